What follows belongs to an exercise in optimizing a design on an open flow for small area and a short achievable clock period; a production flow would make more cautious choices. RTL that was checked went through simulation tests only; none was proved equivalent to the original. Runs are listed by start time; runs that overlapped did not see each other's results, and the first one shown may already differ from the original design. The series may have gaps, and a smaller design here may also do less where the tests do not look. For runs 2 to 9, 12 to 17, 19 and 21 to 23, only the layout was checked, not whether the RTL still works.

==> design.v <==
module DSP(
  input  [17:0] io_Input1,
  input  [17:0] io_Input2,
  output [35:0] io_Out
);
  assign io_Out = io_Input1 * io_Input2;  
endmodule
module SineGenerator(
  input         clock,
  input         reset,
  output [19:0] io_WaveOut,
  input  [17:0] io_Amp,
  input  [19:0] io_Index,
  output        io_OutputValid
);
  wire [17:0] DSP_io_Input1;  
  wire [17:0] DSP_io_Input2;  
  wire [35:0] DSP_io_Out;  
  reg  OpCounter;  
  reg [17:0] WaveReg;  
  reg [19:0] WaveReg2;  
  wire [17:0] _IndexAr_T_3 = 18'h3ffff - io_Index[17:0];  
  wire [17:0] IndexAr = io_Index[18] ? io_Index[17:0] : _IndexAr_T_3;  
  wire [35:0] DSPOut = DSP_io_Out;  
  wire [19:0] _io_WaveOut_T_1 = {1'b0,$signed(DSPOut[35:17])};  
  wire [19:0] _io_WaveOut_T_4 = 20'sh0 - $signed(_io_WaveOut_T_1);  
  wire [19:0] _GEN_2 = io_Index[19] ? $signed(_io_WaveOut_T_4) : $signed(_io_WaveOut_T_1);  
  wire [17:0] _WaveReg_T_2 = 18'h3ffff - DSPOut[35:18];  
  DSP DSP (  
    .io_Input1(DSP_io_Input1),
    .io_Input2(DSP_io_Input2),
    .io_Out(DSP_io_Out)
  );
  assign io_WaveOut = OpCounter ? $signed(_GEN_2) : $signed(WaveReg2);  
  assign io_OutputValid = OpCounter;  
  assign DSP_io_Input1 = OpCounter ? WaveReg : IndexAr;  
  assign DSP_io_Input2 = OpCounter ? io_Amp : IndexAr;  
  always @(posedge clock) begin
    if (reset) begin  
      OpCounter <= 1'h0;  
    end else if (OpCounter) begin  
      OpCounter <= 1'h0;  
    end else begin
      OpCounter <= OpCounter + 1'h1;  
    end
    if (reset) begin  
      WaveReg <= 18'h0;  
    end else if (!(OpCounter)) begin  
      WaveReg <= _WaveReg_T_2;  
    end
    if (reset) begin  
      WaveReg2 <= 20'sh0;  
    end else if (OpCounter) begin  
      if (io_Index[19]) begin  
        WaveReg2 <= _io_WaveOut_T_4;  
      end else begin
        WaveReg2 <= _io_WaveOut_T_1;  
      end
    end
  end
endmodule
module IntructionMemory(
  input  [2:0] io_Step,
  output [5:0] io_ReadReg,
  output [2:0] io_WriteReg,
  output       io_IsOutput
);
  wire [7:0] _GEN_6 = {{5'd0}, io_Step};  
  wire [7:0] Address = 8'h8 + _GEN_6;  
  wire [9:0] _GEN_1 = 3'h1 == Address[2:0] ? 10'h160 : 10'h180;  
  wire [9:0] _GEN_2 = 3'h2 == Address[2:0] ? 10'h110 : _GEN_1;  
  wire [9:0] _GEN_3 = 3'h3 == Address[2:0] ? 10'h2c8 : _GEN_2;  
  wire [9:0] _GEN_4 = 3'h4 == Address[2:0] ? 10'h82 : _GEN_3;  
  wire [9:0] Data = 3'h5 == Address[2:0] ? 10'h242 : _GEN_4;  
  assign io_ReadReg = Data[5:0];  
  assign io_WriteReg = Data[8:6];  
  assign io_IsOutput = Data[9];  
endmodule
module Voice(
  input         clock,
  input         reset,
  output [22:0] io_WaveOut,
  input  [19:0] io_Freq_0,
  input  [19:0] io_Freq_1,
  input  [19:0] io_Freq_2,
  input  [19:0] io_Freq_3,
  input  [19:0] io_Freq_4,
  input  [19:0] io_Freq_5,
  input  [17:0] io_Amp_0,
  input  [17:0] io_Amp_1,
  input  [17:0] io_Amp_2,
  input  [17:0] io_Amp_3,
  input  [17:0] io_Amp_4,
  input  [17:0] io_Amp_5
);
  wire  SineGenerator_clock;  
  wire  SineGenerator_reset;  
  wire [19:0] SineGenerator_io_WaveOut;  
  wire [17:0] SineGenerator_io_Amp;  
  wire [19:0] SineGenerator_io_Index;  
  wire  SineGenerator_io_OutputValid;  
  wire [2:0] Mem_io_Step;  
  wire [5:0] Mem_io_ReadReg;  
  wire [2:0] Mem_io_WriteReg;  
  wire  Mem_io_IsOutput;  
  reg [19:0] WaveReg_0;  
  reg [19:0] WaveReg_1;  
  reg [19:0] WaveReg_2;  
  reg [19:0] WaveReg_3;  
  reg [19:0] WaveReg_4;  
  reg [19:0] WaveReg_5;  
  reg [2:0] OpCounter;  
  reg [1:0] ScaleReg;  
  reg [19:0] FreqReg_0;  
  reg [19:0] FreqReg_1;  
  reg [19:0] FreqReg_2;  
  reg [19:0] FreqReg_3;  
  reg [19:0] FreqReg_4;  
  reg [19:0] FreqReg_5;  
  reg [19:0] IndexReg_0;  
  reg [19:0] IndexReg_1;  
  reg [19:0] IndexReg_2;  
  reg [19:0] IndexReg_3;  
  reg [19:0] IndexReg_4;  
  reg [19:0] IndexReg_5;  
  reg [22:0] OutputTempReg;  
  reg [22:0] OutputReg;  
  wire [19:0] _FreqReg_0_T_1 = FreqReg_0 + 20'h1;  
  wire [19:0] _IndexReg_0_T_1 = IndexReg_0 + 20'h1;  
  wire [19:0] _FreqReg_1_T_1 = FreqReg_1 + 20'h1;  
  wire [19:0] _IndexReg_1_T_1 = IndexReg_1 + 20'h1;  
  wire [19:0] _FreqReg_2_T_1 = FreqReg_2 + 20'h1;  
  wire [19:0] _IndexReg_2_T_1 = IndexReg_2 + 20'h1;  
  wire [19:0] _FreqReg_3_T_1 = FreqReg_3 + 20'h1;  
  wire [19:0] _IndexReg_3_T_1 = IndexReg_3 + 20'h1;  
  wire [19:0] _FreqReg_4_T_1 = FreqReg_4 + 20'h1;  
  wire [19:0] _IndexReg_4_T_1 = IndexReg_4 + 20'h1;  
  wire [19:0] _FreqReg_5_T_1 = FreqReg_5 + 20'h1;  
  wire [19:0] _IndexReg_5_T_1 = IndexReg_5 + 20'h1;  
  wire [1:0] _ScaleReg_T_1 = ScaleReg + 2'h1;  
  wire  _T_6 = ScaleReg == 2'h1;  
  wire [2:0] _OpCounter_T_1 = OpCounter + 3'h1;  
  wire [19:0] _IndexTemp_T_2 = Mem_io_ReadReg[0] ? $signed(WaveReg_0) : $signed(20'sh0);  
  wire [19:0] _IndexTemp_T_5 = Mem_io_ReadReg[1] ? $signed(WaveReg_1) : $signed(20'sh0);  
  wire [19:0] _IndexTemp_T_8 = $signed(_IndexTemp_T_2) + $signed(_IndexTemp_T_5);  
  wire [19:0] _IndexTemp_T_11 = Mem_io_ReadReg[2] ? $signed(WaveReg_2) : $signed(20'sh0);  
  wire [19:0] _IndexTemp_T_14 = $signed(_IndexTemp_T_8) + $signed(_IndexTemp_T_11);  
  wire [19:0] _IndexTemp_T_17 = Mem_io_ReadReg[3] ? $signed(WaveReg_3) : $signed(20'sh0);  
  wire [19:0] _IndexTemp_T_20 = $signed(_IndexTemp_T_14) + $signed(_IndexTemp_T_17);  
  wire [19:0] _IndexTemp_T_23 = Mem_io_ReadReg[4] ? $signed(WaveReg_4) : $signed(20'sh0);  
  wire [19:0] _IndexTemp_T_26 = $signed(_IndexTemp_T_20) + $signed(_IndexTemp_T_23);  
  wire [19:0] _IndexTemp_T_29 = Mem_io_ReadReg[5] ? $signed(WaveReg_5) : $signed(20'sh0);  
  wire [19:0] _IndexTemp_T_32 = $signed(_IndexTemp_T_26) + $signed(_IndexTemp_T_29);  
  wire [22:0] _SineGenerator_io_Index_T = {{3{_IndexTemp_T_32[19]}},_IndexTemp_T_32};  
  wire [19:0] _GEN_16 = 3'h1 == OpCounter ? IndexReg_1 : IndexReg_0;  
  wire [19:0] _GEN_17 = 3'h2 == OpCounter ? IndexReg_2 : _GEN_16;  
  wire [19:0] _GEN_18 = 3'h3 == OpCounter ? IndexReg_3 : _GEN_17;  
  wire [19:0] _GEN_19 = 3'h4 == OpCounter ? IndexReg_4 : _GEN_18;  
  wire [19:0] _GEN_20 = 3'h5 == OpCounter ? IndexReg_5 : _GEN_19;  
  wire [22:0] _GEN_45 = {{3'd0}, _GEN_20};  
  wire [22:0] _SineGenerator_io_Index_T_2 = _SineGenerator_io_Index_T + _GEN_45;  
  wire [17:0] _GEN_21 = 3'h1 == OpCounter ? io_Amp_1 : io_Amp_0;  
  wire [17:0] _GEN_22 = 3'h2 == OpCounter ? io_Amp_2 : _GEN_21;  
  wire [17:0] _GEN_23 = 3'h3 == OpCounter ? io_Amp_3 : _GEN_22;  
  wire [17:0] _GEN_24 = 3'h4 == OpCounter ? io_Amp_4 : _GEN_23;  
  wire [17:0] _GEN_25 = 3'h5 == OpCounter ? io_Amp_5 : _GEN_24;  
  wire [2:0] _T_9 = Mem_io_WriteReg - 3'h1;  
  wire [19:0] _WaveReg_T_9 = SineGenerator_io_WaveOut;  
  wire [22:0] _GEN_46 = {{3{SineGenerator_io_WaveOut[19]}},SineGenerator_io_WaveOut};  
  wire [22:0] _OutputTempReg_T_2 = $signed(OutputTempReg) + $signed(_GEN_46);  
  SineGenerator SineGenerator (  
    .clock(SineGenerator_clock),
    .reset(SineGenerator_reset),
    .io_WaveOut(SineGenerator_io_WaveOut),
    .io_Amp(SineGenerator_io_Amp),
    .io_Index(SineGenerator_io_Index),
    .io_OutputValid(SineGenerator_io_OutputValid)
  );
  IntructionMemory Mem (  
    .io_Step(Mem_io_Step),
    .io_ReadReg(Mem_io_ReadReg),
    .io_WriteReg(Mem_io_WriteReg),
    .io_IsOutput(Mem_io_IsOutput)
  );
  assign io_WaveOut = OutputReg;  
  assign SineGenerator_clock = clock;
  assign SineGenerator_reset = reset;
  assign SineGenerator_io_Amp = _GEN_25;  
  assign SineGenerator_io_Index = _SineGenerator_io_Index_T_2[19:0];  
  assign Mem_io_Step = OpCounter;  
  always @(posedge clock) begin
    if (reset) begin
      WaveReg_0 <= 20'h0;
    end else if (SineGenerator_io_OutputValid) begin  
      if (3'h0 == _T_9) begin  
        WaveReg_0 <= _WaveReg_T_9;  
      end
    end
    if (reset) begin
      WaveReg_1 <= 20'h0;
    end else if (SineGenerator_io_OutputValid) begin  
      if (3'h1 == _T_9) begin  
        WaveReg_1 <= _WaveReg_T_9;  
      end
    end
    if (reset) begin
      WaveReg_2 <= 20'h0;
    end else if (SineGenerator_io_OutputValid) begin  
      if (3'h2 == _T_9) begin  
        WaveReg_2 <= _WaveReg_T_9;  
      end
    end
    if (reset) begin
      WaveReg_3 <= 20'h0;
    end else if (SineGenerator_io_OutputValid) begin  
      if (3'h3 == _T_9) begin  
        WaveReg_3 <= _WaveReg_T_9;  
      end
    end
    if (reset) begin
      WaveReg_4 <= 20'h0;
    end else if (SineGenerator_io_OutputValid) begin  
      if (3'h4 == _T_9) begin  
        WaveReg_4 <= _WaveReg_T_9;  
      end
    end
    if (reset) begin
      WaveReg_5 <= 20'h0;
    end else if (SineGenerator_io_OutputValid) begin  
      if (3'h5 == _T_9) begin  
        WaveReg_5 <= _WaveReg_T_9;  
      end
    end
    if (reset) begin  
      OpCounter <= 3'h0;  
    end else if (ScaleReg == 2'h1) begin  
      if (OpCounter != 3'h5) begin  
        OpCounter <= _OpCounter_T_1;  
      end else begin
        OpCounter <= 3'h0;  
      end
    end
    if (reset) begin  
      ScaleReg <= 2'h0;  
    end else if (ScaleReg == 2'h1) begin  
      ScaleReg <= 2'h0;  
    end else begin
      ScaleReg <= _ScaleReg_T_1;  
    end
    if (reset) begin
      FreqReg_0 <= 20'h0;
    end else if (FreqReg_0 == io_Freq_0) begin  
      FreqReg_0 <= 20'h0;  
    end else begin
      FreqReg_0 <= _FreqReg_0_T_1;  
    end
    if (reset) begin
      FreqReg_1 <= 20'h0;
    end else if (FreqReg_1 == io_Freq_1) begin  
      FreqReg_1 <= 20'h0;  
    end else begin
      FreqReg_1 <= _FreqReg_1_T_1;  
    end
    if (reset) begin
      FreqReg_2 <= 20'h0;
    end else if (FreqReg_2 == io_Freq_2) begin  
      FreqReg_2 <= 20'h0;  
    end else begin
      FreqReg_2 <= _FreqReg_2_T_1;  
    end
    if (reset) begin
      FreqReg_3 <= 20'h0;
    end else if (FreqReg_3 == io_Freq_3) begin  
      FreqReg_3 <= 20'h0;  
    end else begin
      FreqReg_3 <= _FreqReg_3_T_1;  
    end
    if (reset) begin
      FreqReg_4 <= 20'h0;
    end else if (FreqReg_4 == io_Freq_4) begin  
      FreqReg_4 <= 20'h0;  
    end else begin
      FreqReg_4 <= _FreqReg_4_T_1;  
    end
    if (reset) begin
      FreqReg_5 <= 20'h0;
    end else if (FreqReg_5 == io_Freq_5) begin  
      FreqReg_5 <= 20'h0;  
    end else begin
      FreqReg_5 <= _FreqReg_5_T_1;  
    end
    if (reset) begin
      IndexReg_0 <= 20'h0;
    end else if (FreqReg_0 == io_Freq_0) begin  
      IndexReg_0 <= _IndexReg_0_T_1;  
    end
    if (reset) begin
      IndexReg_1 <= 20'h0;
    end else if (FreqReg_1 == io_Freq_1) begin  
      IndexReg_1 <= _IndexReg_1_T_1;  
    end
    if (reset) begin
      IndexReg_2 <= 20'h0;
    end else if (FreqReg_2 == io_Freq_2) begin  
      IndexReg_2 <= _IndexReg_2_T_1;  
    end
    if (reset) begin
      IndexReg_3 <= 20'h0;
    end else if (FreqReg_3 == io_Freq_3) begin  
      IndexReg_3 <= _IndexReg_3_T_1;  
    end
    if (reset) begin
      IndexReg_4 <= 20'h0;
    end else if (FreqReg_4 == io_Freq_4) begin  
      IndexReg_4 <= _IndexReg_4_T_1;  
    end
    if (reset) begin
      IndexReg_5 <= 20'h0;
    end else if (FreqReg_5 == io_Freq_5) begin  
      IndexReg_5 <= _IndexReg_5_T_1;  
    end
    if (reset) begin  
      OutputTempReg <= 23'sh0;  
    end else if (SineGenerator_io_OutputValid) begin  
      if (Mem_io_IsOutput) begin  
        if (OpCounter == 3'h5 & _T_6) begin  
          OutputTempReg <= 23'sh0;  
        end else begin
          OutputTempReg <= _OutputTempReg_T_2;  
        end
      end
    end
    if (reset) begin  
      OutputReg <= 23'sh0;  
    end else if (SineGenerator_io_OutputValid) begin  
      if (Mem_io_IsOutput) begin  
        if (OpCounter == 3'h5 & _T_6) begin  
          OutputReg <= _OutputTempReg_T_2;  
        end
      end
    end
  end
endmodule
module Synth(
  input         clock,
  input         reset,
  input  [19:0] io_Freq_0,
  input  [19:0] io_Freq_1,
  input  [19:0] io_Freq_2,
  input  [19:0] io_Freq_3,
  input  [19:0] io_Freq_4,
  input  [19:0] io_Freq_5,
  input  [17:0] io_Amp_0,
  input  [17:0] io_Amp_1,
  input  [17:0] io_Amp_2,
  input  [17:0] io_Amp_3,
  input  [17:0] io_Amp_4,
  input  [17:0] io_Amp_5,
  output [22:0] io_Out
);
  wire [22:0] Voice0_io_WaveOut;  
  Voice Voice0 (  
    .clock(clock),
    .reset(reset),
    .io_WaveOut(Voice0_io_WaveOut),
    .io_Freq_0(io_Freq_0),
    .io_Freq_1(io_Freq_1),
    .io_Freq_2(io_Freq_2),
    .io_Freq_3(io_Freq_3),
    .io_Freq_4(io_Freq_4),
    .io_Freq_5(io_Freq_5),
    .io_Amp_0(io_Amp_0),
    .io_Amp_1(io_Amp_1),
    .io_Amp_2(io_Amp_2),
    .io_Amp_3(io_Amp_3),
    .io_Amp_4(io_Amp_4),
    .io_Amp_5(io_Amp_5)
  );
  assign io_Out = Voice0_io_WaveOut;  
endmodule
==> run.sh <==
#!/bin/bash
# synth_recipe.tcl (not shown) runs the flow's synth.tcl, then flattens the netlist and writes it again
# the make line also repeats each setting of config.mk as NAME=value (left out here)
make -C /OpenROAD-flow-scripts/flow DESIGN_CONFIG=/design/flow/config.mk WORK_HOME=/design/flow/orfs CLKGATE_MAP_FILE= SYNTH_SCRIPT=/design/flow/synth_recipe.tcl finish
==> config.mk <==
export PLATFORM = sky130hd
export DESIGN_NAME = Synth
export DESIGN_NICKNAME = Synth
export VERILOG_FILES = /design/flow/design.v
export SDC_FILE = /design/flow/constraint.sdc
export NUM_CORES = 4
export LEC_CHECK = 0
export CAP_MARGIN = 20
export CORE_MARGIN = 2
export CORE_UTILIZATION = 40
export SLEW_MARGIN = 20
==> constraint.sdc <==
create_clock -name core_clock -period 15.0 [get_ports {clock}]
set_input_delay 3.0000 -clock core_clock [delete_from_list [all_inputs] [get_ports {clock}]]
set_output_delay 3.0000 -clock core_clock [all_outputs]
set_load 0.01 [all_outputs]
==> results of run 1 <==
[worst max-delay path, delay by kind of cell (launching register included)]
| family | cells | cell delay [ns] |
|---|---|---|
| AO/OA/AOI/OAI | 13 | 2.83 |
| XOR/XNOR | 1 | 0.29 |
| adder cells (fa/ha/maj) | 12 | 5.64 |
| buffers and inverters | 14 | 2.01 |
| flip-flops | 1 | 0.40 |
| multiplexers | 2 | 0.48 |
| AND/OR/NAND/NOR | 14 | 2.68 |
[path summary, 6_finish.rpt]
| path | start | to | depth (start not counted) |
|---|---|---|---|
| max | Voice0.OpCounter[0] | Voice0.OutputReg[22] | 56 |
| min | Voice0.ScaleReg[0] | Voice0.ScaleReg[0] | 1 |
| max reg2reg | Voice0.OpCounter[0] | Voice0.OutputReg[22] | 56 |
| min reg2reg | Voice0.ScaleReg[0] | Voice0.ScaleReg[0] | 1 |
[state kept, by name, indices dropped and copies added, names as in the netlist]
register                        cells
Voice0.IndexReg_5                  20
Voice0.FreqReg_1                   20
Voice0.OutputReg                   23
Voice0.ScaleReg                     2
Voice0.WaveReg_3                   20
Voice0.IndexReg_3                  20
Voice0.FreqReg_0                   20
Voice0.IndexReg_4                  20
Voice0.IndexReg_1                  20
Voice0.OutputTempReg               23
Voice0.FreqReg_2                   20
Voice0.SineGenerator.OpCounter      1
Voice0.WaveReg_5                   20
Voice0.WaveReg_4                   20
Voice0.FreqReg_3                   20
Voice0.IndexReg_0                  20
Voice0.FreqReg_5                   20
Voice0.WaveReg_1                   20
Voice0.FreqReg_4                   20
Voice0.SineGenerator.WaveReg2      20
Voice0.OpCounter                    3
Voice0.IndexReg_2                  20
Voice0.SineGenerator.WaveReg       18
[routing by layer]
metal | share of wire [%] | up-vias
met1 | 42 | 16000
met5 | 0.023 | -
met2 | 44 | 1435
met4 | 5.6 | 4
met3 | 8.4 | 328
li1 | - | 15800
[Yosys cell counts, drive strengths merged, types with 5 or more instances]
master / instances / area share [%]
a31oi: 33 / 0.57
a21boi: 5 / 0.10
xnor2: 177 / 4.2
nand3: 129 / 1.8
or2: 19 / 0.33
dfxtp: 410 / 22
o31ai: 11 / 0.26
nor2b: 19 / 0.33
a21o: 52 / 1.1
o211a: 7 / 0.19
or3: 62 / 1.1
and4: 19 / 0.46
and2: 70 / 1.2
a21oi: 321 / 4.4
buf: 43 / 0.54
nand4: 58 / 1.0
and3: 59 / 1.0
o211ai: 18 / 0.37
a2bb2oi: 15 / 0.36
nor4: 31 / 0.55
o21ai: 194 / 2.7
fa: 311 / 17
nor3: 77 / 1.1
ha: 165 / 5.7
xor2: 179 / 4.3
a211o: 10 / 0.25
mux2i: 141 / 3.9
o21bai: 11 / 0.23
nand2b: 26 / 0.45
o22ai: 49 / 0.84
a211oi: 106 / 2.2
clkbuf: 193 / 2.0
inv: 462 / 4.7
nand2: 360 / 3.7
o21a: 25 / 0.51
nor2: 526 / 5.4
nor3b: 8 / 0.18
o22a: 23 / 0.55
a22oi: 19 / 0.39
[final cells by class]
cell class / instances / share of cell area (%)
well taps: 1176 / 3.35
flip-flops and latches: 410 / 18.7
inverters: 462 / 3.95
multi-input cells: 3391 / 59.3
repair buffers: 540 / 11.1
clock buffers: 62 / 2.92
clock inverters: 21 / 0.621
[per-stage QoR]
stage          utilization [%]  hold slack (ns)  setup WS, ns  instance area (sq um)
2_1_floorplan                -            0.404        0.0130                  36600
3_3_place_gp              46.3            0.417         0.235                  41800
3_5_place_dp              46.3            0.430         0.102                  41800
4_1_cts                   48.1            0.437        0.0463                  43400
5_1_grt                   48.6            0.454       -0.0808                  43900
6_report                  48.6            0.433         0.495                  43900
[kinds of logic after synthesis]
logic type	count (synthesis)
multiplexers	145
flip-flops	410
AO/OA/AOI/OAI	937
AND/OR/NAND/NOR	1477
XOR/XNOR	356
adder cells (fa/ha/maj)	476
buffers and inverters	699
[what timing repair did]
item                                    4_1_cts  5_1_grt
setup buffers                                 0       22
pin swaps                                     0       27
endpoints found under the hold margin         0        0
gates resized for setup                       1       85
endpoints found under the setup margin        2       20
gates cloned                                  0        2
==> impl_metrics.toml, run 1 <==
[yosys]
synth_ff_type = "dfxtp_1"
synth_top_family_by_area = "adder cells"
syn_area_sq_mm = 0.0365
muxShareOfSynthArea_pct = 3.99
synth_seq_cells = 410
synth-compound-area-share_pct = 16.0
syn_nets = 5206
synthSimpleGateAreaFrac_pct = 18.9
yosysUniqueCellTypes = 95
async_flop_share_pct = 0
ys_seq_area_share_pct = 22.5
synthAdderAreaFrac_pct = 22.7
synth_cells = 4500
yosysWarnings = 2
synth-xor-area-share_pct = 8.54
avgSynthCellArea_sq_um = 8.11
synth_edf_count = 0

[clock_tree]
tritoncts = "built"
cts_buffers = 46
clock_latency_ns = 0.62
cts_root_buf = "clkbuf_16"
clk_pin_slew_worst_paths_ns = 0.06
hold_buffers = 0
htree_levels = 2
clock_sinks = 410
cts.path.max_buffers = 3

[sta]
setup_viol = 0
fin_tns_setup_ns = 0
fmax_ghz = 0.0689
final.min_clock_period_ns = 14.51
tightest_slew_ns = 0.962
relSlewSlack_pct = 35.2
drv_slew = 0
hold_violations = 0
fin_crit_sh_pct = 96.7
fin_skew_ns = 0.0377

[global_routing]
met2_usage_pct = 43.8
grt.overflow.total = 0
grt_pass1_wl_um = 200000
grtUsageMet1_pct = 36.3
grt_pass1_vias = 32800
grtUsageTotal_pct = 27.6
antenna_found_initial = 2
grt-busiest-layer = "met2"
met3_usage_pct = 5.39
grt_max_degree = 164

[worst_hold_path]
hold_class = "reg2reg"

[layout]
multi_input_area_sq_mm = 0.0260
nNetsFinal = 5557
diodes = 0
nFillCells = 8968
area_growth_pct = 20.3
final_cells = 6062
regArea_sq_mm = 0.00822
layout_commonest_cell = "nor2_1"
final_cell_mix = "520 x nor2_1, 460 x inv_1, 406 x dfxtp_1"
drive_gt1_share_pct = 10.3

[die]
rows = 110
io_pins = 253
die_w_um = 306
initial_core_util_pct = 40.4
die_h_um = 306
die_area_sq_mm = 0.0937
core_area_sq_mm = 0.0903

[setup_path]
cp-end-kind = "flip-flop"
required_ns = 15.51
start_kind = "flip-flop"
cpPeakStageDelay_ns = 0.66
path_max_fanout = 17
slowest_stage = "fa_1"
regToRegSetupSlack_ns = 0.49
crit_type = "reg2reg"
critPathArrivalTime_ns = 15.02
cp_common_cell = "fa_1"

[route]
drt_wl_total_um = 132000
ant_nets = 0
first_pass_iters = 5
drt_iter0_markers = 3161
via_per_inst = 5.55
num_vias = 33600
wl_per_cell_um = 21.8
remaining_drc_errors = 0

[run]
drv_cap = 0

[placed_design]
place_congestion = 1.03
portBuffers = 252
placed_cells = 5955
dp_hpwl_um = 104000

[run_status]
status = "complete, no violations"
Power of run 1 is left out: the tool's default activity adds up to more than one toggle a clock period on the data nets, which glitch-free logic cannot reach.
==> run 2: changes to the inputs <==
==> design.v (replaced) <==
module Synth(
  input         clock,
  input         reset,
  input  [19:0] io_Freq_0,
  input  [19:0] io_Freq_1,
  input  [19:0] io_Freq_2,
  input  [19:0] io_Freq_3,
  input  [19:0] io_Freq_4,
  input  [19:0] io_Freq_5,
  input  [17:0] io_Amp_0,
  input  [17:0] io_Amp_1,
  input  [17:0] io_Amp_2,
  input  [17:0] io_Amp_3,
  input  [17:0] io_Amp_4,
  input  [17:0] io_Amp_5,
  output [22:0] io_Out
);
  reg        ph;             
  reg  [2:0] step;           
  reg [19:0] div [0:5];
  reg [19:0] idx [0:5];
  reg [19:0] P;
  reg [19:0] W1;
  reg [17:0] WaveReg;
  reg [22:0] OutputReg;
  wire [19:0] freq [0:5];
  wire [17:0] amp  [0:5];
  assign freq[0] = io_Freq_0; assign freq[1] = io_Freq_1; assign freq[2] = io_Freq_2;
  assign freq[3] = io_Freq_3; assign freq[4] = io_Freq_4; assign freq[5] = io_Freq_5;
  assign amp[0] = io_Amp_0; assign amp[1] = io_Amp_1; assign amp[2] = io_Amp_2;
  assign amp[3] = io_Amp_3; assign amp[4] = io_Amp_4; assign amp[5] = io_Amp_5;
  integer i;
  always @(posedge clock) begin
    for (i = 0; i < 6; i = i + 1) begin
      if (reset) begin
        div[i] <= 20'h0;
        idx[i] <= 20'h0;
      end else if (div[i] == freq[i]) begin
        div[i] <= 20'h0;
        idx[i] <= idx[i] + 20'h1;
      end else begin
        div[i] <= div[i] + 20'h1;
      end
    end
  end
  reg [19:0] idx_s;
  reg [17:0] amp_s;
  always @* begin
    case (step)
      3'd1: begin idx_s = idx[1]; amp_s = amp[1]; end
      3'd2: begin idx_s = idx[2]; amp_s = amp[2]; end
      3'd3: begin idx_s = idx[3]; amp_s = amp[3]; end
      3'd4: begin idx_s = idx[4]; amp_s = amp[4]; end
      3'd5: begin idx_s = idx[5]; amp_s = amp[5]; end
      default: begin idx_s = idx[0]; amp_s = amp[0]; end
    endcase
  end
  wire [19:0] mod = (step == 3'd0) ? 20'h0 : (step[2] ? W1 : P);
  wire [19:0] index = mod + idx_s;
  wire [17:0] fold = index[18] ? index[17:0] : ~index[17:0];
  wire [17:0] m1 = ph ? WaveReg : fold;
  wire [17:0] m2 = ph ? amp_s : fold;
  wire [35:0] prod = m1 * m2;
  wire [19:0] mag  = {1'b0, prod[35:17]};
  wire [19:0] wave = index[19] ? 20'h0 - mag : mag;
  wire [22:0] sum  = {{3{P[19]}}, P} + {{3{wave[19]}}, wave};
  always @(posedge clock) begin
    if (reset) begin
      ph <= 1'b0;
      step <= 3'd0;
    end else begin
      ph <= ~ph;
      if (ph) step <= (step == 3'd5) ? 3'd0 : step + 3'd1;
    end
    if (!ph) WaveReg <= ~prod[35:18];
    if (ph && !step[2]) P <= wave;
    if (reset) W1 <= 20'h0;
    else if (ph && step == 3'd4) W1 <= wave;
    if (reset) OutputReg <= 23'h0;
    else if (ph && step == 3'd5) OutputReg <= sum;
  end
  assign io_Out = OutputReg;
endmodule
==> impl_metrics.toml, run 2 <==
[run_status]
status = "complete, no violations"

[sta]
hold_ws_ns = 0.454
hold_violations = 0
final.min_clock_period_ns = 13.76
setup_viol = 0
drv_slew = 0
fin_crit_sh_pct = 91.7
tightest_slew_ns = 1.14
fin_skew_ns = 0.0273
relSlewSlack_pct = 23.8
fmax_ghz = 0.0727
fin_tns_setup_ns = 0
grt_setup_unrepaired = "no"

[clock_tree]
clock_sinks = 323
hold_buffers = 0
tritoncts = "built"
post_cts_buffers = 0
htree_levels = 2
cts_buffers = 37
ctsResizeCount = 0
cts.path.max_buffers = 3
clock_latency_ns = 0.56
cts_root_buf = "clkbuf_16"
clk_pin_slew_worst_paths_ns = 0.06

[global_routing]
antenna_found_initial = 2
grt_max_degree = 77
grt.overflow.total = 0
grt_pass1_wl_um = 140000
grt_pass1_vias = 24700
grtUsageTotal_pct = 23.6

[die]
rows = 99
core_area_sq_mm = 0.0727
io_pins = 253
die_h_um = 275
initial_core_util_pct = 40.3
die_w_um = 275
die_area_sq_mm = 0.0754

[route]
drt_wl_total_um = 88000
wl_per_cell_um = 18.8
remaining_drc_errors = 0
ant_nets = 0
num_vias = 24700
via_per_inst = 5.26
drt_iter0_markers = 1884
first_pass_iters = 5

[yosys]
synth_seq_cells = 323
ys_seq_area_share_pct = 23.4
synth_ff_type = "dfxtp_1"
synth_cells = 3511
yosys.area.top_type = "dfxtp_1"
synth_edf_count = 38
async_flop_share_pct = 0
yosysUniqueCellTypes = 87
avgSynthCellArea_sq_um = 8.34
yosys-top-cells-count = "472 x nor2_1, 387 x inv_1, 343 x nand2_1"
yosysWarnings = 3
syn_nets = 4158
synthTopCellsByArea = "dfxtp_1 19%, fa_1 18%, ha_1 6.9%, nor2_1 6.1%, xor2_1 5.5%"
syn_area_sq_mm = 0.0293
synth.top_cell.area_share_pct = 19.5
yosysMostFrequentCell = "nor2_1"

[setup_path]
required_ns = 15.48
startpoint = "step[2]"
reg2reg_depth = 45
start_kind = "flip-flop"
cp_common_cell = "fa_1"
path_max_fanout = 20
reg2reg_from = "step[2]"
crit_type = "reg2reg"
regToRegSetupSlack_ns = 1.24
crit_path_end = "OutputReg[18]"
slowest_stage = "o21ai_2"
cpPeakStageDelay_ns = 0.82
reg2reg_to = "OutputReg[18]"
critPathArrivalTime_ns = 14.24
cp-end-kind = "flip-flop"

[layout]
drive_gt1_share_pct = 4.42
area_growth_pct = 16.2
nNetsFinal = 4352
reg_top3 = "div: 120 flops, idx: 120 flops, OutputReg: 21 flops"
layout_commonest_cell = "nor2_1"
diodes = 0
design_area_sq_mm = 0.0340
final_cell_mix = "470 x nor2_1, 387 x inv_1, 343 x nand2_1"
nFillCells = 7163

[run]
drv_cap = 0

[placed_design]
place_congestion = 0.953
portBuffers = 252
placed_area_sq_mm = 0.0328
dp_hpwl_um = 70100

[worst_hold_path]
hold_class = "reg2reg"
run 2: changes by cell type after synthesis, sizes merged, moves of 75 or more:
cell / previous run / this run
a21oi: 321 / 175
mux2i: 141 / 30
dfxtp: 410 / 285
inv: 462 / 387
clkbuf: 193 / 99
a211oi: 106 / 16
run 2: cell families (layout without fill, tap and decap cells):
kind of cell / after synthesis / count (layout) / synth area share (%)
adders and majority gates: 417 / 417 / 24.4
AOI/OAI and AO/OA: 554 / 554 / 12.3
muxes: 37 / 37 / 1.35
buffers and inverters: 530 / 753 / 7.02
xor gates and xnor gates: 369 / 369 / 11.6
DFF: 323 / 323 / 23.4
and+or+nand+nor: 1281 / 1281 / 20.0
run 2: worst min-delay path by stage:
stage                    end     startpoint  cells after the start
6_report       OutputReg[12]  OutputReg[12]                      2
5_1_grt         OutputReg[5]   OutputReg[5]                      2
4_1_cts        OutputReg[12]  OutputReg[12]                      2
3_5_place_dp   OutputReg[17]  OutputReg[17]                      2
3_3_place_gp   OutputReg[17]  OutputReg[17]                      2
2_1_floorplan          W1[0]          W1[0]                      2
run 2: layout make-up:
class / instances / area [sq um] / area share (%)
clock buffer: 54 / 1100 / 3.24
sequential: 323 / 6850 / 20.1
inverter: 387 / 1450 / 4.27
clock inverter: 14 / 150 / 0.441
timing repair buffer: 298 / 2870 / 8.43
multi-input combinational: 2658 / 20400 / 60.0
tap: 959 / 1200 / 3.53
run 2: critical path: cells and delay by family (launching register included):
kind	cells	cell delay, ns
fa+ha+maj	11	5.25
flops	1	0.53
compound gates	17	4.70
xor+xnor	4	0.92
simple gates	8	1.59
buf+inv	5	0.67
run 2: metrics by stage:
step                      std cells  setup WS, ns  util (%)
after global placement         4624          1.10      45.1
after global routing           4693         0.333      46.8
after detailed placement       4624         0.926      45.1
after CTS                      4692          1.37      46.8
after floorplan                3511          2.21         -
final                          4693          1.24      46.8
run 2: layer usage:
metal,GRT usage (%),vias up,part of all wire [%]
li1,-,12000,-
met1,33.2,11800,46
met2,37.5,782,44
met3,4.04,125,7.6
met4,5.81,0,2.5
met5,0,-,0
Power of run 2 is left out for the same reason.
==> run 3: changes to the inputs <==
--- a/design.v
+++ b/design.v
@@ -56,13 +56,36 @@
     endcase
   end
-  wire [19:0] mod = (step == 3'd0) ? 20'h0 : (step[2] ? W1 : P);
+  wire [19:0] mod   = (step == 3'd0) ? 20'h0 : (step[2] ? W1 : P);
   wire [19:0] index = mod + idx_s;
-  wire [17:0] fold = index[18] ? index[17:0] : ~index[17:0];
+  wire [17:0] fold  = index[18] ? index[17:0] : ~index[17:0];
+  wire        negw  = ph & index[19];
+  wire        acc   = ph & (step == 3'd5);
   wire [17:0] m1 = ph ? WaveReg : fold;
   wire [17:0] m2 = ph ? amp_s : fold;
-  wire [35:0] prod = m1 * m2;
-  wire [19:0] mag  = {1'b0, prod[35:17]};
-  wire [19:0] wave = index[19] ? 20'h0 - mag : mag;
-  wire [22:0] sum  = {{3{P[19]}}, P} + {{3{wave[19]}}, wave};
+  wire [20:0] m1x = {2'b00, m1, 1'b0};
+  wire [39:0] row [0:9];
+  wire [39:0] nrow;
+  genvar k;
+  generate
+    for (k = 0; k < 10; k = k + 1) begin : booth
+      wire b0 = m1x[2*k];
+      wire b1 = m1x[2*k+1];
+      wire b2 = m1x[2*k+2];
+      wire one = b1 ^ b0;
+      wire two = (b2 & ~b1 & ~b0) | (~b2 & b1 & b0);
+      wire neg = b2 ^ negw;
+      wire [18:0] mag = ({19{one}} & {1'b0, m2}) | ({19{two}} & {m2, 1'b0});
+      wire [19:0] pp = {~neg, mag ^ {19{neg}}};
+      assign row[k] = {20'h0, pp} << (2*k);
+      assign nrow[2*k] = neg;
+      assign nrow[2*k+1] = 1'b0;
+    end
+  endgenerate
+  assign nrow[39:20] = 20'h0;
+  localparam [39:0] BOOTHK = 40'hD5_5558_0000;  
+  wire [39:0] krow = {23'h0, {17{negw}}};                  
+  wire [39:0] prow = acc ? {{3{P[19]}}, P, 17'h0} : 40'h0;  
+  wire [39:0] sum = row[0] + row[1] + row[2] + row[3] + row[4] + row[5] + row[6]
+                  + row[7] + row[8] + row[9] + nrow + krow + prow + BOOTHK;
   always @(posedge clock) begin
     if (reset) begin
@@ -73,10 +96,10 @@
       if (ph) step <= (step == 3'd5) ? 3'd0 : step + 3'd1;
     end
-    if (!ph) WaveReg <= ~prod[35:18];
-    if (ph && !step[2]) P <= wave;
+    WaveReg <= ~sum[35:18];
+    if (ph && !step[2]) P <= sum[36:17];
     if (reset) W1 <= 20'h0;
-    else if (ph && step == 3'd4) W1 <= wave;
+    else if (ph && step == 3'd4) W1 <= sum[36:17];
     if (reset) OutputReg <= 23'h0;
-    else if (ph && step == 3'd5) OutputReg <= sum;
+    else if (acc) OutputReg <= sum[39:17];
   end
   assign io_Out = OutputReg;
==> impl_metrics.toml, run 3 <==
[placed_design]
dp_hpwl_um = 65900
place_congestion = 0.908
portBuffers = 252

[yosys]
async_flop_share_pct = 0
syn_area_sq_mm = 0.0281
yosys.area.top_type = "dfxtp_1"
synth.top_cell.area_share_pct = 21.8
yosysMostFrequentCell = "nor2_1"
synth_edf_count = 20
synthTopCellsByArea = "dfxtp_1 22%, fa_1 12%, xnor2_1 11%, xor2_1 6.8%, ha_1 6.5%"
avgSynthCellArea_sq_um = 8.47
yosysUniqueCellTypes = 82
synth_seq_cells = 325
ys_seq_area_share_pct = 23.9
synth_ff_type = "dfxtp_1"
synth_cells = 3310
syn_nets = 3851
yosysWarnings = 3
yosys-top-cells-count = "379 x nor2_1, 343 x xnor2_1, 305 x dfxtp_1"

[run_status]
status = "complete, no violations"

[route]
remaining_drc_errors = 0
drt_wl_total_um = 85500
drt_iter0_markers = 1833
first_pass_iters = 8
num_vias = 23900
via_per_inst = 5.35
wl_per_cell_um = 19.2
ant_nets = 0

[setup_path]
start_kind = "flip-flop"
path_max_fanout = 51
critPathArrivalTime_ns = 13.48
cpPeakStageDelay_ns = 0.89
cp_common_cell = "a21o_1"
required_ns = 15.30
cp-end-kind = "flip-flop"
slowest_stage = "o21ai_0"
crit_type = "reg2reg"
reg2reg_from = "step[0]"
regToRegSetupSlack_ns = 1.82
reg2reg_depth = 37
reg2reg_to = "P[18]"

[run]
drv_cap = 0

[clock_tree]
cts_root_buf = "clkbuf_16"
hold_buffers = 0
ctsResizeCount = 0
clock_latency_ns = 0.58
cts.path.max_buffers = 3
tritoncts = "built"
htree_levels = 2
clock_sinks = 325
post_cts_buffers = 0
cts_buffers = 39
clk_pin_slew_worst_paths_ns = 0.06

[sta]
fmax_ghz = 0.0759
tightest_slew_ns = 1.20
drv_slew = 0
final.min_clock_period_ns = 13.18
hold_violations = 0
grt_setup_unrepaired = "no"
setup_viol = 0
relSlewSlack_pct = 19.3
fin_tns_setup_ns = 0
fin_skew_ns = 0.0349
fin_crit_sh_pct = 87.9

[die]
rows = 97
die_h_um = 269
initial_core_util_pct = 40.2
die_area_sq_mm = 0.0723
io_pins = 253
core_area_sq_mm = 0.0698
die_w_um = 269

[global_routing]
grtUsageTotal_pct = 23.6
grt_pass1_wl_um = 134000
antenna_found_initial = 2
grt_pass1_vias = 23200
grt_max_degree = 88
grt.overflow.total = 0

[layout]
reg_top3 = "div: 120 flops, idx: 120 flops, OutputReg: 23 flops"
drive_gt1_share_pct = 6.51
final_util_pct = 47.1
final_cell_mix = "378 x nor2_1, 340 x xnor2_1, 302 x dfxtp_1"
layout_commonest_cell = "nor2_1"
area_growth_pct = 17.2
nNetsFinal = 4028

[worst_hold_path]
hold_start = "OutputReg[17]"
min_to = "OutputReg[17]"
hold_class = "reg2reg"
worstHoldPathCells = 2
## run 3: cell types whose count changed after synthesis, moves of 20 or more
cell     previous run  this run
o21a_1             30         3
nand2_1           343       210
nor2_1            472       379
mux2_2              7        39
xor2_1            185       218
dfxtp_1           285       305
a22oi_1             8        44
fa_1              256       166
and2_1             70        20
nand3_1            95       123
inv_1             387       251
o22ai_1            25       139
xnor2_1           173       343
## run 3: per-stage QoR
stage	std cells	instance area [sq um]	setup slack, ns	hold slack (ns)
floorplan	3310	28100	3.39	0.432
finish	4459	32900	1.82	0.458
CTS	4457	32900	2.05	0.460
global route	4457	32900	1.09	0.478
detailed placement	4386	31500	2.11	0.451
global placement	4386	31500	2.16	0.444
## run 3: how the worst max path moves through the flow
stage / from / endpoint / slack (ns) / cells past startpoint
floorplan: step[1] / P[16] / 3.39 / 49
global placement: step[0] / P[18] / 2.16 / 37
detailed placement: step[0] / P[18] / 2.11 / 36
CTS: step[0] / P[18] / 2.05 / 36
global route: step[0] / P[18] / 1.09 / 37
finish: step[0] / P[18] / 1.82 / 37
## run 3: cell families (layout without fill, tap and decap cells)
logic type | Yosys count | after routing | synth area share, %
simple gates | 988 | 988 | 16.3
compound gates | 633 | 633 | 14.5
xor+xnor | 575 | 575 | 18.6
buf+inv | 421 | 628 | 5.89
flops | 325 | 325 | 23.9
fa+ha+maj | 311 | 311 | 18.3
mux | 57 | 57 | 2.48
other cells | 0 | 2 | 0
## run 3: layout make-up
cell class | count | area, sq um
timing repair buffer | 302 | 2900
fill | 6815 | 36900
multi-input combinational | 2564 | 19800
clock inverter | 21 | 297
clock buffer | 50 | 1070
sequential | 325 | 6710
inverter | 255 | 957
tap | 940 | 1180
antenna | 2 | 5.00
## run 3: layer usage
metal,vias to the layer above,GRT usage (%),routed length (um)
li1,11600,-,-
met3,119,3.95,6030
met1,11300,34.3,40500
met5,-,0,24
met4,4,7.31,2560
met2,783,35.7,36300
## run 3: worst max-delay path: cells and delay by family (launching register included)
family	cells	cell delay (ns)
flops	1	0.31
compound gates	16	5.33
fa+ha+maj	8	4.07
xor+xnor	3	0.89
buf+inv	5	1.22
simple gates	5	1.08
Power of run 3 is left out for the same reason.
==> run 4: changes to the inputs <==
==> design.v (replaced) <==
module Synth(
  input         clock,
  input         reset,
  input  [19:0] io_Freq_0,
  input  [19:0] io_Freq_1,
  input  [19:0] io_Freq_2,
  input  [19:0] io_Freq_3,
  input  [19:0] io_Freq_4,
  input  [19:0] io_Freq_5,
  input  [17:0] io_Amp_0,
  input  [17:0] io_Amp_1,
  input  [17:0] io_Amp_2,
  input  [17:0] io_Amp_3,
  input  [17:0] io_Amp_4,
  input  [17:0] io_Amp_5,
  output [22:0] io_Out
);
  reg [11:0] t;              
  reg [19:0] div [0:5];
  reg [19:0] idx [0:5];
  reg [19:0] IRS;            
  reg [19:0] P;
  reg [19:0] W1;
  reg [17:0] WaveReg;
  reg [22:0] OutputReg;
  wire [19:0] freq [0:5];
  wire [17:0] amp  [0:5];
  assign freq[0] = io_Freq_0; assign freq[1] = io_Freq_1; assign freq[2] = io_Freq_2;
  assign freq[3] = io_Freq_3; assign freq[4] = io_Freq_4; assign freq[5] = io_Freq_5;
  assign amp[0] = io_Amp_0; assign amp[1] = io_Amp_1; assign amp[2] = io_Amp_2;
  assign amp[3] = io_Amp_3; assign amp[4] = io_Amp_4; assign amp[5] = io_Amp_5;
  wire ph = t[1] | t[3] | t[5] | t[7] | t[9] | t[11];
  reg [19:0] idx_n [0:5];
  integer i;
  always @* begin
    for (i = 0; i < 6; i = i + 1)
      idx_n[i] = (div[i] == freq[i]) ? idx[i] + 20'h1 : idx[i];
  end
  always @(posedge clock) begin
    for (i = 0; i < 6; i = i + 1) begin
      if (reset) begin
        div[i] <= 20'h0;
        idx[i] <= 20'h0;
      end else begin
        div[i] <= (div[i] == freq[i]) ? 20'h0 : div[i] + 20'h1;
        idx[i] <= idx_n[i];
      end
    end
  end
  reg [19:0] irs_n;
  reg [17:0] amp_s;
  always @* begin
    irs_n = 20'h0;
    amp_s = 18'h0;
    for (i = 0; i < 6; i = i + 1) begin
      if (t[(2*i+11) % 12] | t[2*i]) irs_n = irs_n | idx_n[i];
      if (t[2*i+1]) amp_s = amp_s | amp[i];
    end
  end
  wire [19:0] mod   = ({20{t[2] | t[3] | t[4] | t[5] | t[6] | t[7]}} & P)
                    | ({20{t[8] | t[9] | t[10] | t[11]}} & W1);
  wire [19:0] index = mod + IRS;
  wire [17:0] fold  = index[18] ? index[17:0] : ~index[17:0];
  wire        negw  = ph & index[19];
  wire [17:0] m1 = ph ? WaveReg : fold;
  wire [17:0] m2 = ({18{~ph}} & fold) | amp_s;
  wire [20:0] m1x = {2'b00, m1, 1'b0};
  wire [39:0] row [0:9];
  wire [39:0] nrow;
  genvar k;
  generate
    for (k = 0; k < 10; k = k + 1) begin : booth
      wire b0 = m1x[2*k];
      wire b1 = m1x[2*k+1];
      wire b2 = m1x[2*k+2];
      wire one = b1 ^ b0;
      wire two = (b2 & ~b1 & ~b0) | (~b2 & b1 & b0);
      wire neg = b2 ^ negw;
      wire [18:0] mag = ({19{one}} & {1'b0, m2}) | ({19{two}} & {m2, 1'b0});
      wire [19:0] pp = {~neg, mag ^ {19{neg}}};
      assign row[k] = {20'h0, pp} << (2*k);
      assign nrow[2*k] = neg;
      assign nrow[2*k+1] = 1'b0;
    end
  endgenerate
  assign nrow[39:20] = 20'h0;
  localparam [39:0] BOOTHK = 40'hD5_5558_0000;  
  wire [39:0] krow = {23'h0, {17{negw}}};                   
  wire [39:0] prow = t[11] ? {{3{P[19]}}, P, 17'h0} : 40'h0;  
  wire [39:0] sum = row[0] + row[1] + row[2] + row[3] + row[4] + row[5] + row[6]
                  + row[7] + row[8] + row[9] + nrow + krow + prow + BOOTHK;
  always @(posedge clock) begin
    if (reset) t <= 12'h001;
    else t <= {t[10:0], t[11]};
    if (reset) IRS <= 20'h0;
    else IRS <= irs_n;
    WaveReg <= ~sum[35:18];
    if (t[1] | t[3] | t[5] | t[7]) P <= sum[36:17];
    if (reset) W1 <= 20'h0;
    else if (t[9]) W1 <= sum[36:17];
    if (reset) OutputReg <= 23'h0;
    else if (t[11]) OutputReg <= sum[39:17];
  end
  assign io_Out = OutputReg;
endmodule
--- a/config.mk
+++ b/config.mk
@@ -9,3 +9,4 @@
 export CORE_MARGIN = 2
 export CORE_UTILIZATION = 40
+export SETUP_SLACK_MARGIN = 5
 export SLEW_MARGIN = 20
==> impl_metrics.toml, run 4 <==
[layout]
reg_top3 = "div: 120 flops, idx: 120 flops, OutputReg: 23 flops"
nNetsFinal = 4146
layout_commonest_cell = "nor2_1"
diodes = 0
final_cell_mix = "371 x nor2_1, 330 x dfxtp_1, 327 x xnor2_1"
final_cells = 4584
drive_gt1_share_pct = 12.7
area_growth_pct = 24.1

[global_routing]
grt_pass1_vias = 24600
grt-busiest-layer = "met2"
grt_max_degree = 73
grtUsageMet1_pct = 32.1
met3_usage_pct = 3.37
grtUsageTotal_pct = 24.5
grt_pass1_wl_um = 143000
grt.overflow.total = 0
met2_usage_pct = 41.2
antenna_found_initial = 2

[die]
die_area_sq_mm = 0.0746
initial_core_util_pct = 40.4
die_h_um = 273
rows = 98
io_pins = 253
die_w_um = 273
core_area_sq_mm = 0.0716

[yosys]
ys_seq_area_share_pct = 25.1
synth_seq_cells = 353
yosys-top-cells-count = "374 x nor2_1, 344 x xnor2_1, 333 x dfxtp_1"
synth_cells = 3321
avgSynthCellArea_sq_um = 8.72
syn_area_sq_mm = 0.0290
syn_nets = 3861
synth_ff_type = "dfxtp_1"
synth_edf_count = 20
synthTopCellsByArea = "dfxtp_1 23%, fa_1 11%, xnor2_1 10%, xor2_1 7.4%, ha_1 6.2%"
async_flop_share_pct = 0
yosys.area.top_type = "dfxtp_1"
yosysMostFrequentCell = "nor2_1"
yosysUniqueCellTypes = 100
yosysWarnings = 4
synth.top_cell.area_share_pct = 23.0

[placed_design]
place_congestion = 0.959
portBuffers = 252
dp_hpwl_um = 69500
placed_cells = 4404

[route]
via_per_inst = 5.42
remaining_drc_errors = 0
drt_wl_total_um = 94300
ant_nets = 0
first_pass_iters = 6
num_vias = 24900
drt_iter0_markers = 1984
wl_per_cell_um = 20.6

[clock_tree]
clock_latency_ns = 0.55
cts.path.max_buffers = 3
hold_buffers = 0
cts_buffers = 38
tritoncts = "built"
cts_root_buf = "clkbuf_16"
htree_levels = 2
clock_sinks = 353
clk_pin_slew_worst_paths_ns = 0.06

[sta]
fin_crit_sh_pct = 66.2
relSlewSlack_pct = 28.3
fin_tns_setup_ns = 0
grt_setup_unrepaired = "yes"
fmax_ghz = 0.101
final.min_clock_period_ns = 9.93
setup_viol = 0
drv_slew = 0
tightest_slew_ns = 1.07
hold_violations = 0
fin_skew_ns = 0.0224

[setup_path]
slowest_stage = "fa_1"
cp_common_cell = "fa_1"
path_max_fanout = 10
cpPeakStageDelay_ns = 0.62
critPathArrivalTime_ns = 10.21
required_ns = 15.28
regToRegSetupSlack_ns = 5.07
start_kind = "flip-flop"
crit_type = "reg2reg"
cp-end-kind = "flip-flop"

[run]
drv_cap = 0

[run_status]
status = "complete, no violations"

[worst_hold_path]
hold_class = "reg2reg"
==> run 4: changes by cell type after synthesis, sizes merged, moves of 28 or more <==
cell | before | now
mux2 | 39 | 9
dfxtp | 305 | 333
o21ai | 133 | 36
xor2 | 218 | 248
or3 | 49 | 18
o22ai | 141 | 73
a22oi | 45 | 176
a21oi | 167 | 84
==> run 4: cell type report <==
cell class	instances	area [sq um]
flip-flops and latches	353	7280
repair buffers	400	3820
clock inverters	12	101
inverters	241	911
clock buffers	56	1160
multi-input cells	2572	21500
fillers	6794	35700
well taps	950	1190
==> run 4: cells by family (layout without fill, tap and decap cells) <==
logic type	after synthesis	after routing	share of synthesized area (%)
simple gates	1072	1077	18.2
compound gates	541	541	13.3
fa+ha+maj	310	310	17.7
flops	353	353	25.1
buf+inv	403	709	5.53
xor+xnor	598	598	18.4
mux	44	46	1.81
==> run 4: path summary, 6_finish.rpt <==
kind              startpoint     to  cells after the start
setup / recovery        t[2]  P[18]                     35
hold / removal         t[10]  t[11]                      1
setup reg to reg        t[2]  P[18]                     35
hold reg to reg        t[10]  t[11]                      1
==> run 4: through the flow <==
| step | worst slack (ns) | hold WS, ns | area, sq um | utilization [%] |
|---|---|---|---|---|
| finish | 5.07 | 0.470 | 35900 | 50.2 |
| global route | 4.84 | 0.484 | 35900 | 50.2 |
| CTS | 4.98 | 0.476 | 34700 | 48.4 |
| detailed placement | 3.13 | 0.463 | 32300 | 45.2 |
| global placement | 3.27 | 0.453 | 32300 | 45.2 |
| floorplan | 5.01 | 0.448 | 29000 | - |
==> run 4: repair_timing <==
action / CTS / global route
endpoints found under the hold margin: 0 / 0
buffers inserted: 58 / 46
setup endpoints to repair: 80 / 76
pin swaps: 18 / 79
resized for setup: 101 / 164
cloned: 4 / 4
==> run 4: worst max-delay path, delay by kind of cell (launching register included) <==
kind | cells | cell delay (ns)
compound gates | 12 | 2.74
xor+xnor | 4 | 0.96
fa+ha+maj | 7 | 3.30
buf+inv | 6 | 0.90
flops | 1 | 0.35
mux | 1 | 0.18
simple gates | 5 | 1.22
==> run 4: layer usage <==
metal  share of wire, %  wire length (um)  vias to the layer above
li1                   -                 -                    11900
met5                  0                 0                        -
met3                5.8              5480                      173
met1                 43             40400                    12000
met2                 48             44900                      804
met4                3.6              3390                        0
Power of run 4 is left out for the same reason.
==> run 5: changes to the inputs <==
--- a/config.mk
+++ b/config.mk
@@ -9,4 +9,3 @@
 export CORE_MARGIN = 2
 export CORE_UTILIZATION = 40
-export SETUP_SLACK_MARGIN = 5
 export SLEW_MARGIN = 20
==> impl_metrics.toml, run 5 <==
[run_status]
status = "complete, no violations"

[route]
via_per_inst = 5.36
num_vias = 24000
remaining_drc_errors = 0
drt_wl_total_um = 90100
ant_nets = 0
drt_iter0_markers = 1534
wl_per_cell_um = 20.1
first_pass_iters = 5

[yosys]
yosys.area.top_type = "dfxtp_1"
synth_cells = 3321
yosys-top-cells-count = "374 x nor2_1, 344 x xnor2_1, 333 x dfxtp_1"
yosysUniqueCellTypes = 100
syn_nets = 3861
synth_edf_count = 20
avgSynthCellArea_sq_um = 8.72
ys_seq_area_share_pct = 25.1
async_flop_share_pct = 0
synth_ff_type = "dfxtp_1"
yosysMostFrequentCell = "nor2_1"
synth.top_cell.area_share_pct = 23.0
synthTopCellsByArea = "dfxtp_1 23%, fa_1 11%, xnor2_1 10%, xor2_1 7.4%, ha_1 6.2%"
yosysWarnings = 4
syn_area_sq_mm = 0.0290
synth_seq_cells = 353

[placed_design]
placed_cells = 4405
place_congestion = 0.944
portBuffers = 252
placed_area_sq_mm = 0.0323
dp_hpwl_um = 69500

[global_routing]
antenna_found_initial = 0
grt_max_degree = 84
grt-busiest-layer = "met2"
met3_usage_pct = 3.37
grtUsageMet1_pct = 31.9
met2_usage_pct = 40.6
grtUsageTotal_pct = 24.0
grt_pass1_wl_um = 141000
grt.overflow.total = 0
grt_pass1_vias = 23800

[layout]
nNetsFinal = 4036
final_cell_mix = "372 x nor2_1, 343 x xnor2_1, 331 x dfxtp_1"
nFillCells = 6997
diodes = 0
layout_commonest_cell = "nor2_1"
reg_top3 = "div: 120 flops, idx: 120 flops, OutputReg: 23 flops"
drive_gt1_share_pct = 5.47
final_cells = 4476
area_growth_pct = 16.7
design_area_sq_mm = 0.0338

[setup_path]
path_max_fanout = 24
cpPeakStageDelay_ns = 0.87
cp_common_cell = "fa_1"
critPathArrivalTime_ns = 12.54
required_ns = 15.30
cp-end-kind = "flip-flop"
slowest_stage = "xnor2_2"
crit_type = "reg2reg"
start_kind = "flip-flop"

[sta]
final.min_clock_period_ns = 12.24
drv_slew = 0
fmax_ghz = 0.0817
tightest_slew_ns = 1.22
relSlewSlack_pct = 18.4
setup_viol = 0
fin_crit_sh_pct = 81.6
fin_tns_setup_ns = 0
grt_setup_unrepaired = "no"
fin_skew_ns = 0.0199
hold_violations = 0

[clock_tree]
clk_pin_slew_worst_paths_ns = 0.07
post_cts_buffers = 0
htree_levels = 2
ctsResizeCount = 0
hold_buffers = 0
tritoncts = "built"
clock_sinks = 353
cts_root_buf = "clkbuf_16"
cts.path.max_buffers = 3
cts_buffers = 39
clock_latency_ns = 0.56

[die]
io_pins = 253
die_w_um = 273
initial_core_util_pct = 40.4
die_h_um = 273
die_area_sq_mm = 0.0746
core_area_sq_mm = 0.0716
rows = 98

[worst_hold_path]
hold_class = "reg2reg"

[run]
drv_cap = 0
==> run 5: cell counts after synthesis <==
No cell type changed its count.
==> run 5: metrics by stage <==
stage	hold WS [ns]	utilization [%]	worst slack, ns
after floorplan	0.448	-	4.92
after global placement	0.466	45.2	3.07
after detailed placement	0.473	45.2	2.87
after CTS	0.479	47.2	2.83
after global routing	0.503	47.2	1.85
final	0.479	47.2	2.76
==> run 5: per-layer routing <==
metal	share of wire (%)	vias to the layer above
met4	2.6	0
met5	0	-
li1	-	11700
met3	5.4	108
met2	47	626
met1	45	11500
==> run 5: final cells by class <==
class	count	area [sq um]	area share, %
sequential	353	7270	21.5
clock buffer	51	1150	3.41
tap	950	1190	3.52
inverter	241	905	2.68
timing repair buffer	296	2850	8.44
multi-input combinational	2565	20100	59.5
clock inverter	20	310	0.918
==> run 5: cells by family (layout without fill, tap and decap cells) <==
logic type | count (synthesis) | in the layout | share of synthesized area [%]
compound gates | 541 | 541 | 13.3
xor+xnor | 598 | 598 | 18.4
fa+ha+maj | 310 | 310 | 17.7
buf+inv | 403 | 608 | 5.53
flops | 353 | 353 | 25.1
mux | 44 | 44 | 1.81
simple gates | 1072 | 1072 | 18.2
==> run 5: path summary, 6_finish.rpt <==
kind / startpoint / to / slack (ns) / depth (start not counted)
worst max-delay path: t[5] / P[15] / 2.76 / 31
worst min-delay path: t[6] / t[7] / 0.48 / 1
worst max register to register: t[5] / P[15] / 2.76 / 31
worst min register to register: t[6] / t[7] / 0.48 / 1
==> run 5: critical path: cells and delay by family (launching register included) <==
family / cells / cell delay [ns]
XOR/XNOR: 4 / 1.48
flip-flops: 1 / 0.31
AND/OR/NAND/NOR: 10 / 3.71
AO/OA/AOI/OAI: 7 / 2.50
buffers and inverters: 3 / 0.67
adder cells (fa/ha/maj): 7 / 3.27
Power of run 5 is left out for the same reason.
==> run 6: changes to the inputs <==
--- a/design.v
+++ b/design.v
@@ -32,18 +32,25 @@
   wire ph = t[1] | t[3] | t[5] | t[7] | t[9] | t[11];
   reg [19:0] idx_n [0:5];
-  integer i;
+  reg [19:0] div_n [0:5];
+  reg [20:0] cd, cp;
+  reg        eq;
+  integer i, b;
   always @* begin
-    for (i = 0; i < 6; i = i + 1)
-      idx_n[i] = (div[i] == freq[i]) ? idx[i] + 20'h1 : idx[i];
+    for (i = 0; i < 6; i = i + 1) begin
+      eq = ~|(div[i] ^ freq[i]);
+      cd[0] = 1'b1;
+      cp[0] = 1'b1;
+      for (b = 0; b < 20; b = b + 1) begin
+        cd[b+1] = cd[b] & div[i][b];
+        cp[b+1] = cp[b] & idx[i][b];
+      end
+      div_n[i] = (div[i] ^ cd[19:0]) & {20{~eq}};
+      idx_n[i] = idx[i] ^ (cp[19:0] & {20{eq}});
+    end
   end
   always @(posedge clock) begin
     for (i = 0; i < 6; i = i + 1) begin
-      if (reset) begin
-        div[i] <= 20'h0;
-        idx[i] <= 20'h0;
-      end else begin
-        div[i] <= (div[i] == freq[i]) ? 20'h0 : div[i] + 20'h1;
-        idx[i] <= idx_n[i];
-      end
+      div[i] <= div_n[i] & {20{~reset}};
+      idx[i] <= idx_n[i] & {20{~reset}};
     end
   end
==> flow/run.sh (new file) <==
#!/bin/bash
# Standard ORFS layout with a tighter setup-repair target and minimum-size
# port buffers. Full tool output goes to standard.log in the work folder.
set -euo pipefail
bash standard.sh SETUP_SLACK_MARGIN=8 'BUFFER_PORTS_ARGS=-buffer_cell sky130_fd_sc_hd__buf_1' finish > standard.log 2>&1
==> standard.sh (new file) <==
#!/bin/bash
# synth_recipe.tcl (not shown) runs the flow's synth.tcl, then flattens the netlist and writes it again
# the make line also repeats each setting of config.mk as NAME=value (left out here)
make -C /OpenROAD-flow-scripts/flow DESIGN_CONFIG=/design/flow/config.mk WORK_HOME=/design/flow/orfs CLKGATE_MAP_FILE= SYNTH_SCRIPT=/design/flow/synth_recipe.tcl "${@:-finish}"
removed: run.sh
==> impl_metrics.toml, run 6 <==
[sta]
tightest_slew_ns = 1.04
relSlewSlack_pct = 30.7
drv_slew = 0
hold_violations = 0
fmax_ghz = 0.102
hold_ws_ns = 0.449
setup_viol = 0
fin_crit_sh_pct = 65.4
fin_skew_ns = 0.0160
grt_setup_unrepaired = "yes"
final.min_clock_period_ns = 9.82
fin_tns_setup_ns = 0

[route]
drt_wl_total_um = 97200
via_per_inst = 5.59
wl_per_cell_um = 21.6
remaining_drc_errors = 0
ant_nets = 0
num_vias = 25100
first_pass_iters = 6
drt_iter0_markers = 2480

[placed_design]
dp_hpwl_um = 70400
place_congestion = 0.947
portBuffers = 252

[layout]
nNetsFinal = 4169
final_cell_mix = "330 x dfxtp_1, 304 x xnor2_1, 251 x nor2_1, 251 x buf_1, 220 x buf_4"
reg_top3 = "div: 120 flops, idx: 120 flops, OutputReg: 23 flops"
nFillCells = 6499
final_util_pct = 50.9
drive_gt1_share_pct = 18.8
layout_commonest_cell = "dfxtp_1"
area_growth_pct = 25.6

[yosys]
synth_edf_count = 20
yosysMostFrequentCell = "dfxtp_1"
ys_seq_area_share_pct = 25.6
yosysUniqueCellTypes = 99
synth_cells = 3113
yosys-top-cells-count = "333 x dfxtp_1, 323 x xnor2_1, 267 x nor2_1"
avgSynthCellArea_sq_um = 9.13
synth_ff_type = "dfxtp_1"
async_flop_share_pct = 0
syn_area_sq_mm = 0.0284
synthTopCellsByArea = "dfxtp_1 23%, fa_1 12%, ha_1 11%, xnor2_1 10%, xor2_1 4.8%"
synth_seq_cells = 353
yosys.area.top_type = "dfxtp_1"
syn_nets = 3755
synth.top_cell.area_share_pct = 23.5
yosysWarnings = 5

[die]
rows = 97
initial_core_util_pct = 40.5
die_w_um = 271
die_h_um = 271
io_pins = 253
die_area_sq_mm = 0.0732
core_area_sq_mm = 0.0701

[setup_path]
crit_family = "adder cells"
cpPeakStageDelay_ns = 0.63
cp-end-kind = "flip-flop"
required_ns = 15.46
path_max_fanout = 8
critPathArrivalTime_ns = 10.28
start_kind = "flip-flop"
cp_num_buf_inv = 4
cp_common_cell = "fa_1"
crit_type = "reg2reg"
slowest_stage = "and4_1"

[global_routing]
grt_pass1_vias = 24500
grt_max_degree = 63
grt_pass1_wl_um = 146000
antenna_found_initial = 1
grtUsageTotal_pct = 25.6
grt.overflow.total = 0

[clock_tree]
cts_root_buf = "clkbuf_16"
tritoncts = "built"
htree_levels = 2
cts_buffers = 40
cts.path.max_buffers = 3
clk_pin_slew_worst_paths_ns = 0.06
clock_latency_ns = 0.56
clock_sinks = 353
hold_buffers = 0

[run]
drv_cap = 0

[run_status]
status = "complete, no violations"

[worst_hold_path]
hold_class = "reg2reg"
-- run 6: cell types whose count changed after synthesis, sizes merged, moves of 23 or more --
cell,previous run,this run
nor2,375,268
ha,144,246
xor2,248,158
and2,43,118
a22oi,176,118
nand3,115,67
nand2,190,149
inv,240,200
a21oi,84,112
nand4,68,43
nor3,37,60
-- run 6: final cells by class --
class	count	area [sq um]	share of cell area (%)
clock inverters	13	164	0.459
flip-flops and latches	353	7270	20.4
multi-input cells	2402	21600	60.6
repair buffers	528	3440	9.65
diodes	3	7.51	0.0210
clock buffers	61	1210	3.40
inverters	202	787	2.21
well taps	940	1180	3.30
-- run 6: worst paths after layout --
path	start	to	cells after the start	slack [ns]
worst max-delay path	t[7]	OutputReg[19]	33	5.18
worst min register to register	OutputReg[20]	OutputReg[20]	2	0.45
worst min-delay path	OutputReg[20]	OutputReg[20]	2	0.45
worst max register to register	t[7]	OutputReg[19]	33	5.18
-- run 6: what timing repair did --
item                                    4_1_cts  5_1_grt
pin swaps                                   112      109
cloned                                        2        3
setup buffers                               167       63
resized for setup                           185      145
endpoints found under the setup margin       81       81
-- run 6: worst min-delay path, stage by stage, from the launching register on --
cell and delay, ns:
dfxtp_1 0.31, nand2_1 0.05, o21ai_1 0.05
-- run 6: cells by family (layout without fill, tap and decap cells) --
group	Yosys count	after routing	share of synthesized area, %
XOR/XNOR	495	495	15.9
buffers and inverters	361	804	5.01
flip-flops	353	353	25.6
AND/OR/NAND/NOR	893	894	15.9
multiplexers	27	29	1.02
other	0	3	0
AO/OA/AOI/OAI	572	572	14.1
adder cells (fa/ha/maj)	412	412	22.5
-- run 6: per-layer routing --
layer / global-route usage (%) / up-vias / wire (um)
met2: 39.7 / 1265 / 42200
li1: - / 11600 / -
met4: 7.75 / 2 / 3560
met1: 35.2 / 12000 / 41200
met5: 0 / - / 13
met3: 6.12 / 246 / 10300
-- run 6: through the flow --
| step | std cells | setup slack [ns] | instance area (sq um) |
|---|---|---|---|
| 3_5_place_dp | 4190 | 3.90 | 30700 |
| 5_1_grt | 4499 | 4.90 | 35700 |
| 3_3_place_gp | 4190 | 3.89 | 30700 |
| 2_1_floorplan | 3113 | 5.61 | 29000 |
| 4_1_cts | 4433 | 5.38 | 34400 |
| 6_report | 4502 | 5.18 | 35700 |
Power of run 6 is left out for the same reason.
==> run 7: changes to the inputs <==
==> flow/run.sh (replaced) <==
#!/bin/bash
# Standard ORFS layout with a tighter setup-repair target and minimum-size
# port buffers. Full tool output goes to standard.log in the work folder.
set -euo pipefail
bash standard.sh SETUP_SLACK_MARGIN=6.5 'BUFFER_PORTS_ARGS=-buffer_cell sky130_fd_sc_hd__buf_1' finish > standard.log 2>&1
==> impl_metrics.toml, run 7 <==
[global_routing]
grtUsageTotal_pct = 26.1
grt_max_degree = 83
grt.overflow.total = 0
antenna_found_initial = 2
grt_pass1_wl_um = 148000
grt_pass1_vias = 24800

[yosys]
synthTopCellsByArea = "dfxtp_1 23%, fa_1 12%, ha_1 11%, xnor2_1 10%, xor2_1 4.8%"
synthAdderAreaFrac_pct = 22.5
syn_nets = 3755
muxShareOfSynthArea_pct = 1.02
synth_edf_count = 20
synth-compound-area-share_pct = 14.1
syn_area_sq_mm = 0.0284
yosysUniqueCellTypes = 99
async_flop_share_pct = 0
yosys.area.top_type = "dfxtp_1"
ys_seq_area_share_pct = 25.6
synth.top_cell.area_share_pct = 23.5
synth_ff_type = "dfxtp_1"
synth_cells = 3113
yosys-top-cells-count = "333 x dfxtp_1, 323 x xnor2_1, 267 x nor2_1"
avgSynthCellArea_sq_um = 9.13
yosysWarnings = 5
synthSimpleGateAreaFrac_pct = 15.9
synth_seq_cells = 353
synth_top_family_by_area = "adder cells"
yosysMostFrequentCell = "dfxtp_1"
synth-xor-area-share_pct = 15.9

[layout]
final_cell_mix = "330 x dfxtp_1, 306 x xnor2_1, 253 x nor2_1"
reg_top3 = "div: 120 flops, idx: 120 flops, OutputReg: 23 flops"
nNetsFinal = 4161
layout_commonest_cell = "dfxtp_1"
nFillCells = 6526
diodes = 0
area_growth_pct = 25.6
drive_gt1_share_pct = 18.6
design_area_sq_mm = 0.0357

[worst_hold_path]
hold_class = "reg2reg"

[route]
wl_met1_um = 42400
drt_wl_total_um = 97900
drt_iter0_markers = 2048
via_per_inst = 5.55
wl_met3_um = 9480
ant_nets = 0
wl_met2_um = 42400
num_vias = 24900
remaining_drc_errors = 0
first_pass_iters = 6
top_layer_used = "met5"
wl_per_cell_um = 21.8

[sta]
fin_crit_sh_pct = 65.4
hold_violations = 0
drv_slew = 0
fin_tns_setup_ns = 0
fin_skew_ns = 0.0222
hold_ws_ns = 0.451
relSlewSlack_pct = 38.2
fmax_ghz = 0.102
final.min_clock_period_ns = 9.81
tightest_slew_ns = 0.923
grt_setup_unrepaired = "yes"
setup_viol = 0

[clock_tree]
htree_levels = 2
clock_latency_ns = 0.56
clk_pin_slew_worst_paths_ns = 0.06
cts_buffers = 41
cts_root_buf = "clkbuf_16"
tritoncts = "built"
cts.path.max_buffers = 3
clock_sinks = 353

[die]
core_area_sq_mm = 0.0701
rows = 97
initial_core_util_pct = 40.5
io_pins = 253
die_area_sq_mm = 0.0732
die_h_um = 271
die_w_um = 271

[setup_path]
path_max_fanout = 6
cpPeakStageDelay_ns = 0.55
required_ns = 15.45
crit_family = "adder cells"
crit_type = "reg2reg"
critPathArrivalTime_ns = 10.27
cp-end-kind = "flip-flop"
cp_num_buf_inv = 10
slowest_stage = "or4_4"
start_kind = "flip-flop"

[placed_design]
placed_area_sq_mm = 0.0306
place_congestion = 0.970
portBuffers = 252
dp_hpwl_um = 70000

[run]
drv_cap = 0

[run_status]
status = "complete, no violations"
run 7: cell counts after synthesis:
Identical to the previous run, type by type.
run 7: path summary, 6_finish.rpt:
check | start | end | slack (ns) | cells past startpoint
hold / removal | OutputReg[20] | OutputReg[20] | 0.45 | 2
setup / recovery | t[7] | OutputReg[15] | 5.19 | 40
setup reg to reg | t[7] | OutputReg[15] | 5.19 | 40
hold reg to reg | OutputReg[20] | OutputReg[20] | 0.45 | 2
run 7: repair_timing:
item	in CTS	in global routing
hold buffers	0	0
endpoints found under the setup margin	81	81
resized for setup	284	101
cloned	10	0
buffers inserted	177	38
pin swaps	117	71
run 7: cell families after synthesis:
kind of cell | after synthesis
flip-flops | 353
multiplexers | 27
adder cells (fa/ha/maj) | 412
AND/OR/NAND/NOR | 893
buffers and inverters | 361
XOR/XNOR | 495
AO/OA/AOI/OAI | 572
run 7: routing by layer:
layer,GRT usage (%),vias to the layer above
li1,-,11600
met1,36.0,12000
met2,40.1,1111
met3,6.29,236
met4,8.32,4
met5,0,-
run 7: worst reg2reg max path, delay by kind of cell, from the launching register on:
family / cells / cell delay (ns)
AO/OA/AOI/OAI: 10 / 1.98
XOR/XNOR: 3 / 0.60
adder cells (fa/ha/maj): 8 / 3.36
buffers and inverters: 10 / 1.28
flip-flops: 1 / 0.32
multiplexers: 1 / 0.19
AND/OR/NAND/NOR: 8 / 1.97
run 7: metrics by stage:
| stage | std cells | worst slack, ns | utilization, % |
|---|---|---|---|
| after floorplan | 3113 | 5.61 | - |
| after global placement | 4191 | 3.90 | 43.6 |
| after detailed placement | 4191 | 3.81 | 43.6 |
| after CTS | 4449 | 5.36 | 49.8 |
| after global routing | 4487 | 4.90 | 50.9 |
| final | 4487 | 5.19 | 50.9 |
run 7: cell type report:
| class | instances | area (sq um) | share of cell area [%] |
|---|---|---|---|
| multi-input combinational | 2403 | 21700 | 60.7 |
| sequential | 353 | 7270 | 20.4 |
| clock buffer | 57 | 1170 | 3.28 |
| inverter | 202 | 785 | 2.20 |
| timing repair buffer | 518 | 3420 | 9.59 |
| clock inverter | 14 | 198 | 0.554 |
| tap | 940 | 1180 | 3.30 |
Power of run 7 is left out for the same reason.
==> run 8: changes to the inputs <==
==> design.v (replaced) <==
module Synth(
  input         clock,
  input         reset,
  input  [19:0] io_Freq_0,
  input  [19:0] io_Freq_1,
  input  [19:0] io_Freq_2,
  input  [19:0] io_Freq_3,
  input  [19:0] io_Freq_4,
  input  [19:0] io_Freq_5,
  input  [17:0] io_Amp_0,
  input  [17:0] io_Amp_1,
  input  [17:0] io_Amp_2,
  input  [17:0] io_Amp_3,
  input  [17:0] io_Amp_4,
  input  [17:0] io_Amp_5,
  output [22:0] io_Out
);
  reg [11:0] t;              
  reg        ph;             
  reg        selP, selW;     
  reg [19:0] div [0:5];
  reg [19:0] idx [0:5];
  reg [19:0] IRS;            
  reg [17:0] WS, WC;         
  reg        Wc;
  reg [19:0] PS, PC;         
  reg        Pc;
  reg [19:0] W1S, W1C;       
  reg        W1c;
  reg [20:0] OS, OC;         
  reg        Oc;
  wire [19:0] freq [0:5];
  wire [17:0] amp  [0:5];
  assign freq[0] = io_Freq_0; assign freq[1] = io_Freq_1; assign freq[2] = io_Freq_2;
  assign freq[3] = io_Freq_3; assign freq[4] = io_Freq_4; assign freq[5] = io_Freq_5;
  assign amp[0] = io_Amp_0; assign amp[1] = io_Amp_1; assign amp[2] = io_Amp_2;
  assign amp[3] = io_Amp_3; assign amp[4] = io_Amp_4; assign amp[5] = io_Amp_5;
  reg [19:0] idx_n [0:5];
  reg [19:0] div_n [0:5];
  reg [20:0] cd, cp;
  reg        eq;
  integer i, b;
  always @* begin
    for (i = 0; i < 6; i = i + 1) begin
      eq = ~|(div[i] ^ freq[i]);
      cd[0] = 1'b1;
      cp[0] = 1'b1;
      for (b = 0; b < 20; b = b + 1) begin
        cd[b+1] = cd[b] & div[i][b];
        cp[b+1] = cp[b] & idx[i][b];
      end
      div_n[i] = (div[i] ^ cd[19:0]) & {20{~eq}};
      idx_n[i] = idx[i] ^ (cp[19:0] & {20{eq}});
    end
  end
  always @(posedge clock) begin
    for (i = 0; i < 6; i = i + 1) begin
      div[i] <= div_n[i] & {20{~reset}};
      idx[i] <= idx_n[i] & {20{~reset}};
    end
  end
  reg [19:0] irs_n;
  reg [17:0] amp_s;
  always @* begin
    irs_n = 20'h0;
    amp_s = 18'h0;
    for (i = 0; i < 6; i = i + 1) begin
      if (t[(2*i+11) % 12] | t[2*i]) irs_n = irs_n | idx_n[i];
      if (t[2*i+1]) amp_s = amp_s | amp[i];
    end
  end
  wire [19:0] MS = ({20{selP}} & PS) | ({20{selW}} & W1S);
  wire [19:0] MC = ({20{selP}} & PC) | ({20{selW}} & W1C);
  wire        Mc = (selP & Pc) | (selW & W1c);
  wire [19:0] index = MS + MC + IRS + {19'h0, Mc};
  wire [17:0] fold  = index[18] ? index[17:0] : ~index[17:0];
  wire        negw  = ph & index[19];
  wire [17:0] Wv   = ~(WS + WC + {17'h0, Wc});     
  wire [19:0] Pres = PS + PC + {19'h0, Pc};         
  wire [22:0] prow = {23{t[11]}} & {{3{Pres[19]}}, Pres};
  wire [17:0] m1 = ph ? Wv : fold;
  wire [17:0] m2 = ({18{~ph}} & fold) | amp_s;
  wire [20:0] m1x = {2'b00, m1, 1'b0};
  wire [9:0]  neg;
  wire [18:0] pp0, pp1, pp2, pp3, pp4, pp5, pp6, pp7, pp8, pp9;
  wire [18:0] pp [0:9];
  genvar k;
  generate
    for (k = 0; k < 10; k = k + 1) begin : booth
      wire b0 = m1x[2*k];
      wire b1 = m1x[2*k+1];
      wire b2 = m1x[2*k+2];
      wire one = b1 ^ b0;
      wire two = (b2 & ~b1 & ~b0) | (~b2 & b1 & b0);
      assign neg[k] = b2 ^ negw;
      wire [18:0] mag = ({19{one}} & {1'b0, m2}) | ({19{two}} & {m2, 1'b0});
      assign pp[k] = mag ^ {19{neg[k]}};
    end
  endgenerate
  assign pp0 = pp[0]; assign pp1 = pp[1]; assign pp2 = pp[2]; assign pp3 = pp[3];
  assign pp4 = pp[4]; assign pp5 = pp[5]; assign pp6 = pp[6]; assign pp7 = pp[7];
  assign pp8 = pp[8]; assign pp9 = pp[9];
  wire [39:0] R0, R1;
  wire ts1 = neg[0] ^ negw;
  wire tc2 = neg[0] & negw;
  wire ts3 = negw ^ tc2;
  wire tc4 = negw & tc2;
  wire ts5, tc6;
  FA utc6 (.a(neg[1]), .b(negw), .c(tc4), .s(ts5), .co(tc6));
  wire ts7 = ts5 ^ pp0[2];
  wire tc8 = ts5 & pp0[2];
  wire ts9, tc10;
  FA utc10 (.a(negw), .b(tc6), .c(pp0[3]), .s(ts9), .co(tc10));
  wire ts11 = pp1[1] ^ tc8;
  wire tc12 = pp1[1] & tc8;
  wire ts13, tc14;
  FA utc14 (.a(neg[2]), .b(negw), .c(pp0[4]), .s(ts13), .co(tc14));
  wire ts15, tc16;
  FA utc16 (.a(pp1[2]), .b(pp2[0]), .c(tc10), .s(ts15), .co(tc16));
  wire ts17 = tc12 ^ ts13;
  wire tc18 = tc12 & ts13;
  wire ts19, tc20;
  FA utc20 (.a(negw), .b(pp0[5]), .c(pp1[3]), .s(ts19), .co(tc20));
  wire ts21, tc22;
  FA utc22 (.a(pp2[1]), .b(tc14), .c(ts19), .s(ts21), .co(tc22));
  wire ts23 = tc18 ^ tc16;
  wire tc24 = tc18 & tc16;
  wire ts25, tc26;
  FA utc26 (.a(neg[3]), .b(negw), .c(pp0[6]), .s(ts25), .co(tc26));
  wire ts27, tc28;
  FA utc28 (.a(pp1[4]), .b(pp2[2]), .c(pp3[0]), .s(ts27), .co(tc28));
  wire ts29, tc30;
  FA utc30 (.a(tc20), .b(ts25), .c(ts27), .s(ts29), .co(tc30));
  wire ts31 = tc22 ^ tc24;
  wire tc32 = tc22 & tc24;
  wire ts33, tc34;
  FA utc34 (.a(negw), .b(pp0[7]), .c(pp1[5]), .s(ts33), .co(tc34));
  wire ts35, tc36;
  FA utc36 (.a(pp2[3]), .b(pp3[1]), .c(tc26), .s(ts35), .co(tc36));
  wire ts37, tc38;
  FA utc38 (.a(tc28), .b(ts33), .c(tc30), .s(ts37), .co(tc38));
  wire ts39 = ts35 ^ tc32;
  wire tc40 = ts35 & tc32;
  wire ts41, tc42;
  FA utc42 (.a(neg[4]), .b(negw), .c(pp0[8]), .s(ts41), .co(tc42));
  wire ts43, tc44;
  FA utc44 (.a(pp1[6]), .b(pp2[4]), .c(pp3[2]), .s(ts43), .co(tc44));
  wire ts45, tc46;
  FA utc46 (.a(pp4[0]), .b(tc34), .c(ts41), .s(ts45), .co(tc46));
  wire ts47, tc48;
  FA utc48 (.a(ts43), .b(tc36), .c(ts45), .s(ts47), .co(tc48));
  wire ts49 = tc38 ^ tc40;
  wire tc50 = tc38 & tc40;
  wire ts51, tc52;
  FA utc52 (.a(negw), .b(pp0[9]), .c(pp1[7]), .s(ts51), .co(tc52));
  wire ts53, tc54;
  FA utc54 (.a(pp2[5]), .b(pp3[3]), .c(pp4[1]), .s(ts53), .co(tc54));
  wire ts55, tc56;
  FA utc56 (.a(tc42), .b(tc44), .c(ts51), .s(ts55), .co(tc56));
  wire ts57, tc58;
  FA utc58 (.a(ts53), .b(tc46), .c(ts55), .s(ts57), .co(tc58));
  wire ts59 = tc48 ^ ts57;
  wire tc60 = tc48 & ts57;
  wire ts61, tc62;
  FA utc62 (.a(neg[5]), .b(negw), .c(pp0[10]), .s(ts61), .co(tc62));
  wire ts63, tc64;
  FA utc64 (.a(pp1[8]), .b(pp2[6]), .c(pp3[4]), .s(ts63), .co(tc64));
  wire ts65, tc66;
  FA utc66 (.a(pp4[2]), .b(pp5[0]), .c(tc52), .s(ts65), .co(tc66));
  wire ts67, tc68;
  FA utc68 (.a(tc54), .b(ts61), .c(ts63), .s(ts67), .co(tc68));
  wire ts69, tc70;
  FA utc70 (.a(tc56), .b(ts65), .c(ts67), .s(ts69), .co(tc70));
  wire ts71 = tc58 ^ ts69;
  wire tc72 = tc58 & ts69;
  wire ts73, tc74;
  FA utc74 (.a(negw), .b(pp0[11]), .c(pp1[9]), .s(ts73), .co(tc74));
  wire ts75, tc76;
  FA utc76 (.a(pp2[7]), .b(pp3[5]), .c(pp4[3]), .s(ts75), .co(tc76));
  wire ts77, tc78;
  FA utc78 (.a(pp5[1]), .b(tc62), .c(tc64), .s(ts77), .co(tc78));
  wire ts79, tc80;
  FA utc80 (.a(ts73), .b(ts75), .c(tc66), .s(ts79), .co(tc80));
  wire ts81, tc82;
  FA utc82 (.a(tc68), .b(ts77), .c(ts79), .s(ts81), .co(tc82));
  wire ts83 = tc70 ^ tc72;
  wire tc84 = tc70 & tc72;
  wire ts85, tc86;
  FA utc86 (.a(neg[6]), .b(negw), .c(pp0[12]), .s(ts85), .co(tc86));
  wire ts87, tc88;
  FA utc88 (.a(pp1[10]), .b(pp2[8]), .c(pp3[6]), .s(ts87), .co(tc88));
  wire ts89, tc90;
  FA utc90 (.a(pp4[4]), .b(pp5[2]), .c(pp6[0]), .s(ts89), .co(tc90));
  wire ts91, tc92;
  FA utc92 (.a(tc74), .b(tc76), .c(ts85), .s(ts91), .co(tc92));
  wire ts93, tc94;
  FA utc94 (.a(ts87), .b(ts89), .c(tc78), .s(ts93), .co(tc94));
  wire ts95, tc96;
  FA utc96 (.a(ts91), .b(tc80), .c(ts93), .s(ts95), .co(tc96));
  wire ts97 = tc82 ^ ts95;
  wire tc98 = tc82 & ts95;
  wire ts99, tc100;
  FA utc100 (.a(negw), .b(pp0[13]), .c(pp1[11]), .s(ts99), .co(tc100));
  wire ts101, tc102;
  FA utc102 (.a(pp2[9]), .b(pp3[7]), .c(pp4[5]), .s(ts101), .co(tc102));
  wire ts103, tc104;
  FA utc104 (.a(pp5[3]), .b(pp6[1]), .c(tc86), .s(ts103), .co(tc104));
  wire ts105, tc106;
  FA utc106 (.a(tc88), .b(tc90), .c(ts101), .s(ts105), .co(tc106));
  wire ts107, tc108;
  FA utc108 (.a(ts99), .b(tc92), .c(ts103), .s(ts107), .co(tc108));
  wire ts109, tc110;
  FA utc110 (.a(ts105), .b(tc94), .c(ts107), .s(ts109), .co(tc110));
  wire ts111 = tc96 ^ ts109;
  wire tc112 = tc96 & ts109;
  wire ts113, tc114;
  FA utc114 (.a(neg[7]), .b(negw), .c(pp0[14]), .s(ts113), .co(tc114));
  wire ts115, tc116;
  FA utc116 (.a(pp1[12]), .b(pp2[10]), .c(pp3[8]), .s(ts115), .co(tc116));
  wire ts117, tc118;
  FA utc118 (.a(pp4[6]), .b(pp5[4]), .c(pp6[2]), .s(ts117), .co(tc118));
  wire ts119, tc120;
  FA utc120 (.a(pp7[0]), .b(tc100), .c(tc102), .s(ts119), .co(tc120));
  wire ts121, tc122;
  FA utc122 (.a(ts113), .b(ts115), .c(ts117), .s(ts121), .co(tc122));
  wire ts123, tc124;
  FA utc124 (.a(tc104), .b(tc106), .c(ts119), .s(ts123), .co(tc124));
  wire ts125, tc126;
  FA utc126 (.a(ts121), .b(tc108), .c(ts123), .s(ts125), .co(tc126));
  wire ts127 = tc110 ^ ts125;
  wire tc128 = tc110 & ts125;
  wire ts129, tc130;
  FA utc130 (.a(negw), .b(pp0[15]), .c(pp1[13]), .s(ts129), .co(tc130));
  wire ts131, tc132;
  FA utc132 (.a(pp2[11]), .b(pp3[9]), .c(pp4[7]), .s(ts131), .co(tc132));
  wire ts133, tc134;
  FA utc134 (.a(pp5[5]), .b(pp6[3]), .c(pp7[1]), .s(ts133), .co(tc134));
  wire ts135, tc136;
  FA utc136 (.a(tc114), .b(tc116), .c(tc118), .s(ts135), .co(tc136));
  wire ts137, tc138;
  FA utc138 (.a(ts129), .b(ts131), .c(ts133), .s(ts137), .co(tc138));
  wire ts139, tc140;
  FA utc140 (.a(tc120), .b(tc122), .c(ts135), .s(ts139), .co(tc140));
  wire ts141, tc142;
  FA utc142 (.a(ts137), .b(tc124), .c(ts139), .s(ts141), .co(tc142));
  wire ts143 = tc126 ^ ts141;
  wire tc144 = tc126 & ts141;
  wire ts145, tc146;
  FA utc146 (.a(neg[8]), .b(negw), .c(pp0[16]), .s(ts145), .co(tc146));
  wire ts147, tc148;
  FA utc148 (.a(pp1[14]), .b(pp2[12]), .c(pp3[10]), .s(ts147), .co(tc148));
  wire ts149, tc150;
  FA utc150 (.a(pp4[8]), .b(pp5[6]), .c(pp6[4]), .s(ts149), .co(tc150));
  wire ts151, tc152;
  FA utc152 (.a(pp7[2]), .b(pp8[0]), .c(tc130), .s(ts151), .co(tc152));
  wire ts153, tc154;
  FA utc154 (.a(tc132), .b(tc134), .c(ts145), .s(ts153), .co(tc154));
  wire ts155, tc156;
  FA utc156 (.a(ts147), .b(ts149), .c(tc136), .s(ts155), .co(tc156));
  wire ts157, tc158;
  FA utc158 (.a(tc138), .b(ts151), .c(ts153), .s(ts157), .co(tc158));
  wire ts159, tc160;
  FA utc160 (.a(tc140), .b(ts155), .c(ts157), .s(ts159), .co(tc160));
  wire ts161 = tc142 ^ ts159;
  wire tc162 = tc142 & ts159;
  wire ts163, tc164;
  FA utc164 (.a(prow[0]), .b(pp0[17]), .c(pp1[15]), .s(ts163), .co(tc164));
  wire ts165, tc166;
  FA utc166 (.a(pp2[13]), .b(pp3[11]), .c(pp4[9]), .s(ts165), .co(tc166));
  wire ts167, tc168;
  FA utc168 (.a(pp5[7]), .b(pp6[5]), .c(pp7[3]), .s(ts167), .co(tc168));
  wire ts169, tc170;
  FA utc170 (.a(pp8[1]), .b(tc146), .c(tc148), .s(ts169), .co(tc170));
  wire ts171, tc172;
  FA utc172 (.a(tc150), .b(ts163), .c(ts165), .s(ts171), .co(tc172));
  wire ts173, tc174;
  FA utc174 (.a(ts167), .b(tc152), .c(tc154), .s(ts173), .co(tc174));
  wire ts175, tc176;
  FA utc176 (.a(ts169), .b(ts171), .c(tc156), .s(ts175), .co(tc176));
  wire ts177, tc178;
  FA utc178 (.a(tc158), .b(ts173), .c(ts175), .s(ts177), .co(tc178));
  wire ts179 = tc160 ^ ts177;
  wire tc180 = tc160 & ts177;
  wire ts181, tc182;
  FA utc182 (.a(neg[9]), .b(prow[1]), .c(pp0[18]), .s(ts181), .co(tc182));
  wire ts183, tc184;
  FA utc184 (.a(pp1[16]), .b(pp2[14]), .c(pp3[12]), .s(ts183), .co(tc184));
  wire ts185, tc186;
  FA utc186 (.a(pp4[10]), .b(pp5[8]), .c(pp6[6]), .s(ts185), .co(tc186));
  wire ts187, tc188;
  FA utc188 (.a(pp7[4]), .b(pp8[2]), .c(pp9[0]), .s(ts187), .co(tc188));
  wire ts189, tc190;
  FA utc190 (.a(tc164), .b(tc166), .c(tc168), .s(ts189), .co(tc190));
  wire ts191, tc192;
  FA utc192 (.a(ts181), .b(ts183), .c(ts185), .s(ts191), .co(tc192));
  wire ts193, tc194;
  FA utc194 (.a(ts187), .b(tc170), .c(tc172), .s(ts193), .co(tc194));
  wire ts195, tc196;
  FA utc196 (.a(ts189), .b(ts191), .c(tc174), .s(ts195), .co(tc196));
  wire ts197, tc198;
  FA utc198 (.a(ts193), .b(tc176), .c(ts195), .s(ts197), .co(tc198));
  wire ts199 = tc178 ^ ts197;
  wire tc200 = tc178 & ts197;
  wire ts201 = ~(prow[2] ^ ~neg[0]);
  wire tc202 = prow[2] | ~neg[0];
  wire ts203, tc204;
  FA utc204 (.a(ts201), .b(pp1[17]), .c(pp2[15]), .s(ts203), .co(tc204));
  wire ts205, tc206;
  FA utc206 (.a(pp3[13]), .b(pp4[11]), .c(pp5[9]), .s(ts205), .co(tc206));
  wire ts207, tc208;
  FA utc208 (.a(pp6[7]), .b(pp7[5]), .c(pp8[3]), .s(ts207), .co(tc208));
  wire ts209, tc210;
  FA utc210 (.a(pp9[1]), .b(tc182), .c(tc184), .s(ts209), .co(tc210));
  wire ts211, tc212;
  FA utc212 (.a(tc186), .b(tc188), .c(ts203), .s(ts211), .co(tc212));
  wire ts213, tc214;
  FA utc214 (.a(ts205), .b(ts207), .c(tc190), .s(ts213), .co(tc214));
  wire ts215, tc216;
  FA utc216 (.a(tc192), .b(ts209), .c(ts211), .s(ts215), .co(tc216));
  wire ts217, tc218;
  FA utc218 (.a(tc194), .b(ts213), .c(ts215), .s(ts217), .co(tc218));
  wire ts219, tc220;
  FA utc220 (.a(tc196), .b(ts217), .c(tc198), .s(ts219), .co(tc220));
  wire ts221 = ~(prow[3] ^ tc202);
  wire tc222 = prow[3] | tc202;
  wire ts223, tc224;
  FA utc224 (.a(ts221), .b(pp1[18]), .c(pp2[16]), .s(ts223), .co(tc224));
  wire ts225, tc226;
  FA utc226 (.a(pp3[14]), .b(pp4[12]), .c(pp5[10]), .s(ts225), .co(tc226));
  wire ts227, tc228;
  FA utc228 (.a(pp6[8]), .b(pp7[6]), .c(pp8[4]), .s(ts227), .co(tc228));
  wire ts229, tc230;
  FA utc230 (.a(pp9[2]), .b(tc204), .c(tc206), .s(ts229), .co(tc230));
  wire ts231, tc232;
  FA utc232 (.a(tc208), .b(ts223), .c(ts225), .s(ts231), .co(tc232));
  wire ts233, tc234;
  FA utc234 (.a(ts227), .b(tc210), .c(tc212), .s(ts233), .co(tc234));
  wire ts235, tc236;
  FA utc236 (.a(ts229), .b(ts231), .c(tc214), .s(ts235), .co(tc236));
  wire ts237, tc238;
  FA utc238 (.a(tc216), .b(ts233), .c(ts235), .s(ts237), .co(tc238));
  wire ts239 = tc218 ^ ts237;
  wire tc240 = tc218 & ts237;
  wire ts241, tc242;
  FA utc242 (.a(prow[4]), .b(~neg[1]), .c(tc222), .s(ts241), .co(tc242));
  wire ts243, tc244;
  FA utc244 (.a(pp2[17]), .b(pp3[15]), .c(pp4[13]), .s(ts243), .co(tc244));
  wire ts245, tc246;
  FA utc246 (.a(pp5[11]), .b(pp6[9]), .c(pp7[7]), .s(ts245), .co(tc246));
  wire ts247, tc248;
  FA utc248 (.a(pp8[5]), .b(pp9[3]), .c(ts241), .s(ts247), .co(tc248));
  wire ts249, tc250;
  FA utc250 (.a(tc224), .b(tc226), .c(tc228), .s(ts249), .co(tc250));
  wire ts251, tc252;
  FA utc252 (.a(ts243), .b(ts245), .c(tc230), .s(ts251), .co(tc252));
  wire ts253, tc254;
  FA utc254 (.a(ts247), .b(tc232), .c(ts249), .s(ts253), .co(tc254));
  wire ts255, tc256;
  FA utc256 (.a(tc234), .b(ts251), .c(ts253), .s(ts255), .co(tc256));
  wire ts257, tc258;
  FA utc258 (.a(tc236), .b(ts255), .c(tc238), .s(ts257), .co(tc258));
  wire ts259 = ~(prow[5] ^ pp2[18]);
  wire tc260 = prow[5] | pp2[18];
  wire ts261, tc262;
  FA utc262 (.a(pp3[16]), .b(pp4[14]), .c(pp5[12]), .s(ts261), .co(tc262));
  wire ts263, tc264;
  FA utc264 (.a(pp6[10]), .b(pp7[8]), .c(pp8[6]), .s(ts263), .co(tc264));
  wire ts265, tc266;
  FA utc266 (.a(pp9[4]), .b(tc242), .c(tc244), .s(ts265), .co(tc266));
  wire ts267, tc268;
  FA utc268 (.a(tc246), .b(ts259), .c(ts261), .s(ts267), .co(tc268));
  wire ts269, tc270;
  FA utc270 (.a(ts263), .b(tc248), .c(tc250), .s(ts269), .co(tc270));
  wire ts271, tc272;
  FA utc272 (.a(ts265), .b(ts267), .c(tc252), .s(ts271), .co(tc272));
  wire ts273, tc274;
  FA utc274 (.a(tc254), .b(ts269), .c(ts271), .s(ts273), .co(tc274));
  wire ts275 = tc256 ^ ts273;
  wire tc276 = tc256 & ts273;
  wire ts277, tc278;
  FA utc278 (.a(prow[6]), .b(~neg[2]), .c(pp3[17]), .s(ts277), .co(tc278));
  wire ts279, tc280;
  FA utc280 (.a(pp4[15]), .b(pp5[13]), .c(pp6[11]), .s(ts279), .co(tc280));
  wire ts281, tc282;
  FA utc282 (.a(pp7[9]), .b(pp8[7]), .c(pp9[5]), .s(ts281), .co(tc282));
  wire ts283, tc284;
  FA utc284 (.a(tc260), .b(tc262), .c(tc264), .s(ts283), .co(tc284));
  wire ts285, tc286;
  FA utc286 (.a(ts277), .b(ts279), .c(ts281), .s(ts285), .co(tc286));
  wire ts287, tc288;
  FA utc288 (.a(tc266), .b(tc268), .c(ts283), .s(ts287), .co(tc288));
  wire ts289, tc290;
  FA utc290 (.a(ts285), .b(tc270), .c(ts287), .s(ts289), .co(tc290));
  wire ts291, tc292;
  FA utc292 (.a(tc272), .b(ts289), .c(tc274), .s(ts291), .co(tc292));
  wire ts293 = ~(prow[7] ^ pp3[18]);
  wire tc294 = prow[7] | pp3[18];
  wire ts295, tc296;
  FA utc296 (.a(pp4[16]), .b(pp5[14]), .c(pp6[12]), .s(ts295), .co(tc296));
  wire ts297, tc298;
  FA utc298 (.a(pp7[10]), .b(pp8[8]), .c(pp9[6]), .s(ts297), .co(tc298));
  wire ts299, tc300;
  FA utc300 (.a(tc278), .b(tc280), .c(tc282), .s(ts299), .co(tc300));
  wire ts301, tc302;
  FA utc302 (.a(ts293), .b(ts295), .c(ts297), .s(ts301), .co(tc302));
  wire ts303, tc304;
  FA utc304 (.a(tc284), .b(tc286), .c(ts299), .s(ts303), .co(tc304));
  wire ts305, tc306;
  FA utc306 (.a(ts301), .b(tc288), .c(ts303), .s(ts305), .co(tc306));
  wire ts307 = tc290 ^ ts305;
  wire tc308 = tc290 & ts305;
  wire ts309, tc310;
  FA utc310 (.a(prow[8]), .b(~neg[3]), .c(pp4[17]), .s(ts309), .co(tc310));
  wire ts311, tc312;
  FA utc312 (.a(pp5[15]), .b(pp6[13]), .c(pp7[11]), .s(ts311), .co(tc312));
  wire ts313, tc314;
  FA utc314 (.a(pp8[9]), .b(pp9[7]), .c(tc294), .s(ts313), .co(tc314));
  wire ts315, tc316;
  FA utc316 (.a(tc296), .b(tc298), .c(ts309), .s(ts315), .co(tc316));
  wire ts317, tc318;
  FA utc318 (.a(ts311), .b(tc300), .c(tc302), .s(ts317), .co(tc318));
  wire ts319, tc320;
  FA utc320 (.a(ts313), .b(ts315), .c(tc304), .s(ts319), .co(tc320));
  wire ts321, tc322;
  FA utc322 (.a(ts317), .b(tc306), .c(ts319), .s(ts321), .co(tc322));
  wire ts323 = ~(prow[9] ^ pp4[18]);
  wire tc324 = prow[9] | pp4[18];
  wire ts325, tc326;
  FA utc326 (.a(pp5[16]), .b(pp6[14]), .c(pp7[12]), .s(ts325), .co(tc326));
  wire ts327, tc328;
  FA utc328 (.a(pp8[10]), .b(pp9[8]), .c(tc310), .s(ts327), .co(tc328));
  wire ts329, tc330;
  FA utc330 (.a(tc312), .b(ts323), .c(ts325), .s(ts329), .co(tc330));
  wire ts331, tc332;
  FA utc332 (.a(tc314), .b(tc316), .c(ts327), .s(ts331), .co(tc332));
  wire ts333, tc334;
  FA utc334 (.a(ts329), .b(tc318), .c(ts331), .s(ts333), .co(tc334));
  wire ts335 = tc320 ^ ts333;
  wire tc336 = tc320 & ts333;
  wire ts337, tc338;
  FA utc338 (.a(prow[10]), .b(~neg[4]), .c(pp5[17]), .s(ts337), .co(tc338));
  wire ts339, tc340;
  FA utc340 (.a(pp6[15]), .b(pp7[13]), .c(pp8[11]), .s(ts339), .co(tc340));
  wire ts341, tc342;
  FA utc342 (.a(pp9[9]), .b(tc324), .c(tc326), .s(ts341), .co(tc342));
  wire ts343, tc344;
  FA utc344 (.a(ts337), .b(ts339), .c(tc328), .s(ts343), .co(tc344));
  wire ts345, tc346;
  FA utc346 (.a(tc330), .b(ts341), .c(tc332), .s(ts345), .co(tc346));
  wire ts347, tc348;
  FA utc348 (.a(ts343), .b(tc334), .c(ts345), .s(ts347), .co(tc348));
  wire ts349 = ~(prow[11] ^ pp5[18]);
  wire tc350 = prow[11] | pp5[18];
  wire ts351, tc352;
  FA utc352 (.a(pp6[16]), .b(pp7[14]), .c(pp8[12]), .s(ts351), .co(tc352));
  wire ts353, tc354;
  FA utc354 (.a(pp9[10]), .b(tc338), .c(tc340), .s(ts353), .co(tc354));
  wire ts355, tc356;
  FA utc356 (.a(ts349), .b(ts351), .c(tc342), .s(ts355), .co(tc356));
  wire ts357, tc358;
  FA utc358 (.a(ts353), .b(tc344), .c(ts355), .s(ts357), .co(tc358));
  wire ts359 = tc346 ^ ts357;
  wire tc360 = tc346 & ts357;
  wire ts361, tc362;
  FA utc362 (.a(prow[12]), .b(~neg[5]), .c(pp6[17]), .s(ts361), .co(tc362));
  wire ts363, tc364;
  FA utc364 (.a(pp7[15]), .b(pp8[13]), .c(pp9[11]), .s(ts363), .co(tc364));
  wire ts365, tc366;
  FA utc366 (.a(tc350), .b(tc352), .c(ts361), .s(ts365), .co(tc366));
  wire ts367, tc368;
  FA utc368 (.a(ts363), .b(tc354), .c(ts365), .s(ts367), .co(tc368));
  wire ts369, tc370;
  FA utc370 (.a(tc356), .b(ts367), .c(tc358), .s(ts369), .co(tc370));
  wire ts371 = ~(prow[13] ^ pp6[18]);
  wire tc372 = prow[13] | pp6[18];
  wire ts373, tc374;
  FA utc374 (.a(pp7[16]), .b(pp8[14]), .c(pp9[12]), .s(ts373), .co(tc374));
  wire ts375, tc376;
  FA utc376 (.a(tc362), .b(tc364), .c(ts371), .s(ts375), .co(tc376));
  wire ts377, tc378;
  FA utc378 (.a(ts373), .b(tc366), .c(ts375), .s(ts377), .co(tc378));
  wire ts379 = tc368 ^ ts377;
  wire tc380 = tc368 & ts377;
  wire ts381, tc382;
  FA utc382 (.a(prow[14]), .b(~neg[6]), .c(pp7[17]), .s(ts381), .co(tc382));
  wire ts383, tc384;
  FA utc384 (.a(pp8[15]), .b(pp9[13]), .c(tc372), .s(ts383), .co(tc384));
  wire ts385, tc386;
  FA utc386 (.a(tc374), .b(ts381), .c(tc376), .s(ts385), .co(tc386));
  wire ts387, tc388;
  FA utc388 (.a(ts383), .b(tc378), .c(ts385), .s(ts387), .co(tc388));
  wire ts389 = ~(prow[15] ^ pp7[18]);
  wire tc390 = prow[15] | pp7[18];
  wire ts391, tc392;
  FA utc392 (.a(pp8[16]), .b(pp9[14]), .c(tc382), .s(ts391), .co(tc392));
  wire ts393, tc394;
  FA utc394 (.a(ts389), .b(tc384), .c(ts391), .s(ts393), .co(tc394));
  wire ts395 = tc386 ^ ts393;
  wire tc396 = tc386 & ts393;
  wire ts397, tc398;
  FA utc398 (.a(prow[16]), .b(~neg[7]), .c(pp8[17]), .s(ts397), .co(tc398));
  wire ts399, tc400;
  FA utc400 (.a(pp9[15]), .b(tc390), .c(ts397), .s(ts399), .co(tc400));
  wire ts401, tc402;
  FA utc402 (.a(tc392), .b(ts399), .c(tc394), .s(ts401), .co(tc402));
  wire ts403 = ~(prow[17] ^ pp8[18]);
  wire tc404 = prow[17] | pp8[18];
  wire ts405, tc406;
  FA utc406 (.a(pp9[16]), .b(tc398), .c(ts403), .s(ts405), .co(tc406));
  wire ts407 = tc400 ^ ts405;
  wire tc408 = tc400 & ts405;
  wire ts409, tc410;
  FA utc410 (.a(prow[18]), .b(~neg[8]), .c(pp9[17]), .s(ts409), .co(tc410));
  wire ts411, tc412;
  FA utc412 (.a(tc404), .b(ts409), .c(tc406), .s(ts411), .co(tc412));
  wire ts413 = ~(prow[19] ^ pp9[18]);
  wire tc414 = prow[19] | pp9[18];
  wire ts415 = tc410 ^ ts413;
  wire tc416 = tc410 & ts413;
  wire ts417, tc418;
  FA utc418 (.a(prow[20]), .b(~neg[9]), .c(tc414), .s(ts417), .co(tc418));
  wire ts419 = ~prow[21];
  wire tc420 = prow[21];
  wire ts421 = ~prow[22];
  wire tc422 = prow[22];
  assign R0 = {tc420, tc418, tc416, tc412, tc408, tc402, tc396, tc388, tc380, tc370, tc360, tc348, tc336, tc322, tc308, tc292, tc276, tc258, tc240, tc220, tc200, tc180, tc162, tc144, tc128, tc112, tc98, tc84, ts81, tc60, tc50, ts47, ts37, ts29, ts21, ts15, ts9, pp1[0], pp0[1], pp0[0]};
  assign R1 = {ts421, ts419, ts417, ts415, ts411, ts407, ts401, ts395, ts387, ts379, ts369, ts359, ts347, ts335, ts321, ts307, ts291, ts275, ts257, ts239, ts219, ts199, ts179, ts161, ts143, ts127, ts111, ts97, ts83, ts71, ts59, ts49, ts39, ts31, ts23, ts17, ts11, ts7, ts3, ts1};
  wire [17:0] lo = {1'b0, R0[16:0]} + {1'b0, R1[16:0]};
  wire        c17 = lo[17];
  wire        c18 = (R0[17] & R1[17]) | ((R0[17] ^ R1[17]) & c17);
  always @(posedge clock) begin
    if (reset) begin
      t <= 12'h001;
      ph <= 1'b0;
      selP <= 1'b0;
      selW <= 1'b0;
      IRS <= 20'h0;
    end else begin
      t <= {t[10:0], t[11]};
      ph <= ~ph;
      selP <= t[1] | t[2] | t[3] | t[4] | t[5] | t[6];
      selW <= t[7] | t[8] | t[9] | t[10];
      IRS <= irs_n;
    end
    WS <= R0[35:18];
    WC <= R1[35:18];
    Wc <= c18;
    if (t[1] | t[3] | t[5] | t[7]) begin
      PS <= R0[36:17];
      PC <= R1[36:17];
      Pc <= c17;
    end
    if (reset) begin
      W1S <= 20'h0;
      W1C <= 20'h0;
      W1c <= 1'b0;
    end else if (t[9]) begin
      W1S <= R0[36:17];
      W1C <= R1[36:17];
      W1c <= c17;
    end
    if (reset) begin
      OS <= 21'h0;
      OC <= 21'h0;
      Oc <= 1'b0;
    end else if (t[11]) begin
      OS <= R0[37:17];
      OC <= R1[37:17];
      Oc <= c17;
    end
  end
  wire [20:0] out = OS + OC + {20'h0, Oc};
  assign io_Out = {{2{out[20]}}, out};
endmodule
module FA(
  input  a,
  input  b,
  input  c,
  output s,
  output co
);
  assign s  = a ^ b ^ c;
  assign co = (a & b) | (a & c) | (b & c);
endmodule
==> flow/run.sh (replaced) <==
#!/bin/bash
# Standard ORFS layout with a tighter setup-repair target and minimum-size
# port buffers. Full tool output goes to standard.log in the work folder.
set -euo pipefail
bash standard.sh SETUP_SLACK_MARGIN=8.5 'BUFFER_PORTS_ARGS=-buffer_cell sky130_fd_sc_hd__buf_1' finish > standard.log 2>&1
==> impl_metrics.toml, run 8 <==
[clock_tree]
tritoncts = "built"
clock_sinks = 437
cts.path.max_buffers = 3
hold_buffers = 0
clk_pin_slew_worst_paths_ns = 0.06
htree_levels = 2
clock_latency_ns = 0.61
cts_buffers = 48
cts_root_buf = "clkbuf_16"

[die]
core_area_sq_mm = 0.0804
rows = 104
io_pins = 253
die_area_sq_mm = 0.0835
initial_core_util_pct = 40.4
die_h_um = 289
die_w_um = 289

[sta]
grt_setup_unrepaired = "yes"
relSlewSlack_pct = 28.3
hold_violations = 0
fmax_ghz = 0.126
drv_slew = 0
fin_ws_ns = 7.04
fin_skew_ns = 0.0522
tightest_slew_ns = 1.07
fin_crit_sh_pct = 53.1
final.min_clock_period_ns = 7.96
setup_viol = 0
fin_tns_setup_ns = 0

[global_routing]
grt.overflow.total = 0
grt_pass1_vias = 27100
grtUsageTotal_pct = 24.5
grt_max_degree = 70
antenna_found_initial = 2
grt_pass1_wl_um = 158000

[layout]
nNetsFinal = 4565
area_growth_pct = 23.6
final_cell_mix = "387 x dfxtp_1, 352 x nor2_1, 253 x xnor2_1"
reg_top3 = "div: 120 flops, idx: 120 flops"
drive_gt1_share_pct = 20.1
layout_commonest_cell = "dfxtp_1"

[yosys]
yosysMostFrequentCell = "dfxtp_1"
synth_cells = 3541
yosys-top-cells-count = "396 x dfxtp_1, 367 x nor2_1, 292 x xnor2_1"
avgSynthCellArea_sq_um = 9.17
yosys.area.top_type = "dfxtp_1"
synth.top_cell.area_share_pct = 24.4
syn_area_sq_mm = 0.0325
syn_nets = 4200
async_flop_share_pct = 0
ys_seq_area_share_pct = 28.2
synthTopCellsByArea = "dfxtp_1 24%, fa_1 12%, ha_1 9.3%, xnor2_1 7.9%, xor2_1 4.9%"
synth_seq_cells = 437
synth_ff_type = "dfxtp_1"
synth_edf_count = 41
yosysWarnings = 5
yosysUniqueCellTypes = 99

[placed_design]
place_congestion = 0.966
portBuffers = 252
preCtsSetupSlack_ns = 5.32
dp_hpwl_um = 76100

[setup_path]
cp-end-kind = "flip-flop"
reg2reg_depth = 36
crit_type = "in2reg"
reg2reg_to = "Wc"
critPathArrivalTime_ns = 8.44
reg2reg_from = "selW"
path_max_fanout = 11
required_ns = 15.48
regToRegSetupSlack_ns = 7.04
start_kind = "primary input"

[worst_hold_path]
min_to = "t[11]"
worstHoldPathCells = 1
hold_start = "t[10]"
hold_class = "reg2reg"

[route]
drt_wl_total_um = 104000
remaining_drc_errors = 0
first_pass_iters = 6
wl_per_cell_um = 20.7
num_vias = 27300
via_per_inst = 5.46
ant_nets = 0
drt_iter0_markers = 2578

[run_status]
status = "complete, no violations"

[run]
drv_cap = 0
-- run 8: per-layer routing --
layer / track usage, % / share of wire (%) / vias to the layer above
met5: 0 / 0 / -
met4: 8.98 / 4.2 / 0
met3: 4.03 / 7.9 / 233
met2: 39.9 / 45 / 1118
met1: 32.7 / 43 / 13100
li1: - / - / 12900
-- run 8: kinds of logic (layout without fill, tap and decap cells) --
logic type | count (synthesis) | in the layout | share of synthesized area (%)
simple gates | 1031 | 1033 | 15.5
compound gates | 638 | 638 | 14.0
xor+xnor | 477 | 477 | 13.0
flops | 437 | 437 | 28.2
buf+inv | 432 | 834 | 5.37
fa+ha+maj | 429 | 429 | 20.9
mux | 97 | 97 | 3.13
other cells | 0 | 1 | 0
-- run 8: area by class of cell --
class / count / area [sq um]
clock buffer: 65 / 1320
antenna: 1 / 2.50
timing repair inverter: 1 / 8.76
tap: 1060 / 1330
clock inverter: 24 / 319
timing repair buffer: 482 / 3160
fill: 7441 / 40300
multi-input combinational: 2674 / 23800
sequential: 437 / 9180
inverter: 262 / 1010
-- run 8: critical path, stage by stage --
cell and delay, ns:
buf_1 0.07, a22oi_1 0.26, nand2_1 0.12, a221oi_1 0.52
o21a_2 0.49, o22ai_1 0.19, xnor2_1 0.18, a21boi_1 0.51
fa_2 0.58, fa_1 0.45, fa_1 0.49, inv_1 0.04
ha_1 0.29, ha_1 0.30, nand4_1 0.11, nor3_2 0.22
and2_4 0.18, a211oi_4 0.06, buf_12 0.14, a211oi_1 0.21
-- run 8: repair_timing --
action	in CTS	in global routing
endpoints found under the hold margin	0	0
pin swaps	111	135
endpoints found under the setup margin	172	163
gates resized for setup	313	176
cloned	5	0
buffers inserted	130	49
-- run 8: worst max-delay path by stage --
stage / end / cells past startpoint / startpoint
after floorplan: Pc / 36 / selW
after global placement: Wc / 27 / selW
after detailed placement: Wc / 27 / selW
after CTS: Wc / 39 / selW
after global routing: Wc / 39 / selW
final: W1c / 20 / io_Amp_5[14]
-- run 8: through the flow --
| step | instance area, sq um | util [%] | hold WS [ns] | std cells |
|---|---|---|---|---|
| floorplan | 33100 | - | 0.453 | 3541 |
| global placement | 34900 | 43.4 | 0.459 | 4732 |
| detailed placement | 34900 | 43.4 | 0.463 | 4732 |
| CTS | 39100 | 48.6 | 0.472 | 4956 |
| global route | 40100 | 49.9 | 0.489 | 5005 |
| finish | 40100 | 49.9 | 0.472 | 5006 |
Power of run 8 is left out for the same reason.
==> run 9: changes to the inputs <==
--- a/config.mk
+++ b/config.mk
@@ -10,2 +10,4 @@
 export CORE_UTILIZATION = 40
 export SLEW_MARGIN = 20
+export SYNTH_HIERARCHICAL = 1
+export SYNTH_MINIMUM_KEEP_SIZE = 0
==> impl_metrics.toml, run 9 <==
[sta]
fmax_ghz = 0.125
fin_skew_ns = 0.0232
grt_setup_unrepaired = "yes"
final.min_clock_period_ns = 7.98
fin_crit_sh_pct = 53.2
drv_slew = 0
relSlewSlack_pct = 25.0
tightest_slew_ns = 1.10
hold_violations = 0
setup_viol = 0
fin_tns_setup_ns = 0

[die]
initial_core_util_pct = 40.4
die_h_um = 283
io_pins = 253
die_area_sq_mm = 0.0804
rows = 102
core_area_sq_mm = 0.0773
die_w_um = 283

[layout]
diodes = 0
drive_gt1_share_pct = 16.8
layout_commonest_cell = "nor2_1"
final_cell_mix = "392 x nor2_1, 389 x dfxtp_1, 248 x xor2_1"
reg_top3 = "div: 120 flops, idx: 120 flops"
area_growth_pct = 22.7
nNetsFinal = 4303

[setup_path]
slowest_stage = "fa_2"
crit_type = "reg2reg"
required_ns = 15.52
path_max_fanout = 6
start_kind = "flip-flop"
critPathArrivalTime_ns = 8.50
cp-end-kind = "flip-flop"
cpPeakStageDelay_ns = 0.69
cp_common_cell = "buf_6"

[global_routing]
grt.overflow.total = 0
antenna_found_initial = 2
grtUsageTotal_pct = 23.7
grt_pass1_vias = 25500
grt_max_degree = 96
grt_pass1_wl_um = 149000

[clock_tree]
htree_levels = 2
clock_sinks = 437
clock_latency_ns = 0.61
tritoncts = "built"
cts.path.max_buffers = 3
clk_pin_slew_worst_paths_ns = 0.06
hold_buffers = 0
cts_buffers = 48
cts_root_buf = "clkbuf_16"

[yosys]
syn_area_sq_mm = 0.0312
async_flop_share_pct = 0
yosysUniqueCellTypes = 83
yosys-top-cells-count = "406 x nor2_1, 396 x dfxtp_1, 258 x xnor2_1"
yosys.area.top_type = "dfxtp_1"
synth_cells = 3279
ys_seq_area_share_pct = 29.3
synth_seq_cells = 437
syn_nets = 3947
yosysMostFrequentCell = "nor2_1"
synth_ff_type = "dfxtp_1"
avgSynthCellArea_sq_um = 9.53
synthTopCellsByArea = "dfxtp_1 25%, fa_1 13%, ha_1 9.7%, xnor2_1 7.2%, xor2_1 7.1%"
yosysWarnings = 11
synth.top_cell.area_share_pct = 25.4
synth_edf_count = 41

[route]
wl_per_cell_um = 20.9
first_pass_iters = 8
drt_iter0_markers = 2244
num_vias = 25800
ant_nets = 0
remaining_drc_errors = 0
via_per_inst = 5.47
drt_wl_total_um = 98700

[placed_design]
place_congestion = 0.914
portBuffers = 252
dp_hpwl_um = 70500

[run_status]
status = "complete, no violations"

[worst_hold_path]
hold_class = "reg2reg"

[run]
drv_cap = 0
[run 9: logic make-up (layout without fill, tap and decap cells)]
| kind of cell | Yosys count | count (layout) | share of synthesized area, % |
|---|---|---|---|
| simple gates | 969 | 969 | 15.0 |
| compound gates | 530 | 530 | 11.8 |
| xor+xnor | 517 | 517 | 14.7 |
| fa+ha+maj | 438 | 438 | 22.3 |
| flops | 437 | 437 | 29.3 |
| buf+inv | 294 | 690 | 3.88 |
| mux | 94 | 94 | 3.10 |
[run 9: modules after synthesis (local to each module, per instance)]
module,cells inside,flops+latches,copies in the design,cell area [sq um]
FA,1,0,171,20.0
Synth,3108,437,1,27800
[run 9: what timing repair did]
item,in CTS,in global routing
endpoints found under the setup margin,173,163
setup buffers,92,79
pin swaps,70,129
resized for setup,200,201
gates cloned,0,1
[run 9: final timing paths]
| kind | start | endpoint | slack, ns | cells past startpoint |
|---|---|---|---|---|
| worst max-delay path | selP | W1C[2] | 7.02 | 33 |
| worst min-delay path | t[8] | t[9] | 0.48 | 1 |
| worst max register to register | selP | W1C[2] | 7.02 | 33 |
| worst min register to register | t[8] | t[9] | 0.48 | 1 |
[run 9: layout make-up]
| class | instances | area (sq um) |
|---|---|---|
| sequential | 437 | 9180 |
| timing repair buffer | 476 | 3220 |
| inverter | 124 | 468 |
| multi-input combinational | 2548 | 22400 |
| fill | 7166 | 39000 |
| clock inverter | 25 | 318 |
| clock buffer | 65 | 1430 |
| tap | 1040 | 1300 |
[run 9: metal layers]
metal | track usage, % | vias to the layer above | routed length, um
met5 | 0 | - | 13
met3 | 4.53 | 254 | 7430
met2 | 39.3 | 1074 | 46100
li1 | - | 12100 | -
met1 | 30.3 | 12400 | 40900
met4 | 9.60 | 2 | 4310
[run 9: critical path: cells and delay by family (launching register included)]
kind                     cells  cell delay [ns]
AO/OA/AOI/OAI                6             1.23
XOR/XNOR                     3             0.33
adder cells (fa/ha/maj)      7             3.51
buffers and inverters       12             1.54
flip-flops                   1             0.42
multiplexers                 1             0.12
AND/OR/NAND/NOR              4             0.76
[run 9: stage by stage]
step                setup WS (ns)  hold WS [ns]  area, sq um  instances  util (%)
floorplan                    7.26         0.451        31500       3279         -
global placement             5.72         0.458        33400       4453      43.2
detailed placement           5.58         0.461        33400       4453      43.2
CTS                          7.06         0.472        36800       4635      47.6
global route                 6.81         0.487        38300       4715      49.6
finish                       7.02         0.477        38300       4715      49.6
Power of run 9 is left out for the same reason.
==> run 10: changes to the inputs <==
--- a/design.v
+++ b/design.v
@@ -18,8 +18,8 @@
   reg [11:0] t;              
   reg        ph;             
-  reg        selP, selW;     
   reg [19:0] div [0:5];
   reg [19:0] idx [0:5];
-  reg [19:0] IRS;            
+  reg [19:0] X0, X1;         
+  reg        incR;           
   reg [17:0] WS, WC;         
   reg        Wc;
@@ -40,8 +40,10 @@
   reg [20:0] cd, cp;
   reg        eq;
+  reg  [5:0] eqv;
   integer i, b;
   always @* begin
     for (i = 0; i < 6; i = i + 1) begin
       eq = ~|(div[i] ^ freq[i]);
+      eqv[i] = eq;
       cd[0] = 1'b1;
       cp[0] = 1'b1;
@@ -70,8 +72,5 @@
     end
   end
-  wire [19:0] MS = ({20{selP}} & PS) | ({20{selW}} & W1S);
-  wire [19:0] MC = ({20{selP}} & PC) | ({20{selW}} & W1C);
-  wire        Mc = (selP & Pc) | (selW & W1c);
-  wire [19:0] index = MS + MC + IRS + {19'h0, Mc};
+  wire [19:0] index = X0 + X1 + {19'h0, ph & incR};
   wire [17:0] fold  = index[18] ? index[17:0] : ~index[17:0];
   wire        negw  = ph & index[19];
@@ -524,27 +523,99 @@
   wire ts421 = ~prow[22];
   wire tc422 = prow[22];
+  wire g0_0 = pp0[0] & ts1;
+  wire p0_0 = pp0[0] | ts1;
+  wire g1_1 = pp0[1] & ts3;
+  wire p1_1 = pp0[1] | ts3;
+  wire g2_2 = pp1[0] & ts7;
+  wire p2_2 = pp1[0] | ts7;
+  wire g3_3 = ts9 & ts11;
+  wire p3_3 = ts9 | ts11;
+  wire g4_4 = ts15 & ts17;
+  wire p4_4 = ts15 | ts17;
+  wire g5_5 = ts21 & ts23;
+  wire p5_5 = ts21 | ts23;
+  wire g6_6 = ts29 & ts31;
+  wire p6_6 = ts29 | ts31;
+  wire g7_7 = ts37 & ts39;
+  wire p7_7 = ts37 | ts39;
+  wire g8_8 = ts47 & ts49;
+  wire p8_8 = ts47 | ts49;
+  wire g9_9 = tc50 & ts59;
+  wire p9_9 = tc50 | ts59;
+  wire g10_10 = tc60 & ts71;
+  wire p10_10 = tc60 | ts71;
+  wire g11_11 = ts81 & ts83;
+  wire p11_11 = ts81 | ts83;
+  wire g12_12 = tc84 & ts97;
+  wire p12_12 = tc84 | ts97;
+  wire g13_13 = tc98 & ts111;
+  wire p13_13 = tc98 | ts111;
+  wire g14_14 = tc112 & ts127;
+  wire p14_14 = tc112 | ts127;
+  wire g15_15 = tc128 & ts143;
+  wire p15_15 = tc128 | ts143;
+  wire g16_16 = tc144 & ts161;
+  wire p16_16 = tc144 | ts161;
+  wire g15_16, p15_16;
+  GP ugp15_16 (.gh(g16_16), .ph(p16_16), .gl(g15_15), .pl(p15_15), .g(g15_16), .p(p15_16));
+  wire g13_14, p13_14;
+  GP ugp13_14 (.gh(g14_14), .ph(p14_14), .gl(g13_13), .pl(p13_13), .g(g13_14), .p(p13_14));
+  wire g13_16, p13_16;
+  GP ugp13_16 (.gh(g15_16), .ph(p15_16), .gl(g13_14), .pl(p13_14), .g(g13_16), .p(p13_16));
+  wire g11_12, p11_12;
+  GP ugp11_12 (.gh(g12_12), .ph(p12_12), .gl(g11_11), .pl(p11_11), .g(g11_12), .p(p11_12));
+  wire g9_10, p9_10;
+  GP ugp9_10 (.gh(g10_10), .ph(p10_10), .gl(g9_9), .pl(p9_9), .g(g9_10), .p(p9_10));
+  wire g0_1;
+  GC ugc0_1 (.gh(g1_1), .ph(p1_1), .gl(g0_0), .g(g0_1));
+  wire g0_2;
+  GC ugc0_2 (.gh(g2_2), .ph(p2_2), .gl(g0_1), .g(g0_2));
+  wire g0_3;
+  GC ugc0_3 (.gh(g3_3), .ph(p3_3), .gl(g0_2), .g(g0_3));
+  wire g0_4;
+  GC ugc0_4 (.gh(g4_4), .ph(p4_4), .gl(g0_3), .g(g0_4));
+  wire g0_5;
+  GC ugc0_5 (.gh(g5_5), .ph(p5_5), .gl(g0_4), .g(g0_5));
+  wire g0_6;
+  GC ugc0_6 (.gh(g6_6), .ph(p6_6), .gl(g0_5), .g(g0_6));
+  wire g0_7;
+  GC ugc0_7 (.gh(g7_7), .ph(p7_7), .gl(g0_6), .g(g0_7));
+  wire g0_8;
+  GC ugc0_8 (.gh(g8_8), .ph(p8_8), .gl(g0_7), .g(g0_8));
+  wire g0_10;
+  GC ugc0_10 (.gh(g9_10), .ph(p9_10), .gl(g0_8), .g(g0_10));
+  wire g0_12;
+  GC ugc0_12 (.gh(g11_12), .ph(p11_12), .gl(g0_10), .g(g0_12));
+  wire g0_16;
+  GC ugc0_16 (.gh(g13_16), .ph(p13_16), .gl(g0_12), .g(g0_16));
+  wire c17 = g0_16;
   assign R0 = {tc420, tc418, tc416, tc412, tc408, tc402, tc396, tc388, tc380, tc370, tc360, tc348, tc336, tc322, tc308, tc292, tc276, tc258, tc240, tc220, tc200, tc180, tc162, tc144, tc128, tc112, tc98, tc84, ts81, tc60, tc50, ts47, ts37, ts29, ts21, ts15, ts9, pp1[0], pp0[1], pp0[0]};
   assign R1 = {ts421, ts419, ts417, ts415, ts411, ts407, ts401, ts395, ts387, ts379, ts369, ts359, ts347, ts335, ts321, ts307, ts291, ts275, ts257, ts239, ts219, ts199, ts179, ts161, ts143, ts127, ts111, ts97, ts83, ts71, ts59, ts49, ts39, ts31, ts23, ts17, ts11, ts7, ts3, ts1};
-  wire [17:0] lo = {1'b0, R0[16:0]} + {1'b0, R1[16:0]};
-  wire        c17 = lo[17];
-  wire        c18 = (R0[17] & R1[17]) | ((R0[17] ^ R1[17]) & c17);
+  wire        c18 = (R0[17] & R1[17]) | ((R0[17] | R1[17]) & c17);
+  wire [19:0] A0 = t[7] ? W1S : t[11] ? 20'h0 : R0[36:17];
+  wire [19:0] A1 = t[7] ? W1C : t[11] ? 20'h0 : R1[36:17];
+  wire        ac = t[7] ? W1c : t[11] ? 1'b0  : c17;
+  wire [19:0] X0n = A0 ^ A1 ^ irs_n;
+  wire [19:0] X1n = {(A0[18:0] & A1[18:0]) | (A0[18:0] & irs_n[18:0]) | (A1[18:0] & irs_n[18:0]), ac};
   always @(posedge clock) begin
     if (reset) begin
       t <= 12'h001;
       ph <= 1'b0;
-      selP <= 1'b0;
-      selW <= 1'b0;
-      IRS <= 20'h0;
+      incR <= 1'b0;
+      X0 <= 20'h0;
+      X1 <= 20'h0;
     end else begin
       t <= {t[10:0], t[11]};
       ph <= ~ph;
-      selP <= t[1] | t[2] | t[3] | t[4] | t[5] | t[6];
-      selW <= t[7] | t[8] | t[9] | t[10];
-      IRS <= irs_n;
+      incR <= |(eqv & {t[10], t[8], t[6], t[4], t[2], t[0]});
+      if (ph) begin
+        X0 <= X0n;
+        X1 <= X1n;
+      end
     end
     WS <= R0[35:18];
     WC <= R1[35:18];
     Wc <= c18;
-    if (t[1] | t[3] | t[5] | t[7]) begin
+    if (t[7]) begin
       PS <= R0[36:17];
       PC <= R1[36:17];
@@ -583,2 +654,21 @@
   assign co = (a & b) | (a & c) | (b & c);
 endmodule
+module GP(
+  input  gh,
+  input  ph,
+  input  gl,
+  input  pl,
+  output g,
+  output p
+);
+  assign g = gh | (ph & gl);
+  assign p = ph & pl;
+endmodule
+module GC(
+  input  gh,
+  input  ph,
+  input  gl,
+  output g
+);
+  assign g = gh | (ph & gl);
+endmodule
==> impl_metrics.toml, run 10 <==
[layout]
layout_commonest_cell = "dfxtp_1"
final_util_pct = 51.8
reg_top3 = "div: 120 flops, idx: 120 flops"
diodes = 0
final_cell_mix = "402 x dfxtp_1, 364 x nor2_1, 288 x xnor2_1"
area_growth_pct = 27.8
nNetsFinal = 4538
nFillCells = 7318
drive_gt1_share_pct = 23.5

[setup_path]
crit_type = "in2reg"
start_kind = "primary input"
startpoint = "io_Amp_2[14]"
cpPeakStageDelay_ns = 0.59
required_ns = 15.45
critPathArrivalTime_ns = 7.97
path_max_fanout = 5
slowest_stage = "fa_2"
cp-end-kind = "flip-flop"
crit_chain = "buf_1 -> a22oi_1 -> nand2_1 -> a221oi_2 -> o21ai_1 -> buf_4 -> buf_12 -> clkinvlp_4 -> o22ai_1 -> xor2_1 -> fa_1 -> fa_2 -> fa_2 -> fa_1 -> fa_2 -> fa_2 -> nor3b_4 -> a21oi_2 -> fa_2 -> a211oi_2"
cp_common_cell = "fa_2"
reg2reg_from = "ph"

[yosys]
yosys-top-cells-count = "415 x dfxtp_1, 376 x nor2_1, 335 x xnor2_1"
synth_edf_count = 41
yosys.area.top_type = "dfxtp_1"
synth_seq_cells = 456
synthTopCellsByArea = "dfxtp_1 25%, fa_1 12%, xnor2_1 9.0%, ha_1 8.5%, xor2_1 4.8%"
synth.top_cell.area_share_pct = 25.4
ys_seq_area_share_pct = 29.2
avgSynthCellArea_sq_um = 9.50
yosysMostFrequentCell = "dfxtp_1"
yosysUniqueCellTypes = 104
synth_top_family_by_area = "adder cells"
synth-compound-area-share_pct = 13.0
synth_ff_type = "dfxtp_1"
synthAdderAreaFrac_pct = 20.8
synthSimpleGateAreaFrac_pct = 16.0
synth_cells = 3441
synth-xor-area-share_pct = 14.4
syn_nets = 4092
async_flop_share_pct = 0
yosysWarnings = 11
muxShareOfSynthArea_pct = 3.20
syn_area_sq_mm = 0.0327

[sta]
relSlewSlack_pct = 19.7
fin_tns_setup_ns = 0
setup_viol = 0
final.min_clock_period_ns = 7.53
fmax_ghz = 0.133
grt_setup_unrepaired = "yes"
drv_slew = 0
tightest_slew_ns = 1.20
fin_crit_sh_pct = 50.2
fin_skew_ns = 0.0491
hold_violations = 0

[die]
die_w_um = 290
rows = 104
die_h_um = 290
core_area_sq_mm = 0.0807
die_area_sq_mm = 0.0840
io_pins = 253
initial_core_util_pct = 40.5

[global_routing]
grt.overflow.total = 0
grt_max_degree = 157
grt_pass1_wl_um = 158000
grt_pass1_vias = 26900
grtUsageTotal_pct = 23.9
antenna_found_initial = 2

[route]
wl_per_cell_um = 21.1
ant_nets = 0
drt_iter0_markers = 2455
first_pass_iters = 6
remaining_drc_errors = 0
drt_wl_total_um = 106000
num_vias = 27600
via_per_inst = 5.54

[run]
drv_cap = 0

[placed_design]
place_congestion = 0.939
portBuffers = 252
dp_hpwl_um = 71700

[worst_hold_path]
hold_class = "reg2reg"
hold_start = "X0[14]"

[run_status]
status = "complete, no violations"

[clock_tree]
cts_root_buf = "clkbuf_16"
clock_latency_ns = 0.64
cts_buffers = 53
tritoncts = "built"
clock_sinks = 456
cts.path.max_buffers = 3
clk_pin_slew_worst_paths_ns = 0.06
htree_levels = 2
[run 10: critical path, delay by kind of cell]
| kind | cells | cell delay (ns) |
|---|---|---|
| AO/OA/AOI/OAI | 6 | 0.82 |
| XOR/XNOR | 1 | 0.16 |
| adder cells (fa/ha/maj) | 7 | 3.18 |
| buffers and inverters | 4 | 0.52 |
| AND/OR/NAND/NOR | 2 | 0.28 |
[run 10: per-stage QoR]
stage                     hold slack [ns]  setup WS, ns  instance area [sq um]  std cells
after floorplan                     0.453          7.15                  33300       3441
after CTS                           0.480          7.60                  40100       4894
final                               0.487          7.47                  41800       4991
after global placement              0.473          6.04                  35000       4616
after global routing                0.503          7.30                  41800       4991
after detailed placement            0.473          5.93                  35000       4616
[run 10: cell families (layout without fill, tap and decap cells)]
kind of cell | count (synthesis) | after routing
DFF | 456 | 456
and+or+nand+nor | 1053 | 1055
buffers and inverters | 265 | 751
muxes | 98 | 99
xor gates and xnor gates | 524 | 524
AOI/OAI and AO/OA | 618 | 619
adders and majority gates | 427 | 427
[run 10: cell type report]
| class | count | area (sq um) | share of cell area [%] |
|---|---|---|---|
| tap | 1060 | 1330 | 3.18 |
| sequential | 456 | 9570 | 22.9 |
| clock buffer | 76 | 1560 | 3.74 |
| clock inverter | 23 | 308 | 0.737 |
| multi-input combinational | 2724 | 24600 | 58.9 |
| timing repair buffer | 567 | 4020 | 9.61 |
| timing repair inverter | 4 | 32.5 | 0.0779 |
| inverter | 81 | 358 | 0.857 |
[run 10: routing by layer]
metal	vias to the layer above	wire [um]	global-route usage, %
met5	-	11	0
met4	2	5960	10.8
met3	336	7670	3.72
met2	1090	49700	40.0
met1	13300	42200	30.6
li1	12900	-	-
[run 10: final timing paths]
kind,cells after the start,end,slack (ns)
worst max-delay path,20,X0[2],7.47
worst max register to register,28,X0[2],7.56
worst min register to register,2,X0[14],0.49
worst min-delay path,2,X0[14],0.49
[run 10: what timing repair did]
action	in CTS	in global routing
setup endpoints to repair	192	156
gates cloned	9	4
buffers inserted	170	93
resized for setup	380	176
pin swaps	205	146
hold buffers	0	0
[run 10: per-module statistics from Yosys, one instance, submodules excluded]
module / cells / cell area (sq um) / flip-flops and latches
GP: 2 / 13.8 / 0
Synth: 3249 / 29100 / 456
FA: 1 / 20.0 / 0
GC: 1 / 7.51 / 0
Power of run 10 is left out for the same reason.
==> run 11: changes to the inputs <==
==> flow/run.sh (replaced) <==
#!/bin/bash
# Standard ORFS layout with a tighter setup-repair target and minimum-size
# port buffers. Full tool output goes to standard.log in the work folder.
set -euo pipefail
bash standard.sh SETUP_SLACK_MARGIN=8.0 'BUFFER_PORTS_ARGS=-buffer_cell sky130_fd_sc_hd__buf_1' finish > standard.log 2>&1
--- a/config.mk
+++ b/config.mk
@@ -12,2 +12,3 @@
 export SYNTH_HIERARCHICAL = 1
 export SYNTH_MINIMUM_KEEP_SIZE = 0
+export TNS_END_PERCENT = 20
==> impl_metrics.toml, run 11 <==
[sta]
fmax_ghz = 0.135
fin_crit_sh_pct = 49.5
setup_viol = 0
hold_ws_ns = 0.484
hold_violations = 0
drv_slew = 0
grt_setup_unrepaired = "yes"
relSlewSlack_pct = 23.1
tightest_slew_ns = 1.14
fin_tns_setup_ns = 0
final.min_clock_period_ns = 7.43
fin_ws_ns = 7.57
fin_skew_ns = 0.0412

[yosys]
yosys-top-cells-count = "415 x dfxtp_1, 376 x nor2_1, 335 x xnor2_1"
synthAdderAreaFrac_pct = 20.8
yosys.area.top_type = "dfxtp_1"
synth_edf_count = 41
ys_seq_area_share_pct = 29.2
yosysWarnings = 11
synth_top_family_by_area = "adder cells"
async_flop_share_pct = 0
synthSimpleGateAreaFrac_pct = 16.0
synth-compound-area-share_pct = 13.0
avgSynthCellArea_sq_um = 9.50
muxShareOfSynthArea_pct = 3.20
syn_nets = 4092
synth-xor-area-share_pct = 14.4
synth_cells = 3441
synthTopCellsByArea = "dfxtp_1 25%, fa_1 12%, xnor2_1 9.0%, ha_1 8.5%, xor2_1 4.8%"
yosysUniqueCellTypes = 104
syn_area_sq_mm = 0.0327
synth.top_cell.area_share_pct = 25.4
synth_seq_cells = 456
yosysMostFrequentCell = "dfxtp_1"
synth_ff_type = "dfxtp_1"

[die]
io_pins = 253
die_h_um = 290
initial_core_util_pct = 40.5
core_area_sq_mm = 0.0807
die_w_um = 290
rows = 104
die_area_sq_mm = 0.0840

[clock_tree]
hold_buffers = 0
clock_latency_ns = 0.63
cts_buffers = 51
clk_pin_slew_worst_paths_ns = 0.06
cts_root_buf = "clkbuf_16"
clock_sinks = 456
cts.path.max_buffers = 3
htree_levels = 2
tritoncts = "built"

[global_routing]
grt_pass1_vias = 25900
grtUsageTotal_pct = 22.7
antenna_found_initial = 2
grt_pass1_wl_um = 150000
grt.overflow.total = 0
grt_max_degree = 168

[layout]
area_growth_pct = 20.7
drive_gt1_share_pct = 16.1
reg_top3 = "div: 120 flops, idx: 120 flops"
nNetsFinal = 4401
diodes = 0
final_cell_mix = "409 x dfxtp_1, 370 x nor2_1, 312 x xnor2_1"
final_util_pct = 48.9
layout_commonest_cell = "dfxtp_1"

[setup_path]
start_kind = "primary input"
path_max_fanout = 7
crit_type = "in2reg"
critPathArrivalTime_ns = 7.88
cp-end-kind = "flip-flop"
required_ns = 15.45

[route]
ant_nets = 0
first_pass_iters = 5
drt_iter0_markers = 2137
num_vias = 26600
remaining_drc_errors = 0
via_per_inst = 5.48
wl_per_cell_um = 20.3
drt_wl_total_um = 98300

[placed_design]
portBuffers = 252
place_congestion = 0.928
preCtsSetupSlack_ns = 5.99
dp_hpwl_um = 70900

[worst_hold_path]
hold_class = "reg2reg"

[run_status]
status = "complete, no violations"

[run]
drv_cap = 0
run 11: repair_timing:
action	in CTS	in global routing
resized for setup	203	87
gates cloned	6	0
endpoints found under the setup margin	123	57
buffers inserted	105	31
pin swaps	75	64
run 11: Yosys stat by module, one instance, submodules excluded:
module	flip-flops and latches	cell area, sq um	copies in the design
GP	0	13.8	5
FA	0	20.0	171
Synth	456	29100	1
GC	0	7.51	11
run 11: layout make-up:
class                   count  area, sq um
fillers                  7547        41200
multi-input cells        2723        23700
flip-flops and latches    456         9560
repair buffers            435         2680
clock buffers              69         1410
well taps                1060         1330
clock inverters            26          405
inverters                  81          347
repair inverters            2         16.3
run 11: cells by family (layout without fill, tap and decap cells):
| group | Yosys count | after routing |
|---|---|---|
| and+or+nand+nor | 1053 | 1054 |
| AOI/OAI and AO/OA | 618 | 618 |
| xor gates and xnor gates | 524 | 524 |
| DFF | 456 | 456 |
| adders and majority gates | 427 | 427 |
| buffers and inverters | 265 | 613 |
| muxes | 98 | 100 |
run 11: metal layers:
| layer | share of wire [%] | global-route usage, % | up-vias |
|---|---|---|---|
| met5 | 0.014 | 0 | - |
| met4 | 4.9 | 10.1 | 2 |
| met3 | 6.5 | 3.12 | 223 |
| met2 | 48 | 38.7 | 960 |
| met1 | 40 | 28.7 | 12800 |
| li1 | - | - | 12600 |
run 11: worst paths after layout:
check        depth (start not counted)         start  slack, ns      to
max                                 20  io_Amp_2[14]       7.57   X0[6]
max reg2reg                         26          incR       7.65   X0[6]
min reg2reg                          2        X0[16]       0.48  X0[16]
min                                  2        X0[16]       0.48  X0[16]
run 11: through the flow:
step / area, sq um / cells
3_3_place_gp: 34900 / 4613
3_5_place_dp: 34900 / 4613
5_1_grt: 39400 / 4852
6_report: 39400 / 4852
4_1_cts: 38700 / 4819
2_1_floorplan: 33100 / 3441
run 11: worst max-delay path, cell delays in order:
cell	delay, ns
buf_1	0.09
a22oi_2	0.20
nand2_2	0.08
a221oi_4	0.25
o21ai_1	0.13
buf_4	0.17
clkinvlp_4	0.16
buf_6	0.13
o22ai_2	0.07
xnor2_2	0.15
fa_2	0.36
fa_2	0.38
fa_2	0.36
fa_1	0.49
fa_2	0.36
fa_2	0.60
nor3b_4	0.21
a21oi_2	0.06
fa_2	0.56
a211oi_2	0.06
Power of run 11 is left out for the same reason.
==> run 12: changes to the inputs <==
--- a/design.v
+++ b/design.v
@@ -63,21 +63,522 @@
   end
   reg [19:0] irs_n;
-  reg [17:0] amp_s;
   always @* begin
     irs_n = 20'h0;
-    amp_s = 18'h0;
     for (i = 0; i < 6; i = i + 1) begin
       if (t[(2*i+11) % 12] | t[2*i]) irs_n = irs_n | idx_n[i];
-      if (t[2*i+1]) amp_s = amp_s | amp[i];
     end
   end
-  wire [19:0] index = X0 + X1 + {19'h0, ph & incR};
+  wire        cinx  = ph & incR;
+  wire idxs_g1_1 = X0[0] & X1[0];
+  wire idxs_p1_1 = X0[0] ^ X1[0];
+  wire idxs_g2_2 = X0[1] & X1[1];
+  wire idxs_p2_2 = X0[1] ^ X1[1];
+  wire idxs_g3_3 = X0[2] & X1[2];
+  wire idxs_p3_3 = X0[2] ^ X1[2];
+  wire idxs_g4_4 = X0[3] & X1[3];
+  wire idxs_p4_4 = X0[3] ^ X1[3];
+  wire idxs_g5_5 = X0[4] & X1[4];
+  wire idxs_p5_5 = X0[4] ^ X1[4];
+  wire idxs_g6_6 = X0[5] & X1[5];
+  wire idxs_p6_6 = X0[5] ^ X1[5];
+  wire idxs_g7_7 = X0[6] & X1[6];
+  wire idxs_p7_7 = X0[6] ^ X1[6];
+  wire idxs_g8_8 = X0[7] & X1[7];
+  wire idxs_p8_8 = X0[7] ^ X1[7];
+  wire idxs_g9_9 = X0[8] & X1[8];
+  wire idxs_p9_9 = X0[8] ^ X1[8];
+  wire idxs_g10_10 = X0[9] & X1[9];
+  wire idxs_p10_10 = X0[9] ^ X1[9];
+  wire idxs_g11_11 = X0[10] & X1[10];
+  wire idxs_p11_11 = X0[10] ^ X1[10];
+  wire idxs_g12_12 = X0[11] & X1[11];
+  wire idxs_p12_12 = X0[11] ^ X1[11];
+  wire idxs_g13_13 = X0[12] & X1[12];
+  wire idxs_p13_13 = X0[12] ^ X1[12];
+  wire idxs_g14_14 = X0[13] & X1[13];
+  wire idxs_p14_14 = X0[13] ^ X1[13];
+  wire idxs_g15_15 = X0[14] & X1[14];
+  wire idxs_p15_15 = X0[14] ^ X1[14];
+  wire idxs_g16_16 = X0[15] & X1[15];
+  wire idxs_p16_16 = X0[15] ^ X1[15];
+  wire idxs_g17_17 = X0[16] & X1[16];
+  wire idxs_p17_17 = X0[16] ^ X1[16];
+  wire idxs_g18_18 = X0[17] & X1[17];
+  wire idxs_p18_18 = X0[17] ^ X1[17];
+  wire idxs_g19_19 = X0[18] & X1[18];
+  wire idxs_p19_19 = X0[18] ^ X1[18];
+  wire idxs_g20_20 = X0[19] & X1[19];
+  wire idxs_p20_20 = X0[19] ^ X1[19];
+  wire idxs_g1_0;
+  GC uidxs_g1_0 (.gh(idxs_g1_1), .ph(idxs_p1_1), .gl(cinx), .g(idxs_g1_0));
+  wire idxs_g3_2, idxs_p3_2;
+  GP uidxs_g3_2 (.gh(idxs_g3_3), .ph(idxs_p3_3), .gl(idxs_g2_2), .pl(idxs_p2_2), .g(idxs_g3_2), .p(idxs_p3_2));
+  wire idxs_g5_4, idxs_p5_4;
+  GP uidxs_g5_4 (.gh(idxs_g5_5), .ph(idxs_p5_5), .gl(idxs_g4_4), .pl(idxs_p4_4), .g(idxs_g5_4), .p(idxs_p5_4));
+  wire idxs_g7_6, idxs_p7_6;
+  GP uidxs_g7_6 (.gh(idxs_g7_7), .ph(idxs_p7_7), .gl(idxs_g6_6), .pl(idxs_p6_6), .g(idxs_g7_6), .p(idxs_p7_6));
+  wire idxs_g9_8, idxs_p9_8;
+  GP uidxs_g9_8 (.gh(idxs_g9_9), .ph(idxs_p9_9), .gl(idxs_g8_8), .pl(idxs_p8_8), .g(idxs_g9_8), .p(idxs_p9_8));
+  wire idxs_g11_10, idxs_p11_10;
+  GP uidxs_g11_10 (.gh(idxs_g11_11), .ph(idxs_p11_11), .gl(idxs_g10_10), .pl(idxs_p10_10), .g(idxs_g11_10), .p(idxs_p11_10));
+  wire idxs_g13_12, idxs_p13_12;
+  GP uidxs_g13_12 (.gh(idxs_g13_13), .ph(idxs_p13_13), .gl(idxs_g12_12), .pl(idxs_p12_12), .g(idxs_g13_12), .p(idxs_p13_12));
+  wire idxs_g15_14, idxs_p15_14;
+  GP uidxs_g15_14 (.gh(idxs_g15_15), .ph(idxs_p15_15), .gl(idxs_g14_14), .pl(idxs_p14_14), .g(idxs_g15_14), .p(idxs_p15_14));
+  wire idxs_g17_16, idxs_p17_16;
+  GP uidxs_g17_16 (.gh(idxs_g17_17), .ph(idxs_p17_17), .gl(idxs_g16_16), .pl(idxs_p16_16), .g(idxs_g17_16), .p(idxs_p17_16));
+  wire idxs_g19_18, idxs_p19_18;
+  GP uidxs_g19_18 (.gh(idxs_g19_19), .ph(idxs_p19_19), .gl(idxs_g18_18), .pl(idxs_p18_18), .g(idxs_g19_18), .p(idxs_p19_18));
+  wire idxs_g2_0;
+  GC uidxs_g2_0 (.gh(idxs_g2_2), .ph(idxs_p2_2), .gl(idxs_g1_0), .g(idxs_g2_0));
+  wire idxs_g3_0;
+  GC uidxs_g3_0 (.gh(idxs_g3_2), .ph(idxs_p3_2), .gl(idxs_g1_0), .g(idxs_g3_0));
+  wire idxs_g6_4, idxs_p6_4;
+  GP uidxs_g6_4 (.gh(idxs_g6_6), .ph(idxs_p6_6), .gl(idxs_g5_4), .pl(idxs_p5_4), .g(idxs_g6_4), .p(idxs_p6_4));
+  wire idxs_g7_4, idxs_p7_4;
+  GP uidxs_g7_4 (.gh(idxs_g7_6), .ph(idxs_p7_6), .gl(idxs_g5_4), .pl(idxs_p5_4), .g(idxs_g7_4), .p(idxs_p7_4));
+  wire idxs_g10_8, idxs_p10_8;
+  GP uidxs_g10_8 (.gh(idxs_g10_10), .ph(idxs_p10_10), .gl(idxs_g9_8), .pl(idxs_p9_8), .g(idxs_g10_8), .p(idxs_p10_8));
+  wire idxs_g11_8, idxs_p11_8;
+  GP uidxs_g11_8 (.gh(idxs_g11_10), .ph(idxs_p11_10), .gl(idxs_g9_8), .pl(idxs_p9_8), .g(idxs_g11_8), .p(idxs_p11_8));
+  wire idxs_g14_12, idxs_p14_12;
+  GP uidxs_g14_12 (.gh(idxs_g14_14), .ph(idxs_p14_14), .gl(idxs_g13_12), .pl(idxs_p13_12), .g(idxs_g14_12), .p(idxs_p14_12));
+  wire idxs_g15_12, idxs_p15_12;
+  GP uidxs_g15_12 (.gh(idxs_g15_14), .ph(idxs_p15_14), .gl(idxs_g13_12), .pl(idxs_p13_12), .g(idxs_g15_12), .p(idxs_p15_12));
+  wire idxs_g18_16, idxs_p18_16;
+  GP uidxs_g18_16 (.gh(idxs_g18_18), .ph(idxs_p18_18), .gl(idxs_g17_16), .pl(idxs_p17_16), .g(idxs_g18_16), .p(idxs_p18_16));
+  wire idxs_g19_16, idxs_p19_16;
+  GP uidxs_g19_16 (.gh(idxs_g19_18), .ph(idxs_p19_18), .gl(idxs_g17_16), .pl(idxs_p17_16), .g(idxs_g19_16), .p(idxs_p19_16));
+  wire idxs_g4_0;
+  GC uidxs_g4_0 (.gh(idxs_g4_4), .ph(idxs_p4_4), .gl(idxs_g3_0), .g(idxs_g4_0));
+  wire idxs_g5_0;
+  GC uidxs_g5_0 (.gh(idxs_g5_4), .ph(idxs_p5_4), .gl(idxs_g3_0), .g(idxs_g5_0));
+  wire idxs_g6_0;
+  GC uidxs_g6_0 (.gh(idxs_g6_4), .ph(idxs_p6_4), .gl(idxs_g3_0), .g(idxs_g6_0));
+  wire idxs_g7_0;
+  GC uidxs_g7_0 (.gh(idxs_g7_4), .ph(idxs_p7_4), .gl(idxs_g3_0), .g(idxs_g7_0));
+  wire idxs_g12_8, idxs_p12_8;
+  GP uidxs_g12_8 (.gh(idxs_g12_12), .ph(idxs_p12_12), .gl(idxs_g11_8), .pl(idxs_p11_8), .g(idxs_g12_8), .p(idxs_p12_8));
+  wire idxs_g13_8, idxs_p13_8;
+  GP uidxs_g13_8 (.gh(idxs_g13_12), .ph(idxs_p13_12), .gl(idxs_g11_8), .pl(idxs_p11_8), .g(idxs_g13_8), .p(idxs_p13_8));
+  wire idxs_g14_8, idxs_p14_8;
+  GP uidxs_g14_8 (.gh(idxs_g14_12), .ph(idxs_p14_12), .gl(idxs_g11_8), .pl(idxs_p11_8), .g(idxs_g14_8), .p(idxs_p14_8));
+  wire idxs_g15_8, idxs_p15_8;
+  GP uidxs_g15_8 (.gh(idxs_g15_12), .ph(idxs_p15_12), .gl(idxs_g11_8), .pl(idxs_p11_8), .g(idxs_g15_8), .p(idxs_p15_8));
+  wire idxs_g20_16, idxs_p20_16;
+  GP uidxs_g20_16 (.gh(idxs_g20_20), .ph(idxs_p20_20), .gl(idxs_g19_16), .pl(idxs_p19_16), .g(idxs_g20_16), .p(idxs_p20_16));
+  wire idxs_g8_0;
+  GC uidxs_g8_0 (.gh(idxs_g8_8), .ph(idxs_p8_8), .gl(idxs_g7_0), .g(idxs_g8_0));
+  wire idxs_g9_0;
+  GC uidxs_g9_0 (.gh(idxs_g9_8), .ph(idxs_p9_8), .gl(idxs_g7_0), .g(idxs_g9_0));
+  wire idxs_g10_0;
+  GC uidxs_g10_0 (.gh(idxs_g10_8), .ph(idxs_p10_8), .gl(idxs_g7_0), .g(idxs_g10_0));
+  wire idxs_g11_0;
+  GC uidxs_g11_0 (.gh(idxs_g11_8), .ph(idxs_p11_8), .gl(idxs_g7_0), .g(idxs_g11_0));
+  wire idxs_g12_0;
+  GC uidxs_g12_0 (.gh(idxs_g12_8), .ph(idxs_p12_8), .gl(idxs_g7_0), .g(idxs_g12_0));
+  wire idxs_g13_0;
+  GC uidxs_g13_0 (.gh(idxs_g13_8), .ph(idxs_p13_8), .gl(idxs_g7_0), .g(idxs_g13_0));
+  wire idxs_g14_0;
+  GC uidxs_g14_0 (.gh(idxs_g14_8), .ph(idxs_p14_8), .gl(idxs_g7_0), .g(idxs_g14_0));
+  wire idxs_g15_0;
+  GC uidxs_g15_0 (.gh(idxs_g15_8), .ph(idxs_p15_8), .gl(idxs_g7_0), .g(idxs_g15_0));
+  wire idxs_g16_0;
+  GC uidxs_g16_0 (.gh(idxs_g16_16), .ph(idxs_p16_16), .gl(idxs_g15_0), .g(idxs_g16_0));
+  wire idxs_g17_0;
+  GC uidxs_g17_0 (.gh(idxs_g17_16), .ph(idxs_p17_16), .gl(idxs_g15_0), .g(idxs_g17_0));
+  wire idxs_g18_0;
+  GC uidxs_g18_0 (.gh(idxs_g18_16), .ph(idxs_p18_16), .gl(idxs_g15_0), .g(idxs_g18_0));
+  wire idxs_g19_0;
+  GC uidxs_g19_0 (.gh(idxs_g19_16), .ph(idxs_p19_16), .gl(idxs_g15_0), .g(idxs_g19_0));
+  wire idxs_g20_0;
+  GC uidxs_g20_0 (.gh(idxs_g20_16), .ph(idxs_p20_16), .gl(idxs_g15_0), .g(idxs_g20_0));
+  wire [19:0] idxs = {idxs_p20_20 ^ idxs_g19_0, idxs_p19_19 ^ idxs_g18_0, idxs_p18_18 ^ idxs_g17_0, idxs_p17_17 ^ idxs_g16_0, idxs_p16_16 ^ idxs_g15_0, idxs_p15_15 ^ idxs_g14_0, idxs_p14_14 ^ idxs_g13_0, idxs_p13_13 ^ idxs_g12_0, idxs_p12_12 ^ idxs_g11_0, idxs_p11_11 ^ idxs_g10_0, idxs_p10_10 ^ idxs_g9_0, idxs_p9_9 ^ idxs_g8_0, idxs_p8_8 ^ idxs_g7_0, idxs_p7_7 ^ idxs_g6_0, idxs_p6_6 ^ idxs_g5_0, idxs_p5_5 ^ idxs_g4_0, idxs_p4_4 ^ idxs_g3_0, idxs_p3_3 ^ idxs_g2_0, idxs_p2_2 ^ idxs_g1_0, idxs_p1_1 ^ cinx};
+  wire wvs_g1_1 = WS[0] & WC[0];
+  wire wvs_p1_1 = WS[0] ^ WC[0];
+  wire wvs_g2_2 = WS[1] & WC[1];
+  wire wvs_p2_2 = WS[1] ^ WC[1];
+  wire wvs_g3_3 = WS[2] & WC[2];
+  wire wvs_p3_3 = WS[2] ^ WC[2];
+  wire wvs_g4_4 = WS[3] & WC[3];
+  wire wvs_p4_4 = WS[3] ^ WC[3];
+  wire wvs_g5_5 = WS[4] & WC[4];
+  wire wvs_p5_5 = WS[4] ^ WC[4];
+  wire wvs_g6_6 = WS[5] & WC[5];
+  wire wvs_p6_6 = WS[5] ^ WC[5];
+  wire wvs_g7_7 = WS[6] & WC[6];
+  wire wvs_p7_7 = WS[6] ^ WC[6];
+  wire wvs_g8_8 = WS[7] & WC[7];
+  wire wvs_p8_8 = WS[7] ^ WC[7];
+  wire wvs_g9_9 = WS[8] & WC[8];
+  wire wvs_p9_9 = WS[8] ^ WC[8];
+  wire wvs_g10_10 = WS[9] & WC[9];
+  wire wvs_p10_10 = WS[9] ^ WC[9];
+  wire wvs_g11_11 = WS[10] & WC[10];
+  wire wvs_p11_11 = WS[10] ^ WC[10];
+  wire wvs_g12_12 = WS[11] & WC[11];
+  wire wvs_p12_12 = WS[11] ^ WC[11];
+  wire wvs_g13_13 = WS[12] & WC[12];
+  wire wvs_p13_13 = WS[12] ^ WC[12];
+  wire wvs_g14_14 = WS[13] & WC[13];
+  wire wvs_p14_14 = WS[13] ^ WC[13];
+  wire wvs_g15_15 = WS[14] & WC[14];
+  wire wvs_p15_15 = WS[14] ^ WC[14];
+  wire wvs_g16_16 = WS[15] & WC[15];
+  wire wvs_p16_16 = WS[15] ^ WC[15];
+  wire wvs_g17_17 = WS[16] & WC[16];
+  wire wvs_p17_17 = WS[16] ^ WC[16];
+  wire wvs_g18_18 = WS[17] & WC[17];
+  wire wvs_p18_18 = WS[17] ^ WC[17];
+  wire wvs_g1_0;
+  GC uwvs_g1_0 (.gh(wvs_g1_1), .ph(wvs_p1_1), .gl(Wc), .g(wvs_g1_0));
+  wire wvs_g3_2, wvs_p3_2;
+  GP uwvs_g3_2 (.gh(wvs_g3_3), .ph(wvs_p3_3), .gl(wvs_g2_2), .pl(wvs_p2_2), .g(wvs_g3_2), .p(wvs_p3_2));
+  wire wvs_g5_4, wvs_p5_4;
+  GP uwvs_g5_4 (.gh(wvs_g5_5), .ph(wvs_p5_5), .gl(wvs_g4_4), .pl(wvs_p4_4), .g(wvs_g5_4), .p(wvs_p5_4));
+  wire wvs_g7_6, wvs_p7_6;
+  GP uwvs_g7_6 (.gh(wvs_g7_7), .ph(wvs_p7_7), .gl(wvs_g6_6), .pl(wvs_p6_6), .g(wvs_g7_6), .p(wvs_p7_6));
+  wire wvs_g9_8, wvs_p9_8;
+  GP uwvs_g9_8 (.gh(wvs_g9_9), .ph(wvs_p9_9), .gl(wvs_g8_8), .pl(wvs_p8_8), .g(wvs_g9_8), .p(wvs_p9_8));
+  wire wvs_g11_10, wvs_p11_10;
+  GP uwvs_g11_10 (.gh(wvs_g11_11), .ph(wvs_p11_11), .gl(wvs_g10_10), .pl(wvs_p10_10), .g(wvs_g11_10), .p(wvs_p11_10));
+  wire wvs_g13_12, wvs_p13_12;
+  GP uwvs_g13_12 (.gh(wvs_g13_13), .ph(wvs_p13_13), .gl(wvs_g12_12), .pl(wvs_p12_12), .g(wvs_g13_12), .p(wvs_p13_12));
+  wire wvs_g15_14, wvs_p15_14;
+  GP uwvs_g15_14 (.gh(wvs_g15_15), .ph(wvs_p15_15), .gl(wvs_g14_14), .pl(wvs_p14_14), .g(wvs_g15_14), .p(wvs_p15_14));
+  wire wvs_g17_16, wvs_p17_16;
+  GP uwvs_g17_16 (.gh(wvs_g17_17), .ph(wvs_p17_17), .gl(wvs_g16_16), .pl(wvs_p16_16), .g(wvs_g17_16), .p(wvs_p17_16));
+  wire wvs_g2_0;
+  GC uwvs_g2_0 (.gh(wvs_g2_2), .ph(wvs_p2_2), .gl(wvs_g1_0), .g(wvs_g2_0));
+  wire wvs_g3_0;
+  GC uwvs_g3_0 (.gh(wvs_g3_2), .ph(wvs_p3_2), .gl(wvs_g1_0), .g(wvs_g3_0));
+  wire wvs_g6_4, wvs_p6_4;
+  GP uwvs_g6_4 (.gh(wvs_g6_6), .ph(wvs_p6_6), .gl(wvs_g5_4), .pl(wvs_p5_4), .g(wvs_g6_4), .p(wvs_p6_4));
+  wire wvs_g7_4, wvs_p7_4;
+  GP uwvs_g7_4 (.gh(wvs_g7_6), .ph(wvs_p7_6), .gl(wvs_g5_4), .pl(wvs_p5_4), .g(wvs_g7_4), .p(wvs_p7_4));
+  wire wvs_g10_8, wvs_p10_8;
+  GP uwvs_g10_8 (.gh(wvs_g10_10), .ph(wvs_p10_10), .gl(wvs_g9_8), .pl(wvs_p9_8), .g(wvs_g10_8), .p(wvs_p10_8));
+  wire wvs_g11_8, wvs_p11_8;
+  GP uwvs_g11_8 (.gh(wvs_g11_10), .ph(wvs_p11_10), .gl(wvs_g9_8), .pl(wvs_p9_8), .g(wvs_g11_8), .p(wvs_p11_8));
+  wire wvs_g14_12, wvs_p14_12;
+  GP uwvs_g14_12 (.gh(wvs_g14_14), .ph(wvs_p14_14), .gl(wvs_g13_12), .pl(wvs_p13_12), .g(wvs_g14_12), .p(wvs_p14_12));
+  wire wvs_g15_12, wvs_p15_12;
+  GP uwvs_g15_12 (.gh(wvs_g15_14), .ph(wvs_p15_14), .gl(wvs_g13_12), .pl(wvs_p13_12), .g(wvs_g15_12), .p(wvs_p15_12));
+  wire wvs_g18_16, wvs_p18_16;
+  GP uwvs_g18_16 (.gh(wvs_g18_18), .ph(wvs_p18_18), .gl(wvs_g17_16), .pl(wvs_p17_16), .g(wvs_g18_16), .p(wvs_p18_16));
+  wire wvs_g4_0;
+  GC uwvs_g4_0 (.gh(wvs_g4_4), .ph(wvs_p4_4), .gl(wvs_g3_0), .g(wvs_g4_0));
+  wire wvs_g5_0;
+  GC uwvs_g5_0 (.gh(wvs_g5_4), .ph(wvs_p5_4), .gl(wvs_g3_0), .g(wvs_g5_0));
+  wire wvs_g6_0;
+  GC uwvs_g6_0 (.gh(wvs_g6_4), .ph(wvs_p6_4), .gl(wvs_g3_0), .g(wvs_g6_0));
+  wire wvs_g7_0;
+  GC uwvs_g7_0 (.gh(wvs_g7_4), .ph(wvs_p7_4), .gl(wvs_g3_0), .g(wvs_g7_0));
+  wire wvs_g12_8, wvs_p12_8;
+  GP uwvs_g12_8 (.gh(wvs_g12_12), .ph(wvs_p12_12), .gl(wvs_g11_8), .pl(wvs_p11_8), .g(wvs_g12_8), .p(wvs_p12_8));
+  wire wvs_g13_8, wvs_p13_8;
+  GP uwvs_g13_8 (.gh(wvs_g13_12), .ph(wvs_p13_12), .gl(wvs_g11_8), .pl(wvs_p11_8), .g(wvs_g13_8), .p(wvs_p13_8));
+  wire wvs_g14_8, wvs_p14_8;
+  GP uwvs_g14_8 (.gh(wvs_g14_12), .ph(wvs_p14_12), .gl(wvs_g11_8), .pl(wvs_p11_8), .g(wvs_g14_8), .p(wvs_p14_8));
+  wire wvs_g15_8, wvs_p15_8;
+  GP uwvs_g15_8 (.gh(wvs_g15_12), .ph(wvs_p15_12), .gl(wvs_g11_8), .pl(wvs_p11_8), .g(wvs_g15_8), .p(wvs_p15_8));
+  wire wvs_g8_0;
+  GC uwvs_g8_0 (.gh(wvs_g8_8), .ph(wvs_p8_8), .gl(wvs_g7_0), .g(wvs_g8_0));
+  wire wvs_g9_0;
+  GC uwvs_g9_0 (.gh(wvs_g9_8), .ph(wvs_p9_8), .gl(wvs_g7_0), .g(wvs_g9_0));
+  wire wvs_g10_0;
+  GC uwvs_g10_0 (.gh(wvs_g10_8), .ph(wvs_p10_8), .gl(wvs_g7_0), .g(wvs_g10_0));
+  wire wvs_g11_0;
+  GC uwvs_g11_0 (.gh(wvs_g11_8), .ph(wvs_p11_8), .gl(wvs_g7_0), .g(wvs_g11_0));
+  wire wvs_g12_0;
+  GC uwvs_g12_0 (.gh(wvs_g12_8), .ph(wvs_p12_8), .gl(wvs_g7_0), .g(wvs_g12_0));
+  wire wvs_g13_0;
+  GC uwvs_g13_0 (.gh(wvs_g13_8), .ph(wvs_p13_8), .gl(wvs_g7_0), .g(wvs_g13_0));
+  wire wvs_g14_0;
+  GC uwvs_g14_0 (.gh(wvs_g14_8), .ph(wvs_p14_8), .gl(wvs_g7_0), .g(wvs_g14_0));
+  wire wvs_g15_0;
+  GC uwvs_g15_0 (.gh(wvs_g15_8), .ph(wvs_p15_8), .gl(wvs_g7_0), .g(wvs_g15_0));
+  wire wvs_g16_0;
+  GC uwvs_g16_0 (.gh(wvs_g16_16), .ph(wvs_p16_16), .gl(wvs_g15_0), .g(wvs_g16_0));
+  wire wvs_g17_0;
+  GC uwvs_g17_0 (.gh(wvs_g17_16), .ph(wvs_p17_16), .gl(wvs_g15_0), .g(wvs_g17_0));
+  wire wvs_g18_0;
+  GC uwvs_g18_0 (.gh(wvs_g18_16), .ph(wvs_p18_16), .gl(wvs_g15_0), .g(wvs_g18_0));
+  wire [17:0] wvs = {wvs_p18_18 ^ wvs_g17_0, wvs_p17_17 ^ wvs_g16_0, wvs_p16_16 ^ wvs_g15_0, wvs_p15_15 ^ wvs_g14_0, wvs_p14_14 ^ wvs_g13_0, wvs_p13_13 ^ wvs_g12_0, wvs_p12_12 ^ wvs_g11_0, wvs_p11_11 ^ wvs_g10_0, wvs_p10_10 ^ wvs_g9_0, wvs_p9_9 ^ wvs_g8_0, wvs_p8_8 ^ wvs_g7_0, wvs_p7_7 ^ wvs_g6_0, wvs_p6_6 ^ wvs_g5_0, wvs_p5_5 ^ wvs_g4_0, wvs_p4_4 ^ wvs_g3_0, wvs_p3_3 ^ wvs_g2_0, wvs_p2_2 ^ wvs_g1_0, wvs_p1_1 ^ Wc};
+  wire outs_g1_1 = OS[0] & OC[0];
+  wire outs_p1_1 = OS[0] ^ OC[0];
+  wire outs_g2_2 = OS[1] & OC[1];
+  wire outs_p2_2 = OS[1] ^ OC[1];
+  wire outs_g3_3 = OS[2] & OC[2];
+  wire outs_p3_3 = OS[2] ^ OC[2];
+  wire outs_g4_4 = OS[3] & OC[3];
+  wire outs_p4_4 = OS[3] ^ OC[3];
+  wire outs_g5_5 = OS[4] & OC[4];
+  wire outs_p5_5 = OS[4] ^ OC[4];
+  wire outs_g6_6 = OS[5] & OC[5];
+  wire outs_p6_6 = OS[5] ^ OC[5];
+  wire outs_g7_7 = OS[6] & OC[6];
+  wire outs_p7_7 = OS[6] ^ OC[6];
+  wire outs_g8_8 = OS[7] & OC[7];
+  wire outs_p8_8 = OS[7] ^ OC[7];
+  wire outs_g9_9 = OS[8] & OC[8];
+  wire outs_p9_9 = OS[8] ^ OC[8];
+  wire outs_g10_10 = OS[9] & OC[9];
+  wire outs_p10_10 = OS[9] ^ OC[9];
+  wire outs_g11_11 = OS[10] & OC[10];
+  wire outs_p11_11 = OS[10] ^ OC[10];
+  wire outs_g12_12 = OS[11] & OC[11];
+  wire outs_p12_12 = OS[11] ^ OC[11];
+  wire outs_g13_13 = OS[12] & OC[12];
+  wire outs_p13_13 = OS[12] ^ OC[12];
+  wire outs_g14_14 = OS[13] & OC[13];
+  wire outs_p14_14 = OS[13] ^ OC[13];
+  wire outs_g15_15 = OS[14] & OC[14];
+  wire outs_p15_15 = OS[14] ^ OC[14];
+  wire outs_g16_16 = OS[15] & OC[15];
+  wire outs_p16_16 = OS[15] ^ OC[15];
+  wire outs_g17_17 = OS[16] & OC[16];
+  wire outs_p17_17 = OS[16] ^ OC[16];
+  wire outs_g18_18 = OS[17] & OC[17];
+  wire outs_p18_18 = OS[17] ^ OC[17];
+  wire outs_g19_19 = OS[18] & OC[18];
+  wire outs_p19_19 = OS[18] ^ OC[18];
+  wire outs_g20_20 = OS[19] & OC[19];
+  wire outs_p20_20 = OS[19] ^ OC[19];
+  wire outs_g21_21 = OS[20] & OC[20];
+  wire outs_p21_21 = OS[20] ^ OC[20];
+  wire outs_g1_0;
+  GC uouts_g1_0 (.gh(outs_g1_1), .ph(outs_p1_1), .gl(Oc), .g(outs_g1_0));
+  wire outs_g3_2, outs_p3_2;
+  GP uouts_g3_2 (.gh(outs_g3_3), .ph(outs_p3_3), .gl(outs_g2_2), .pl(outs_p2_2), .g(outs_g3_2), .p(outs_p3_2));
+  wire outs_g5_4, outs_p5_4;
+  GP uouts_g5_4 (.gh(outs_g5_5), .ph(outs_p5_5), .gl(outs_g4_4), .pl(outs_p4_4), .g(outs_g5_4), .p(outs_p5_4));
+  wire outs_g7_6, outs_p7_6;
+  GP uouts_g7_6 (.gh(outs_g7_7), .ph(outs_p7_7), .gl(outs_g6_6), .pl(outs_p6_6), .g(outs_g7_6), .p(outs_p7_6));
+  wire outs_g9_8, outs_p9_8;
+  GP uouts_g9_8 (.gh(outs_g9_9), .ph(outs_p9_9), .gl(outs_g8_8), .pl(outs_p8_8), .g(outs_g9_8), .p(outs_p9_8));
+  wire outs_g11_10, outs_p11_10;
+  GP uouts_g11_10 (.gh(outs_g11_11), .ph(outs_p11_11), .gl(outs_g10_10), .pl(outs_p10_10), .g(outs_g11_10), .p(outs_p11_10));
+  wire outs_g13_12, outs_p13_12;
+  GP uouts_g13_12 (.gh(outs_g13_13), .ph(outs_p13_13), .gl(outs_g12_12), .pl(outs_p12_12), .g(outs_g13_12), .p(outs_p13_12));
+  wire outs_g15_14, outs_p15_14;
+  GP uouts_g15_14 (.gh(outs_g15_15), .ph(outs_p15_15), .gl(outs_g14_14), .pl(outs_p14_14), .g(outs_g15_14), .p(outs_p15_14));
+  wire outs_g17_16, outs_p17_16;
+  GP uouts_g17_16 (.gh(outs_g17_17), .ph(outs_p17_17), .gl(outs_g16_16), .pl(outs_p16_16), .g(outs_g17_16), .p(outs_p17_16));
+  wire outs_g19_18, outs_p19_18;
+  GP uouts_g19_18 (.gh(outs_g19_19), .ph(outs_p19_19), .gl(outs_g18_18), .pl(outs_p18_18), .g(outs_g19_18), .p(outs_p19_18));
+  wire outs_g21_20, outs_p21_20;
+  GP uouts_g21_20 (.gh(outs_g21_21), .ph(outs_p21_21), .gl(outs_g20_20), .pl(outs_p20_20), .g(outs_g21_20), .p(outs_p21_20));
+  wire outs_g2_0;
+  GC uouts_g2_0 (.gh(outs_g2_2), .ph(outs_p2_2), .gl(outs_g1_0), .g(outs_g2_0));
+  wire outs_g3_0;
+  GC uouts_g3_0 (.gh(outs_g3_2), .ph(outs_p3_2), .gl(outs_g1_0), .g(outs_g3_0));
+  wire outs_g6_4, outs_p6_4;
+  GP uouts_g6_4 (.gh(outs_g6_6), .ph(outs_p6_6), .gl(outs_g5_4), .pl(outs_p5_4), .g(outs_g6_4), .p(outs_p6_4));
+  wire outs_g7_4, outs_p7_4;
+  GP uouts_g7_4 (.gh(outs_g7_6), .ph(outs_p7_6), .gl(outs_g5_4), .pl(outs_p5_4), .g(outs_g7_4), .p(outs_p7_4));
+  wire outs_g10_8, outs_p10_8;
+  GP uouts_g10_8 (.gh(outs_g10_10), .ph(outs_p10_10), .gl(outs_g9_8), .pl(outs_p9_8), .g(outs_g10_8), .p(outs_p10_8));
+  wire outs_g11_8, outs_p11_8;
+  GP uouts_g11_8 (.gh(outs_g11_10), .ph(outs_p11_10), .gl(outs_g9_8), .pl(outs_p9_8), .g(outs_g11_8), .p(outs_p11_8));
+  wire outs_g14_12, outs_p14_12;
+  GP uouts_g14_12 (.gh(outs_g14_14), .ph(outs_p14_14), .gl(outs_g13_12), .pl(outs_p13_12), .g(outs_g14_12), .p(outs_p14_12));
+  wire outs_g15_12, outs_p15_12;
+  GP uouts_g15_12 (.gh(outs_g15_14), .ph(outs_p15_14), .gl(outs_g13_12), .pl(outs_p13_12), .g(outs_g15_12), .p(outs_p15_12));
+  wire outs_g18_16, outs_p18_16;
+  GP uouts_g18_16 (.gh(outs_g18_18), .ph(outs_p18_18), .gl(outs_g17_16), .pl(outs_p17_16), .g(outs_g18_16), .p(outs_p18_16));
+  wire outs_g19_16, outs_p19_16;
+  GP uouts_g19_16 (.gh(outs_g19_18), .ph(outs_p19_18), .gl(outs_g17_16), .pl(outs_p17_16), .g(outs_g19_16), .p(outs_p19_16));
+  wire outs_g4_0;
+  GC uouts_g4_0 (.gh(outs_g4_4), .ph(outs_p4_4), .gl(outs_g3_0), .g(outs_g4_0));
+  wire outs_g5_0;
+  GC uouts_g5_0 (.gh(outs_g5_4), .ph(outs_p5_4), .gl(outs_g3_0), .g(outs_g5_0));
+  wire outs_g6_0;
+  GC uouts_g6_0 (.gh(outs_g6_4), .ph(outs_p6_4), .gl(outs_g3_0), .g(outs_g6_0));
+  wire outs_g7_0;
+  GC uouts_g7_0 (.gh(outs_g7_4), .ph(outs_p7_4), .gl(outs_g3_0), .g(outs_g7_0));
+  wire outs_g12_8, outs_p12_8;
+  GP uouts_g12_8 (.gh(outs_g12_12), .ph(outs_p12_12), .gl(outs_g11_8), .pl(outs_p11_8), .g(outs_g12_8), .p(outs_p12_8));
+  wire outs_g13_8, outs_p13_8;
+  GP uouts_g13_8 (.gh(outs_g13_12), .ph(outs_p13_12), .gl(outs_g11_8), .pl(outs_p11_8), .g(outs_g13_8), .p(outs_p13_8));
+  wire outs_g14_8, outs_p14_8;
+  GP uouts_g14_8 (.gh(outs_g14_12), .ph(outs_p14_12), .gl(outs_g11_8), .pl(outs_p11_8), .g(outs_g14_8), .p(outs_p14_8));
+  wire outs_g15_8, outs_p15_8;
+  GP uouts_g15_8 (.gh(outs_g15_12), .ph(outs_p15_12), .gl(outs_g11_8), .pl(outs_p11_8), .g(outs_g15_8), .p(outs_p15_8));
+  wire outs_g20_16, outs_p20_16;
+  GP uouts_g20_16 (.gh(outs_g20_20), .ph(outs_p20_20), .gl(outs_g19_16), .pl(outs_p19_16), .g(outs_g20_16), .p(outs_p20_16));
+  wire outs_g21_16, outs_p21_16;
+  GP uouts_g21_16 (.gh(outs_g21_20), .ph(outs_p21_20), .gl(outs_g19_16), .pl(outs_p19_16), .g(outs_g21_16), .p(outs_p21_16));
+  wire outs_g8_0;
+  GC uouts_g8_0 (.gh(outs_g8_8), .ph(outs_p8_8), .gl(outs_g7_0), .g(outs_g8_0));
+  wire outs_g9_0;
+  GC uouts_g9_0 (.gh(outs_g9_8), .ph(outs_p9_8), .gl(outs_g7_0), .g(outs_g9_0));
+  wire outs_g10_0;
+  GC uouts_g10_0 (.gh(outs_g10_8), .ph(outs_p10_8), .gl(outs_g7_0), .g(outs_g10_0));
+  wire outs_g11_0;
+  GC uouts_g11_0 (.gh(outs_g11_8), .ph(outs_p11_8), .gl(outs_g7_0), .g(outs_g11_0));
+  wire outs_g12_0;
+  GC uouts_g12_0 (.gh(outs_g12_8), .ph(outs_p12_8), .gl(outs_g7_0), .g(outs_g12_0));
+  wire outs_g13_0;
+  GC uouts_g13_0 (.gh(outs_g13_8), .ph(outs_p13_8), .gl(outs_g7_0), .g(outs_g13_0));
+  wire outs_g14_0;
+  GC uouts_g14_0 (.gh(outs_g14_8), .ph(outs_p14_8), .gl(outs_g7_0), .g(outs_g14_0));
+  wire outs_g15_0;
+  GC uouts_g15_0 (.gh(outs_g15_8), .ph(outs_p15_8), .gl(outs_g7_0), .g(outs_g15_0));
+  wire outs_g16_0;
+  GC uouts_g16_0 (.gh(outs_g16_16), .ph(outs_p16_16), .gl(outs_g15_0), .g(outs_g16_0));
+  wire outs_g17_0;
+  GC uouts_g17_0 (.gh(outs_g17_16), .ph(outs_p17_16), .gl(outs_g15_0), .g(outs_g17_0));
+  wire outs_g18_0;
+  GC uouts_g18_0 (.gh(outs_g18_16), .ph(outs_p18_16), .gl(outs_g15_0), .g(outs_g18_0));
+  wire outs_g19_0;
+  GC uouts_g19_0 (.gh(outs_g19_16), .ph(outs_p19_16), .gl(outs_g15_0), .g(outs_g19_0));
+  wire outs_g20_0;
+  GC uouts_g20_0 (.gh(outs_g20_16), .ph(outs_p20_16), .gl(outs_g15_0), .g(outs_g20_0));
+  wire outs_g21_0;
+  GC uouts_g21_0 (.gh(outs_g21_16), .ph(outs_p21_16), .gl(outs_g15_0), .g(outs_g21_0));
+  wire [20:0] outs = {outs_p21_21 ^ outs_g20_0, outs_p20_20 ^ outs_g19_0, outs_p19_19 ^ outs_g18_0, outs_p18_18 ^ outs_g17_0, outs_p17_17 ^ outs_g16_0, outs_p16_16 ^ outs_g15_0, outs_p15_15 ^ outs_g14_0, outs_p14_14 ^ outs_g13_0, outs_p13_13 ^ outs_g12_0, outs_p12_12 ^ outs_g11_0, outs_p11_11 ^ outs_g10_0, outs_p10_10 ^ outs_g9_0, outs_p9_9 ^ outs_g8_0, outs_p8_8 ^ outs_g7_0, outs_p7_7 ^ outs_g6_0, outs_p6_6 ^ outs_g5_0, outs_p5_5 ^ outs_g4_0, outs_p4_4 ^ outs_g3_0, outs_p3_3 ^ outs_g2_0, outs_p2_2 ^ outs_g1_0, outs_p1_1 ^ Oc};
+  wire pres_g1_1 = PS[0] & PC[0];
+  wire pres_p1_1 = PS[0] ^ PC[0];
+  wire pres_g2_2 = PS[1] & PC[1];
+  wire pres_p2_2 = PS[1] ^ PC[1];
+  wire pres_g3_3 = PS[2] & PC[2];
+  wire pres_p3_3 = PS[2] ^ PC[2];
+  wire pres_g4_4 = PS[3] & PC[3];
+  wire pres_p4_4 = PS[3] ^ PC[3];
+  wire pres_g5_5 = PS[4] & PC[4];
+  wire pres_p5_5 = PS[4] ^ PC[4];
+  wire pres_g6_6 = PS[5] & PC[5];
+  wire pres_p6_6 = PS[5] ^ PC[5];
+  wire pres_g7_7 = PS[6] & PC[6];
+  wire pres_p7_7 = PS[6] ^ PC[6];
+  wire pres_g8_8 = PS[7] & PC[7];
+  wire pres_p8_8 = PS[7] ^ PC[7];
+  wire pres_g9_9 = PS[8] & PC[8];
+  wire pres_p9_9 = PS[8] ^ PC[8];
+  wire pres_g10_10 = PS[9] & PC[9];
+  wire pres_p10_10 = PS[9] ^ PC[9];
+  wire pres_g11_11 = PS[10] & PC[10];
+  wire pres_p11_11 = PS[10] ^ PC[10];
+  wire pres_g12_12 = PS[11] & PC[11];
+  wire pres_p12_12 = PS[11] ^ PC[11];
+  wire pres_g13_13 = PS[12] & PC[12];
+  wire pres_p13_13 = PS[12] ^ PC[12];
+  wire pres_g14_14 = PS[13] & PC[13];
+  wire pres_p14_14 = PS[13] ^ PC[13];
+  wire pres_g15_15 = PS[14] & PC[14];
+  wire pres_p15_15 = PS[14] ^ PC[14];
+  wire pres_g16_16 = PS[15] & PC[15];
+  wire pres_p16_16 = PS[15] ^ PC[15];
+  wire pres_g17_17 = PS[16] & PC[16];
+  wire pres_p17_17 = PS[16] ^ PC[16];
+  wire pres_g18_18 = PS[17] & PC[17];
+  wire pres_p18_18 = PS[17] ^ PC[17];
+  wire pres_g19_19 = PS[18] & PC[18];
+  wire pres_p19_19 = PS[18] ^ PC[18];
+  wire pres_g20_20 = PS[19] & PC[19];
+  wire pres_p20_20 = PS[19] ^ PC[19];
+  wire pres_g1_0;
+  GC upres_g1_0 (.gh(pres_g1_1), .ph(pres_p1_1), .gl(Pc), .g(pres_g1_0));
+  wire pres_g3_2, pres_p3_2;
+  GP upres_g3_2 (.gh(pres_g3_3), .ph(pres_p3_3), .gl(pres_g2_2), .pl(pres_p2_2), .g(pres_g3_2), .p(pres_p3_2));
+  wire pres_g5_4, pres_p5_4;
+  GP upres_g5_4 (.gh(pres_g5_5), .ph(pres_p5_5), .gl(pres_g4_4), .pl(pres_p4_4), .g(pres_g5_4), .p(pres_p5_4));
+  wire pres_g7_6, pres_p7_6;
+  GP upres_g7_6 (.gh(pres_g7_7), .ph(pres_p7_7), .gl(pres_g6_6), .pl(pres_p6_6), .g(pres_g7_6), .p(pres_p7_6));
+  wire pres_g9_8, pres_p9_8;
+  GP upres_g9_8 (.gh(pres_g9_9), .ph(pres_p9_9), .gl(pres_g8_8), .pl(pres_p8_8), .g(pres_g9_8), .p(pres_p9_8));
+  wire pres_g11_10, pres_p11_10;
+  GP upres_g11_10 (.gh(pres_g11_11), .ph(pres_p11_11), .gl(pres_g10_10), .pl(pres_p10_10), .g(pres_g11_10), .p(pres_p11_10));
+  wire pres_g13_12, pres_p13_12;
+  GP upres_g13_12 (.gh(pres_g13_13), .ph(pres_p13_13), .gl(pres_g12_12), .pl(pres_p12_12), .g(pres_g13_12), .p(pres_p13_12));
+  wire pres_g15_14, pres_p15_14;
+  GP upres_g15_14 (.gh(pres_g15_15), .ph(pres_p15_15), .gl(pres_g14_14), .pl(pres_p14_14), .g(pres_g15_14), .p(pres_p15_14));
+  wire pres_g17_16, pres_p17_16;
+  GP upres_g17_16 (.gh(pres_g17_17), .ph(pres_p17_17), .gl(pres_g16_16), .pl(pres_p16_16), .g(pres_g17_16), .p(pres_p17_16));
+  wire pres_g19_18, pres_p19_18;
+  GP upres_g19_18 (.gh(pres_g19_19), .ph(pres_p19_19), .gl(pres_g18_18), .pl(pres_p18_18), .g(pres_g19_18), .p(pres_p19_18));
+  wire pres_g2_0;
+  GC upres_g2_0 (.gh(pres_g2_2), .ph(pres_p2_2), .gl(pres_g1_0), .g(pres_g2_0));
+  wire pres_g3_0;
+  GC upres_g3_0 (.gh(pres_g3_2), .ph(pres_p3_2), .gl(pres_g1_0), .g(pres_g3_0));
+  wire pres_g6_4, pres_p6_4;
+  GP upres_g6_4 (.gh(pres_g6_6), .ph(pres_p6_6), .gl(pres_g5_4), .pl(pres_p5_4), .g(pres_g6_4), .p(pres_p6_4));
+  wire pres_g7_4, pres_p7_4;
+  GP upres_g7_4 (.gh(pres_g7_6), .ph(pres_p7_6), .gl(pres_g5_4), .pl(pres_p5_4), .g(pres_g7_4), .p(pres_p7_4));
+  wire pres_g10_8, pres_p10_8;
+  GP upres_g10_8 (.gh(pres_g10_10), .ph(pres_p10_10), .gl(pres_g9_8), .pl(pres_p9_8), .g(pres_g10_8), .p(pres_p10_8));
+  wire pres_g11_8, pres_p11_8;
+  GP upres_g11_8 (.gh(pres_g11_10), .ph(pres_p11_10), .gl(pres_g9_8), .pl(pres_p9_8), .g(pres_g11_8), .p(pres_p11_8));
+  wire pres_g14_12, pres_p14_12;
+  GP upres_g14_12 (.gh(pres_g14_14), .ph(pres_p14_14), .gl(pres_g13_12), .pl(pres_p13_12), .g(pres_g14_12), .p(pres_p14_12));
+  wire pres_g15_12, pres_p15_12;
+  GP upres_g15_12 (.gh(pres_g15_14), .ph(pres_p15_14), .gl(pres_g13_12), .pl(pres_p13_12), .g(pres_g15_12), .p(pres_p15_12));
+  wire pres_g18_16, pres_p18_16;
+  GP upres_g18_16 (.gh(pres_g18_18), .ph(pres_p18_18), .gl(pres_g17_16), .pl(pres_p17_16), .g(pres_g18_16), .p(pres_p18_16));
+  wire pres_g19_16, pres_p19_16;
+  GP upres_g19_16 (.gh(pres_g19_18), .ph(pres_p19_18), .gl(pres_g17_16), .pl(pres_p17_16), .g(pres_g19_16), .p(pres_p19_16));
+  wire pres_g4_0;
+  GC upres_g4_0 (.gh(pres_g4_4), .ph(pres_p4_4), .gl(pres_g3_0), .g(pres_g4_0));
+  wire pres_g5_0;
+  GC upres_g5_0 (.gh(pres_g5_4), .ph(pres_p5_4), .gl(pres_g3_0), .g(pres_g5_0));
+  wire pres_g6_0;
+  GC upres_g6_0 (.gh(pres_g6_4), .ph(pres_p6_4), .gl(pres_g3_0), .g(pres_g6_0));
+  wire pres_g7_0;
+  GC upres_g7_0 (.gh(pres_g7_4), .ph(pres_p7_4), .gl(pres_g3_0), .g(pres_g7_0));
+  wire pres_g12_8, pres_p12_8;
+  GP upres_g12_8 (.gh(pres_g12_12), .ph(pres_p12_12), .gl(pres_g11_8), .pl(pres_p11_8), .g(pres_g12_8), .p(pres_p12_8));
+  wire pres_g13_8, pres_p13_8;
+  GP upres_g13_8 (.gh(pres_g13_12), .ph(pres_p13_12), .gl(pres_g11_8), .pl(pres_p11_8), .g(pres_g13_8), .p(pres_p13_8));
+  wire pres_g14_8, pres_p14_8;
+  GP upres_g14_8 (.gh(pres_g14_12), .ph(pres_p14_12), .gl(pres_g11_8), .pl(pres_p11_8), .g(pres_g14_8), .p(pres_p14_8));
+  wire pres_g15_8, pres_p15_8;
+  GP upres_g15_8 (.gh(pres_g15_12), .ph(pres_p15_12), .gl(pres_g11_8), .pl(pres_p11_8), .g(pres_g15_8), .p(pres_p15_8));
+  wire pres_g20_16, pres_p20_16;
+  GP upres_g20_16 (.gh(pres_g20_20), .ph(pres_p20_20), .gl(pres_g19_16), .pl(pres_p19_16), .g(pres_g20_16), .p(pres_p20_16));
+  wire pres_g8_0;
+  GC upres_g8_0 (.gh(pres_g8_8), .ph(pres_p8_8), .gl(pres_g7_0), .g(pres_g8_0));
+  wire pres_g9_0;
+  GC upres_g9_0 (.gh(pres_g9_8), .ph(pres_p9_8), .gl(pres_g7_0), .g(pres_g9_0));
+  wire pres_g10_0;
+  GC upres_g10_0 (.gh(pres_g10_8), .ph(pres_p10_8), .gl(pres_g7_0), .g(pres_g10_0));
+  wire pres_g11_0;
+  GC upres_g11_0 (.gh(pres_g11_8), .ph(pres_p11_8), .gl(pres_g7_0), .g(pres_g11_0));
+  wire pres_g12_0;
+  GC upres_g12_0 (.gh(pres_g12_8), .ph(pres_p12_8), .gl(pres_g7_0), .g(pres_g12_0));
+  wire pres_g13_0;
+  GC upres_g13_0 (.gh(pres_g13_8), .ph(pres_p13_8), .gl(pres_g7_0), .g(pres_g13_0));
+  wire pres_g14_0;
+  GC upres_g14_0 (.gh(pres_g14_8), .ph(pres_p14_8), .gl(pres_g7_0), .g(pres_g14_0));
+  wire pres_g15_0;
+  GC upres_g15_0 (.gh(pres_g15_8), .ph(pres_p15_8), .gl(pres_g7_0), .g(pres_g15_0));
+  wire pres_g16_0;
+  GC upres_g16_0 (.gh(pres_g16_16), .ph(pres_p16_16), .gl(pres_g15_0), .g(pres_g16_0));
+  wire pres_g17_0;
+  GC upres_g17_0 (.gh(pres_g17_16), .ph(pres_p17_16), .gl(pres_g15_0), .g(pres_g17_0));
+  wire pres_g18_0;
+  GC upres_g18_0 (.gh(pres_g18_16), .ph(pres_p18_16), .gl(pres_g15_0), .g(pres_g18_0));
+  wire pres_g19_0;
+  GC upres_g19_0 (.gh(pres_g19_16), .ph(pres_p19_16), .gl(pres_g15_0), .g(pres_g19_0));
+  wire pres_g20_0;
+  GC upres_g20_0 (.gh(pres_g20_16), .ph(pres_p20_16), .gl(pres_g15_0), .g(pres_g20_0));
+  wire [19:0] pres = {pres_p20_20 ^ pres_g19_0, pres_p19_19 ^ pres_g18_0, pres_p18_18 ^ pres_g17_0, pres_p17_17 ^ pres_g16_0, pres_p16_16 ^ pres_g15_0, pres_p15_15 ^ pres_g14_0, pres_p14_14 ^ pres_g13_0, pres_p13_13 ^ pres_g12_0, pres_p12_12 ^ pres_g11_0, pres_p11_11 ^ pres_g10_0, pres_p10_10 ^ pres_g9_0, pres_p9_9 ^ pres_g8_0, pres_p8_8 ^ pres_g7_0, pres_p7_7 ^ pres_g6_0, pres_p6_6 ^ pres_g5_0, pres_p5_5 ^ pres_g4_0, pres_p4_4 ^ pres_g3_0, pres_p3_3 ^ pres_g2_0, pres_p2_2 ^ pres_g1_0, pres_p1_1 ^ Pc};
+  wire [19:0] index = idxs;
   wire [17:0] fold  = index[18] ? index[17:0] : ~index[17:0];
   wire        negw  = ph & index[19];
-  wire [17:0] Wv   = ~(WS + WC + {17'h0, Wc});     
-  wire [19:0] Pres = PS + PC + {19'h0, Pc};         
+  wire [17:0] Wv   = ~wvs;                          
+  wire [19:0] Pres = pres;                          
   wire [22:0] prow = {23{t[11]}} & {{3{Pres[19]}}, Pres};
   wire [17:0] m1 = ph ? Wv : fold;
-  wire [17:0] m2 = ({18{~ph}} & fold) | amp_s;
+  wire [17:0] m2;
+  wire [17:0] foldq = {18{~ph}} & fold;
+  wire  [5:0] asel = {t[11], t[9], t[7], t[5], t[3], t[1]};
+  genvar q;
+  generate
+    for (q = 0; q < 18; q = q + 1) begin : amux
+      AMUX u (.a({amp[5][q], amp[4][q], amp[3][q], amp[2][q], amp[1][q], amp[0][q]}),
+              .s(asel), .f(foldq[q]), .y(m2[q]));
+    end
+  endgenerate
   wire [20:0] m1x = {2'b00, m1, 1'b0};
   wire [9:0]  neg;
@@ -641,6 +1142,5 @@
     end
   end
-  wire [20:0] out = OS + OC + {20'h0, Oc};
-  assign io_Out = {{2{out[20]}}, out};
+  assign io_Out = {{2{outs[20]}}, outs};
 endmodule
 module FA(
@@ -673,2 +1173,10 @@
   assign g = gh | (ph & gl);
 endmodule
+module AMUX(
+  input  [5:0] a,
+  input  [5:0] s,
+  input        f,
+  output       y
+);
+  assign y = |(a & s) | f;
+endmodule
==> flow/run.sh (replaced) <==
#!/bin/bash
# Standard ORFS layout with a tighter setup-repair target and minimum-size
# port buffers. Full tool output goes to standard.log in the work folder.
set -euo pipefail
bash standard.sh SETUP_SLACK_MARGIN=8.5 'BUFFER_PORTS_ARGS=-buffer_cell sky130_fd_sc_hd__buf_1' finish > standard.log 2>&1
==> impl_metrics.toml, run 12 <==
[sta]
fin_skew_ns = 0.0248
hold_ws_ns = 0.487
grt_setup_unrepaired = "yes"
setup_viol = 0
fmax_ghz = 0.137
hold_violations = 0
relSlewSlack_pct = 29.9
tightest_slew_ns = 1.04
fin_crit_sh_pct = 48.5
final.min_clock_period_ns = 7.28
fin_tns_setup_ns = 0
fin_ws_ns = 7.72
drv_slew = 0

[route]
wl_per_cell_um = 20.0
first_pass_iters = 8
remaining_drc_errors = 0
via_per_inst = 5.38
drt_wl_total_um = 91900
num_vias = 24700
drt_iter0_markers = 1703
ant_nets = 0

[die]
initial_core_util_pct = 40.3
core_area_sq_mm = 0.0789
io_pins = 253
die_w_um = 286
die_h_um = 286
die_area_sq_mm = 0.0818
rows = 103

[yosys]
syn_nets = 3828
synth_seq_cells = 456
yosysMostFrequentCell = "dfxtp_1"
synth_edf_count = 41
syn_area_sq_mm = 0.0318
avgSynthCellArea_sq_um = 10.0
synth_ff_type = "dfxtp_1"
async_flop_share_pct = 0
synth_cells = 3181
yosys.area.top_type = "dfxtp_1"
yosys-top-cells-count = "415 x dfxtp_1, 331 x xnor2_1, 278 x nor2_1"
yosysUniqueCellTypes = 68
synthTopCellsByArea = "dfxtp_1 26%, fa_1 12%, xnor2_1 9.1%, ha_1 8.9%, xor2_1 5.6%"
synth.top_cell.area_share_pct = 26.1
ys_seq_area_share_pct = 30.0
yosysWarnings = 11

[layout]
multi_input_area_sq_mm = 0.0232
nNetsFinal = 4144
reg_top3 = "div: 120 flops, idx: 120 flops"
final_util_pct = 49.3
final_cell_mix = "407 x dfxtp_1, 299 x xnor2_1, 268 x nor2_1"
layout_commonest_cell = "dfxtp_1"
regArea_sq_mm = 0.00956
area_growth_pct = 22.1
nFillCells = 7275
drive_gt1_share_pct = 18.2

[clock_tree]
cts_buffers = 50
clock_latency_ns = 0.59
clk_pin_slew_worst_paths_ns = 0.06
cts.path.max_buffers = 3
cts_root_buf = "clkbuf_16"
tritoncts = "built"
htree_levels = 2
clock_sinks = 456

[setup_path]
reg2reg_depth = 26
start_kind = "primary input"
critPathArrivalTime_ns = 7.70
cp-end-kind = "flip-flop"
path_max_fanout = 17
crit_type = "in2reg"
slowest_stage = "fa_2"
reg2reg_from = "X0[0]"
crit_chain = "buf_1 -> a222oi_1 -> nand3_4 -> buf_12 -> a22oi_1 -> xnor2_1 -> fa_2 -> fa_1 -> fa_1 -> fa_1 -> fa_2 -> nor3b_2 -> a21oi_2 -> fa_2 -> a211oi_2"
cpPeakStageDelay_ns = 0.61
startpoint = "io_Amp_0[10]"
required_ns = 15.42
crit_path_end = "X0[2]"
reg2reg_to = "X0[2]"
regToRegSetupSlack_ns = 7.82

[worst_hold_path]
hold_class = "reg2reg"

[run]
drv_cap = 0

[placed_design]
portBuffers = 252
preCtsSetupSlack_ns = 6.40
dp_hpwl_um = 63400
place_congestion = 0.838

[run_status]
status = "complete, no violations"

[global_routing]
grt_max_degree = 140
grtUsageTotal_pct = 22.2
grt_pass1_wl_um = 144000
grt_pass1_vias = 25500
antenna_found_initial = 4
grt.overflow.total = 0
[run 12: per-stage QoR]
step                area, sq um  cells
floorplan                 32500   3181
global placement          34000   4350
detailed placement        34000   4350
CTS                       38400   4574
global route              38900   4589
finish                    38900   4590
[run 12: per-module statistics from Yosys (local to each module, per instance)]
module	times used	area, sq um	flops+latches	cells inside
AMUX	18	27.5	0	4
Synth	1	26100	456	2678
GP	87	13.8	0	2
FA	171	20.0	0	1
GC	86	7.51	0	1
[run 12: critical path, delay by kind of cell]
kind	cells	cell delay, ns
buf+inv	2	0.26
xor+xnor	1	0.15
compound gates	4	0.86
simple gates	2	0.33
fa+ha+maj	6	3.09
[run 12: how the worst min path moves through the flow]
stage	from	end	slack [ns]	depth (start not counted)
after floorplan	div[3][0]	div[3][0]	0.45	1
final	div[0][0]	div[0][0]	0.49	1
after detailed placement	X1[16]	X1[16]	0.48	2
after global placement	W1C[8]	W1C[8]	0.47	2
after CTS	X1[16]	X1[16]	0.49	2
after global routing	X0[13]	X0[13]	0.51	2
[run 12: cell type report]
type                            instances  area share, %
Multi-Input combinational cell       2527           59.8
Sequential cell                       456           24.6
Timing Repair Buffer                  426           7.34
Clock buffer                           80           3.98
Tap cell                             1050           3.38
Clock inverter                         14          0.493
Inverter                               36          0.431
Antenna cell                            1        0.00644
[run 12: repair_timing]
item / 4_1_cts / 5_1_grt
hold buffers: 0 / 0
pin swaps: 122 / 60
setup endpoints to repair: 182 / 94
gates cloned: 6 / 0
setup buffers: 124 / 15
resized for setup: 231 / 70
[run 12: layer usage]
layer  wire length, um  part of all wire, %  global-route usage (%)  up-vias
met5                 0                    0                       0        -
met4              2630                  2.9                    6.56        0
met3              5190                  5.6                    2.90      149
met2             45200                   49                    38.9      777
met1             38900                   42                    28.5    12100
li1                  -                    -                       -    11700
[run 12: cell families (layout without fill, tap and decap cells)]
group	count (synthesis)	in the layout	synth area share, %
other	0	1	0
adders and majority gates	418	418	20.9
xor gates and xnor gates	544	544	15.2
AOI/OAI and AO/OA	547	547	12.8
buffers and inverters	201	556	2.82
DFF	456	456	30.0
muxes	85	85	2.67
and+or+nand+nor	930	933	15.6
Power of run 12 is left out for the same reason.
==> run 13: changes to the inputs <==
--- a/design.v
+++ b/design.v
@@ -21,4 +21,6 @@
   reg [19:0] idx [0:5];
   reg [19:0] X0, X1;         
+  reg        Xc;
+  reg [19:0] IR5;            
   reg        incR;           
   reg [17:0] WS, WC;         
@@ -69,5 +71,5 @@
     end
   end
-  wire        cinx  = ph & incR;
+  wire        cinx  = Xc;
   wire idxs_g1_1 = X0[0] & X1[0];
   wire idxs_p1_1 = X0[0] ^ X1[0];
@@ -566,8 +568,9 @@
   wire [19:0] index = idxs;
   wire [17:0] fold  = index[18] ? index[17:0] : ~index[17:0];
-  wire        negw  = ph & index[19];
+  wire        negw  = ph & (index[19] ^ (incR & (&index[18:0])));
   wire [17:0] Wv   = ~wvs;                          
   wire [19:0] Pres = pres;                          
   wire [22:0] prow = {23{t[11]}} & {{3{Pres[19]}}, Pres};
+  wire [19:0] irow = {20{t[1] | t[3] | t[5] | t[9]}} & irs_n;
   wire [17:0] m1 = ph ? Wv : fold;
   wire [17:0] m2;
@@ -765,263 +768,301 @@
   wire tc162 = tc142 & ts159;
   wire ts163, tc164;
-  FA utc164 (.a(prow[0]), .b(pp0[17]), .c(pp1[15]), .s(ts163), .co(tc164));
+  FA utc164 (.a(prow[0]), .b(irow[0]), .c(pp0[17]), .s(ts163), .co(tc164));
   wire ts165, tc166;
-  FA utc166 (.a(pp2[13]), .b(pp3[11]), .c(pp4[9]), .s(ts165), .co(tc166));
+  FA utc166 (.a(pp1[15]), .b(pp2[13]), .c(pp3[11]), .s(ts165), .co(tc166));
   wire ts167, tc168;
-  FA utc168 (.a(pp5[7]), .b(pp6[5]), .c(pp7[3]), .s(ts167), .co(tc168));
+  FA utc168 (.a(pp4[9]), .b(pp5[7]), .c(pp6[5]), .s(ts167), .co(tc168));
   wire ts169, tc170;
-  FA utc170 (.a(pp8[1]), .b(tc146), .c(tc148), .s(ts169), .co(tc170));
+  FA utc170 (.a(pp7[3]), .b(pp8[1]), .c(tc146), .s(ts169), .co(tc170));
   wire ts171, tc172;
-  FA utc172 (.a(tc150), .b(ts163), .c(ts165), .s(ts171), .co(tc172));
+  FA utc172 (.a(tc148), .b(tc150), .c(ts163), .s(ts171), .co(tc172));
   wire ts173, tc174;
-  FA utc174 (.a(ts167), .b(tc152), .c(tc154), .s(ts173), .co(tc174));
+  FA utc174 (.a(ts165), .b(ts167), .c(tc152), .s(ts173), .co(tc174));
   wire ts175, tc176;
-  FA utc176 (.a(ts169), .b(ts171), .c(tc156), .s(ts175), .co(tc176));
+  FA utc176 (.a(tc154), .b(ts169), .c(ts171), .s(ts175), .co(tc176));
   wire ts177, tc178;
-  FA utc178 (.a(tc158), .b(ts173), .c(ts175), .s(ts177), .co(tc178));
-  wire ts179 = tc160 ^ ts177;
-  wire tc180 = tc160 & ts177;
+  FA utc178 (.a(tc156), .b(ts173), .c(tc158), .s(ts177), .co(tc178));
+  wire ts179, tc180;
+  FA utc180 (.a(ts175), .b(tc160), .c(ts177), .s(ts179), .co(tc180));
   wire ts181, tc182;
-  FA utc182 (.a(neg[9]), .b(prow[1]), .c(pp0[18]), .s(ts181), .co(tc182));
+  FA utc182 (.a(neg[9]), .b(prow[1]), .c(irow[1]), .s(ts181), .co(tc182));
   wire ts183, tc184;
-  FA utc184 (.a(pp1[16]), .b(pp2[14]), .c(pp3[12]), .s(ts183), .co(tc184));
+  FA utc184 (.a(pp0[18]), .b(pp1[16]), .c(pp2[14]), .s(ts183), .co(tc184));
   wire ts185, tc186;
-  FA utc186 (.a(pp4[10]), .b(pp5[8]), .c(pp6[6]), .s(ts185), .co(tc186));
+  FA utc186 (.a(pp3[12]), .b(pp4[10]), .c(pp5[8]), .s(ts185), .co(tc186));
   wire ts187, tc188;
-  FA utc188 (.a(pp7[4]), .b(pp8[2]), .c(pp9[0]), .s(ts187), .co(tc188));
+  FA utc188 (.a(pp6[6]), .b(pp7[4]), .c(pp8[2]), .s(ts187), .co(tc188));
   wire ts189, tc190;
-  FA utc190 (.a(tc164), .b(tc166), .c(tc168), .s(ts189), .co(tc190));
+  FA utc190 (.a(pp9[0]), .b(tc164), .c(tc166), .s(ts189), .co(tc190));
   wire ts191, tc192;
-  FA utc192 (.a(ts181), .b(ts183), .c(ts185), .s(ts191), .co(tc192));
+  FA utc192 (.a(tc168), .b(ts181), .c(ts183), .s(ts191), .co(tc192));
   wire ts193, tc194;
-  FA utc194 (.a(ts187), .b(tc170), .c(tc172), .s(ts193), .co(tc194));
+  FA utc194 (.a(ts185), .b(ts187), .c(tc170), .s(ts193), .co(tc194));
   wire ts195, tc196;
-  FA utc196 (.a(ts189), .b(ts191), .c(tc174), .s(ts195), .co(tc196));
+  FA utc196 (.a(tc172), .b(ts189), .c(ts191), .s(ts195), .co(tc196));
   wire ts197, tc198;
-  FA utc198 (.a(ts193), .b(tc176), .c(ts195), .s(ts197), .co(tc198));
-  wire ts199 = tc178 ^ ts197;
-  wire tc200 = tc178 & ts197;
+  FA utc198 (.a(tc174), .b(ts193), .c(tc176), .s(ts197), .co(tc198));
+  wire ts199, tc200;
+  FA utc200 (.a(ts195), .b(tc178), .c(ts197), .s(ts199), .co(tc200));
   wire ts201 = ~(prow[2] ^ ~neg[0]);
   wire tc202 = prow[2] | ~neg[0];
   wire ts203, tc204;
-  FA utc204 (.a(ts201), .b(pp1[17]), .c(pp2[15]), .s(ts203), .co(tc204));
+  FA utc204 (.a(ts201), .b(irow[2]), .c(pp1[17]), .s(ts203), .co(tc204));
   wire ts205, tc206;
-  FA utc206 (.a(pp3[13]), .b(pp4[11]), .c(pp5[9]), .s(ts205), .co(tc206));
+  FA utc206 (.a(pp2[15]), .b(pp3[13]), .c(pp4[11]), .s(ts205), .co(tc206));
   wire ts207, tc208;
-  FA utc208 (.a(pp6[7]), .b(pp7[5]), .c(pp8[3]), .s(ts207), .co(tc208));
+  FA utc208 (.a(pp5[9]), .b(pp6[7]), .c(pp7[5]), .s(ts207), .co(tc208));
   wire ts209, tc210;
-  FA utc210 (.a(pp9[1]), .b(tc182), .c(tc184), .s(ts209), .co(tc210));
+  FA utc210 (.a(pp8[3]), .b(pp9[1]), .c(tc182), .s(ts209), .co(tc210));
   wire ts211, tc212;
-  FA utc212 (.a(tc186), .b(tc188), .c(ts203), .s(ts211), .co(tc212));
+  FA utc212 (.a(tc184), .b(tc186), .c(tc188), .s(ts211), .co(tc212));
   wire ts213, tc214;
-  FA utc214 (.a(ts205), .b(ts207), .c(tc190), .s(ts213), .co(tc214));
+  FA utc214 (.a(ts203), .b(ts205), .c(ts207), .s(ts213), .co(tc214));
   wire ts215, tc216;
-  FA utc216 (.a(tc192), .b(ts209), .c(ts211), .s(ts215), .co(tc216));
+  FA utc216 (.a(tc190), .b(tc192), .c(ts209), .s(ts215), .co(tc216));
   wire ts217, tc218;
-  FA utc218 (.a(tc194), .b(ts213), .c(ts215), .s(ts217), .co(tc218));
+  FA utc218 (.a(ts211), .b(ts213), .c(tc194), .s(ts217), .co(tc218));
   wire ts219, tc220;
-  FA utc220 (.a(tc196), .b(ts217), .c(tc198), .s(ts219), .co(tc220));
-  wire ts221 = ~(prow[3] ^ tc202);
-  wire tc222 = prow[3] | tc202;
-  wire ts223, tc224;
-  FA utc224 (.a(ts221), .b(pp1[18]), .c(pp2[16]), .s(ts223), .co(tc224));
+  FA utc220 (.a(tc196), .b(ts215), .c(ts217), .s(ts219), .co(tc220));
+  wire ts221 = tc198 ^ ts219;
+  wire tc222 = tc198 & ts219;
+  wire ts223 = ~(prow[3] ^ tc202);
+  wire tc224 = prow[3] | tc202;
   wire ts225, tc226;
-  FA utc226 (.a(pp3[14]), .b(pp4[12]), .c(pp5[10]), .s(ts225), .co(tc226));
+  FA utc226 (.a(ts223), .b(irow[3]), .c(pp1[18]), .s(ts225), .co(tc226));
   wire ts227, tc228;
-  FA utc228 (.a(pp6[8]), .b(pp7[6]), .c(pp8[4]), .s(ts227), .co(tc228));
+  FA utc228 (.a(pp2[16]), .b(pp3[14]), .c(pp4[12]), .s(ts227), .co(tc228));
   wire ts229, tc230;
-  FA utc230 (.a(pp9[2]), .b(tc204), .c(tc206), .s(ts229), .co(tc230));
+  FA utc230 (.a(pp5[10]), .b(pp6[8]), .c(pp7[6]), .s(ts229), .co(tc230));
   wire ts231, tc232;
-  FA utc232 (.a(tc208), .b(ts223), .c(ts225), .s(ts231), .co(tc232));
+  FA utc232 (.a(pp8[4]), .b(pp9[2]), .c(tc204), .s(ts231), .co(tc232));
   wire ts233, tc234;
-  FA utc234 (.a(ts227), .b(tc210), .c(tc212), .s(ts233), .co(tc234));
+  FA utc234 (.a(tc206), .b(tc208), .c(ts225), .s(ts233), .co(tc234));
   wire ts235, tc236;
-  FA utc236 (.a(ts229), .b(ts231), .c(tc214), .s(ts235), .co(tc236));
+  FA utc236 (.a(ts227), .b(ts229), .c(tc210), .s(ts235), .co(tc236));
   wire ts237, tc238;
-  FA utc238 (.a(tc216), .b(ts233), .c(ts235), .s(ts237), .co(tc238));
-  wire ts239 = tc218 ^ ts237;
-  wire tc240 = tc218 & ts237;
+  FA utc238 (.a(tc212), .b(tc214), .c(ts231), .s(ts237), .co(tc238));
+  wire ts239, tc240;
+  FA utc240 (.a(ts233), .b(tc216), .c(ts235), .s(ts239), .co(tc240));
   wire ts241, tc242;
-  FA utc242 (.a(prow[4]), .b(~neg[1]), .c(tc222), .s(ts241), .co(tc242));
-  wire ts243, tc244;
-  FA utc244 (.a(pp2[17]), .b(pp3[15]), .c(pp4[13]), .s(ts243), .co(tc244));
+  FA utc242 (.a(ts237), .b(tc218), .c(ts239), .s(ts241), .co(tc242));
+  wire ts243 = tc220 ^ ts241;
+  wire tc244 = tc220 & ts241;
   wire ts245, tc246;
-  FA utc246 (.a(pp5[11]), .b(pp6[9]), .c(pp7[7]), .s(ts245), .co(tc246));
+  FA utc246 (.a(prow[4]), .b(~neg[1]), .c(tc224), .s(ts245), .co(tc246));
   wire ts247, tc248;
-  FA utc248 (.a(pp8[5]), .b(pp9[3]), .c(ts241), .s(ts247), .co(tc248));
+  FA utc248 (.a(irow[4]), .b(pp2[17]), .c(pp3[15]), .s(ts247), .co(tc248));
   wire ts249, tc250;
-  FA utc250 (.a(tc224), .b(tc226), .c(tc228), .s(ts249), .co(tc250));
+  FA utc250 (.a(pp4[13]), .b(pp5[11]), .c(pp6[9]), .s(ts249), .co(tc250));
   wire ts251, tc252;
-  FA utc252 (.a(ts243), .b(ts245), .c(tc230), .s(ts251), .co(tc252));
+  FA utc252 (.a(pp7[7]), .b(pp8[5]), .c(pp9[3]), .s(ts251), .co(tc252));
   wire ts253, tc254;
-  FA utc254 (.a(ts247), .b(tc232), .c(ts249), .s(ts253), .co(tc254));
+  FA utc254 (.a(ts245), .b(tc226), .c(tc228), .s(ts253), .co(tc254));
   wire ts255, tc256;
-  FA utc256 (.a(tc234), .b(ts251), .c(ts253), .s(ts255), .co(tc256));
+  FA utc256 (.a(tc230), .b(ts247), .c(ts249), .s(ts255), .co(tc256));
   wire ts257, tc258;
-  FA utc258 (.a(tc236), .b(ts255), .c(tc238), .s(ts257), .co(tc258));
-  wire ts259 = ~(prow[5] ^ pp2[18]);
-  wire tc260 = prow[5] | pp2[18];
+  FA utc258 (.a(ts251), .b(tc232), .c(tc234), .s(ts257), .co(tc258));
+  wire ts259, tc260;
+  FA utc260 (.a(ts253), .b(ts255), .c(tc236), .s(ts259), .co(tc260));
   wire ts261, tc262;
-  FA utc262 (.a(pp3[16]), .b(pp4[14]), .c(pp5[12]), .s(ts261), .co(tc262));
+  FA utc262 (.a(tc238), .b(ts257), .c(tc240), .s(ts261), .co(tc262));
   wire ts263, tc264;
-  FA utc264 (.a(pp6[10]), .b(pp7[8]), .c(pp8[6]), .s(ts263), .co(tc264));
-  wire ts265, tc266;
-  FA utc266 (.a(pp9[4]), .b(tc242), .c(tc244), .s(ts265), .co(tc266));
+  FA utc264 (.a(ts259), .b(tc242), .c(ts261), .s(ts263), .co(tc264));
+  wire ts265 = ~(prow[5] ^ irow[5]);
+  wire tc266 = prow[5] | irow[5];
   wire ts267, tc268;
-  FA utc268 (.a(tc246), .b(ts259), .c(ts261), .s(ts267), .co(tc268));
+  FA utc268 (.a(pp2[18]), .b(pp3[16]), .c(pp4[14]), .s(ts267), .co(tc268));
   wire ts269, tc270;
-  FA utc270 (.a(ts263), .b(tc248), .c(tc250), .s(ts269), .co(tc270));
+  FA utc270 (.a(pp5[12]), .b(pp6[10]), .c(pp7[8]), .s(ts269), .co(tc270));
   wire ts271, tc272;
-  FA utc272 (.a(ts265), .b(ts267), .c(tc252), .s(ts271), .co(tc272));
+  FA utc272 (.a(pp8[6]), .b(pp9[4]), .c(tc246), .s(ts271), .co(tc272));
   wire ts273, tc274;
-  FA utc274 (.a(tc254), .b(ts269), .c(ts271), .s(ts273), .co(tc274));
-  wire ts275 = tc256 ^ ts273;
-  wire tc276 = tc256 & ts273;
+  FA utc274 (.a(tc248), .b(tc250), .c(tc252), .s(ts273), .co(tc274));
+  wire ts275, tc276;
+  FA utc276 (.a(ts265), .b(ts267), .c(ts269), .s(ts275), .co(tc276));
   wire ts277, tc278;
-  FA utc278 (.a(prow[6]), .b(~neg[2]), .c(pp3[17]), .s(ts277), .co(tc278));
+  FA utc278 (.a(ts271), .b(tc254), .c(tc256), .s(ts277), .co(tc278));
   wire ts279, tc280;
-  FA utc280 (.a(pp4[15]), .b(pp5[13]), .c(pp6[11]), .s(ts279), .co(tc280));
+  FA utc280 (.a(ts273), .b(ts275), .c(tc258), .s(ts279), .co(tc280));
   wire ts281, tc282;
-  FA utc282 (.a(pp7[9]), .b(pp8[7]), .c(pp9[5]), .s(ts281), .co(tc282));
-  wire ts283, tc284;
-  FA utc284 (.a(tc260), .b(tc262), .c(tc264), .s(ts283), .co(tc284));
+  FA utc282 (.a(ts277), .b(tc260), .c(ts279), .s(ts281), .co(tc282));
+  wire ts283 = tc262 ^ ts281;
+  wire tc284 = tc262 & ts281;
   wire ts285, tc286;
-  FA utc286 (.a(ts277), .b(ts279), .c(ts281), .s(ts285), .co(tc286));
+  FA utc286 (.a(prow[6]), .b(~neg[2]), .c(irow[6]), .s(ts285), .co(tc286));
   wire ts287, tc288;
-  FA utc288 (.a(tc266), .b(tc268), .c(ts283), .s(ts287), .co(tc288));
+  FA utc288 (.a(pp3[17]), .b(pp4[15]), .c(pp5[13]), .s(ts287), .co(tc288));
   wire ts289, tc290;
-  FA utc290 (.a(ts285), .b(tc270), .c(ts287), .s(ts289), .co(tc290));
+  FA utc290 (.a(pp6[11]), .b(pp7[9]), .c(pp8[7]), .s(ts289), .co(tc290));
   wire ts291, tc292;
-  FA utc292 (.a(tc272), .b(ts289), .c(tc274), .s(ts291), .co(tc292));
-  wire ts293 = ~(prow[7] ^ pp3[18]);
-  wire tc294 = prow[7] | pp3[18];
+  FA utc292 (.a(pp9[5]), .b(tc266), .c(tc268), .s(ts291), .co(tc292));
+  wire ts293, tc294;
+  FA utc294 (.a(tc270), .b(ts285), .c(ts287), .s(ts293), .co(tc294));
   wire ts295, tc296;
-  FA utc296 (.a(pp4[16]), .b(pp5[14]), .c(pp6[12]), .s(ts295), .co(tc296));
+  FA utc296 (.a(ts289), .b(tc272), .c(tc274), .s(ts295), .co(tc296));
   wire ts297, tc298;
-  FA utc298 (.a(pp7[10]), .b(pp8[8]), .c(pp9[6]), .s(ts297), .co(tc298));
+  FA utc298 (.a(tc276), .b(ts291), .c(ts293), .s(ts297), .co(tc298));
   wire ts299, tc300;
-  FA utc300 (.a(tc278), .b(tc280), .c(tc282), .s(ts299), .co(tc300));
+  FA utc300 (.a(tc278), .b(ts295), .c(ts297), .s(ts299), .co(tc300));
   wire ts301, tc302;
-  FA utc302 (.a(ts293), .b(ts295), .c(ts297), .s(ts301), .co(tc302));
-  wire ts303, tc304;
-  FA utc304 (.a(tc284), .b(tc286), .c(ts299), .s(ts303), .co(tc304));
+  FA utc302 (.a(tc280), .b(ts299), .c(tc282), .s(ts301), .co(tc302));
+  wire ts303 = ~(prow[7] ^ irow[7]);
+  wire tc304 = prow[7] | irow[7];
   wire ts305, tc306;
-  FA utc306 (.a(ts301), .b(tc288), .c(ts303), .s(ts305), .co(tc306));
-  wire ts307 = tc290 ^ ts305;
-  wire tc308 = tc290 & ts305;
+  FA utc306 (.a(pp3[18]), .b(pp4[16]), .c(pp5[14]), .s(ts305), .co(tc306));
+  wire ts307, tc308;
+  FA utc308 (.a(pp6[12]), .b(pp7[10]), .c(pp8[8]), .s(ts307), .co(tc308));
   wire ts309, tc310;
-  FA utc310 (.a(prow[8]), .b(~neg[3]), .c(pp4[17]), .s(ts309), .co(tc310));
+  FA utc310 (.a(pp9[6]), .b(tc286), .c(tc288), .s(ts309), .co(tc310));
   wire ts311, tc312;
-  FA utc312 (.a(pp5[15]), .b(pp6[13]), .c(pp7[11]), .s(ts311), .co(tc312));
+  FA utc312 (.a(tc290), .b(ts303), .c(ts305), .s(ts311), .co(tc312));
   wire ts313, tc314;
-  FA utc314 (.a(pp8[9]), .b(pp9[7]), .c(tc294), .s(ts313), .co(tc314));
+  FA utc314 (.a(ts307), .b(tc292), .c(tc294), .s(ts313), .co(tc314));
   wire ts315, tc316;
-  FA utc316 (.a(tc296), .b(tc298), .c(ts309), .s(ts315), .co(tc316));
+  FA utc316 (.a(ts309), .b(ts311), .c(tc296), .s(ts315), .co(tc316));
   wire ts317, tc318;
-  FA utc318 (.a(ts311), .b(tc300), .c(tc302), .s(ts317), .co(tc318));
-  wire ts319, tc320;
-  FA utc320 (.a(ts313), .b(ts315), .c(tc304), .s(ts319), .co(tc320));
+  FA utc318 (.a(tc298), .b(ts313), .c(ts315), .s(ts317), .co(tc318));
+  wire ts319 = tc300 ^ ts317;
+  wire tc320 = tc300 & ts317;
   wire ts321, tc322;
-  FA utc322 (.a(ts317), .b(tc306), .c(ts319), .s(ts321), .co(tc322));
-  wire ts323 = ~(prow[9] ^ pp4[18]);
-  wire tc324 = prow[9] | pp4[18];
+  FA utc322 (.a(prow[8]), .b(~neg[3]), .c(irow[8]), .s(ts321), .co(tc322));
+  wire ts323, tc324;
+  FA utc324 (.a(pp4[17]), .b(pp5[15]), .c(pp6[13]), .s(ts323), .co(tc324));
   wire ts325, tc326;
-  FA utc326 (.a(pp5[16]), .b(pp6[14]), .c(pp7[12]), .s(ts325), .co(tc326));
+  FA utc326 (.a(pp7[11]), .b(pp8[9]), .c(pp9[7]), .s(ts325), .co(tc326));
   wire ts327, tc328;
-  FA utc328 (.a(pp8[10]), .b(pp9[8]), .c(tc310), .s(ts327), .co(tc328));
+  FA utc328 (.a(tc304), .b(tc306), .c(tc308), .s(ts327), .co(tc328));
   wire ts329, tc330;
-  FA utc330 (.a(tc312), .b(ts323), .c(ts325), .s(ts329), .co(tc330));
+  FA utc330 (.a(ts321), .b(ts323), .c(ts325), .s(ts329), .co(tc330));
   wire ts331, tc332;
-  FA utc332 (.a(tc314), .b(tc316), .c(ts327), .s(ts331), .co(tc332));
+  FA utc332 (.a(tc310), .b(tc312), .c(ts327), .s(ts331), .co(tc332));
   wire ts333, tc334;
-  FA utc334 (.a(ts329), .b(tc318), .c(ts331), .s(ts333), .co(tc334));
-  wire ts335 = tc320 ^ ts333;
-  wire tc336 = tc320 & ts333;
-  wire ts337, tc338;
-  FA utc338 (.a(prow[10]), .b(~neg[4]), .c(pp5[17]), .s(ts337), .co(tc338));
+  FA utc334 (.a(ts329), .b(tc314), .c(ts331), .s(ts333), .co(tc334));
+  wire ts335, tc336;
+  FA utc336 (.a(tc316), .b(ts333), .c(tc318), .s(ts335), .co(tc336));
+  wire ts337 = ~(prow[9] ^ irow[9]);
+  wire tc338 = prow[9] | irow[9];
   wire ts339, tc340;
-  FA utc340 (.a(pp6[15]), .b(pp7[13]), .c(pp8[11]), .s(ts339), .co(tc340));
+  FA utc340 (.a(pp4[18]), .b(pp5[16]), .c(pp6[14]), .s(ts339), .co(tc340));
   wire ts341, tc342;
-  FA utc342 (.a(pp9[9]), .b(tc324), .c(tc326), .s(ts341), .co(tc342));
+  FA utc342 (.a(pp7[12]), .b(pp8[10]), .c(pp9[8]), .s(ts341), .co(tc342));
   wire ts343, tc344;
-  FA utc344 (.a(ts337), .b(ts339), .c(tc328), .s(ts343), .co(tc344));
+  FA utc344 (.a(tc322), .b(tc324), .c(tc326), .s(ts343), .co(tc344));
   wire ts345, tc346;
-  FA utc346 (.a(tc330), .b(ts341), .c(tc332), .s(ts345), .co(tc346));
+  FA utc346 (.a(ts337), .b(ts339), .c(ts341), .s(ts345), .co(tc346));
   wire ts347, tc348;
-  FA utc348 (.a(ts343), .b(tc334), .c(ts345), .s(ts347), .co(tc348));
-  wire ts349 = ~(prow[11] ^ pp5[18]);
-  wire tc350 = prow[11] | pp5[18];
-  wire ts351, tc352;
-  FA utc352 (.a(pp6[16]), .b(pp7[14]), .c(pp8[12]), .s(ts351), .co(tc352));
+  FA utc348 (.a(tc328), .b(tc330), .c(ts343), .s(ts347), .co(tc348));
+  wire ts349, tc350;
+  FA utc350 (.a(ts345), .b(tc332), .c(ts347), .s(ts349), .co(tc350));
+  wire ts351 = tc334 ^ ts349;
+  wire tc352 = tc334 & ts349;
   wire ts353, tc354;
-  FA utc354 (.a(pp9[10]), .b(tc338), .c(tc340), .s(ts353), .co(tc354));
+  FA utc354 (.a(prow[10]), .b(~neg[4]), .c(irow[10]), .s(ts353), .co(tc354));
   wire ts355, tc356;
-  FA utc356 (.a(ts349), .b(ts351), .c(tc342), .s(ts355), .co(tc356));
+  FA utc356 (.a(pp5[17]), .b(pp6[15]), .c(pp7[13]), .s(ts355), .co(tc356));
   wire ts357, tc358;
-  FA utc358 (.a(ts353), .b(tc344), .c(ts355), .s(ts357), .co(tc358));
-  wire ts359 = tc346 ^ ts357;
-  wire tc360 = tc346 & ts357;
+  FA utc358 (.a(pp8[11]), .b(pp9[9]), .c(tc338), .s(ts357), .co(tc358));
+  wire ts359, tc360;
+  FA utc360 (.a(tc340), .b(tc342), .c(ts353), .s(ts359), .co(tc360));
   wire ts361, tc362;
-  FA utc362 (.a(prow[12]), .b(~neg[5]), .c(pp6[17]), .s(ts361), .co(tc362));
+  FA utc362 (.a(ts355), .b(tc344), .c(tc346), .s(ts361), .co(tc362));
   wire ts363, tc364;
-  FA utc364 (.a(pp7[15]), .b(pp8[13]), .c(pp9[11]), .s(ts363), .co(tc364));
+  FA utc364 (.a(ts357), .b(ts359), .c(tc348), .s(ts363), .co(tc364));
   wire ts365, tc366;
-  FA utc366 (.a(tc350), .b(tc352), .c(ts361), .s(ts365), .co(tc366));
-  wire ts367, tc368;
-  FA utc368 (.a(ts363), .b(tc354), .c(ts365), .s(ts367), .co(tc368));
+  FA utc366 (.a(ts361), .b(tc350), .c(ts363), .s(ts365), .co(tc366));
+  wire ts367 = ~(prow[11] ^ irow[11]);
+  wire tc368 = prow[11] | irow[11];
   wire ts369, tc370;
-  FA utc370 (.a(tc356), .b(ts367), .c(tc358), .s(ts369), .co(tc370));
-  wire ts371 = ~(prow[13] ^ pp6[18]);
-  wire tc372 = prow[13] | pp6[18];
+  FA utc370 (.a(pp5[18]), .b(pp6[16]), .c(pp7[14]), .s(ts369), .co(tc370));
+  wire ts371, tc372;
+  FA utc372 (.a(pp8[12]), .b(pp9[10]), .c(tc354), .s(ts371), .co(tc372));
   wire ts373, tc374;
-  FA utc374 (.a(pp7[16]), .b(pp8[14]), .c(pp9[12]), .s(ts373), .co(tc374));
+  FA utc374 (.a(tc356), .b(ts367), .c(ts369), .s(ts373), .co(tc374));
   wire ts375, tc376;
-  FA utc376 (.a(tc362), .b(tc364), .c(ts371), .s(ts375), .co(tc376));
+  FA utc376 (.a(tc358), .b(tc360), .c(ts371), .s(ts375), .co(tc376));
   wire ts377, tc378;
-  FA utc378 (.a(ts373), .b(tc366), .c(ts375), .s(ts377), .co(tc378));
-  wire ts379 = tc368 ^ ts377;
-  wire tc380 = tc368 & ts377;
+  FA utc378 (.a(ts373), .b(tc362), .c(ts375), .s(ts377), .co(tc378));
+  wire ts379 = tc364 ^ ts377;
+  wire tc380 = tc364 & ts377;
   wire ts381, tc382;
-  FA utc382 (.a(prow[14]), .b(~neg[6]), .c(pp7[17]), .s(ts381), .co(tc382));
+  FA utc382 (.a(prow[12]), .b(~neg[5]), .c(irow[12]), .s(ts381), .co(tc382));
   wire ts383, tc384;
-  FA utc384 (.a(pp8[15]), .b(pp9[13]), .c(tc372), .s(ts383), .co(tc384));
+  FA utc384 (.a(pp6[17]), .b(pp7[15]), .c(pp8[13]), .s(ts383), .co(tc384));
   wire ts385, tc386;
-  FA utc386 (.a(tc374), .b(ts381), .c(tc376), .s(ts385), .co(tc386));
+  FA utc386 (.a(pp9[11]), .b(tc368), .c(tc370), .s(ts385), .co(tc386));
   wire ts387, tc388;
-  FA utc388 (.a(ts383), .b(tc378), .c(ts385), .s(ts387), .co(tc388));
-  wire ts389 = ~(prow[15] ^ pp7[18]);
-  wire tc390 = prow[15] | pp7[18];
+  FA utc388 (.a(ts381), .b(ts383), .c(tc372), .s(ts387), .co(tc388));
+  wire ts389, tc390;
+  FA utc390 (.a(tc374), .b(ts385), .c(tc376), .s(ts389), .co(tc390));
   wire ts391, tc392;
-  FA utc392 (.a(pp8[16]), .b(pp9[14]), .c(tc382), .s(ts391), .co(tc392));
-  wire ts393, tc394;
-  FA utc394 (.a(ts389), .b(tc384), .c(ts391), .s(ts393), .co(tc394));
-  wire ts395 = tc386 ^ ts393;
-  wire tc396 = tc386 & ts393;
+  FA utc392 (.a(ts387), .b(tc378), .c(ts389), .s(ts391), .co(tc392));
+  wire ts393 = ~(prow[13] ^ irow[13]);
+  wire tc394 = prow[13] | irow[13];
+  wire ts395, tc396;
+  FA utc396 (.a(pp6[18]), .b(pp7[16]), .c(pp8[14]), .s(ts395), .co(tc396));
   wire ts397, tc398;
-  FA utc398 (.a(prow[16]), .b(~neg[7]), .c(pp8[17]), .s(ts397), .co(tc398));
+  FA utc398 (.a(pp9[12]), .b(tc382), .c(tc384), .s(ts397), .co(tc398));
   wire ts399, tc400;
-  FA utc400 (.a(pp9[15]), .b(tc390), .c(ts397), .s(ts399), .co(tc400));
+  FA utc400 (.a(ts393), .b(ts395), .c(tc386), .s(ts399), .co(tc400));
   wire ts401, tc402;
-  FA utc402 (.a(tc392), .b(ts399), .c(tc394), .s(ts401), .co(tc402));
-  wire ts403 = ~(prow[17] ^ pp8[18]);
-  wire tc404 = prow[17] | pp8[18];
+  FA utc402 (.a(ts397), .b(tc388), .c(ts399), .s(ts401), .co(tc402));
+  wire ts403 = tc390 ^ ts401;
+  wire tc404 = tc390 & ts401;
   wire ts405, tc406;
-  FA utc406 (.a(pp9[16]), .b(tc398), .c(ts403), .s(ts405), .co(tc406));
-  wire ts407 = tc400 ^ ts405;
-  wire tc408 = tc400 & ts405;
+  FA utc406 (.a(prow[14]), .b(~neg[6]), .c(irow[14]), .s(ts405), .co(tc406));
+  wire ts407, tc408;
+  FA utc408 (.a(pp7[17]), .b(pp8[15]), .c(pp9[13]), .s(ts407), .co(tc408));
   wire ts409, tc410;
-  FA utc410 (.a(prow[18]), .b(~neg[8]), .c(pp9[17]), .s(ts409), .co(tc410));
+  FA utc410 (.a(tc394), .b(tc396), .c(ts405), .s(ts409), .co(tc410));
   wire ts411, tc412;
-  FA utc412 (.a(tc404), .b(ts409), .c(tc406), .s(ts411), .co(tc412));
-  wire ts413 = ~(prow[19] ^ pp9[18]);
-  wire tc414 = prow[19] | pp9[18];
-  wire ts415 = tc410 ^ ts413;
-  wire tc416 = tc410 & ts413;
+  FA utc412 (.a(ts407), .b(tc398), .c(ts409), .s(ts411), .co(tc412));
+  wire ts413, tc414;
+  FA utc414 (.a(tc400), .b(ts411), .c(tc402), .s(ts413), .co(tc414));
+  wire ts415 = ~(prow[15] ^ irow[15]);
+  wire tc416 = prow[15] | irow[15];
   wire ts417, tc418;
-  FA utc418 (.a(prow[20]), .b(~neg[9]), .c(tc414), .s(ts417), .co(tc418));
-  wire ts419 = ~prow[21];
-  wire tc420 = prow[21];
-  wire ts421 = ~prow[22];
-  wire tc422 = prow[22];
+  FA utc418 (.a(pp7[18]), .b(pp8[16]), .c(pp9[14]), .s(ts417), .co(tc418));
+  wire ts419, tc420;
+  FA utc420 (.a(tc406), .b(tc408), .c(ts415), .s(ts419), .co(tc420));
+  wire ts421, tc422;
+  FA utc422 (.a(ts417), .b(tc410), .c(ts419), .s(ts421), .co(tc422));
+  wire ts423 = tc412 ^ ts421;
+  wire tc424 = tc412 & ts421;
+  wire ts425, tc426;
+  FA utc426 (.a(prow[16]), .b(~neg[7]), .c(irow[16]), .s(ts425), .co(tc426));
+  wire ts427, tc428;
+  FA utc428 (.a(pp8[17]), .b(pp9[15]), .c(tc416), .s(ts427), .co(tc428));
+  wire ts429, tc430;
+  FA utc430 (.a(tc418), .b(ts425), .c(tc420), .s(ts429), .co(tc430));
+  wire ts431, tc432;
+  FA utc432 (.a(ts427), .b(tc422), .c(ts429), .s(ts431), .co(tc432));
+  wire ts433 = ~(prow[17] ^ irow[17]);
+  wire tc434 = prow[17] | irow[17];
+  wire ts435, tc436;
+  FA utc436 (.a(pp8[18]), .b(pp9[16]), .c(tc426), .s(ts435), .co(tc436));
+  wire ts437, tc438;
+  FA utc438 (.a(ts433), .b(tc428), .c(ts435), .s(ts437), .co(tc438));
+  wire ts439 = tc430 ^ ts437;
+  wire tc440 = tc430 & ts437;
+  wire ts441, tc442;
+  FA utc442 (.a(prow[18]), .b(~neg[8]), .c(irow[18]), .s(ts441), .co(tc442));
+  wire ts443, tc444;
+  FA utc444 (.a(pp9[17]), .b(tc434), .c(ts441), .s(ts443), .co(tc444));
+  wire ts445, tc446;
+  FA utc446 (.a(tc436), .b(ts443), .c(tc438), .s(ts445), .co(tc446));
+  wire ts447 = ~(prow[19] ^ irow[19]);
+  wire tc448 = prow[19] | irow[19];
+  wire ts449, tc450;
+  FA utc450 (.a(pp9[18]), .b(tc442), .c(ts447), .s(ts449), .co(tc450));
+  wire ts451 = tc444 ^ ts449;
+  wire tc452 = tc444 & ts449;
+  wire ts453, tc454;
+  FA utc454 (.a(prow[20]), .b(~neg[9]), .c(tc448), .s(ts453), .co(tc454));
+  wire ts455 = tc450 ^ ts453;
+  wire tc456 = tc450 & ts453;
+  wire ts457 = ~(prow[21] ^ tc454);
+  wire tc458 = prow[21] | tc454;
+  wire ts459 = ~prow[22];
+  wire tc460 = prow[22];
   wire g0_0 = pp0[0] & ts1;
   wire p0_0 = pp0[0] | ts1;
@@ -1091,12 +1132,12 @@
   GC ugc0_16 (.gh(g13_16), .ph(p13_16), .gl(g0_12), .g(g0_16));
   wire c17 = g0_16;
-  assign R0 = {tc420, tc418, tc416, tc412, tc408, tc402, tc396, tc388, tc380, tc370, tc360, tc348, tc336, tc322, tc308, tc292, tc276, tc258, tc240, tc220, tc200, tc180, tc162, tc144, tc128, tc112, tc98, tc84, ts81, tc60, tc50, ts47, ts37, ts29, ts21, ts15, ts9, pp1[0], pp0[1], pp0[0]};
-  assign R1 = {ts421, ts419, ts417, ts415, ts411, ts407, ts401, ts395, ts387, ts379, ts369, ts359, ts347, ts335, ts321, ts307, ts291, ts275, ts257, ts239, ts219, ts199, ts179, ts161, ts143, ts127, ts111, ts97, ts83, ts71, ts59, ts49, ts39, ts31, ts23, ts17, ts11, ts7, ts3, ts1};
+  assign R0 = {tc458, tc456, tc452, tc446, tc440, tc432, tc424, tc414, tc404, tc392, tc380, tc366, tc352, tc336, tc320, tc302, tc284, tc264, tc244, tc222, tc200, tc180, tc162, tc144, tc128, tc112, tc98, tc84, ts81, tc60, tc50, ts47, ts37, ts29, ts21, ts15, ts9, pp1[0], pp0[1], pp0[0]};
+  assign R1 = {ts459, ts457, ts455, ts451, ts445, ts439, ts431, ts423, ts413, ts403, ts391, ts379, ts365, ts351, ts335, ts319, ts301, ts283, ts263, ts243, ts221, ts199, ts179, ts161, ts143, ts127, ts111, ts97, ts83, ts71, ts59, ts49, ts39, ts31, ts23, ts17, ts11, ts7, ts3, ts1};
   wire        c18 = (R0[17] & R1[17]) | ((R0[17] | R1[17]) & c17);
-  wire [19:0] A0 = t[7] ? W1S : t[11] ? 20'h0 : R0[36:17];
-  wire [19:0] A1 = t[7] ? W1C : t[11] ? 20'h0 : R1[36:17];
-  wire        ac = t[7] ? W1c : t[11] ? 1'b0  : c17;
-  wire [19:0] X0n = A0 ^ A1 ^ irs_n;
-  wire [19:0] X1n = {(A0[18:0] & A1[18:0]) | (A0[18:0] & irs_n[18:0]) | (A1[18:0] & irs_n[18:0]), ac};
+  wire [19:0] nIR5 = ~IR5;
+  wire [19:0] s1 = W1S ^ W1C ^ nIR5;
+  wire [19:0] k1 = {(W1S[18:0] & W1C[18:0]) | (W1S[18:0] & nIR5[18:0]) | (W1C[18:0] & nIR5[18:0]), W1c};
+  wire [19:0] Y0 = s1 ^ k1 ^ irs_n;
+  wire [19:0] Y1 = {(s1[18:0] & k1[18:0]) | (s1[18:0] & irs_n[18:0]) | (k1[18:0] & irs_n[18:0]), 1'b1};
   always @(posedge clock) begin
     if (reset) begin
@@ -1106,11 +1147,21 @@
       X0 <= 20'h0;
       X1 <= 20'h0;
+      Xc <= 1'b0;
     end else begin
       t <= {t[10:0], t[11]};
       ph <= ~ph;
       incR <= |(eqv & {t[10], t[8], t[6], t[4], t[2], t[0]});
-      if (ph) begin
-        X0 <= X0n;
-        X1 <= X1n;
+      if (t[7]) begin
+        X0 <= Y0;
+        X1 <= Y1;
+        Xc <= 1'b0;
+      end else if (t[11]) begin
+        X0 <= irs_n;
+        X1 <= 20'h0;
+        Xc <= 1'b0;
+      end else if (ph) begin
+        X0 <= R0[36:17];
+        X1 <= R1[36:17];
+        Xc <= c17;
       end
     end
@@ -1124,8 +1175,10 @@
     end
     if (reset) begin
+      IR5 <= 20'h0;
       W1S <= 20'h0;
       W1C <= 20'h0;
       W1c <= 1'b0;
     end else if (t[9]) begin
+      IR5 <= irs_n;
       W1S <= R0[36:17];
       W1C <= R1[36:17];
==> impl_metrics.toml, run 13 <==
[sta]
setup_viol = 0
fin_crit_sh_pct = 50.4
relSlewSlack_pct = 27.8
fin_tns_setup_ns = 0
fmax_ghz = 0.132
tightest_slew_ns = 1.08
fin_skew_ns = 0.0405
drv_slew = 0
final.min_clock_period_ns = 7.55
grt_setup_unrepaired = "yes"
hold_violations = 0

[yosys]
yosysMostFrequentCell = "dfxtp_1"
synth.top_cell.area_share_pct = 25.7
syn_area_sq_mm = 0.0340
synthTopCellsByArea = "dfxtp_1 26%, fa_1 13%, ha_1 8.3%, xnor2_1 8.2%, xor2_1 5.3%"
synth_cells = 3494
yosys.area.top_type = "dfxtp_1"
synth_ff_type = "dfxtp_1"
yosysWarnings = 11
async_flop_share_pct = 0
yosysUniqueCellTypes = 69
yosys-top-cells-count = "436 x dfxtp_1, 320 x xnor2_1, 307 x nor2_1"
synth_seq_cells = 477
syn_nets = 4178
ys_seq_area_share_pct = 29.3
synth_edf_count = 41
avgSynthCellArea_sq_um = 9.73

[setup_path]
crit_chain = "buf_1 -> xor2_1 -> nor4_4 -> buf_4 -> buf_4 -> a41oi_2 -> a31oi_4 -> o21ai_2 -> a2111oi_4 -> nor2_2 -> fa_1 -> fa_2 -> fa_2 -> fa_1 -> fa_2 -> fa_2 -> o21ai_1 -> o21ai_1 -> o21ai_0 -> nor2_1"
reg2reg_from = "X0[0]"
cp_common_cell = "fa_2"
required_ns = 15.55
critPathArrivalTime_ns = 8.10
start_kind = "primary input"
cp-end-kind = "flip-flop"
regToRegSetupSlack_ns = 7.58
cpPeakStageDelay_ns = 0.64
reg2reg_to = "Wc"
slowest_stage = "fa_2"
path_max_fanout = 4
reg2reg_depth = 26
crit_type = "in2reg"

[layout]
area_growth_pct = 23.8
nFillCells = 7785
reg_top3 = "div: 120 flops, idx: 120 flops"
layout_commonest_cell = "dfxtp_1"
final_cell_mix = "425 x dfxtp_1, 290 x xnor2_1, 271 x nor2_1"
drive_gt1_share_pct = 18.8
nNetsFinal = 4548

[global_routing]
grt_pass1_vias = 27100
grt_max_degree = 74
grt.overflow.total = 0
grt_pass1_wl_um = 163000
grtUsageTotal_pct = 24.3
antenna_found_initial = 2

[route]
remaining_drc_errors = 0
ant_nets = 0
wl_per_cell_um = 21.5
via_per_inst = 5.50
drt_iter0_markers = 2168
first_pass_iters = 7
num_vias = 27700
drt_wl_total_um = 108000

[die]
die_h_um = 296
io_pins = 253
die_area_sq_mm = 0.0873
core_area_sq_mm = 0.0840
rows = 106
initial_core_util_pct = 40.5
die_w_um = 296

[placed_design]
place_congestion = 0.877
portBuffers = 252
dp_hpwl_um = 77100

[clock_tree]
tritoncts = "built"
clk_pin_slew_worst_paths_ns = 0.06
cts_buffers = 53
htree_levels = 2
cts.path.max_buffers = 3
clock_sinks = 477
hold_buffers = 0
clock_latency_ns = 0.64
cts_root_buf = "clkbuf_16"

[worst_hold_path]
min_to = "X0[1]"
worstHoldPathCells = 2
hold_start = "X0[1]"
hold_class = "reg2reg"

[run_status]
status = "complete, no violations"

[run]
drv_cap = 0
run 13: changes by cell type in the layout (fill, tap and decap cells not counted), sizes merged, moves of 22 or more:
cell and delta:
nor3 +33, nand2 +22, o21ai +54, fa +38, nor4 +28, nor3b -34
inv +69, buf +60
run 13: repair_timing:
item	in CTS	in global routing
cloned	3	2
resized for setup	274	139
setup buffers	124	49
endpoints found under the setup margin	203	203
pin swaps	106	76
run 13: Yosys stat by module (local to each module, per instance):
module / area [sq um] / cells inside
Synth: 27800 / 2972
AMUX: 27.5 / 4
GC: 7.51 / 1
GP: 13.8 / 2
FA: 20.0 / 1
run 13: metrics by stage:
step           util (%)  hold slack (ns)  setup WS, ns  cells  cell area, sq um
6_report           50.1            0.477          7.45   5043             42100
5_1_grt            50.1            0.502          7.24   5042             42100
4_1_cts            48.8            0.475          7.50   4991             40900
3_5_place_dp       43.6            0.479          5.75   4765             36600
3_3_place_gp       43.6            0.475          5.74   4765             36600
2_1_floorplan         -            0.453          7.17   3494             34600
run 13: worst max path at each step:
stage | start | end | slack [ns] | cells past startpoint
after floorplan | X1[0] | Wc | 7.17 | 27
after global placement | io_Freq_0[10] | X0[9] | 5.74 | 19
after detailed placement | io_Freq_1[2] | X1[4] | 5.75 | 20
after CTS | io_Freq_4[12] | X1[16] | 7.50 | 18
after global routing | io_Freq_0[10] | X1[6] | 7.24 | 20
final | io_Freq_4[16] | X1[6] | 7.45 | 20
run 13: cell type report:
class	instances	area, sq um	share of cell area [%]
clock inverters	16	231	0.550
well taps	1134	1420	3.37
multi-input cells	2737	25400	60.4
clock buffers	83	1600	3.81
repair buffers	489	3010	7.15
diodes	1	2.50	0.00594
flip-flops and latches	477	9980	23.7
inverters	106	442	1.05
run 13: worst max-delay path: cells and delay by family:
kind	cells	cell delay, ns
compound gates	7	1.28
xor+xnor	1	0.20
fa+ha+maj	6	2.67
buf+inv	3	0.37
simple gates	3	0.57
run 13: cell families (layout without fill, tap and decap cells):
logic type	Yosys count	after routing	synth area share, %
AND/OR/NAND/NOR	1024	1025	15.5
multiplexers	100	100	2.95
flip-flops	477	477	29.3
AO/OA/AOI/OAI	623	623	13.2
XOR/XNOR	534	534	13.9
buffers and inverters	281	694	3.36
other	0	1	0
adder cells (fa/ha/maj)	455	455	21.8
run 13: metal layers:
layer | global-route usage, % | wire length [um]
met2 | 40.2 | 50100
met4 | 8.69 | 4070
met3 | 4.42 | 8060
met1 | 31.8 | 46000
met5 | 0 | 13
Power of run 13 is left out for the same reason.
==> run 14: changes to the inputs <==
--- a/config.mk
+++ b/config.mk
@@ -8,5 +8,6 @@
 export CAP_MARGIN = 20
 export CORE_MARGIN = 2
-export CORE_UTILIZATION = 40
+export CORE_UTILIZATION = 55
+export CTS_BUF_LIST = sky130_fd_sc_hd__clkbuf_4 sky130_fd_sc_hd__clkbuf_8
 export SLEW_MARGIN = 20
 export SYNTH_HIERARCHICAL = 1
==> impl_metrics.toml, run 14 <==
[yosys]
yosysUniqueCellTypes = 69
yosysMostFrequentCell = "dfxtp_1"
synthSimpleGateAreaFrac_pct = 15.5
synth_top_family_by_area = "adder cells"
synth_cells = 3494
yosysWarnings = 11
syn_nets = 4178
synth-xor-area-share_pct = 13.9
synth_ff_type = "dfxtp_1"
synthAdderAreaFrac_pct = 21.8
synth-compound-area-share_pct = 13.2
yosys-top-cells-count = "436 x dfxtp_1, 320 x xnor2_1, 307 x nor2_1"
avgSynthCellArea_sq_um = 9.73
synth.top_cell.area_share_pct = 25.7
muxShareOfSynthArea_pct = 2.95
yosys.area.top_type = "dfxtp_1"
ys_seq_area_share_pct = 29.3
synth_seq_cells = 477
async_flop_share_pct = 0
synth_edf_count = 41
syn_area_sq_mm = 0.0340
synthTopCellsByArea = "dfxtp_1 26%, fa_1 13%, ha_1 8.3%, xnor2_1 8.2%, xor2_1 5.3%"

[route]
first_pass_iters = 6
remaining_drc_errors = 0
drt_wl_total_um = 111000
wl_per_cell_um = 23.0
ant_nets = 0
via_per_inst = 5.95
drt_iter0_markers = 2432
num_vias = 28600

[clock_tree]
cts_buffers = 83
clock_latency_ns = 0.69
cts.path.max_buffers = 3
htree_levels = 3
cts_root_buf = "clkbuf_8"
clk_pin_slew_worst_paths_ns = 0.06
tritoncts = "built"
hold_buffers = 0
clock_sinks = 477

[sta]
setup_viol = 0
fin_skew_ns = 0.0554
fmax_ghz = 0.132
final.min_clock_period_ns = 7.57
drv_slew = 0
tightest_slew_ns = 1.06
hold_violations = 0
relSlewSlack_pct = 29.3
fin_tns_setup_ns = 0
fin_crit_sh_pct = 50.5
grt_setup_unrepaired = "yes"

[setup_path]
slowest_stage = "fa_2"
path_max_fanout = 5
required_ns = 15.57
critPathArrivalTime_ns = 8.14
crit_type = "in2reg"
cpPeakStageDelay_ns = 0.61
crit_chain = "buf_1 -> xor2_1 -> nor4_2 -> nand3_4 -> buf_4 -> buf_4 -> nor3_2 -> xnor2_1 -> o2bb2ai_2 -> a2111oi_4 -> buf_4 -> or2_2 -> ha_1 -> inv_1 -> fa_2 -> fa_2 -> fa_1 -> fa_2 -> o21ai_1 -> o21ai_1 -> o21ai_1 -> nor2_1"
start_kind = "primary input"
cp-end-kind = "flip-flop"

[placed_design]
placed_area_sq_mm = 0.0361
dp_hpwl_um = 76700
portBuffers = 252
place_congestion = 0.928

[worst_hold_path]
hold_class = "reg2reg"

[die]
io_pins = 253
die_h_um = 253
initial_core_util_pct = 55.4
die_w_um = 253
die_area_sq_mm = 0.0638
rows = 91
core_area_sq_mm = 0.0614

[global_routing]
grtUsageTotal_pct = 34.3
grt_pass1_vias = 29100
grt.overflow.total = 0
antenna_found_initial = 2
grt_pass1_wl_um = 168000
grt_max_degree = 176

[layout]
reg_top3 = "div: 120 flops, idx: 120 flops"
layout_commonest_cell = "dfxtp_1"
design_area_sq_mm = 0.0421
nNetsFinal = 4635
drive_gt1_share_pct = 20.8
area_growth_pct = 23.8
final_util_pct = 68.5
final_cell_mix = "421 x dfxtp_1, 282 x xnor2_1, 278 x nor2_1"

[run_status]
status = "complete, no violations"

[run]
drv_cap = 0
==> run 14: kinds of logic (layout without fill, tap and decap cells) <==
kind of cell / Yosys count / count (layout)
buf+inv: 281 / 798
other cells: 0 / 2
compound gates: 623 / 624
xor+xnor: 534 / 534
simple gates: 1024 / 1028
flops: 477 / 477
fa+ha+maj: 455 / 455
mux: 100 / 100
==> run 14: cell type report <==
cell class | count | area [sq um]
Multi-Input combinational cell | 2741 | 25400
Fill cell | 4782 | 19300
Sequential cell | 477 | 9990
Timing Repair Buffer | 542 | 3510
Clock buffer | 130 | 1560
Tap cell | 790 | 988
Inverter | 106 | 467
Clock inverter | 20 | 173
Antenna cell | 2 | 5.00
==> run 14: worst max-delay path: cells and delay by family <==
family	cells	cell delay, ns
AOI/OAI and AO/OA	5	0.54
buffers and inverters	5	0.65
adders and majority gates	5	2.41
and+or+nand+nor	5	1.24
xor gates and xnor gates	2	0.29
==> run 14: path summary, 6_finish.rpt <==
path	from	end	slack, ns	cells after the start
worst max-delay path	io_Freq_0[18]	X1[6]	7.43	22
worst min-delay path	X0[1]	X0[1]	0.48	2
worst max register to register	X0[4]	Wc	7.66	27
worst min register to register	X0[1]	X0[1]	0.48	2
==> run 14: timing repair <==
action | 4_1_cts | 5_1_grt
gates cloned | 5 | 2
resized for setup | 253 | 151
setup buffers | 156 | 82
setup endpoints to repair | 203 | 203
pin swaps | 114 | 70
==> run 14: Yosys stat by module, one instance, submodules excluded <==
module  cell area, sq um  flip-flops and latches
AMUX                27.5                       0
FA                  20.0                       0
GC                  7.51                       0
GP                  13.8                       0
Synth              27800                     477
==> run 14: metal layers <==
layer  wire length (um)  track usage (%)
met4               6140             17.0
met1              43500             42.8
met2              53200             57.6
met3               8010             5.67
met5                  0                0
==> run 14: stage by stage <==
stage,setup slack (ns),std cells,hold WS [ns]
floorplan,7.17,3494,0.453
global placement,5.98,4411,0.473
detailed placement,5.89,4411,0.482
CTS,7.58,4722,0.495
global route,7.31,4808,0.500
finish,7.43,4808,0.483
Power of run 14 is left out for the same reason.
==> run 15: changes to the inputs <==
--- a/design.v
+++ b/design.v
@@ -23,5 +23,5 @@
   reg        Xc;
   reg [19:0] IR5;            
-  reg        incR;           
+  reg        negR;           
   reg [17:0] WS, WC;         
   reg        Wc;
@@ -64,9 +64,16 @@
     end
   end
-  reg [19:0] irs_n;
+  reg [19:0] irs_n, irs_c;
+  reg        ieq_n;
   always @* begin
     irs_n = 20'h0;
+    irs_c = 20'h0;
+    ieq_n = 1'b0;
     for (i = 0; i < 6; i = i + 1) begin
-      if (t[(2*i+11) % 12] | t[2*i]) irs_n = irs_n | idx_n[i];
+      if (t[(2*i+11) % 12] | t[2*i]) begin
+        irs_n = irs_n | idx_n[i];
+        irs_c = irs_c | idx[i];
+        ieq_n = ieq_n | eqv[i];
+      end
     end
   end
@@ -568,9 +575,11 @@
   wire [19:0] index = idxs;
   wire [17:0] fold  = index[18] ? index[17:0] : ~index[17:0];
-  wire        negw  = ph & (index[19] ^ (incR & (&index[18:0])));
+  wire        negw  = ph & negR;
   wire [17:0] Wv   = ~wvs;                          
   wire [19:0] Pres = pres;                          
   wire [22:0] prow = {23{t[11]}} & {{3{Pres[19]}}, Pres};
-  wire [19:0] irow = {20{t[1] | t[3] | t[5] | t[9]}} & irs_n;
+  wire        gi   = t[1] | t[3] | t[5] | t[9];
+  wire [19:0] irow = {20{gi}} & irs_c;
+  wire        ibit = gi & ieq_n;
   wire [17:0] m1 = ph ? Wv : fold;
   wire [17:0] m2;
@@ -780,289 +789,293 @@
   FA utc174 (.a(ts165), .b(ts167), .c(tc152), .s(ts173), .co(tc174));
   wire ts175, tc176;
-  FA utc176 (.a(tc154), .b(ts169), .c(ts171), .s(ts175), .co(tc176));
+  FA utc176 (.a(tc154), .b(ts169), .c(ibit), .s(ts175), .co(tc176));
   wire ts177, tc178;
-  FA utc178 (.a(tc156), .b(ts173), .c(tc158), .s(ts177), .co(tc178));
+  FA utc178 (.a(ts171), .b(tc156), .c(ts173), .s(ts177), .co(tc178));
   wire ts179, tc180;
-  FA utc180 (.a(ts175), .b(tc160), .c(ts177), .s(ts179), .co(tc180));
-  wire ts181, tc182;
-  FA utc182 (.a(neg[9]), .b(prow[1]), .c(irow[1]), .s(ts181), .co(tc182));
+  FA utc180 (.a(tc158), .b(ts175), .c(ts177), .s(ts179), .co(tc180));
+  wire ts181 = tc160 ^ tc162;
+  wire tc182 = tc160 & tc162;
   wire ts183, tc184;
-  FA utc184 (.a(pp0[18]), .b(pp1[16]), .c(pp2[14]), .s(ts183), .co(tc184));
+  FA utc184 (.a(neg[9]), .b(prow[1]), .c(irow[1]), .s(ts183), .co(tc184));
   wire ts185, tc186;
-  FA utc186 (.a(pp3[12]), .b(pp4[10]), .c(pp5[8]), .s(ts185), .co(tc186));
+  FA utc186 (.a(ts183), .b(pp0[18]), .c(pp1[16]), .s(ts185), .co(tc186));
   wire ts187, tc188;
-  FA utc188 (.a(pp6[6]), .b(pp7[4]), .c(pp8[2]), .s(ts187), .co(tc188));
+  FA utc188 (.a(pp2[14]), .b(pp3[12]), .c(pp4[10]), .s(ts187), .co(tc188));
   wire ts189, tc190;
-  FA utc190 (.a(pp9[0]), .b(tc164), .c(tc166), .s(ts189), .co(tc190));
+  FA utc190 (.a(pp5[8]), .b(pp6[6]), .c(pp7[4]), .s(ts189), .co(tc190));
   wire ts191, tc192;
-  FA utc192 (.a(tc168), .b(ts181), .c(ts183), .s(ts191), .co(tc192));
+  FA utc192 (.a(pp8[2]), .b(pp9[0]), .c(tc164), .s(ts191), .co(tc192));
   wire ts193, tc194;
-  FA utc194 (.a(ts185), .b(ts187), .c(tc170), .s(ts193), .co(tc194));
+  FA utc194 (.a(tc166), .b(tc168), .c(ts185), .s(ts193), .co(tc194));
   wire ts195, tc196;
-  FA utc196 (.a(tc172), .b(ts189), .c(ts191), .s(ts195), .co(tc196));
+  FA utc196 (.a(ts187), .b(ts189), .c(tc170), .s(ts195), .co(tc196));
   wire ts197, tc198;
-  FA utc198 (.a(tc174), .b(ts193), .c(tc176), .s(ts197), .co(tc198));
+  FA utc198 (.a(tc172), .b(ts191), .c(ts193), .s(ts197), .co(tc198));
   wire ts199, tc200;
-  FA utc200 (.a(ts195), .b(tc178), .c(ts197), .s(ts199), .co(tc200));
-  wire ts201 = ~(prow[2] ^ ~neg[0]);
-  wire tc202 = prow[2] | ~neg[0];
-  wire ts203, tc204;
-  FA utc204 (.a(ts201), .b(irow[2]), .c(pp1[17]), .s(ts203), .co(tc204));
-  wire ts205, tc206;
-  FA utc206 (.a(pp2[15]), .b(pp3[13]), .c(pp4[11]), .s(ts205), .co(tc206));
+  FA utc200 (.a(tc174), .b(ts195), .c(tc176), .s(ts199), .co(tc200));
+  wire ts201, tc202;
+  FA utc202 (.a(ts197), .b(tc178), .c(ts199), .s(ts201), .co(tc202));
+  wire ts203 = tc180 ^ ts201;
+  wire tc204 = tc180 & ts201;
+  wire ts205 = ~(prow[2] ^ ~neg[0]);
+  wire tc206 = prow[2] | ~neg[0];
   wire ts207, tc208;
-  FA utc208 (.a(pp5[9]), .b(pp6[7]), .c(pp7[5]), .s(ts207), .co(tc208));
+  FA utc208 (.a(irow[2]), .b(ts205), .c(tc184), .s(ts207), .co(tc208));
   wire ts209, tc210;
-  FA utc210 (.a(pp8[3]), .b(pp9[1]), .c(tc182), .s(ts209), .co(tc210));
+  FA utc210 (.a(pp1[17]), .b(pp2[15]), .c(pp3[13]), .s(ts209), .co(tc210));
   wire ts211, tc212;
-  FA utc212 (.a(tc184), .b(tc186), .c(tc188), .s(ts211), .co(tc212));
+  FA utc212 (.a(pp4[11]), .b(pp5[9]), .c(pp6[7]), .s(ts211), .co(tc212));
   wire ts213, tc214;
-  FA utc214 (.a(ts203), .b(ts205), .c(ts207), .s(ts213), .co(tc214));
+  FA utc214 (.a(pp7[5]), .b(pp8[3]), .c(pp9[1]), .s(ts213), .co(tc214));
   wire ts215, tc216;
-  FA utc216 (.a(tc190), .b(tc192), .c(ts209), .s(ts215), .co(tc216));
+  FA utc216 (.a(ts207), .b(tc186), .c(tc188), .s(ts215), .co(tc216));
   wire ts217, tc218;
-  FA utc218 (.a(ts211), .b(ts213), .c(tc194), .s(ts217), .co(tc218));
+  FA utc218 (.a(tc190), .b(ts209), .c(ts211), .s(ts217), .co(tc218));
   wire ts219, tc220;
-  FA utc220 (.a(tc196), .b(ts215), .c(ts217), .s(ts219), .co(tc220));
-  wire ts221 = tc198 ^ ts219;
-  wire tc222 = tc198 & ts219;
-  wire ts223 = ~(prow[3] ^ tc202);
-  wire tc224 = prow[3] | tc202;
+  FA utc220 (.a(ts213), .b(tc192), .c(tc194), .s(ts219), .co(tc220));
+  wire ts221, tc222;
+  FA utc222 (.a(ts215), .b(ts217), .c(tc196), .s(ts221), .co(tc222));
+  wire ts223, tc224;
+  FA utc224 (.a(tc198), .b(ts219), .c(ts221), .s(ts223), .co(tc224));
   wire ts225, tc226;
-  FA utc226 (.a(ts223), .b(irow[3]), .c(pp1[18]), .s(ts225), .co(tc226));
-  wire ts227, tc228;
-  FA utc228 (.a(pp2[16]), .b(pp3[14]), .c(pp4[12]), .s(ts227), .co(tc228));
+  FA utc226 (.a(tc200), .b(ts223), .c(tc202), .s(ts225), .co(tc226));
+  wire ts227 = ~(prow[3] ^ irow[3]);
+  wire tc228 = prow[3] | irow[3];
   wire ts229, tc230;
-  FA utc230 (.a(pp5[10]), .b(pp6[8]), .c(pp7[6]), .s(ts229), .co(tc230));
+  FA utc230 (.a(tc206), .b(ts227), .c(pp1[18]), .s(ts229), .co(tc230));
   wire ts231, tc232;
-  FA utc232 (.a(pp8[4]), .b(pp9[2]), .c(tc204), .s(ts231), .co(tc232));
+  FA utc232 (.a(pp2[16]), .b(pp3[14]), .c(pp4[12]), .s(ts231), .co(tc232));
   wire ts233, tc234;
-  FA utc234 (.a(tc206), .b(tc208), .c(ts225), .s(ts233), .co(tc234));
+  FA utc234 (.a(pp5[10]), .b(pp6[8]), .c(pp7[6]), .s(ts233), .co(tc234));
   wire ts235, tc236;
-  FA utc236 (.a(ts227), .b(ts229), .c(tc210), .s(ts235), .co(tc236));
+  FA utc236 (.a(pp8[4]), .b(pp9[2]), .c(tc208), .s(ts235), .co(tc236));
   wire ts237, tc238;
-  FA utc238 (.a(tc212), .b(tc214), .c(ts231), .s(ts237), .co(tc238));
+  FA utc238 (.a(tc210), .b(tc212), .c(tc214), .s(ts237), .co(tc238));
   wire ts239, tc240;
-  FA utc240 (.a(ts233), .b(tc216), .c(ts235), .s(ts239), .co(tc240));
+  FA utc240 (.a(ts229), .b(ts231), .c(ts233), .s(ts239), .co(tc240));
   wire ts241, tc242;
-  FA utc242 (.a(ts237), .b(tc218), .c(ts239), .s(ts241), .co(tc242));
-  wire ts243 = tc220 ^ ts241;
-  wire tc244 = tc220 & ts241;
+  FA utc242 (.a(ts235), .b(tc216), .c(tc218), .s(ts241), .co(tc242));
+  wire ts243, tc244;
+  FA utc244 (.a(ts237), .b(ts239), .c(tc220), .s(ts243), .co(tc244));
   wire ts245, tc246;
-  FA utc246 (.a(prow[4]), .b(~neg[1]), .c(tc224), .s(ts245), .co(tc246));
-  wire ts247, tc248;
-  FA utc248 (.a(irow[4]), .b(pp2[17]), .c(pp3[15]), .s(ts247), .co(tc248));
+  FA utc246 (.a(ts241), .b(tc222), .c(ts243), .s(ts245), .co(tc246));
+  wire ts247 = tc224 ^ ts245;
+  wire tc248 = tc224 & ts245;
   wire ts249, tc250;
-  FA utc250 (.a(pp4[13]), .b(pp5[11]), .c(pp6[9]), .s(ts249), .co(tc250));
+  FA utc250 (.a(prow[4]), .b(~neg[1]), .c(irow[4]), .s(ts249), .co(tc250));
   wire ts251, tc252;
-  FA utc252 (.a(pp7[7]), .b(pp8[5]), .c(pp9[3]), .s(ts251), .co(tc252));
+  FA utc252 (.a(tc228), .b(ts249), .c(pp2[17]), .s(ts251), .co(tc252));
   wire ts253, tc254;
-  FA utc254 (.a(ts245), .b(tc226), .c(tc228), .s(ts253), .co(tc254));
+  FA utc254 (.a(pp3[15]), .b(pp4[13]), .c(pp5[11]), .s(ts253), .co(tc254));
   wire ts255, tc256;
-  FA utc256 (.a(tc230), .b(ts247), .c(ts249), .s(ts255), .co(tc256));
+  FA utc256 (.a(pp6[9]), .b(pp7[7]), .c(pp8[5]), .s(ts255), .co(tc256));
   wire ts257, tc258;
-  FA utc258 (.a(ts251), .b(tc232), .c(tc234), .s(ts257), .co(tc258));
+  FA utc258 (.a(pp9[3]), .b(tc230), .c(tc232), .s(ts257), .co(tc258));
   wire ts259, tc260;
-  FA utc260 (.a(ts253), .b(ts255), .c(tc236), .s(ts259), .co(tc260));
+  FA utc260 (.a(tc234), .b(tc236), .c(ts251), .s(ts259), .co(tc260));
   wire ts261, tc262;
-  FA utc262 (.a(tc238), .b(ts257), .c(tc240), .s(ts261), .co(tc262));
+  FA utc262 (.a(ts253), .b(ts255), .c(tc238), .s(ts261), .co(tc262));
   wire ts263, tc264;
-  FA utc264 (.a(ts259), .b(tc242), .c(ts261), .s(ts263), .co(tc264));
-  wire ts265 = ~(prow[5] ^ irow[5]);
-  wire tc266 = prow[5] | irow[5];
+  FA utc264 (.a(tc240), .b(ts257), .c(ts259), .s(ts263), .co(tc264));
+  wire ts265, tc266;
+  FA utc266 (.a(tc242), .b(ts261), .c(ts263), .s(ts265), .co(tc266));
   wire ts267, tc268;
-  FA utc268 (.a(pp2[18]), .b(pp3[16]), .c(pp4[14]), .s(ts267), .co(tc268));
-  wire ts269, tc270;
-  FA utc270 (.a(pp5[12]), .b(pp6[10]), .c(pp7[8]), .s(ts269), .co(tc270));
+  FA utc268 (.a(tc244), .b(ts265), .c(tc246), .s(ts267), .co(tc268));
+  wire ts269 = ~(prow[5] ^ irow[5]);
+  wire tc270 = prow[5] | irow[5];
   wire ts271, tc272;
-  FA utc272 (.a(pp8[6]), .b(pp9[4]), .c(tc246), .s(ts271), .co(tc272));
+  FA utc272 (.a(tc250), .b(ts269), .c(pp2[18]), .s(ts271), .co(tc272));
   wire ts273, tc274;
-  FA utc274 (.a(tc248), .b(tc250), .c(tc252), .s(ts273), .co(tc274));
+  FA utc274 (.a(pp3[16]), .b(pp4[14]), .c(pp5[12]), .s(ts273), .co(tc274));
   wire ts275, tc276;
-  FA utc276 (.a(ts265), .b(ts267), .c(ts269), .s(ts275), .co(tc276));
+  FA utc276 (.a(pp6[10]), .b(pp7[8]), .c(pp8[6]), .s(ts275), .co(tc276));
   wire ts277, tc278;
-  FA utc278 (.a(ts271), .b(tc254), .c(tc256), .s(ts277), .co(tc278));
+  FA utc278 (.a(pp9[4]), .b(tc252), .c(tc254), .s(ts277), .co(tc278));
   wire ts279, tc280;
-  FA utc280 (.a(ts273), .b(ts275), .c(tc258), .s(ts279), .co(tc280));
+  FA utc280 (.a(tc256), .b(ts271), .c(ts273), .s(ts279), .co(tc280));
   wire ts281, tc282;
-  FA utc282 (.a(ts277), .b(tc260), .c(ts279), .s(ts281), .co(tc282));
-  wire ts283 = tc262 ^ ts281;
-  wire tc284 = tc262 & ts281;
+  FA utc282 (.a(ts275), .b(tc258), .c(tc260), .s(ts281), .co(tc282));
+  wire ts283, tc284;
+  FA utc284 (.a(ts277), .b(ts279), .c(tc262), .s(ts283), .co(tc284));
   wire ts285, tc286;
-  FA utc286 (.a(prow[6]), .b(~neg[2]), .c(irow[6]), .s(ts285), .co(tc286));
-  wire ts287, tc288;
-  FA utc288 (.a(pp3[17]), .b(pp4[15]), .c(pp5[13]), .s(ts287), .co(tc288));
+  FA utc286 (.a(tc264), .b(ts281), .c(ts283), .s(ts285), .co(tc286));
+  wire ts287 = tc266 ^ ts285;
+  wire tc288 = tc266 & ts285;
   wire ts289, tc290;
-  FA utc290 (.a(pp6[11]), .b(pp7[9]), .c(pp8[7]), .s(ts289), .co(tc290));
+  FA utc290 (.a(prow[6]), .b(~neg[2]), .c(irow[6]), .s(ts289), .co(tc290));
   wire ts291, tc292;
-  FA utc292 (.a(pp9[5]), .b(tc266), .c(tc268), .s(ts291), .co(tc292));
+  FA utc292 (.a(tc270), .b(ts289), .c(pp3[17]), .s(ts291), .co(tc292));
   wire ts293, tc294;
-  FA utc294 (.a(tc270), .b(ts285), .c(ts287), .s(ts293), .co(tc294));
+  FA utc294 (.a(pp4[15]), .b(pp5[13]), .c(pp6[11]), .s(ts293), .co(tc294));
   wire ts295, tc296;
-  FA utc296 (.a(ts289), .b(tc272), .c(tc274), .s(ts295), .co(tc296));
+  FA utc296 (.a(pp7[9]), .b(pp8[7]), .c(pp9[5]), .s(ts295), .co(tc296));
   wire ts297, tc298;
-  FA utc298 (.a(tc276), .b(ts291), .c(ts293), .s(ts297), .co(tc298));
+  FA utc298 (.a(tc272), .b(tc274), .c(tc276), .s(ts297), .co(tc298));
   wire ts299, tc300;
-  FA utc300 (.a(tc278), .b(ts295), .c(ts297), .s(ts299), .co(tc300));
+  FA utc300 (.a(ts291), .b(ts293), .c(ts295), .s(ts299), .co(tc300));
   wire ts301, tc302;
-  FA utc302 (.a(tc280), .b(ts299), .c(tc282), .s(ts301), .co(tc302));
-  wire ts303 = ~(prow[7] ^ irow[7]);
-  wire tc304 = prow[7] | irow[7];
+  FA utc302 (.a(tc278), .b(tc280), .c(ts297), .s(ts301), .co(tc302));
+  wire ts303, tc304;
+  FA utc304 (.a(ts299), .b(tc282), .c(ts301), .s(ts303), .co(tc304));
   wire ts305, tc306;
-  FA utc306 (.a(pp3[18]), .b(pp4[16]), .c(pp5[14]), .s(ts305), .co(tc306));
-  wire ts307, tc308;
-  FA utc308 (.a(pp6[12]), .b(pp7[10]), .c(pp8[8]), .s(ts307), .co(tc308));
+  FA utc306 (.a(tc284), .b(ts303), .c(tc286), .s(ts305), .co(tc306));
+  wire ts307 = ~(prow[7] ^ irow[7]);
+  wire tc308 = prow[7] | irow[7];
   wire ts309, tc310;
-  FA utc310 (.a(pp9[6]), .b(tc286), .c(tc288), .s(ts309), .co(tc310));
+  FA utc310 (.a(tc290), .b(ts307), .c(pp3[18]), .s(ts309), .co(tc310));
   wire ts311, tc312;
-  FA utc312 (.a(tc290), .b(ts303), .c(ts305), .s(ts311), .co(tc312));
+  FA utc312 (.a(pp4[16]), .b(pp5[14]), .c(pp6[12]), .s(ts311), .co(tc312));
   wire ts313, tc314;
-  FA utc314 (.a(ts307), .b(tc292), .c(tc294), .s(ts313), .co(tc314));
+  FA utc314 (.a(pp7[10]), .b(pp8[8]), .c(pp9[6]), .s(ts313), .co(tc314));
   wire ts315, tc316;
-  FA utc316 (.a(ts309), .b(ts311), .c(tc296), .s(ts315), .co(tc316));
+  FA utc316 (.a(tc292), .b(tc294), .c(tc296), .s(ts315), .co(tc316));
   wire ts317, tc318;
-  FA utc318 (.a(tc298), .b(ts313), .c(ts315), .s(ts317), .co(tc318));
-  wire ts319 = tc300 ^ ts317;
-  wire tc320 = tc300 & ts317;
+  FA utc318 (.a(ts309), .b(ts311), .c(ts313), .s(ts317), .co(tc318));
+  wire ts319, tc320;
+  FA utc320 (.a(tc298), .b(tc300), .c(ts315), .s(ts319), .co(tc320));
   wire ts321, tc322;
-  FA utc322 (.a(prow[8]), .b(~neg[3]), .c(irow[8]), .s(ts321), .co(tc322));
-  wire ts323, tc324;
-  FA utc324 (.a(pp4[17]), .b(pp5[15]), .c(pp6[13]), .s(ts323), .co(tc324));
+  FA utc322 (.a(ts317), .b(tc302), .c(ts319), .s(ts321), .co(tc322));
+  wire ts323 = tc304 ^ ts321;
+  wire tc324 = tc304 & ts321;
   wire ts325, tc326;
-  FA utc326 (.a(pp7[11]), .b(pp8[9]), .c(pp9[7]), .s(ts325), .co(tc326));
+  FA utc326 (.a(prow[8]), .b(~neg[3]), .c(irow[8]), .s(ts325), .co(tc326));
   wire ts327, tc328;
-  FA utc328 (.a(tc304), .b(tc306), .c(tc308), .s(ts327), .co(tc328));
+  FA utc328 (.a(tc308), .b(ts325), .c(pp4[17]), .s(ts327), .co(tc328));
   wire ts329, tc330;
-  FA utc330 (.a(ts321), .b(ts323), .c(ts325), .s(ts329), .co(tc330));
+  FA utc330 (.a(pp5[15]), .b(pp6[13]), .c(pp7[11]), .s(ts329), .co(tc330));
   wire ts331, tc332;
-  FA utc332 (.a(tc310), .b(tc312), .c(ts327), .s(ts331), .co(tc332));
+  FA utc332 (.a(pp8[9]), .b(pp9[7]), .c(tc310), .s(ts331), .co(tc332));
   wire ts333, tc334;
-  FA utc334 (.a(ts329), .b(tc314), .c(ts331), .s(ts333), .co(tc334));
+  FA utc334 (.a(tc312), .b(tc314), .c(ts327), .s(ts333), .co(tc334));
   wire ts335, tc336;
-  FA utc336 (.a(tc316), .b(ts333), .c(tc318), .s(ts335), .co(tc336));
-  wire ts337 = ~(prow[9] ^ irow[9]);
-  wire tc338 = prow[9] | irow[9];
+  FA utc336 (.a(ts329), .b(tc316), .c(tc318), .s(ts335), .co(tc336));
+  wire ts337, tc338;
+  FA utc338 (.a(ts331), .b(ts333), .c(tc320), .s(ts337), .co(tc338));
   wire ts339, tc340;
-  FA utc340 (.a(pp4[18]), .b(pp5[16]), .c(pp6[14]), .s(ts339), .co(tc340));
-  wire ts341, tc342;
-  FA utc342 (.a(pp7[12]), .b(pp8[10]), .c(pp9[8]), .s(ts341), .co(tc342));
+  FA utc340 (.a(ts335), .b(tc322), .c(ts337), .s(ts339), .co(tc340));
+  wire ts341 = ~(prow[9] ^ irow[9]);
+  wire tc342 = prow[9] | irow[9];
   wire ts343, tc344;
-  FA utc344 (.a(tc322), .b(tc324), .c(tc326), .s(ts343), .co(tc344));
+  FA utc344 (.a(tc326), .b(ts341), .c(pp4[18]), .s(ts343), .co(tc344));
   wire ts345, tc346;
-  FA utc346 (.a(ts337), .b(ts339), .c(ts341), .s(ts345), .co(tc346));
+  FA utc346 (.a(pp5[16]), .b(pp6[14]), .c(pp7[12]), .s(ts345), .co(tc346));
   wire ts347, tc348;
-  FA utc348 (.a(tc328), .b(tc330), .c(ts343), .s(ts347), .co(tc348));
+  FA utc348 (.a(pp8[10]), .b(pp9[8]), .c(tc328), .s(ts347), .co(tc348));
   wire ts349, tc350;
-  FA utc350 (.a(ts345), .b(tc332), .c(ts347), .s(ts349), .co(tc350));
-  wire ts351 = tc334 ^ ts349;
-  wire tc352 = tc334 & ts349;
+  FA utc350 (.a(tc330), .b(ts343), .c(ts345), .s(ts349), .co(tc350));
+  wire ts351, tc352;
+  FA utc352 (.a(tc332), .b(tc334), .c(ts347), .s(ts351), .co(tc352));
   wire ts353, tc354;
-  FA utc354 (.a(prow[10]), .b(~neg[4]), .c(irow[10]), .s(ts353), .co(tc354));
-  wire ts355, tc356;
-  FA utc356 (.a(pp5[17]), .b(pp6[15]), .c(pp7[13]), .s(ts355), .co(tc356));
+  FA utc354 (.a(ts349), .b(tc336), .c(ts351), .s(ts353), .co(tc354));
+  wire ts355 = tc338 ^ ts353;
+  wire tc356 = tc338 & ts353;
   wire ts357, tc358;
-  FA utc358 (.a(pp8[11]), .b(pp9[9]), .c(tc338), .s(ts357), .co(tc358));
+  FA utc358 (.a(prow[10]), .b(~neg[4]), .c(irow[10]), .s(ts357), .co(tc358));
   wire ts359, tc360;
-  FA utc360 (.a(tc340), .b(tc342), .c(ts353), .s(ts359), .co(tc360));
+  FA utc360 (.a(tc342), .b(ts357), .c(pp5[17]), .s(ts359), .co(tc360));
   wire ts361, tc362;
-  FA utc362 (.a(ts355), .b(tc344), .c(tc346), .s(ts361), .co(tc362));
+  FA utc362 (.a(pp6[15]), .b(pp7[13]), .c(pp8[11]), .s(ts361), .co(tc362));
   wire ts363, tc364;
-  FA utc364 (.a(ts357), .b(ts359), .c(tc348), .s(ts363), .co(tc364));
+  FA utc364 (.a(pp9[9]), .b(tc344), .c(tc346), .s(ts363), .co(tc364));
   wire ts365, tc366;
-  FA utc366 (.a(ts361), .b(tc350), .c(ts363), .s(ts365), .co(tc366));
-  wire ts367 = ~(prow[11] ^ irow[11]);
-  wire tc368 = prow[11] | irow[11];
+  FA utc366 (.a(ts359), .b(ts361), .c(tc348), .s(ts365), .co(tc366));
+  wire ts367, tc368;
+  FA utc368 (.a(tc350), .b(ts363), .c(tc352), .s(ts367), .co(tc368));
   wire ts369, tc370;
-  FA utc370 (.a(pp5[18]), .b(pp6[16]), .c(pp7[14]), .s(ts369), .co(tc370));
-  wire ts371, tc372;
-  FA utc372 (.a(pp8[12]), .b(pp9[10]), .c(tc354), .s(ts371), .co(tc372));
+  FA utc370 (.a(ts365), .b(tc354), .c(ts367), .s(ts369), .co(tc370));
+  wire ts371 = ~(prow[11] ^ irow[11]);
+  wire tc372 = prow[11] | irow[11];
   wire ts373, tc374;
-  FA utc374 (.a(tc356), .b(ts367), .c(ts369), .s(ts373), .co(tc374));
+  FA utc374 (.a(tc358), .b(ts371), .c(pp5[18]), .s(ts373), .co(tc374));
   wire ts375, tc376;
-  FA utc376 (.a(tc358), .b(tc360), .c(ts371), .s(ts375), .co(tc376));
+  FA utc376 (.a(pp6[16]), .b(pp7[14]), .c(pp8[12]), .s(ts375), .co(tc376));
   wire ts377, tc378;
-  FA utc378 (.a(ts373), .b(tc362), .c(ts375), .s(ts377), .co(tc378));
-  wire ts379 = tc364 ^ ts377;
-  wire tc380 = tc364 & ts377;
+  FA utc378 (.a(pp9[10]), .b(tc360), .c(tc362), .s(ts377), .co(tc378));
+  wire ts379, tc380;
+  FA utc380 (.a(ts373), .b(ts375), .c(tc364), .s(ts379), .co(tc380));
   wire ts381, tc382;
-  FA utc382 (.a(prow[12]), .b(~neg[5]), .c(irow[12]), .s(ts381), .co(tc382));
-  wire ts383, tc384;
-  FA utc384 (.a(pp6[17]), .b(pp7[15]), .c(pp8[13]), .s(ts383), .co(tc384));
+  FA utc382 (.a(ts377), .b(tc366), .c(ts379), .s(ts381), .co(tc382));
+  wire ts383 = tc368 ^ ts381;
+  wire tc384 = tc368 & ts381;
   wire ts385, tc386;
-  FA utc386 (.a(pp9[11]), .b(tc368), .c(tc370), .s(ts385), .co(tc386));
+  FA utc386 (.a(prow[12]), .b(~neg[5]), .c(irow[12]), .s(ts385), .co(tc386));
   wire ts387, tc388;
-  FA utc388 (.a(ts381), .b(ts383), .c(tc372), .s(ts387), .co(tc388));
+  FA utc388 (.a(tc372), .b(ts385), .c(pp6[17]), .s(ts387), .co(tc388));
   wire ts389, tc390;
-  FA utc390 (.a(tc374), .b(ts385), .c(tc376), .s(ts389), .co(tc390));
+  FA utc390 (.a(pp7[15]), .b(pp8[13]), .c(pp9[11]), .s(ts389), .co(tc390));
   wire ts391, tc392;
-  FA utc392 (.a(ts387), .b(tc378), .c(ts389), .s(ts391), .co(tc392));
-  wire ts393 = ~(prow[13] ^ irow[13]);
-  wire tc394 = prow[13] | irow[13];
+  FA utc392 (.a(tc374), .b(tc376), .c(ts387), .s(ts391), .co(tc392));
+  wire ts393, tc394;
+  FA utc394 (.a(ts389), .b(tc378), .c(ts391), .s(ts393), .co(tc394));
   wire ts395, tc396;
-  FA utc396 (.a(pp6[18]), .b(pp7[16]), .c(pp8[14]), .s(ts395), .co(tc396));
-  wire ts397, tc398;
-  FA utc398 (.a(pp9[12]), .b(tc382), .c(tc384), .s(ts397), .co(tc398));
+  FA utc396 (.a(tc380), .b(ts393), .c(tc382), .s(ts395), .co(tc396));
+  wire ts397 = ~(prow[13] ^ irow[13]);
+  wire tc398 = prow[13] | irow[13];
   wire ts399, tc400;
-  FA utc400 (.a(ts393), .b(ts395), .c(tc386), .s(ts399), .co(tc400));
+  FA utc400 (.a(tc386), .b(ts397), .c(pp6[18]), .s(ts399), .co(tc400));
   wire ts401, tc402;
-  FA utc402 (.a(ts397), .b(tc388), .c(ts399), .s(ts401), .co(tc402));
-  wire ts403 = tc390 ^ ts401;
-  wire tc404 = tc390 & ts401;
+  FA utc402 (.a(pp7[16]), .b(pp8[14]), .c(pp9[12]), .s(ts401), .co(tc402));
+  wire ts403, tc404;
+  FA utc404 (.a(tc388), .b(tc390), .c(ts399), .s(ts403), .co(tc404));
   wire ts405, tc406;
-  FA utc406 (.a(prow[14]), .b(~neg[6]), .c(irow[14]), .s(ts405), .co(tc406));
-  wire ts407, tc408;
-  FA utc408 (.a(pp7[17]), .b(pp8[15]), .c(pp9[13]), .s(ts407), .co(tc408));
+  FA utc406 (.a(ts401), .b(tc392), .c(ts403), .s(ts405), .co(tc406));
+  wire ts407 = tc394 ^ ts405;
+  wire tc408 = tc394 & ts405;
   wire ts409, tc410;
-  FA utc410 (.a(tc394), .b(tc396), .c(ts405), .s(ts409), .co(tc410));
+  FA utc410 (.a(prow[14]), .b(~neg[6]), .c(irow[14]), .s(ts409), .co(tc410));
   wire ts411, tc412;
-  FA utc412 (.a(ts407), .b(tc398), .c(ts409), .s(ts411), .co(tc412));
+  FA utc412 (.a(tc398), .b(ts409), .c(pp7[17]), .s(ts411), .co(tc412));
   wire ts413, tc414;
-  FA utc414 (.a(tc400), .b(ts411), .c(tc402), .s(ts413), .co(tc414));
-  wire ts415 = ~(prow[15] ^ irow[15]);
-  wire tc416 = prow[15] | irow[15];
+  FA utc414 (.a(pp8[15]), .b(pp9[13]), .c(tc400), .s(ts413), .co(tc414));
+  wire ts415, tc416;
+  FA utc416 (.a(tc402), .b(ts411), .c(tc404), .s(ts415), .co(tc416));
   wire ts417, tc418;
-  FA utc418 (.a(pp7[18]), .b(pp8[16]), .c(pp9[14]), .s(ts417), .co(tc418));
-  wire ts419, tc420;
-  FA utc420 (.a(tc406), .b(tc408), .c(ts415), .s(ts419), .co(tc420));
+  FA utc418 (.a(ts413), .b(tc406), .c(ts415), .s(ts417), .co(tc418));
+  wire ts419 = ~(prow[15] ^ irow[15]);
+  wire tc420 = prow[15] | irow[15];
   wire ts421, tc422;
-  FA utc422 (.a(ts417), .b(tc410), .c(ts419), .s(ts421), .co(tc422));
-  wire ts423 = tc412 ^ ts421;
-  wire tc424 = tc412 & ts421;
+  FA utc422 (.a(tc410), .b(ts419), .c(pp7[18]), .s(ts421), .co(tc422));
+  wire ts423, tc424;
+  FA utc424 (.a(pp8[16]), .b(pp9[14]), .c(tc412), .s(ts423), .co(tc424));
   wire ts425, tc426;
-  FA utc426 (.a(prow[16]), .b(~neg[7]), .c(irow[16]), .s(ts425), .co(tc426));
-  wire ts427, tc428;
-  FA utc428 (.a(pp8[17]), .b(pp9[15]), .c(tc416), .s(ts427), .co(tc428));
+  FA utc426 (.a(ts421), .b(tc414), .c(ts423), .s(ts425), .co(tc426));
+  wire ts427 = tc416 ^ ts425;
+  wire tc428 = tc416 & ts425;
   wire ts429, tc430;
-  FA utc430 (.a(tc418), .b(ts425), .c(tc420), .s(ts429), .co(tc430));
+  FA utc430 (.a(prow[16]), .b(~neg[7]), .c(irow[16]), .s(ts429), .co(tc430));
   wire ts431, tc432;
-  FA utc432 (.a(ts427), .b(tc422), .c(ts429), .s(ts431), .co(tc432));
-  wire ts433 = ~(prow[17] ^ irow[17]);
-  wire tc434 = prow[17] | irow[17];
+  FA utc432 (.a(tc420), .b(ts429), .c(pp8[17]), .s(ts431), .co(tc432));
+  wire ts433, tc434;
+  FA utc434 (.a(pp9[15]), .b(tc422), .c(ts431), .s(ts433), .co(tc434));
   wire ts435, tc436;
-  FA utc436 (.a(pp8[18]), .b(pp9[16]), .c(tc426), .s(ts435), .co(tc436));
-  wire ts437, tc438;
-  FA utc438 (.a(ts433), .b(tc428), .c(ts435), .s(ts437), .co(tc438));
-  wire ts439 = tc430 ^ ts437;
-  wire tc440 = tc430 & ts437;
+  FA utc436 (.a(tc424), .b(ts433), .c(tc426), .s(ts435), .co(tc436));
+  wire ts437 = ~(prow[17] ^ irow[17]);
+  wire tc438 = prow[17] | irow[17];
+  wire ts439, tc440;
+  FA utc440 (.a(tc430), .b(ts437), .c(pp8[18]), .s(ts439), .co(tc440));
   wire ts441, tc442;
-  FA utc442 (.a(prow[18]), .b(~neg[8]), .c(irow[18]), .s(ts441), .co(tc442));
-  wire ts443, tc444;
-  FA utc444 (.a(pp9[17]), .b(tc434), .c(ts441), .s(ts443), .co(tc444));
+  FA utc442 (.a(pp9[16]), .b(tc432), .c(ts439), .s(ts441), .co(tc442));
+  wire ts443 = tc434 ^ ts441;
+  wire tc444 = tc434 & ts441;
   wire ts445, tc446;
-  FA utc446 (.a(tc436), .b(ts443), .c(tc438), .s(ts445), .co(tc446));
-  wire ts447 = ~(prow[19] ^ irow[19]);
-  wire tc448 = prow[19] | irow[19];
+  FA utc446 (.a(prow[18]), .b(~neg[8]), .c(irow[18]), .s(ts445), .co(tc446));
+  wire ts447, tc448;
+  FA utc448 (.a(tc438), .b(ts445), .c(pp9[17]), .s(ts447), .co(tc448));
   wire ts449, tc450;
-  FA utc450 (.a(pp9[18]), .b(tc442), .c(ts447), .s(ts449), .co(tc450));
-  wire ts451 = tc444 ^ ts449;
-  wire tc452 = tc444 & ts449;
+  FA utc450 (.a(tc440), .b(ts447), .c(tc442), .s(ts449), .co(tc450));
+  wire ts451 = ~(prow[19] ^ irow[19]);
+  wire tc452 = prow[19] | irow[19];
   wire ts453, tc454;
-  FA utc454 (.a(prow[20]), .b(~neg[9]), .c(tc448), .s(ts453), .co(tc454));
-  wire ts455 = tc450 ^ ts453;
-  wire tc456 = tc450 & ts453;
-  wire ts457 = ~(prow[21] ^ tc454);
-  wire tc458 = prow[21] | tc454;
-  wire ts459 = ~prow[22];
-  wire tc460 = prow[22];
+  FA utc454 (.a(tc446), .b(ts451), .c(pp9[18]), .s(ts453), .co(tc454));
+  wire ts455 = tc448 ^ ts453;
+  wire tc456 = tc448 & ts453;
+  wire ts457, tc458;
+  FA utc458 (.a(prow[20]), .b(~neg[9]), .c(tc452), .s(ts457), .co(tc458));
+  wire ts459 = ts457 ^ tc454;
+  wire tc460 = ts457 & tc454;
+  wire ts461 = ~(prow[21] ^ tc458);
+  wire tc462 = prow[21] | tc458;
+  wire ts463 = ~prow[22];
+  wire tc464 = prow[22];
   wire g0_0 = pp0[0] & ts1;
   wire p0_0 = pp0[0] | ts1;
@@ -1132,6 +1145,6 @@
   GC ugc0_16 (.gh(g13_16), .ph(p13_16), .gl(g0_12), .g(g0_16));
   wire c17 = g0_16;
-  assign R0 = {tc458, tc456, tc452, tc446, tc440, tc432, tc424, tc414, tc404, tc392, tc380, tc366, tc352, tc336, tc320, tc302, tc284, tc264, tc244, tc222, tc200, tc180, tc162, tc144, tc128, tc112, tc98, tc84, ts81, tc60, tc50, ts47, ts37, ts29, ts21, ts15, ts9, pp1[0], pp0[1], pp0[0]};
-  assign R1 = {ts459, ts457, ts455, ts451, ts445, ts439, ts431, ts423, ts413, ts403, ts391, ts379, ts365, ts351, ts335, ts319, ts301, ts283, ts263, ts243, ts221, ts199, ts179, ts161, ts143, ts127, ts111, ts97, ts83, ts71, ts59, ts49, ts39, ts31, ts23, ts17, ts11, ts7, ts3, ts1};
+  assign R0 = {tc462, tc460, tc456, tc450, tc444, tc436, tc428, tc418, tc408, tc396, tc384, tc370, tc356, tc340, tc324, tc306, tc288, tc268, tc248, tc226, tc204, tc182, ts179, tc144, tc128, tc112, tc98, tc84, ts81, tc60, tc50, ts47, ts37, ts29, ts21, ts15, ts9, pp1[0], pp0[1], pp0[0]};
+  assign R1 = {ts463, ts461, ts459, ts455, ts449, ts443, ts435, ts427, ts417, ts407, ts395, ts383, ts369, ts355, ts339, ts323, ts305, ts287, ts267, ts247, ts225, ts203, ts181, ts161, ts143, ts127, ts111, ts97, ts83, ts71, ts59, ts49, ts39, ts31, ts23, ts17, ts11, ts7, ts3, ts1};
   wire        c18 = (R0[17] & R1[17]) | ((R0[17] | R1[17]) & c17);
   wire [19:0] nIR5 = ~IR5;
@@ -1144,5 +1157,5 @@
       t <= 12'h001;
       ph <= 1'b0;
-      incR <= 1'b0;
+      negR <= 1'b0;
       X0 <= 20'h0;
       X1 <= 20'h0;
@@ -1151,5 +1164,5 @@
       t <= {t[10:0], t[11]};
       ph <= ~ph;
-      incR <= |(eqv & {t[10], t[8], t[6], t[4], t[2], t[0]});
+      negR <= index[19] ^ (ieq_n & ~ph & (&index[18:0]));
       if (t[7]) begin
         X0 <= Y0;
--- a/config.mk
+++ b/config.mk
@@ -8,6 +8,5 @@
 export CAP_MARGIN = 20
 export CORE_MARGIN = 2
-export CORE_UTILIZATION = 55
-export CTS_BUF_LIST = sky130_fd_sc_hd__clkbuf_4 sky130_fd_sc_hd__clkbuf_8
+export CORE_UTILIZATION = 40
 export SLEW_MARGIN = 20
 export SYNTH_HIERARCHICAL = 1
==> impl_metrics.toml, run 15 <==
[sta]
hold_violations = 0
fin_skew_ns = 0.0545
tightest_slew_ns = 1.07
grt_setup_unrepaired = "yes"
setup_viol = 0
fin_crit_sh_pct = 47.7
relSlewSlack_pct = 28.3
fin_tns_setup_ns = 0
fmax_ghz = 0.140
final.min_clock_period_ns = 7.15
drv_slew = 0

[global_routing]
met2_usage_pct = 38.7
grt_max_degree = 75
grt_pass1_wl_um = 166000
grt.overflow.total = 0
grtUsageMet1_pct = 30.9
grt-busiest-layer = "met2"
antenna_found_initial = 0
grtUsageTotal_pct = 24.1
met3_usage_pct = 4.48
grt_pass1_vias = 28100

[yosys]
ys_seq_area_share_pct = 29.0
synth_ff_type = "dfxtp_1"
yosysUniqueCellTypes = 69
synthTopCellsByArea = "dfxtp_1 25%, fa_1 13%, xnor2_1 9.7%, ha_1 8.3%, a22oi_1 5.0%"
yosysMostFrequentCell = "dfxtp_1"
avgSynthCellArea_sq_um = 9.63
async_flop_share_pct = 0
yosys-top-cells-count = "436 x dfxtp_1, 379 x xnor2_1, 295 x nor2_1"
synth.top_cell.area_share_pct = 25.5
yosysWarnings = 11
yosys.area.top_type = "dfxtp_1"
synth_edf_count = 41
synth_cells = 3562
syn_area_sq_mm = 0.0343
syn_nets = 4248
synth_seq_cells = 477

[run_status]
status = "complete, no violations"

[route]
ant_nets = 0
num_vias = 27700
drt_wl_total_um = 108000
wl_per_cell_um = 21.5
drt_iter0_markers = 2385
remaining_drc_errors = 0
via_per_inst = 5.53
first_pass_iters = 10

[layout]
layout_commonest_cell = "dfxtp_1"
area_growth_pct = 18.2
drive_gt1_share_pct = 13.2
final_cell_mix = "423 x dfxtp_1, 358 x xnor2_1, 276 x nor2_1"
diodes = 0
nNetsFinal = 4515
reg_top3 = "div: 120 flops, idx: 120 flops"
final_util_pct = 47.7

[clock_tree]
cts_buffers = 55
cts_root_buf = "clkbuf_16"
tritoncts = "built"
htree_levels = 2
clock_latency_ns = 0.65
clk_pin_slew_worst_paths_ns = 0.06
clock_sinks = 477
cts.path.max_buffers = 3

[setup_path]
crit_family = "adder cells"
critPathArrivalTime_ns = 7.64
start_kind = "primary input"
crit_chain = "buf_1 -> a222oi_1 -> nand3_4 -> buf_8 -> a22oi_2 -> xnor2_2 -> fa_2 -> fa_2 -> fa_1 -> fa_1 -> ha_4 -> or2_4 -> a21o_1 -> a21o_1 -> a21o_4 -> maj3_2"
slowest_stage = "a222oi_1"
cp-end-kind = "flip-flop"
crit_type = "in2reg"
path_max_fanout = 5
cp_num_buf_inv = 2
required_ns = 15.49
cpPeakStageDelay_ns = 0.77

[die]
core_area_sq_mm = 0.0850
initial_core_util_pct = 40.3
die_area_sq_mm = 0.0881
die_h_um = 297
io_pins = 253
die_w_um = 297
rows = 107

[run]
drv_cap = 0

[placed_design]
portBuffers = 252
place_congestion = 0.886
dp_hpwl_um = 76300

[worst_hold_path]
hold_class = "reg2reg"
## run 15: final timing paths
path               startpoint     to  slack, ns  depth (start not counted)
setup / recovery  io_Amp_0[3]     Wc       7.85                         16
hold / removal          t[10]  t[11]       0.47                          1
setup reg to reg        X1[2]     Wc       8.01                         28
hold reg to reg         t[10]  t[11]       0.47                          1
## run 15: per-stage QoR
stage	hold WS (ns)	area, sq um	setup WS [ns]	std cells
after floorplan	0.450	34600	7.66	3562
after global placement	0.457	36500	6.40	4825
after detailed placement	0.458	36500	6.45	4825
after CTS	0.471	40000	7.91	4999
after global routing	0.497	40500	7.75	5017
final	0.466	40500	7.85	5017
## run 15: metal layers
layer / wire, um / up-vias
met5: 0 / -
met4: 6360 / 0
met3: 7230 / 266
met2: 49100 / 1030
met1: 45300 / 13400
li1: - / 13000
## run 15: cells by family (layout without fill, tap and decap cells)
logic type,count (synthesis),count (layout),share of synthesized area (%)
AO/OA/AOI/OAI,670,670,14.0
XOR/XNOR,549,549,14.1
adder cells (fa/ha/maj),457,457,21.7
buffers and inverters,314,624,3.57
flip-flops,477,477,29.0
multiplexers,100,100,2.94
AND/OR/NAND/NOR,995,996,14.7
## run 15: worst register-to-register path: cells and delay by family, from the launching register on
family / cells / cell delay [ns]
AOI/OAI and AO/OA: 9 / 1.74
xor gates and xnor gates: 3 / 0.49
adders and majority gates: 7 / 2.81
buffers and inverters: 5 / 0.87
DFF: 1 / 0.36
and+or+nand+nor: 4 / 0.54
## run 15: what timing repair did
action,in CTS,in global routing
hold buffers,0,0
resized for setup,195,67
setup buffers,70,17
endpoints found under the setup margin,182,129
pin swaps,70,57
gates cloned,3,1
## run 15: modules after synthesis, one instance, submodules excluded
| module | cells inside | times used |
|---|---|---|
| GC | 1 | 86 |
| FA | 1 | 191 |
| GP | 2 | 87 |
| Synth | 3039 | 1 |
| AMUX | 4 | 18 |
## run 15: cell type report
cell class / instances / area, sq um
fill: 7987 / 44500
multi-input combinational: 2772 / 24300
sequential: 477 / 9980
timing repair buffer: 409 / 2440
clock buffer: 81 / 1600
clock inverter: 20 / 298
tap: 1144 / 1430
inverter: 114 / 428
Power of run 15 is left out for the same reason.
==> run 16: changes to the inputs <==
--- a/design.v
+++ b/design.v
@@ -22,5 +22,4 @@
   reg [19:0] X0, X1;         
   reg        Xc;
-  reg [19:0] IR5;            
   reg        negR;           
   reg [17:0] WS, WC;         
@@ -1148,9 +1147,7 @@
   assign R1 = {ts463, ts461, ts459, ts455, ts449, ts443, ts435, ts427, ts417, ts407, ts395, ts383, ts369, ts355, ts339, ts323, ts305, ts287, ts267, ts247, ts225, ts203, ts181, ts161, ts143, ts127, ts111, ts97, ts83, ts71, ts59, ts49, ts39, ts31, ts23, ts17, ts11, ts7, ts3, ts1};
   wire        c18 = (R0[17] & R1[17]) | ((R0[17] | R1[17]) & c17);
-  wire [19:0] nIR5 = ~IR5;
-  wire [19:0] s1 = W1S ^ W1C ^ nIR5;
-  wire [19:0] k1 = {(W1S[18:0] & W1C[18:0]) | (W1S[18:0] & nIR5[18:0]) | (W1C[18:0] & nIR5[18:0]), W1c};
-  wire [19:0] Y0 = s1 ^ k1 ^ irs_n;
-  wire [19:0] Y1 = {(s1[18:0] & k1[18:0]) | (s1[18:0] & irs_n[18:0]) | (k1[18:0] & irs_n[18:0]), 1'b1};
+  wire [19:0] wop = t[10] ? ~irs_c : irs_n;
+  wire [19:0] Y0 = W1S ^ W1C ^ wop;
+  wire [19:0] Y1 = {(W1S[18:0] & W1C[18:0]) | (W1S[18:0] & wop[18:0]) | (W1C[18:0] & wop[18:0]), W1c};
   always @(posedge clock) begin
     if (reset) begin
@@ -1188,10 +1185,12 @@
     end
     if (reset) begin
-      IR5 <= 20'h0;
       W1S <= 20'h0;
       W1C <= 20'h0;
       W1c <= 1'b0;
+    end else if (t[10]) begin
+      W1S <= Y0;
+      W1C <= Y1;
+      W1c <= 1'b1;
     end else if (t[9]) begin
-      IR5 <= irs_n;
       W1S <= R0[36:17];
       W1C <= R1[36:17];
==> impl_metrics.toml, run 16 <==
[setup_path]
start_kind = "primary input"
crit_chain = "buf_1 -> a222oi_1 -> nand3_4 -> buf_6 -> a22oi_2 -> xnor2_1 -> fa_1 -> fa_2 -> fa_2 -> fa_1 -> ha_1 -> or2_4 -> and2_4 -> a21o_1 -> a21o_4 -> maj3_2"
critPathArrivalTime_ns = 7.53
cpPeakStageDelay_ns = 0.56
path_max_fanout = 6
regToRegSetupSlack_ns = 8.00
required_ns = 15.48
path_depth = 16
crit_type = "in2reg"
crit_family = "adder cells"
cp_num_buf_inv = 2
startpoint = "io_Amp_0[1]"
reg2reg_from = "X1[0]"
reg2reg_depth = 27
slowest_stage = "fa_2"
cp-end-kind = "flip-flop"

[layout]
reg_top3 = "div: 120 flops, idx: 120 flops"
area_growth_pct = 18.7
nNetsFinal = 4521
layout_commonest_cell = "dfxtp_1"
nFillCells = 8041
final_cell_mix = "410 x dfxtp_1, 341 x xnor2_1, 271 x nor2_1"
drive_gt1_share_pct = 14.7

[yosys]
synth_edf_count = 41
synthTopCellsByArea = "dfxtp_1 24%, fa_1 12%, xnor2_1 9.5%, ha_1 8.3%, xor2_1 4.5%"
async_flop_share_pct = 0
avgSynthCellArea_sq_um = 9.59
yosys-top-cells-count = "416 x dfxtp_1, 371 x xnor2_1, 274 x nor2_1"
synth.top_cell.area_share_pct = 24.4
synth_cells = 3559
yosysMostFrequentCell = "dfxtp_1"
ys_seq_area_share_pct = 28.0
yosys.area.top_type = "dfxtp_1"
syn_area_sq_mm = 0.0341
yosysWarnings = 11
synth_ff_type = "dfxtp_1"
yosysUniqueCellTypes = 81
synth_seq_cells = 457
syn_nets = 4226

[die]
die_area_sq_mm = 0.0877
die_h_um = 296
initial_core_util_pct = 40.2
io_pins = 253
core_area_sq_mm = 0.0849
die_w_um = 296
rows = 107

[route]
wl_per_cell_um = 21.5
num_vias = 28400
remaining_drc_errors = 0
ant_nets = 0
top_layer_used = "met5"
wl_met2_um = 49400
wl_met1_um = 46300
via_per_inst = 5.64
first_pass_iters = 7
drt_wl_total_um = 108000
wl_met3_um = 8710
drt_iter0_markers = 2269

[sta]
setup_viol = 0
fin_tns_setup_ns = 0
fin_ws_ns = 7.95
fmax_ghz = 0.142
relSlewSlack_pct = 24.5
hold_violations = 0
fin_crit_sh_pct = 47.0
fin_skew_ns = 0.0175
grt_setup_unrepaired = "yes"
final.min_clock_period_ns = 7.05
drv_slew = 0
tightest_slew_ns = 1.13

[placed_design]
preCtsSetupSlack_ns = 6.66
place_congestion = 0.890
portBuffers = 252
dp_hpwl_um = 75100

[run]
drv_cap = 0

[clock_tree]
cts_root_buf = "clkbuf_16"
tritoncts = "built"
clk_pin_slew_worst_paths_ns = 0.06
clock_latency_ns = 0.60
cts_buffers = 53
clock_sinks = 457
htree_levels = 2
cts.path.max_buffers = 3

[run_status]
status = "complete, no violations"

[global_routing]
grt_pass1_wl_um = 166000
grt.overflow.total = 0
antenna_found_initial = 5
grt_max_degree = 151
grt_pass1_vias = 28000
grtUsageTotal_pct = 24.4

[worst_hold_path]
hold_start = "t[8]"
hold_class = "reg2reg"
worstHoldPathCells = 1
run 16: cell families after synthesis:
family	count (synthesis)	share of synthesized area (%)
compound gates	744	16.3
flops	457	28.0
fa+ha+maj	438	20.7
mux	59	1.76
xor+xnor	549	14.2
simple gates	1001	15.1
buf+inv	311	3.93
run 16: through the flow:
stage | std cells | hold slack [ns] | area [sq um] | util, %
after floorplan | 3559 | 0.443 | 34400 | -
after global placement | 4797 | 0.459 | 36200 | 42.6
after detailed placement | 4797 | 0.467 | 36200 | 42.6
after CTS | 5023 | 0.480 | 40000 | 47.1
after global routing | 5042 | 0.482 | 40500 | 47.7
final | 5043 | 0.478 | 40500 | 47.7
run 16: timing repair:
action | CTS | global route
hold endpoints to repair | 0 | 0
hold buffers | 0 | 0
resized for setup | 154 | 90
buffers inserted | 122 | 17
cloned | 5 | 1
endpoints found under the setup margin | 179 | 134
pin swaps | 70 | 66
run 16: final timing paths:
| kind | endpoint |
|---|---|
| max | Wc |
| max reg2reg | Wc |
| min | t[9] |
| min reg2reg | t[9] |
run 16: Yosys stat by module, one instance, submodules excluded:
| module | times used | flip-flops and latches |
|---|---|---|
| GC | 86 | 0 |
| Synth | 1 | 457 |
| AMUX | 18 | 0 |
| FA | 191 | 0 |
| GP | 87 | 0 |
run 16: area by class of cell:
class / count / area, sq um / share of cell area (%)
Antenna cell: 1 / 2.50 / 0.00618
Clock buffer: 78 / 1600 / 3.96
Clock inverter: 21 / 249 / 0.615
Inverter: 96 / 368 / 0.908
Multi-Input combinational cell: 2795 / 24500 / 60.4
Sequential cell: 457 / 9580 / 23.6
Tap cell: 1144 / 1430 / 3.53
Timing Repair Buffer: 451 / 2820 / 6.97
run 16: worst register-to-register path, cell delays in order, from the launching register on:
cell     delay (ns)
dfxtp_1        0.32
ha_1           0.31
a21o_1         0.18
a21o_4         0.22
a21o_4         0.24
a21o_1         0.20
a21o_1         0.23
xor2_4         0.18
buf_12         0.15
buf_16         0.15
xnor2_4        0.20
nor2_4         0.08
a21oi_4        0.32
buf_4          0.18
xor2_1         0.17
buf_6          0.25
a22oi_2        0.10
xnor2_1        0.21
fa_1           0.47
fa_2           0.38
fa_1           0.55
fa_1           0.46
ha_4           0.26
or2_4          0.24
and2_4         0.16
a21o_1         0.16
a21o_4         0.22
maj3_2         0.29
run 16: per-layer routing:
layer | vias up | global-route usage (%)
li1 | 13200 | -
met3 | 224 | 4.38
met4 | 4 | 8.17
met1 | 13800 | 32.9
met2 | 1192 | 39.3
met5 | - | 0
Power of run 16 is left out for the same reason.
==> run 17: changes to the inputs <==
--- a/design.v
+++ b/design.v
@@ -23,5 +23,5 @@
   reg        Xc;
   reg        negR;           
-  reg [17:0] WS, WC;         
+  reg [18:0] WS, WC;         
   reg        Wc;
   reg [19:0] PS, PC;         
@@ -239,4 +239,6 @@
   wire wvs_g18_18 = WS[17] & WC[17];
   wire wvs_p18_18 = WS[17] ^ WC[17];
+  wire wvs_g19_19 = WS[18] & WC[18];
+  wire wvs_p19_19 = WS[18] ^ WC[18];
   wire wvs_g1_0;
   GC uwvs_g1_0 (.gh(wvs_g1_1), .ph(wvs_p1_1), .gl(Wc), .g(wvs_g1_0));
@@ -257,4 +259,6 @@
   wire wvs_g17_16, wvs_p17_16;
   GP uwvs_g17_16 (.gh(wvs_g17_17), .ph(wvs_p17_17), .gl(wvs_g16_16), .pl(wvs_p16_16), .g(wvs_g17_16), .p(wvs_p17_16));
+  wire wvs_g19_18, wvs_p19_18;
+  GP uwvs_g19_18 (.gh(wvs_g19_19), .ph(wvs_p19_19), .gl(wvs_g18_18), .pl(wvs_p18_18), .g(wvs_g19_18), .p(wvs_p19_18));
   wire wvs_g2_0;
   GC uwvs_g2_0 (.gh(wvs_g2_2), .ph(wvs_p2_2), .gl(wvs_g1_0), .g(wvs_g2_0));
@@ -275,4 +279,6 @@
   wire wvs_g18_16, wvs_p18_16;
   GP uwvs_g18_16 (.gh(wvs_g18_18), .ph(wvs_p18_18), .gl(wvs_g17_16), .pl(wvs_p17_16), .g(wvs_g18_16), .p(wvs_p18_16));
+  wire wvs_g19_16, wvs_p19_16;
+  GP uwvs_g19_16 (.gh(wvs_g19_18), .ph(wvs_p19_18), .gl(wvs_g17_16), .pl(wvs_p17_16), .g(wvs_g19_16), .p(wvs_p19_16));
   wire wvs_g4_0;
   GC uwvs_g4_0 (.gh(wvs_g4_4), .ph(wvs_p4_4), .gl(wvs_g3_0), .g(wvs_g4_0));
@@ -313,268 +319,12 @@
   wire wvs_g18_0;
   GC uwvs_g18_0 (.gh(wvs_g18_16), .ph(wvs_p18_16), .gl(wvs_g15_0), .g(wvs_g18_0));
-  wire [17:0] wvs = {wvs_p18_18 ^ wvs_g17_0, wvs_p17_17 ^ wvs_g16_0, wvs_p16_16 ^ wvs_g15_0, wvs_p15_15 ^ wvs_g14_0, wvs_p14_14 ^ wvs_g13_0, wvs_p13_13 ^ wvs_g12_0, wvs_p12_12 ^ wvs_g11_0, wvs_p11_11 ^ wvs_g10_0, wvs_p10_10 ^ wvs_g9_0, wvs_p9_9 ^ wvs_g8_0, wvs_p8_8 ^ wvs_g7_0, wvs_p7_7 ^ wvs_g6_0, wvs_p6_6 ^ wvs_g5_0, wvs_p5_5 ^ wvs_g4_0, wvs_p4_4 ^ wvs_g3_0, wvs_p3_3 ^ wvs_g2_0, wvs_p2_2 ^ wvs_g1_0, wvs_p1_1 ^ Wc};
-  wire outs_g1_1 = OS[0] & OC[0];
-  wire outs_p1_1 = OS[0] ^ OC[0];
-  wire outs_g2_2 = OS[1] & OC[1];
-  wire outs_p2_2 = OS[1] ^ OC[1];
-  wire outs_g3_3 = OS[2] & OC[2];
-  wire outs_p3_3 = OS[2] ^ OC[2];
-  wire outs_g4_4 = OS[3] & OC[3];
-  wire outs_p4_4 = OS[3] ^ OC[3];
-  wire outs_g5_5 = OS[4] & OC[4];
-  wire outs_p5_5 = OS[4] ^ OC[4];
-  wire outs_g6_6 = OS[5] & OC[5];
-  wire outs_p6_6 = OS[5] ^ OC[5];
-  wire outs_g7_7 = OS[6] & OC[6];
-  wire outs_p7_7 = OS[6] ^ OC[6];
-  wire outs_g8_8 = OS[7] & OC[7];
-  wire outs_p8_8 = OS[7] ^ OC[7];
-  wire outs_g9_9 = OS[8] & OC[8];
-  wire outs_p9_9 = OS[8] ^ OC[8];
-  wire outs_g10_10 = OS[9] & OC[9];
-  wire outs_p10_10 = OS[9] ^ OC[9];
-  wire outs_g11_11 = OS[10] & OC[10];
-  wire outs_p11_11 = OS[10] ^ OC[10];
-  wire outs_g12_12 = OS[11] & OC[11];
-  wire outs_p12_12 = OS[11] ^ OC[11];
-  wire outs_g13_13 = OS[12] & OC[12];
-  wire outs_p13_13 = OS[12] ^ OC[12];
-  wire outs_g14_14 = OS[13] & OC[13];
-  wire outs_p14_14 = OS[13] ^ OC[13];
-  wire outs_g15_15 = OS[14] & OC[14];
-  wire outs_p15_15 = OS[14] ^ OC[14];
-  wire outs_g16_16 = OS[15] & OC[15];
-  wire outs_p16_16 = OS[15] ^ OC[15];
-  wire outs_g17_17 = OS[16] & OC[16];
-  wire outs_p17_17 = OS[16] ^ OC[16];
-  wire outs_g18_18 = OS[17] & OC[17];
-  wire outs_p18_18 = OS[17] ^ OC[17];
-  wire outs_g19_19 = OS[18] & OC[18];
-  wire outs_p19_19 = OS[18] ^ OC[18];
-  wire outs_g20_20 = OS[19] & OC[19];
-  wire outs_p20_20 = OS[19] ^ OC[19];
-  wire outs_g21_21 = OS[20] & OC[20];
-  wire outs_p21_21 = OS[20] ^ OC[20];
-  wire outs_g1_0;
-  GC uouts_g1_0 (.gh(outs_g1_1), .ph(outs_p1_1), .gl(Oc), .g(outs_g1_0));
-  wire outs_g3_2, outs_p3_2;
-  GP uouts_g3_2 (.gh(outs_g3_3), .ph(outs_p3_3), .gl(outs_g2_2), .pl(outs_p2_2), .g(outs_g3_2), .p(outs_p3_2));
-  wire outs_g5_4, outs_p5_4;
-  GP uouts_g5_4 (.gh(outs_g5_5), .ph(outs_p5_5), .gl(outs_g4_4), .pl(outs_p4_4), .g(outs_g5_4), .p(outs_p5_4));
-  wire outs_g7_6, outs_p7_6;
-  GP uouts_g7_6 (.gh(outs_g7_7), .ph(outs_p7_7), .gl(outs_g6_6), .pl(outs_p6_6), .g(outs_g7_6), .p(outs_p7_6));
-  wire outs_g9_8, outs_p9_8;
-  GP uouts_g9_8 (.gh(outs_g9_9), .ph(outs_p9_9), .gl(outs_g8_8), .pl(outs_p8_8), .g(outs_g9_8), .p(outs_p9_8));
-  wire outs_g11_10, outs_p11_10;
-  GP uouts_g11_10 (.gh(outs_g11_11), .ph(outs_p11_11), .gl(outs_g10_10), .pl(outs_p10_10), .g(outs_g11_10), .p(outs_p11_10));
-  wire outs_g13_12, outs_p13_12;
-  GP uouts_g13_12 (.gh(outs_g13_13), .ph(outs_p13_13), .gl(outs_g12_12), .pl(outs_p12_12), .g(outs_g13_12), .p(outs_p13_12));
-  wire outs_g15_14, outs_p15_14;
-  GP uouts_g15_14 (.gh(outs_g15_15), .ph(outs_p15_15), .gl(outs_g14_14), .pl(outs_p14_14), .g(outs_g15_14), .p(outs_p15_14));
-  wire outs_g17_16, outs_p17_16;
-  GP uouts_g17_16 (.gh(outs_g17_17), .ph(outs_p17_17), .gl(outs_g16_16), .pl(outs_p16_16), .g(outs_g17_16), .p(outs_p17_16));
-  wire outs_g19_18, outs_p19_18;
-  GP uouts_g19_18 (.gh(outs_g19_19), .ph(outs_p19_19), .gl(outs_g18_18), .pl(outs_p18_18), .g(outs_g19_18), .p(outs_p19_18));
-  wire outs_g21_20, outs_p21_20;
-  GP uouts_g21_20 (.gh(outs_g21_21), .ph(outs_p21_21), .gl(outs_g20_20), .pl(outs_p20_20), .g(outs_g21_20), .p(outs_p21_20));
-  wire outs_g2_0;
-  GC uouts_g2_0 (.gh(outs_g2_2), .ph(outs_p2_2), .gl(outs_g1_0), .g(outs_g2_0));
-  wire outs_g3_0;
-  GC uouts_g3_0 (.gh(outs_g3_2), .ph(outs_p3_2), .gl(outs_g1_0), .g(outs_g3_0));
-  wire outs_g6_4, outs_p6_4;
-  GP uouts_g6_4 (.gh(outs_g6_6), .ph(outs_p6_6), .gl(outs_g5_4), .pl(outs_p5_4), .g(outs_g6_4), .p(outs_p6_4));
-  wire outs_g7_4, outs_p7_4;
-  GP uouts_g7_4 (.gh(outs_g7_6), .ph(outs_p7_6), .gl(outs_g5_4), .pl(outs_p5_4), .g(outs_g7_4), .p(outs_p7_4));
-  wire outs_g10_8, outs_p10_8;
-  GP uouts_g10_8 (.gh(outs_g10_10), .ph(outs_p10_10), .gl(outs_g9_8), .pl(outs_p9_8), .g(outs_g10_8), .p(outs_p10_8));
-  wire outs_g11_8, outs_p11_8;
-  GP uouts_g11_8 (.gh(outs_g11_10), .ph(outs_p11_10), .gl(outs_g9_8), .pl(outs_p9_8), .g(outs_g11_8), .p(outs_p11_8));
-  wire outs_g14_12, outs_p14_12;
-  GP uouts_g14_12 (.gh(outs_g14_14), .ph(outs_p14_14), .gl(outs_g13_12), .pl(outs_p13_12), .g(outs_g14_12), .p(outs_p14_12));
-  wire outs_g15_12, outs_p15_12;
-  GP uouts_g15_12 (.gh(outs_g15_14), .ph(outs_p15_14), .gl(outs_g13_12), .pl(outs_p13_12), .g(outs_g15_12), .p(outs_p15_12));
-  wire outs_g18_16, outs_p18_16;
-  GP uouts_g18_16 (.gh(outs_g18_18), .ph(outs_p18_18), .gl(outs_g17_16), .pl(outs_p17_16), .g(outs_g18_16), .p(outs_p18_16));
-  wire outs_g19_16, outs_p19_16;
-  GP uouts_g19_16 (.gh(outs_g19_18), .ph(outs_p19_18), .gl(outs_g17_16), .pl(outs_p17_16), .g(outs_g19_16), .p(outs_p19_16));
-  wire outs_g4_0;
-  GC uouts_g4_0 (.gh(outs_g4_4), .ph(outs_p4_4), .gl(outs_g3_0), .g(outs_g4_0));
-  wire outs_g5_0;
-  GC uouts_g5_0 (.gh(outs_g5_4), .ph(outs_p5_4), .gl(outs_g3_0), .g(outs_g5_0));
-  wire outs_g6_0;
-  GC uouts_g6_0 (.gh(outs_g6_4), .ph(outs_p6_4), .gl(outs_g3_0), .g(outs_g6_0));
-  wire outs_g7_0;
-  GC uouts_g7_0 (.gh(outs_g7_4), .ph(outs_p7_4), .gl(outs_g3_0), .g(outs_g7_0));
-  wire outs_g12_8, outs_p12_8;
-  GP uouts_g12_8 (.gh(outs_g12_12), .ph(outs_p12_12), .gl(outs_g11_8), .pl(outs_p11_8), .g(outs_g12_8), .p(outs_p12_8));
-  wire outs_g13_8, outs_p13_8;
-  GP uouts_g13_8 (.gh(outs_g13_12), .ph(outs_p13_12), .gl(outs_g11_8), .pl(outs_p11_8), .g(outs_g13_8), .p(outs_p13_8));
-  wire outs_g14_8, outs_p14_8;
-  GP uouts_g14_8 (.gh(outs_g14_12), .ph(outs_p14_12), .gl(outs_g11_8), .pl(outs_p11_8), .g(outs_g14_8), .p(outs_p14_8));
-  wire outs_g15_8, outs_p15_8;
-  GP uouts_g15_8 (.gh(outs_g15_12), .ph(outs_p15_12), .gl(outs_g11_8), .pl(outs_p11_8), .g(outs_g15_8), .p(outs_p15_8));
-  wire outs_g20_16, outs_p20_16;
-  GP uouts_g20_16 (.gh(outs_g20_20), .ph(outs_p20_20), .gl(outs_g19_16), .pl(outs_p19_16), .g(outs_g20_16), .p(outs_p20_16));
-  wire outs_g21_16, outs_p21_16;
-  GP uouts_g21_16 (.gh(outs_g21_20), .ph(outs_p21_20), .gl(outs_g19_16), .pl(outs_p19_16), .g(outs_g21_16), .p(outs_p21_16));
-  wire outs_g8_0;
-  GC uouts_g8_0 (.gh(outs_g8_8), .ph(outs_p8_8), .gl(outs_g7_0), .g(outs_g8_0));
-  wire outs_g9_0;
-  GC uouts_g9_0 (.gh(outs_g9_8), .ph(outs_p9_8), .gl(outs_g7_0), .g(outs_g9_0));
-  wire outs_g10_0;
-  GC uouts_g10_0 (.gh(outs_g10_8), .ph(outs_p10_8), .gl(outs_g7_0), .g(outs_g10_0));
-  wire outs_g11_0;
-  GC uouts_g11_0 (.gh(outs_g11_8), .ph(outs_p11_8), .gl(outs_g7_0), .g(outs_g11_0));
-  wire outs_g12_0;
-  GC uouts_g12_0 (.gh(outs_g12_8), .ph(outs_p12_8), .gl(outs_g7_0), .g(outs_g12_0));
-  wire outs_g13_0;
-  GC uouts_g13_0 (.gh(outs_g13_8), .ph(outs_p13_8), .gl(outs_g7_0), .g(outs_g13_0));
-  wire outs_g14_0;
-  GC uouts_g14_0 (.gh(outs_g14_8), .ph(outs_p14_8), .gl(outs_g7_0), .g(outs_g14_0));
-  wire outs_g15_0;
-  GC uouts_g15_0 (.gh(outs_g15_8), .ph(outs_p15_8), .gl(outs_g7_0), .g(outs_g15_0));
-  wire outs_g16_0;
-  GC uouts_g16_0 (.gh(outs_g16_16), .ph(outs_p16_16), .gl(outs_g15_0), .g(outs_g16_0));
-  wire outs_g17_0;
-  GC uouts_g17_0 (.gh(outs_g17_16), .ph(outs_p17_16), .gl(outs_g15_0), .g(outs_g17_0));
-  wire outs_g18_0;
-  GC uouts_g18_0 (.gh(outs_g18_16), .ph(outs_p18_16), .gl(outs_g15_0), .g(outs_g18_0));
-  wire outs_g19_0;
-  GC uouts_g19_0 (.gh(outs_g19_16), .ph(outs_p19_16), .gl(outs_g15_0), .g(outs_g19_0));
-  wire outs_g20_0;
-  GC uouts_g20_0 (.gh(outs_g20_16), .ph(outs_p20_16), .gl(outs_g15_0), .g(outs_g20_0));
-  wire outs_g21_0;
-  GC uouts_g21_0 (.gh(outs_g21_16), .ph(outs_p21_16), .gl(outs_g15_0), .g(outs_g21_0));
-  wire [20:0] outs = {outs_p21_21 ^ outs_g20_0, outs_p20_20 ^ outs_g19_0, outs_p19_19 ^ outs_g18_0, outs_p18_18 ^ outs_g17_0, outs_p17_17 ^ outs_g16_0, outs_p16_16 ^ outs_g15_0, outs_p15_15 ^ outs_g14_0, outs_p14_14 ^ outs_g13_0, outs_p13_13 ^ outs_g12_0, outs_p12_12 ^ outs_g11_0, outs_p11_11 ^ outs_g10_0, outs_p10_10 ^ outs_g9_0, outs_p9_9 ^ outs_g8_0, outs_p8_8 ^ outs_g7_0, outs_p7_7 ^ outs_g6_0, outs_p6_6 ^ outs_g5_0, outs_p5_5 ^ outs_g4_0, outs_p4_4 ^ outs_g3_0, outs_p3_3 ^ outs_g2_0, outs_p2_2 ^ outs_g1_0, outs_p1_1 ^ Oc};
-  wire pres_g1_1 = PS[0] & PC[0];
-  wire pres_p1_1 = PS[0] ^ PC[0];
-  wire pres_g2_2 = PS[1] & PC[1];
-  wire pres_p2_2 = PS[1] ^ PC[1];
-  wire pres_g3_3 = PS[2] & PC[2];
-  wire pres_p3_3 = PS[2] ^ PC[2];
-  wire pres_g4_4 = PS[3] & PC[3];
-  wire pres_p4_4 = PS[3] ^ PC[3];
-  wire pres_g5_5 = PS[4] & PC[4];
-  wire pres_p5_5 = PS[4] ^ PC[4];
-  wire pres_g6_6 = PS[5] & PC[5];
-  wire pres_p6_6 = PS[5] ^ PC[5];
-  wire pres_g7_7 = PS[6] & PC[6];
-  wire pres_p7_7 = PS[6] ^ PC[6];
-  wire pres_g8_8 = PS[7] & PC[7];
-  wire pres_p8_8 = PS[7] ^ PC[7];
-  wire pres_g9_9 = PS[8] & PC[8];
-  wire pres_p9_9 = PS[8] ^ PC[8];
-  wire pres_g10_10 = PS[9] & PC[9];
-  wire pres_p10_10 = PS[9] ^ PC[9];
-  wire pres_g11_11 = PS[10] & PC[10];
-  wire pres_p11_11 = PS[10] ^ PC[10];
-  wire pres_g12_12 = PS[11] & PC[11];
-  wire pres_p12_12 = PS[11] ^ PC[11];
-  wire pres_g13_13 = PS[12] & PC[12];
-  wire pres_p13_13 = PS[12] ^ PC[12];
-  wire pres_g14_14 = PS[13] & PC[13];
-  wire pres_p14_14 = PS[13] ^ PC[13];
-  wire pres_g15_15 = PS[14] & PC[14];
-  wire pres_p15_15 = PS[14] ^ PC[14];
-  wire pres_g16_16 = PS[15] & PC[15];
-  wire pres_p16_16 = PS[15] ^ PC[15];
-  wire pres_g17_17 = PS[16] & PC[16];
-  wire pres_p17_17 = PS[16] ^ PC[16];
-  wire pres_g18_18 = PS[17] & PC[17];
-  wire pres_p18_18 = PS[17] ^ PC[17];
-  wire pres_g19_19 = PS[18] & PC[18];
-  wire pres_p19_19 = PS[18] ^ PC[18];
-  wire pres_g20_20 = PS[19] & PC[19];
-  wire pres_p20_20 = PS[19] ^ PC[19];
-  wire pres_g1_0;
-  GC upres_g1_0 (.gh(pres_g1_1), .ph(pres_p1_1), .gl(Pc), .g(pres_g1_0));
-  wire pres_g3_2, pres_p3_2;
-  GP upres_g3_2 (.gh(pres_g3_3), .ph(pres_p3_3), .gl(pres_g2_2), .pl(pres_p2_2), .g(pres_g3_2), .p(pres_p3_2));
-  wire pres_g5_4, pres_p5_4;
-  GP upres_g5_4 (.gh(pres_g5_5), .ph(pres_p5_5), .gl(pres_g4_4), .pl(pres_p4_4), .g(pres_g5_4), .p(pres_p5_4));
-  wire pres_g7_6, pres_p7_6;
-  GP upres_g7_6 (.gh(pres_g7_7), .ph(pres_p7_7), .gl(pres_g6_6), .pl(pres_p6_6), .g(pres_g7_6), .p(pres_p7_6));
-  wire pres_g9_8, pres_p9_8;
-  GP upres_g9_8 (.gh(pres_g9_9), .ph(pres_p9_9), .gl(pres_g8_8), .pl(pres_p8_8), .g(pres_g9_8), .p(pres_p9_8));
-  wire pres_g11_10, pres_p11_10;
-  GP upres_g11_10 (.gh(pres_g11_11), .ph(pres_p11_11), .gl(pres_g10_10), .pl(pres_p10_10), .g(pres_g11_10), .p(pres_p11_10));
-  wire pres_g13_12, pres_p13_12;
-  GP upres_g13_12 (.gh(pres_g13_13), .ph(pres_p13_13), .gl(pres_g12_12), .pl(pres_p12_12), .g(pres_g13_12), .p(pres_p13_12));
-  wire pres_g15_14, pres_p15_14;
-  GP upres_g15_14 (.gh(pres_g15_15), .ph(pres_p15_15), .gl(pres_g14_14), .pl(pres_p14_14), .g(pres_g15_14), .p(pres_p15_14));
-  wire pres_g17_16, pres_p17_16;
-  GP upres_g17_16 (.gh(pres_g17_17), .ph(pres_p17_17), .gl(pres_g16_16), .pl(pres_p16_16), .g(pres_g17_16), .p(pres_p17_16));
-  wire pres_g19_18, pres_p19_18;
-  GP upres_g19_18 (.gh(pres_g19_19), .ph(pres_p19_19), .gl(pres_g18_18), .pl(pres_p18_18), .g(pres_g19_18), .p(pres_p19_18));
-  wire pres_g2_0;
-  GC upres_g2_0 (.gh(pres_g2_2), .ph(pres_p2_2), .gl(pres_g1_0), .g(pres_g2_0));
-  wire pres_g3_0;
-  GC upres_g3_0 (.gh(pres_g3_2), .ph(pres_p3_2), .gl(pres_g1_0), .g(pres_g3_0));
-  wire pres_g6_4, pres_p6_4;
-  GP upres_g6_4 (.gh(pres_g6_6), .ph(pres_p6_6), .gl(pres_g5_4), .pl(pres_p5_4), .g(pres_g6_4), .p(pres_p6_4));
-  wire pres_g7_4, pres_p7_4;
-  GP upres_g7_4 (.gh(pres_g7_6), .ph(pres_p7_6), .gl(pres_g5_4), .pl(pres_p5_4), .g(pres_g7_4), .p(pres_p7_4));
-  wire pres_g10_8, pres_p10_8;
-  GP upres_g10_8 (.gh(pres_g10_10), .ph(pres_p10_10), .gl(pres_g9_8), .pl(pres_p9_8), .g(pres_g10_8), .p(pres_p10_8));
-  wire pres_g11_8, pres_p11_8;
-  GP upres_g11_8 (.gh(pres_g11_10), .ph(pres_p11_10), .gl(pres_g9_8), .pl(pres_p9_8), .g(pres_g11_8), .p(pres_p11_8));
-  wire pres_g14_12, pres_p14_12;
-  GP upres_g14_12 (.gh(pres_g14_14), .ph(pres_p14_14), .gl(pres_g13_12), .pl(pres_p13_12), .g(pres_g14_12), .p(pres_p14_12));
-  wire pres_g15_12, pres_p15_12;
-  GP upres_g15_12 (.gh(pres_g15_14), .ph(pres_p15_14), .gl(pres_g13_12), .pl(pres_p13_12), .g(pres_g15_12), .p(pres_p15_12));
-  wire pres_g18_16, pres_p18_16;
-  GP upres_g18_16 (.gh(pres_g18_18), .ph(pres_p18_18), .gl(pres_g17_16), .pl(pres_p17_16), .g(pres_g18_16), .p(pres_p18_16));
-  wire pres_g19_16, pres_p19_16;
-  GP upres_g19_16 (.gh(pres_g19_18), .ph(pres_p19_18), .gl(pres_g17_16), .pl(pres_p17_16), .g(pres_g19_16), .p(pres_p19_16));
-  wire pres_g4_0;
-  GC upres_g4_0 (.gh(pres_g4_4), .ph(pres_p4_4), .gl(pres_g3_0), .g(pres_g4_0));
-  wire pres_g5_0;
-  GC upres_g5_0 (.gh(pres_g5_4), .ph(pres_p5_4), .gl(pres_g3_0), .g(pres_g5_0));
-  wire pres_g6_0;
-  GC upres_g6_0 (.gh(pres_g6_4), .ph(pres_p6_4), .gl(pres_g3_0), .g(pres_g6_0));
-  wire pres_g7_0;
-  GC upres_g7_0 (.gh(pres_g7_4), .ph(pres_p7_4), .gl(pres_g3_0), .g(pres_g7_0));
-  wire pres_g12_8, pres_p12_8;
-  GP upres_g12_8 (.gh(pres_g12_12), .ph(pres_p12_12), .gl(pres_g11_8), .pl(pres_p11_8), .g(pres_g12_8), .p(pres_p12_8));
-  wire pres_g13_8, pres_p13_8;
-  GP upres_g13_8 (.gh(pres_g13_12), .ph(pres_p13_12), .gl(pres_g11_8), .pl(pres_p11_8), .g(pres_g13_8), .p(pres_p13_8));
-  wire pres_g14_8, pres_p14_8;
-  GP upres_g14_8 (.gh(pres_g14_12), .ph(pres_p14_12), .gl(pres_g11_8), .pl(pres_p11_8), .g(pres_g14_8), .p(pres_p14_8));
-  wire pres_g15_8, pres_p15_8;
-  GP upres_g15_8 (.gh(pres_g15_12), .ph(pres_p15_12), .gl(pres_g11_8), .pl(pres_p11_8), .g(pres_g15_8), .p(pres_p15_8));
-  wire pres_g20_16, pres_p20_16;
-  GP upres_g20_16 (.gh(pres_g20_20), .ph(pres_p20_20), .gl(pres_g19_16), .pl(pres_p19_16), .g(pres_g20_16), .p(pres_p20_16));
-  wire pres_g8_0;
-  GC upres_g8_0 (.gh(pres_g8_8), .ph(pres_p8_8), .gl(pres_g7_0), .g(pres_g8_0));
-  wire pres_g9_0;
-  GC upres_g9_0 (.gh(pres_g9_8), .ph(pres_p9_8), .gl(pres_g7_0), .g(pres_g9_0));
-  wire pres_g10_0;
-  GC upres_g10_0 (.gh(pres_g10_8), .ph(pres_p10_8), .gl(pres_g7_0), .g(pres_g10_0));
-  wire pres_g11_0;
-  GC upres_g11_0 (.gh(pres_g11_8), .ph(pres_p11_8), .gl(pres_g7_0), .g(pres_g11_0));
-  wire pres_g12_0;
-  GC upres_g12_0 (.gh(pres_g12_8), .ph(pres_p12_8), .gl(pres_g7_0), .g(pres_g12_0));
-  wire pres_g13_0;
-  GC upres_g13_0 (.gh(pres_g13_8), .ph(pres_p13_8), .gl(pres_g7_0), .g(pres_g13_0));
-  wire pres_g14_0;
-  GC upres_g14_0 (.gh(pres_g14_8), .ph(pres_p14_8), .gl(pres_g7_0), .g(pres_g14_0));
-  wire pres_g15_0;
-  GC upres_g15_0 (.gh(pres_g15_8), .ph(pres_p15_8), .gl(pres_g7_0), .g(pres_g15_0));
-  wire pres_g16_0;
-  GC upres_g16_0 (.gh(pres_g16_16), .ph(pres_p16_16), .gl(pres_g15_0), .g(pres_g16_0));
-  wire pres_g17_0;
-  GC upres_g17_0 (.gh(pres_g17_16), .ph(pres_p17_16), .gl(pres_g15_0), .g(pres_g17_0));
-  wire pres_g18_0;
-  GC upres_g18_0 (.gh(pres_g18_16), .ph(pres_p18_16), .gl(pres_g15_0), .g(pres_g18_0));
-  wire pres_g19_0;
-  GC upres_g19_0 (.gh(pres_g19_16), .ph(pres_p19_16), .gl(pres_g15_0), .g(pres_g19_0));
-  wire pres_g20_0;
-  GC upres_g20_0 (.gh(pres_g20_16), .ph(pres_p20_16), .gl(pres_g15_0), .g(pres_g20_0));
-  wire [19:0] pres = {pres_p20_20 ^ pres_g19_0, pres_p19_19 ^ pres_g18_0, pres_p18_18 ^ pres_g17_0, pres_p17_17 ^ pres_g16_0, pres_p16_16 ^ pres_g15_0, pres_p15_15 ^ pres_g14_0, pres_p14_14 ^ pres_g13_0, pres_p13_13 ^ pres_g12_0, pres_p12_12 ^ pres_g11_0, pres_p11_11 ^ pres_g10_0, pres_p10_10 ^ pres_g9_0, pres_p9_9 ^ pres_g8_0, pres_p8_8 ^ pres_g7_0, pres_p7_7 ^ pres_g6_0, pres_p6_6 ^ pres_g5_0, pres_p5_5 ^ pres_g4_0, pres_p4_4 ^ pres_g3_0, pres_p3_3 ^ pres_g2_0, pres_p2_2 ^ pres_g1_0, pres_p1_1 ^ Pc};
+  wire wvs_g19_0;
+  GC uwvs_g19_0 (.gh(wvs_g19_16), .ph(wvs_p19_16), .gl(wvs_g15_0), .g(wvs_g19_0));
+  wire [18:0] wvs = {wvs_p19_19 ^ wvs_g18_0, wvs_p18_18 ^ wvs_g17_0, wvs_p17_17 ^ wvs_g16_0, wvs_p16_16 ^ wvs_g15_0, wvs_p15_15 ^ wvs_g14_0, wvs_p14_14 ^ wvs_g13_0, wvs_p13_13 ^ wvs_g12_0, wvs_p12_12 ^ wvs_g11_0, wvs_p11_11 ^ wvs_g10_0, wvs_p10_10 ^ wvs_g9_0, wvs_p9_9 ^ wvs_g8_0, wvs_p8_8 ^ wvs_g7_0, wvs_p7_7 ^ wvs_g6_0, wvs_p6_6 ^ wvs_g5_0, wvs_p5_5 ^ wvs_g4_0, wvs_p4_4 ^ wvs_g3_0, wvs_p3_3 ^ wvs_g2_0, wvs_p2_2 ^ wvs_g1_0, wvs_p1_1 ^ Wc};
   wire [19:0] index = idxs;
   wire [17:0] fold  = index[18] ? index[17:0] : ~index[17:0];
   wire        negw  = ph & negR;
-  wire [17:0] Wv   = ~wvs;                          
-  wire [19:0] Pres = pres;                          
+  wire [17:0] Wv   = ~wvs[18:1];                     
+  wire [19:0] Pres = PS + PC + {19'h0, Pc};         
   wire [22:0] prow = {23{t[11]}} & {{3{Pres[19]}}, Pres};
   wire        gi   = t[1] | t[3] | t[5] | t[9];
@@ -583,11 +333,15 @@
   wire [17:0] m1 = ph ? Wv : fold;
   wire [17:0] m2;
-  wire [17:0] foldq = {18{~ph}} & fold;
   wire  [5:0] asel = {t[11], t[9], t[7], t[5], t[3], t[1]};
-  genvar q;
+  wire        ph0 = ~ph;
+  genvar q, r;
   generate
     for (q = 0; q < 18; q = q + 1) begin : amux
-      AMUX u (.a({amp[5][q], amp[4][q], amp[3][q], amp[2][q], amp[1][q], amp[0][q]}),
-              .s(asel), .f(foldq[q]), .y(m2[q]));
+      wire [6:0] n;
+      for (r = 0; r < 6; r = r + 1) begin : an
+        NAND2 u (.a(amp[r][q]), .b(asel[r]), .y(n[r]));
+      end
+      NAND2 uf (.a(fold[q]), .b(ph0), .y(n[6]));
+      NAND7 uo (.a(n), .y(m2[q]));
     end
   endgenerate
@@ -1146,5 +900,4 @@
   assign R0 = {tc462, tc460, tc456, tc450, tc444, tc436, tc428, tc418, tc408, tc396, tc384, tc370, tc356, tc340, tc324, tc306, tc288, tc268, tc248, tc226, tc204, tc182, ts179, tc144, tc128, tc112, tc98, tc84, ts81, tc60, tc50, ts47, ts37, ts29, ts21, ts15, ts9, pp1[0], pp0[1], pp0[0]};
   assign R1 = {ts463, ts461, ts459, ts455, ts449, ts443, ts435, ts427, ts417, ts407, ts395, ts383, ts369, ts355, ts339, ts323, ts305, ts287, ts267, ts247, ts225, ts203, ts181, ts161, ts143, ts127, ts111, ts97, ts83, ts71, ts59, ts49, ts39, ts31, ts23, ts17, ts11, ts7, ts3, ts1};
-  wire        c18 = (R0[17] & R1[17]) | ((R0[17] | R1[17]) & c17);
   wire [19:0] wop = t[10] ? ~irs_c : irs_n;
   wire [19:0] Y0 = W1S ^ W1C ^ wop;
@@ -1176,7 +929,7 @@
       end
     end
-    WS <= R0[35:18];
-    WC <= R1[35:18];
-    Wc <= c18;
+    WS <= R0[35:17];
+    WC <= R1[35:17];
+    Wc <= c17;
     if (t[7]) begin
       PS <= R0[36:17];
@@ -1207,4 +960,5 @@
     end
   end
+  wire [20:0] outs = OS + OC + {20'h0, Oc};
   assign io_Out = {{2{outs[20]}}, outs};
 endmodule
@@ -1238,10 +992,15 @@
   assign g = gh | (ph & gl);
 endmodule
-module AMUX(
-  input  [5:0] a,
-  input  [5:0] s,
-  input        f,
+module NAND2(
+  input  a,
+  input  b,
+  output y
+);
+  assign y = ~(a & b);
+endmodule
+module NAND7(
+  input  [6:0] a,
   output       y
 );
-  assign y = |(a & s) | f;
+  assign y = ~&a;
 endmodule
==> impl_metrics.toml, run 17 <==
[run_status]
status = "complete, no violations"

[clock_tree]
cts_buffers = 50
cts.path.max_buffers = 3
hold_buffers = 0
clock_sinks = 459
tritoncts = "built"
cts_root_buf = "clkbuf_16"
clk_pin_slew_worst_paths_ns = 0.06
htree_levels = 2
clock_latency_ns = 0.62

[layout]
area_growth_pct = 21.6
layout_commonest_cell = "dfxtp_1"
final_cell_mix = "391 x dfxtp_1, 316 x nor2_1, 316 x xnor2_1"
diodes = 0
nNetsFinal = 4680
reg_top3 = "div: 120 flops, idx: 120 flops"
drive_gt1_share_pct = 17.0

[global_routing]
grtUsageTotal_pct = 24.7
grt_pass1_vias = 27900
grt.overflow.total = 0
antenna_found_initial = 1
grt_max_degree = 151
grt_pass1_wl_um = 166000

[setup_path]
cp_common_cell = "fa_2"
critPathArrivalTime_ns = 7.29
cp-end-kind = "flip-flop"
regToRegSetupSlack_ns = 8.19
crit_family = "adder cells"
cp_num_buf_inv = 2
path_max_fanout = 19
cpPeakStageDelay_ns = 0.55
start_kind = "primary input"
required_ns = 15.43
crit_chain = "buf_1 -> nand2_1 -> and4_1 -> nand4_1 -> buf_4 -> a22oi_2 -> xnor2_2 -> fa_2 -> fa_2 -> fa_2 -> fa_1 -> ha_1 -> or2_4 -> and2_4 -> a21o_1 -> a21o_4 -> mux2i_1 -> a21oi_1"
crit_type = "in2reg"
slowest_stage = "fa_2"

[yosys]
avgSynthCellArea_sq_um = 9.32
synth_top_family_by_area = "adder cells"
synthTopCellsByArea = "dfxtp_1 25%, fa_1 13%, xnor2_1 8.9%, ha_1 8.3%, xor2_1 4.7%"
syn_area_sq_mm = 0.0341
synthAdderAreaFrac_pct = 20.9
synth_seq_cells = 459
synthSimpleGateAreaFrac_pct = 17.9
yosysWarnings = 15
yosysUniqueCellTypes = 86
yosys-top-cells-count = "418 x dfxtp_1, 347 x xnor2_1, 318 x nor2_1"
async_flop_share_pct = 0
yosys.area.top_type = "dfxtp_1"
yosysMostFrequentCell = "dfxtp_1"
synth-xor-area-share_pct = 13.8
synth_ff_type = "dfxtp_1"
synth.top_cell.area_share_pct = 24.6
synth-compound-area-share_pct = 13.5
synth_edf_count = 41
syn_nets = 4328
muxShareOfSynthArea_pct = 2.11
synth_cells = 3658
ys_seq_area_share_pct = 28.2

[die]
rows = 107
die_area_sq_mm = 0.0876
die_h_um = 296
initial_core_util_pct = 40.2
die_w_um = 296
core_area_sq_mm = 0.0847
io_pins = 253

[route]
num_vias = 28900
drt_iter0_markers = 2803
wl_per_cell_um = 21.5
first_pass_iters = 6
remaining_drc_errors = 0
drt_wl_total_um = 112000
via_per_inst = 5.56
ant_nets = 0

[run]
drv_cap = 0

[sta]
drv_slew = 0
final.min_clock_period_ns = 6.86
setup_viol = 0
fin_tns_setup_ns = 0
hold_violations = 0
fin_crit_sh_pct = 45.8
fmax_ghz = 0.146
fin_ws_ns = 8.14
fin_skew_ns = 0.0448
grt_setup_unrepaired = "yes"
tightest_slew_ns = 1.15
relSlewSlack_pct = 22.9

[placed_design]
preCtsSetupSlack_ns = 6.68
portBuffers = 252
place_congestion = 0.901
dp_hpwl_um = 78200

[worst_hold_path]
hold_class = "reg2reg"
[run 17: what timing repair did]
action                                  4_1_cts  5_1_grt
endpoints found under the setup margin      210      124
pin swaps                                    90       89
setup buffers                               131       44
resized for setup                           219      138
cloned                                        5        2
[run 17: final cells by class]
class / count / area, sq um
clock buffers: 68 / 1440
inverters: 119 / 449
fillers: 7856 / 43300
clock inverters: 25 / 359
repair buffers: 494 / 3280
well taps: 1144 / 1430
flip-flops and latches: 459 / 9650
multi-input cells: 2886 / 24800
[run 17: per-layer routing]
metal  vias to the layer above  share of wire, %  track usage (%)
met3                       228               8.0             3.77
met1                     14000                41             32.3
li1                      13400                 -                -
met5                         -                 0                0
met4                         0               4.2             10.3
met2                      1288                47             40.5
[run 17: worst paths after layout]
| check | from | end | cells after the start |
|---|---|---|---|
| hold / removal | t[0] | t[1] | 1 |
| setup reg to reg | X0[8] | W1c | 29 |
| setup / recovery | io_Amp_4[9] | W1c | 18 |
| hold reg to reg | t[0] | t[1] | 1 |
[run 17: Yosys stat by module, one instance, submodules excluded]
module,times used,area [sq um],cells inside,flops+latches
Synth,1,28500,3167,459
FA,191,20.0,1,0
NAND7,18,15.0,2,0
GP,45,13.8,2,0
GC,48,7.51,1,0
NAND2,126,3.75,1,0
[run 17: worst reg2reg max path: cells and delay by family, from the launching register on]
| kind | cells | cell delay (ns) |
|---|---|---|
| fa+ha+maj | 6 | 2.50 |
| mux | 1 | 0.15 |
| flops | 1 | 0.34 |
| simple gates | 5 | 0.81 |
| compound gates | 9 | 1.63 |
| buf+inv | 5 | 0.74 |
| xor+xnor | 3 | 0.49 |
[run 17: cells by family after synthesis]
kind of cell	after synthesis
compound gates	646
xor+xnor	532
fa+ha+maj	440
buf+inv	314
flops	459
mux	71
simple gates	1196
[run 17: through the flow]
step                      hold WS [ns]  cell area [sq um]  util, %  instances
after floorplan                  0.450              34500        -       3658
after global placement           0.459              36300     42.9       4917
after detailed placement         0.469              36400     42.9       4920
after CTS                        0.481              40400     47.7       5149
after global routing             0.497              41400     48.9       5195
final                            0.482              41400     48.9       5195
Power of run 17 is left out for the same reason.
==> run 18: changes to the inputs <==
--- a/design.v
+++ b/design.v
@@ -21,6 +21,5 @@
   reg [19:0] idx [0:5];
   reg [19:0] X0, X1;         
-  reg        Xc;
-  reg        negR;           
+  reg        incR;           
   reg [18:0] WS, WC;         
   reg        Wc;
@@ -63,19 +62,12 @@
     end
   end
-  reg [19:0] irs_n, irs_c;
-  reg        ieq_n;
+  reg [19:0] irs_n;
   always @* begin
     irs_n = 20'h0;
-    irs_c = 20'h0;
-    ieq_n = 1'b0;
     for (i = 0; i < 6; i = i + 1) begin
-      if (t[(2*i+11) % 12] | t[2*i]) begin
-        irs_n = irs_n | idx_n[i];
-        irs_c = irs_c | idx[i];
-        ieq_n = ieq_n | eqv[i];
-      end
+      if (t[(2*i+11) % 12] | t[2*i]) irs_n = irs_n | idx_n[i];
     end
   end
-  wire        cinx  = Xc;
+  wire        cinx  = ph & incR;
   wire idxs_g1_1 = X0[0] & X1[0];
   wire idxs_p1_1 = X0[0] ^ X1[0];
@@ -324,11 +316,8 @@
   wire [19:0] index = idxs;
   wire [17:0] fold  = index[18] ? index[17:0] : ~index[17:0];
-  wire        negw  = ph & negR;
+  wire        negw  = ph & index[19];
   wire [17:0] Wv   = ~wvs[18:1];                     
   wire [19:0] Pres = PS + PC + {19'h0, Pc};         
   wire [22:0] prow = {23{t[11]}} & {{3{Pres[19]}}, Pres};
-  wire        gi   = t[1] | t[3] | t[5] | t[9];
-  wire [19:0] irow = {20{gi}} & irs_c;
-  wire        ibit = gi & ieq_n;
   wire [17:0] m1 = ph ? Wv : fold;
   wire [17:0] m2;
@@ -530,305 +519,263 @@
   wire tc162 = tc142 & ts159;
   wire ts163, tc164;
-  FA utc164 (.a(prow[0]), .b(irow[0]), .c(pp0[17]), .s(ts163), .co(tc164));
+  FA utc164 (.a(prow[0]), .b(pp0[17]), .c(pp1[15]), .s(ts163), .co(tc164));
   wire ts165, tc166;
-  FA utc166 (.a(pp1[15]), .b(pp2[13]), .c(pp3[11]), .s(ts165), .co(tc166));
+  FA utc166 (.a(pp2[13]), .b(pp3[11]), .c(pp4[9]), .s(ts165), .co(tc166));
   wire ts167, tc168;
-  FA utc168 (.a(pp4[9]), .b(pp5[7]), .c(pp6[5]), .s(ts167), .co(tc168));
+  FA utc168 (.a(pp5[7]), .b(pp6[5]), .c(pp7[3]), .s(ts167), .co(tc168));
   wire ts169, tc170;
-  FA utc170 (.a(pp7[3]), .b(pp8[1]), .c(tc146), .s(ts169), .co(tc170));
+  FA utc170 (.a(pp8[1]), .b(tc146), .c(tc148), .s(ts169), .co(tc170));
   wire ts171, tc172;
-  FA utc172 (.a(tc148), .b(tc150), .c(ts163), .s(ts171), .co(tc172));
+  FA utc172 (.a(tc150), .b(ts163), .c(ts165), .s(ts171), .co(tc172));
   wire ts173, tc174;
-  FA utc174 (.a(ts165), .b(ts167), .c(tc152), .s(ts173), .co(tc174));
+  FA utc174 (.a(ts167), .b(tc152), .c(tc154), .s(ts173), .co(tc174));
   wire ts175, tc176;
-  FA utc176 (.a(tc154), .b(ts169), .c(ibit), .s(ts175), .co(tc176));
+  FA utc176 (.a(ts169), .b(ts171), .c(tc156), .s(ts175), .co(tc176));
   wire ts177, tc178;
-  FA utc178 (.a(ts171), .b(tc156), .c(ts173), .s(ts177), .co(tc178));
-  wire ts179, tc180;
-  FA utc180 (.a(tc158), .b(ts175), .c(ts177), .s(ts179), .co(tc180));
-  wire ts181 = tc160 ^ tc162;
-  wire tc182 = tc160 & tc162;
+  FA utc178 (.a(tc158), .b(ts173), .c(ts175), .s(ts177), .co(tc178));
+  wire ts179 = tc160 ^ ts177;
+  wire tc180 = tc160 & ts177;
+  wire ts181, tc182;
+  FA utc182 (.a(neg[9]), .b(prow[1]), .c(pp0[18]), .s(ts181), .co(tc182));
   wire ts183, tc184;
-  FA utc184 (.a(neg[9]), .b(prow[1]), .c(irow[1]), .s(ts183), .co(tc184));
+  FA utc184 (.a(pp1[16]), .b(pp2[14]), .c(pp3[12]), .s(ts183), .co(tc184));
   wire ts185, tc186;
-  FA utc186 (.a(ts183), .b(pp0[18]), .c(pp1[16]), .s(ts185), .co(tc186));
+  FA utc186 (.a(pp4[10]), .b(pp5[8]), .c(pp6[6]), .s(ts185), .co(tc186));
   wire ts187, tc188;
-  FA utc188 (.a(pp2[14]), .b(pp3[12]), .c(pp4[10]), .s(ts187), .co(tc188));
+  FA utc188 (.a(pp7[4]), .b(pp8[2]), .c(pp9[0]), .s(ts187), .co(tc188));
   wire ts189, tc190;
-  FA utc190 (.a(pp5[8]), .b(pp6[6]), .c(pp7[4]), .s(ts189), .co(tc190));
+  FA utc190 (.a(tc164), .b(tc166), .c(tc168), .s(ts189), .co(tc190));
   wire ts191, tc192;
-  FA utc192 (.a(pp8[2]), .b(pp9[0]), .c(tc164), .s(ts191), .co(tc192));
+  FA utc192 (.a(ts181), .b(ts183), .c(ts185), .s(ts191), .co(tc192));
   wire ts193, tc194;
-  FA utc194 (.a(tc166), .b(tc168), .c(ts185), .s(ts193), .co(tc194));
+  FA utc194 (.a(ts187), .b(tc170), .c(tc172), .s(ts193), .co(tc194));
   wire ts195, tc196;
-  FA utc196 (.a(ts187), .b(ts189), .c(tc170), .s(ts195), .co(tc196));
+  FA utc196 (.a(ts189), .b(ts191), .c(tc174), .s(ts195), .co(tc196));
   wire ts197, tc198;
-  FA utc198 (.a(tc172), .b(ts191), .c(ts193), .s(ts197), .co(tc198));
-  wire ts199, tc200;
-  FA utc200 (.a(tc174), .b(ts195), .c(tc176), .s(ts199), .co(tc200));
-  wire ts201, tc202;
-  FA utc202 (.a(ts197), .b(tc178), .c(ts199), .s(ts201), .co(tc202));
-  wire ts203 = tc180 ^ ts201;
-  wire tc204 = tc180 & ts201;
-  wire ts205 = ~(prow[2] ^ ~neg[0]);
-  wire tc206 = prow[2] | ~neg[0];
+  FA utc198 (.a(ts193), .b(tc176), .c(ts195), .s(ts197), .co(tc198));
+  wire ts199 = tc178 ^ ts197;
+  wire tc200 = tc178 & ts197;
+  wire ts201 = ~(prow[2] ^ ~neg[0]);
+  wire tc202 = prow[2] | ~neg[0];
+  wire ts203, tc204;
+  FA utc204 (.a(ts201), .b(pp1[17]), .c(pp2[15]), .s(ts203), .co(tc204));
+  wire ts205, tc206;
+  FA utc206 (.a(pp3[13]), .b(pp4[11]), .c(pp5[9]), .s(ts205), .co(tc206));
   wire ts207, tc208;
-  FA utc208 (.a(irow[2]), .b(ts205), .c(tc184), .s(ts207), .co(tc208));
+  FA utc208 (.a(pp6[7]), .b(pp7[5]), .c(pp8[3]), .s(ts207), .co(tc208));
   wire ts209, tc210;
-  FA utc210 (.a(pp1[17]), .b(pp2[15]), .c(pp3[13]), .s(ts209), .co(tc210));
+  FA utc210 (.a(pp9[1]), .b(tc182), .c(tc184), .s(ts209), .co(tc210));
   wire ts211, tc212;
-  FA utc212 (.a(pp4[11]), .b(pp5[9]), .c(pp6[7]), .s(ts211), .co(tc212));
+  FA utc212 (.a(tc186), .b(tc188), .c(ts203), .s(ts211), .co(tc212));
   wire ts213, tc214;
-  FA utc214 (.a(pp7[5]), .b(pp8[3]), .c(pp9[1]), .s(ts213), .co(tc214));
+  FA utc214 (.a(ts205), .b(ts207), .c(tc190), .s(ts213), .co(tc214));
   wire ts215, tc216;
-  FA utc216 (.a(ts207), .b(tc186), .c(tc188), .s(ts215), .co(tc216));
+  FA utc216 (.a(tc192), .b(ts209), .c(ts211), .s(ts215), .co(tc216));
   wire ts217, tc218;
-  FA utc218 (.a(tc190), .b(ts209), .c(ts211), .s(ts217), .co(tc218));
+  FA utc218 (.a(tc194), .b(ts213), .c(ts215), .s(ts217), .co(tc218));
   wire ts219, tc220;
-  FA utc220 (.a(ts213), .b(tc192), .c(tc194), .s(ts219), .co(tc220));
-  wire ts221, tc222;
-  FA utc222 (.a(ts215), .b(ts217), .c(tc196), .s(ts221), .co(tc222));
+  FA utc220 (.a(tc196), .b(ts217), .c(tc198), .s(ts219), .co(tc220));
+  wire ts221 = ~(prow[3] ^ tc202);
+  wire tc222 = prow[3] | tc202;
   wire ts223, tc224;
-  FA utc224 (.a(tc198), .b(ts219), .c(ts221), .s(ts223), .co(tc224));
+  FA utc224 (.a(ts221), .b(pp1[18]), .c(pp2[16]), .s(ts223), .co(tc224));
   wire ts225, tc226;
-  FA utc226 (.a(tc200), .b(ts223), .c(tc202), .s(ts225), .co(tc226));
-  wire ts227 = ~(prow[3] ^ irow[3]);
-  wire tc228 = prow[3] | irow[3];
+  FA utc226 (.a(pp3[14]), .b(pp4[12]), .c(pp5[10]), .s(ts225), .co(tc226));
+  wire ts227, tc228;
+  FA utc228 (.a(pp6[8]), .b(pp7[6]), .c(pp8[4]), .s(ts227), .co(tc228));
   wire ts229, tc230;
-  FA utc230 (.a(tc206), .b(ts227), .c(pp1[18]), .s(ts229), .co(tc230));
+  FA utc230 (.a(pp9[2]), .b(tc204), .c(tc206), .s(ts229), .co(tc230));
   wire ts231, tc232;
-  FA utc232 (.a(pp2[16]), .b(pp3[14]), .c(pp4[12]), .s(ts231), .co(tc232));
+  FA utc232 (.a(tc208), .b(ts223), .c(ts225), .s(ts231), .co(tc232));
   wire ts233, tc234;
-  FA utc234 (.a(pp5[10]), .b(pp6[8]), .c(pp7[6]), .s(ts233), .co(tc234));
+  FA utc234 (.a(ts227), .b(tc210), .c(tc212), .s(ts233), .co(tc234));
   wire ts235, tc236;
-  FA utc236 (.a(pp8[4]), .b(pp9[2]), .c(tc208), .s(ts235), .co(tc236));
+  FA utc236 (.a(ts229), .b(ts231), .c(tc214), .s(ts235), .co(tc236));
   wire ts237, tc238;
-  FA utc238 (.a(tc210), .b(tc212), .c(tc214), .s(ts237), .co(tc238));
-  wire ts239, tc240;
-  FA utc240 (.a(ts229), .b(ts231), .c(ts233), .s(ts239), .co(tc240));
+  FA utc238 (.a(tc216), .b(ts233), .c(ts235), .s(ts237), .co(tc238));
+  wire ts239 = tc218 ^ ts237;
+  wire tc240 = tc218 & ts237;
   wire ts241, tc242;
-  FA utc242 (.a(ts235), .b(tc216), .c(tc218), .s(ts241), .co(tc242));
+  FA utc242 (.a(prow[4]), .b(~neg[1]), .c(tc222), .s(ts241), .co(tc242));
   wire ts243, tc244;
-  FA utc244 (.a(ts237), .b(ts239), .c(tc220), .s(ts243), .co(tc244));
+  FA utc244 (.a(pp2[17]), .b(pp3[15]), .c(pp4[13]), .s(ts243), .co(tc244));
   wire ts245, tc246;
-  FA utc246 (.a(ts241), .b(tc222), .c(ts243), .s(ts245), .co(tc246));
-  wire ts247 = tc224 ^ ts245;
-  wire tc248 = tc224 & ts245;
+  FA utc246 (.a(pp5[11]), .b(pp6[9]), .c(pp7[7]), .s(ts245), .co(tc246));
+  wire ts247, tc248;
+  FA utc248 (.a(pp8[5]), .b(pp9[3]), .c(ts241), .s(ts247), .co(tc248));
   wire ts249, tc250;
-  FA utc250 (.a(prow[4]), .b(~neg[1]), .c(irow[4]), .s(ts249), .co(tc250));
+  FA utc250 (.a(tc224), .b(tc226), .c(tc228), .s(ts249), .co(tc250));
   wire ts251, tc252;
-  FA utc252 (.a(tc228), .b(ts249), .c(pp2[17]), .s(ts251), .co(tc252));
+  FA utc252 (.a(ts243), .b(ts245), .c(tc230), .s(ts251), .co(tc252));
   wire ts253, tc254;
-  FA utc254 (.a(pp3[15]), .b(pp4[13]), .c(pp5[11]), .s(ts253), .co(tc254));
+  FA utc254 (.a(ts247), .b(tc232), .c(ts249), .s(ts253), .co(tc254));
   wire ts255, tc256;
-  FA utc256 (.a(pp6[9]), .b(pp7[7]), .c(pp8[5]), .s(ts255), .co(tc256));
+  FA utc256 (.a(tc234), .b(ts251), .c(ts253), .s(ts255), .co(tc256));
   wire ts257, tc258;
-  FA utc258 (.a(pp9[3]), .b(tc230), .c(tc232), .s(ts257), .co(tc258));
-  wire ts259, tc260;
-  FA utc260 (.a(tc234), .b(tc236), .c(ts251), .s(ts259), .co(tc260));
+  FA utc258 (.a(tc236), .b(ts255), .c(tc238), .s(ts257), .co(tc258));
+  wire ts259 = ~(prow[5] ^ pp2[18]);
+  wire tc260 = prow[5] | pp2[18];
   wire ts261, tc262;
-  FA utc262 (.a(ts253), .b(ts255), .c(tc238), .s(ts261), .co(tc262));
+  FA utc262 (.a(pp3[16]), .b(pp4[14]), .c(pp5[12]), .s(ts261), .co(tc262));
   wire ts263, tc264;
-  FA utc264 (.a(tc240), .b(ts257), .c(ts259), .s(ts263), .co(tc264));
+  FA utc264 (.a(pp6[10]), .b(pp7[8]), .c(pp8[6]), .s(ts263), .co(tc264));
   wire ts265, tc266;
-  FA utc266 (.a(tc242), .b(ts261), .c(ts263), .s(ts265), .co(tc266));
+  FA utc266 (.a(pp9[4]), .b(tc242), .c(tc244), .s(ts265), .co(tc266));
   wire ts267, tc268;
-  FA utc268 (.a(tc244), .b(ts265), .c(tc246), .s(ts267), .co(tc268));
-  wire ts269 = ~(prow[5] ^ irow[5]);
-  wire tc270 = prow[5] | irow[5];
+  FA utc268 (.a(tc246), .b(ts259), .c(ts261), .s(ts267), .co(tc268));
+  wire ts269, tc270;
+  FA utc270 (.a(ts263), .b(tc248), .c(tc250), .s(ts269), .co(tc270));
   wire ts271, tc272;
-  FA utc272 (.a(tc250), .b(ts269), .c(pp2[18]), .s(ts271), .co(tc272));
+  FA utc272 (.a(ts265), .b(ts267), .c(tc252), .s(ts271), .co(tc272));
   wire ts273, tc274;
-  FA utc274 (.a(pp3[16]), .b(pp4[14]), .c(pp5[12]), .s(ts273), .co(tc274));
-  wire ts275, tc276;
-  FA utc276 (.a(pp6[10]), .b(pp7[8]), .c(pp8[6]), .s(ts275), .co(tc276));
+  FA utc274 (.a(tc254), .b(ts269), .c(ts271), .s(ts273), .co(tc274));
+  wire ts275 = tc256 ^ ts273;
+  wire tc276 = tc256 & ts273;
   wire ts277, tc278;
-  FA utc278 (.a(pp9[4]), .b(tc252), .c(tc254), .s(ts277), .co(tc278));
+  FA utc278 (.a(prow[6]), .b(~neg[2]), .c(pp3[17]), .s(ts277), .co(tc278));
   wire ts279, tc280;
-  FA utc280 (.a(tc256), .b(ts271), .c(ts273), .s(ts279), .co(tc280));
+  FA utc280 (.a(pp4[15]), .b(pp5[13]), .c(pp6[11]), .s(ts279), .co(tc280));
   wire ts281, tc282;
-  FA utc282 (.a(ts275), .b(tc258), .c(tc260), .s(ts281), .co(tc282));
+  FA utc282 (.a(pp7[9]), .b(pp8[7]), .c(pp9[5]), .s(ts281), .co(tc282));
   wire ts283, tc284;
-  FA utc284 (.a(ts277), .b(ts279), .c(tc262), .s(ts283), .co(tc284));
+  FA utc284 (.a(tc260), .b(tc262), .c(tc264), .s(ts283), .co(tc284));
   wire ts285, tc286;
-  FA utc286 (.a(tc264), .b(ts281), .c(ts283), .s(ts285), .co(tc286));
-  wire ts287 = tc266 ^ ts285;
-  wire tc288 = tc266 & ts285;
+  FA utc286 (.a(ts277), .b(ts279), .c(ts281), .s(ts285), .co(tc286));
+  wire ts287, tc288;
+  FA utc288 (.a(tc266), .b(tc268), .c(ts283), .s(ts287), .co(tc288));
   wire ts289, tc290;
-  FA utc290 (.a(prow[6]), .b(~neg[2]), .c(irow[6]), .s(ts289), .co(tc290));
+  FA utc290 (.a(ts285), .b(tc270), .c(ts287), .s(ts289), .co(tc290));
   wire ts291, tc292;
-  FA utc292 (.a(tc270), .b(ts289), .c(pp3[17]), .s(ts291), .co(tc292));
-  wire ts293, tc294;
-  FA utc294 (.a(pp4[15]), .b(pp5[13]), .c(pp6[11]), .s(ts293), .co(tc294));
+  FA utc292 (.a(tc272), .b(ts289), .c(tc274), .s(ts291), .co(tc292));
+  wire ts293 = ~(prow[7] ^ pp3[18]);
+  wire tc294 = prow[7] | pp3[18];
   wire ts295, tc296;
-  FA utc296 (.a(pp7[9]), .b(pp8[7]), .c(pp9[5]), .s(ts295), .co(tc296));
+  FA utc296 (.a(pp4[16]), .b(pp5[14]), .c(pp6[12]), .s(ts295), .co(tc296));
   wire ts297, tc298;
-  FA utc298 (.a(tc272), .b(tc274), .c(tc276), .s(ts297), .co(tc298));
+  FA utc298 (.a(pp7[10]), .b(pp8[8]), .c(pp9[6]), .s(ts297), .co(tc298));
   wire ts299, tc300;
-  FA utc300 (.a(ts291), .b(ts293), .c(ts295), .s(ts299), .co(tc300));
+  FA utc300 (.a(tc278), .b(tc280), .c(tc282), .s(ts299), .co(tc300));
   wire ts301, tc302;
-  FA utc302 (.a(tc278), .b(tc280), .c(ts297), .s(ts301), .co(tc302));
+  FA utc302 (.a(ts293), .b(ts295), .c(ts297), .s(ts301), .co(tc302));
   wire ts303, tc304;
-  FA utc304 (.a(ts299), .b(tc282), .c(ts301), .s(ts303), .co(tc304));
+  FA utc304 (.a(tc284), .b(tc286), .c(ts299), .s(ts303), .co(tc304));
   wire ts305, tc306;
-  FA utc306 (.a(tc284), .b(ts303), .c(tc286), .s(ts305), .co(tc306));
-  wire ts307 = ~(prow[7] ^ irow[7]);
-  wire tc308 = prow[7] | irow[7];
+  FA utc306 (.a(ts301), .b(tc288), .c(ts303), .s(ts305), .co(tc306));
+  wire ts307 = tc290 ^ ts305;
+  wire tc308 = tc290 & ts305;
   wire ts309, tc310;
-  FA utc310 (.a(tc290), .b(ts307), .c(pp3[18]), .s(ts309), .co(tc310));
+  FA utc310 (.a(prow[8]), .b(~neg[3]), .c(pp4[17]), .s(ts309), .co(tc310));
   wire ts311, tc312;
-  FA utc312 (.a(pp4[16]), .b(pp5[14]), .c(pp6[12]), .s(ts311), .co(tc312));
+  FA utc312 (.a(pp5[15]), .b(pp6[13]), .c(pp7[11]), .s(ts311), .co(tc312));
   wire ts313, tc314;
-  FA utc314 (.a(pp7[10]), .b(pp8[8]), .c(pp9[6]), .s(ts313), .co(tc314));
+  FA utc314 (.a(pp8[9]), .b(pp9[7]), .c(tc294), .s(ts313), .co(tc314));
   wire ts315, tc316;
-  FA utc316 (.a(tc292), .b(tc294), .c(tc296), .s(ts315), .co(tc316));
+  FA utc316 (.a(tc296), .b(tc298), .c(ts309), .s(ts315), .co(tc316));
   wire ts317, tc318;
-  FA utc318 (.a(ts309), .b(ts311), .c(ts313), .s(ts317), .co(tc318));
+  FA utc318 (.a(ts311), .b(tc300), .c(tc302), .s(ts317), .co(tc318));
   wire ts319, tc320;
-  FA utc320 (.a(tc298), .b(tc300), .c(ts315), .s(ts319), .co(tc320));
+  FA utc320 (.a(ts313), .b(ts315), .c(tc304), .s(ts319), .co(tc320));
   wire ts321, tc322;
-  FA utc322 (.a(ts317), .b(tc302), .c(ts319), .s(ts321), .co(tc322));
-  wire ts323 = tc304 ^ ts321;
-  wire tc324 = tc304 & ts321;
+  FA utc322 (.a(ts317), .b(tc306), .c(ts319), .s(ts321), .co(tc322));
+  wire ts323 = ~(prow[9] ^ pp4[18]);
+  wire tc324 = prow[9] | pp4[18];
   wire ts325, tc326;
-  FA utc326 (.a(prow[8]), .b(~neg[3]), .c(irow[8]), .s(ts325), .co(tc326));
+  FA utc326 (.a(pp5[16]), .b(pp6[14]), .c(pp7[12]), .s(ts325), .co(tc326));
   wire ts327, tc328;
-  FA utc328 (.a(tc308), .b(ts325), .c(pp4[17]), .s(ts327), .co(tc328));
+  FA utc328 (.a(pp8[10]), .b(pp9[8]), .c(tc310), .s(ts327), .co(tc328));
   wire ts329, tc330;
-  FA utc330 (.a(pp5[15]), .b(pp6[13]), .c(pp7[11]), .s(ts329), .co(tc330));
+  FA utc330 (.a(tc312), .b(ts323), .c(ts325), .s(ts329), .co(tc330));
   wire ts331, tc332;
-  FA utc332 (.a(pp8[9]), .b(pp9[7]), .c(tc310), .s(ts331), .co(tc332));
+  FA utc332 (.a(tc314), .b(tc316), .c(ts327), .s(ts331), .co(tc332));
   wire ts333, tc334;
-  FA utc334 (.a(tc312), .b(tc314), .c(ts327), .s(ts333), .co(tc334));
-  wire ts335, tc336;
-  FA utc336 (.a(ts329), .b(tc316), .c(tc318), .s(ts335), .co(tc336));
+  FA utc334 (.a(ts329), .b(tc318), .c(ts331), .s(ts333), .co(tc334));
+  wire ts335 = tc320 ^ ts333;
+  wire tc336 = tc320 & ts333;
   wire ts337, tc338;
-  FA utc338 (.a(ts331), .b(ts333), .c(tc320), .s(ts337), .co(tc338));
+  FA utc338 (.a(prow[10]), .b(~neg[4]), .c(pp5[17]), .s(ts337), .co(tc338));
   wire ts339, tc340;
-  FA utc340 (.a(ts335), .b(tc322), .c(ts337), .s(ts339), .co(tc340));
-  wire ts341 = ~(prow[9] ^ irow[9]);
-  wire tc342 = prow[9] | irow[9];
+  FA utc340 (.a(pp6[15]), .b(pp7[13]), .c(pp8[11]), .s(ts339), .co(tc340));
+  wire ts341, tc342;
+  FA utc342 (.a(pp9[9]), .b(tc324), .c(tc326), .s(ts341), .co(tc342));
   wire ts343, tc344;
-  FA utc344 (.a(tc326), .b(ts341), .c(pp4[18]), .s(ts343), .co(tc344));
+  FA utc344 (.a(ts337), .b(ts339), .c(tc328), .s(ts343), .co(tc344));
   wire ts345, tc346;
-  FA utc346 (.a(pp5[16]), .b(pp6[14]), .c(pp7[12]), .s(ts345), .co(tc346));
+  FA utc346 (.a(tc330), .b(ts341), .c(tc332), .s(ts345), .co(tc346));
   wire ts347, tc348;
-  FA utc348 (.a(pp8[10]), .b(pp9[8]), .c(tc328), .s(ts347), .co(tc348));
-  wire ts349, tc350;
-  FA utc350 (.a(tc330), .b(ts343), .c(ts345), .s(ts349), .co(tc350));
+  FA utc348 (.a(ts343), .b(tc334), .c(ts345), .s(ts347), .co(tc348));
+  wire ts349 = ~(prow[11] ^ pp5[18]);
+  wire tc350 = prow[11] | pp5[18];
   wire ts351, tc352;
-  FA utc352 (.a(tc332), .b(tc334), .c(ts347), .s(ts351), .co(tc352));
+  FA utc352 (.a(pp6[16]), .b(pp7[14]), .c(pp8[12]), .s(ts351), .co(tc352));
   wire ts353, tc354;
-  FA utc354 (.a(ts349), .b(tc336), .c(ts351), .s(ts353), .co(tc354));
-  wire ts355 = tc338 ^ ts353;
-  wire tc356 = tc338 & ts353;
+  FA utc354 (.a(pp9[10]), .b(tc338), .c(tc340), .s(ts353), .co(tc354));
+  wire ts355, tc356;
+  FA utc356 (.a(ts349), .b(ts351), .c(tc342), .s(ts355), .co(tc356));
   wire ts357, tc358;
-  FA utc358 (.a(prow[10]), .b(~neg[4]), .c(irow[10]), .s(ts357), .co(tc358));
-  wire ts359, tc360;
-  FA utc360 (.a(tc342), .b(ts357), .c(pp5[17]), .s(ts359), .co(tc360));
+  FA utc358 (.a(ts353), .b(tc344), .c(ts355), .s(ts357), .co(tc358));
+  wire ts359 = tc346 ^ ts357;
+  wire tc360 = tc346 & ts357;
   wire ts361, tc362;
-  FA utc362 (.a(pp6[15]), .b(pp7[13]), .c(pp8[11]), .s(ts361), .co(tc362));
+  FA utc362 (.a(prow[12]), .b(~neg[5]), .c(pp6[17]), .s(ts361), .co(tc362));
   wire ts363, tc364;
-  FA utc364 (.a(pp9[9]), .b(tc344), .c(tc346), .s(ts363), .co(tc364));
+  FA utc364 (.a(pp7[15]), .b(pp8[13]), .c(pp9[11]), .s(ts363), .co(tc364));
   wire ts365, tc366;
-  FA utc366 (.a(ts359), .b(ts361), .c(tc348), .s(ts365), .co(tc366));
+  FA utc366 (.a(tc350), .b(tc352), .c(ts361), .s(ts365), .co(tc366));
   wire ts367, tc368;
-  FA utc368 (.a(tc350), .b(ts363), .c(tc352), .s(ts367), .co(tc368));
+  FA utc368 (.a(ts363), .b(tc354), .c(ts365), .s(ts367), .co(tc368));
   wire ts369, tc370;
-  FA utc370 (.a(ts365), .b(tc354), .c(ts367), .s(ts369), .co(tc370));
-  wire ts371 = ~(prow[11] ^ irow[11]);
-  wire tc372 = prow[11] | irow[11];
+  FA utc370 (.a(tc356), .b(ts367), .c(tc358), .s(ts369), .co(tc370));
+  wire ts371 = ~(prow[13] ^ pp6[18]);
+  wire tc372 = prow[13] | pp6[18];
   wire ts373, tc374;
-  FA utc374 (.a(tc358), .b(ts371), .c(pp5[18]), .s(ts373), .co(tc374));
+  FA utc374 (.a(pp7[16]), .b(pp8[14]), .c(pp9[12]), .s(ts373), .co(tc374));
   wire ts375, tc376;
-  FA utc376 (.a(pp6[16]), .b(pp7[14]), .c(pp8[12]), .s(ts375), .co(tc376));
+  FA utc376 (.a(tc362), .b(tc364), .c(ts371), .s(ts375), .co(tc376));
   wire ts377, tc378;
-  FA utc378 (.a(pp9[10]), .b(tc360), .c(tc362), .s(ts377), .co(tc378));
-  wire ts379, tc380;
-  FA utc380 (.a(ts373), .b(ts375), .c(tc364), .s(ts379), .co(tc380));
+  FA utc378 (.a(ts373), .b(tc366), .c(ts375), .s(ts377), .co(tc378));
+  wire ts379 = tc368 ^ ts377;
+  wire tc380 = tc368 & ts377;
   wire ts381, tc382;
-  FA utc382 (.a(ts377), .b(tc366), .c(ts379), .s(ts381), .co(tc382));
-  wire ts383 = tc368 ^ ts381;
-  wire tc384 = tc368 & ts381;
+  FA utc382 (.a(prow[14]), .b(~neg[6]), .c(pp7[17]), .s(ts381), .co(tc382));
+  wire ts383, tc384;
+  FA utc384 (.a(pp8[15]), .b(pp9[13]), .c(tc372), .s(ts383), .co(tc384));
   wire ts385, tc386;
-  FA utc386 (.a(prow[12]), .b(~neg[5]), .c(irow[12]), .s(ts385), .co(tc386));
+  FA utc386 (.a(tc374), .b(ts381), .c(tc376), .s(ts385), .co(tc386));
   wire ts387, tc388;
-  FA utc388 (.a(tc372), .b(ts385), .c(pp6[17]), .s(ts387), .co(tc388));
-  wire ts389, tc390;
-  FA utc390 (.a(pp7[15]), .b(pp8[13]), .c(pp9[11]), .s(ts389), .co(tc390));
+  FA utc388 (.a(ts383), .b(tc378), .c(ts385), .s(ts387), .co(tc388));
+  wire ts389 = ~(prow[15] ^ pp7[18]);
+  wire tc390 = prow[15] | pp7[18];
   wire ts391, tc392;
-  FA utc392 (.a(tc374), .b(tc376), .c(ts387), .s(ts391), .co(tc392));
+  FA utc392 (.a(pp8[16]), .b(pp9[14]), .c(tc382), .s(ts391), .co(tc392));
   wire ts393, tc394;
-  FA utc394 (.a(ts389), .b(tc378), .c(ts391), .s(ts393), .co(tc394));
-  wire ts395, tc396;
-  FA utc396 (.a(tc380), .b(ts393), .c(tc382), .s(ts395), .co(tc396));
-  wire ts397 = ~(prow[13] ^ irow[13]);
-  wire tc398 = prow[13] | irow[13];
+  FA utc394 (.a(ts389), .b(tc384), .c(ts391), .s(ts393), .co(tc394));
+  wire ts395 = tc386 ^ ts393;
+  wire tc396 = tc386 & ts393;
+  wire ts397, tc398;
+  FA utc398 (.a(prow[16]), .b(~neg[7]), .c(pp8[17]), .s(ts397), .co(tc398));
   wire ts399, tc400;
-  FA utc400 (.a(tc386), .b(ts397), .c(pp6[18]), .s(ts399), .co(tc400));
+  FA utc400 (.a(pp9[15]), .b(tc390), .c(ts397), .s(ts399), .co(tc400));
   wire ts401, tc402;
-  FA utc402 (.a(pp7[16]), .b(pp8[14]), .c(pp9[12]), .s(ts401), .co(tc402));
-  wire ts403, tc404;
-  FA utc404 (.a(tc388), .b(tc390), .c(ts399), .s(ts403), .co(tc404));
+  FA utc402 (.a(tc392), .b(ts399), .c(tc394), .s(ts401), .co(tc402));
+  wire ts403 = ~(prow[17] ^ pp8[18]);
+  wire tc404 = prow[17] | pp8[18];
   wire ts405, tc406;
-  FA utc406 (.a(ts401), .b(tc392), .c(ts403), .s(ts405), .co(tc406));
-  wire ts407 = tc394 ^ ts405;
-  wire tc408 = tc394 & ts405;
+  FA utc406 (.a(pp9[16]), .b(tc398), .c(ts403), .s(ts405), .co(tc406));
+  wire ts407 = tc400 ^ ts405;
+  wire tc408 = tc400 & ts405;
   wire ts409, tc410;
-  FA utc410 (.a(prow[14]), .b(~neg[6]), .c(irow[14]), .s(ts409), .co(tc410));
+  FA utc410 (.a(prow[18]), .b(~neg[8]), .c(pp9[17]), .s(ts409), .co(tc410));
   wire ts411, tc412;
-  FA utc412 (.a(tc398), .b(ts409), .c(pp7[17]), .s(ts411), .co(tc412));
-  wire ts413, tc414;
-  FA utc414 (.a(pp8[15]), .b(pp9[13]), .c(tc400), .s(ts413), .co(tc414));
-  wire ts415, tc416;
-  FA utc416 (.a(tc402), .b(ts411), .c(tc404), .s(ts415), .co(tc416));
+  FA utc412 (.a(tc404), .b(ts409), .c(tc406), .s(ts411), .co(tc412));
+  wire ts413 = ~(prow[19] ^ pp9[18]);
+  wire tc414 = prow[19] | pp9[18];
+  wire ts415 = tc410 ^ ts413;
+  wire tc416 = tc410 & ts413;
   wire ts417, tc418;
-  FA utc418 (.a(ts413), .b(tc406), .c(ts415), .s(ts417), .co(tc418));
-  wire ts419 = ~(prow[15] ^ irow[15]);
-  wire tc420 = prow[15] | irow[15];
-  wire ts421, tc422;
-  FA utc422 (.a(tc410), .b(ts419), .c(pp7[18]), .s(ts421), .co(tc422));
-  wire ts423, tc424;
-  FA utc424 (.a(pp8[16]), .b(pp9[14]), .c(tc412), .s(ts423), .co(tc424));
-  wire ts425, tc426;
-  FA utc426 (.a(ts421), .b(tc414), .c(ts423), .s(ts425), .co(tc426));
-  wire ts427 = tc416 ^ ts425;
-  wire tc428 = tc416 & ts425;
-  wire ts429, tc430;
-  FA utc430 (.a(prow[16]), .b(~neg[7]), .c(irow[16]), .s(ts429), .co(tc430));
-  wire ts431, tc432;
-  FA utc432 (.a(tc420), .b(ts429), .c(pp8[17]), .s(ts431), .co(tc432));
-  wire ts433, tc434;
-  FA utc434 (.a(pp9[15]), .b(tc422), .c(ts431), .s(ts433), .co(tc434));
-  wire ts435, tc436;
-  FA utc436 (.a(tc424), .b(ts433), .c(tc426), .s(ts435), .co(tc436));
-  wire ts437 = ~(prow[17] ^ irow[17]);
-  wire tc438 = prow[17] | irow[17];
-  wire ts439, tc440;
-  FA utc440 (.a(tc430), .b(ts437), .c(pp8[18]), .s(ts439), .co(tc440));
-  wire ts441, tc442;
-  FA utc442 (.a(pp9[16]), .b(tc432), .c(ts439), .s(ts441), .co(tc442));
-  wire ts443 = tc434 ^ ts441;
-  wire tc444 = tc434 & ts441;
-  wire ts445, tc446;
-  FA utc446 (.a(prow[18]), .b(~neg[8]), .c(irow[18]), .s(ts445), .co(tc446));
-  wire ts447, tc448;
-  FA utc448 (.a(tc438), .b(ts445), .c(pp9[17]), .s(ts447), .co(tc448));
-  wire ts449, tc450;
-  FA utc450 (.a(tc440), .b(ts447), .c(tc442), .s(ts449), .co(tc450));
-  wire ts451 = ~(prow[19] ^ irow[19]);
-  wire tc452 = prow[19] | irow[19];
-  wire ts453, tc454;
-  FA utc454 (.a(tc446), .b(ts451), .c(pp9[18]), .s(ts453), .co(tc454));
-  wire ts455 = tc448 ^ ts453;
-  wire tc456 = tc448 & ts453;
-  wire ts457, tc458;
-  FA utc458 (.a(prow[20]), .b(~neg[9]), .c(tc452), .s(ts457), .co(tc458));
-  wire ts459 = ts457 ^ tc454;
-  wire tc460 = ts457 & tc454;
-  wire ts461 = ~(prow[21] ^ tc458);
-  wire tc462 = prow[21] | tc458;
-  wire ts463 = ~prow[22];
-  wire tc464 = prow[22];
+  FA utc418 (.a(prow[20]), .b(~neg[9]), .c(tc414), .s(ts417), .co(tc418));
+  wire ts419 = ~prow[21];
+  wire tc420 = prow[21];
+  wire ts421 = ~prow[22];
+  wire tc422 = prow[22];
   wire g0_0 = pp0[0] & ts1;
   wire p0_0 = pp0[0] | ts1;
@@ -898,33 +845,25 @@
   GC ugc0_16 (.gh(g13_16), .ph(p13_16), .gl(g0_12), .g(g0_16));
   wire c17 = g0_16;
-  assign R0 = {tc462, tc460, tc456, tc450, tc444, tc436, tc428, tc418, tc408, tc396, tc384, tc370, tc356, tc340, tc324, tc306, tc288, tc268, tc248, tc226, tc204, tc182, ts179, tc144, tc128, tc112, tc98, tc84, ts81, tc60, tc50, ts47, ts37, ts29, ts21, ts15, ts9, pp1[0], pp0[1], pp0[0]};
-  assign R1 = {ts463, ts461, ts459, ts455, ts449, ts443, ts435, ts427, ts417, ts407, ts395, ts383, ts369, ts355, ts339, ts323, ts305, ts287, ts267, ts247, ts225, ts203, ts181, ts161, ts143, ts127, ts111, ts97, ts83, ts71, ts59, ts49, ts39, ts31, ts23, ts17, ts11, ts7, ts3, ts1};
-  wire [19:0] wop = t[10] ? ~irs_c : irs_n;
-  wire [19:0] Y0 = W1S ^ W1C ^ wop;
-  wire [19:0] Y1 = {(W1S[18:0] & W1C[18:0]) | (W1S[18:0] & wop[18:0]) | (W1C[18:0] & wop[18:0]), W1c};
+  assign R0 = {tc420, tc418, tc416, tc412, tc408, tc402, tc396, tc388, tc380, tc370, tc360, tc348, tc336, tc322, tc308, tc292, tc276, tc258, tc240, tc220, tc200, tc180, tc162, tc144, tc128, tc112, tc98, tc84, ts81, tc60, tc50, ts47, ts37, ts29, ts21, ts15, ts9, pp1[0], pp0[1], pp0[0]};
+  assign R1 = {ts421, ts419, ts417, ts415, ts411, ts407, ts401, ts395, ts387, ts379, ts369, ts359, ts347, ts335, ts321, ts307, ts291, ts275, ts257, ts239, ts219, ts199, ts179, ts161, ts143, ts127, ts111, ts97, ts83, ts71, ts59, ts49, ts39, ts31, ts23, ts17, ts11, ts7, ts3, ts1};
+  wire [19:0] A0 = t[7] ? W1S : t[11] ? 20'h0 : R0[36:17];
+  wire [19:0] A1 = t[7] ? W1C : t[11] ? 20'h0 : R1[36:17];
+  wire        ac = t[7] ? W1c : t[11] ? 1'b0  : c17;
+  wire [19:0] X0n = A0 ^ A1 ^ irs_n;
+  wire [19:0] X1n = {(A0[18:0] & A1[18:0]) | (A0[18:0] & irs_n[18:0]) | (A1[18:0] & irs_n[18:0]), ac};
   always @(posedge clock) begin
     if (reset) begin
       t <= 12'h001;
       ph <= 1'b0;
-      negR <= 1'b0;
+      incR <= 1'b0;
       X0 <= 20'h0;
       X1 <= 20'h0;
-      Xc <= 1'b0;
     end else begin
       t <= {t[10:0], t[11]};
       ph <= ~ph;
-      negR <= index[19] ^ (ieq_n & ~ph & (&index[18:0]));
-      if (t[7]) begin
-        X0 <= Y0;
-        X1 <= Y1;
-        Xc <= 1'b0;
-      end else if (t[11]) begin
-        X0 <= irs_n;
-        X1 <= 20'h0;
-        Xc <= 1'b0;
-      end else if (ph) begin
-        X0 <= R0[36:17];
-        X1 <= R1[36:17];
-        Xc <= c17;
+      incR <= |(eqv & {t[10], t[8], t[6], t[4], t[2], t[0]});
+      if (ph) begin
+        X0 <= X0n;
+        X1 <= X1n;
       end
     end
@@ -941,8 +880,4 @@
       W1C <= 20'h0;
       W1c <= 1'b0;
-    end else if (t[10]) begin
-      W1S <= Y0;
-      W1C <= Y1;
-      W1c <= 1'b1;
     end else if (t[9]) begin
       W1S <= R0[36:17];
==> impl_metrics.toml, run 18 <==
[layout]
layout_commonest_cell = "dfxtp_1"
reg_top3 = "div: 120 flops, idx: 120 flops"
final_cell_mix = "406 x dfxtp_1, 316 x nor2_1, 310 x xnor2_1"
nNetsFinal = 4316
area_growth_pct = 21.8
nFillCells = 7398
drive_gt1_share_pct = 17.6

[die]
die_area_sq_mm = 0.0824
core_area_sq_mm = 0.0791
io_pins = 253
die_w_um = 287
initial_core_util_pct = 40.5
die_h_um = 287
rows = 103

[global_routing]
grt_pass1_vias = 25400
antenna_found_initial = 2
grt.overflow.total = 0
grtUsageTotal_pct = 22.7
grt_pass1_wl_um = 146000
grt_max_degree = 167

[route]
drt_wl_total_um = 94700
ant_nets = 0
wl_met2_um = 46500
wl_met3_um = 5470
num_vias = 25300
via_per_inst = 5.32
wl_per_cell_um = 19.9
drt_iter0_markers = 1827
remaining_drc_errors = 0
wl_met1_um = 40100
first_pass_iters = 5
top_layer_used = "met4"

[setup_path]
crit_family = "adder cells"
reg2reg_to = "X0[2]"
crit_type = "in2reg"
critPathArrivalTime_ns = 7.58
cp_common_cell = "fa_2"
reg2reg_depth = 28
path_depth = 18
reg2reg_from = "X0[0]"
path_max_fanout = 4
start_kind = "primary input"
crit_path_end = "X0[2]"
slowest_stage = "fa_2"
cp_num_buf_inv = 2
required_ns = 15.44
crit_chain = "buf_1 -> nand2_1 -> and4_1 -> nand4_1 -> buf_8 -> and3_4 -> a21oi_4 -> xnor2_2 -> fa_1 -> fa_2 -> fa_2 -> fa_1 -> fa_2 -> fa_2 -> nor3b_4 -> a21oi_2 -> fa_2 -> a211oi_2"
cp-end-kind = "flip-flop"
regToRegSetupSlack_ns = 7.91
cpPeakStageDelay_ns = 0.59
startpoint = "io_Amp_2[15]"

[sta]
fin_tns_setup_ns = 0
relSlewSlack_pct = 29.7
grt_setup_unrepaired = "yes"
final.min_clock_period_ns = 7.14
setup_viol = 0
tightest_slew_ns = 1.05
fin_crit_sh_pct = 47.6
fmax_ghz = 0.140
drv_slew = 0
fin_skew_ns = 0.0223
hold_violations = 0

[yosys]
yosysWarnings = 15
yosysUniqueCellTypes = 73
synth-compound-area-share_pct = 10.8
synth_top_family_by_area = "adder cells"
yosys.area.top_type = "dfxtp_1"
synth_cells = 3327
muxShareOfSynthArea_pct = 2.66
synthSimpleGateAreaFrac_pct = 17.5
ys_seq_area_share_pct = 29.9
syn_nets = 3977
synth_ff_type = "dfxtp_1"
synth-xor-area-share_pct = 15.1
synthAdderAreaFrac_pct = 20.9
synthTopCellsByArea = "dfxtp_1 26%, fa_1 12%, xnor2_1 9.3%, ha_1 8.8%, xor2_1 4.9%"
yosys-top-cells-count = "417 x dfxtp_1, 340 x xnor2_1, 318 x nor2_1"
synth_seq_cells = 458
avgSynthCellArea_sq_um = 9.63
async_flop_share_pct = 0
synth.top_cell.area_share_pct = 26.1
yosysMostFrequentCell = "dfxtp_1"
syn_area_sq_mm = 0.0320
synth_edf_count = 41

[clock_tree]
clock_sinks = 458
cts_root_buf = "clkbuf_16"
cts_buffers = 50
clock_latency_ns = 0.60
tritoncts = "built"
htree_levels = 2
cts.path.max_buffers = 3
clk_pin_slew_worst_paths_ns = 0.06

[placed_design]
place_congestion = 0.856
dp_hpwl_um = 65800
portBuffers = 252

[run_status]
status = "complete, no violations"

[worst_hold_path]
hold_class = "reg2reg"
hold_start = "X0[13]"

[run]
drv_cap = 0
run 18: tightest hold or removal path, stage by stage (launching register included):
cell and delay (ns):
dfxtp_1 0.31, nor2_1 0.08, a211oi_1 0.04
run 18: how the worst min path moves through the flow:
stage,slack (ns),cells past startpoint,to
global placement,0.47,2,X1[12]
global route,0.50,2,X0[14]
floorplan,0.45,1,div[1][0]
CTS,0.48,2,X0[13]
finish,0.48,2,X0[13]
detailed placement,0.47,2,X0[13]
run 18: cell type report:
type | instances | area (sq um) | area share, %
sequential | 458 | 9610 | 24.6
clock buffer | 76 | 1500 | 3.85
clock inverter | 18 | 193 | 0.494
multi-input combinational | 2645 | 23100 | 59.2
tap | 1050 | 1310 | 3.37
inverter | 68 | 302 | 0.773
timing repair inverter | 1 | 6.26 | 0.0160
antenna | 1 | 2.50 | 0.00641
timing repair buffer | 442 | 2980 | 7.64
run 18: metal layers:
metal	vias up	GRT usage (%)
li1	12100	-
met1	12300	29.3
met2	759	39.2
met3	136	2.96
met4	0	7.21
met5	-	0
run 18: timing repair:
item,4_1_cts,5_1_grt
buffers inserted,129,11
cloned,5,2
endpoints found under the hold margin,0,0
endpoints found under the setup margin,206,87
hold buffers,0,0
pin swaps,156,45
gates resized for setup,280,75
run 18: kinds of logic after synthesis:
logic type                 Yosys count
AOI/OAI and AO/OA                  489
muxes                               85
and+or+nand+nor                   1112
buffers and inverters              227
adders and majority gates          420
xor gates and xnor gates           536
DFF                                458
run 18: stage by stage:
step / cells / util, % / setup slack, ns / hold WS, ns / instance area [sq um]
after floorplan: 3327 / - / 7.66 / 0.453 / 32500
after global placement: 4516 / 43.3 / 5.91 / 0.470 / 34200
after detailed placement: 4517 / 43.3 / 6.01 / 0.472 / 34200
after CTS: 4745 / 48.7 / 7.93 / 0.482 / 38600
after global routing: 4758 / 49.3 / 7.66 / 0.503 / 39000
final: 4759 / 49.3 / 7.86 / 0.480 / 39000
run 18: per-module statistics from Yosys (local to each module, per instance):
module | times used | cells inside
GP | 45 | 2
NAND2 | 126 | 1
FA | 171 | 1
Synth | 1 | 2856
NAND7 | 18 | 2
GC | 48 | 1
Power of run 18 is left out for the same reason.
==> run 19: changes to the inputs <==
--- a/design.v
+++ b/design.v
@@ -320,5 +320,4 @@
   wire [19:0] Pres = PS + PC + {19'h0, Pc};         
   wire [22:0] prow = {23{t[11]}} & {{3{Pres[19]}}, Pres};
-  wire [17:0] m1 = ph ? Wv : fold;
   wire [17:0] m2;
   wire  [5:0] asel = {t[11], t[9], t[7], t[5], t[3], t[1]};
@@ -335,5 +334,7 @@
     end
   endgenerate
-  wire [20:0] m1x = {2'b00, m1, 1'b0};
+  wire [20:0] wx = {2'b00, Wv, 1'b0};
+  wire [20:0] fx = {2'b00, fold, 1'b0};
+  wire [20:0] ix = {2'b00, index[17:0], 1'b0};
   wire [9:0]  neg;
   wire [18:0] pp0, pp1, pp2, pp3, pp4, pp5, pp6, pp7, pp8, pp9;
@@ -342,10 +343,14 @@
   generate
     for (k = 0; k < 10; k = k + 1) begin : booth
-      wire b0 = m1x[2*k];
-      wire b1 = m1x[2*k+1];
-      wire b2 = m1x[2*k+2];
-      wire one = b1 ^ b0;
-      wire two = (b2 & ~b1 & ~b0) | (~b2 & b1 & b0);
-      assign neg[k] = b2 ^ negw;
+      wire oneW = wx[2*k+1] ^ wx[2*k];
+      wire twoW = (wx[2*k+2] & ~wx[2*k+1] & ~wx[2*k]) | (~wx[2*k+2] & wx[2*k+1] & wx[2*k]);
+      wire negW = wx[2*k+2] ^ negw;
+      wire [20:0] ux = (k >= 1 && k <= 8) ? ix : fx;
+      wire oneX = ux[2*k+1] ^ ux[2*k];
+      wire twoX = (ux[2*k+2] & ~ux[2*k+1] & ~ux[2*k]) | (~ux[2*k+2] & ux[2*k+1] & ux[2*k]);
+      wire negX = fx[2*k+2];
+      wire one = ph ? oneW : oneX;
+      wire two = ph ? twoW : twoX;
+      assign neg[k] = ph ? negW : negX;
       wire [18:0] mag = ({19{one}} & {1'b0, m2}) | ({19{two}} & {m2, 1'b0});
       assign pp[k] = mag ^ {19{neg[k]}};
==> impl_metrics.toml, run 19 <==
[run_status]
status = "complete, no violations"

[yosys]
synth_seq_cells = 458
yosys.area.top_type = "dfxtp_1"
async_flop_share_pct = 0
yosysWarnings = 15
ys_seq_area_share_pct = 29.7
yosys-top-cells-count = "417 x dfxtp_1, 363 x xor2_1, 309 x nor2_1"
synth_edf_count = 41
synth_ff_type = "dfxtp_1"
synthTopCellsByArea = "dfxtp_1 26%, fa_1 12%, xor2_1 9.9%, ha_1 8.8%, xnor2_1 4.9%"
avgSynthCellArea_sq_um = 9.54
synth_cells = 3381
syn_area_sq_mm = 0.0323
yosysUniqueCellTypes = 73
synth.top_cell.area_share_pct = 25.9
syn_nets = 4031
yosysMostFrequentCell = "dfxtp_1"

[die]
die_w_um = 288
core_area_sq_mm = 0.0802
io_pins = 253
initial_core_util_pct = 40.2
rows = 104
die_area_sq_mm = 0.0829
die_h_um = 288

[clock_tree]
tritoncts = "built"
cts_root_buf = "clkbuf_16"
cts.path.max_buffers = 3
clk_pin_slew_worst_paths_ns = 0.06
hold_buffers = 0
clock_sinks = 458
clock_latency_ns = 0.60
cts_buffers = 51
htree_levels = 2

[setup_path]
required_ns = 15.43
crit_type = "in2reg"
start_kind = "primary input"
cp-end-kind = "flip-flop"
path_max_fanout = 5
critPathArrivalTime_ns = 7.58

[route]
first_pass_iters = 6
num_vias = 25700
drt_iter0_markers = 2082
wl_per_cell_um = 19.9
drt_wl_total_um = 94900
via_per_inst = 5.39
ant_nets = 0
remaining_drc_errors = 0

[layout]
final_cell_mix = "410 x dfxtp_1, 355 x xor2_1, 309 x nor2_1"
drive_gt1_share_pct = 12.7
regArea_sq_mm = 0.00960
reg_top3 = "div: 120 flops, idx: 120 flops"
area_growth_pct = 17.5
nNetsFinal = 4312
multi_input_area_sq_mm = 0.0228
nFillCells = 7803
layout_commonest_cell = "dfxtp_1"

[sta]
fin_tns_setup_ns = 0
hold_violations = 0
grt_setup_unrepaired = "yes"
fin_crit_sh_pct = 47.6
fmax_ghz = 0.140
drv_slew = 0
setup_viol = 0
fin_skew_ns = 0.0278
final.min_clock_period_ns = 7.15
tightest_slew_ns = 1.13
fin_ws_ns = 7.85
relSlewSlack_pct = 24.7

[worst_hold_path]
hold_class = "reg2reg"

[global_routing]
antenna_found_initial = 4
grt_pass1_vias = 25400
grt.overflow.total = 0
grt_max_degree = 81
grtUsageTotal_pct = 22.4
grt_pass1_wl_um = 145000

[placed_design]
place_congestion = 0.914
dp_hpwl_um = 67100
portBuffers = 252
preCtsSetupSlack_ns = 7.01

[run]
drv_cap = 0
==> run 19: cell types whose count changed after synthesis, sizes merged, moves of 10 or more <==
cell	change
a21oi	-25
a22oi	+19
a31oi	+12
buf	-20
clkbuf	+25
nand3	+12
nor4	+13
o22ai	-13
or2	+10
or3	+10
xnor2	-168
xor2	+178
==> run 19: cell families (layout without fill, tap and decap cells) <==
| group | count (synthesis) | count (layout) | synth area share [%] |
|---|---|---|---|
| simple gates | 1148 | 1148 | 18.3 |
| flops | 458 | 458 | 29.7 |
| fa+ha+maj | 420 | 420 | 20.8 |
| buf+inv | 222 | 540 | 2.80 |
| compound gates | 500 | 500 | 10.8 |
| mux | 87 | 87 | 2.71 |
| xor+xnor | 546 | 546 | 14.9 |
| other cells | 0 | 2 | 0 |
==> run 19: final timing paths <==
| kind | slack, ns | cells after the start | endpoint | startpoint |
|---|---|---|---|---|
| setup reg to reg | 7.92 | 27 | X0[6] | X0[0] |
| hold reg to reg | 0.48 | 1 | t[9] | t[8] |
| setup / recovery | 7.85 | 18 | X0[6] | io_Amp_3[9] |
| hold / removal | 0.48 | 1 | t[9] | t[8] |
==> run 19: cell type report <==
class,count,area share (%)
antenna,2,0.0132
inverter,58,0.588
sequential,458,25.3
multi-input combinational,2701,60.2
clock buffer,72,3.84
clock inverter,18,0.492
tap,1060,3.50
timing repair buffer,392,6.08
==> run 19: through the flow <==
stage	util, %	hold slack, ns	cells	instance area, sq um
2_1_floorplan	-	0.453	3381	33000
3_3_place_gp	43.5	0.473	4595	34900
3_5_place_dp	43.5	0.472	4595	34900
4_1_cts	46.8	0.482	4742	37500
5_1_grt	47.3	0.507	4760	37900
6_report	47.3	0.477	4761	37900
==> run 19: metal layers <==
metal  global-route usage [%]  vias up  wire, um
met1                     29.6    12500     41100
met3                     2.81      164      5600
met4                     6.90        2      2830
met5                        0        -        13
li1                         -    12300         -
met2                     38.2      788     45300
==> run 19: repair_timing <==
item / CTS / global route
cloned: 3 / 1
hold endpoints to repair: 0 / 0
pin swaps: 49 / 51
setup buffers: 54 / 16
setup endpoints to repair: 159 / 100
gates resized for setup: 86 / 49
==> run 19: worst max-delay path: stages <==
cell and delay (ns):
buf_1 0.07, nand2_1 0.08, and4_1 0.20, nand4_1 0.13, buf_12 0.18, buf_12 0.14
a22oi_2 0.19, xor2_2 0.11, fa_2 0.42, fa_2 0.37, fa_2 0.37, fa_1 0.48
fa_2 0.37, fa_2 0.60, nor3b_4 0.20, a21oi_2 0.05, fa_2 0.55, a211oi_2 0.06
==> run 19: Yosys stat by module (local to each module, per instance) <==
module,times used,flops+latches,cells
GC,48,0,1
NAND2,126,0,1
FA,171,0,1
GP,45,0,2
Synth,1,458,2910
NAND7,18,0,2
Power of run 19 is left out for the same reason.
==> run 20: changes to the inputs <==
--- a/design.v
+++ b/design.v
@@ -320,4 +320,5 @@
   wire [19:0] Pres = PS + PC + {19'h0, Pc};         
   wire [22:0] prow = {23{t[11]}} & {{3{Pres[19]}}, Pres};
+  wire [17:0] m1 = ph ? Wv : fold;
   wire [17:0] m2;
   wire  [5:0] asel = {t[11], t[9], t[7], t[5], t[3], t[1]};
@@ -334,7 +335,5 @@
     end
   endgenerate
-  wire [20:0] wx = {2'b00, Wv, 1'b0};
-  wire [20:0] fx = {2'b00, fold, 1'b0};
-  wire [20:0] ix = {2'b00, index[17:0], 1'b0};
+  wire [20:0] m1x = {2'b00, m1, 1'b0};
   wire [9:0]  neg;
   wire [18:0] pp0, pp1, pp2, pp3, pp4, pp5, pp6, pp7, pp8, pp9;
@@ -343,14 +342,10 @@
   generate
     for (k = 0; k < 10; k = k + 1) begin : booth
-      wire oneW = wx[2*k+1] ^ wx[2*k];
-      wire twoW = (wx[2*k+2] & ~wx[2*k+1] & ~wx[2*k]) | (~wx[2*k+2] & wx[2*k+1] & wx[2*k]);
-      wire negW = wx[2*k+2] ^ negw;
-      wire [20:0] ux = (k >= 1 && k <= 8) ? ix : fx;
-      wire oneX = ux[2*k+1] ^ ux[2*k];
-      wire twoX = (ux[2*k+2] & ~ux[2*k+1] & ~ux[2*k]) | (~ux[2*k+2] & ux[2*k+1] & ux[2*k]);
-      wire negX = fx[2*k+2];
-      wire one = ph ? oneW : oneX;
-      wire two = ph ? twoW : twoX;
-      assign neg[k] = ph ? negW : negX;
+      wire b0 = m1x[2*k];
+      wire b1 = m1x[2*k+1];
+      wire b2 = m1x[2*k+2];
+      wire one = b1 ^ b0;
+      wire two = (b2 & ~b1 & ~b0) | (~b2 & b1 & b0);
+      assign neg[k] = b2 ^ negw;
       wire [18:0] mag = ({19{one}} & {1'b0, m2}) | ({19{two}} & {m2, 1'b0});
       assign pp[k] = mag ^ {19{neg[k]}};
--- a/config.mk
+++ b/config.mk
@@ -9,4 +9,6 @@
 export CORE_MARGIN = 2
 export CORE_UTILIZATION = 40
+export CTS_CLUSTER_DIAMETER = 150
+export CTS_CLUSTER_SIZE = 30
 export SLEW_MARGIN = 20
 export SYNTH_HIERARCHICAL = 1
==> impl_metrics.toml, run 20 <==
[layout]
final_cell_mix = "404 x dfxtp_1, 317 x nor2_1, 309 x xnor2_1"
final_cells = 4710
area_growth_pct = 18.3
multi_input_area_sq_mm = 0.0231
drive_gt1_share_pct = 16.3
layout_commonest_cell = "dfxtp_1"
nNetsFinal = 4302
nFillCells = 7486
regArea_sq_mm = 0.00961
reg_top3 = "div: 120 flops, idx: 120 flops"

[sta]
setup_viol = 0
fin_tns_setup_ns = 0
fin_skew_ns = 0.0327
final.min_clock_period_ns = 7.13
grt_setup_unrepaired = "yes"
drv_slew = 0
fmax_ghz = 0.140
relSlewSlack_pct = 27.8
tightest_slew_ns = 1.07
fin_ws_ns = 7.87
hold_violations = 0
fin_crit_sh_pct = 47.5

[yosys]
yosysMostFrequentCell = "dfxtp_1"
avgSynthCellArea_sq_um = 9.63
yosys.area.top_type = "dfxtp_1"
yosys-top-cells-count = "417 x dfxtp_1, 340 x xnor2_1, 318 x nor2_1"
syn_nets = 3977
yosysUniqueCellTypes = 73
synth_ff_type = "dfxtp_1"
synth_seq_cells = 458
synth_edf_count = 41
synth_cells = 3327
yosysWarnings = 15
synth.top_cell.area_share_pct = 26.1
ys_seq_area_share_pct = 29.9
syn_area_sq_mm = 0.0320
synthTopCellsByArea = "dfxtp_1 26%, fa_1 12%, xnor2_1 9.3%, ha_1 8.8%, xor2_1 4.9%"
async_flop_share_pct = 0

[die]
die_h_um = 287
die_area_sq_mm = 0.0824
core_area_sq_mm = 0.0791
initial_core_util_pct = 40.5
rows = 103
io_pins = 253
die_w_um = 287

[run]
drv_cap = 0

[global_routing]
grt_pass1_wl_um = 144000
grt-busiest-layer = "met2"
grt_pass1_vias = 25000
antenna_found_initial = 1
met3_usage_pct = 2.28
grtUsageTotal_pct = 22.3
grt_max_degree = 167
met2_usage_pct = 38.6
grtUsageMet1_pct = 29.6
grt.overflow.total = 0

[placed_design]
dp_hpwl_um = 65800
place_congestion = 0.856
placed_cells = 4517
portBuffers = 252
preCtsSetupSlack_ns = 6.01

[route]
remaining_drc_errors = 0
drt_wl_total_um = 94300
ant_nets = 0
first_pass_iters = 5
drt_iter0_markers = 1822
wl_per_cell_um = 20.0
num_vias = 25300
via_per_inst = 5.37

[worst_hold_path]
hold_start = "X0[13]"
hold_class = "reg2reg"
min_to = "X0[13]"
worstHoldPathCells = 2

[setup_path]
start_kind = "primary input"
cp-end-kind = "flip-flop"
critPathArrivalTime_ns = 7.56
crit_type = "in2reg"
reg2reg_depth = 31
regToRegSetupSlack_ns = 7.93
path_max_fanout = 3
required_ns = 15.43
reg2reg_from = "X0[0]"
reg2reg_to = "X1[0]"

[clock_tree]
hold_buffers = 0
cts_buffers = 19
clock_sinks = 458
cts_root_buf = "clkbuf_16"
clock_latency_ns = 0.56
clk_pin_slew_worst_paths_ns = 0.12
htree_levels = 1
cts.path.max_buffers = 3
tritoncts = "built"

[run_status]
status = "complete, no violations"
## run 20: cell types whose count changed after synthesis, sizes merged, moves of 9 or more
| cell | delta |
|---|---|
| clkbuf | -25 |
| buf | +20 |
| xor2 | -178 |
| or3 | -10 |
| a21oi | +25 |
| o22ai | +13 |
| inv | +9 |
| nor4 | -13 |
| or2 | -10 |
| nand3 | -12 |
| nand4 | -9 |
| a22oi | -19 |
| xnor2 | +168 |
| a31oi | -12 |
## run 20: routing by layer
metal	routed length [um]	vias to the layer above
li1	-	12000
met1	40400	12300
met2	45600	765
met3	5190	156
met4	3070	0
met5	0	-
## run 20: timing repair
item,in CTS,in global routing
setup endpoints to repair,204,88
pin swaps,135,68
buffers inserted,127,30
hold endpoints to repair,0,0
cloned,4,3
gates resized for setup,243,88
## run 20: layout make-up
cell class	count	area share, %
inverters	68	0.851
flip-flops and latches	458	25.3
well taps	1050	3.47
clock inverters	1	0.0792
clock buffers	27	1.33
multi-input cells	2644	60.8
repair buffers	461	8.13
diodes	1	0.00660
## run 20: critical path, stage by stage
cell	delay (ns)
buf_1	0.08
nand2_1	0.05
and4_1	0.19
nand4_1	0.13
buf_8	0.18
and3_1	0.17
a21oi_4	0.14
xnor2_2	0.09
fa_1	0.52
fa_2	0.38
fa_2	0.34
fa_1	0.46
fa_2	0.37
fa_2	0.59
nor3b_4	0.20
a21oi_2	0.06
fa_2	0.56
a211oi_2	0.06
## run 20: per-stage QoR
stage          utilization [%]  hold slack, ns  area (sq um)
2_1_floorplan                -           0.453         32500
3_3_place_gp              43.3           0.470         34200
3_5_place_dp              43.3           0.472         34200
4_1_cts                   46.9           0.491         37100
5_1_grt                   47.9           0.512         37900
6_report                  47.9           0.488         37900
## run 20: how the worst max path moves through the flow
stage | endpoint | cells after the start | from | slack [ns]
after floorplan | X0[2] | 17 | io_Amp_3[15] | 7.66
final | X0[2] | 18 | io_Amp_2[15] | 7.87
after CTS | X0[2] | 18 | io_Amp_4[16] | 7.94
after global placement | X1[0] | 27 | ph | 5.91
after global routing | X0[4] | 18 | io_Amp_3[12] | 7.70
after detailed placement | X1[0] | 26 | ph | 6.01
## run 20: logic make-up after synthesis
kind of cell | count (synthesis) | synth area share (%)
AND/OR/NAND/NOR | 1112 | 17.5
XOR/XNOR | 536 | 15.1
AO/OA/AOI/OAI | 489 | 10.8
flip-flops | 458 | 29.9
adder cells (fa/ha/maj) | 420 | 20.9
buffers and inverters | 227 | 3.12
multiplexers | 85 | 2.66
## run 20: modules after synthesis (local to each module, per instance)
module,copies in the design,area (sq um),flops+latches,cells
NAND7,18,15.0,0,2
FA,171,20.0,0,1
Synth,1,26900,458,2856
GP,45,13.8,0,2
GC,48,7.51,0,1
NAND2,126,3.75,0,1
Power of run 20 is left out for the same reason.
==> run 21: changes to the inputs <==
--- a/design.v
+++ b/design.v
@@ -320,5 +320,4 @@
   wire [19:0] Pres = PS + PC + {19'h0, Pc};         
   wire [22:0] prow = {23{t[11]}} & {{3{Pres[19]}}, Pres};
-  wire [17:0] m1 = ph ? Wv : fold;
   wire [17:0] m2;
   wire  [5:0] asel = {t[11], t[9], t[7], t[5], t[3], t[1]};
@@ -335,5 +334,7 @@
     end
   endgenerate
-  wire [20:0] m1x = {2'b00, m1, 1'b0};
+  wire [20:0] wx = {2'b00, Wv, 1'b0};
+  wire [20:0] fx = {2'b00, fold, 1'b0};
+  wire [20:0] ix = {2'b00, index[17:0], 1'b0};
   wire [9:0]  neg;
   wire [18:0] pp0, pp1, pp2, pp3, pp4, pp5, pp6, pp7, pp8, pp9;
@@ -342,10 +343,14 @@
   generate
     for (k = 0; k < 10; k = k + 1) begin : booth
-      wire b0 = m1x[2*k];
-      wire b1 = m1x[2*k+1];
-      wire b2 = m1x[2*k+2];
-      wire one = b1 ^ b0;
-      wire two = (b2 & ~b1 & ~b0) | (~b2 & b1 & b0);
-      assign neg[k] = b2 ^ negw;
+      wire oneW = wx[2*k+1] ^ wx[2*k];
+      wire twoW = (wx[2*k+2] & ~wx[2*k+1] & ~wx[2*k]) | (~wx[2*k+2] & wx[2*k+1] & wx[2*k]);
+      wire negW = wx[2*k+2] ^ negw;
+      wire [20:0] ux = (k >= 1 && k <= 8) ? ix : fx;
+      wire oneX = ux[2*k+1] ^ ux[2*k];
+      wire twoX = (ux[2*k+2] & ~ux[2*k+1] & ~ux[2*k]) | (~ux[2*k+2] & ux[2*k+1] & ux[2*k]);
+      wire negX = fx[2*k+2];
+      wire one = ph ? oneW : oneX;
+      wire two = ph ? twoW : twoX;
+      assign neg[k] = ph ? negW : negX;
       wire [18:0] mag = ({19{one}} & {1'b0, m2}) | ({19{two}} & {m2, 1'b0});
       assign pp[k] = mag ^ {19{neg[k]}};
--- a/config.mk
+++ b/config.mk
@@ -10,5 +10,5 @@
 export CORE_UTILIZATION = 40
 export CTS_CLUSTER_DIAMETER = 150
-export CTS_CLUSTER_SIZE = 30
+export CTS_CLUSTER_SIZE = 24
 export SLEW_MARGIN = 20
 export SYNTH_HIERARCHICAL = 1
==> impl_metrics.toml, run 21 <==
[layout]
layout_commonest_cell = "dfxtp_1"
reg_top3 = "div: 120 flops, idx: 120 flops"
final_cell_mix = "410 x dfxtp_1, 352 x xor2_1, 309 x nor2_1"
design_area_sq_mm = 0.0371
nFillCells = 7856
drive_gt1_share_pct = 12.6
area_growth_pct = 15.1
final_util_pct = 46.3
nNetsFinal = 4294

[yosys]
yosysWarnings = 15
syn_area_sq_mm = 0.0323
yosysMostFrequentCell = "dfxtp_1"
ys_seq_area_share_pct = 29.7
yosysUniqueCellTypes = 73
yosys.area.top_type = "dfxtp_1"
async_flop_share_pct = 0
synth.top_cell.area_share_pct = 25.9
synth_cells = 3381
yosys-top-cells-count = "417 x dfxtp_1, 363 x xor2_1, 309 x nor2_1"
avgSynthCellArea_sq_um = 9.54
synth_seq_cells = 458
synth_edf_count = 41
synthTopCellsByArea = "dfxtp_1 26%, fa_1 12%, xor2_1 9.9%, ha_1 8.8%, xnor2_1 4.9%"
syn_nets = 4031
synth_ff_type = "dfxtp_1"

[setup_path]
cp-end-kind = "flip-flop"
reg2reg_to = "X0[2]"
reg2reg_from = "X0[0]"
regToRegSetupSlack_ns = 7.99
reg2reg_depth = 26
crit_type = "in2reg"
start_kind = "primary input"
path_max_fanout = 7
crit_path_end = "X0[6]"
critPathArrivalTime_ns = 7.53
required_ns = 15.41
startpoint = "io_Amp_4[12]"

[sta]
tightest_slew_ns = 0.938
relSlewSlack_pct = 36.9
fmax_ghz = 0.140
grt_setup_unrepaired = "yes"
drv_slew = 0
fin_tns_setup_ns = 0
fin_skew_ns = 0.0258
setup_viol = 0
hold_violations = 0
fin_ws_ns = 7.88
final.min_clock_period_ns = 7.12
fin_crit_sh_pct = 47.5

[placed_design]
dp_hpwl_um = 67100
placed_area_sq_mm = 0.0349
portBuffers = 252
place_congestion = 0.914
preCtsSetupSlack_ns = 7.01

[worst_hold_path]
hold_start = "div[5][0]"
hold_class = "reg2reg"

[die]
die_w_um = 288
die_h_um = 288
die_area_sq_mm = 0.0829
initial_core_util_pct = 40.2
core_area_sq_mm = 0.0802
rows = 104
io_pins = 253

[global_routing]
antenna_found_initial = 6
grt_pass1_wl_um = 143000
grtUsageTotal_pct = 22.1
grt_pass1_vias = 25100
grt_max_degree = 81
grt.overflow.total = 0

[route]
ant_nets = 0
first_pass_iters = 6
num_vias = 25500
drt_wl_total_um = 93900
wl_per_cell_um = 19.9
remaining_drc_errors = 0
via_per_inst = 5.40
drt_iter0_markers = 1835

[clock_tree]
cts.path.max_buffers = 3
htree_levels = 1
cts_root_buf = "clkbuf_16"
clock_latency_ns = 0.57
cts_buffers = 23
clk_pin_slew_worst_paths_ns = 0.09
tritoncts = "built"
clock_sinks = 458

[run_status]
status = "complete, no violations"

[run]
drv_cap = 0
[run 21: cell count changes after synthesis, moves of 11 or more]
cell      before  now
xor2_1       178  363
xnor2_1      340  182
clkbuf_1      81  106
a22oi_1      138  158
o22ai_1       49   36
a31oi_1        2   14
a21oi_1       84   73
buf_2         40   29
inv_2         14    3
xnor2_2       11    0
[run 21: how the worst min path moves through the flow]
stage / endpoint / slack (ns) / depth (start not counted)
floorplan: div[2][0] / 0.45 / 1
global placement: div[0][0] / 0.47 / 1
detailed placement: t[9] / 0.47 / 1
CTS: t[9] / 0.49 / 1
global route: X0[9] / 0.51 / 2
finish: div[5][0] / 0.49 / 1
[run 21: cell type report]
cell class	count	area, sq um	share of cell area [%]
Timing Repair Buffer	402	2390	6.45
Inverter	58	223	0.600
Sequential cell	458	9600	25.8
Multi-Input combinational cell	2701	23000	61.8
Antenna cell	3	7.51	0.0202
Clock buffer	29	598	1.61
Clock inverter	1	30.0	0.0809
Tap cell	1060	1330	3.57
[run 21: Yosys stat by module (local to each module, per instance)]
module / cell area (sq um) / times used / flops+latches / cells
Synth: 27100 / 1 / 458 / 2910
FA: 20.0 / 171 / 0 / 1
NAND7: 15.0 / 18 / 0 / 2
GP: 13.8 / 45 / 0 / 2
GC: 7.51 / 48 / 0 / 1
NAND2: 3.75 / 126 / 0 / 1
[run 21: per-layer routing]
metal | track usage (%) | vias to the layer above | share of wire, % | wire [um]
li1 | - | 12200 | - | -
met4 | 5.89 | 2 | 2.8 | 2630
met2 | 38.3 | 810 | 49 | 45600
met1 | 29.4 | 12300 | 43 | 40400
met5 | 0 | - | 0.014 | 13
met3 | 2.00 | 155 | 5.6 | 5270
[run 21: cells by family (layout without fill, tap and decap cells)]
logic type / count (synthesis) / after routing / share of synthesized area, %
AO/OA/AOI/OAI: 500 / 500 / 10.8
buffers and inverters: 222 / 490 / 2.80
flip-flops: 458 / 458 / 29.7
other: 0 / 3 / 0
adder cells (fa/ha/maj): 420 / 420 / 20.8
XOR/XNOR: 546 / 546 / 14.9
AND/OR/NAND/NOR: 1148 / 1148 / 18.3
multiplexers: 87 / 87 / 2.71
[run 21: repair_timing]
action | 4_1_cts | 5_1_grt
buffers inserted | 59 | 19
gates cloned | 3 | 3
setup endpoints to repair | 160 | 82
pin swaps | 34 | 38
resized for setup | 97 | 73
hold buffers | 0 | 0
[run 21: stage by stage]
step                hold slack (ns)  instances
detailed placement            0.472       4595
finish                        0.487       4712
floorplan                     0.453       3381
global placement              0.473       4595
global route                  0.508       4710
CTS                           0.490       4687
[run 21: worst max-delay path: stages]
cell	delay [ns]
buf_1	0.07
nand2_1	0.07
and4_4	0.23
nand4_1	0.10
buf_6	0.16
buf_12	0.15
a22oi_2	0.22
xor2_2	0.11
fa_2	0.43
fa_2	0.38
fa_2	0.35
fa_1	0.48
fa_2	0.36
fa_2	0.58
nor3b_2	0.19
a21oi_2	0.05
fa_2	0.55
a211oi_2	0.06
Power of run 21 is left out for the same reason.
==> run 22: changes to the inputs <==
==> flow/run.sh (replaced) <==
#!/bin/bash
# Standard ORFS layout with a tighter setup-repair target and minimum-size
# port buffers. Full tool output goes to standard.log in the work folder.
set -euo pipefail
bash standard.sh SETUP_SLACK_MARGIN=8.0 'BUFFER_PORTS_ARGS=-buffer_cell sky130_fd_sc_hd__buf_1' finish > standard.log 2>&1
--- a/config.mk
+++ b/config.mk
@@ -14,3 +14,3 @@
 export SYNTH_HIERARCHICAL = 1
 export SYNTH_MINIMUM_KEEP_SIZE = 0
-export TNS_END_PERCENT = 20
+export TNS_END_PERCENT = 10
==> impl_metrics.toml, run 22 <==
[setup_path]
critPathArrivalTime_ns = 7.66
path_max_fanout = 5
crit_path_end = "X0[6]"
startpoint = "io_Amp_2[10]"
reg2reg_depth = 30
cpPeakStageDelay_ns = 0.60
cp-end-kind = "flip-flop"
reg2reg_from = "X0[1]"
required_ns = 15.48
start_kind = "primary input"
crit_chain = "buf_1 -> nand2_1 -> and4_1 -> nand4_1 -> buf_6 -> buf_4 -> a22oi_1 -> xor2_1 -> fa_1 -> fa_2 -> fa_1 -> fa_2 -> fa_2 -> nor3b_2 -> a21oi_2 -> fa_1 -> a211oi_2"
slowest_stage = "fa_2"
regToRegSetupSlack_ns = 7.90
crit_type = "in2reg"
reg2reg_to = "X1[0]"

[route]
via_per_inst = 5.42
first_pass_iters = 6
drt_iter0_markers = 1626
remaining_drc_errors = 0
ant_nets = 0
num_vias = 25500
drt_wl_total_um = 94100
wl_per_cell_um = 20.0

[placed_design]
place_congestion = 0.896
placed_area_sq_mm = 0.0346
portBuffers = 252
dp_hpwl_um = 68400

[layout]
design_area_sq_mm = 0.0368
drive_gt1_share_pct = 10.5
nFillCells = 7820
final_util_pct = 45.9
layout_commonest_cell = "dfxtp_1"
final_cell_mix = "406 x dfxtp_1, 358 x xor2_1, 309 x nor2_1"
area_growth_pct = 14.0
reg_top3 = "div: 120 flops, idx: 120 flops"
nNetsFinal = 4288

[global_routing]
grtUsageTotal_pct = 22.2
antenna_found_initial = 7
grt_pass1_wl_um = 144000
grt_max_degree = 169
grt.overflow.total = 0
grt_pass1_vias = 25200

[sta]
grt_setup_unrepaired = "yes"
relSlewSlack_pct = 23.3
hold_ws_ns = 0.488
hold_violations = 0
fin_tns_setup_ns = 0
fmax_ghz = 0.139
fin_crit_sh_pct = 47.9
setup_viol = 0
tightest_slew_ns = 1.14
drv_slew = 0
final.min_clock_period_ns = 7.18
fin_skew_ns = 0.0406

[yosys]
synth_seq_cells = 458
avgSynthCellArea_sq_um = 9.54
synth_ff_type = "dfxtp_1"
syn_area_sq_mm = 0.0323
synth.top_cell.area_share_pct = 25.9
synth_cells = 3381
async_flop_share_pct = 0
synthTopCellsByArea = "dfxtp_1 26%, fa_1 12%, xor2_1 9.9%, ha_1 8.8%, xnor2_1 4.9%"
yosysWarnings = 15
ys_seq_area_share_pct = 29.7
yosys-top-cells-count = "417 x dfxtp_1, 363 x xor2_1, 309 x nor2_1"
yosysMostFrequentCell = "dfxtp_1"
yosysUniqueCellTypes = 73
synth_edf_count = 41
syn_nets = 4031
yosys.area.top_type = "dfxtp_1"

[die]
core_area_sq_mm = 0.0802
die_w_um = 288
die_h_um = 288
initial_core_util_pct = 40.2
io_pins = 253
rows = 104
die_area_sq_mm = 0.0829

[clock_tree]
cts_buffers = 23
htree_levels = 1
tritoncts = "built"
cts.path.max_buffers = 3
clk_pin_slew_worst_paths_ns = 0.10
clock_sinks = 458
clock_latency_ns = 0.58
cts_root_buf = "clkbuf_16"

[run]
drv_cap = 0

[worst_hold_path]
hold_class = "reg2reg"
hold_start = "t[6]"

[run_status]
status = "complete, no violations"
-- run 22: changes by cell type in the layout (fill, tap and decap cells not counted), moves of 5 or more --
cell and delta:
a211oi_2 -5, buf_4 -5, a22oi_1 +18, a22oi_2 -18, a211oi_1 +5, xor2_2 -5
a21oi_2 -8, nor3b_1 +5, buf_12 +7, xor2_1 +6, a21oi_1 +8, fa_2 -25
fa_1 +25
-- run 22: how the worst min path moves through the flow --
stage | to | slack (ns) | depth (start not counted)
global placement | W1S[0] | 0.47 | 2
finish | t[7] | 0.49 | 1
floorplan | div[2][0] | 0.45 | 1
detailed placement | X0[13] | 0.47 | 2
global route | t[7] | 0.51 | 1
CTS | X0[11] | 0.49 | 2
-- run 22: metal layers --
| metal | routed length, um | up-vias | track usage [%] |
|---|---|---|---|
| li1 | - | 12200 | - |
| met1 | 40200 | 12400 | 29.0 |
| met2 | 46000 | 802 | 38.4 |
| met3 | 5060 | 151 | 2.41 |
| met4 | 2870 | 2 | 6.68 |
| met5 | 13 | - | 0 |
-- run 22: logic make-up (layout without fill, tap and decap cells) --
logic type | Yosys count | count (layout) | synth area share [%]
buffers and inverters | 222 | 484 | 2.80
DFF | 458 | 458 | 29.7
muxes | 87 | 87 | 2.71
other | 0 | 3 | 0
adders and majority gates | 420 | 420 | 20.8
AOI/OAI and AO/OA | 500 | 500 | 10.8
and+or+nand+nor | 1148 | 1148 | 18.3
xor gates and xnor gates | 546 | 546 | 14.9
-- run 22: cell type report --
cell class,count,area [sq um],share of cell area (%)
clock inverters,1,30.0,0.0816
well taps,1060,1330,3.61
inverters,58,220,0.599
diodes,3,7.51,0.0204
clock buffers,29,598,1.63
repair buffers,396,2390,6.50
flip-flops and latches,458,9600,26.1
multi-input cells,2701,22600,61.5
-- run 22: per-module statistics from Yosys (local to each module, per instance) --
module	cell area, sq um	flops+latches
FA	20.0	0
NAND2	3.75	0
GC	7.51	0
GP	13.8	0
NAND7	15.0	0
Synth	27100	458
-- run 22: metrics by stage --
step | instances | setup WS [ns]
2_1_floorplan | 3381 | 7.53
3_3_place_gp | 4587 | 6.22
3_5_place_dp | 4590 | 6.23
4_1_cts | 4696 | 7.86
5_1_grt | 4704 | 7.67
6_report | 4706 | 7.82
-- run 22: what timing repair did --
item,4_1_cts,5_1_grt
cloned,3,0
gates resized for setup,100,48
hold buffers,0,0
setup endpoints to repair,167,38
setup buffers,73,7
pin swaps,62,32
-- run 22: critical path: cells and delay by family --
kind	cells	cell delay, ns
compound gates	3	0.45
xor+xnor	1	0.12
fa+ha+maj	6	3.00
buf+inv	3	0.44
simple gates	4	0.64
Power of run 22 is left out for the same reason.
==> run 23: changes to the inputs <==
==> flow/run.sh (replaced) <==
#!/bin/bash
# Standard ORFS layout with a tighter setup-repair target and minimum-size
# port buffers. Full tool output goes to standard.log in the work folder.
set -euo pipefail
bash standard.sh SETUP_SLACK_MARGIN=9.5 'BUFFER_PORTS_ARGS=-buffer_cell sky130_fd_sc_hd__buf_1' finish > standard.log 2>&1
--- a/config.mk
+++ b/config.mk
@@ -14,3 +14,3 @@
 export SYNTH_HIERARCHICAL = 1
 export SYNTH_MINIMUM_KEEP_SIZE = 0
-export TNS_END_PERCENT = 10
+export TNS_END_PERCENT = 20
==> impl_metrics.toml, run 23 <==
[worst_hold_path]
hold_start = "X0[18]"
min_to = "X0[18]"
worstHoldPathCells = 2
hold_class = "reg2reg"

[yosys]
yosysWarnings = 15
syn_nets = 4031
syn_area_sq_mm = 0.0323
yosysMostFrequentCell = "dfxtp_1"
synth.top_cell.area_share_pct = 25.9
yosys-top-cells-count = "417 x dfxtp_1, 363 x xor2_1, 309 x nor2_1"
synth_seq_cells = 458
avgSynthCellArea_sq_um = 9.54
synth_cells = 3381
ys_seq_area_share_pct = 29.7
yosysUniqueCellTypes = 73
async_flop_share_pct = 0
synthTopCellsByArea = "dfxtp_1 26%, fa_1 12%, xor2_1 9.9%, ha_1 8.8%, xnor2_1 4.9%"
yosys.area.top_type = "dfxtp_1"
synth_edf_count = 41
synth_ff_type = "dfxtp_1"

[setup_path]
reg2reg_to = "X0[4]"
critPathArrivalTime_ns = 7.59
start_kind = "primary input"
crit_type = "in2reg"
reg2reg_depth = 24
path_max_fanout = 4
required_ns = 15.42
reg2reg_from = "X1[1]"
regToRegSetupSlack_ns = 7.91
cp-end-kind = "flip-flop"

[route]
ant_nets = 0
num_vias = 25600
drt_iter0_markers = 1892
via_per_inst = 5.42
wl_per_cell_um = 20.2
drt_wl_total_um = 95800
first_pass_iters = 6
remaining_drc_errors = 0

[layout]
drive_gt1_share_pct = 14.9
regArea_sq_mm = 0.00960
reg_top3 = "div: 120 flops, idx: 120 flops"
nFillCells = 7753
area_growth_pct = 17.0
final_cell_mix = "405 x dfxtp_1, 356 x xor2_1, 309 x nor2_1"
multi_input_area_sq_mm = 0.0233
layout_commonest_cell = "dfxtp_1"
nNetsFinal = 4315
final_cells = 4732

[die]
io_pins = 253
rows = 104
initial_core_util_pct = 40.2
die_w_um = 288
die_h_um = 288
core_area_sq_mm = 0.0802
die_area_sq_mm = 0.0829

[clock_tree]
htree_levels = 1
clock_latency_ns = 0.57
cts.path.max_buffers = 3
clk_pin_slew_worst_paths_ns = 0.10
tritoncts = "built"
cts_root_buf = "clkbuf_16"
hold_buffers = 0
clock_sinks = 458
cts_buffers = 23

[sta]
setup_viol = 0
hold_ws_ns = 0.488
hold_violations = 0
fmax_ghz = 0.140
relSlewSlack_pct = 17.0
fin_skew_ns = 0.0252
final.min_clock_period_ns = 7.17
tightest_slew_ns = 1.25
grt_setup_unrepaired = "yes"
fin_tns_setup_ns = 0
fin_crit_sh_pct = 47.8
drv_slew = 0

[placed_design]
placed_cells = 4595
place_congestion = 0.924
dp_hpwl_um = 67600
portBuffers = 252

[global_routing]
grt_pass1_wl_um = 147000
grt.overflow.total = 0
antenna_found_initial = 7
grtUsageTotal_pct = 22.6
grt_max_degree = 95
grt_pass1_vias = 25400

[run_status]
status = "complete, no violations"

[run]
drv_cap = 0
==> run 23: cell counts after synthesis <==
No cell type changed its count.
==> run 23: kinds of logic after synthesis <==
group                      count (synthesis)  synth area share (%)
DFF                                      458                  29.7
muxes                                     87                  2.71
and+or+nand+nor                         1148                  18.3
buffers and inverters                    222                  2.80
xor gates and xnor gates                 546                  14.9
adders and majority gates                420                  20.8
AOI/OAI and AO/OA                        500                  10.8
==> run 23: layer usage <==
| metal | share of wire [%] | global-route usage [%] |
|---|---|---|
| met2 | 48 | 38.6 |
| met1 | 43 | 29.8 |
| met3 | 5.6 | 2.56 |
| met5 | 0 | 0 |
| met4 | 3.4 | 7.36 |
==> run 23: area by class of cell <==
class | count | area share, %
Clock inverter | 1 | 0.0530
Inverter | 58 | 0.590
Clock buffer | 30 | 1.62
Antenna cell | 1 | 0.00663
Sequential cell | 458 | 25.4
Tap cell | 1060 | 3.51
Multi-Input combinational cell | 2702 | 61.7
Timing Repair Buffer | 422 | 7.08
==> run 23: modules after synthesis, one instance, submodules excluded <==
module,cells inside,copies in the design,area [sq um],flip-flops and latches
FA,1,171,20.0,0
GC,1,48,7.51,0
GP,2,45,13.8,0
NAND2,1,126,3.75,0
NAND7,2,18,15.0,0
Synth,2910,1,27100,458
==> run 23: worst max-delay path by stage <==
stage,cells past startpoint,end,start,slack [ns]
after detailed placement,16,X0[2],io_Amp_2[2],6.56
after global routing,18,X0[4],io_Amp_4[6],7.69
after CTS,17,X0[2],io_Amp_2[16],7.91
after floorplan,17,X0[2],io_Amp_3[16],7.53
after global placement,16,X0[2],io_Amp_4[16],6.37
final,17,X0[2],io_Amp_2[16],7.83
==> run 23: worst max-delay path, stage by stage <==
cell and delay (ns):
buf_1 0.08, nand2_2 0.05, and4_1 0.20, nand4_1 0.09, buf_6 0.16, buf_12 0.13
a22oi_2 0.16, xor2_1 0.24, fa_2 0.49, fa_1 0.48, fa_1 0.59, fa_2 0.48
fa_2 0.59, nor3b_2 0.19, a21oi_2 0.05, fa_2 0.54, a211oi_1 0.06
==> run 23: stage by stage <==
| step | cell area [sq um] | utilization, % | worst slack (ns) |
|---|---|---|---|
| 2_1_floorplan | 33100 | - | 7.53 |
| 5_1_grt | 37700 | 47.1 | 7.69 |
| 3_5_place_dp | 35000 | 43.6 | 6.56 |
| 6_report | 37700 | 47.1 | 7.83 |
| 3_3_place_gp | 35000 | 43.6 | 6.37 |
| 4_1_cts | 37100 | 46.3 | 7.91 |
==> run 23: what timing repair did <==
item,4_1_cts,5_1_grt
endpoints found under the setup margin,220,205
buffers inserted,81,17
pin swaps,73,57
resized for setup,139,105
gates cloned,5,2
Power of run 23 is left out for the same reason.
==> run 24: changes to the inputs <==
--- a/design.v
+++ b/design.v
@@ -326,10 +326,12 @@
   generate
     for (q = 0; q < 18; q = q + 1) begin : amux
-      wire [6:0] n;
+      wire [5:0] n;
       for (r = 0; r < 6; r = r + 1) begin : an
         NAND2 u (.a(amp[r][q]), .b(asel[r]), .y(n[r]));
       end
-      NAND2 uf (.a(fold[q]), .b(ph0), .y(n[6]));
-      NAND7 uo (.a(n), .y(m2[q]));
+      wire na, nf;
+      AND6 ua (.a(n[5:0]), .y(na));
+      NAND2 uf (.a(fold[q]), .b(ph0), .y(nf));
+      NAND2 uo (.a(na), .b(nf), .y(m2[q]));
     end
   endgenerate
@@ -852,7 +854,8 @@
   assign R0 = {tc420, tc418, tc416, tc412, tc408, tc402, tc396, tc388, tc380, tc370, tc360, tc348, tc336, tc322, tc308, tc292, tc276, tc258, tc240, tc220, tc200, tc180, tc162, tc144, tc128, tc112, tc98, tc84, ts81, tc60, tc50, ts47, ts37, ts29, ts21, ts15, ts9, pp1[0], pp0[1], pp0[0]};
   assign R1 = {ts421, ts419, ts417, ts415, ts411, ts407, ts401, ts395, ts387, ts379, ts369, ts359, ts347, ts335, ts321, ts307, ts291, ts275, ts257, ts239, ts219, ts199, ts179, ts161, ts143, ts127, ts111, ts97, ts83, ts71, ts59, ts49, ts39, ts31, ts23, ts17, ts11, ts7, ts3, ts1};
-  wire [19:0] A0 = t[7] ? W1S : t[11] ? 20'h0 : R0[36:17];
-  wire [19:0] A1 = t[7] ? W1C : t[11] ? 20'h0 : R1[36:17];
-  wire        ac = t[7] ? W1c : t[11] ? 1'b0  : c17;
+  wire        gR = ~(t[7] | t[11]);
+  wire [19:0] A0 = ({20{gR}} & R0[36:17]) | ({20{t[7]}} & W1S);
+  wire [19:0] A1 = ({20{gR}} & R1[36:17]) | ({20{t[7]}} & W1C);
+  wire        ac = (gR & c17) | (t[7] & W1c);
   wire [19:0] X0n = A0 ^ A1 ^ irs_n;
   wire [19:0] X1n = {(A0[18:0] & A1[18:0]) | (A0[18:0] & irs_n[18:0]) | (A1[18:0] & irs_n[18:0]), ac};
@@ -939,8 +942,8 @@
   assign y = ~(a & b);
 endmodule
-module NAND7(
-  input  [6:0] a,
+module AND6(
+  input  [5:0] a,
   output       y
 );
-  assign y = ~&a;
+  assign y = &a;
 endmodule
==> flow/run.sh (replaced) <==
#!/bin/bash
# Standard ORFS layout with a tighter setup-repair target and minimum-size
# port buffers. Full tool output goes to standard.log in the work folder.
set -euo pipefail
bash standard.sh SETUP_SLACK_MARGIN=8.5 'BUFFER_PORTS_ARGS=-buffer_cell sky130_fd_sc_hd__buf_1' finish > standard.log 2>&1
==> impl_metrics.toml, run 24 <==
[route]
via_per_inst = 5.29
first_pass_iters = 6
wl_per_cell_um = 19.2
drt_iter0_markers = 1653
drt_wl_total_um = 91000
remaining_drc_errors = 0
ant_nets = 0
num_vias = 25000

[yosys]
synth_edf_count = 41
yosys.area.top_type = "dfxtp_1"
ys_seq_area_share_pct = 29.9
synth_seq_cells = 458
async_flop_share_pct = 0
avgSynthCellArea_sq_um = 9.46
yosys-top-cells-count = "417 x dfxtp_1, 341 x xor2_1, 322 x nor2_1"
syn_area_sq_mm = 0.0321
syn_nets = 4041
synthTopCellsByArea = "dfxtp_1 26%, fa_1 12%, xor2_1 9.3%, ha_1 8.8%, xnor2_1 5.7%"
yosysWarnings = 15
yosysMostFrequentCell = "dfxtp_1"
synth_ff_type = "dfxtp_1"
synth.top_cell.area_share_pct = 26.0
synth_cells = 3391
yosysUniqueCellTypes = 72

[setup_path]
reg2reg_from = "X1[0]"
start_kind = "primary input"
cp-end-kind = "flip-flop"
path_max_fanout = 7
reg2reg_depth = 28
required_ns = 15.44
regToRegSetupSlack_ns = 8.07
critPathArrivalTime_ns = 7.45
crit_type = "in2reg"
reg2reg_to = "X1[0]"

[layout]
layout_commonest_cell = "dfxtp_1"
final_cell_mix = "409 x dfxtp_1, 329 x xor2_1, 304 x nor2_1"
diodes = 0
nFillCells = 7660
reg_top3 = "div: 120 flops, idx: 120 flops"
drive_gt1_share_pct = 13.9
area_growth_pct = 16.1
regArea_sq_mm = 0.00960
nNetsFinal = 4321
multi_input_area_sq_mm = 0.0231

[die]
die_w_um = 287
initial_core_util_pct = 40.5
rows = 103
die_area_sq_mm = 0.0825
core_area_sq_mm = 0.0793
die_h_um = 287
io_pins = 253

[clock_tree]
hold_buffers = 0
cts_buffers = 23
cts.path.max_buffers = 3
tritoncts = "built"
clock_latency_ns = 0.57
cts_root_buf = "clkbuf_16"
clock_sinks = 458
clk_pin_slew_worst_paths_ns = 0.09
htree_levels = 1

[global_routing]
grt_pass1_wl_um = 143000
grt.overflow.total = 0
grt_pass1_vias = 25200
grt_max_degree = 96
grtUsageTotal_pct = 21.9
antenna_found_initial = 2

[placed_design]
place_congestion = 0.854
dp_hpwl_um = 63700
preCtsSetupSlack_ns = 6.76
portBuffers = 252

[sta]
fin_tns_setup_ns = 0
final.min_clock_period_ns = 7.02
fin_ws_ns = 7.98
fin_crit_sh_pct = 46.8
fin_skew_ns = 0.0236
fmax_ghz = 0.142
grt_setup_unrepaired = "yes"
hold_violations = 0
relSlewSlack_pct = 32.2
drv_slew = 0
tightest_slew_ns = 1.02
setup_viol = 0

[worst_hold_path]
min_to = "X1[0]"
hold_start = "X1[0]"
worstHoldPathCells = 2
hold_class = "reg2reg"

[run_status]
status = "complete, no violations"

[run]
drv_cap = 0
## run 24: cell count changes after synthesis, moves of 19 or more
cell / before / now
nand2_1: 250 / 315
a21oi_1: 73 / 30
o21ai_0: 16 / 58
a211oi_1: 48 / 7
nor3b_1: 41 / 2
mux2i_1: 86 / 123
nand2b_1: 10 / 42
xnor2_1: 182 / 210
xor2_1: 363 / 341
nor4_1: 42 / 23
## run 24: how the worst max path moves through the flow
stage / from / end / slack (ns) / cells past startpoint
final: io_Amp_5[7] / X1[0] / 7.98 / 20
after global routing: io_Amp_2[16] / X0[10] / 7.83 / 19
after CTS: io_Amp_5[7] / X0[6] / 8.02 / 18
after detailed placement: io_Amp_4[16] / X0[2] / 6.76 / 18
after global placement: io_Amp_4[5] / X0[2] / 6.82 / 18
after floorplan: io_Amp_3[16] / X0[2] / 7.67 / 19
## run 24: through the flow
step | instances | utilization, % | area (sq um) | hold WS, ns
floorplan | 3391 | - | 32600 | 0.453
global placement | 4580 | 43.5 | 34500 | 0.473
detailed placement | 4580 | 43.5 | 34500 | 0.479
CTS | 4718 | 46.5 | 36900 | 0.496
global route | 4730 | 47.0 | 37300 | 0.522
finish | 4730 | 47.0 | 37300 | 0.491
## run 24: final cells by class
type,count,area share (%)
clock inverters,3,0.0907
clock buffers,31,1.63
well taps,1050,3.53
multi-input cells,2726,62.0
repair buffers,408,6.44
inverters,54,0.544
flip-flops and latches,458,25.8
## run 24: routing by layer
layer	share of wire [%]	wire, um	vias to the layer above	global-route usage (%)
li1	-	-	12100	-
met1	43	39300	12100	28.7
met2	49	44300	734	37.9
met3	5.9	5360	125	3.04
met4	2.2	2000	0	5.14
met5	0	0	-	0
## run 24: logic make-up after synthesis
group	count (synthesis)	synth area share, %
fa+ha+maj	420	20.9
xor+xnor	552	15.1
buf+inv	219	2.67
mux	123	3.84
flops	458	29.9
simple gates	1156	17.6
compound gates	463	10.0
## run 24: what timing repair did
| item | in CTS | in global routing |
|---|---|---|
| resized for setup | 202 | 55 |
| setup endpoints to repair | 183 | 76 |
| pin swaps | 96 | 52 |
| buffers inserted | 89 | 12 |
| gates cloned | 15 | 0 |
## run 24: worst max-delay path: stages
cell and delay [ns]:
buf_1 0.07, nand2_1 0.08, nand4_1 0.18, nor2_4 0.23, buf_12 0.15, nand2_8 0.07, a22oi_2 0.21, xor2_2 0.10
fa_2 0.37, fa_2 0.61, fa_2 0.46, fa_1 0.59, ha_4 0.21, or2_4 0.24, and2_4 0.14, and2_1 0.16
a21o_4 0.22, nor3b_1 0.14, a21oi_1 0.15, a211oi_1 0.09
## run 24: per-module statistics from Yosys, one instance, submodules excluded
| module | cells inside | copies in the design | flops+latches |
|---|---|---|---|
| NAND2 | 1 | 144 | 0 |
| AND6 | 3 | 18 | 0 |
| GC | 1 | 48 | 0 |
| Synth | 2884 | 1 | 458 |
| FA | 1 | 171 | 0 |
| GP | 2 | 45 | 0 |
Power of run 24 is left out for the same reason.
==> run 25: changes to the inputs <==
==> flow/run.sh (replaced) <==
#!/bin/bash
# Standard ORFS layout with a tighter setup-repair target and minimum-size
# port buffers. Full tool output goes to standard.log in the work folder.
set -euo pipefail
bash standard.sh SETUP_SLACK_MARGIN=8.0 'BUFFER_PORTS_ARGS=-buffer_cell sky130_fd_sc_hd__buf_1' finish > standard.log 2>&1
--- a/config.mk
+++ b/config.mk
@@ -14,3 +14,3 @@
 export SYNTH_HIERARCHICAL = 1
 export SYNTH_MINIMUM_KEEP_SIZE = 0
-export TNS_END_PERCENT = 20
+export TNS_END_PERCENT = 10
==> impl_metrics.toml, run 25 <==
[clock_tree]
cts.path.max_buffers = 3
tritoncts = "built"
cts_buffers = 23
htree_levels = 1
clock_latency_ns = 0.58
cts_root_buf = "clkbuf_16"
clk_pin_slew_worst_paths_ns = 0.09
clock_sinks = 458

[die]
initial_core_util_pct = 40.5
die_w_um = 287
rows = 103
io_pins = 253
die_area_sq_mm = 0.0825
die_h_um = 287
core_area_sq_mm = 0.0793

[setup_path]
cp-end-kind = "flip-flop"
path_max_fanout = 10
required_ns = 15.44
start_kind = "primary input"
crit_type = "in2reg"
critPathArrivalTime_ns = 7.55

[sta]
fmax_ghz = 0.141
fin_tns_setup_ns = 0
fin_skew_ns = 0.0287
tightest_slew_ns = 1.06
fin_crit_sh_pct = 47.4
grt_setup_unrepaired = "yes"
hold_ws_ns = 0.494
setup_viol = 0
drv_slew = 0
hold_violations = 0
relSlewSlack_pct = 29.4
final.min_clock_period_ns = 7.11

[layout]
drive_gt1_share_pct = 10.1
design_area_sq_mm = 0.0365
final_util_pct = 46.0
nNetsFinal = 4287
regArea_sq_mm = 0.00959
nFillCells = 7614
multi_input_area_sq_mm = 0.0226
reg_top3 = "div: 120 flops, idx: 120 flops"
layout_commonest_cell = "dfxtp_1"
final_cell_mix = "413 x dfxtp_1, 333 x xor2_1, 304 x nor2_1"
diodes = 0
area_growth_pct = 13.7

[yosys]
synth_edf_count = 41
synthTopCellsByArea = "dfxtp_1 26%, fa_1 12%, xor2_1 9.3%, ha_1 8.8%, xnor2_1 5.7%"
yosysMostFrequentCell = "dfxtp_1"
synth_ff_type = "dfxtp_1"
yosysWarnings = 15
syn_nets = 4041
synth.top_cell.area_share_pct = 26.0
synth_cells = 3391
yosys-top-cells-count = "417 x dfxtp_1, 341 x xor2_1, 322 x nor2_1"
syn_area_sq_mm = 0.0321
async_flop_share_pct = 0
yosys.area.top_type = "dfxtp_1"
yosysUniqueCellTypes = 72
avgSynthCellArea_sq_um = 9.46
synth_seq_cells = 458
ys_seq_area_share_pct = 29.9

[placed_design]
place_congestion = 0.858
dp_hpwl_um = 64400
portBuffers = 252
placed_area_sq_mm = 0.0342

[global_routing]
grtUsageTotal_pct = 21.5
grt_max_degree = 169
grt_pass1_wl_um = 140000
grtUsageMet1_pct = 27.6
antenna_found_initial = 4
grt.overflow.total = 0
grt_pass1_vias = 24900
met3_usage_pct = 2.41
met2_usage_pct = 37.6
grt-busiest-layer = "met2"

[route]
num_vias = 24800
first_pass_iters = 6
remaining_drc_errors = 0
drt_wl_total_um = 90400
drt_iter0_markers = 1854
wl_per_cell_um = 19.2
via_per_inst = 5.28
ant_nets = 0

[run_status]
status = "complete, no violations"

[worst_hold_path]
hold_class = "reg2reg"

[run]
drv_cap = 0
-- run 25: cell count changes in the layout (fill, tap and decap cells not counted), sizes merged --
cell	before	now
clkbuf	32	35
xnor2	211	212
buf	404	378
inv	56	55
bufbuf	3	1
nand2	327	318
-- run 25: timing repair --
item,4_1_cts,5_1_grt
pin swaps,33,45
setup buffers,62,17
setup endpoints to repair,140,39
gates resized for setup,118,82
gates cloned,3,2
hold buffers,0,0
-- run 25: worst paths after layout --
| kind | from | end | slack (ns) | cells after the start |
|---|---|---|---|---|
| setup / recovery | io_Amp_4[17] | X0[2] | 7.89 | 17 |
| hold reg to reg | div[2][0] | div[2][0] | 0.49 | 1 |
| hold / removal | div[2][0] | div[2][0] | 0.49 | 1 |
| setup reg to reg | X0[2] | X1[0] | 8.00 | 27 |
-- run 25: logic make-up after synthesis --
| group | count (synthesis) | synth area share (%) |
|---|---|---|
| AND/OR/NAND/NOR | 1156 | 17.6 |
| XOR/XNOR | 552 | 15.1 |
| AO/OA/AOI/OAI | 463 | 10.0 |
| flip-flops | 458 | 29.9 |
| adder cells (fa/ha/maj) | 420 | 20.9 |
| buffers and inverters | 219 | 2.67 |
| multiplexers | 123 | 3.84 |
-- run 25: area by class of cell --
cell class / instances / area share (%)
tap: 1050 / 3.60
clock inverter: 2 / 0.106
inverter: 54 / 0.556
clock buffer: 32 / 1.67
sequential: 458 / 26.3
multi-input combinational: 2718 / 61.9
timing repair buffer: 382 / 5.88
-- run 25: metrics by stage --
stage | setup slack [ns] | instances
5_1_grt | 7.76 | 4696
4_1_cts | 7.92 | 4677
3_5_place_dp | 6.68 | 4578
3_3_place_gp | 6.76 | 4578
2_1_floorplan | 7.60 | 3391
6_report | 7.89 | 4696
-- run 25: per-layer routing --
metal	vias to the layer above	wire length, um
li1	12000	-
met1	12000	38600
met2	693	43900
met3	142	4960
met4	2	2870
met5	-	13
-- run 25: critical path: stages --
cell	delay (ns)
buf_1	0.08
nand2_1	0.09
nand4_1	0.15
nor2_4	0.24
nand2_8	0.12
a22oi_2	0.18
xor2_1	0.24
fa_2	0.49
fa_1	0.48
fa_1	0.54
fa_1	0.46
fa_2	0.64
nand2b_1	0.09
o21ai_2	0.13
fa_1	0.42
mux2i_1	0.15
nor2_1	0.05
-- run 25: per-module statistics from Yosys (local to each module, per instance) --
| module | cells | flip-flops and latches | times used |
|---|---|---|---|
| NAND2 | 1 | 0 | 144 |
| FA | 1 | 0 | 171 |
| GP | 2 | 0 | 45 |
| GC | 1 | 0 | 48 |
| Synth | 2884 | 458 | 1 |
| AND6 | 3 | 0 | 18 |
Power of run 25 is left out for the same reason.
==> run 26: changes to the inputs <==
--- a/config.mk
+++ b/config.mk
@@ -8,5 +8,5 @@
 export CAP_MARGIN = 20
 export CORE_MARGIN = 2
-export CORE_UTILIZATION = 40
+export CORE_UTILIZATION = 50
 export CTS_CLUSTER_DIAMETER = 150
 export CTS_CLUSTER_SIZE = 24
==> impl_metrics.toml, run 26 <==
[run_status]
status = "complete, no violations"

[route]
remaining_drc_errors = 0
wl_per_cell_um = 21.2
ant_nets = 0
first_pass_iters = 6
drt_wl_total_um = 95800
via_per_inst = 5.69
drt_iter0_markers = 1926
num_vias = 25700

[layout]
regArea_sq_mm = 0.00960
final_cell_mix = "412 x dfxtp_1, 335 x xor2_1, 306 x nor2_1"
area_growth_pct = 13.2
nNetsFinal = 4307
drive_gt1_share_pct = 10.4
layout_commonest_cell = "dfxtp_1"
reg_top3 = "div: 120 flops, idx: 120 flops"
nFillCells = 5718
multi_input_area_sq_mm = 0.0225

[sta]
tightest_slew_ns = 1.26
drv_slew = 0
fmax_ghz = 0.138
final.min_clock_period_ns = 7.22
fin_skew_ns = 0.0465
setup_viol = 0
relSlewSlack_pct = 16.3
fin_tns_setup_ns = 0
fin_crit_sh_pct = 48.2
grt_setup_unrepaired = "yes"
hold_violations = 0
fin_ws_ns = 7.78

[clock_tree]
cts.path.max_buffers = 3
htree_levels = 1
cts_root_buf = "clkbuf_16"
tritoncts = "built"
clock_sinks = 458
clk_pin_slew_worst_paths_ns = 0.09
clock_latency_ns = 0.59
cts_buffers = 23

[global_routing]
grt_pass1_wl_um = 150000
grtUsageTotal_pct = 28.6
grt.overflow.total = 0
grt_pass1_vias = 26500
antenna_found_initial = 2
grt_max_degree = 167

[setup_path]
reg2reg_depth = 27
start_kind = "primary input"
cp_num_buf_inv = 1
reg2reg_to = "X1[0]"
regToRegSetupSlack_ns = 7.82
cpPeakStageDelay_ns = 0.58
crit_family = "adder cells"
crit_chain = "buf_1 -> nand2_1 -> nand4_1 -> nor2_4 -> nand2_4 -> a22oi_1 -> xor2_1 -> fa_2 -> fa_1 -> fa_2 -> fa_1 -> ha_1 -> or2_2 -> and2_1 -> a21o_1 -> a21o_1 -> nor3b_1 -> a21oi_1 -> a211oi_1"
critPathArrivalTime_ns = 7.63
reg2reg_from = "X1[0]"
slowest_stage = "fa_2"
path_max_fanout = 8
required_ns = 15.40
crit_type = "in2reg"
cp-end-kind = "flip-flop"
path_depth = 19

[yosys]
yosys.area.top_type = "dfxtp_1"
syn_nets = 4041
syn_area_sq_mm = 0.0321
synth_ff_type = "dfxtp_1"
yosysMostFrequentCell = "dfxtp_1"
yosysWarnings = 15
yosysUniqueCellTypes = 72
synth_seq_cells = 458
async_flop_share_pct = 0
synth_edf_count = 41
synth_cells = 3391
synthTopCellsByArea = "dfxtp_1 26%, fa_1 12%, xor2_1 9.3%, ha_1 8.8%, xnor2_1 5.7%"
avgSynthCellArea_sq_um = 9.46
yosys-top-cells-count = "417 x dfxtp_1, 341 x xor2_1, 322 x nor2_1"
ys_seq_area_share_pct = 29.9
synth.top_cell.area_share_pct = 26.0

[die]
die_w_um = 257
initial_core_util_pct = 50.7
rows = 92
die_area_sq_mm = 0.0662
io_pins = 253
core_area_sq_mm = 0.0633
die_h_um = 257

[run]
drv_cap = 0

[placed_design]
preCtsSetupSlack_ns = 6.33
dp_hpwl_um = 67800
place_congestion = 0.951
portBuffers = 252

[worst_hold_path]
min_to = "div[1][0]"
hold_start = "div[1][0]"
worstHoldPathCells = 1
hold_class = "reg2reg"
==> run 26: worst max path at each step <==
stage / from / end
finish: io_Amp_3[8] / X1[0]
global route: io_Amp_1[16] / X0[2]
CTS: io_Amp_2[6] / X0[4]
detailed placement: io_Amp_1[16] / X0[8]
global placement: io_Amp_1[16] / X0[8]
floorplan: io_Amp_3[16] / X0[2]
==> run 26: kinds of logic after synthesis <==
| kind of cell | count (synthesis) | synth area share [%] |
|---|---|---|
| mux | 123 | 3.84 |
| compound gates | 463 | 10.0 |
| simple gates | 1156 | 17.6 |
| buf+inv | 219 | 2.67 |
| fa+ha+maj | 420 | 20.9 |
| flops | 458 | 29.9 |
| xor+xnor | 552 | 15.1 |
==> run 26: routing by layer <==
layer  part of all wire [%]  GRT usage (%)
met1                     42           36.7
met4                    3.5           9.70
met3                    5.7           3.20
met2                     49           50.0
met5                      0              0
==> run 26: through the flow <==
| step | utilization [%] | std cells | cell area (sq um) | hold slack, ns |
|---|---|---|---|---|
| final | 57.4 | 4513 | 36300 | 0.493 |
| after floorplan | - | 3391 | 32200 | 0.453 |
| after global routing | 57.4 | 4512 | 36300 | 0.513 |
| after global placement | 53.6 | 4371 | 33900 | 0.473 |
| after detailed placement | 53.6 | 4371 | 33900 | 0.471 |
| after CTS | 56.9 | 4489 | 36000 | 0.492 |
==> run 26: final cells by class <==
class,count,share of cell area [%]
clock buffers,31,1.67
clock inverters,3,0.0999
well taps,846,2.92
multi-input cells,2721,62.1
inverters,54,0.558
repair buffers,399,6.27
flip-flops and latches,458,26.4
diodes,1,0.00689
==> run 26: Yosys stat by module, one instance, submodules excluded <==
module  cells  cell area, sq um  flip-flops and latches  times used
AND6        3              13.8                       0          18
FA          1              20.0                       0         171
GC          1              7.51                       0          48
GP          2              13.8                       0          45
NAND2       1              3.75                       0         144
Synth    2884             26900                     458           1
==> run 26: repair_timing <==
item,in CTS,in global routing
setup buffers,76,22
pin swaps,56,34
endpoints found under the hold margin,0,0
resized for setup,160,30
hold buffers,0,0
cloned,8,1
setup endpoints to repair,150,39
Power of run 26 is left out for the same reason.

==> afterwards: timing with drivers on the ports <==
In the flow no input, the clock included, has a driving cell. The finished layouts below were timed again as built, in two steps. Step 1: set_driving_cell puts a clkbuf_16 on clock and a buf_2 on each other input, an assumption about the parent block. Step 2 adds t to the input delays and takes it off the output delays; t is the mean of the earliest and latest rising clock arrival at the registers after step 1. Input paths then give back, and output paths get back, about the clock's delay inside the block. Slacks: no drivers / after step 1 / after step 2; pairs: no drivers / after step 1.
| run | t (ns) | slack for setup (ns) | clock arrival spread, ns | worst register clock-pin slew, ns | cell pins on the clock port's net |
|---|---|---|---|---|---|
| run 1 | 0.665 | 0.495 / 0.495 / 0.495 | 0.038 / 0.039 | 0.07 / 0.07 | 1 |
| run 2 | 0.601 | 1.239 / 1.239 / 1.024 | 0.027 / 0.027 | 0.06 / 0.06 | 1 |
| run 3 | 0.626 | 1.820 / 1.820 / 1.820 | 0.037 / 0.038 | 0.07 / 0.07 | 1 |
| run 4 | 0.601 | 5.071 / 5.071 / 4.588 | 0.023 / 0.023 | 0.07 / 0.07 | 1 |
| run 5 | 0.606 | 2.756 / 2.756 / 2.756 | 0.021 / 0.022 | 0.07 / 0.07 | 1 |
| run 6 | 0.617 | 5.183 / 5.183 / 4.746 | 0.021 / 0.021 | 0.07 / 0.07 | 1 |
| run 7 | 0.610 | 5.185 / 5.185 / 4.890 | 0.022 / 0.022 | 0.06 / 0.06 | 1 |
| run 8 | 0.645 | 7.039 / 7.045 / 6.435 | 0.054 / 0.054 | 0.07 / 0.07 | 1 |
| run 9 | 0.657 | 7.022 / 7.022 / 6.524 | 0.026 / 0.026 | 0.07 / 0.07 | 1 |
| run 10 | 0.684 | 7.473 / 7.518 / 6.834 | 0.049 / 0.049 | 0.09 / 0.09 | 1 |
| run 11 | 0.675 | 7.570 / 7.614 / 6.939 | 0.041 / 0.041 | 0.07 / 0.07 | 1 |
| run 12 | 0.643 | 7.721 / 7.759 / 7.116 | 0.025 / 0.025 | 0.07 / 0.07 | 1 |
| run 13 | 0.680 | 7.446 / 7.476 / 6.795 | 0.040 / 0.041 | 0.07 / 0.07 | 1 |
| run 14 | 0.729 | 7.432 / 7.460 / 6.731 | 0.060 / 0.060 | 0.07 / 0.07 | 1 |
| run 15 | 0.681 | 7.850 / 7.889 / 7.208 | 0.057 / 0.057 | 0.07 / 0.07 | 1 |
| run 16 | 0.648 | 7.949 / 7.984 / 7.336 | 0.018 / 0.018 | 0.06 / 0.06 | 1 |
| run 17 | 0.661 | 8.137 / 8.166 / 7.505 | 0.046 / 0.046 | 0.08 / 0.08 | 1 |
| run 18 | 0.653 | 7.865 / 7.904 / 7.251 | 0.022 / 0.022 | 0.07 / 0.07 | 1 |
| run 19 | 0.646 | 7.854 / 7.894 / 7.248 | 0.028 / 0.028 | 0.07 / 0.07 | 1 |
| run 20 | 0.613 | 7.869 / 7.906 / 7.293 | 0.034 / 0.034 | 0.12 / 0.12 | 1 |
| run 21 | 0.623 | 7.878 / 7.917 / 7.293 | 0.031 / 0.031 | 0.11 / 0.11 | 1 |
| run 22 | 0.615 | 7.819 / 7.853 / 7.239 | 0.042 / 0.041 | 0.11 / 0.11 | 1 |
| run 23 | 0.619 | 7.832 / 7.865 / 7.246 | 0.029 / 0.029 | 0.10 / 0.10 | 1 |
| run 24 | 0.619 | 7.981 / 8.015 / 7.396 | 0.029 / 0.028 | 0.10 / 0.10 | 1 |
| run 25 | 0.624 | 7.891 / 7.922 / 7.298 | 0.030 / 0.030 | 0.11 / 0.11 | 1 |
| run 26 | 0.630 | 7.777 / 7.816 / 7.186 | 0.050 / 0.050 | 0.11 / 0.11 | 1 |
After both steps every run listed still meets setup and hold. The setup slack of run 14, which loses most, moves by +0.028 ns with the drivers and by -0.701 ns with both steps.
